What follows belongs to an exercise in optimizing a design on an open flow for a short achievable clock period and few clock cycles; a production flow would make more cautious choices. RTL that was checked went through simulation tests only; none was proved equivalent to the original. The runs stand in the order in which they began. Some may have run side by side, so a run need not build on the results above it, and the first need not be the original design. The series may have gaps, and a smaller design here may also do less where the tests do not look. Function not checked in runs 4, 7, 9 to 12, 14, 15, 17, 18, 20 and 21: the RTL went through the layout flow alone. In runs 12, 15 to 17 and 22 the design's own scripts or RTL, not TritonCTS, make the clock network. No driver is modelled on the clock port, so clock power and skew are understated where the tree is cut down; a real chip needs a root buffer or a tree. No activity file was given, so power comes from the tool's default toggle rates.

--- design/flow/design.v ---
`timescale 1ns / 1ps
module ALU(function_select,shift,A,B,F,zero,neg,carry,overflow,X);
    input [3:0] function_select;
    input [2:0] shift;
    input [7:0] A,B;
    output reg [7:0] X;
    output wire [7:0] F;
    output zero,neg,carry,overflow;
     reg zero,neg,carry,overflow;
    reg [8:0] regcarry;  
    always@(*)begin
        regcarry = 9'b0;
        X = ~B+1;
        case(function_select)
            4'b0000: regcarry = A+B;
            4'b0001: regcarry = A&B;
            4'b0010: regcarry[7:0] = A+ (~B +1);
            4'b0011: regcarry = A<B;
            4'b0100: regcarry = ~A;
            4'b0101: regcarry = A|B;
            4'b0110: regcarry = A^B;
            4'b0111: regcarry = A<< shift;
            4'b1000: regcarry = A>> shift; 
            4'b1001: regcarry = A;
            default: regcarry = 9'b0;
        endcase
        if(regcarry == 0)
        begin
           zero = 1; 
        end
        else 
        begin 
            zero = 0;
         end
        if( regcarry[7]== 1 )
            begin 
            neg = 1;
            end
        else
            begin
            neg = 0;
            end
        if(regcarry[8]== 1'b1)
        begin
            carry = 1;
        end
        else
        begin
            carry = 0;
        end 
        if(function_select == 4'b0010)
        begin
            if(A[7]== X[7] && regcarry[7]!=A[7])
                begin
                overflow = 1;
                end
           else
                begin
                overflow = 0;
                end
        end
        else
        if(A[7]== B[7]&& regcarry[7]!=A[7])
        begin
            overflow = 1;
        end
        else
        begin
            overflow = 0;
        end
     end
    assign F = regcarry[7:0];
endmodule
`timescale 1ns / 1ps
module BranchDetection(BS_In,RW_In,MW_In,PS_In,Inst_In,BranchD_O,BS_N);
input wire [1:0] BS_In;
input wire  RW_In,MW_In,PS_In;
input wire [16:0] Inst_In;
output wire BS_N;
output wire [16:0] BranchD_O;
wire  BSTemp;
assign BSTemp = BS_In[0] || BS_In[1];
assign BS_N = ~ BSTemp;
assign RW_O = RW_In && BS_N;
assign MW_O = MW_In && BS_N;
assign PS_O = PS_In && BS_N;
assign BranchD_O = Inst_In & BS_N;
endmodule
`timescale 1ns / 1ps
module Branch_select(pc,bus_B,BrA);
input [7:0] pc,bus_B;
output reg [7:0]BrA;
always @(pc,bus_B)
begin
    BrA = pc + bus_B;
end
endmodule
`timescale 1ns / 1ps
module Constant_unit(IM,CS,cu_out);
input [5:0] IM;
input CS;
output reg [7:0] cu_out;
    always @(CS or IM)
begin
if(CS==0)
     cu_out[7:0] = {2'b00,IM[5:0]};
else if(CS==1 && IM[5]==1'b1)
     cu_out[7:0] = {{2{IM[5]}},IM[5:0]};
else
     cu_out[7:0] = {{2{IM[5]}},IM[5:0]};
end
endmodule
`timescale 1ns / 1ps
module DHS(MA,MB,RW,AA,BA,DA,DHS_O,DHS_I);
input wire MA,MB,RW;
input wire [2:0] AA,BA,DA;
output wire DHS_O,DHS_I;
wire HA,HB,CmpAOut,CmpBOut,NMA,NMB,DAOr;
assign CmpAOut = (AA == DA) ? 1:0;
assign CmpBOut = (BA == DA) ? 1:0;
assign DAOr = (DA[2] || DA[1] || DA[0]);
assign NMA = ~MA;
assign NMB = ~MB;
assign HA = RW && NMA && DAOr && CmpAOut;
assign HB = RW && NMB && DAOr && CmpBOut;
assign DHS_O = HA || HB;
assign DHS_I = ~DHS_O;
endmodule
`timescale 1ns / 1ps
module Reg_f(clk,A_add,B_add,D_add,Data_in,write_enable,A_data,B_data);
input clk;
input write_enable;
input [2:0] A_add,B_add,D_add;
input [7:0] Data_in;
output reg [7:0] A_data, B_data;
reg [7:0] Rf [1:7];  
always @(*) begin
    case(A_add)
    0 : A_data = 8'b0;
    1 : A_data = Rf[1];
    2 : A_data = Rf[2];
    3 : A_data = Rf[3];
    4 : A_data = Rf[4];
    5 : A_data = Rf[5];
    6 : A_data = Rf[6];
    default : A_data = Rf[7];
    endcase
    case(B_add)
    0 : B_data = 8'b0;
    1 : B_data = Rf[1];
    2 : B_data = Rf[2];
    3 : B_data = Rf[3];
    4 : B_data = Rf[4];
    5 : B_data = Rf[5];
    6 : B_data = Rf[6];
    default : B_data = Rf[7];
    endcase
end
always @(negedge clk)begin
    if(write_enable) begin
    case(D_add)
    0 : ;
    1 : Rf[1] <= Data_in;
    2 : Rf[2] <= Data_in;
    3 : Rf[3] <= Data_in;
    4 : Rf[4] <= Data_in;
    5 : Rf[5] <= Data_in;
    6 : Rf[6] <= Data_in;
    7 : Rf[7] <= Data_in;
endcase
    end
    end
endmodule
`timescale 1ns / 1ps
module MUX_A(registerA,pc_1,bus_A,MA);
    input [7:0] registerA;
    input [7:0] pc_1;
    input MA;
    output reg [7:0] bus_A;
    always@(MA or pc_1 or registerA)
    begin
        if(MA == 0)
        begin
            bus_A = registerA;
        end
       else 
        begin
            bus_A = pc_1;
        end
        end
endmodule
`timescale 1ns / 1ps
module MUX_B(registerB,CS,MB,bus_B);
input [7 :0] registerB;
    input [7:0] CS;
    input MB;
    output reg [7:0]bus_B;
    always@(MB or registerB or CS)
    begin
        if(MB == 0)
        begin
            bus_B = registerB;
        end
       else
        begin
            bus_B = CS;
        end
        end
endmodule
`timescale 1ns / 1ps
module MUX_C(BS,PCIn,PCout,BrA,RAA,PS,Z);
input PS,Z;
input [1:0] BS;
input [7:0] BrA,RAA,PCIn;
output [7:0] PCout;
wire [1:0] Select;
assign Select = {BS[1] & ~BS[0], BS[0] & (BS [1] | (PS^Z))};
assign PCout = (Select == 2'b00) ? PCIn:
               (Select == 2'b01) ? BrA:
               (Select == 2'b10) ? RAA:
               (Select == 2'b11) ? BrA:
               8'b0;
endmodule
`timescale 1ns / 1ps
module MUX_D(alu_fs,datamem_out,MD,bus_D,Fpga_imp);
input [7:0] alu_fs,datamem_out,Fpga_imp;
input [1:0] MD;
output reg [7:0] bus_D;
always@(*)
    begin
        if(MD == 0)
        begin
            bus_D = alu_fs;
        end
       else if (MD == 1)
        begin
            bus_D = datamem_out;
        end
        else if(MD == 2)
        begin 
            bus_D = Fpga_imp;
        end
        else
        begin
            bus_D = alu_fs;
        end
        end
endmodule
`timescale 1ns / 1ps
module Instruction_Decoder(instruct,RW,DA,MD,BS,PS,MW,FS,MA,MB,AA,BA,CS,fpga_wrt);
    input [16:0] instruct;
    output reg [1:0] MD,BS;
    output reg [3:0] FS;
    output reg RW,PS,MW,MA,MB,CS;
    output reg [2:0] DA,AA,BA;
    output reg fpga_wrt;  
    reg [4:0] OPCODE;
    always@(*)
    begin
    AA = instruct[8:6];
    BA = instruct[5:3];
    DA = instruct[11:9];
    OPCODE=instruct[16:12];
    FS = 4'b1001; MD = 2'b00; BS = 2'b00; RW = 1'b0; PS = 1'b0; MW = 1'b0;
    MA = 1'b0; MB = 1'b0; CS = 1'b0; fpga_wrt = 1'b0;
    case(OPCODE)
    5'b00000: begin
     FS = 4'b1001; 
     MD = 2'b00;
     BS = 2'b00; 
     RW = 1'b0;
     PS = 1'b0; 
     MW = 1'b0;
     MA = 1'b0; 
     MB = 1'b0; 
     CS = 1'b0;
     AA = 3'b000;
     BA = 3'b000;
     DA = 3'b000;
     end
    5'b00001: begin 
    FS = 4'b0000; 
    MD = 2'b00 ; 
    BS = 2'b00;
    RW = 1'b1;
    PS = 1'b0; 
    MW = 1'b0;
    MA = 1'b0; 
    MB = 1'b0; 
    CS = 1'b0; 
    AA = instruct[8:6];
    BA = instruct[5:3];
    DA = instruct[11:9];
    end
    5'b00010: begin 
    FS = 4'b0001; 
    MD = 2'b00 ; 
    BS = 2'b00;
    RW = 1'b1;
    PS = 1'b0; 
    MW = 1'b0;
    MA = 1'b0; 
    MB = 1'b1; 
    CS = 1'b0;
    BA = 3'b000; 
    AA = instruct[8:6];
    DA = instruct[11:9];
    end
    5'b00011: begin 
    FS = 4'b0000; 
    MD = 2'b00; 
    BS = 2'b00; 
    RW = 1'b1;
    PS = 1'b0; 
    MW = 1'b0;
    MA = 1'b0; 
    MB = 1'b1; 
    CS = 1'b1;
    BA = 3'b000;
    AA = instruct[8:6];
    DA = instruct[11:9];
    end
    5'b00100: begin 
    FS = 4'b0010; 
    MD = 2'b00 ; 
    BS = 2'b00;
    RW = 1'b1;
    PS = 1'b0; 
    MW = 1'b0;
    MA = 1'b0; 
    MB = 1'b0; 
    CS = 1'b0; 
    AA = instruct[8:6];
    BA = instruct[5:3];
    DA = instruct[11:9];
    end
    5'b00101: begin 
    FS = 4'b0011; 
    MD = 2'b00; 
    BS = 2'b00; 
    RW = 1'b1;
    PS = 1'b0; 
    MW = 1'b0;
    MA = 1'b0; 
    MB = 1'b0; 
    CS = 1'b0; 
    AA = instruct[8:6];
    BA = instruct[5:3];
    DA = instruct[11:9];
    end
    5'b00110: begin 
    FS = 4'b0100;
    MD = 2'b00; 
    BS = 2'b00; 
    RW = 1'b1;
    PS = 1'b0; 
    MW = 1'b0;
    MA = 1'b0; 
    MB = 1'b0; 
    CS = 1'b0;
    BA = 3'b000; 
    AA = instruct[8:6];
    DA = instruct[11:9];
    end
    5'b00111: begin 
    FS = 4'b1001; 
    MD = 2'b01; 
    BS = 2'b00;
    RW = 1'b1;
    PS = 1'b0; 
    MW = 1'b0;
    MA = 1'b0; 
    MB = 1'b0; 
    CS = 1'b0;
    BA = 3'b000;
    AA = instruct[8:6];
    DA = instruct[11:9];
    end
    5'b01000: begin 
    FS = 4'b1001; 
    MD = 2'b00; 
    BS = 2'b00; 
    RW = 1'b0;
    PS = 1'b0; 
    MW = 1'b1;
    MA = 1'b0; 
    MB = 1'b0; 
    CS = 1'b0;
    DA = 3'b000;
    AA = instruct[8:6]; 
    BA = instruct[5:3];
    end
    5'b01001: begin 
    FS = 4'b1001; 
    MD = 2'b00; 
    BS = 2'b00; 
    RW = 1'b1;
    PS = 1'b0; 
    MW = 1'b0;
    MA = 1'b0; 
    MB = 1'b0; 
    CS = 1'b0;
    BA = 3'b000; 
    AA = instruct[8:6];
    DA = instruct[11:9];
    end
    5'b01010: begin 
    FS = 4'b1001; 
    MD = 2'b00; 
    BS = 2'b11; 
    RW = 1'b0;
    PS = 1'b0; 
    MW = 1'b0;
    MA = 1'b1; 
    MB = 1'b1; 
    CS = 1'b1;
    DA = 3'b000;
    AA = 3'b000;
    BA = 3'b000; 
    end
    5'b01011:begin 
    FS = 4'b1001; 
    MD = 2'b00; 
    BS = 2'b10; 
    RW = 1'b0;
    PS = 1'b0; 
    MW = 1'b0;
    MA = 1'b0; 
    MB = 1'b0; 
    CS = 1'b1;
    DA = 3'b000;
    BA = instruct[5:3];
    AA = instruct[8:6]; 
    end
    5'b01100: begin 
    FS = 4'b1001; 
    MD = 2'b00; 
    BS = 2'b11; 
    RW = 1'b1;
    PS = 1'b0; 
    MW = 1'b0;
    MA = 1'b1; 
    MB = 1'b1; 
    CS = 1'b1;
    DA = instruct[11:9]; 
    AA = 3'b000;
    BA = 3'b000;
    end
    5'b01101: begin 
    FS = 4'b0101; 
    MD = 2'b00; 
    BS = 2'b00;
    RW = 1'b1;
    PS = 1'b0; 
    MW = 1'b0;
    MA = 1'b0; 
    MB = 1'b1; 
    CS = 1'b0;
    BA = 3'b000; 
    AA = instruct[8:6];
    DA = instruct[11:9];
    end 
    5'b01110: begin 
    FS = 4'b0110; 
    MD = 2'b00; 
    BS = 2'b00; 
    RW = 1'b1;
    PS = 1'b0; 
    MW = 1'b0;
    MA = 1'b0; 
    MB = 1'b0; 
    CS = 1'b0; 
    AA = instruct[8:6];
    BA = instruct[5:3];
    end
    5'b01111: begin 
    FS = 4'b0111; 
    MD = 2'b00; 
    BS = 2'b00; 
    RW = 1'b1;
    PS = 1'b0; 
    MW = 1'b0;
    MA = 1'b0; 
    MB = 1'b0; 
    CS = 1'b0;
    BA = 3'b000;  
    AA = instruct[8:6];
    DA = instruct[11:9];
    end
    5'b10001: begin 
    FS = 4'b1000; 
    MD = 2'b00; 
    BS = 2'b00;
    RW = 1'b1;
    PS = 1'b0; 
    MW = 1'b0;
    MA = 1'b0; 
    MB = 1'b0; 
    CS = 1'b0;
    BA = 3'b000;
    AA = instruct[8:6];
    DA = instruct[11:9]; 
    end
    5'b10010: begin 
    FS = 4'b1001; 
    MD = 2'b00; 
    BS = 2'b01; 
    RW = 1'b0;
    PS = 1'b0; 
    MW = 1'b0;
    MA = 1'b0; 
    MB = 1'b1; 
    CS = 1'b1;
    DA = 3'b000;
    AA = instruct[8:6];
    BA = 3'b000; 
    end
    5'b10011: begin 
    FS = 4'b1001; 
    MD = 2'b00; 
    BS = 2'b01;
    RW = 1'b0;
    PS = 1'b1; 
    MW = 1'b0;
    MA = 1'b0; 
    MB = 1'b1; 
    CS = 1'b1;
    DA = 3'b000;
    AA = instruct[8:6];
    BA = 3'b000; 
    end
    5'b10100: begin
    FS = 4'b0000; MD = 2'b10 ; BS = 2'b00; DA = instruct[11:9]; AA = instruct[8:6]; BA = instruct[5:3]; 
    RW = 1'b1;PS = 1'b0; MW = 1'b0;MA = 1'b0; MB = 1'b0; CS = 1'b0; fpga_wrt = 1'b0;
    end
    5'b10101: begin
     FS = 4'b0000; MD = 2'b00 ; BS = 2'b00; DA = 3'b000; AA = instruct[8:6]; BA = instruct[5:3]; 
    RW = 1'b1;PS = 1'b0; MW = 1'b0;MA = 1'b0; MB = 1'b0; CS = 1'b0; fpga_wrt = 1'b1;
    end
    default : begin
    AA = 3'b000; BA = 3'b000; DA = 3'b000;
    end
    endcase
    end
endmodule
`timescale 1ns / 1ps
module MCU(clk,reset,imem_addr,imem_data,dmem_addr,dmem_we,dmem_wdata,dmem_rdata,
           in_data,out_we,out_addr,out_data);
input clk,reset;
output [7:0] imem_addr;    
input [16:0] imem_data;    
output [7:0] dmem_addr;    
output dmem_we;            
output [7:0] dmem_wdata;   
input [7:0] dmem_rdata;    
input [7:0] in_data;       
output out_we;             
output [7:0] out_addr, out_data;
reg [7:0] PC_R;
wire [7:0] MuxC_Out;
wire [7:0] Pc_Fetch, Pc_pc1_Fetch;
wire [16:0] Inst_Fetch;
wire [16:0] Branch_Fetch;
reg [7:0] Pc1_IF_R;
reg [16:0] IR_IF_R;
assign Pc_Fetch = PC_R;
assign Pc_pc1_Fetch = PC_R + 8'h1;  
assign imem_addr = Pc_Fetch;
assign Inst_Fetch = imem_data;
wire [2:0] AA_Decoder,BA_Decoder, DA_Dec, SH_Dec;
wire [7:0] A_Data_Decoder,B_Data_Decoder,PC1_Dec;
wire RW_Dec,PS_Dec,MW_Dec, MA_Dec, MB_Dec,CS_Dec,BS_Invert_wire;
wire [1:0] MD_Dec, BS_Dec;
wire [3:0] FS_Dec;
wire [7:0] busA_Dec, busB_Dec, constant_output_Dec;
wire [5:0] IM_Dec;
wire [16:0] IR_Dec;
wire FPGA_Dec;  
reg [7:0] PC2_Dec_R, busA_Dec_R,busB_Dec_R;
reg RW_Dec_R,PS_Dec_R,MW_Dec_R;
reg [2:0] DA_Dec_R,SH_Dec_R;
reg [1:0] MD_Dec_R, BS_Dec_R;
reg [3 :0] FS_Dec_R;
assign PC1_Dec = Pc1_IF_R;
assign IR_Dec = IR_IF_R;
assign IM_Dec = IR_IF_R[5:0];
assign SH_Dec = IR_IF_R[2:0];
MUX_A MuxACall(.registerA(A_Data_Decoder),.pc_1(PC1_Dec),.bus_A(busA_Dec),.MA(MA_Dec));
MUX_B MuxBCall(.registerB(B_Data_Decoder),.CS(constant_output_Dec),.MB(MB_Dec),.bus_B(busB_Dec));
Instruction_Decoder InstructionDecoderCall(.instruct(IR_Dec),.RW(RW_Dec),.DA(DA_Dec),.MD(MD_Dec),.BS(BS_Dec),
           .PS(PS_Dec),.MW(MW_Dec),.FS(FS_Dec),.MA(MA_Dec),.MB(MB_Dec),.AA(AA_Decoder),.BA(BA_Decoder),.CS(CS_Dec),.fpga_wrt(FPGA_Dec));
   Constant_unit ConstantunitCall(.IM(IM_Dec),.CS(CS_Dec),.cu_out(constant_output_Dec));
BranchDetection BranchdetectCall(.BS_In(BS_Dec),.RW_In(RW_Dec),.MW_In(MW_Dec),.PS_In(PS_Dec),.Inst_In(Inst_Fetch),.BranchD_O(Branch_Fetch),.BS_N(BS_Invert_wire));   
wire RW_EX,PS_EX, MW_EX;
wire [2:0] DA_EX,SH_EX; 
wire [1:0] MD_EX,BS_EX;
wire [3:0] FS_EX; 
wire [7:0] PC2_EX;
wire [7:0] BrA_EX; 
wire [7:0] BusB_EX,RAA_EX;
wire [7:0] ALU_FS_EX,Datamem_EX;
wire Zero_EX,Carry_EX,Neg_EX,Overflow_EX;
wire DHS_Out, DHS_Not_W;
wire [7:0] Fpga_DataIO_Ex;  
reg RW_EX_R;
reg [2:0] DA_EX_R;
reg [1:0] MD_EX_R;
reg [7:0] ALU_EX_R, Datamem_EX_R;
reg [7:0] FPGA_DataIO_R;
reg FPGA_Dec_R;  
assign RW_EX = RW_Dec_R; 
assign PS_EX = PS_Dec_R;
assign MW_EX = MW_Dec_R;
assign DA_EX = DA_Dec_R; 
assign SH_EX = SH_Dec_R;
assign MD_EX = MD_Dec_R;
assign BS_EX = BS_Dec_R;
assign FS_EX = FS_Dec_R;
assign PC2_EX = PC2_Dec_R; 
assign BusB_EX = busB_Dec_R;
assign RAA_EX = busA_Dec_R;
Branch_select AdderCall(.pc(PC2_EX),.bus_B(BusB_EX),.BrA(BrA_EX));
ALU ALUCall(.function_select(FS_EX),.shift(SH_EX),.A(RAA_EX),.B(BusB_EX),.F(ALU_FS_EX),.zero(Zero_EX),.neg(Neg_EX),.carry(Carry_EX),.overflow(Overflow_EX));
assign dmem_addr = RAA_EX;
assign dmem_we = MW_EX;
assign dmem_wdata = BusB_EX;
assign Datamem_EX = dmem_rdata;
MUX_C PC_Fetch(.BS(BS_EX),.PCIn(Pc_pc1_Fetch),.PCout(MuxC_Out),.BrA(BrA_EX),.RAA(RAA_EX),.PS(PS_EX),.Z(Zero_EX));
DHS DHSCall(.MA(MA_Dec),.MB(MB_Dec),.RW(RW_EX),.AA(AA_Decoder),.BA(BA_Decoder),.DA(DA_EX),.DHS_O(DHS_Out),.DHS_I(DHS_Not_W));
assign out_we = FPGA_Dec_R;
assign out_addr = RAA_EX;
assign out_data = BusB_EX;
assign Fpga_DataIO_Ex = in_data;
wire [7:0] alu_wb,busD_wb;
wire [2:0] da_wb;
wire rw_wb;
wire [7:0] datamem_wb;
wire [1:0] md_wb;
wire [7:0] FPGA_wb;
assign alu_wb = ALU_EX_R;
assign da_wb = DA_EX_R;
assign rw_wb = RW_EX_R;
assign datamem_wb = Datamem_EX_R;
assign md_wb = MD_EX_R;
assign FPGA_wb = FPGA_DataIO_R;
Reg_f Regfile_Fetch(.clk(clk),.A_add(AA_Decoder),.B_add(BA_Decoder),.D_add(da_wb),.Data_in(busD_wb),.write_enable(rw_wb),.A_data(A_Data_Decoder),.B_data(B_Data_Decoder));
MUX_D MUX_D_Call(.alu_fs(alu_wb),.datamem_out(datamem_wb),.MD(md_wb),.bus_D(busD_wb),.Fpga_imp(FPGA_wb));
always @(posedge clk or negedge reset)
begin
if(!reset)
begin
PC_R <= 0;
Pc1_IF_R <= 0;
IR_IF_R <= 0;
PC2_Dec_R <= 0;
busA_Dec_R <= 0;
busB_Dec_R <= 0;
RW_Dec_R <= 0;
PS_Dec_R <= 0;
MW_Dec_R <= 0;
DA_Dec_R <= 0;
SH_Dec_R <= 0;
MD_Dec_R <= 0;
BS_Dec_R <= 0;
FS_Dec_R <= 0;
FPGA_Dec_R <= 0;
 RW_EX_R <= 0;
 DA_EX_R <= 0;
 MD_EX_R <= 0;
 ALU_EX_R <= 0;
 Datamem_EX_R <= 0;
 FPGA_DataIO_R <= 0;
end
else
begin
if(DHS_Out == 0)  
begin
PC_R <= MuxC_Out;
Pc1_IF_R <= Pc_pc1_Fetch;
IR_IF_R <= (BS_Dec[0] || BS_Dec[1]) ? Branch_Fetch : Inst_Fetch;
PC2_Dec_R <= PC1_Dec;
busA_Dec_R <= busA_Dec;
busB_Dec_R <= busB_Dec;
RW_Dec_R <= RW_Dec;
PS_Dec_R <= PS_Dec;
MW_Dec_R <= MW_Dec;
DA_Dec_R <= DA_Dec;
SH_Dec_R <= SH_Dec;
MD_Dec_R <= MD_Dec;
BS_Dec_R <= BS_Dec;
FS_Dec_R <= FS_Dec;
FPGA_Dec_R <= FPGA_Dec;
end
else  
begin
 PC_R   <= PC_R;
 Pc1_IF_R <= Pc1_IF_R;
 IR_IF_R <= IR_IF_R;
 PC2_Dec_R <= PC2_Dec_R;
 busA_Dec_R <= busA_Dec;
 busB_Dec_R <= busB_Dec;
 RW_Dec_R <= RW_Dec && DHS_Not_W;
 DA_Dec_R <= DA_Dec & {3{DHS_Not_W}};
 MD_Dec_R <= MD_Dec;
 BS_Dec_R <= BS_Dec & {2{DHS_Not_W}};
 PS_Dec_R <= PS_Dec;
 MW_Dec_R <= MW_Dec && DHS_Not_W;
 FS_Dec_R <= FS_Dec;
 SH_Dec_R <= SH_Dec;
 FPGA_Dec_R <= FPGA_Dec && DHS_Not_W;
  end 
 RW_EX_R <= RW_EX;
 DA_EX_R <= DA_EX;
 MD_EX_R <= MD_EX;
 ALU_EX_R <= ALU_FS_EX;
 Datamem_EX_R <= Datamem_EX;
 FPGA_DataIO_R <= Fpga_DataIO_Ex;
end
end
endmodule
--- design/flow/run.sh ---
#!/bin/bash
# synth_recipe.tcl (not shown) runs the flow's synth.tcl, then flattens the netlist and writes it again
# the make line also repeats each setting of config.mk as NAME=value (left out here)
make -C /OpenROAD-flow-scripts/flow DESIGN_CONFIG=/design/flow/config.mk WORK_HOME=/design/flow/orfs CLKGATE_MAP_FILE= SYNTH_SCRIPT=/design/flow/synth_recipe.tcl finish
--- design/flow/config.mk ---
export PLATFORM = sky130hd
export DESIGN_NAME = MCU
export DESIGN_NICKNAME = MCU
export VERILOG_FILES = /design/flow/design.v
export SDC_FILE = /design/flow/constraint.sdc
export NUM_CORES = 4
export LEC_CHECK = 0
export CAP_MARGIN = 20
export CORE_MARGIN = 2
export CORE_UTILIZATION = 40
export SLEW_MARGIN = 20
--- design/flow/constraint.sdc ---
create_clock -name core_clock -period 8.0 [get_ports {clk}]
set_input_delay 1.6000 -clock core_clock [delete_from_list [all_inputs] [get_ports {clk}]]
set_output_delay 1.6000 -clock core_clock [all_outputs]
set_load 0.01 [all_outputs]
==> results by group, run 1 <==
Routing
  – Vias: 7,634
  – Antenna-violating nets left: 0
  – DRC viols: 0
  – Vias per cell: ~5.8
  – WL final: ~27,000 microns
  – DR WL/cell: 20.5 microns
  – Iteration count of the initial detailed-routing pass: 6
  – First DRT Iteration DRCs: just over 700

Hold path
  – Worst Min Path Start: MD_Dec_R[0]$_DFF_PN0_
  – Worst Hold Class: reg -> reg
  – Hold endpoint: MD_EX_R[0]$_DFF_PN0_
  – Worst Hold Path Cells: 0

Synth
  – Synth Flop Type: dfrtp_1
  – Synth warn: 13
  – Fraction of registers with async set/reset: 0.652
  – Post-synth EDFFs: 56
  – Synth Instances: around 930
  – Synth unique cells: 71
  – Cell area after synthesis: 0.00921 sq mm
  – Post-synthesis sequential area ratio: 0.468
  – Mean post-synth cell area: between 9 and 10 sq um
  – Yosys reg bits: 161

Clock network
  – Number of gates resized after cts: 0
  – Reg clk slew, reported paths: about 0.070 ns
  – Htree depth: 4
  – # hold bufs at CTS: 0
  – CTS tree: done
  – Post-CTS setup buffers: 0
  – Clock Path Buffers: 2
  – Num CTS Buffers: 17
  – Root buf cell: clkbuf_16
  – TritonCTS Sinks: 161
  – Clock latency on the worst-skew pair: about 0.47 ns

Layout
  – NumNets Final: 1,094
  – Area growth, synth to finish: 18.5%
  – Final core utilization: 0.482
  – Ant. Diodes: 0
  – Multi-input gate area in the final layout: 0.00440 sq mm
  – Fillers: 2,113
  – Layout cells sized above 1: 0.0714
  – Post-route cell area: ~0.011 sq mm
  – Sequential cell area: 0.00431 sq mm
  – Most common cell after layout, fill and taps aside: nand2_1
  – Commonest cells after routing, fill and taps aside: 110 x nand2_1, 105 x dfrtp_1, 101 x inv_1

Worst setup path
  – Slowest-stage cell, CP: dfrtp_1
  – Crit start category: flop
  – Critical-path cell list: nand2b_1 > nand2_1 > nor2_1 > nor2_1
  – Most Frequent Cell on Critical Path: nor2_1
  – CP max stage delay: 0.63 ns
  – Crit Path Max Fanout: 14
  – Largest delay share family, worst path: simple AND/OR/NAND/NOR gates
  – Reg2reg end: Regfile_Fetch.Rf[7][2]$_DFFE_NP_
  – Reg-to-reg critical path startpoint: MD_EX_R[0]$_DFF_PN0_
  – WP buf/inv: 0
  – FF-to-FF path depth: 4
  – Required @ worst endpoint: about 4.2 ns
  – WP data arrival: 1.90 ns
  – WS Path Type: reg -> reg
  – FF-to-FF setup slack: 2.28 ns
  – Crit path capture type: flop

Global routing
  – Grt ovf: 0
  – Largest net degree at the start of global routing: 55
  – Vias in the first global route: 7,268
  – Initial antenna violation count: 0
  – GR Util All Layers: 0.228
  – Global-route wire length before repair: 42,000 microns

Placement
  – Hpwl dp: roughly 19,000 microns
  – PortBufs: 76
  – GPL Wtd Cong: 0.929
  – Placed cell areas: about 0.010 sq mm

Status
  – Status: finished clean

Timing
  – Least-Margin Pin Slew: around 1.1 ns
  – Slew Limit Fails: 0
  – Final Setup Violations: 0
  – Fin Setup TNS: 0 ns
  – Clock skew: 0.0440 ns
  – Max transition margin: 0.234
  – Hold Fails Final Rpt: 0
  – RSZ-0062 raised after global routing: no
  – Worst Hold Margin: between 0.3 and 0.4 ns

Pwr
  – Leakage: about 4.5 nW
  – IR drop worst, VDD: 210 uV
  – Cell Pwr Density: approximately 440 mW/mm^2

Floorplanning
  – Starting density of the core: 0.407
  – Num rows: 55
  – Number of placed I/O pins: 77
  – Die Span X: around 160 microns
  – Die Y: around 160 microns
  – Core area: 0.0226 sq mm
  – Die ar.: 0.0243 sq mm

Job
  – MaxCap Viol Count: 0
Yosys cell counts (18+ instances only):
cell type	n	area [sq um]
dfrtp_1	105	2630
mux2i_1	27	270
edfxtp_1	56	1680
a22oi_1	26	195
nand2_1	110	413
nor2b_1	19	119
inv_1	46	173
nor2_1	69	259
o21ai_0	66	330
a21oi_1	45	225
ha_1	33	413
clkbuf_1	37	139
nor3_1	18	90.1
worst max path at each step:
stage,from,to,slack [ns],cells past startpoint
after floorplan,DA_EX_R[2]$_DFF_PN0_,Regfile_Fetch.Rf[2][0]$_DFFE_NP_,2.58,1
after global placement,DA_EX_R[0]$_DFF_PN0_,Regfile_Fetch.Rf[6][1]$_DFFE_NP_,2.40,2
after detailed placement,MD_EX_R[0]$_DFF_PN0_,Regfile_Fetch.Rf[3][2]$_DFFE_NP_,2.31,4
after CTS,MD_EX_R[0]$_DFF_PN0_,Regfile_Fetch.Rf[6][0]$_DFFE_NP_,2.29,4
after global routing,MD_EX_R[0]$_DFF_PN0_,Regfile_Fetch.Rf[1][2]$_DFFE_NP_,2.12,4
final,MD_EX_R[0]$_DFF_PN0_,Regfile_Fetch.Rf[7][2]$_DFFE_NP_,2.28,4
where the power goes:
| group | switching (mW) | total (mW) | leakage (nW) | internal, mW |
|---|---|---|---|---|
| combinational | 1.22 | 2.15 | 2.06 | 0.925 |
| sequential | 0.476 | 1.61 | 1.82 | 1.14 |
| clock | 0.441 | 1.01 | 0.619 | 0.573 |
metrics by stage:
step	cells	worst slack [ns]	total power, mW
2_1_floorplan	933	2.58	3.04
4_1_cts	1321	2.29	4.76
3_5_place_dp	1234	2.31	3.78
5_1_grt	1321	2.12	5.10
3_3_place_gp	1234	2.40	3.76
6_report	1321	2.28	4.77
routing by layer:
metal / GRT usage / routed length, microns / share of wire / up-vias
li1: - / - / - / 3571
met1: 0.304 / 11800 / 0.44 / 3684
met2: 0.366 / 12700 / 0.47 / 309
met3: 0.0369 / 1520 / 0.056 / 70
met4: 0.105 / 1110 / 0.041 / 0
met5: 0 / 0 / 0 / -
flip-flops by register name, summed over array words and instances (netlist names), 2 cells and up:
name,cells
IR_IF_R,17
Datamem_EX_R,8
SH_Dec_R,3
ALU_EX_R,8
Pc1_IF_R,8
MD_EX_R,2
DA_Dec_R,3
FS_Dec_R,4
busB_Dec_R,8
busA_Dec_R,8
DA_EX_R,3
PC_R,8
BS_Dec_R,2
FPGA_DataIO_R,8
Regfile_Fetch.Rf,56
PC2_Dec_R,8
MD_Dec_R,2
cell families after synthesis:
family / Yosys count / share of synthesized area
AO/OA/AOI/OAI: 250 / 0.179
XOR/XNOR: 20 / 0.0198
adder cells (fa/ha/maj): 36 / 0.0513
buffers and inverters: 114 / 0.0561
flip-flops: 161 / 0.468
multiplexers: 48 / 0.0664
AND/OR/NAND/NOR: 304 / 0.159
cell type report:
class                   instances  share of cell area
clock inverters                71              0.0400
clock buffers                  17              0.0390
well taps                     285              0.0327
inverters                      45              0.0155
repair buffers                 84              0.0750
multi-input cells             658               0.403
flip-flops and latches        161               0.395
Testbench counts, summed over its fixed seeds: cycles 180,928.
==> inputs of run 2 (changes only) <==
==> design/flow/design.v (replaced) <==
`timescale 1ns / 1ps
module MCU(clk,reset,imem_addr,imem_data,dmem_addr,dmem_we,dmem_wdata,dmem_rdata,
           in_data,out_we,out_addr,out_data);
input clk,reset;
output [7:0] imem_addr;
input [16:0] imem_data;
output [7:0] dmem_addr;
output dmem_we;
output [7:0] dmem_wdata;
input [7:0] dmem_rdata;
input [7:0] in_data;
output out_we;
output [7:0] out_addr, out_data;
localparam [4:0] OP_ADD = 5'b00001, OP_ANI = 5'b00010, OP_ADI = 5'b00011,
                 OP_SUB = 5'b00100, OP_SLT = 5'b00101, OP_NOT = 5'b00110,
                 OP_LD  = 5'b00111, OP_ST  = 5'b01000, OP_MOV = 5'b01001,
                 OP_JMP = 5'b01010, OP_JMR = 5'b01011, OP_JML = 5'b01100,
                 OP_ORI = 5'b01101, OP_XOR = 5'b01110, OP_SHL = 5'b01111,
                 OP_SHR = 5'b10001, OP_BZ  = 5'b10010, OP_BNZ = 5'b10011,
                 OP_IN  = 5'b10100, OP_OUT = 5'b10101;
reg [7:0]  pc_f;         
reg        kill_f;       
reg [16:0] ir_d;         
reg [7:0]  pc1_d;        
reg        kill_d;       
reg [7:0]  a_ex, b_ex;   
reg [2:0]  sh_ex;
reg [2:0]  da_ex;
reg        rw_ex, mw_ex, out_ex;
reg        add_ex, sub_ex, slt_ex, and_ex, or_ex, xor_ex, not_ex, mov_ex,
           shl_ex, shr_ex, ld_ex, in_ex;
reg        bz_ex, bnz_ex, jr_ex, jpc_ex;
reg [7:0]  t_ex;         
reg [7:0]  rf [1:7];
wire [7:0] sum  = a_ex + b_ex;
wire [7:0] diff = a_ex - b_ex;
wire [7:0] shl  = a_ex << sh_ex;
wire [7:0] shr  = a_ex >> sh_ex;
wire       lt   = a_ex < b_ex;
wire [7:0] res_ex = ({8{add_ex}} & sum)
                  | ({8{sub_ex}} & diff)
                  | ({8{slt_ex}} & {7'b0, lt})
                  | ({8{and_ex}} & (a_ex & b_ex))
                  | ({8{or_ex}}  & (a_ex | b_ex))
                  | ({8{xor_ex}} & (a_ex ^ b_ex))
                  | ({8{not_ex}} & ~a_ex)
                  | ({8{mov_ex}} & a_ex)
                  | ({8{shl_ex}} & shl)
                  | ({8{shr_ex}} & shr)
                  | ({8{ld_ex}}  & dmem_rdata)
                  | ({8{in_ex}}  & in_data);
assign dmem_addr  = a_ex;
assign dmem_wdata = b_ex;
assign dmem_we    = mw_ex;
assign out_addr   = a_ex;
assign out_data   = b_ex;
assign out_we     = out_ex;
always @(posedge clk)
  if (rw_ex && da_ex != 3'd0) rf[da_ex] <= res_ex;
wire [4:0] op  = ir_d[16:12];
wire [2:0] da  = ir_d[11:9];
wire [2:0] aa  = ir_d[8:6];
wire [2:0] ba  = ir_d[5:3];
wire [5:0] im  = ir_d[5:0];
wire d_add = (op == OP_ADD) | (op == OP_ADI);
wire d_sub = (op == OP_SUB);
wire d_slt = (op == OP_SLT);
wire d_and = (op == OP_ANI);
wire d_or  = (op == OP_ORI);
wire d_xor = (op == OP_XOR);
wire d_not = (op == OP_NOT);
wire d_mov = (op == OP_MOV) | (op == OP_JML);
wire d_shl = (op == OP_SHL);
wire d_shr = (op == OP_SHR);
wire d_ld  = (op == OP_LD);
wire d_in  = (op == OP_IN);
wire d_st  = (op == OP_ST);
wire d_out = (op == OP_OUT);
wire d_jmp = (op == OP_JMP);
wire d_jml = (op == OP_JML);
wire d_jmr = (op == OP_JMR);
wire d_bz  = (op == OP_BZ);
wire d_bnz = (op == OP_BNZ);
wire d_rw  = d_add | d_sub | d_slt | d_and | d_or | d_xor | d_not | d_mov |
             d_shl | d_shr | d_ld | d_in;
wire d_imm  = (op == OP_ANI) | (op == OP_ORI) | (op == OP_ADI);
wire d_sext = (op == OP_ADI);
wire d_link = d_jmp | d_jml;        
wire [7:0] imm = {{2{d_sext & im[5]}}, im};
wire [7:0] rf_a = (aa == 3'd0) ? 8'd0 : rf[aa];
wire [7:0] rf_b = (ba == 3'd0) ? 8'd0 : rf[ba];
wire fwd_a = rw_ex && (da_ex != 3'd0) && (da_ex == aa) && !d_link;
wire fwd_b = rw_ex && (da_ex != 3'd0) && (da_ex == ba) && !d_imm;
wire [7:0] a_oth = d_link ? pc1_d : rf_a;
wire [7:0] b_oth = d_imm ? imm : rf_b;
wire [7:0] a_val = fwd_a ? res_ex : a_oth;
wire [7:0] b_val = fwd_b ? res_ex : b_oth;
wire [7:0] t_rel = pc1_d + {{2{im[5]}}, im};
wire       a_zero = (a_val == 8'd0);
wire       d_taken = d_jmp | d_jml | d_jmr | (d_bz & a_zero) | (d_bnz & ~a_zero);
wire [7:0] t_d = d_jmr ? a_val : t_rel;
wire [4:0] fop = imem_data[16:12];
wire f_isbr = ~kill_f & ((fop == OP_JMP) | (fop == OP_JMR) | (fop == OP_JML) |
                         (fop == OP_BZ) | (fop == OP_BNZ));
wire ex_taken = jpc_ex | jr_ex | (bz_ex & (a_ex == 8'd0)) | (bnz_ex & (a_ex != 8'd0));
wire take_d  = ~kill_f & ~kill_d & d_taken;
wire take_ex = kill_d & ex_taken;
wire [7:0] t_ex_full = jr_ex ? a_ex : t_ex;
wire [7:0] pc_seq = f_isbr ? pc_f + 8'd2 : pc_f + 8'd1;
wire [7:0] pc_nxt = take_d ? t_d : take_ex ? t_ex_full : pc_seq;
assign imem_addr = pc_f;
always @(posedge clk or negedge reset)
begin
  if (!reset) begin
    pc_f   <= 8'd0;
    kill_f <= 1'b0;
    ir_d   <= 17'd0;
    pc1_d  <= 8'd0;
    kill_d <= 1'b0;
    rw_ex  <= 1'b0;
    mw_ex  <= 1'b0;
    out_ex <= 1'b0;
    da_ex  <= 3'd0;
    add_ex <= 1'b0; sub_ex <= 1'b0; slt_ex <= 1'b0; and_ex <= 1'b0;
    or_ex  <= 1'b0; xor_ex <= 1'b0; not_ex <= 1'b0; mov_ex <= 1'b0;
    shl_ex <= 1'b0; shr_ex <= 1'b0; ld_ex  <= 1'b0; in_ex  <= 1'b0;
    bz_ex  <= 1'b0; bnz_ex <= 1'b0; jr_ex  <= 1'b0; jpc_ex <= 1'b0;
    a_ex   <= 8'd0;
    b_ex   <= 8'd0;
    sh_ex  <= 3'd0;
    t_ex   <= 8'd0;
  end else begin
    pc_f   <= pc_nxt;
    kill_f <= (take_d | take_ex) & f_isbr;
    ir_d   <= kill_f ? 17'd0 : imem_data;
    pc1_d  <= pc_f + 8'd1;
    kill_d <= kill_f;
    rw_ex  <= d_rw;
    mw_ex  <= d_st;
    out_ex <= d_out;
    da_ex  <= da;
    add_ex <= d_add; sub_ex <= d_sub; slt_ex <= d_slt; and_ex <= d_and;
    or_ex  <= d_or;  xor_ex <= d_xor; not_ex <= d_not; mov_ex <= d_mov;
    shl_ex <= d_shl; shr_ex <= d_shr; ld_ex  <= d_ld;  in_ex  <= d_in;
    bz_ex  <= d_bz;  bnz_ex <= d_bnz; jr_ex  <= d_jmr; jpc_ex <= d_jmp | d_jml;
    a_ex   <= a_val;
    b_ex   <= b_val;
    sh_ex  <= ir_d[2:0];
    t_ex   <= t_rel;
  end
end
endmodule
==> results by group, run 2 <==
Synth
  – Synth warn: 1 (-12)
  – Post-synth EDFFs: 56 (unchanged)
  – Fraction of registers with async set/reset: 0.600 (-0.0522)
  – Cell area after synthesis: 0.00872 sq mm (-5.4%)
  – Synth Flop Type: dfrtp_1
  – Synth unique cells: 83 (+17%)
  – Largest cells by area after synthesis: dfrtp_1 24%, edfxtp_1 19%, mux2i_1 6.5%, ha_1 4.9%, mux4_2 4.4%
  – Mean post-synth cell area: 10.9 sq um (+11%)
  – Synth top area share: 0.241 (-0.0440)
  – Synth Instances: 798 (-14%)
  – Most common cell in the synthesized netlist: dfrtp_1
  – Yosys reg bits: 140 (-13%)
  – Post-synthesis sequential area ratio: 0.434 (-0.0336)
  – Area leader, netlist: dfrtp_1
  – Commonest cells in the netlist: 84 x dfrtp_1, 57 x mux2i_1, 56 x edfxtp_1, 52 x nor2_1, 40 x inv_1

Placement
  – Placed cell areas: 0.00945 sq mm (-6.0%)
  – Placed Cells: 1,086 (-12%)
  – GPL Wtd Cong: 0.872 (-6.1%)
  – PortBufs: 76 (unchanged)
  – Hpwl dp: 16,400 microns (-14%)

Worst setup path
  – Slowest-stage cell, CP: or4b_1
  – Reg2reg end: pc_f[7]$_DFF_PN0_
  – Reg-to-reg critical path startpoint: a_ex[0]$_DFF_PN0_
  – Crit Path Max Fanout: 9 (-5)
  – Required @ worst endpoint: 8.31 ns (+4.13 ns)
  – Critical-path cell list: clkdlybuf4s50_1 > a22oi_1 > o21ai_0 > a2111oi_0 > nand4_1 > nand2_1 > o21ai_0 > or4b_1 > o211a_1 > mux2_4
  – WS Path Type: in -> reg
  – Crit path capture type: flop
  – Most Frequent Cell on Critical Path: o21ai_0
  – CP max stage delay: 0.57 ns (-0.06 ns)
  – WP data arrival: 4.88 ns (+2.98 ns)
  – FF-to-FF path depth: 12 (+8)
  – Crit start category: input pin
  – FF-to-FF setup slack: 3.49 ns (+1.21 ns)

Timing
  – Slew Limit Fails: 0 (unchanged)
  – Tmin final: approximately 4.6 ns
  – FMAX: about 220 MHz
  – RSZ-0062 raised after global routing: no
  – Tcrit/Tclk final: 0.570
  – Clock skew: 0.0105 ns (-0.0334 ns)
  – Final Setup Violations: 0 (unchanged)
  – Least-Margin Pin Slew: 1.07 ns (-0.0778 ns)
  – Max transition margin: 0.289 (+0.0547)
  – Fin Setup TNS: 0 ns (unchanged)
  – Hold Fails Final Rpt: 0 (unchanged)

Global routing
  – Largest net degree at the start of global routing: 85 (+55%)
  – GR Util All Layers: 0.207 (-0.0211)
  – Global-route wire length before repair: 35,300 microns (-16%)
  – Vias in the first global route: 6,056 (-17%)
  – Initial antenna violation count: 0 (unchanged)
  – Grt ovf: 0 (unchanged)

Layout
  – Layout cells sized above 1: 0.103 (+0.0312)
  – Commonest cells after routing, fill and taps aside: 84 x dfrtp_1, 75 x clkdlybuf4s50_1, 57 x mux2i_1
  – Ant. Diodes: 0 (unchanged)
  – Regs by FF count: rf (56), ir_d (17)
  – Reg with most FFs: rf
  – NumNets Final: 897 (-18%)
  – Most common cell after layout, fill and taps aside: dfrtp_1
  – Final core utilization: 0.466 (-0.0164)
  – Max FFs per register: 56 (unchanged)
  – Area growth, synth to finish: 15.5%
  – Non-Filler Instances: 1,118 (-15%)
  – Post-route cell area: 0.0101 sq mm (-7.7%)

Job
  – MaxCap Viol Count: 0 (unchanged)

Floorplanning
  – Num rows: 54 (-1.8%)
  – Die ar.: 0.0230 sq mm (-5.3%)
  – Die Y: 152 microns (-2.7%)
  – Core area: 0.0216 sq mm (-4.5%)
  – Die Span X: 152 microns (-2.7%)
  – Number of placed I/O pins: 77 (unchanged)
  – Starting density of the core: 0.403 (-0.00378)

Clock network
  – # hold bufs at CTS: 0 (unchanged)
  – Htree depth: 4 (unchanged)
  – Reg clk slew, reported paths: 0.06 ns (about the same)
  – CTS tree: done
  – Post-CTS setup buffers: 0 (unchanged)
  – Clock Path Buffers: 2 (unchanged)
  – TritonCTS Sinks: 140 (-13%)
  – Number of gates resized after cts: 0 (unchanged)
  – Num CTS Buffers: 17 (unchanged)
  – Root buf cell: clkbuf_16
  – Clock latency on the worst-skew pair: 0.43 ns (-0.04 ns)

Pwr
  – IR drop worst, VDD: 197 uV (-6.3%)
  – Leakage: 3.93 nW (-12%)
  – Final Power: 2.58 mW (-46%)
  – Cell Pwr Density: 256 mW/mm^2 (-41%)

Routing
  – DR WL/cell: 20.4 microns (-0.32%)
  – WL final: 22,900 microns (-16%)
  – Antenna-violating nets left: 0 (unchanged)
  – DRC viols: 0 (unchanged)
  – Iteration count of the initial detailed-routing pass: 5 (-1)
  – First DRT Iteration DRCs: 616 (-13%)
  – Vias per cell: 5.66 (-2.0%)
  – Vias: 6,330 (-17%)

Hold path
  – Worst Hold Path Cells: 0 (unchanged)
  – Hold endpoint: da_ex[1]$_DFF_PN0_
  – Worst Min Path Start: ir_d[10]$_DFF_PN0_
  – Worst Hold Class: reg -> reg

Status
  – Status: finished clean
==> run 2: report_power, final <==
group          internal [mW]  switching [mW]
Clock                  0.508           0.298
Sequential             0.860           0.146
Combinational          0.370           0.398
Total                   1.74           0.842
==> run 2: worst max-delay path, delay by kind of cell <==
family	cells	cell delay (ns)
muxes	1	0.36
and+or+nand+nor	3	1.23
AOI/OAI and AO/OA	5	1.30
buffers and inverters	1	0.40
==> run 2: worst max path at each step <==
stage                            from           endpoint  cells past startpoint
floorplan                  in_data[7]  pc_f[7]$_DFF_PN0_                      9
global placement           in_data[5]  pc_f[7]$_DFF_PN0_                     10
detailed placement         in_data[5]  pc_f[7]$_DFF_PN0_                     10
CTS                        in_data[5]  pc_f[7]$_DFF_PN0_                     10
global route        a_ex[0]$_DFF_PN0_  pc_f[7]$_DFF_PN0_                     12
finish                     in_data[5]  pc_f[7]$_DFF_PN0_                     10
==> run 2: layout make-up <==
class                           instances  area, sq um
Inverter                               41          154
Sequential cell                       140         3780
Timing Repair Buffer                   78          777
Tap cell                              280          350
Clock inverter                          9          108
Multi-Input combinational cell        547         4390
Clock buffer                           23          508
Fill cell                            2019        11600
==> run 2: cell families (layout without fill, tap and decap cells) <==
group / Yosys count / after routing / share of synthesized area
AOI/OAI and AO/OA: 167 / 167 / 0.142
xor gates and xnor gates: 28 / 28 / 0.0281
adders and majority gates: 37 / 37 / 0.0557
buffers and inverters: 111 / 151 / 0.0629
DFF: 140 / 140 / 0.434
muxes: 92 / 92 / 0.134
and+or+nand+nor: 223 / 223 / 0.143
==> run 2: stage by stage <==
step	setup slack, ns	hold slack, ns
3_3_place_gp	2.99	0.333
4_1_cts	3.43	0.348
5_1_grt	3.23	0.355
2_1_floorplan	4.10	0.331
3_5_place_dp	2.97	0.335
6_report	3.44	0.346
==> run 2: layer usage <==
metal  track usage  part of all wire
met1         0.300              0.47
met5             0                 0
met2         0.318              0.46
met3        0.0305             0.054
met4        0.0708             0.019
Testbench counts for the RTL of run 2, summed over its fixed seeds: cycles 140,939.
==> inputs of run 3 (changes only) <==
--- a/design/flow/config.mk
+++ b/design/flow/config.mk
@@ -5,7 +5,10 @@
 export SDC_FILE = /design/flow/constraint.sdc
 export NUM_CORES = 4
 export LEC_CHECK = 0
+export ABC_CLOCK_PERIOD_IN_PS = 2500
 export CAP_MARGIN = 20
 export CORE_MARGIN = 2
 export CORE_UTILIZATION = 40
+export SETUP_SLACK_MARGIN = 5
 export SLEW_MARGIN = 20
+export TNS_END_PERCENT = 100
==> results by group, run 3 <==
Global routing
  – Vias in the first global route: 6,532 (+7.9%)
  – GR Util All Layers: 0.225 (+0.0181)
  – Global-route wire length before repair: 38,300 microns (+8.6%)
  – Grt ovf: 0 (unchanged)
  – Largest net degree at the start of global routing: 85 (unchanged)
  – Initial antenna violation count: 1 (+1)

Synth
  – Simple-Gate Fraction of Synth Area: 0.143 (unchanged)
  – Cell area after synthesis: 0.00872 sq mm (unchanged)
  – Mean post-synth cell area: 10.9 sq um (unchanged)
  – Synth Instances: 798 (unchanged)
  – Synth warn: 1 (unchanged)
  – Synth top area share: 0.241 (unchanged)
  – Mux cell area share after synthesis: 0.134 (unchanged)
  – Adder-Cell Fraction of Synth Area: 0.0557 (unchanged)
  – Commonest cells in the netlist: 84 x dfrtp_1, 57 x mux2i_1, 56 x edfxtp_1, 52 x nor2_1, 40 x inv_1
  – Post-synth EDFFs: 56 (unchanged)
  – Fraction of registers with async set/reset: 0.600 (unchanged)
  – Synth unique cells: 83 (unchanged)
  – Xor-xnor portion of the synthesized cell area: 0.0281 (unchanged)
  – Post-synthesis sequential area ratio: 0.434 (unchanged)
  – Largest cells by area after synthesis: dfrtp_1 24%, edfxtp_1 19%, mux2i_1 6.5%, ha_1 4.9%, mux4_2 4.4%
  – Largest family of logic cells by synthesized area: simple AND/OR/NAND/NOR gates
  – Area leader, netlist: dfrtp_1
  – Most common cell in the synthesized netlist: dfrtp_1
  – Compound-Gate Fraction of Synth Area: 0.142 (unchanged)
  – Yosys reg bits: 140 (unchanged)
  – Synth Flop Type: dfrtp_1

Layout
  – Post-route cell area: 0.0108 sq mm (+7.1%)
  – NumNets Final: 962 (+7.2%)
  – Max FFs per register: 56 (unchanged)
  – Final core utilization: 0.499 (+0.0333)
  – Reg with most FFs: rf
  – Regs by FF count: rf (56), ir_d (17)
  – Fillers: 1,994 (-1.2%)
  – Area growth, synth to finish: 23.8%
  – Most common cell after layout, fill and taps aside: dfrtp_1
  – Commonest cells after routing, fill and taps aside: 65 x dfrtp_1, 56 x edfxtp_1, 55 x mux2i_1
  – Multi-input gate area in the final layout: 0.00460 sq mm (+4.8%)
  – Ant. Diodes: 0 (unchanged)
  – Sequential cell area: 0.00381 sq mm (+0.63%)
  – Layout cells sized above 1: 0.236 (+0.133)

Timing
  – Max transition margin: 0.258 (-0.0308)
  – Slew Limit Fails: 0 (unchanged)
  – Hold Fails Final Rpt: 0 (unchanged)
  – Worst Hold Margin: 0.345 ns (-0.00111 ns)
  – FMAX: 263 MHz (+20%)
  – RSZ-0062 raised after global routing: yes
  – Final Setup Violations: 0 (unchanged)
  – Tcrit/Tclk final: 0.476 (-0.0942)
  – Fin Setup TNS: 0 ns (unchanged)
  – Tmin final: 3.81 ns (-0.754 ns)
  – Clock skew: 0.0114 ns (+0.000843 ns)
  – Least-Margin Pin Slew: 1.10 ns (+0.0322 ns)

Routing
  – Vias: 6,705 (+5.9%)
  – DRC viols: 0 (unchanged)
  – Met2 wire length: 11,200 microns (+6.1%)
  – DR WL/cell: 21.4 microns (+4.4%)
  – Vias per cell: 5.67 (+0.10%)
  – First DRT Iteration DRCs: 554 (-10%)
  – Top sig layer: met4
  – Antenna-violating nets left: 0 (unchanged)
  – Met1 WL: 11,800 microns (+11%)
  – Iteration count of the initial detailed-routing pass: 5 (unchanged)
  – WL met3: 1370 microns (+10%)
  – WL final: 25,300 microns (+11%)

Worst setup path
  – Crit start category: input pin
  – Crit path capture type: flop
  – Required @ worst endpoint: 8.30 ns (about the same)
  – Crit Path Max Fanout: 7 (-2)
  – WP data arrival: 4.11 ns (-0.77 ns)
  – WS Path Type: in -> reg
  – FF-to-FF path depth: 13 (+1)

Floorplanning
  – Starting density of the core: 0.403 (unchanged)
  – Die Span X: 152 microns (unchanged)
  – Die ar.: 0.0230 sq mm (unchanged)
  – Number of placed I/O pins: 77 (unchanged)
  – Core area: 0.0216 sq mm (unchanged)
  – Die Y: 152 microns (unchanged)
  – Num rows: 54 (unchanged)

Clock network
  – Root buf cell: clkbuf_16
  – Clock Path Buffers: 2 (unchanged)
  – Clock latency on the worst-skew pair: 0.42 ns (about the same)
  – Htree depth: 4 (unchanged)
  – Reg clk slew, reported paths: 0.05 ns (about the same)
  – TritonCTS Sinks: 140 (unchanged)
  – CTS tree: done
  – # hold bufs at CTS: 0 (unchanged)
  – Num CTS Buffers: 17 (unchanged)

Pwr
  – P_int: 1.80 mW (+3.8%)
  – IR drop worst, VDD: 161 uV (-18%)
  – Leakage: 4.38 nW (+11%)
  – Sw frac: 0.332 (+0.00576)
  – Comb power frac: 0.349 (+0.051)
  – Final Power: 2.70 mW (+4.7%)
  – Cell Pwr Density: 250 mW/mm^2 (-2.2%)
  – Clock power frac: 0.292 (-0.020)
  – Seq pwr share: 0.359 (-0.031)
  – Switch Pwr: 0.897 mW (+6.6%)

Placement
  – Hpwl dp: 16,500 microns (+0.81%)
  – Placed cell areas: 0.00947 sq mm (+0.25%)
  – GPL Wtd Cong: 0.901 (+3.3%)
  – PortBufs: 76 (unchanged)

Hold path
  – Worst Hold Class: reg -> reg
  – Worst Hold Path Cells: 0 (unchanged)

Status
  – Status: finished clean

Job
  – MaxCap Viol Count: 0 (unchanged)
run 3: cell types whose count changed in the layout (fill, tap and decap cells not counted), moves of 5 or more:
cell,previous run,this run
clkdlybuf4s50_1,75,26
buf_4,2,46
dlygate4sd2_1,0,28
buf_6,1,21
dfrtp_1,84,65
dfrtp_2,0,19
clkbuf_2,0,11
clkbuf_1,0,6
a21oi_1,25,20
run 3: stage by stage:
stage / cells / setup slack, ns
after detailed placement: 1088 / 3.19
after floorplan: 798 / 4.17
after global routing: 1183 / 4.10
after CTS: 1174 / 4.21
after global placement: 1088 / 3.08
final: 1183 / 4.19
run 3: timing repair:
| action | CTS | global route |
|---|---|---|
| gates resized for setup | 127 | 52 |
| cloned | 0 | 0 |
| pin swaps | 39 | 28 |
| endpoints found under the setup margin | 103 | 40 |
| setup buffers | 54 | 9 |
run 3: cell families after synthesis:
| group | Yosys count |
|---|---|
| flops | 140 |
| mux | 92 |
| xor+xnor | 28 |
| fa+ha+maj | 37 |
| buf+inv | 111 |
| simple gates | 223 |
| compound gates | 167 |
run 3: path summary, 6_finish.rpt:
check                                   startpoint                 end  slack, ns
min in group asynchronous                    reset     rw_ex$_DFF_PN0_       1.23
worst max-delay path                    in_data[6]   pc_f[7]$_DFF_PN0_       4.19
worst min register to register  ir_d[11]$_DFF_PN0_  da_ex[2]$_DFF_PN0_       0.34
worst min-delay path            ir_d[11]$_DFF_PN0_  da_ex[2]$_DFF_PN0_       0.34
max in group asynchronous                    reset  sh_ex[0]$_DFF_PN0_       6.20
worst max register to register   a_ex[0]$_DFF_PN0_   pc_f[7]$_DFF_PN0_       4.22
run 3: critical path, stage by stage:
cell and delay (ns):
clkbuf_2 0.09, a22oi_1 0.14, and4_1 0.24, nand4b_1 0.17, nor4_4 0.43, a21oi_2 0.13, nor4_2 0.31, or4b_4 0.50
o211a_4 0.19, mux2_4 0.30
run 3: metal layers:
metal  GRT usage  up-vias
met4      0.0912        0
met3      0.0371       53
li1            -     3106
met5           0        -
met1       0.326     3326
met2       0.336      220
run 3: final cells by class:
| class | instances | area share |
|---|---|---|
| inverter | 41 | 0.0150 |
| multi-input combinational | 547 | 0.427 |
| clock inverter | 5 | 0.00754 |
| sequential | 140 | 0.353 |
| timing repair buffer | 143 | 0.118 |
| clock buffer | 27 | 0.0477 |
| tap | 280 | 0.0325 |
run 3: power groups by stage:
stage	Clock, mW	Sequential [mW]	Combinational, mW
2_1_floorplan	0	0.952	0.560
3_3_place_gp	0	1.02	0.773
3_5_place_dp	0	1.01	0.772
4_1_cts	0.797	0.967	0.902
5_1_grt	0.826	0.980	1.03
6_report	0.788	0.971	0.943
==> inputs of run 4 (changes only) <==
--- a/design/flow/design.v
+++ b/design/flow/design.v
@@ -1,4 +1,43 @@
 `timescale 1ns / 1ps
+module MCU_add8(a, b, cin, s, cout);
+input  [7:0] a, b;
+input        cin;
+output [7:0] s;
+output       cout;
+wire [7:0] p0 = a ^ b;
+wire [7:0] g0 = (a & b) | {7'b0, p0[0] & cin};
+wire [7:0] g1, p1, g2, p2, g3;
+genvar i;
+generate
+  for (i = 0; i < 8; i = i + 1) begin : l1
+    if (i >= 1) begin : x
+      assign g1[i] = g0[i] | (p0[i] & g0[i-1]);
+      assign p1[i] = p0[i] & p0[i-1];
+    end else begin : y
+      assign g1[i] = g0[i];
+      assign p1[i] = p0[i];
+    end
+  end
+  for (i = 0; i < 8; i = i + 1) begin : l2
+    if (i >= 2) begin : x
+      assign g2[i] = g1[i] | (p1[i] & g1[i-2]);
+      assign p2[i] = p1[i] & p1[i-2];
+    end else begin : y
+      assign g2[i] = g1[i];
+      assign p2[i] = p1[i];
+    end
+  end
+  for (i = 0; i < 8; i = i + 1) begin : l3
+    if (i >= 4) begin : x
+      assign g3[i] = g2[i] | (p2[i] & g2[i-4]);
+    end else begin : y
+      assign g3[i] = g2[i];
+    end
+  end
+endgenerate
+assign s    = p0 ^ {g3[6:0], cin};
+assign cout = g3[7];
+endmodule
 module MCU(clk,reset,imem_addr,imem_data,dmem_addr,dmem_we,dmem_wdata,dmem_rdata,
            in_data,out_we,out_addr,out_data);
 input clk,reset;
@@ -25,6 +64,7 @@
 reg        kill_d;       
 reg [7:0]  a_ex, b_ex;   
 reg [2:0]  sh_ex;
+reg [7:0]  mskl_ex, mskr_ex;   
 reg [2:0]  da_ex;
 reg        rw_ex, mw_ex, out_ex;
 reg        add_ex, sub_ex, slt_ex, and_ex, or_ex, xor_ex, not_ex, mov_ex,
@@ -32,11 +72,13 @@
 reg        bz_ex, bnz_ex, jr_ex, jpc_ex;
 reg [7:0]  t_ex;         
 reg [7:0]  rf [1:7];
-wire [7:0] sum  = a_ex + b_ex;
-wire [7:0] diff = a_ex - b_ex;
+wire [7:0] sum, diff;
+wire       c_add, c_sub;
+MCU_add8 u_add (.a(a_ex), .b(b_ex),  .cin(1'b0), .s(sum),  .cout(c_add));
+MCU_add8 u_sub (.a(a_ex), .b(~b_ex), .cin(1'b1), .s(diff), .cout(c_sub));
+wire       lt   = ~c_sub;
 wire [7:0] shl  = a_ex << sh_ex;
 wire [7:0] shr  = a_ex >> sh_ex;
-wire       lt   = a_ex < b_ex;
 wire [7:0] res_ex = ({8{add_ex}} & sum)
                   | ({8{sub_ex}} & diff)
                   | ({8{slt_ex}} & {7'b0, lt})
@@ -49,6 +91,20 @@
                   | ({8{shr_ex}} & shr)
                   | ({8{ld_ex}}  & dmem_rdata)
                   | ({8{in_ex}}  & in_data);
+wire z_add = ~|((a_ex ^ b_ex) ^ {a_ex[6:0] | b_ex[6:0], 1'b0});
+wire z_sub = ~|(a_ex ^ b_ex);
+wire z_res = (add_ex & z_add)
+           | (sub_ex & z_sub)
+           | (slt_ex & c_sub)
+           | (and_ex & ~|(a_ex & b_ex))
+           | (or_ex  & ~|(a_ex | b_ex))
+           | (xor_ex & z_sub)
+           | (not_ex & (&a_ex))
+           | (mov_ex & ~|a_ex)
+           | (shl_ex & ~|(a_ex & mskl_ex))
+           | (shr_ex & ~|(a_ex & mskr_ex))
+           | (ld_ex  & ~|dmem_rdata)
+           | (in_ex  & ~|in_data);
 assign dmem_addr  = a_ex;
 assign dmem_wdata = b_ex;
 assign dmem_we    = mw_ex;
@@ -62,6 +118,7 @@
 wire [2:0] aa  = ir_d[8:6];
 wire [2:0] ba  = ir_d[5:3];
 wire [5:0] im  = ir_d[5:0];
+wire [2:0] sh  = ir_d[2:0];
 wire d_add = (op == OP_ADD) | (op == OP_ADI);
 wire d_sub = (op == OP_SUB);
 wire d_slt = (op == OP_SLT);
@@ -89,25 +146,30 @@
 wire [7:0] imm = {{2{d_sext & im[5]}}, im};
 wire [7:0] rf_a = (aa == 3'd0) ? 8'd0 : rf[aa];
 wire [7:0] rf_b = (ba == 3'd0) ? 8'd0 : rf[ba];
-wire fwd_a = rw_ex && (da_ex != 3'd0) && (da_ex == aa) && !d_link;
-wire fwd_b = rw_ex && (da_ex != 3'd0) && (da_ex == ba) && !d_imm;
+wire ex_wr = rw_ex && (da_ex != 3'd0);
+wire fwd_a = ex_wr && (da_ex == aa) && !d_link;
+wire fwd_b = ex_wr && (da_ex == ba) && !d_imm;
 wire [7:0] a_oth = d_link ? pc1_d : rf_a;
 wire [7:0] b_oth = d_imm ? imm : rf_b;
 wire [7:0] a_val = fwd_a ? res_ex : a_oth;
 wire [7:0] b_val = fwd_b ? res_ex : b_oth;
 wire [7:0] t_rel = pc1_d + {{2{im[5]}}, im};
-wire       a_zero = (a_val == 8'd0);
-wire       d_taken = d_jmp | d_jml | d_jmr | (d_bz & a_zero) | (d_bnz & ~a_zero);
-wire [7:0] t_d = d_jmr ? a_val : t_rel;
+wire       a_zero = fwd_a ? z_res : (rf_a == 8'd0);
 wire [4:0] fop = imem_data[16:12];
-wire f_isbr = ~kill_f & ((fop == OP_JMP) | (fop == OP_JMR) | (fop == OP_JML) |
-                         (fop == OP_BZ) | (fop == OP_BNZ));
+wire f_isbr = ~kill_f & ((fop[4:1] == 4'b0101) | (fop == OP_JML) | (fop[4:1] == 4'b1001));
 wire ex_taken = jpc_ex | jr_ex | (bz_ex & (a_ex == 8'd0)) | (bnz_ex & (a_ex != 8'd0));
-wire take_d  = ~kill_f & ~kill_d & d_taken;
-wire take_ex = kill_d & ex_taken;
+wire take_ex  = kill_d & ex_taken;
 wire [7:0] t_ex_full = jr_ex ? a_ex : t_ex;
-wire [7:0] pc_seq = f_isbr ? pc_f + 8'd2 : pc_f + 8'd1;
-wire [7:0] pc_nxt = take_d ? t_d : take_ex ? t_ex_full : pc_seq;
+wire dv = ~kill_f;
+wire take_jr_fwd = dv & d_jmr & fwd_a;                  
+wire take_jr_rf  = dv & d_jmr & ~fwd_a;                 
+wire take_rel    = dv & (d_jmp | d_jml | (d_bz & a_zero) | (d_bnz & ~a_zero));
+wire take_d      = take_jr_fwd | take_jr_rf | take_rel;
+wire [7:0] pc_p1 = pc_f + 8'd1;
+wire [7:0] pc_p2 = pc_f + 8'd2;
+wire [7:0] pc_seq = take_ex ? t_ex_full : (f_isbr ? pc_p2 : pc_p1);
+wire [7:0] pc_b   = take_rel ? t_rel : take_jr_rf ? rf_a : pc_seq;
+wire [7:0] pc_nxt = take_jr_fwd ? res_ex : pc_b;
 assign imem_addr = pc_f;
 always @(posedge clk or negedge reset)
 begin
@@ -115,38 +177,37 @@
     pc_f   <= 8'd0;
     kill_f <= 1'b0;
     ir_d   <= 17'd0;
-    pc1_d  <= 8'd0;
     kill_d <= 1'b0;
     rw_ex  <= 1'b0;
     mw_ex  <= 1'b0;
     out_ex <= 1'b0;
-    da_ex  <= 3'd0;
     add_ex <= 1'b0; sub_ex <= 1'b0; slt_ex <= 1'b0; and_ex <= 1'b0;
     or_ex  <= 1'b0; xor_ex <= 1'b0; not_ex <= 1'b0; mov_ex <= 1'b0;
     shl_ex <= 1'b0; shr_ex <= 1'b0; ld_ex  <= 1'b0; in_ex  <= 1'b0;
     bz_ex  <= 1'b0; bnz_ex <= 1'b0; jr_ex  <= 1'b0; jpc_ex <= 1'b0;
-    a_ex   <= 8'd0;
-    b_ex   <= 8'd0;
-    sh_ex  <= 3'd0;
-    t_ex   <= 8'd0;
   end else begin
     pc_f   <= pc_nxt;
     kill_f <= (take_d | take_ex) & f_isbr;
     ir_d   <= kill_f ? 17'd0 : imem_data;
-    pc1_d  <= pc_f + 8'd1;
     kill_d <= kill_f;
     rw_ex  <= d_rw;
     mw_ex  <= d_st;
     out_ex <= d_out;
-    da_ex  <= da;
     add_ex <= d_add; sub_ex <= d_sub; slt_ex <= d_slt; and_ex <= d_and;
     or_ex  <= d_or;  xor_ex <= d_xor; not_ex <= d_not; mov_ex <= d_mov;
     shl_ex <= d_shl; shr_ex <= d_shr; ld_ex  <= d_ld;  in_ex  <= d_in;
     bz_ex  <= d_bz;  bnz_ex <= d_bnz; jr_ex  <= d_jmr; jpc_ex <= d_jmp | d_jml;
-    a_ex   <= a_val;
-    b_ex   <= b_val;
-    sh_ex  <= ir_d[2:0];
-    t_ex   <= t_rel;
-  end
+  end
+end
+always @(posedge clk)
+begin
+  pc1_d   <= pc_p1;
+  da_ex   <= da;
+  a_ex    <= a_val;
+  b_ex    <= b_val;
+  sh_ex   <= sh;
+  mskl_ex <= 8'hFF >> sh;
+  mskr_ex <= 8'hFF << sh;
+  t_ex    <= t_rel;
 end
 endmodule
==> results by group, run 4 <==
Clock network
  – Htree depth: 4 (unchanged)
  – TritonCTS Sinks: 147 (+5.0%)
  – # hold bufs at CTS: 0 (unchanged)
  – Clock latency on the worst-skew pair: 0.43 ns (about the same)
  – Num CTS Buffers: 17 (unchanged)
  – CTS tree: done
  – Root buf cell: clkbuf_16
  – Clock Path Buffers: 2 (unchanged)
  – Reg clk slew, reported paths: 0.07 ns (+0.02 ns)

Synth
  – Synth top area share: 0.190 (-0.0508)
  – Largest family of logic cells by synthesized area: compound AO/OA/AOI/OAI gates
  – Fraction of registers with async set/reset: 0.313 (-0.287)
  – Most common cell in the synthesized netlist: nor2_1
  – Mux cell area share after synthesis: 0.114 (-0.0194)
  – Simple-Gate Fraction of Synth Area: 0.126 (-0.0168)
  – Synth unique cells: 76 (-8.4%)
  – Mean post-synth cell area: 10.2 sq um (-6.4%)
  – Synth warn: 1 (unchanged)
  – Cell area after synthesis: 0.00883 sq mm (+1.4%)
  – Area leader, netlist: edfxtp_1
  – Synth Instances: 864 (+8.3%)
  – Commonest cells in the netlist: 71 x nor2_1, 58 x nand2_1, 56 x edfxtp_1, 52 x inv_1, 46 x dfrtp_1
  – Synth Flop Type: edfxtp_1
  – Yosys reg bits: 147 (+5.0%)
  – Post-synthesis sequential area ratio: 0.423 (-0.0115)
  – Adder-Cell Fraction of Synth Area: 0.0535 (-0.00217)
  – Xor-xnor portion of the synthesized cell area: 0.0406 (+0.0125)
  – Post-synth EDFFs: 56 (unchanged)
  – Largest cells by area after synthesis: edfxtp_1 19%, dfrtp_1 13%, dfxtp_1 10%, ha_1 4.7%, mux2i_1 4.5%
  – Compound-Gate Fraction of Synth Area: 0.171 (+0.0284)

Worst setup path
  – Slowest-stage cell, CP: o41a_4
  – WP buf/inv: 1 (unchanged)
  – Critical-path cell list: buf_6 > nor4_4 > nand4_1 > o21ai_1 > or4_4 > a211oi_4 > o41a_4 > a21oi_4 > mux2_4 > mux2_4
  – FF-to-FF setup slack: 4.65 ns (+0.43 ns)
  – WP data arrival: 3.80 ns (-0.31 ns)
  – Most Frequent Cell on Critical Path: mux2_4
  – CP max stage delay: 0.47 ns (-0.03 ns)
  – Crit start category: input pin
  – WS Path Type: in -> reg
  – Crit Path Max Fanout: 5 (-2)
  – Crit path capture type: flop
  – Required @ worst endpoint: 8.32 ns (+0.02 ns)
  – Largest delay share family, worst path: compound AO/OA/AOI/OAI gates

Timing
  – FMAX: 287 MHz (+9.5%)
  – Fin Setup TNS: 0 ns (unchanged)
  – Tmin final: 3.48 ns (-0.330 ns)
  – Max transition margin: 0.307 (+0.0491)
  – Clock skew: 0.00948 ns (-0.00189 ns)
  – RSZ-0062 raised after global routing: yes
  – Slew Limit Fails: 0 (unchanged)
  – Hold Fails Final Rpt: 0 (unchanged)
  – Least-Margin Pin Slew: 1.04 ns (-0.0597 ns)
  – Final Setup Violations: 0 (unchanged)
  – Tcrit/Tclk final: 0.435 (-0.0413)

Pwr
  – P_int: 1.82 mW (+1.0%)
  – Seq pwr share: 0.363 (+0.004)
  – Clock power frac: 0.287 (-0.005)
  – Switch Pwr: 0.979 mW (+9.1%)
  – Leakage: 4.40 nW (+0.41%)
  – Cell Pwr Density: 259 mW/mm^2 (+3.4%)
  – IR drop worst, VDD: 204 uV (+27%)
  – Comb power frac: 0.350 (about the same)
  – Sw frac: 0.349 (+0.0173)

Floorplanning
  – Starting density of the core: 0.406 (+0.00296)
  – Number of placed I/O pins: 77 (unchanged)
  – Die Y: 153 microns (+0.66%)
  – Core area: 0.0218 sq mm (+0.63%)
  – Die ar.: 0.0233 sq mm (+1.3%)
  – Num rows: 54 (unchanged)
  – Die Span X: 153 microns (+0.66%)

Global routing
  – GR Util All Layers: 0.228 (+0.00280)
  – Vias in the first global route: 6,894 (+5.5%)
  – Global-route wire length before repair: 41,200 microns (+7.4%)
  – Largest net degree at the start of global routing: 47 (-45%)
  – Grt ovf: 0 (unchanged)
  – Initial antenna violation count: 0 (-1)

Routing
  – Iteration count of the initial detailed-routing pass: 5 (unchanged)
  – DR WL/cell: 22.1 microns (+3.3%)
  – DRC viols: 0 (unchanged)
  – Vias per cell: 5.84 (+3.1%)
  – First DRT Iteration DRCs: 832 (+50%)
  – Vias: 7,160 (+6.8%)
  – Antenna-violating nets left: 0 (unchanged)
  – WL final: 27,000 microns (+7.0%)

Hold path
  – Worst Hold Class: reg -> reg

Job
  – MaxCap Viol Count: 0 (unchanged)

Status
  – Status: finished clean

Layout
  – Regs by FF count: rf (56), ir_d (17)
  – Reg with most FFs: rf
  – Max FFs per register: 56 (unchanged)
  – Commonest cells after routing, fill and taps aside: 65 x nor2_1, 57 x nand2_1, 56 x edfxtp_1
  – Layout cells sized above 1: 0.224 (-0.0115)
  – Most common cell after layout, fill and taps aside: nor2_1
  – Area growth, synth to finish: 22.5%
  – NumNets Final: 1,003 (+4.3%)
  – Post-route cell area: 0.0108 sq mm (+0.30%)
  – Ant. Diodes: 0 (unchanged)

Placement
  – Placed cell areas: 0.00962 sq mm (+1.5%)
  – Hpwl dp: 18,300 microns (+10%)
  – GPL Wtd Cong: 0.953 (+5.8%)
  – PortBufs: 76 (unchanged)
run 4: cell types whose count changed after synthesis, moves of 7 or more:
cell,previous run,this run
a21oi_1,25,41
a221oi_1,8,21
a22oi_1,19,12
dfrtp_1,84,46
dfxtp_1,0,45
inv_1,40,52
mux2i_1,57,40
nand2_1,38,58
nand3b_1,12,0
nor2_1,52,71
nor2b_1,35,25
xnor2_1,18,27
run 4: cell families (layout without fill, tap and decap cells):
logic type,Yosys count,in the layout
muxes,77,77
adders and majority gates,36,36
AOI/OAI and AO/OA,202,203
xor gates and xnor gates,41,41
and+or+nand+nor,232,232
DFF,147,147
buffers and inverters,129,209
run 4: layout make-up:
cell class | instances | area, sq um
fill | 2000 | 10900
clock buffer | 20 | 479
clock inverter | 12 | 118
tap | 280 | 350
inverter | 55 | 210
multi-input combinational | 589 | 4790
sequential | 147 | 3780
timing repair buffer | 122 | 1100
run 4: timing repair:
item | CTS | global route
setup endpoints to repair | 120 | 43
setup buffers | 27 | 9
resized for setup | 154 | 52
pin swaps | 16 | 20
gates cloned | 0 | 1
run 4: worst paths after layout:
| path | start | endpoint | depth (start not counted) |
|---|---|---|---|
| max | dmem_rdata[3] | pc_f[3]$_DFF_PN0_ | 10 |
| min | ir_d[11]$_DFF_PN0_ | da_ex[2]$_DFF_P_ | 0 |
| max reg2reg | a_ex[5]$_DFF_P_ | pc_f[3]$_DFF_PN0_ | 12 |
| min reg2reg | ir_d[11]$_DFF_PN0_ | da_ex[2]$_DFF_P_ | 0 |
| max in group asynchronous | reset | pc_f[6]$_DFF_PN0_ | 1 |
| min in group asynchronous | reset | in_ex$_DFF_PN0_ | 1 |
run 4: routing by layer:
metal	vias to the layer above	routed length, microns	global-route usage	share of wire
li1	3279	-	-	-
met1	3515	12000	0.327	0.44
met2	327	12400	0.350	0.46
met3	39	1930	0.0356	0.071
met4	0	655	0.0794	0.024
met5	-	0	0	0
run 4: power by group through the flow:
stage          Sequential (mW)  Clock (mW)  Combinational, mW
6_report                  1.02       0.804              0.982
3_3_place_gp              1.05           0              0.821
2_1_floorplan            0.989           0              0.583
3_5_place_dp              1.05           0              0.826
5_1_grt                   1.03       0.851               1.05
4_1_cts                   1.01       0.810              0.928
run 4: metrics by stage:
stage | instances | hold slack (ns) | setup slack [ns] | utilization | total power, mW
finish | 1225 | 0.341 | 4.52 | 0.497 | 2.80
global placement | 1156 | 0.327 | 3.53 | 0.442 | 1.87
detailed placement | 1156 | 0.327 | 3.46 | 0.442 | 1.88
global route | 1225 | 0.348 | 4.50 | 0.497 | 2.93
CTS | 1215 | 0.342 | 4.55 | 0.486 | 2.75
floorplan | 864 | 0.324 | 4.39 | - | 1.57
==> inputs of run 5 (changes only) <==
==> design/flow/design.v (replaced) <==
`timescale 1ns / 1ps
module MCU_add8(a, b, s, cout);
parameter CIN = 1'b0;
input  [7:0] a, b;
output [7:0] s;
output       cout;
wire [7:0] p0 = a ^ b;
wire       cin = CIN;
wire [7:0] g0 = (a & b) | {7'b0, p0[0] & cin};
wire [7:0] g1, p1, g2, p2, g3;
genvar i;
generate
  for (i = 0; i < 8; i = i + 1) begin : l1
    if (i >= 1) begin : x
      assign g1[i] = g0[i] | (p0[i] & g0[i-1]);
      assign p1[i] = p0[i] & p0[i-1];
    end else begin : y
      assign g1[i] = g0[i];
      assign p1[i] = p0[i];
    end
  end
  for (i = 0; i < 8; i = i + 1) begin : l2
    if (i >= 2) begin : x
      assign g2[i] = g1[i] | (p1[i] & g1[i-2]);
      assign p2[i] = p1[i] & p1[i-2];
    end else begin : y
      assign g2[i] = g1[i];
      assign p2[i] = p1[i];
    end
  end
  for (i = 0; i < 8; i = i + 1) begin : l3
    if (i >= 4) begin : x
      assign g3[i] = g2[i] | (p2[i] & g2[i-4]);
    end else begin : y
      assign g3[i] = g2[i];
    end
  end
endgenerate
assign s    = p0 ^ {g3[6:0], cin};
assign cout = g3[7];
endmodule
module MCU_alu(a, b, sh, mskl, mskr, op_add, op_sub, op_slt, op_and, op_or,
               op_xor, op_not, op_mov, op_shl, op_shr, op_ld, op_in,
               rdata, indata, res, zr);
input  [7:0] a, b;
input  [2:0] sh;
input  [7:0] mskl, mskr;
input        op_add, op_sub, op_slt, op_and, op_or, op_xor, op_not, op_mov,
             op_shl, op_shr, op_ld, op_in;
input  [7:0] rdata, indata;
output [7:0] res;
output       zr;
wire [7:0] sum, diff;
wire       c_add, c_sub;
MCU_add8 #(.CIN(1'b0)) u_add (.a(a), .b(b),  .s(sum),  .cout(c_add));
MCU_add8 #(.CIN(1'b1)) u_sub (.a(a), .b(~b), .s(diff), .cout(c_sub));
wire       lt  = ~c_sub;
wire [7:0] shl = a << sh;
wire [7:0] shr = a >> sh;
assign res = ({8{op_add}} & sum)
           | ({8{op_sub}} & diff)
           | ({8{op_slt}} & {7'b0, lt})
           | ({8{op_and}} & (a & b))
           | ({8{op_or}}  & (a | b))
           | ({8{op_xor}} & (a ^ b))
           | ({8{op_not}} & ~a)
           | ({8{op_mov}} & a)
           | ({8{op_shl}} & shl)
           | ({8{op_shr}} & shr)
           | ({8{op_ld}}  & rdata)
           | ({8{op_in}}  & indata);
wire z_add = ~|((a ^ b) ^ {a[6:0] | b[6:0], 1'b0});
wire z_eq  = ~|(a ^ b);
assign zr = (op_add & z_add)
          | (op_sub & z_eq)
          | (op_slt & c_sub)
          | (op_and & ~|(a & b))
          | (op_or  & ~|(a | b))
          | (op_xor & z_eq)
          | (op_not & (&a))
          | (op_mov & ~|a)
          | (op_shl & ~|(a & mskl))
          | (op_shr & ~|(a & mskr));
endmodule
`timescale 1ns / 1ps
module MCU_pcsel(r, t, p1, p2, jr, e1, e2, e3, z, b, pc, kill);
input  [7:0] r, t, p1, p2;
input        jr, e1, e2, e3, z, b;
output [7:0] pc;
output       kill;
wire taken = e1 | (e2 & z) | (e3 & ~z);
assign pc   = jr ? r : taken ? t : b ? p2 : p1;
assign kill = (jr | taken) & b;
endmodule
`timescale 1ns / 1ps
module MCU(clk,reset,imem_addr,imem_data,dmem_addr,dmem_we,dmem_wdata,dmem_rdata,
           in_data,out_we,out_addr,out_data);
input clk,reset;
output [7:0] imem_addr;
input [16:0] imem_data;
output [7:0] dmem_addr;
output dmem_we;
output [7:0] dmem_wdata;
input [7:0] dmem_rdata;
input [7:0] in_data;
output out_we;
output [7:0] out_addr, out_data;
localparam [4:0] OP_ADD = 5'b00001, OP_ANI = 5'b00010, OP_ADI = 5'b00011,
                 OP_SUB = 5'b00100, OP_SLT = 5'b00101, OP_NOT = 5'b00110,
                 OP_LD  = 5'b00111, OP_ST  = 5'b01000, OP_MOV = 5'b01001,
                 OP_JMP = 5'b01010, OP_JMR = 5'b01011, OP_JML = 5'b01100,
                 OP_ORI = 5'b01101, OP_XOR = 5'b01110, OP_SHL = 5'b01111,
                 OP_SHR = 5'b10001, OP_BZ  = 5'b10010, OP_BNZ = 5'b10011,
                 OP_IN  = 5'b10100, OP_OUT = 5'b10101;
reg [7:0]  pc_f;         
reg        kill_f;       
reg [16:0] ir_d;         
reg [7:0]  pc1_d;        
reg        kill_d;       
reg [7:0]  a_ex, b_ex;   
reg [7:0]  q_addr;       
reg [7:0]  q_wdata;      
reg [2:0]  sh_ex;
reg [7:0]  mskl_ex, mskr_ex;   
reg [2:0]  da_ex;
reg        rw_ex, mw_ex, out_ex;
reg        add_ex, sub_ex, slt_ex, and_ex, or_ex, xor_ex, not_ex, mov_ex,
           shl_ex, shr_ex, ld_ex, in_ex;
reg        bz_ex, bnz_ex, jr_ex, jpc_ex;
reg        pend_ex;      
reg [7:0]  t_ex;         
reg [7:0]  t1_ex;        
reg [7:0]  rf [1:7];
wire [7:0] res_ex;
wire       zr_ex;
MCU_alu u_alu (.a(a_ex), .b(b_ex), .sh(sh_ex), .mskl(mskl_ex), .mskr(mskr_ex),
               .op_add(add_ex), .op_sub(sub_ex), .op_slt(slt_ex), .op_and(and_ex),
               .op_or(or_ex), .op_xor(xor_ex), .op_not(not_ex), .op_mov(mov_ex),
               .op_shl(shl_ex), .op_shr(shr_ex), .op_ld(ld_ex), .op_in(in_ex),
               .rdata(dmem_rdata), .indata(in_data), .res(res_ex), .zr(zr_ex));
assign dmem_addr  = q_addr;
assign dmem_wdata = q_wdata;
assign dmem_we    = mw_ex;
assign out_addr   = q_addr;
assign out_data   = q_wdata;
assign out_we     = out_ex;
always @(posedge clk)
  if (rw_ex && da_ex != 3'd0) rf[da_ex] <= res_ex;
wire a_ex_zero = (a_ex == 8'd0);
wire ex_cond   = (bz_ex & a_ex_zero) | (bnz_ex & ~a_ex_zero);
wire ex_taken  = jpc_ex | jr_ex | ex_cond;
wire take_ex   = kill_d & ex_taken;         
wire recover   = pend_ex & ex_cond;         
wire [4:0] op  = ir_d[16:12];
wire [2:0] da  = ir_d[11:9];
wire [2:0] aa  = ir_d[8:6];
wire [2:0] ba  = ir_d[5:3];
wire [5:0] im  = ir_d[5:0];
wire [2:0] sh  = ir_d[2:0];
wire d_add = (op == OP_ADD) | (op == OP_ADI);
wire d_sub = (op == OP_SUB);
wire d_slt = (op == OP_SLT);
wire d_and = (op == OP_ANI);
wire d_or  = (op == OP_ORI);
wire d_xor = (op == OP_XOR);
wire d_not = (op == OP_NOT);
wire d_mov = (op == OP_MOV) | (op == OP_JML);
wire d_shl = (op == OP_SHL);
wire d_shr = (op == OP_SHR);
wire d_ld  = (op == OP_LD);
wire d_in  = (op == OP_IN);
wire d_st  = (op == OP_ST);
wire d_out = (op == OP_OUT);
wire d_jmp = (op == OP_JMP);
wire d_jml = (op == OP_JML);
wire d_jmr = (op == OP_JMR);
wire d_bz  = (op == OP_BZ);
wire d_bnz = (op == OP_BNZ);
wire d_isbr = d_jmp | d_jml | d_jmr | d_bz | d_bnz;
wire d_rw  = d_add | d_sub | d_slt | d_and | d_or | d_xor | d_not | d_mov |
             d_shl | d_shr | d_ld | d_in;
wire d_imm  = (op == OP_ANI) | (op == OP_ORI) | (op == OP_ADI);
wire d_sext = (op == OP_ADI);
wire d_link = d_jmp | d_jml;        
wire [7:0] imm = {{2{d_sext & im[5]}}, im};
wire [7:0] rf_a = (aa == 3'd0) ? 8'd0 : rf[aa];
wire [7:0] rf_b = (ba == 3'd0) ? 8'd0 : rf[ba];
wire ex_wr = rw_ex && (da_ex != 3'd0);
wire fwd_a = ex_wr && (da_ex == aa) && !d_link;
wire fwd_b = ex_wr && (da_ex == ba) && !d_imm;
wire [7:0] a_oth = d_link ? pc1_d : rf_a;
wire [7:0] b_oth = d_imm ? imm : rf_b;
wire [7:0] a_val = fwd_a ? res_ex : a_oth;
wire [7:0] b_val = fwd_b ? res_ex : b_oth;
wire [7:0] t_rel = pc1_d + {{2{im[5]}}, im};
wire       rf_a_zero = (rf_a == 8'd0);
wire dv    = ~kill_f & ~recover;            
wire defer = fwd_a & (ld_ex | in_ex);       
wire d_pend = dv & (d_bz | d_bnz) & defer;
wire jr = dv & d_jmr & fwd_a;
wire e1 = take_ex | recover
        | (dv & (d_jmp | d_jml | (d_jmr & ~fwd_a)))
        | (dv & ~fwd_a & ((d_bz & rf_a_zero) | (d_bnz & ~rf_a_zero)));
wire e2 = dv & fwd_a & ~defer & d_bz;
wire e3 = dv & fwd_a & ~defer & d_bnz;
wire [7:0] t = recover ? (d_isbr ? t1_ex : t_ex)
             : take_ex ? (jr_ex ? a_ex : t_ex)
             : (dv & d_jmr) ? rf_a
             : t_rel;
wire [4:0] fop = imem_data[16:12];
wire f_isbr = ~kill_f & ~recover &
              ((fop[4:1] == 4'b0101) | (fop == OP_JML) | (fop[4:1] == 4'b1001));
wire [7:0] pc_p1 = pc_f + 8'd1;
wire [7:0] pc_p2 = pc_f + 8'd2;
wire [7:0] pc_nxt;
wire       kill_nxt;
MCU_pcsel u_pcsel (.r(res_ex), .t(t), .p1(pc_p1), .p2(pc_p2), .jr(jr),
                   .e1(e1), .e2(e2), .e3(e3), .z(zr_ex), .b(f_isbr),
                   .pc(pc_nxt), .kill(kill_nxt));
assign imem_addr = pc_f;
always @(posedge clk or negedge reset)
begin
  if (!reset) begin
    pc_f    <= 8'd0;
    kill_f  <= 1'b0;
    ir_d    <= 17'd0;
    kill_d  <= 1'b0;
    rw_ex   <= 1'b0;
    mw_ex   <= 1'b0;
    out_ex  <= 1'b0;
    add_ex  <= 1'b0; sub_ex <= 1'b0; slt_ex <= 1'b0; and_ex <= 1'b0;
    or_ex   <= 1'b0; xor_ex <= 1'b0; not_ex <= 1'b0; mov_ex <= 1'b0;
    shl_ex  <= 1'b0; shr_ex <= 1'b0; ld_ex  <= 1'b0; in_ex  <= 1'b0;
    bz_ex   <= 1'b0; bnz_ex <= 1'b0; jr_ex  <= 1'b0; jpc_ex <= 1'b0;
    pend_ex <= 1'b0;
  end else begin
    pc_f    <= pc_nxt;
    kill_f  <= kill_nxt;
    ir_d    <= (kill_f | recover) ? 17'd0 : imem_data;
    kill_d  <= kill_f | recover;
    rw_ex   <= d_rw;
    mw_ex   <= d_st;
    out_ex  <= d_out;
    add_ex  <= d_add; sub_ex <= d_sub; slt_ex <= d_slt; and_ex <= d_and;
    or_ex   <= d_or;  xor_ex <= d_xor; not_ex <= d_not; mov_ex <= d_mov;
    shl_ex  <= d_shl; shr_ex <= d_shr; ld_ex  <= d_ld;  in_ex  <= d_in;
    bz_ex   <= d_bz;  bnz_ex <= d_bnz; jr_ex  <= d_jmr; jpc_ex <= d_jmp | d_jml;
    pend_ex <= d_pend;
  end
end
always @(posedge clk)
begin
  pc1_d   <= pc_p1;
  da_ex   <= da;
  a_ex    <= a_val;
  b_ex    <= b_val;
  if (d_ld | d_st | d_out) q_addr <= a_val;
  if (d_st | d_out) q_wdata <= b_val;
  sh_ex   <= sh;
  mskl_ex <= 8'hFF >> sh;
  mskr_ex <= 8'hFF << sh;
  t_ex    <= t_rel;
  t1_ex   <= t_rel + 8'd1;
end
endmodule
--- a/design/flow/config.mk
+++ b/design/flow/config.mk
@@ -5,10 +5,11 @@
 export SDC_FILE = /design/flow/constraint.sdc
 export NUM_CORES = 4
 export LEC_CHECK = 0
-export ABC_CLOCK_PERIOD_IN_PS = 2500
+export ABC_CLOCK_PERIOD_IN_PS = 2000
 export CAP_MARGIN = 20
 export CORE_MARGIN = 2
 export CORE_UTILIZATION = 40
 export SETUP_SLACK_MARGIN = 5
 export SLEW_MARGIN = 20
+export SYNTH_HIERARCHICAL = 1
 export TNS_END_PERCENT = 100
==> results by group, run 5 <==
Clock network
  – # hold bufs at CTS: 0 (unchanged)
  – Clock Path Buffers: 2 (unchanged)
  – Root buf cell: clkbuf_16
  – Num CTS Buffers: 17 (unchanged)
  – TritonCTS Sinks: 172 (+17%)
  – Htree depth: 4 (unchanged)
  – Reg clk slew, reported paths: 0.07 ns (about the same)
  – Clock latency on the worst-skew pair: 0.44 ns (about the same)
  – CTS tree: done

Timing
  – Slew Limit Fails: 0 (unchanged)
  – FMAX: 325 MHz (+13%)
  – Max transition margin: 0.427 (+0.120)
  – Hold Fails Final Rpt: 0 (unchanged)
  – Least-Margin Pin Slew: 0.857 ns (-0.183 ns)
  – Fin Setup TNS: 0 ns (unchanged)
  – Tcrit/Tclk final: 0.384 (-0.0504)
  – Clock skew: 0.00829 ns (-0.00119 ns)
  – Worst Hold Margin: 0.346 ns (+0.00490 ns)
  – Final Setup Violations: 0 (unchanged)
  – RSZ-0062 raised after global routing: yes
  – Tmin final: 3.08 ns (-0.403 ns)

Status
  – Status: finished clean

Global routing
  – Largest net degree at the start of global routing: 48 (+2.1%)
  – Initial antenna violation count: 0 (unchanged)
  – GR Util All Layers: 0.219 (-0.00850)
  – Grt ovf: 0 (unchanged)
  – Global-route wire length before repair: 44,100 microns (+7.1%)
  – Vias in the first global route: 7,726 (+12%)

Layout
  – Layout cells sized above 1: 0.219 (-0.00532)
  – Ant. Diodes: 0 (unchanged)
  – NumNets Final: 1,108 (+10%)
  – Reg with most FFs: rf
  – Commonest cells after routing, fill and taps aside: 72 x edfxtp_1, 65 x nand2_1, 62 x clkdlybuf4s50_1
  – Non-Filler Instances: 1,371 (+12%)
  – Fillers: 2,315 (+16%)
  – Max FFs per register: 56 (unchanged)
  – Regs by FF count: rf (56), ir_d (17)
  – Most common cell after layout, fill and taps aside: edfxtp_1
  – Area growth, synth to finish: 22.6% (about the same)

Placement
  – Placed Cells: 1,293 (+12%)
  – GPL Wtd Cong: 0.878 (-7.8%)
  – Hpwl dp: 20,200 microns (+10%)
  – PortBufs: 76 (unchanged)

Floorplanning
  – Num rows: 58 (+7.4%)
  – Die Y: 164 microns (+7.4%)
  – Die ar.: 0.0269 sq mm (+15%)
  – Starting density of the core: 0.407 (+0.00108)
  – Number of placed I/O pins: 77 (unchanged)
  – Die Span X: 164 microns (+7.4%)
  – Core area: 0.0251 sq mm (+15%)

Hold path
  – Hold endpoint: da_ex[2]$_DFF_P_
  – Worst Min Path Start: ir_d[11]$_DFF_PN0_
  – Worst Hold Class: reg -> reg
  – Worst Hold Path Cells: 0 (unchanged)

Synth
  – Synth warn: 7 (+6)
  – Mean post-synth cell area: 10.8 sq um (+5.4%)
  – Synth Instances: 949 (+9.8%)
  – Cell area after synthesis: 0.0102 sq mm (+16%)

Job
  – MaxCap Viol Count: 0 (unchanged)

Worst setup path
  – Reg-to-reg critical path startpoint: b_ex[2]$_DFF_P_
  – WP buf/inv: 4 (+3)
  – FF-to-FF setup slack: 4.92 ns (+0.27 ns)
  – Reg2reg end: pc_f[6]$_DFF_PN0_
  – FF-to-FF path depth: 15 (+3)
  – CP max stage delay: 0.38 ns (-0.09 ns)
  – WS Path Type: reg -> reg
  – Critical-path cell list: inv_1 > ha_4 > nor2b_4 > o21ai_2 > a21oi_2 > a211oi_2 > a21oi_2 > a2111oi_4 > nand4_1 > buf_6 > buf_6 > mux2i_4 > buf_6 > a21oi_2 > o31ai_1
  – Largest delay share family, worst path: compound AO/OA/AOI/OAI gates
  – Required @ worst endpoint: 8.33 ns (about the same)
  – Crit start category: flop
  – Crit Path Max Fanout: 5 (unchanged)
  – WP data arrival: 3.41 ns (-0.39 ns)
  – Slowest-stage cell, CP: dfxtp_1
  – Crit path capture type: flop

Pwr
  – Leakage: 4.92 nW (+12%)
  – Cell Pwr Density: 259 mW/mm^2 (about the same)
  – IR drop worst, VDD: 211 uV (+3.3%)
  – Final Power: 3.25 mW (+16%)

Routing
  – First DRT Iteration DRCs: 641 (-23%)
  – DRC viols: 0 (unchanged)
  – WL final: 28,900 microns (+7.0%)
  – DR WL/cell: 21.1 microns (-4.4%)
  – Antenna-violating nets left: 0 (unchanged)
  – Iteration count of the initial detailed-routing pass: 5 (unchanged)
  – Vias: 7,815 (+9.1%)
  – Vias per cell: 5.70 (-2.5%)
## run 5: metal layers
metal	wire length [microns]	global-route usage
met4	976	0.0877
met2	13600	0.348
met3	1580	0.0407
met1	12800	0.297
met5	0	0
## run 5: cell type report
| cell class | count | area (sq um) | area share |
|---|---|---|---|
| clock buffers | 17 | 425 | 0.0340 |
| repair buffers | 138 | 1390 | 0.111 |
| inverters | 49 | 188 | 0.0150 |
| flip-flops and latches | 172 | 4430 | 0.354 |
| clock inverters | 15 | 158 | 0.0126 |
| well taps | 330 | 413 | 0.0330 |
| multi-input cells | 650 | 5530 | 0.441 |
## run 5: worst max path at each step
stage	startpoint	end	slack [ns]	cells past startpoint
after floorplan	b_ex[0]$_DFF_P_	pc_f[5]$_DFF_PN0_	5.00	14
after detailed placement	imem_data[13]	pc_f[0]$_DFF_PN0_	3.82	9
after global placement	imem_data[13]	pc_f[1]$_DFF_PN0_	3.83	9
final	b_ex[2]$_DFF_P_	pc_f[6]$_DFF_PN0_	4.92	15
after CTS	b_ex[0]$_DFF_P_	pc_f[7]$_DFF_PN0_	4.99	15
after global routing	b_ex[0]$_DFF_P_	pc_f[6]$_DFF_PN0_	4.82	17
## run 5: power breakdown
group / internal (mW) / switching (mW) / leakage, nW
clock: 0.441 / 0.371 / 0.293
sequential: 1.07 / 0.123 / 1.70
combinational: 0.580 / 0.661 / 2.93
## run 5: worst register-to-register path, cell delays in order, from the launching register on
cell       delay [ns]
dfxtp_1          0.38
inv_1            0.13
ha_4             0.26
nor2b_4          0.12
o21ai_2          0.15
a21oi_2          0.10
a211oi_2         0.25
a21oi_2          0.09
a2111oi_4        0.37
nand4_1          0.15
buf_6            0.16
buf_6            0.12
mux2i_4          0.22
buf_6            0.16
a21oi_2          0.05
o31ai_1          0.26
## run 5: what timing repair did
item | 4_1_cts | 5_1_grt
pin swaps | 19 | 42
setup endpoints to repair | 61 | 30
gates cloned | 3 | 0
gates resized for setup | 72 | 50
setup buffers | 29 | 14
## run 5: stage by stage
stage | instance area [sq um] | utilization | setup slack (ns)
2_1_floorplan | 10200 | - | 5.00
3_3_place_gp | 11100 | 0.442 | 3.83
3_5_place_dp | 11100 | 0.442 | 3.82
4_1_cts | 12200 | 0.487 | 4.99
5_1_grt | 12500 | 0.499 | 4.82
6_report | 12500 | 0.499 | 4.92
Testbench counts for the RTL of run 5, summed over its fixed seeds: cycles 140,963.
==> inputs of run 6 (changes only) <==
==> design/flow/flow/run.sh (new file) <==
#!/bin/bash
set -euo pipefail
bash standard.sh SETUP_SLACK_MARGIN=5.8 finish > standard_flow.log 2>&1
==> design/flow/standard.sh (new file) <==
#!/bin/bash
# synth_recipe.tcl (not shown) runs the flow's synth.tcl, then flattens the netlist and writes it again
# the make line also repeats each setting of config.mk as NAME=value (left out here)
make -C /OpenROAD-flow-scripts/flow DESIGN_CONFIG=/design/flow/config.mk WORK_HOME=/design/flow/orfs CLKGATE_MAP_FILE= SYNTH_SCRIPT=/design/flow/synth_recipe.tcl "${@:-finish}"
--- a/design/flow/config.mk
+++ b/design/flow/config.mk
@@ -9,7 +9,6 @@
 export CAP_MARGIN = 20
 export CORE_MARGIN = 2
 export CORE_UTILIZATION = 40
-export SETUP_SLACK_MARGIN = 5
 export SLEW_MARGIN = 20
 export SYNTH_HIERARCHICAL = 1
 export TNS_END_PERCENT = 100
removed: design/flow/run.sh
==> results by group, run 6 <==
Routing
  – WL final: 30,800 microns (+6.6%)
  – Iteration count of the initial detailed-routing pass: 7 (+2)
  – DRC viols: 0 (unchanged)
  – DR WL/cell: 22.0 microns (+4.2%)
  – Vias: 8,101 (+3.7%)
  – Vias per cell: 5.78 (+1.4%)
  – First DRT Iteration DRCs: 695 (+8.4%)
  – Antenna-violating nets left: 0 (unchanged)

Clock network
  – Htree depth: 4 (unchanged)
  – Root buf cell: clkbuf_16
  – # hold bufs at CTS: 0 (unchanged)
  – Num CTS Buffers: 17 (unchanged)
  – CTS tree: done
  – Clock Path Buffers: 2 (unchanged)
  – TritonCTS Sinks: 172 (unchanged)
  – Clock latency on the worst-skew pair: 0.44 ns (about the same)
  – Reg clk slew, reported paths: 0.07 ns (about the same)

Layout
  – Regs by FF count: rf (56), ir_d (17)
  – Most common cell after layout, fill and taps aside: edfxtp_1
  – Final core utilization: 0.518 (+0.0193)
  – Commonest cells after routing, fill and taps aside: 72 x edfxtp_1, 64 x nand2_1, 63 x buf_4
  – Fillers: 2,243 (-3.1%)
  – Layout cells sized above 1: 0.339 (+0.120)
  – NumNets Final: 1,139 (+2.8%)
  – Max FFs per register: 56 (unchanged)
  – Reg with most FFs: rf
  – Ant. Diodes: 0 (unchanged)
  – Area growth, synth to finish: 27.3%

Timing
  – RSZ-0062 raised after global routing: yes
  – Max transition margin: 0.283 (-0.143)
  – Clock skew: 0.0100 ns (+0.00172 ns)
  – Final Setup Violations: 0 (unchanged)
  – Least-Margin Pin Slew: 1.07 ns (+0.210 ns)
  – Tmin final: 2.99 ns (-0.0838 ns)
  – Slew Limit Fails: 0 (unchanged)
  – FMAX: 334 MHz (+2.8%)
  – Fin Setup TNS: 0 ns (unchanged)
  – Hold Fails Final Rpt: 0 (unchanged)
  – Tcrit/Tclk final: 0.374 (-0.0105)

Worst setup path
  – Crit path capture type: flop
  – Slowest-stage cell, CP: fa_2
  – CP max stage delay: 0.42 ns (+0.04 ns)
  – WP data arrival: 3.30 ns (-0.11 ns)
  – Required @ worst endpoint: 8.31 ns (-0.02 ns)
  – Crit start category: flop
  – WS Path Type: reg -> reg
  – Crit Path Max Fanout: 4 (-1)
  – Critical-path cell list: inv_4 > inv_2 > ha_4 > fa_2 > nor2b_4 > o21ai_2 > a21oi_2 > a211oi_2 > a21oi_2 > a2111oi_4 > nand4_1 > buf_6 > mux2_4 > buf_12 > a2111oi_4 > o31ai_1
  – WP buf/inv: 4 (unchanged)
  – Largest delay share family, worst path: compound AO/OA/AOI/OAI gates

Floorplanning
  – Die Span X: 164 microns (unchanged)
  – Number of placed I/O pins: 77 (unchanged)
  – Core area: 0.0251 sq mm (unchanged)
  – Num rows: 58 (unchanged)
  – Starting density of the core: 0.407 (unchanged)
  – Die ar.: 0.0269 sq mm (unchanged)
  – Die Y: 164 microns (unchanged)

Placement
  – PortBufs: 76 (unchanged)
  – Hpwl dp: 20,200 microns (about the same)
  – GPL Wtd Cong: 0.902 (+2.7%)

Synth
  – Cell area after synthesis: 0.0102 sq mm (unchanged)
  – Synth Instances: 949 (unchanged)
  – Mean post-synth cell area: 10.8 sq um (unchanged)
  – Synth warn: 7 (unchanged)

Pwr
  – Cell Pwr Density: 267 mW/mm^2 (+3.0%)
  – Leakage: 5.11 nW (+3.8%)
  – P_int: 2.24 mW (+7.3%)
  – Seq pwr share: 0.344 (-0.023)
  – Clock power frac: 0.249 (about the same)
  – Sw frac: 0.354 (-0.00165)
  – Switch Pwr: 1.23 mW (+6.5%)
  – IR drop worst, VDD: 195 uV (-7.5%)
  – Comb power frac: 0.407 (+0.025)

Global routing
  – Vias in the first global route: 7,828 (+1.3%)
  – Global-route wire length before repair: 46,300 microns (+5.0%)
  – Grt ovf: 0 (unchanged)
  – Initial antenna violation count: 0 (unchanged)
  – Largest net degree at the start of global routing: 48 (unchanged)
  – GR Util All Layers: 0.230 (+0.0104)

Job
  – MaxCap Viol Count: 0 (unchanged)

Hold path
  – Worst Hold Class: reg -> reg

Status
  – Status: finished clean
[run 6: cell count changes in the layout (fill, tap and decap cells not counted), sizes merged]
cell	before	now
bufinv	1	2
clkdlybuf4s15	0	4
dlygate4sd2	10	7
clkdlybuf4s50	62	18
buf	61	137
clkinv	7	4
inv	55	53
clkinvlp	1	2
bufbuf	2	0
dlymetal6s2s	3	1
clkbuf	17	22
[run 6: final cells by class]
class	instances	area (sq um)	share of cell area
Clock inverter	12	148	0.0113
Multi-Input combinational cell	650	5890	0.453
Timing Repair Buffer	169	1450	0.111
Tap cell	330	413	0.0317
Sequential cell	172	4460	0.342
Clock buffer	20	468	0.0360
Inverter	49	190	0.0146
[run 6: power groups by stage]
stage | Sequential [mW] | Combinational, mW | Clock, mW
floorplan | 1.17 | 0.839 | 0
global placement | 1.23 | 1.09 | 0
detailed placement | 1.23 | 1.10 | 0
CTS | 1.19 | 1.27 | 0.870
global route | 1.21 | 1.52 | 0.908
finish | 1.20 | 1.41 | 0.864
[run 6: metrics by stage]
step / cell area, sq um / power (mW) / cells / setup slack, ns / hold WS, ns
floorplan: 10400 / 2.01 / 950 / 5.10 / 0.324
global placement: 11200 / 2.32 / 1284 / 4.06 / 0.324
detailed placement: 11200 / 2.33 / 1284 / 4.03 / 0.328
CTS: 12400 / 3.33 / 1370 / 5.01 / 0.345
global route: 13000 / 3.64 / 1402 / 4.93 / 0.348
finish: 13000 / 3.47 / 1402 / 5.01 / 0.344
[run 6: worst paths after layout]
kind                                         start                end  slack [ns]  cells past startpoint
worst max-delay path               b_ex[0]$_DFF_P_  pc_f[2]$_DFF_PN0_        5.01                     16
worst min-delay path            ir_d[11]$_DFF_PN0_   da_ex[2]$_DFF_P_        0.34                      0
worst max register to register     b_ex[0]$_DFF_P_  pc_f[2]$_DFF_PN0_        5.01                     16
worst min register to register  ir_d[11]$_DFF_PN0_   da_ex[2]$_DFF_P_        0.34                      0
max in group asynchronous                    reset  ir_d[8]$_DFF_PN0_        6.35                      1
min in group asynchronous                    reset  pc_f[6]$_DFF_PN0_        1.17                      1
[run 6: metal layers]
layer  share of wire  global-route usage
met1            0.44               0.323
met2            0.47               0.354
met3           0.057              0.0369
met4           0.033              0.0921
met5               0                   0
[run 6: repair_timing]
action                                  CTS  global route
pin swaps                                42            49
endpoints found under the setup margin  151           150
setup buffers                            52            32
gates cloned                              2             0
resized for setup                       289            86
==> inputs of run 7 (changes only) <==
--- a/design/flow/design.v
+++ b/design/flow/design.v
@@ -73,7 +73,6 @@
 wire z_eq  = ~|(a ^ b);
 assign zr = (op_add & z_add)
           | (op_sub & z_eq)
-          | (op_slt & c_sub)
           | (op_and & ~|(a & b))
           | (op_or  & ~|(a | b))
           | (op_xor & z_eq)
@@ -91,6 +90,11 @@
 wire taken = e1 | (e2 & z) | (e3 & ~z);
 assign pc   = jr ? r : taken ? t : b ? p2 : p1;
 assign kill = (jr | taken) & b;
+endmodule
+module MCU_isbr(op, y);
+input  [4:0] op;
+output       y;
+assign y = (op[4:1] == 4'b0101) | (op == 5'b01100) | (op[4:1] == 4'b1001);
 endmodule
 `timescale 1ns / 1ps
 module MCU(clk,reset,imem_addr,imem_data,dmem_addr,dmem_we,dmem_wdata,dmem_rdata,
@@ -131,6 +135,7 @@
 reg [7:0]  t_ex;         
 reg [7:0]  t1_ex;        
 reg [7:0]  rf [1:7];
+reg        rfz [1:7];    
 wire [7:0] res_ex;
 wire       zr_ex;
 MCU_alu u_alu (.a(a_ex), .b(b_ex), .sh(sh_ex), .mskl(mskl_ex), .mskr(mskr_ex),
@@ -145,7 +150,10 @@
 assign out_data   = q_wdata;
 assign out_we     = out_ex;
 always @(posedge clk)
-  if (rw_ex && da_ex != 3'd0) rf[da_ex] <= res_ex;
+  if (rw_ex && da_ex != 3'd0) begin
+    rf[da_ex]  <= res_ex;
+    rfz[da_ex] <= (res_ex == 8'd0);
+  end
 wire a_ex_zero = (a_ex == 8'd0);
 wire ex_cond   = (bz_ex & a_ex_zero) | (bnz_ex & ~a_ex_zero);
 wire ex_taken  = jpc_ex | jr_ex | ex_cond;
@@ -193,9 +201,9 @@
 wire [7:0] a_val = fwd_a ? res_ex : a_oth;
 wire [7:0] b_val = fwd_b ? res_ex : b_oth;
 wire [7:0] t_rel = pc1_d + {{2{im[5]}}, im};
-wire       rf_a_zero = (rf_a == 8'd0);
+wire       rf_a_zero = (aa == 3'd0) ? 1'b1 : rfz[aa];
 wire dv    = ~kill_f & ~recover;            
-wire defer = fwd_a & (ld_ex | in_ex);       
+wire defer = fwd_a & (ld_ex | in_ex | slt_ex);   
 wire d_pend = dv & (d_bz | d_bnz) & defer;
 wire jr = dv & d_jmr & fwd_a;
 wire e1 = take_ex | recover
@@ -208,8 +216,9 @@
              : (dv & d_jmr) ? rf_a
              : t_rel;
 wire [4:0] fop = imem_data[16:12];
-wire f_isbr = ~kill_f & ~recover &
-              ((fop[4:1] == 4'b0101) | (fop == OP_JML) | (fop[4:1] == 4'b1001));
+wire f_br;
+MCU_isbr u_isbr (.op(fop), .y(f_br));
+wire f_isbr = ~kill_f & ~recover & f_br;
 wire [7:0] pc_p1 = pc_f + 8'd1;
 wire [7:0] pc_p2 = pc_f + 8'd2;
 wire [7:0] pc_nxt;
==> design/flow/flow/run.sh (replaced) <==
#!/bin/bash
set -euo pipefail
bash standard.sh SETUP_SLACK_MARGIN=5.5 MATCH_CELL_FOOTPRINT=0 \
  "BUFFER_PORTS_ARGS=-buffer_cell sky130_fd_sc_hd__buf_4" finish > standard_flow.log 2>&1
==> results by group, run 7 <==
Status
  – Status: finished clean

Routing
  – Vias: 7,999 (-1.3%)
  – DR WL/cell: 22.2 microns (+0.90%)
  – Iteration count of the initial detailed-routing pass: 7 (unchanged)
  – WL final: 31,100 microns (+0.98%)
  – Antenna-violating nets left: 0 (unchanged)
  – DRC viols: 0 (unchanged)
  – First DRT Iteration DRCs: 900 (+29%)
  – Vias per cell: 5.70 (-1.3%)

Floorplanning
  – Core area: 0.0253 sq mm (+0.87%)
  – Die ar.: 0.0272 sq mm (+1.2%)
  – Num rows: 58 (unchanged)
  – Die Y: 165 microns (+0.61%)
  – Die Span X: 165 microns (+0.61%)
  – Number of placed I/O pins: 77 (unchanged)
  – Starting density of the core: 0.409 (+0.00154)

Global routing
  – Initial antenna violation count: 5 (+5)
  – Vias in the first global route: 7,827 (-0.013%)
  – Grt ovf: 0 (unchanged)
  – Largest net degree at the start of global routing: 48 (unchanged)
  – GR Util All Layers: 0.233 (+0.00316)
  – Global-route wire length before repair: 46,800 microns (+1.1%)

Clock network
  – Clock Path Buffers: 2 (unchanged)
  – CTS tree: done
  – Num CTS Buffers: 17 (unchanged)
  – Clock latency on the worst-skew pair: 0.44 ns (about the same)
  – TritonCTS Sinks: 179 (+4.1%)
  – Reg clk slew, reported paths: 0.07 ns (about the same)
  – Htree depth: 4 (unchanged)
  – Root buf cell: clkbuf_16

Layout
  – Layout cells sized above 1: 0.360 (+0.0218)
  – Max FFs per register: 56 (unchanged)
  – NumNets Final: 1,138 (-0.088%)
  – Area growth, synth to finish: 27.8%
  – Regs by FF count: rf (56), ir_d (17)
  – Commonest cells after routing, fill and taps aside: 94 x buf_4, 79 x edfxtp_1, 64 x buf_6
  – Most common cell after layout, fill and taps aside: buf_4
  – Reg with most FFs: rf
  – Fillers: 2,209 (-1.5%)

Placement
  – Pre-CTS setup slack: 3.62 ns (-0.409 ns)
  – PortBufs: 76 (unchanged)
  – GPL Wtd Cong: 0.911 (+1.0%)
  – Hpwl dp: 20,700 microns (+2.6%)

Pwr
  – Switch Pwr: 1.24 mW (+0.98%)
  – Sw frac: 0.354 (about the same)
  – P_int: 2.27 mW (+1.0%)
  – Comb power frac: 0.406 (about the same)
  – Seq pwr share: 0.355 (+0.011)
  – Leakage: 5.12 nW (+0.19%)
  – Final Power: 3.51 mW (+1.0%)
  – IR drop worst, VDD: 185 uV (-5.0%)
  – Cell Pwr Density: 265 mW/mm^2 (-0.64%)
  – Clock power frac: 0.238 (-0.011)

Timing
  – Fin Setup TNS: 0 ns (unchanged)
  – Tmin final: 3.33 ns (+0.342 ns)
  – FMAX: 300 MHz (-10%)
  – Final Setup Violations: 0 (unchanged)
  – Worst Hold Margin: 0.352 ns (+0.00827 ns)
  – Max transition margin: 0.274 (-0.00971)
  – Hold Fails Final Rpt: 0 (unchanged)
  – Tcrit/Tclk final: 0.417 (+0.0428)
  – Clock skew: 0.0110 ns (+0.00104 ns)
  – RSZ-0062 raised after global routing: yes
  – Slew Limit Fails: 0 (unchanged)
  – Least-Margin Pin Slew: 1.08 ns (+0.0155 ns)
  – Final worst slack: 4.67 ns (-0.342 ns)

Worst setup path
  – Crit path capture type: flop
  – WS Path Type: reg -> reg
  – WP data arrival: 3.61 ns (+0.31 ns)
  – Crit start category: flop
  – Crit Path Max Fanout: 7 (+3)
  – Required @ worst endpoint: 8.27 ns (-0.04 ns)
  – FF-to-FF path depth: 16 (unchanged)

Synth
  – Synth warn: 7 (unchanged)
  – Cell area after synthesis: 0.0104 sq mm (+1.2%)
  – Synth Instances: 947 (-0.21%)
  – Mean post-synth cell area: 10.9 sq um (+1.5%)

Hold path
  – Worst Hold Class: reg -> reg
  – Worst Hold Path Cells: 0 (unchanged)

Job
  – MaxCap Viol Count: 0 (unchanged)
run 7: final cells by class:
type                    instances  area, sq um  area share
multi-input cells             643         5740       0.434
flip-flops and latches        179         4670       0.353
repair buffers                169         1620       0.122
clock buffers                  20          458      0.0346
well taps                     330          413      0.0312
inverters                      48          193      0.0146
clock inverters                12          136      0.0103
diodes                          2         5.00    0.000378
run 7: routing by layer:
metal  track usage  wire [microns]  share of wire
met5             0              17        0.00055
met4        0.0889             996          0.032
met3        0.0445            2190          0.070
met2         0.361           14500           0.47
met1         0.323           13400           0.43
run 7: worst max-delay path, stage by stage (launching register included):
cell	delay, ns
dfxtp_4	0.36
buf_12	0.11
inv_4	0.03
ha_4	0.16
fa_2	0.39
nor2b_4	0.14
o21ai_4	0.08
buf_4	0.14
nand2_4	0.05
xor2_2	0.06
a22oi_2	0.19
nand2_1	0.09
a221oi_2	0.27
o2111ai_2	0.19
buf_6	0.18
or4_4	0.53
nor2_4	0.19
run 7: stage by stage:
step	instances	util	cell area [sq um]
2_1_floorplan	948	-	10500
3_3_place_gp	1287	0.441	11200
3_5_place_dp	1287	0.441	11200
4_1_cts	1365	0.499	12600
5_1_grt	1401	0.522	13200
6_report	1403	0.522	13200
run 7: path summary, 6_finish.rpt:
path,from,to,slack [ns]
worst max-delay path,a_ex[0]$_DFF_P_,rfz[5]$_DFFE_PP_,4.67
worst min-delay path,ir_d[11]$_DFF_PN0_,da_ex[2]$_DFF_P_,0.35
worst max register to register,a_ex[0]$_DFF_P_,rfz[5]$_DFFE_PP_,4.67
worst min register to register,ir_d[11]$_DFF_PN0_,da_ex[2]$_DFF_P_,0.35
max in group asynchronous,reset,ir_d[8]$_DFF_PN0_,6.39
min in group asynchronous,reset,pc_f[1]$_DFF_PN0_,1.17
run 7: timing repair:
item | in CTS | in global routing
resized for setup | 143 | 71
setup buffers | 45 | 36
pin swaps | 36 | 26
endpoints found under the setup margin | 148 | 148
cloned | 1 | 0
hold buffers | 0 | 0
run 7: power groups by stage:
| stage | Sequential, mW | Clock, mW | Combinational [mW] |
|---|---|---|---|
| after global routing | 1.26 | 0.886 | 1.54 |
| after floorplan | 1.21 | 0 | 0.829 |
| after global placement | 1.29 | 0 | 1.09 |
| after detailed placement | 1.29 | 0 | 1.09 |
| final | 1.25 | 0.836 | 1.43 |
| after CTS | 1.25 | 0.848 | 1.28 |
==> inputs of run 8 (changes only) <==
--- a/design/flow/design.v
+++ b/design/flow/design.v
@@ -73,6 +73,7 @@
 wire z_eq  = ~|(a ^ b);
 assign zr = (op_add & z_add)
           | (op_sub & z_eq)
+          | (op_slt & c_sub)
           | (op_and & ~|(a & b))
           | (op_or  & ~|(a | b))
           | (op_xor & z_eq)
@@ -90,11 +91,6 @@
 wire taken = e1 | (e2 & z) | (e3 & ~z);
 assign pc   = jr ? r : taken ? t : b ? p2 : p1;
 assign kill = (jr | taken) & b;
-endmodule
-module MCU_isbr(op, y);
-input  [4:0] op;
-output       y;
-assign y = (op[4:1] == 4'b0101) | (op == 5'b01100) | (op[4:1] == 4'b1001);
 endmodule
 `timescale 1ns / 1ps
 module MCU(clk,reset,imem_addr,imem_data,dmem_addr,dmem_we,dmem_wdata,dmem_rdata,
@@ -135,7 +131,6 @@
 reg [7:0]  t_ex;         
 reg [7:0]  t1_ex;        
 reg [7:0]  rf [1:7];
-reg        rfz [1:7];    
 wire [7:0] res_ex;
 wire       zr_ex;
 MCU_alu u_alu (.a(a_ex), .b(b_ex), .sh(sh_ex), .mskl(mskl_ex), .mskr(mskr_ex),
@@ -150,10 +145,7 @@
 assign out_data   = q_wdata;
 assign out_we     = out_ex;
 always @(posedge clk)
-  if (rw_ex && da_ex != 3'd0) begin
-    rf[da_ex]  <= res_ex;
-    rfz[da_ex] <= (res_ex == 8'd0);
-  end
+  if (rw_ex && da_ex != 3'd0) rf[da_ex] <= res_ex;
 wire a_ex_zero = (a_ex == 8'd0);
 wire ex_cond   = (bz_ex & a_ex_zero) | (bnz_ex & ~a_ex_zero);
 wire ex_taken  = jpc_ex | jr_ex | ex_cond;
@@ -201,9 +193,9 @@
 wire [7:0] a_val = fwd_a ? res_ex : a_oth;
 wire [7:0] b_val = fwd_b ? res_ex : b_oth;
 wire [7:0] t_rel = pc1_d + {{2{im[5]}}, im};
-wire       rf_a_zero = (aa == 3'd0) ? 1'b1 : rfz[aa];
+wire       rf_a_zero = (rf_a == 8'd0);
 wire dv    = ~kill_f & ~recover;            
-wire defer = fwd_a & (ld_ex | in_ex | slt_ex);   
+wire defer = fwd_a & (ld_ex | in_ex);       
 wire d_pend = dv & (d_bz | d_bnz) & defer;
 wire jr = dv & d_jmr & fwd_a;
 wire e1 = take_ex | recover
@@ -216,9 +208,8 @@
              : (dv & d_jmr) ? rf_a
              : t_rel;
 wire [4:0] fop = imem_data[16:12];
-wire f_br;
-MCU_isbr u_isbr (.op(fop), .y(f_br));
-wire f_isbr = ~kill_f & ~recover & f_br;
+wire f_isbr = ~kill_f & ~recover &
+              ((fop[4:1] == 4'b0101) | (fop == OP_JML) | (fop[4:1] == 4'b1001));
 wire [7:0] pc_p1 = pc_f + 8'd1;
 wire [7:0] pc_p2 = pc_f + 8'd2;
 wire [7:0] pc_nxt;
==> design/flow/flow/run.sh (replaced) <==
#!/bin/bash
set -euo pipefail
bash standard.sh SETUP_SLACK_MARGIN=5.5 finish > standard_flow.log 2>&1
==> results by group, run 8 <==
Floorplanning
  – Num rows: 58 (unchanged)
  – Die ar.: 0.0269 sq mm (-1.2%)
  – Number of placed I/O pins: 77 (unchanged)
  – Die Y: 164 microns (-0.60%)
  – Die Span X: 164 microns (-0.60%)
  – Starting density of the core: 0.407 (-0.00154)
  – Core area: 0.0251 sq mm (-0.86%)

Layout
  – Layout cells sized above 1: 0.327 (-0.0336)
  – Most common cell after layout, fill and taps aside: edfxtp_1
  – Max FFs per register: 56 (unchanged)
  – Commonest cells after routing, fill and taps aside: 72 x edfxtp_1, 65 x nand2_1, 61 x buf_4
  – Final core utilization: 0.511 (-0.0115)
  – Regs by FF count: rf (56), ir_d (17)
  – Ant. Diodes: 0 (-2)
  – NumNets Final: 1,135 (-0.26%)
  – Area growth, synth to finish: 25.5%
  – Reg with most FFs: rf

Pwr
  – Final Power: 3.35 mW (-4.4%)
  – Sw frac: 0.357 (+0.00326)
  – Switch Pwr: 1.20 mW (-3.5%)
  – Comb power frac: 0.408 (+0.002)
  – Seq pwr share: 0.355 (about the same)
  – P_int: 2.16 mW (-4.9%)
  – Leakage: 5.06 nW (-1.2%)
  – IR drop worst, VDD: 169 uV (-9.1%)
  – Cell Pwr Density: 261 mW/mm^2 (-1.4%)
  – Clock power frac: 0.237 (about the same)

Routing
  – WL final: 30,900 microns (-0.87%)
  – Iteration count of the initial detailed-routing pass: 7 (unchanged)
  – DR WL/cell: 22.1 microns (-0.51%)
  – Antenna-violating nets left: 0 (unchanged)
  – First DRT Iteration DRCs: 713 (-21%)
  – Vias: 8,070 (+0.89%)
  – DRC viols: 0 (unchanged)
  – Vias per cell: 5.77 (+1.2%)

Placement
  – PortBufs: 76 (unchanged)
  – Pre-CTS setup slack: 3.75 ns (+0.130 ns)
  – GPL Wtd Cong: 0.912 (about the same)
  – Hpwl dp: 20,400 microns (-1.2%)

Hold path
  – Worst Hold Class: reg -> reg

Worst setup path
  – Crit Path Max Fanout: 8 (+1)
  – Crit path capture type: flop
  – WS Path Type: in -> reg
  – Crit start category: input pin
  – Critical-path cell list: dlygate4sd2_1 > mux2i_1 > nor3b_1 > a31oi_1 > nor2_4 > buf_12 > buf_4 > a2111oi_4 > o31ai_1
  – Slowest-stage cell, CP: a2111oi_4
  – CP max stage delay: 0.32 ns (-0.21 ns)
  – WP data arrival: 3.24 ns (-0.37 ns)
  – Required @ worst endpoint: 8.31 ns (+0.04 ns)

Clock network
  – Clock Path Buffers: 2 (unchanged)
  – # hold bufs at CTS: 0 (unchanged)
  – Htree depth: 4 (unchanged)
  – Root buf cell: clkbuf_16
  – CTS tree: done
  – Clock latency on the worst-skew pair: 0.43 ns (about the same)
  – TritonCTS Sinks: 172 (-3.9%)
  – Reg clk slew, reported paths: 0.07 ns (about the same)
  – Num CTS Buffers: 17 (unchanged)

Timing
  – Least-Margin Pin Slew: 1.02 ns (-0.0645 ns)
  – Clock skew: 0.00794 ns (-0.00311 ns)
  – FMAX: 341 MHz (+14%)
  – Slew Limit Fails: 0 (unchanged)
  – Final worst slack: 5.07 ns (+0.405 ns)
  – RSZ-0062 raised after global routing: yes
  – Final Setup Violations: 0 (unchanged)
  – Max transition margin: 0.319 (+0.0453)
  – Tmin final: 2.93 ns (-0.405 ns)
  – Fin Setup TNS: 0 ns (unchanged)
  – Tcrit/Tclk final: 0.366 (-0.0506)
  – Hold Fails Final Rpt: 0 (unchanged)

Status
  – Status: finished clean

Global routing
  – Global-route wire length before repair: 47,800 microns (+2.1%)
  – Initial antenna violation count: 0 (-5)
  – Vias in the first global route: 8,006 (+2.3%)
  – Largest net degree at the start of global routing: 48 (unchanged)
  – Grt ovf: 0 (unchanged)
  – GR Util All Layers: 0.237 (+0.00430)

Job
  – MaxCap Viol Count: 0 (unchanged)

Synth
  – Mean post-synth cell area: 10.8 sq um (-1.4%)
  – Synth Instances: 949 (+0.21%)
  – Cell area after synthesis: 0.0102 sq mm (-1.2%)
  – Synth warn: 7 (unchanged)
run 8: worst paths after layout:
check,depth (start not counted),slack (ns),start,endpoint
worst max-delay path,9,5.07,imem_data[14],pc_f[6]$_DFF_PN0_
worst min-delay path,0,0.34,ir_d[9]$_DFF_PN0_,da_ex[0]$_DFF_P_
worst max register to register,15,5.07,b_ex[0]$_DFF_P_,pc_f[4]$_DFF_PN0_
worst min register to register,0,0.34,ir_d[9]$_DFF_PN0_,da_ex[0]$_DFF_P_
max in group asynchronous,2,6.25,reset,ir_d[6]$_DFF_PN0_
min in group asynchronous,2,1.27,reset,pc_f[4]$_DFF_PN0_
run 8: metal layers:
metal  vias to the layer above  share of wire  GRT usage
met5                         -              0          0
met4                         0          0.033     0.0937
met3                        58          0.064     0.0359
met2                       309           0.48      0.381
met1                      3983           0.43      0.322
li1                       3720              -          -
run 8: through the flow:
| stage | hold WS (ns) | instance area, sq um | std cells |
|---|---|---|---|
| 4_1_cts | 0.346 | 12500 | 1386 |
| 6_report | 0.340 | 12800 | 1398 |
| 3_5_place_dp | 0.331 | 11200 | 1286 |
| 5_1_grt | 0.365 | 12800 | 1398 |
| 2_1_floorplan | 0.324 | 10400 | 950 |
| 3_3_place_gp | 0.326 | 11200 | 1286 |
run 8: repair_timing:
item / 4_1_cts / 5_1_grt
setup endpoints to repair: 144 / 140
cloned: 1 / 0
hold endpoints to repair: 0 / 0
pin swaps: 60 / 42
setup buffers: 67 / 12
gates resized for setup: 325 / 43
run 8: area by class of cell:
cell class,instances,area [sq um]
Inverter,49,190
Sequential cell,172,4450
Timing Repair Buffer,165,1390
Tap cell,330,413
Clock inverter,10,76.3
Fill cell,2274,12300
Clock buffer,22,487
Multi-Input combinational cell,650,5820
run 8: power groups by stage:
stage / clock [mW] / sequential (mW) / combinational, mW
after floorplan: 0 / 1.17 / 0.829
after global placement: 0 / 1.22 / 1.09
after detailed placement: 0 / 1.22 / 1.09
after CTS: 0.801 / 1.19 / 1.29
after global routing: 0.841 / 1.20 / 1.48
final: 0.793 / 1.19 / 1.37
run 8: critical path: cells and delay by family:
kind | cells | cell delay [ns]
multiplexers | 1 | 0.20
AO/OA/AOI/OAI | 3 | 0.70
buffers and inverters | 3 | 0.54
AND/OR/NAND/NOR | 2 | 0.18
Testbench counts for the RTL of run 8, summed over its fixed seeds: cycles 140,963.
==> inputs of run 9 (changes only) <==
--- a/design/flow/design.v
+++ b/design/flow/design.v
@@ -41,7 +41,7 @@
 endmodule
 module MCU_alu(a, b, sh, mskl, mskr, op_add, op_sub, op_slt, op_and, op_or,
                op_xor, op_not, op_mov, op_shl, op_shr, op_ld, op_in,
-               rdata, indata, res, zr);
+               rdata, indata, res, zr, zall);
 input  [7:0] a, b;
 input  [2:0] sh;
 input  [7:0] mskl, mskr;
@@ -50,6 +50,7 @@
 input  [7:0] rdata, indata;
 output [7:0] res;
 output       zr;
+output       zall;    
 wire [7:0] sum, diff;
 wire       c_add, c_sub;
 MCU_add8 #(.CIN(1'b0)) u_add (.a(a), .b(b),  .s(sum),  .cout(c_add));
@@ -73,7 +74,6 @@
 wire z_eq  = ~|(a ^ b);
 assign zr = (op_add & z_add)
           | (op_sub & z_eq)
-          | (op_slt & c_sub)
           | (op_and & ~|(a & b))
           | (op_or  & ~|(a | b))
           | (op_xor & z_eq)
@@ -81,6 +81,10 @@
           | (op_mov & ~|a)
           | (op_shl & ~|(a & mskl))
           | (op_shr & ~|(a & mskr));
+assign zall = zr
+            | (op_slt & c_sub)
+            | (op_ld  & ~|rdata)
+            | (op_in  & ~|indata);
 endmodule
 `timescale 1ns / 1ps
 module MCU_pcsel(r, t, p1, p2, jr, e1, e2, e3, z, b, pc, kill);
@@ -91,6 +95,11 @@
 wire taken = e1 | (e2 & z) | (e3 & ~z);
 assign pc   = jr ? r : taken ? t : b ? p2 : p1;
 assign kill = (jr | taken) & b;
+endmodule
+module MCU_isbr(op, y);
+input  [4:0] op;
+output       y;
+assign y = (op[4:1] == 4'b0101) | (op == 5'b01100) | (op[4:1] == 4'b1001);
 endmodule
 `timescale 1ns / 1ps
 module MCU(clk,reset,imem_addr,imem_data,dmem_addr,dmem_we,dmem_wdata,dmem_rdata,
@@ -131,13 +140,14 @@
 reg [7:0]  t_ex;         
 reg [7:0]  t1_ex;        
 reg [7:0]  rf [1:7];
+reg        rfz [1:7];    
 wire [7:0] res_ex;
-wire       zr_ex;
+wire       zr_ex, zall_ex;
 MCU_alu u_alu (.a(a_ex), .b(b_ex), .sh(sh_ex), .mskl(mskl_ex), .mskr(mskr_ex),
                .op_add(add_ex), .op_sub(sub_ex), .op_slt(slt_ex), .op_and(and_ex),
                .op_or(or_ex), .op_xor(xor_ex), .op_not(not_ex), .op_mov(mov_ex),
                .op_shl(shl_ex), .op_shr(shr_ex), .op_ld(ld_ex), .op_in(in_ex),
-               .rdata(dmem_rdata), .indata(in_data), .res(res_ex), .zr(zr_ex));
+               .rdata(dmem_rdata), .indata(in_data), .res(res_ex), .zr(zr_ex), .zall(zall_ex));
 assign dmem_addr  = q_addr;
 assign dmem_wdata = q_wdata;
 assign dmem_we    = mw_ex;
@@ -145,7 +155,10 @@
 assign out_data   = q_wdata;
 assign out_we     = out_ex;
 always @(posedge clk)
-  if (rw_ex && da_ex != 3'd0) rf[da_ex] <= res_ex;
+  if (rw_ex && da_ex != 3'd0) begin
+    rf[da_ex]  <= res_ex;
+    rfz[da_ex] <= zall_ex;
+  end
 wire a_ex_zero = (a_ex == 8'd0);
 wire ex_cond   = (bz_ex & a_ex_zero) | (bnz_ex & ~a_ex_zero);
 wire ex_taken  = jpc_ex | jr_ex | ex_cond;
@@ -193,9 +206,9 @@
 wire [7:0] a_val = fwd_a ? res_ex : a_oth;
 wire [7:0] b_val = fwd_b ? res_ex : b_oth;
 wire [7:0] t_rel = pc1_d + {{2{im[5]}}, im};
-wire       rf_a_zero = (rf_a == 8'd0);
+wire       rf_a_zero = (aa == 3'd0) ? 1'b1 : rfz[aa];
 wire dv    = ~kill_f & ~recover;            
-wire defer = fwd_a & (ld_ex | in_ex);       
+wire defer = fwd_a & (ld_ex | in_ex | slt_ex);   
 wire d_pend = dv & (d_bz | d_bnz) & defer;
 wire jr = dv & d_jmr & fwd_a;
 wire e1 = take_ex | recover
@@ -208,8 +221,9 @@
              : (dv & d_jmr) ? rf_a
              : t_rel;
 wire [4:0] fop = imem_data[16:12];
-wire f_isbr = ~kill_f & ~recover &
-              ((fop[4:1] == 4'b0101) | (fop == OP_JML) | (fop[4:1] == 4'b1001));
+wire f_br;
+MCU_isbr u_isbr (.op(fop), .y(f_br));
+wire f_isbr = ~kill_f & ~recover & f_br;
 wire [7:0] pc_p1 = pc_f + 8'd1;
 wire [7:0] pc_p2 = pc_f + 8'd2;
 wire [7:0] pc_nxt;
==> design/flow/flow/run.sh (replaced) <==
#!/bin/bash
set -euo pipefail
bash standard.sh SETUP_SLACK_MARGIN=5.5 MATCH_CELL_FOOTPRINT=0 \
  "BUFFER_PORTS_ARGS=-buffer_cell sky130_fd_sc_hd__buf_4" finish > standard_flow.log 2>&1
==> results by group, run 9 <==
Status
  – Status: finished clean

Worst setup path
  – Crit path capture type: flop
  – Required @ worst endpoint: 8.18 ns (-0.13 ns)
  – WS Path Type: reg -> reg
  – Crit Path Max Fanout: 4 (-4)
  – WP data arrival: 3.23 ns (about the same)
  – Reg-to-reg critical path startpoint: a_ex[0]$_DFF_P_
  – Crit start category: flop
  – Crit path launch: a_ex[0]$_DFF_P_

Global routing
  – Grt ovf: 0 (unchanged)
  – Global-route wire length before repair: 50,800 microns (+6.4%)
  – GR Util All Layers: 0.239 (+0.00218)
  – Initial antenna violation count: 0 (unchanged)
  – Largest net degree at the start of global routing: 48 (unchanged)
  – Vias in the first global route: 8,470 (+5.8%)

Floorplanning
  – Die ar.: 0.0279 sq mm (+3.9%)
  – Core area: 0.0261 sq mm (+3.8%)
  – Number of placed I/O pins: 77 (unchanged)
  – Starting density of the core: 0.408 (+0.000958)
  – Die Span X: 167 microns (+1.9%)
  – Num rows: 59 (+1.7%)
  – Die Y: 167 microns (+1.9%)

Pwr
  – Seq pwr share: 0.350 (-0.005)
  – Clock power frac: 0.231 (-0.006)
  – IR drop worst, VDD: 165 uV (-2.4%)
  – Switch Pwr: 1.28 mW (+6.8%)
  – Final Power: 3.55 mW (+5.7%)
  – Sw frac: 0.361 (+0.00354)
  – Comb power frac: 0.420 (+0.012)
  – Cell Pwr Density: 255 mW/mm^2 (-2.5%)
  – P_int: 2.27 mW (+5.1%)
  – Leakage: 5.48 nW (+8.3%)

Synth
  – Cell area after synthesis: 0.0106 sq mm (+4.0%)
  – Synth Instances: 966 (+1.8%)
  – Mean post-synth cell area: 11.0 sq um (+2.2%)
  – Synth warn: 7 (unchanged)

Placement
  – GPL Wtd Cong: 0.895 (-1.9%)
  – Hpwl dp: 22,200 microns (+8.5%)
  – PortBufs: 76 (unchanged)
  – Placed cell areas: 0.0114 sq mm (+1.9%)

Routing
  – First DRT Iteration DRCs: 983 (+38%)
  – DR WL/cell: 23.3 microns (+5.7%)
  – Vias per cell: 5.96 (+3.2%)
  – WL final: 33,900 microns (+9.9%)
  – DRC viols: 0 (unchanged)
  – Vias: 8,659 (+7.3%)
  – Antenna-violating nets left: 0 (unchanged)
  – Iteration count of the initial detailed-routing pass: 6 (-1)

Layout
  – Ant. Diodes: 0 (unchanged)
  – Most common cell after layout, fill and taps aside: buf_4
  – Final core utilization: 0.533 (+0.0226)
  – Post-route cell area: 0.0139 sq mm (+8.4%)
  – Max FFs per register: 56 (unchanged)
  – Commonest cells after routing, fill and taps aside: 116 x buf_4, 79 x edfxtp_1, 75 x buf_6
  – Area growth, synth to finish: 30.7%
  – NumNets Final: 1,186 (+4.5%)
  – Layout cells sized above 1: 0.402 (+0.0754)
  – Reg with most FFs: rf
  – Regs by FF count: rf (56), ir_d (17)

Timing
  – Max transition margin: 0.271 (-0.0480)
  – Tmin final: 3.04 ns (+0.115 ns)
  – Tcrit/Tclk final: 0.381 (+0.0144)
  – Slew Limit Fails: 0 (unchanged)
  – Final Setup Violations: 0 (unchanged)
  – Least-Margin Pin Slew: 1.09 ns (+0.0717 ns)
  – RSZ-0062 raised after global routing: yes
  – FMAX: 328 MHz (-3.8%)
  – Clock skew: 0.0105 ns (+0.00258 ns)
  – Fin Setup TNS: 0 ns (unchanged)
  – Hold Fails Final Rpt: 0 (unchanged)
  – Worst Hold Margin: 0.351 ns (+0.0113 ns)

Clock network
  – Htree depth: 4 (unchanged)
  – Root buf cell: clkbuf_16
  – CTS tree: done
  – Clock Path Buffers: 2 (unchanged)
  – TritonCTS Sinks: 179 (+4.1%)
  – Reg clk slew, reported paths: 0.07 ns (about the same)
  – Clock latency on the worst-skew pair: 0.44 ns (about the same)
  – Num CTS Buffers: 17 (unchanged)

Hold path
  – Worst Hold Class: reg -> reg
  – Worst Min Path Start: ir_d[10]$_DFF_PN0_

Job
  – MaxCap Viol Count: 0 (unchanged)
==> run 9: what timing repair did <==
action,CTS,global route
endpoints found under the setup margin,149,146
gates resized for setup,183,70
gates cloned,3,0
setup buffers,89,21
hold buffers,0,0
pin swaps,47,31
==> run 9: layout make-up <==
class / count / area, sq um
Fill cell: 2254 / 12200
Multi-Input combinational cell: 658 / 6220
Sequential cell: 179 / 4670
Timing Repair Buffer: 195 / 1800
Clock buffer: 21 / 472
Tap cell: 335 / 419
Inverter: 55 / 221
Clock inverter: 11 / 104
==> run 9: power by group through the flow <==
stage	logic, mW	clock network, mW	registers (mW)
floorplan	0.839	0	1.20
global placement	1.09	0	1.29
detailed placement	1.09	0	1.28
CTS	1.37	0.824	1.23
global route	1.59	0.864	1.25
finish	1.49	0.818	1.24
==> run 9: worst max-delay path: stages (launching register included) <==
cell,delay [ns]
dfxtp_4,0.39
inv_1,0.08
ha_4,0.17
fa_2,0.39
nor2b_4,0.12
o21ai_2,0.07
a21oi_2,0.17
a211oi_2,0.06
a21oi_2,0.21
inv_2,0.07
a221oi_4,0.33
o2111ai_4,0.18
mux2_4,0.29
mux2_4,0.27
==> run 9: through the flow <==
step	std cells	setup WS (ns)
CTS	1433	5.00
floorplan	967	4.89
global placement	1308	4.24
detailed placement	1309	4.16
global route	1454	4.88
finish	1454	4.96
==> run 9: path summary, 6_finish.rpt <==
check	to	slack, ns	depth (start not counted)
worst min-delay path	da_ex[1]$_DFF_P_	0.35	0
worst max register to register	q_wdata[0]$_DFFE_PP_	4.96	13
worst min register to register	da_ex[1]$_DFF_P_	0.35	0
worst max-delay path	q_wdata[0]$_DFFE_PP_	4.96	13
min in group asynchronous	bnz_ex$_DFF_PN0_	1.19	1
max in group asynchronous	ir_d[15]$_DFF_PN0_	6.32	1
==> run 9: layer usage <==
layer | GRT usage | share of wire | vias up
li1 | - | - | 3883
met1 | 0.326 | 0.42 | 4297
met2 | 0.386 | 0.48 | 393
met3 | 0.0337 | 0.063 | 86
met4 | 0.0948 | 0.037 | 0
met5 | 0 | 0 | -
==> inputs of run 10 (changes only) <==
--- a/design/flow/config.mk
+++ b/design/flow/config.mk
@@ -9,6 +9,8 @@
 export CAP_MARGIN = 20
 export CORE_MARGIN = 2
 export CORE_UTILIZATION = 40
+export CTS_CLUSTER_DIAMETER = 150
+export CTS_CLUSTER_SIZE = 50
 export SLEW_MARGIN = 20
 export SYNTH_HIERARCHICAL = 1
 export TNS_END_PERCENT = 100
==> results by group, run 10 <==
Timing
  – Max transition margin: 0.271 (unchanged)
  – Tcrit/Tclk final: 0.381 (unchanged)
  – Tmin final: 3.04 ns (unchanged)
  – Fin Setup TNS: 0 ns (unchanged)
  – RSZ-0062 raised after global routing: yes
  – Hold Fails Final Rpt: 0 (unchanged)
  – Clock skew: 0.0105 ns (unchanged)
  – Least-Margin Pin Slew: 1.09 ns (unchanged)
  – Slew Limit Fails: 0 (unchanged)
  – Final Setup Violations: 0 (unchanged)
  – FMAX: 328 MHz (unchanged)

Placement
  – GPL Wtd Cong: 0.895 (unchanged)
  – PortBufs: 76 (unchanged)
  – Hpwl dp: 22,200 microns (unchanged)
  – Placed cell areas: 0.0114 sq mm (unchanged)

Floorplanning
  – Die Y: 167 microns (unchanged)
  – Core area: 0.0261 sq mm (unchanged)
  – Starting density of the core: 0.408 (unchanged)
  – Number of placed I/O pins: 77 (unchanged)
  – Die ar.: 0.0279 sq mm (unchanged)
  – Num rows: 59 (unchanged)
  – Die Span X: 167 microns (unchanged)

Layout
  – Commonest cells after routing, fill and taps aside: 116 x buf_4, 79 x edfxtp_1, 75 x buf_6
  – Max FFs per register: 56 (unchanged)
  – Reg with most FFs: rf
  – Ant. Diodes: 0 (unchanged)
  – Post-route cell area: 0.0139 sq mm (unchanged)
  – Fillers: 2,254 (unchanged)
  – Regs by FF count: rf (56), ir_d (17)
  – Most common cell after layout, fill and taps aside: buf_4
  – Area growth, synth to finish: 30.7% (unchanged)
  – Layout cells sized above 1: 0.402 (unchanged)
  – NumNets Final: 1,186 (unchanged)

Synth
  – Synth Instances: 966 (unchanged)
  – Synth warn: 7 (unchanged)
  – Mean post-synth cell area: 11.0 sq um (unchanged)
  – Cell area after synthesis: 0.0106 sq mm (unchanged)

Worst setup path
  – Crit start category: flop
  – Required @ worst endpoint: 8.18 ns (about the same)
  – WP data arrival: 3.23 ns (about the same)
  – Reg-to-reg critical path startpoint: a_ex[0]$_DFF_P_
  – Crit path capture type: flop
  – Crit path launch: a_ex[0]$_DFF_P_
  – Slowest-stage cell, CP: dfxtp_4
  – FF-to-FF setup slack: 4.96 ns (about the same)
  – Critical-path cell list: inv_1 > ha_4 > fa_2 > nor2b_4 > o21ai_2 > a21oi_2 > a211oi_2 > a21oi_2 > inv_2 > a221oi_4 > o2111ai_4 > mux2_4 > mux2_4
  – WS Path Type: reg -> reg
  – FF-to-FF path depth: 13 (unchanged)
  – Crit Path Max Fanout: 4 (unchanged)
  – Reg2reg end: q_wdata[0]$_DFFE_PP_
  – CP max stage delay: 0.39 ns (about the same)

Global routing
  – Initial antenna violation count: 0 (unchanged)
  – Largest net degree at the start of global routing: 48 (unchanged)
  – Grt ovf: 0 (unchanged)
  – Vias in the first global route: 8,470 (unchanged)
  – Global-route wire length before repair: 50,800 microns (unchanged)
  – GR Util All Layers: 0.239 (unchanged)

Pwr
  – IR drop worst, VDD: 165 uV (unchanged)
  – Leakage: 5.48 nW (unchanged)
  – Cell Pwr Density: 255 mW/mm^2 (unchanged)
  – Final Power: 3.55 mW (unchanged)

Routing
  – DRC viols: 0 (unchanged)
  – Vias: 8,659 (unchanged)
  – WL final: 33,900 microns (unchanged)
  – Antenna-violating nets left: 0 (unchanged)
  – Vias per cell: 5.96 (unchanged)
  – First DRT Iteration DRCs: 983 (unchanged)
  – DR WL/cell: 23.3 microns (unchanged)
  – Iteration count of the initial detailed-routing pass: 6 (unchanged)

Clock network
  – TritonCTS Sinks: 179 (unchanged)
  – Clock Path Buffers: 2 (unchanged)
  – Clock latency on the worst-skew pair: 0.44 ns (about the same)
  – Htree depth: 4 (unchanged)
  – Num CTS Buffers: 17 (unchanged)
  – Root buf cell: clkbuf_16
  – Reg clk slew, reported paths: 0.07 ns (about the same)
  – CTS tree: done

Job
  – MaxCap Viol Count: 0 (unchanged)

Hold path
  – Worst Min Path Start: ir_d[10]$_DFF_PN0_
  – Worst Hold Path Cells: 0 (unchanged)
  – Hold endpoint: da_ex[1]$_DFF_P_
  – Worst Hold Class: reg -> reg

Status
  – Status: finished clean
-- run 10: timing repair --
| item | in CTS | in global routing |
|---|---|---|
| endpoints found under the hold margin | 0 | 0 |
| endpoints found under the setup margin | 149 | 146 |
| hold buffers | 0 | 0 |
| resized for setup | 183 | 70 |
| pin swaps | 47 | 31 |
| cloned | 3 | 0 |
| buffers inserted | 89 | 21 |
-- run 10: layer usage --
metal | wire length, microns | GRT usage | part of all wire | vias up
li1 | - | - | - | 3883
met1 | 14200 | 0.326 | 0.42 | 4297
met2 | 16300 | 0.386 | 0.48 | 393
met3 | 2150 | 0.0337 | 0.063 | 86
met4 | 1270 | 0.0948 | 0.037 | 0
met5 | 0 | 0 | 0 | -
-- run 10: metrics by stage --
stage          hold slack (ns)  std cells  utilization  worst slack [ns]
2_1_floorplan            0.324        967            -              4.89
3_3_place_gp             0.329       1308        0.436              4.24
3_5_place_dp             0.327       1309        0.437              4.16
4_1_cts                  0.344       1433        0.515              5.00
5_1_grt                  0.358       1454        0.533              4.88
6_report                 0.351       1454        0.533              4.96
-- run 10: worst max-delay path by stage --
stage | to | slack [ns] | cells after the start
after floorplan | q_wdata[1]$_DFFE_PP_ | 4.89 | 5
after global placement | pc_f[2]$_DFF_PN0_ | 4.24 | 8
after detailed placement | pc_f[6]$_DFF_PN0_ | 4.16 | 8
after CTS | q_wdata[0]$_DFFE_PP_ | 5.00 | 14
after global routing | q_wdata[0]$_DFFE_PP_ | 4.88 | 13
final | q_wdata[0]$_DFFE_PP_ | 4.96 | 13
-- run 10: final cells by class --
cell class | count | area (sq um) | area share
clock buffers | 21 | 472 | 0.0339
clock inverters | 11 | 104 | 0.00747
inverters | 55 | 221 | 0.0159
multi-input cells | 658 | 6220 | 0.447
flip-flops and latches | 179 | 4670 | 0.336
well taps | 335 | 419 | 0.0302
repair buffers | 195 | 1800 | 0.129
-- run 10: critical path, delay by kind of cell, from the launching register on --
kind            cells  cell delay, ns
simple gates        1            0.12
mux                 2            0.56
buf+inv             2            0.15
flops               1            0.39
compound gates      6            1.02
fa+ha+maj           2            0.56
-- run 10: power breakdown --
group          switching [mW]  total (mW)  internal, mW
Sequential              0.129        1.24          1.11
Combinational           0.770        1.49         0.719
Clock                   0.380       0.818         0.438
==> inputs of run 11 (changes only) <==
--- a/design/flow/design.v
+++ b/design/flow/design.v
@@ -39,10 +39,10 @@
 assign s    = p0 ^ {g3[6:0], cin};
 assign cout = g3[7];
 endmodule
-module MCU_alu(a, b, sh, mskl, mskr, op_add, op_sub, op_slt, op_and, op_or,
+module MCU_alu(a, b, a2, b2, sh, mskl, mskr, op_add, op_sub, op_slt, op_and, op_or,
                op_xor, op_not, op_mov, op_shl, op_shr, op_ld, op_in,
                rdata, indata, res, zr, zall);
-input  [7:0] a, b;
+input  [7:0] a, b, a2, b2;
 input  [2:0] sh;
 input  [7:0] mskl, mskr;
 input        op_add, op_sub, op_slt, op_and, op_or, op_xor, op_not, op_mov,
@@ -50,26 +50,60 @@
 input  [7:0] rdata, indata;
 output [7:0] res;
 output       zr;
-output       zall;    
-wire [7:0] sum, diff;
+output       zall;
+wire [7:0] sum, diff, fast;
 wire       c_add, c_sub;
 MCU_add8 #(.CIN(1'b0)) u_add (.a(a), .b(b),  .s(sum),  .cout(c_add));
 MCU_add8 #(.CIN(1'b1)) u_sub (.a(a), .b(~b), .s(diff), .cout(c_sub));
-wire       lt  = ~c_sub;
+MCU_alufast u_fast (.a(a2), .b(b2), .sh(sh), .op_and(op_and), .op_or(op_or),
+                    .op_xor(op_xor), .op_not(op_not), .op_mov(op_mov),
+                    .op_shl(op_shl), .op_shr(op_shr), .op_ld(op_ld), .op_in(op_in),
+                    .rdata(rdata), .indata(indata), .y(fast));
+MCU_resmix u_mix (.fast(fast), .sum(sum), .diff(diff), .c_sub(c_sub),
+                  .op_add(op_add), .op_sub(op_sub), .op_slt(op_slt), .res(res));
+MCU_aluzero u_zero (.a(a2), .b(b2), .mskl(mskl), .mskr(mskr), .c_sub(c_sub),
+                    .op_add(op_add), .op_sub(op_sub), .op_slt(op_slt),
+                    .op_and(op_and), .op_or(op_or), .op_xor(op_xor),
+                    .op_not(op_not), .op_mov(op_mov), .op_shl(op_shl),
+                    .op_shr(op_shr), .op_ld(op_ld), .op_in(op_in),
+                    .rdata(rdata), .indata(indata), .zr(zr), .zall(zall));
+endmodule
+module MCU_alufast(a, b, sh, op_and, op_or, op_xor, op_not, op_mov, op_shl,
+                   op_shr, op_ld, op_in, rdata, indata, y);
+input  [7:0] a, b;
+input  [2:0] sh;
+input        op_and, op_or, op_xor, op_not, op_mov, op_shl, op_shr, op_ld, op_in;
+input  [7:0] rdata, indata;
+output [7:0] y;
 wire [7:0] shl = a << sh;
 wire [7:0] shr = a >> sh;
-assign res = ({8{op_add}} & sum)
+assign y = ({8{op_and}} & (a & b))
+         | ({8{op_or}}  & (a | b))
+         | ({8{op_xor}} & (a ^ b))
+         | ({8{op_not}} & ~a)
+         | ({8{op_mov}} & a)
+         | ({8{op_shl}} & shl)
+         | ({8{op_shr}} & shr)
+         | ({8{op_ld}}  & rdata)
+         | ({8{op_in}}  & indata);
+endmodule
+module MCU_resmix(fast, sum, diff, c_sub, op_add, op_sub, op_slt, res);
+input  [7:0] fast, sum, diff;
+input        c_sub, op_add, op_sub, op_slt;
+output [7:0] res;
+assign res = fast
+           | ({8{op_add}} & sum)
            | ({8{op_sub}} & diff)
-           | ({8{op_slt}} & {7'b0, lt})
-           | ({8{op_and}} & (a & b))
-           | ({8{op_or}}  & (a | b))
-           | ({8{op_xor}} & (a ^ b))
-           | ({8{op_not}} & ~a)
-           | ({8{op_mov}} & a)
-           | ({8{op_shl}} & shl)
-           | ({8{op_shr}} & shr)
-           | ({8{op_ld}}  & rdata)
-           | ({8{op_in}}  & indata);
+           | {7'b0, op_slt & ~c_sub};
+endmodule
+module MCU_aluzero(a, b, mskl, mskr, c_sub, op_add, op_sub, op_slt, op_and,
+                   op_or, op_xor, op_not, op_mov, op_shl, op_shr, op_ld, op_in,
+                   rdata, indata, zr, zall);
+input  [7:0] a, b, mskl, mskr;
+input        c_sub, op_add, op_sub, op_slt, op_and, op_or, op_xor, op_not,
+             op_mov, op_shl, op_shr, op_ld, op_in;
+input  [7:0] rdata, indata;
+output       zr, zall;
 wire z_add = ~|((a ^ b) ^ {a[6:0] | b[6:0], 1'b0});
 wire z_eq  = ~|(a ^ b);
 assign zr = (op_add & z_add)
@@ -86,6 +120,12 @@
             | (op_ld  & ~|rdata)
             | (op_in  & ~|indata);
 endmodule
+module MCU_opsel(res, oth, fwd, y);
+input  [7:0] res, oth;
+input        fwd;
+output [7:0] y;
+assign y = fwd ? res : oth;
+endmodule
 `timescale 1ns / 1ps
 module MCU_pcsel(r, t, p1, p2, jr, e1, e2, e3, z, b, pc, kill);
 input  [7:0] r, t, p1, p2;
@@ -127,6 +167,7 @@
 reg [7:0]  pc1_d;        
 reg        kill_d;       
 reg [7:0]  a_ex, b_ex;   
+reg [7:0]  a2_ex, b2_ex;   
 reg [7:0]  q_addr;       
 reg [7:0]  q_wdata;      
 reg [2:0]  sh_ex;
@@ -143,7 +184,7 @@
 reg        rfz [1:7];    
 wire [7:0] res_ex;
 wire       zr_ex, zall_ex;
-MCU_alu u_alu (.a(a_ex), .b(b_ex), .sh(sh_ex), .mskl(mskl_ex), .mskr(mskr_ex),
+MCU_alu u_alu (.a(a_ex), .b(b_ex), .a2(a2_ex), .b2(b2_ex), .sh(sh_ex), .mskl(mskl_ex), .mskr(mskr_ex),
                .op_add(add_ex), .op_sub(sub_ex), .op_slt(slt_ex), .op_and(and_ex),
                .op_or(or_ex), .op_xor(xor_ex), .op_not(not_ex), .op_mov(mov_ex),
                .op_shl(shl_ex), .op_shr(shr_ex), .op_ld(ld_ex), .op_in(in_ex),
@@ -159,7 +200,7 @@
     rf[da_ex]  <= res_ex;
     rfz[da_ex] <= zall_ex;
   end
-wire a_ex_zero = (a_ex == 8'd0);
+wire a_ex_zero = (a2_ex == 8'd0);
 wire ex_cond   = (bz_ex & a_ex_zero) | (bnz_ex & ~a_ex_zero);
 wire ex_taken  = jpc_ex | jr_ex | ex_cond;
 wire take_ex   = kill_d & ex_taken;         
@@ -203,8 +244,13 @@
 wire fwd_b = ex_wr && (da_ex == ba) && !d_imm;
 wire [7:0] a_oth = d_link ? pc1_d : rf_a;
 wire [7:0] b_oth = d_imm ? imm : rf_b;
-wire [7:0] a_val = fwd_a ? res_ex : a_oth;
-wire [7:0] b_val = fwd_b ? res_ex : b_oth;
+wire [7:0] a_val, a2_val, qa_val, b_val, b2_val, qd_val;
+MCU_opsel u_sa  (.res(res_ex), .oth(a_oth), .fwd(fwd_a), .y(a_val));
+MCU_opsel u_sa2 (.res(res_ex), .oth(a_oth), .fwd(fwd_a), .y(a2_val));
+MCU_opsel u_sqa (.res(res_ex), .oth(a_oth), .fwd(fwd_a), .y(qa_val));
+MCU_opsel u_sb  (.res(res_ex), .oth(b_oth), .fwd(fwd_b), .y(b_val));
+MCU_opsel u_sb2 (.res(res_ex), .oth(b_oth), .fwd(fwd_b), .y(b2_val));
+MCU_opsel u_sqd (.res(res_ex), .oth(b_oth), .fwd(fwd_b), .y(qd_val));
 wire [7:0] t_rel = pc1_d + {{2{im[5]}}, im};
 wire       rf_a_zero = (aa == 3'd0) ? 1'b1 : rfz[aa];
 wire dv    = ~kill_f & ~recover;            
@@ -217,7 +263,7 @@
 wire e2 = dv & fwd_a & ~defer & d_bz;
 wire e3 = dv & fwd_a & ~defer & d_bnz;
 wire [7:0] t = recover ? (d_isbr ? t1_ex : t_ex)
-             : take_ex ? (jr_ex ? a_ex : t_ex)
+             : take_ex ? (jr_ex ? a2_ex : t_ex)
              : (dv & d_jmr) ? rf_a
              : t_rel;
 wire [4:0] fop = imem_data[16:12];
@@ -268,8 +314,10 @@
   da_ex   <= da;
   a_ex    <= a_val;
   b_ex    <= b_val;
-  if (d_ld | d_st | d_out) q_addr <= a_val;
-  if (d_st | d_out) q_wdata <= b_val;
+  a2_ex   <= a2_val;
+  b2_ex   <= b2_val;
+  q_addr  <= qa_val;
+  q_wdata <= qd_val;
   sh_ex   <= sh;
   mskl_ex <= 8'hFF >> sh;
   mskr_ex <= 8'hFF << sh;
--- a/design/flow/config.mk
+++ b/design/flow/config.mk
@@ -9,8 +9,6 @@
 export CAP_MARGIN = 20
 export CORE_MARGIN = 2
 export CORE_UTILIZATION = 40
-export CTS_CLUSTER_DIAMETER = 150
-export CTS_CLUSTER_SIZE = 50
 export SLEW_MARGIN = 20
 export SYNTH_HIERARCHICAL = 1
 export TNS_END_PERCENT = 100
==> results by group, run 11 <==
Status
  – Status: finished clean

Worst setup path
  – Stages on the worst setup path: 6 (-7)
  – Required @ worst endpoint: 8.33 ns (+0.15 ns)
  – WP buf/inv: 1 (-1)
  – FF-to-FF setup slack: 5.13 ns (+0.17 ns)
  – Crit path launch: dmem_rdata[7]
  – Crit path capture type: flop
  – Largest delay share family, worst path: compound AO/OA/AOI/OAI gates
  – WP data arrival: 3.26 ns (+0.03 ns)
  – Critical-path cell list: buf_6 > a222oi_1 > o2111ai_1 > a21o_1 > a221o_2 > mux2_4
  – Crit Path Max Fanout: 7 (+3)
  – Crit path capture: a2_ex[7]$_DFF_P_
  – CP max stage delay: 0.42 ns (+0.03 ns)
  – FF-to-FF path depth: 10 (-3)
  – Crit start category: input pin
  – WS Path Type: in -> reg
  – Reg2reg end: pc_f[5]$_DFF_PN0_
  – Reg-to-reg critical path startpoint: ir_d[3]$_DFF_PN0_
  – Slowest-stage cell, CP: a221o_2

Floorplanning
  – Number of placed I/O pins: 77 (unchanged)
  – Die ar.: 0.0302 sq mm (+8.4%)
  – Die Span X: 174 microns (+4.1%)
  – Core area: 0.0285 sq mm (+9.6%)
  – Starting density of the core: 0.404 (-0.00363)
  – Num rows: 62 (+5.1%)
  – Die Y: 174 microns (+4.1%)

Clock network
  – Root buf cell: clkbuf_16
  – Num CTS Buffers: 17 (unchanged)
  – # hold bufs at CTS: 0 (unchanged)
  – Reg clk slew, reported paths: 0.09 ns (+0.02 ns)
  – Clock Path Buffers: 2 (unchanged)
  – TritonCTS Sinks: 195 (+8.9%)
  – CTS tree: done
  – Clock latency on the worst-skew pair: 0.46 ns (+0.02 ns)
  – Htree depth: 4 (unchanged)

Synth
  – Cell area after synthesis: 0.0115 sq mm (+8.6%)
  – Synth warn: 7 (unchanged)
  – Mean post-synth cell area: 11.3 sq um (+3.0%)
  – Synth Instances: 1,018 (+5.4%)

Timing
  – Tcrit/Tclk final: 0.365 (-0.0154)
  – Slew Limit Fails: 0 (unchanged)
  – Clock skew: 0.0249 ns (+0.0144 ns)
  – Max transition margin: 0.242 (-0.0287)
  – Fin Setup TNS: 0 ns (unchanged)
  – Final worst slack: 5.08 ns (+0.123 ns)
  – RSZ-0062 raised after global routing: yes
  – Hold Fails Final Rpt: 0 (unchanged)
  – Least-Margin Pin Slew: 1.13 ns (+0.0429 ns)
  – FMAX: 342 MHz (+4.2%)
  – Tmin final: 2.92 ns (-0.123 ns)
  – Final Setup Violations: 0 (unchanged)

Routing
  – Iteration count of the initial detailed-routing pass: 5 (-1)
  – First DRT Iteration DRCs: 735 (-25%)
  – Vias per cell: 5.65 (-5.1%)
  – WL final: 34,400 microns (+1.5%)
  – DRC viols: 0 (unchanged)
  – Antenna-violating nets left: 0 (unchanged)
  – Vias: 8,757 (+1.1%)
  – DR WL/cell: 22.2 microns (-4.8%)

Global routing
  – Grt ovf: 0 (unchanged)
  – Global-route wire length before repair: 52,200 microns (+2.8%)
  – Largest net degree at the start of global routing: 48 (unchanged)
  – Initial antenna violation count: 0 (unchanged)
  – Vias in the first global route: 8,530 (+0.71%)
  – GR Util All Layers: 0.227 (-0.0123)

Layout
  – Reg with most FFs: rf
  – Commonest cells after routing, fill and taps aside: 111 x buf_4, 70 x inv_1, 63 x edfxtp_1
  – Layout cells sized above 1: 0.394 (-0.00815)
  – Post-route cell area: 0.0145 sq mm (+4.6%)
  – Max FFs per register: 56 (unchanged)
  – Fillers: 2,581 (+15%)
  – Ant. Diodes: 0 (unchanged)
  – Area growth, synth to finish: 25.9%
  – Sequential cell area: 0.00485 sq mm (+3.9%)
  – NumNets Final: 1,248 (+5.2%)
  – Most common cell after layout, fill and taps aside: buf_4
  – Multi-input gate area in the final layout: 0.00660 sq mm (+6.0%)
  – Regs by FF count: rf (56), ir_d (17)

Placement
  – GPL Wtd Cong: 0.866 (-3.1%)
  – Placed cell areas: 0.0123 sq mm (+8.1%)
  – PortBufs: 76 (unchanged)
  – Hpwl dp: 22,100 microns (-0.50%)
  – Pre-CTS setup slack: 4.22 ns (+0.0670 ns)

Pwr
  – Leakage: 5.90 nW (+7.7%)
  – Cell Pwr Density: 260 mW/mm^2 (+2.0%)
  – IR drop worst, VDD: 218 uV (+32%)

Job
  – MaxCap Viol Count: 0 (unchanged)

Hold path
  – Worst Hold Path Cells: 0 (unchanged)
  – Worst Hold Class: reg -> reg
## run 11: per-stage QoR
step	hold WS (ns)	power [mW]	util	std cells
2_1_floorplan	0.324	2.19	-	1019
3_3_place_gp	0.329	2.51	0.431	1422
3_5_place_dp	0.329	2.53	0.431	1422
4_1_cts	0.349	3.69	0.493	1520
5_1_grt	0.356	3.95	0.509	1549
6_report	0.348	3.78	0.509	1549
## run 11: worst min path at each step
stage                             startpoint                to  slack (ns)
after floorplan            ir_d[9]$_DFF_PN0_  da_ex[0]$_DFF_P_        0.32
after global placement    ir_d[10]$_DFF_PN0_  da_ex[1]$_DFF_P_        0.33
after detailed placement  ir_d[10]$_DFF_PN0_  da_ex[1]$_DFF_P_        0.33
after CTS                 ir_d[11]$_DFF_PN0_  da_ex[2]$_DFF_P_        0.35
after global routing       ir_d[9]$_DFF_PN0_  da_ex[0]$_DFF_P_        0.36
final                     ir_d[10]$_DFF_PN0_  da_ex[1]$_DFF_P_        0.35
## run 11: final cells by class
class                      instances  share of cell area
clock inverter                    15              0.0160
timing repair buffer             177               0.116
tap                              384              0.0330
multi-input combinational        690               0.454
inverter                          71              0.0183
clock buffer                      17              0.0293
sequential                       195               0.334
## run 11: report_power, final
part	internal [mW]	switching, mW	leakage, nW
sequential	1.20	0.137	1.88
clock	0.469	0.465	0.315
combinational	0.737	0.772	3.70
total	2.41	1.37	5.90
## run 11: routing by layer
layer / GRT usage / wire (microns) / up-vias
met5: 0 / 0 / -
met1: 0.317 / 15200 / 4347
met2: 0.363 / 16300 / 340
met3: 0.0315 / 2040 / 52
met4: 0.0767 / 836 / 0
li1: - / - / 4018
## run 11: timing repair
| action | 4_1_cts | 5_1_grt |
|---|---|---|
| endpoints found under the setup margin | 161 | 161 |
| setup buffers | 59 | 28 |
| gates resized for setup | 152 | 42 |
| gates cloned | 7 | 0 |
| pin swaps | 22 | 29 |
==> inputs of run 12 (changes only) <==
--- a/design/flow/design.v
+++ b/design/flow/design.v
@@ -57,8 +57,7 @@
 MCU_add8 #(.CIN(1'b1)) u_sub (.a(a), .b(~b), .s(diff), .cout(c_sub));
 MCU_alufast u_fast (.a(a2), .b(b2), .sh(sh), .op_and(op_and), .op_or(op_or),
                     .op_xor(op_xor), .op_not(op_not), .op_mov(op_mov),
-                    .op_shl(op_shl), .op_shr(op_shr), .op_ld(op_ld), .op_in(op_in),
-                    .rdata(rdata), .indata(indata), .y(fast));
+                    .op_shl(op_shl), .op_shr(op_shr), .y(fast));
 MCU_resmix u_mix (.fast(fast), .sum(sum), .diff(diff), .c_sub(c_sub),
                   .op_add(op_add), .op_sub(op_sub), .op_slt(op_slt), .res(res));
 MCU_aluzero u_zero (.a(a2), .b(b2), .mskl(mskl), .mskr(mskr), .c_sub(c_sub),
@@ -69,11 +68,10 @@
                     .rdata(rdata), .indata(indata), .zr(zr), .zall(zall));
 endmodule
 module MCU_alufast(a, b, sh, op_and, op_or, op_xor, op_not, op_mov, op_shl,
-                   op_shr, op_ld, op_in, rdata, indata, y);
+                   op_shr, y);
 input  [7:0] a, b;
 input  [2:0] sh;
-input        op_and, op_or, op_xor, op_not, op_mov, op_shl, op_shr, op_ld, op_in;
-input  [7:0] rdata, indata;
+input        op_and, op_or, op_xor, op_not, op_mov, op_shl, op_shr;
 output [7:0] y;
 wire [7:0] shl = a << sh;
 wire [7:0] shr = a >> sh;
@@ -83,9 +81,7 @@
          | ({8{op_not}} & ~a)
          | ({8{op_mov}} & a)
          | ({8{op_shl}} & shl)
-         | ({8{op_shr}} & shr)
-         | ({8{op_ld}}  & rdata)
-         | ({8{op_in}}  & indata);
+         | ({8{op_shr}} & shr);
 endmodule
 module MCU_resmix(fast, sum, diff, c_sub, op_add, op_sub, op_slt, res);
 input  [7:0] fast, sum, diff;
@@ -120,21 +116,31 @@
             | (op_ld  & ~|rdata)
             | (op_in  & ~|indata);
 endmodule
-module MCU_opsel(res, oth, fwd, y);
-input  [7:0] res, oth;
-input        fwd;
+module MCU_opsel(res, rdata, indata, oth, s_res, s_ld, s_in, s_oth, y);
+input  [7:0] res, rdata, indata, oth;
+input        s_res, s_ld, s_in, s_oth;
 output [7:0] y;
-assign y = fwd ? res : oth;
+assign y = ({8{s_res}} & res) | ({8{s_ld}} & rdata) | ({8{s_in}} & indata)
+         | ({8{s_oth}} & oth);
 endmodule
 `timescale 1ns / 1ps
-module MCU_pcsel(r, t, p1, p2, jr, e1, e2, e3, z, b, pc, kill);
+module MCU_pcsel(r, t, p1, p2, jr, e1, e2, e3, z, bok, c0, c1, k1);
 input  [7:0] r, t, p1, p2;
-input        jr, e1, e2, e3, z, b;
+input        jr, e1, e2, e3, z, bok;
+output [7:0] c0, c1;
+output       k1;
+wire taken = e1 | (e2 & z) | (e3 & ~z);
+assign c0 = jr ? r : taken ? t : p1;
+assign c1 = ~bok ? c0 : jr ? r : taken ? t : p2;
+assign k1 = bok & (jr | taken);
+endmodule
+module MCU_bsel(b, c0, c1, k1, pc, kill);
+input  [7:0] c0, c1;
+input        b, k1;
 output [7:0] pc;
 output       kill;
-wire taken = e1 | (e2 & z) | (e3 & ~z);
-assign pc   = jr ? r : taken ? t : b ? p2 : p1;
-assign kill = (jr | taken) & b;
+assign pc   = b ? c1 : c0;
+assign kill = b & k1;
 endmodule
 module MCU_isbr(op, y);
 input  [4:0] op;
@@ -182,13 +188,17 @@
 reg [7:0]  t1_ex;        
 reg [7:0]  rf [1:7];
 reg        rfz [1:7];    
-wire [7:0] res_ex;
+wire [7:0] alu_ex;       
+wire [7:0] res_ex;       
 wire       zr_ex, zall_ex;
 MCU_alu u_alu (.a(a_ex), .b(b_ex), .a2(a2_ex), .b2(b2_ex), .sh(sh_ex), .mskl(mskl_ex), .mskr(mskr_ex),
                .op_add(add_ex), .op_sub(sub_ex), .op_slt(slt_ex), .op_and(and_ex),
                .op_or(or_ex), .op_xor(xor_ex), .op_not(not_ex), .op_mov(mov_ex),
                .op_shl(shl_ex), .op_shr(shr_ex), .op_ld(ld_ex), .op_in(in_ex),
-               .rdata(dmem_rdata), .indata(in_data), .res(res_ex), .zr(zr_ex), .zall(zall_ex));
+               .rdata(dmem_rdata), .indata(in_data), .res(alu_ex), .zr(zr_ex), .zall(zall_ex));
+MCU_opsel u_wb (.res(alu_ex), .rdata(dmem_rdata), .indata(in_data), .oth(8'd0),
+                .s_res(~ld_ex & ~in_ex), .s_ld(ld_ex), .s_in(in_ex), .s_oth(1'b0),
+                .y(res_ex));
 assign dmem_addr  = q_addr;
 assign dmem_wdata = q_wdata;
 assign dmem_we    = mw_ex;
@@ -244,13 +254,21 @@
 wire fwd_b = ex_wr && (da_ex == ba) && !d_imm;
 wire [7:0] a_oth = d_link ? pc1_d : rf_a;
 wire [7:0] b_oth = d_imm ? imm : rf_b;
+wire fa_res = fwd_a & ~ld_ex & ~in_ex, fa_ld = fwd_a & ld_ex, fa_in = fwd_a & in_ex;
+wire fb_res = fwd_b & ~ld_ex & ~in_ex, fb_ld = fwd_b & ld_ex, fb_in = fwd_b & in_ex;
 wire [7:0] a_val, a2_val, qa_val, b_val, b2_val, qd_val;
-MCU_opsel u_sa  (.res(res_ex), .oth(a_oth), .fwd(fwd_a), .y(a_val));
-MCU_opsel u_sa2 (.res(res_ex), .oth(a_oth), .fwd(fwd_a), .y(a2_val));
-MCU_opsel u_sqa (.res(res_ex), .oth(a_oth), .fwd(fwd_a), .y(qa_val));
-MCU_opsel u_sb  (.res(res_ex), .oth(b_oth), .fwd(fwd_b), .y(b_val));
-MCU_opsel u_sb2 (.res(res_ex), .oth(b_oth), .fwd(fwd_b), .y(b2_val));
-MCU_opsel u_sqd (.res(res_ex), .oth(b_oth), .fwd(fwd_b), .y(qd_val));
+MCU_opsel u_sa  (.res(alu_ex), .rdata(dmem_rdata), .indata(in_data), .oth(a_oth),
+                 .s_res(fa_res), .s_ld(fa_ld), .s_in(fa_in), .s_oth(~fwd_a), .y(a_val));
+MCU_opsel u_sa2 (.res(alu_ex), .rdata(dmem_rdata), .indata(in_data), .oth(a_oth),
+                 .s_res(fa_res), .s_ld(fa_ld), .s_in(fa_in), .s_oth(~fwd_a), .y(a2_val));
+MCU_opsel u_sqa (.res(alu_ex), .rdata(dmem_rdata), .indata(in_data), .oth(a_oth),
+                 .s_res(fa_res), .s_ld(fa_ld), .s_in(fa_in), .s_oth(~fwd_a), .y(qa_val));
+MCU_opsel u_sb  (.res(alu_ex), .rdata(dmem_rdata), .indata(in_data), .oth(b_oth),
+                 .s_res(fb_res), .s_ld(fb_ld), .s_in(fb_in), .s_oth(~fwd_b), .y(b_val));
+MCU_opsel u_sb2 (.res(alu_ex), .rdata(dmem_rdata), .indata(in_data), .oth(b_oth),
+                 .s_res(fb_res), .s_ld(fb_ld), .s_in(fb_in), .s_oth(~fwd_b), .y(b2_val));
+MCU_opsel u_sqd (.res(alu_ex), .rdata(dmem_rdata), .indata(in_data), .oth(b_oth),
+                 .s_res(fb_res), .s_ld(fb_ld), .s_in(fb_in), .s_oth(~fwd_b), .y(qd_val));
 wire [7:0] t_rel = pc1_d + {{2{im[5]}}, im};
 wire       rf_a_zero = (aa == 3'd0) ? 1'b1 : rfz[aa];
 wire dv    = ~kill_f & ~recover;            
@@ -269,14 +287,17 @@
 wire [4:0] fop = imem_data[16:12];
 wire f_br;
 MCU_isbr u_isbr (.op(fop), .y(f_br));
-wire f_isbr = ~kill_f & ~recover & f_br;
 wire [7:0] pc_p1 = pc_f + 8'd1;
 wire [7:0] pc_p2 = pc_f + 8'd2;
 wire [7:0] pc_nxt;
 wire       kill_nxt;
+wire [7:0] pc_c0, pc_c1;
+wire       pc_k1;
 MCU_pcsel u_pcsel (.r(res_ex), .t(t), .p1(pc_p1), .p2(pc_p2), .jr(jr),
-                   .e1(e1), .e2(e2), .e3(e3), .z(zr_ex), .b(f_isbr),
-                   .pc(pc_nxt), .kill(kill_nxt));
+                   .e1(e1), .e2(e2), .e3(e3), .z(zr_ex), .bok(~kill_f & ~recover),
+                   .c0(pc_c0), .c1(pc_c1), .k1(pc_k1));
+MCU_bsel u_bsel (.b(f_br), .c0(pc_c0), .c1(pc_c1), .k1(pc_k1), .pc(pc_nxt),
+                 .kill(kill_nxt));
 assign imem_addr = pc_f;
 always @(posedge clk or negedge reset)
 begin
==> design/flow/flow/run.sh (replaced) <==
#!/bin/bash
# The standard layout (standard.sh: the standard synthesis, floorplan,
# placement, CTS and routing) with these changes:
#  - ports are buffered with buf_4 (later resized) instead of delay cells;
#  - the clock tree is two levels of clkbuf_16 (four, then twelve) (flow/manual_cts.tcl,
#    sourced by ORFS's cts.tcl in place of TritonCTS).
# The SDC and the clock period are unchanged.
set -euo pipefail
bash standard.sh SETUP_SLACK_MARGIN=5.5 MATCH_CELL_FOOTPRINT=0 \
  "BUFFER_PORTS_ARGS=-buffer_cell sky130_fd_sc_hd__buf_4" \
  "PRE_CTS_TCL=$PWD/flow/manual_cts.tcl" finish > standard_flow.log 2>&1
==> design/flow/flow/manual_cts.tcl (new file) <==
# Sourced by ORFS's cts.tcl before it builds the clock tree (PRE_CTS_TCL).
# Replaces TritonCTS with a two-level tree of clkbuf_16: the clock port
# drives four buffers, one at the centre of each quarter of the flip-flops;
# each drives three leaf buffers, one at the centre of each third of its
# quarter, which drive the flip-flops.  Everything else in cts.tcl (timing
# repair, detailed placement) runs as usual.
proc mcts_centre { g } {
  set sx 0; set sy 0
  foreach s $g { incr sx [lindex $s 1]; incr sy [lindex $s 2] }
  return [list [expr { $sx / [llength $g] }] [expr { $sy / [llength $g] }]]
}

proc mcts_split { g k idx } {
  set srt [lsort -integer -index $idx $g]
  set n [llength $srt]
  set out {}
  for { set i 0 } { $i < $k } { incr i } {
    set a [expr { ($n * $i) / $k }]
    set b [expr { ($n * ($i + 1)) / $k - 1 }]
    lappend out [lrange $srt $a $b]
  }
  return $out
}

proc mcts_buffer { block master name in_net xy } {
  set inst [odb::dbInst_create $block $master $name]
  set net [odb::dbNet_create $block "net_$name"]
  $net setSigType CLOCK
  [$inst findITerm A] connect $in_net
  [$inst findITerm X] connect $net
  $inst setLocation [lindex $xy 0] [lindex $xy 1]
  $inst setPlacementStatus PLACED
  return $net
}

proc clock_tree_synthesis { args } {
  set block [ord::get_db_block]
  set master [[ord::get_db] findMaster sky130_fd_sc_hd__clkbuf_16]
  set clk [$block findNet clk]
  $clk setSigType CLOCK
  set sinks {}
  foreach it [$clk getITerms] {
    if { [$it isInputSignal] } {
      set bb [[$it getInst] getBBox]
      lappend sinks [list $it [expr { ([$bb xMin] + [$bb xMax]) / 2 }] \
        [expr { ([$bb yMin] + [$bb yMax]) / 2 }]]
    }
  }
  puts "manual_cts: [llength $sinks] clock sinks"
  set quarters {}
  foreach half [mcts_split $sinks 2 1] {
    foreach q [mcts_split $half 2 2] { lappend quarters $q }
  }
  set i 0
  foreach q $quarters {
    set c [mcts_centre $q]
    set n1 [mcts_buffer $block $master "clkbuf_m_$i" $clk $c]
    puts "manual_cts: clkbuf_m_$i at $c"
    set j 0
    foreach leaf [mcts_split $q 3 [expr { 1 + $i % 2 }]] {
      set lc [mcts_centre $leaf]
      set n2 [mcts_buffer $block $master "clkbuf_m_${i}_$j" $n1 $lc]
      foreach s $leaf {
        set it [lindex $s 0]
        $it disconnect
        $it connect $n2
      }
      puts "manual_cts: clkbuf_m_${i}_$j at $lc drives [llength $leaf] sinks"
      incr j
    }
    incr i
  }
  set_propagated_clock [all_clocks]
}
==> results by group, run 12 <==
Status
  – Status: finished clean

Hold path
  – Worst Min Path Start: ir_d[10]$_DFF_PN0_
  – Worst Hold Path Cells: 0 (unchanged)
  – Hold endpoint: da_ex[1]$_DFF_P_
  – Worst Hold Class: reg -> reg

Worst setup path
  – FF-to-FF setup slack: 4.88 ns (-0.25 ns)
  – FF-to-FF path depth: 14 (+4)
  – WP data arrival: 3.30 ns (+0.04 ns)
  – Slowest-stage cell, CP: a221o_2
  – Critical-path cell list: ha_2 > inv_1 > fa_2 > nor2b_4 > o21ai_2 > a21oi_2 > a211oi_2 > xnor2_1 > a221o_2 > a22oi_2 > nand2_4 > a221oi_2 > o21ba_1 > mux2_4
  – Crit start category: flop
  – CP max stage delay: 0.41 ns (about the same)
  – WS Path Type: reg -> reg
  – Largest delay share family, worst path: compound AO/OA/AOI/OAI gates
  – Reg-to-reg critical path startpoint: a_ex[0]$_DFF_P_
  – Crit path capture type: flop
  – Reg2reg end: pc_f[6]$_DFF_PN0_
  – Crit Path Max Fanout: 2 (-5)
  – WP buf/inv: 1 (unchanged)
  – Required @ worst endpoint: 8.18 ns (-0.15 ns)

Layout
  – Max FFs per register: 56 (unchanged)
  – Post-route cell area: 0.0152 sq mm (+4.4%)
  – Regs by FF count: rf (56), ir_d (17)
  – Sequential cell area: 0.00486 sq mm (about the same)
  – Area growth, synth to finish: 22.8%
  – Layout cells sized above 1: 0.369 (-0.0246)
  – Fillers: 2,732 (+5.9%)
  – Ant. Diodes: 0 (unchanged)
  – Commonest cells after routing, fill and taps aside: 160 x buf_4, 94 x nand2_1, 69 x inv_1
  – Most common cell after layout, fill and taps aside: buf_4
  – Multi-input gate area in the final layout: 0.00736 sq mm (+12%)
  – Reg with most FFs: rf
  – Final core utilization: 0.498 (-0.0118)
  – NumNets Final: 1,411 (+13%)

Placement
  – Hpwl dp: 25,500 microns (+16%)
  – GPL Wtd Cong: 0.889 (+2.6%)
  – Placed cell areas: 0.0131 sq mm (+6.6%)
  – PortBufs: 76 (unchanged)

Pwr
  – Seq pwr share: 0.371 (+0.017)
  – Clock power frac: 0.189 (-0.058)
  – Leakage: 6.12 nW (+3.7%)
  – IR drop worst, VDD: 139 uV (-36%)
  – Cell Pwr Density: 238 mW/mm^2 (-8.7%)
  – Switch Pwr: 1.30 mW (-5.7%)
  – P_int: 2.31 mW (-4.1%)
  – Final Power: 3.61 mW (-4.6%)
  – Comb power frac: 0.440 (+0.041)
  – Sw frac: 0.360 (-0.00391)

Job
  – MaxCap Viol Count: 0 (unchanged)

Global routing
  – Grt ovf: 0 (unchanged)
  – Initial antenna violation count: 0 (unchanged)
  – GR Util All Layers: 0.224 (-0.00309)
  – Global-route wire length before repair: 57,600 microns (+10%)
  – Largest net degree at the start of global routing: 48 (unchanged)
  – Vias in the first global route: 9,730 (+14%)

Timing
  – Clock skew: 0.0238 ns (-0.00108 ns)
  – Max transition margin: 0.337 (+0.0944)
  – RSZ-0062 raised after global routing: yes
  – Tcrit/Tclk final: 0.390 (+0.0246)
  – Fin Setup TNS: 0 ns (unchanged)
  – Tmin final: 3.12 ns (+0.197 ns)
  – Final Setup Violations: 0 (unchanged)
  – Slew Limit Fails: 0 (unchanged)
  – Hold Fails Final Rpt: 0 (unchanged)
  – FMAX: 321 MHz (-6.3%)
  – Least-Margin Pin Slew: 0.991 ns (-0.141 ns)

Routing
  – WL final: 37,900 microns (+10%)
  – DR WL/cell: 22.2 microns (-0.26%)
  – Antenna-violating nets left: 0 (unchanged)
  – DRC viols: 0 (unchanged)
  – Iteration count of the initial detailed-routing pass: 5 (unchanged)
  – Vias: 9,929 (+13%)
  – Vias per cell: 5.81 (+2.8%)
  – First DRT Iteration DRCs: 974 (+33%)

Synth
  – Mean post-synth cell area: 10.5 sq um (-7.4%)
  – Synth warn: 7 (unchanged)
  – Cell area after synthesis: 0.0124 sq mm (+7.0%)
  – Synth Instances: 1,177 (+16%)

Floorplanning
  – Num rows: 64 (+3.2%)
  – Starting density of the core: 0.405 (+0.000605)
  – Die Y: 180 microns (+3.4%)
  – Die Span X: 180 microns (+3.4%)
  – Core area: 0.0305 sq mm (+6.9%)
  – Number of placed I/O pins: 77 (unchanged)
  – Die ar.: 0.0323 sq mm (+6.9%)

Clock network
  – Clock latency on the worst-skew pair: 0.30 ns (-0.16 ns)
  – Reg clk slew, reported paths: 0.09 ns (about the same)
==> run 12: worst max path at each step <==
stage                     startpoint           endpoint  slack, ns  depth (start not counted)
finish               a_ex[0]$_DFF_P_  pc_f[6]$_DFF_PN0_       4.88                         14
CTS                  a_ex[0]$_DFF_P_  pc_f[6]$_DFF_PN0_       4.92                         14
detailed placement  sh_ex[1]$_DFF_P_  pc_f[5]$_DFF_PN0_       4.37                         10
floorplan            b_ex[0]$_DFF_P_  pc_f[6]$_DFF_PN0_       5.03                         15
global placement    a2_ex[5]$_DFF_P_  pc_f[5]$_DFF_PN0_       4.19                         10
global route        a2_ex[5]$_DFF_P_  pc_f[7]$_DFF_PN0_       4.79                         12
==> run 12: timing repair <==
item,4_1_cts,5_1_grt
setup buffers,91,22
pin swaps,40,48
gates resized for setup,114,61
setup endpoints to repair,129,108
cloned,4,0
hold buffers,0,0
hold endpoints to repair,0,0
==> run 12: layout make-up <==
type	count	share of cell area
tap	396	0.0326
buffer	16	0.0264
timing repair inverter	1	0.000495
multi-input combinational	824	0.485
inverter	78	0.0195
timing repair buffer	199	0.116
sequential	195	0.320
==> run 12: worst reg2reg max path, stage by stage (launching register included) <==
cell	delay [ns]
dfxtp_2	0.35
ha_2	0.19
inv_1	0.06
fa_2	0.39
nor2b_4	0.12
o21ai_2	0.07
a21oi_2	0.16
a211oi_2	0.05
xnor2_1	0.14
a221o_2	0.41
a22oi_2	0.21
nand2_4	0.11
a221oi_2	0.31
o21ba_1	0.18
mux2_4	0.26
==> run 12: power groups by stage <==
stage | combinational [mW] | sequential, mW | clock (mW)
finish | 1.59 | 1.34 | 0.681
global route | 1.71 | 1.35 | 0.724
CTS | 1.48 | 1.33 | 0.686
detailed placement | 1.26 | 1.39 | 0
global placement | 1.25 | 1.39 | 0
floorplan | 0.946 | 1.32 | 0
==> run 12: layer usage <==
metal | vias to the layer above | track usage | wire, microns
met5 | - | 0 | 0
met4 | 0 | 0.0683 | 1540
met3 | 78 | 0.0150 | 1820
met2 | 353 | 0.379 | 17900
met1 | 4892 | 0.308 | 16600
li1 | 4606 | - | -
==> run 12: stage by stage <==
stage / hold WS [ns] / cells / setup slack (ns)
2_1_floorplan: 0.324 / 1186 / 5.03
3_3_place_gp: 0.326 / 1575 / 4.19
3_5_place_dp: 0.327 / 1576 / 4.37
4_1_cts: 0.347 / 1687 / 4.92
5_1_grt: 0.360 / 1709 / 4.79
6_report: 0.340 / 1709 / 4.88
==> inputs of run 13 (changes only) <==
--- a/design/flow/design.v
+++ b/design/flow/design.v
@@ -124,23 +124,14 @@
          | ({8{s_oth}} & oth);
 endmodule
 `timescale 1ns / 1ps
-module MCU_pcsel(r, t, p1, p2, jr, e1, e2, e3, z, bok, c0, c1, k1);
+module MCU_pcsel(r, t, p1, p2, jr, e1, e2, e3, z, b, pc, kill);
 input  [7:0] r, t, p1, p2;
-input        jr, e1, e2, e3, z, bok;
-output [7:0] c0, c1;
-output       k1;
-wire taken = e1 | (e2 & z) | (e3 & ~z);
-assign c0 = jr ? r : taken ? t : p1;
-assign c1 = ~bok ? c0 : jr ? r : taken ? t : p2;
-assign k1 = bok & (jr | taken);
-endmodule
-module MCU_bsel(b, c0, c1, k1, pc, kill);
-input  [7:0] c0, c1;
-input        b, k1;
+input        jr, e1, e2, e3, z, b;
 output [7:0] pc;
 output       kill;
-assign pc   = b ? c1 : c0;
-assign kill = b & k1;
+wire taken = e1 | (e2 & z) | (e3 & ~z);
+assign pc   = jr ? r : taken ? t : b ? p2 : p1;
+assign kill = (jr | taken) & b;
 endmodule
 module MCU_isbr(op, y);
 input  [4:0] op;
@@ -287,17 +278,14 @@
 wire [4:0] fop = imem_data[16:12];
 wire f_br;
 MCU_isbr u_isbr (.op(fop), .y(f_br));
+wire f_isbr = ~kill_f & ~recover & f_br;
 wire [7:0] pc_p1 = pc_f + 8'd1;
 wire [7:0] pc_p2 = pc_f + 8'd2;
 wire [7:0] pc_nxt;
 wire       kill_nxt;
-wire [7:0] pc_c0, pc_c1;
-wire       pc_k1;
 MCU_pcsel u_pcsel (.r(res_ex), .t(t), .p1(pc_p1), .p2(pc_p2), .jr(jr),
-                   .e1(e1), .e2(e2), .e3(e3), .z(zr_ex), .bok(~kill_f & ~recover),
-                   .c0(pc_c0), .c1(pc_c1), .k1(pc_k1));
-MCU_bsel u_bsel (.b(f_br), .c0(pc_c0), .c1(pc_c1), .k1(pc_k1), .pc(pc_nxt),
-                 .kill(kill_nxt));
+                   .e1(e1), .e2(e2), .e3(e3), .z(zr_ex), .b(f_isbr),
+                   .pc(pc_nxt), .kill(kill_nxt));
 assign imem_addr = pc_f;
 always @(posedge clk or negedge reset)
 begin
==> design/flow/flow/run.sh (replaced) <==
#!/bin/bash
set -euo pipefail
bash standard.sh SETUP_SLACK_MARGIN=5.5 MATCH_CELL_FOOTPRINT=0 \
  "BUFFER_PORTS_ARGS=-buffer_cell sky130_fd_sc_hd__buf_4" finish > standard_flow.log 2>&1
removed: design/flow/flow/manual_cts.tcl
==> results by group, run 13 <==
Routing
  – WL final: 38,000 microns (+0.31%)
  – Iteration count of the initial detailed-routing pass: 6 (+1)
  – First DRT Iteration DRCs: 1,023 (+5.0%)
  – Antenna-violating nets left: 0 (unchanged)
  – DRC viols: 0 (unchanged)
  – Vias per cell: 5.81 (about the same)
  – Vias: 10,100 (+1.8%)
  – DR WL/cell: 21.9 microns (-1.4%)

Global routing
  – Grt ovf: 0 (unchanged)
  – M3 GR Usage: 0.0307 (+0.0158)
  – GR Util All Layers: 0.236 (+0.0125)
  – Largest net degree at the start of global routing: 48 (unchanged)
  – Most Crowded Layer GR: met2
  – Vias in the first global route: 9,554 (-1.8%)
  – Met1 usage: 0.308 (+0.000382)
  – Initial antenna violation count: 1 (+1)
  – GRT met2 Usage: 0.395 (+0.0163)
  – Global-route wire length before repair: 57,000 microns (-1.0%)

Placement
  – PortBufs: 76 (unchanged)
  – Pre-CTS setup slack: 4.18 ns (-0.191 ns)
  – Hpwl dp: 24,600 microns (-3.5%)
  – GPL Wtd Cong: 0.871 (-2.1%)

Timing
  – Final worst slack: 5.21 ns (+0.333 ns)
  – Tmin final: 2.79 ns (-0.333 ns)
  – Max transition margin: 0.320 (-0.0166)
  – FMAX: 359 MHz (+12%)
  – Slew Limit Fails: 0 (unchanged)
  – Least-Margin Pin Slew: 1.01 ns (+0.0200 ns)
  – Tcrit/Tclk final: 0.348 (-0.0416)
  – RSZ-0062 raised after global routing: yes
  – Hold Fails Final Rpt: 0 (unchanged)
  – Clock skew: 0.0205 ns (-0.00336 ns)
  – Fin Setup TNS: 0 ns (unchanged)
  – Final Setup Violations: 0 (unchanged)

Layout
  – NumNets Final: 1,423 (+0.85%)
  – Reg with most FFs: rf
  – Commonest cells after routing, fill and taps aside: 136 x buf_4, 104 x nand2_1, 69 x inv_1, 69 x buf_6
  – Layout cells sized above 1: 0.404 (+0.0351)
  – Max FFs per register: 56 (unchanged)
  – Area growth, synth to finish: 27.7%
  – Regs by FF count: rf (56), ir_d (17)
  – Most common cell after layout, fill and taps aside: buf_4

Floorplanning
  – Num rows: 64 (unchanged)
  – Number of placed I/O pins: 77 (unchanged)
  – Die ar.: 0.0320 sq mm (-0.94%)
  – Core area: 0.0303 sq mm (-0.53%)
  – Starting density of the core: 0.403 (-0.00178)
  – Die Y: 179 microns (-0.47%)
  – Die Span X: 179 microns (-0.47%)

Worst setup path
  – Required @ worst endpoint: 8.33 ns (+0.15 ns)
  – Crit path capture type: flop
  – CP max stage delay: 0.42 ns (about the same)
  – Crit start category: flop
  – WP data arrival: 3.11 ns (-0.19 ns)
  – Slowest-stage cell, CP: dfxtp_4
  – WS Path Type: reg -> reg
  – Most Frequent Cell on Critical Path: buf_6
  – Crit Path Max Fanout: 8 (+6)
  – Critical-path cell list: buf_4 > buf_6 > inv_4 > ha_4 > nor4_1 > o211ai_1 > and3_1 > nand4_1 > buf_6 > mux2i_4 > a21oi_1 > o31ai_1
  – FF-to-FF path depth: 12 (-2)

Synth
  – Synth warn: 7 (unchanged)
  – Mean post-synth cell area: 10.5 sq um (-0.11%)
  – Cell area after synthesis: 0.0122 sq mm (-0.96%)
  – Synth Instances: 1,167 (-0.85%)

Clock network
  – Num CTS Buffers: 17
  – Htree depth: 4
  – CTS tree: done
  – TritonCTS Sinks: just under 200
  – Clock latency on the worst-skew pair: 0.45 ns (+0.15 ns)
  – Reg clk slew, reported paths: 0.08 ns (about the same)
  – Root buf cell: clkbuf_16
  – Clock Path Buffers: 2

Job
  – MaxCap Viol Count: 0 (unchanged)

Hold path
  – Worst Hold Path Cells: 0 (unchanged)
  – Worst Hold Class: reg -> reg

Status
  – Status: finished clean

Pwr
  – Leakage: 6.21 nW (+1.5%)
  – IR drop worst, VDD: 239 uV (+71%)
  – Cell Pwr Density: 243 mW/mm^2 (+2.4%)
[run 13: report_power, final]
| group | switching [mW] | internal, mW | leakage (nW) |
|---|---|---|---|
| logic | 0.827 | 0.788 | 4.03 |
| registers | 0.145 | 1.20 | 1.89 |
| clock network | 0.417 | 0.425 | 0.283 |
[run 13: metrics by stage]
step | utilization | instance area (sq um) | total power [mW] | std cells | hold slack [ns]
CTS | 0.484 | 14700 | 3.58 | 1694 | 0.343
global placement | 0.420 | 12800 | 2.53 | 1567 | 0.328
floorplan | - | 12300 | 2.18 | 1176 | 0.324
detailed placement | 0.420 | 12800 | 2.54 | 1567 | 0.328
finish | 0.515 | 15600 | 3.80 | 1738 | 0.344
global route | 0.515 | 15600 | 3.98 | 1736 | 0.356
[run 13: path summary, 6_finish.rpt]
check	startpoint	slack [ns]	end
worst max-delay path	a2_ex[5]$_DFF_P_	5.21	pc_f[3]$_DFF_PN0_
worst min-delay path	ir_d[10]$_DFF_PN0_	0.34	da_ex[1]$_DFF_P_
worst max register to register	a2_ex[5]$_DFF_P_	5.21	pc_f[3]$_DFF_PN0_
worst min register to register	ir_d[10]$_DFF_PN0_	0.34	da_ex[1]$_DFF_P_
max in group asynchronous	reset	6.38	ir_d[13]$_DFF_PN0_
min in group asynchronous	reset	1.16	ir_d[6]$_DFF_PN0_
[run 13: worst max-delay path: cells and delay by family, from the launching register on]
kind	cells	cell delay, ns
AO/OA/AOI/OAI	3	0.62
adder cells (fa/ha/maj)	1	0.22
buffers and inverters	4	0.41
flip-flops	1	0.42
multiplexers	1	0.38
AND/OR/NAND/NOR	3	0.60
[run 13: repair_timing]
action,in CTS,in global routing
hold endpoints to repair,0,0
endpoints found under the setup margin,163,160
buffers inserted,90,42
gates cloned,5,0
hold buffers,0,0
pin swaps,52,104
gates resized for setup,184,119
[run 13: per-layer routing]
layer | vias to the layer above | share of wire
met3 | 74 | 0.046
met1 | 5048 | 0.42
met2 | 368 | 0.49
met5 | - | 0
met4 | 0 | 0.040
li1 | 4615 | -
[run 13: area by class of cell]
cell class                      count  area [sq um]
Antenna cell                        2          5.00
Clock buffer                       19           443
Clock inverter                     13           140
Fill cell                        2630         14700
Inverter                           79           309
Multi-Input combinational cell    815          7330
Sequential cell                   195          4880
Tap cell                          396           495
Timing Repair Buffer              217          2020
Timing Repair inverter              2          15.0
Testbench counts for the RTL of run 13, summed over its fixed seeds: cycles 140,966.
==> inputs of run 14 (changes only) <==
--- a/design/flow/design.v
+++ b/design/flow/design.v
@@ -124,14 +124,25 @@
          | ({8{s_oth}} & oth);
 endmodule
 `timescale 1ns / 1ps
-module MCU_pcsel(r, t, p1, p2, jr, e1, e2, e3, z, b, pc, kill);
-input  [7:0] r, t, p1, p2;
-input        jr, e1, e2, e3, z, b;
+module MCU_pcsel(ra, rd, ri, t, p1, p2, jra, jrd, jri, e1, e2, e3, z, bok, c0, c1, k1);
+input  [7:0] ra, rd, ri, t, p1, p2;
+input        jra, jrd, jri, e1, e2, e3, z, bok;
+output [7:0] c0, c1;
+output       k1;
+wire jr = jra | jrd | jri;
+wire taken = e1 | (e2 & z) | (e3 & ~z);
+wire [7:0] r = ({8{jra}} & ra) | ({8{jrd}} & rd) | ({8{jri}} & ri);
+assign c0 = r | ({8{~jr}} & (taken ? t : p1));
+assign c1 = ~bok ? c0 : (r | ({8{~jr}} & (taken ? t : p2)));
+assign k1 = bok & (jr | taken);
+endmodule
+module MCU_bsel(b, c0, c1, k1, pc, kill);
+input  [7:0] c0, c1;
+input        b, k1;
 output [7:0] pc;
 output       kill;
-wire taken = e1 | (e2 & z) | (e3 & ~z);
-assign pc   = jr ? r : taken ? t : b ? p2 : p1;
-assign kill = (jr | taken) & b;
+assign pc   = b ? c1 : c0;
+assign kill = b & k1;
 endmodule
 module MCU_isbr(op, y);
 input  [4:0] op;
@@ -177,6 +188,17 @@
 reg        pend_ex;      
 reg [7:0]  t_ex;         
 reg [7:0]  t1_ex;        
+reg        az_ex;        
+reg        fc_v;         
+reg [7:0]  fc_key;       
+reg [7:0]  fc_s;         
+reg [7:0]  fc_t;         
+reg [7:0]  fc_x3;        
+reg [2:0]  fc_r;         
+reg        fc_pol;       
+reg        fold_f;       
+reg        fold_v;       
+reg        fv_pred;      
 reg [7:0]  rf [1:7];
 reg        rfz [1:7];    
 wire [7:0] alu_ex;       
@@ -201,7 +223,7 @@
     rf[da_ex]  <= res_ex;
     rfz[da_ex] <= zall_ex;
   end
-wire a_ex_zero = (a2_ex == 8'd0);
+wire a_ex_zero = az_ex;
 wire ex_cond   = (bz_ex & a_ex_zero) | (bnz_ex & ~a_ex_zero);
 wire ex_taken  = jpc_ex | jr_ex | ex_cond;
 wire take_ex   = kill_d & ex_taken;         
@@ -262,30 +284,55 @@
                  .s_res(fb_res), .s_ld(fb_ld), .s_in(fb_in), .s_oth(~fwd_b), .y(qd_val));
 wire [7:0] t_rel = pc1_d + {{2{im[5]}}, im};
 wire       rf_a_zero = (aa == 3'd0) ? 1'b1 : rfz[aa];
-wire dv    = ~kill_f & ~recover;            
+wire [2:0] fr   = fc_r;
+wire fw_a   = d_rw & (da == fr) & (fr != 3'd0);     
+wire fw_e   = ex_wr & (da_ex == fr);                
+wire fslowa = fw_a & (d_ld | d_in | d_slt);
+wire fslowe = ~fw_a & fw_e & (ld_ex | in_ex | slt_ex);
+wire unfold = fold_f & (fslowa | fslowe);
+wire fpred  = fold_f & fw_a & ~fslowa;              
+wire fexe   = fold_f & ~fw_a & fw_e & ~fslowe;      
+wire frfz   = (fr == 3'd0) ? 1'b1 : rfz[fr];
+wire fexr   = fold_f & ~fw_a & ~fw_e;               
+wire frecover = fold_v & ((fc_pol ? ~zr_ex : zr_ex) != fv_pred);
+wire kill_cur = recover | unfold | frecover;        
+wire dv    = ~kill_f & ~kill_cur;           
 wire defer = fwd_a & (ld_ex | in_ex | slt_ex);   
 wire d_pend = dv & (d_bz | d_bnz) & defer;
 wire jr = dv & d_jmr & fwd_a;
-wire e1 = take_ex | recover
+wire e1 = take_ex | recover | unfold | frecover
+        | (fpred & fc_pol)
+        | (fexr & (fc_pol ? ~frfz : frfz))
         | (dv & (d_jmp | d_jml | (d_jmr & ~fwd_a)))
         | (dv & ~fwd_a & ((d_bz & rf_a_zero) | (d_bnz & ~rf_a_zero)));
-wire e2 = dv & fwd_a & ~defer & d_bz;
-wire e3 = dv & fwd_a & ~defer & d_bnz;
-wire [7:0] t = recover ? (d_isbr ? t1_ex : t_ex)
+wire e2 = (dv & fwd_a & ~defer & d_bz) | (fexe & ~fc_pol);
+wire e3 = (dv & fwd_a & ~defer & d_bnz) | (fexe & fc_pol);
+wire [7:0] t = unfold ? fc_s - 8'd2
+             : frecover ? (fv_pred ? fc_x3 : fc_t)
+             : fold_f ? fc_t
+             : recover ? (d_isbr ? t1_ex : t_ex)
              : take_ex ? (jr_ex ? a2_ex : t_ex)
              : (dv & d_jmr) ? rf_a
              : t_rel;
 wire [4:0] fop = imem_data[16:12];
 wire f_br;
 MCU_isbr u_isbr (.op(fop), .y(f_br));
-wire f_isbr = ~kill_f & ~recover & f_br;
 wire [7:0] pc_p1 = pc_f + 8'd1;
 wire [7:0] pc_p2 = pc_f + 8'd2;
+wire fhit = fc_v & (pc_f == fc_key) & ~kill_f & ~kill_d & ~fold_f & ~fold_v &
+            ~take_ex & ~recover & ~d_isbr;
+wire [7:0] p1 = fhit ? fc_s : fold_f ? fc_x3 : pc_p1;
+wire ffill = dv & (d_bz | d_bnz) & ~defer & im[5] & ~f_br;
 wire [7:0] pc_nxt;
 wire       kill_nxt;
-MCU_pcsel u_pcsel (.r(res_ex), .t(t), .p1(pc_p1), .p2(pc_p2), .jr(jr),
-                   .e1(e1), .e2(e2), .e3(e3), .z(zr_ex), .b(f_isbr),
-                   .pc(pc_nxt), .kill(kill_nxt));
+wire [7:0] pc_c0, pc_c1;
+wire       pc_k1;
+MCU_pcsel u_pcsel (.ra(alu_ex), .rd(dmem_rdata), .ri(in_data), .t(t), .p1(p1), .p2(pc_p2),
+                   .jra(jr & ~ld_ex & ~in_ex), .jrd(jr & ld_ex), .jri(jr & in_ex),
+                   .e1(e1), .e2(e2), .e3(e3), .z(zr_ex), .bok(~kill_f & ~kill_cur),
+                   .c0(pc_c0), .c1(pc_c1), .k1(pc_k1));
+MCU_bsel u_bsel (.b(f_br), .c0(pc_c0), .c1(pc_c1), .k1(pc_k1), .pc(pc_nxt),
+                 .kill(kill_nxt));
 assign imem_addr = pc_f;
 always @(posedge clk or negedge reset)
 begin
@@ -302,11 +349,17 @@
     shl_ex  <= 1'b0; shr_ex <= 1'b0; ld_ex  <= 1'b0; in_ex  <= 1'b0;
     bz_ex   <= 1'b0; bnz_ex <= 1'b0; jr_ex  <= 1'b0; jpc_ex <= 1'b0;
     pend_ex <= 1'b0;
+    fc_v    <= 1'b0;
+    fold_f  <= 1'b0;
+    fold_v  <= 1'b0;
   end else begin
     pc_f    <= pc_nxt;
     kill_f  <= kill_nxt;
-    ir_d    <= (kill_f | recover) ? 17'd0 : imem_data;
-    kill_d  <= kill_f | recover;
+    ir_d    <= (kill_f | kill_cur) ? 17'd0 : imem_data;
+    kill_d  <= kill_f | kill_cur;
+    fold_f  <= fhit & ~f_br;
+    fold_v  <= fpred;
+    if (ffill) fc_v <= 1'b1;
     rw_ex   <= d_rw;
     mw_ex   <= d_st;
     out_ex  <= d_out;
@@ -320,6 +373,15 @@
 always @(posedge clk)
 begin
   pc1_d   <= pc_p1;
+  fv_pred <= fc_pol;
+  if (ffill) begin
+    fc_key <= pc1_d - 8'd2;
+    fc_s   <= pc_f;
+    fc_t   <= t_rel;
+    fc_x3  <= pc_p1;
+    fc_r   <= aa;
+    fc_pol <= d_bnz;
+  end
   da_ex   <= da;
   a_ex    <= a_val;
   b_ex    <= b_val;
@@ -331,6 +393,7 @@
   mskl_ex <= 8'hFF >> sh;
   mskr_ex <= 8'hFF << sh;
   t_ex    <= t_rel;
+  az_ex   <= d_link ? (pc1_d == 8'd0) : fwd_a ? zall_ex : rf_a_zero;
   t1_ex   <= t_rel + 8'd1;
 end
 endmodule
==> results by group, run 14 <==
Routing
  – First DRT Iteration DRCs: 1,414 (+38%)
  – DR WL/cell: 24.2 microns (+11%)
  – Antenna-violating nets left: 0 (unchanged)
  – WL final: 50,400 microns (+33%)
  – Iteration count of the initial detailed-routing pass: 8 (+2)
  – Vias: 12,600 (+25%)
  – Vias per cell: 6.04 (+3.9%)
  – DRC viols: 0 (unchanged)

Timing
  – Least-Margin Pin Slew: 1.08 ns (+0.0684 ns)
  – Slew Limit Fails: 0 (unchanged)
  – Max transition margin: 0.278 (-0.0425)
  – Final Setup Violations: 0 (unchanged)
  – Clock skew: 0.0311 ns (+0.0106 ns)
  – RSZ-0062 raised after global routing: yes
  – Tcrit/Tclk final: 0.457 (+0.108)
  – Tmin final: 3.65 ns (+0.867 ns)
  – FMAX: 274 MHz (-24%)
  – Fin Setup TNS: 0 ns (unchanged)
  – Hold Fails Final Rpt: 0 (unchanged)

Global routing
  – Grt ovf: 0 (unchanged)
  – Initial antenna violation count: 0 (-1)
  – Vias in the first global route: 12,300 (+28%)
  – GR Util All Layers: 0.251 (+0.0150)
  – Global-route wire length before repair: 74,900 microns (+31%)
  – Largest net degree at the start of global routing: 51 (+6.3%)

Worst setup path
  – WP data arrival: 4.13 ns (+1.02 ns)
  – WS Path Type: reg -> reg
  – Crit start category: flop
  – Required @ worst endpoint: 8.48 ns (+0.15 ns)
  – Crit path capture type: flop
  – Crit Path Max Fanout: 8 (unchanged)

Floorplanning
  – Core area: 0.0368 sq mm (+21%)
  – Number of placed I/O pins: 77 (unchanged)
  – Die Span X: 198 microns (+11%)
  – Die Y: 198 microns (+11%)
  – Die ar.: 0.0391 sq mm (+22%)
  – Num rows: 70 (+9.4%)
  – Starting density of the core: 0.408 (+0.00511)

Clock network
  – Num CTS Buffers: 27 (+10)
  – Clock latency on the worst-skew pair: 0.56 ns (+0.11 ns)
  – Clock Path Buffers: 3 (+1)
  – # hold bufs at CTS: 0 (unchanged)
  – Root buf cell: clkbuf_16
  – Reg clk slew, reported paths: 0.07 ns (about the same)
  – Htree depth: 1 (-3)
  – TritonCTS Sinks: 239 (+23%)
  – CTS tree: done

Layout
  – NumNets Final: 1,691 (+19%)
  – Final core utilization: 0.507 (-0.00810)
  – Reg with most FFs: rf
  – Ant. Diodes: 0 (-2)
  – Most common cell after layout, fill and taps aside: buf_4
  – Layout cells sized above 1: 0.354 (-0.0501)
  – Commonest cells after routing, fill and taps aside: 127 x buf_4, 118 x nand2_1, 99 x edfxtp_1
  – Area growth, synth to finish: 24.2%
  – Fillers: 3,223 (+23%)
  – Max FFs per register: 56 (unchanged)
  – Regs by FF count: rf (56), ir_d (17)

Synth
  – Cell area after synthesis: 0.0150 sq mm (+23%)
  – Synth Instances: 1,450 (+24%)
  – Mean post-synth cell area: 10.4 sq um (-1.2%)
  – Synth warn: 7 (unchanged)

Pwr
  – Leakage: 7.46 nW (+20%)
  – Cell Pwr Density: 259 mW/mm^2 (+6.6%)
  – IR drop worst, VDD: 173 uV (-27%)

Job
  – MaxCap Viol Count: 0 (unchanged)

Hold path
  – Worst Hold Class: reg -> reg

Placement
  – Hpwl dp: 33,200 microns (+35%)
  – PortBufs: 76 (unchanged)
  – GPL Wtd Cong: 0.940 (+8.0%)

Status
  – Status: finished clean
## run 14: changes by cell type in the layout (fill, tap and decap cells not counted), moves of 10 or more
cell       delta
a21oi_1      +16
clkbuf_16    +12
edfxtp_1     +36
mux2_4       +11
mux2i_1      +18
nand2_1      +14
nand2_2      +11
nand3_1      +12
nor2_1       +22
o211ai_1     +19
o21ai_0      +10
xnor2_1      +14
xor2_1       +12
## run 14: final timing paths
check / slack [ns] / end / startpoint / depth (start not counted)
worst max-delay path: 4.35 / pc_f[0]$_DFF_PN0_ / a2_ex[2]$_DFF_P_ / 18
worst min-delay path: 0.42 / da_ex[0]$_DFF_P_ / ir_d[9]$_DFF_PN0_ / 0
worst max register to register: 4.35 / pc_f[0]$_DFF_PN0_ / a2_ex[2]$_DFF_P_ / 18
worst min register to register: 0.42 / da_ex[0]$_DFF_P_ / ir_d[9]$_DFF_PN0_ / 0
max in group asynchronous: 6.35 / ir_d[14]$_DFF_PN0_ / reset / 1
min in group asynchronous: 1.10 / rw_ex$_DFF_PN0_ / reset / 1
## run 14: per-stage QoR
| stage | worst slack [ns] | instance area (sq um) | total power [mW] | std cells | hold slack, ns |
|---|---|---|---|---|---|
| finish | 4.35 | 18700 | 4.84 | 2082 | 0.425 |
| global route | 4.23 | 18700 | 5.02 | 2082 | 0.446 |
| CTS | 4.43 | 18200 | 4.70 | 2055 | 0.424 |
| detailed placement | 2.91 | 15700 | 3.18 | 1908 | 0.410 |
| global placement | 3.10 | 15700 | 3.18 | 1908 | 0.406 |
| floorplan | 4.52 | 15200 | 2.68 | 1459 | 0.386 |
## run 14: where the power goes
group	total [mW]	internal, mW	switching, mW
logic	1.89	0.878	1.02
clock network	1.23	0.709	0.519
registers	1.71	1.50	0.211
total	4.84	3.09	1.75
## run 14: worst max-delay path, stage by stage (launching register included)
cell and delay, ns:
dfxtp_4 0.39, inv_2 0.05, ha_4 0.28, xnor2_1 0.13, nor4_2 0.09, a211oi_2 0.23
nand4_1 0.12, buf_6 0.17, xor2_4 0.16, nor2_4 0.16, nor2_4 0.08, o2111a_2 0.21
buf_6 0.14, nand3_2 0.05, o21ai_2 0.07, mux2_4 0.31, or2_4 0.29, o311ai_1 0.40
mux2_4 0.23
## run 14: area by class of cell
cell class | count | area (sq um) | area share
clock inverters | 12 | 71.3 | 0.00382
multi-input cells | 1026 | 8770 | 0.470
repair inverters | 2 | 23.8 | 0.00127
inverters | 92 | 377 | 0.0202
clock buffers | 38 | 811 | 0.0435
repair buffers | 205 | 1890 | 0.101
well taps | 468 | 586 | 0.0314
flip-flops and latches | 239 | 6130 | 0.328
## run 14: per-layer routing
| layer | track usage | part of all wire | routed length (microns) |
|---|---|---|---|
| met5 | 0 | 0 | 0 |
| met2 | 0.410 | 0.47 | 23500 |
| met1 | 0.334 | 0.41 | 20600 |
| met4 | 0.112 | 0.046 | 2300 |
| met3 | 0.0336 | 0.080 | 4010 |
## run 14: timing repair
| item | 4_1_cts | 5_1_grt |
|---|---|---|
| pin swaps | 68 | 57 |
| endpoints found under the setup margin | 226 | 225 |
| gates cloned | 5 | 0 |
| buffers inserted | 92 | 27 |
| resized for setup | 229 | 59 |
==> inputs of run 15 (changes only) <==
==> design/flow/flow/run.sh (replaced) <==
#!/bin/bash
# The standard layout (standard.sh: the standard synthesis, floorplan,
# placement, CTS and routing) with these changes:
#  - ports are buffered with buf_4 (later resized) instead of delay cells;
#  - the clock tree is two levels of clkbuf_16 (four, then twelve) (flow/manual_cts.tcl,
#    sourced by ORFS's cts.tcl in place of TritonCTS).
# The SDC and the clock period are unchanged.
set -euo pipefail
bash standard.sh SETUP_SLACK_MARGIN=5.5 MATCH_CELL_FOOTPRINT=0 \
  "BUFFER_PORTS_ARGS=-buffer_cell sky130_fd_sc_hd__buf_4" \
  "PRE_CTS_TCL=$PWD/flow/manual_cts.tcl" finish > standard_flow.log 2>&1
==> design/flow/flow/manual_cts.tcl: back to that of run 12 <==
==> results by group, run 15 <==
Status
  – Status: finished clean

Layout
  – Reg with most FFs: rf
  – Commonest cells after routing, fill and taps aside: 168 x buf_4, 116 x nand2_1, 99 x edfxtp_1
  – Multi-input gate area in the final layout: 0.00887 sq mm (+1.1%)
  – Fillers: 3,287 (+2.0%)
  – Sequential cell area: 0.00611 sq mm (-0.25%)
  – Max FFs per register: 56 (unchanged)
  – NumNets Final: 1,689 (-0.12%)
  – Post-route cell area: 0.0182 sq mm (-2.2%)
  – Final core utilization: 0.496 (-0.0112)
  – Most common cell after layout, fill and taps aside: buf_4
  – Regs by FF count: rf (56), ir_d (17)
  – Layout cells sized above 1: 0.349 (-0.00575)
  – Area growth, synth to finish: 21.4%
  – Ant. Diodes: 0 (unchanged)

Floorplanning
  – Number of placed I/O pins: 77 (unchanged)
  – Starting density of the core: 0.408 (unchanged)
  – Die Y: 198 microns (unchanged)
  – Num rows: 70 (unchanged)
  – Die Span X: 198 microns (unchanged)
  – Die ar.: 0.0391 sq mm (unchanged)
  – Core area: 0.0368 sq mm (unchanged)

Pwr
  – IR drop worst, VDD: 159 uV (-8.2%)
  – Leakage: 7.24 nW (-3.0%)
  – Cell Pwr Density: 237 mW/mm^2 (-8.7%)

Global routing
  – Grt ovf: 0 (unchanged)
  – Global-route wire length before repair: 73,600 microns (-1.8%)
  – Initial antenna violation count: 3 (+3)
  – Vias in the first global route: 11,900 (-2.9%)
  – GR Util All Layers: 0.245 (-0.00608)
  – Largest net degree at the start of global routing: 51 (unchanged)

Clock network
  – Reg clk slew, reported paths: 0.09 ns (+0.02 ns)
  – Clock latency on the worst-skew pair: 0.31 ns (-0.25 ns)
  – # hold bufs at CTS: 0 (unchanged)

Timing
  – Slew Limit Fails: 0 (unchanged)
  – Fin Setup TNS: 0 ns (unchanged)
  – Final worst slack: 4.40 ns (+0.0525 ns)
  – Hold Fails Final Rpt: 0 (unchanged)
  – Clock skew: 0.0202 ns (-0.0109 ns)
  – Max transition margin: 0.295 (+0.0177)
  – FMAX: 278 MHz (+1.5%)
  – Tcrit/Tclk final: 0.450 (-0.00657)
  – RSZ-0062 raised after global routing: yes
  – Final Setup Violations: 0 (unchanged)
  – Tmin final: 3.60 ns (-0.0525 ns)
  – Least-Margin Pin Slew: 1.05 ns (-0.0265 ns)

Worst setup path
  – Crit start category: flop
  – WS Path Type: reg -> reg
  – Largest delay share family, worst path: simple AND/OR/NAND/NOR gates
  – Reg-to-reg critical path startpoint: a2_ex[1]$_DFF_P_
  – Slowest-stage cell, CP: dfxtp_4
  – Crit Path Max Fanout: 7 (-1)
  – Reg2reg end: pc_f[4]$_DFF_PN0_
  – CP max stage delay: 0.37 ns (-0.03 ns)
  – WP buf/inv: 3 (unchanged)
  – FF-to-FF path depth: 18 (unchanged)
  – WP data arrival: 3.79 ns (-0.34 ns)
  – Required @ worst endpoint: 8.19 ns (-0.29 ns)
  – Critical-path cell list: buf_4 > ha_1 > nor3_2 > nand4b_1 > and3_1 > nand4_1 > buf_6 > xor2_4 > nor2_4 > nor2_4 > o2111a_2 > buf_6 > and2_4 > a21oi_2 > o221a_1 > o211ai_1 > o311ai_1 > mux2_4
  – Crit path capture type: flop
  – FF-to-FF setup slack: 4.40 ns (+0.05 ns)

Placement
  – Placed cell areas: 0.0157 sq mm (unchanged)
  – Pre-CTS setup slack: 2.91 ns (unchanged)
  – Hpwl dp: 33,200 microns (unchanged)
  – PortBufs: 76 (unchanged)
  – GPL Wtd Cong: 0.940 (unchanged)

Synth
  – Cell area after synthesis: 0.0150 sq mm (unchanged)
  – Synth warn: 7 (unchanged)
  – Synth Instances: 1,450 (unchanged)
  – Mean post-synth cell area: 10.4 sq um (unchanged)

Routing
  – Iteration count of the initial detailed-routing pass: 10 (+2)
  – Antenna-violating nets left: 0 (unchanged)
  – Vias: 12,500 (-0.52%)
  – Vias per cell: 6.08 (+0.69%)
  – DR WL/cell: 24.3 microns (+0.22%)
  – WL final: 49,900 microns (-0.98%)
  – DRC viols: 0 (unchanged)
  – First DRT Iteration DRCs: 1,582 (+12%)

Hold path
  – Worst Min Path Start: ir_d[10]$_DFF_PN0_
  – Hold endpoint: da_ex[1]$_DFF_P_
  – Worst Hold Path Cells: 0 (unchanged)
  – Worst Hold Class: reg -> reg

Job
  – MaxCap Viol Count: 0 (unchanged)
==> run 15: worst max-delay path by stage <==
stage | from | to | depth (start not counted)
2_1_floorplan | a2_ex[1]$_DFF_P_ | pc_f[6]$_DFF_PN0_ | 19
3_3_place_gp | a2_ex[6]$_DFF_P_ | pc_f[2]$_DFF_PN0_ | 15
3_5_place_dp | a2_ex[6]$_DFF_P_ | pc_f[4]$_DFF_PN0_ | 15
4_1_cts | a2_ex[4]$_DFF_P_ | pc_f[4]$_DFF_PN0_ | 17
5_1_grt | a2_ex[1]$_DFF_P_ | pc_f[2]$_DFF_PN0_ | 19
6_report | a2_ex[1]$_DFF_P_ | pc_f[4]$_DFF_PN0_ | 18
==> run 15: timing repair <==
item | 4_1_cts | 5_1_grt
pin swaps | 49 | 63
buffers inserted | 83 | 45
endpoints found under the setup margin | 194 | 189
resized for setup | 152 | 124
hold endpoints to repair | 0 | 0
gates cloned | 4 | 1
==> run 15: metrics by stage <==
| step | power, mW | instances | hold slack (ns) |
|---|---|---|---|
| after global routing | 4.50 | 2057 | 0.446 |
| after detailed placement | 3.18 | 1908 | 0.410 |
| after floorplan | 2.68 | 1459 | 0.386 |
| final | 4.32 | 2057 | 0.413 |
| after global placement | 3.18 | 1908 | 0.406 |
| after CTS | 4.13 | 2011 | 0.421 |
==> run 15: final cells by class <==
type	count	area share
repair inverters	3	0.00247
well taps	468	0.0321
inverters	92	0.0213
repair buffers	214	0.101
multi-input cells	1025	0.486
plain buffers	16	0.0219
flip-flops and latches	239	0.335
==> run 15: per-layer routing <==
layer  up-vias  track usage  wire (microns)
li1       5613            -               -
met1      6093        0.336           20300
met2       654        0.401           23100
met3       150       0.0332            4250
met4         6       0.0805            2210
met5         -            0              35
==> run 15: power by group <==
group,switching [mW],internal (mW),total [mW]
combinational,1.02,0.860,1.88
clock,0.380,0.359,0.739
sequential,0.203,1.50,1.70
total,1.60,2.71,4.32
==> inputs of run 16 (changes only) <==
--- a/design/flow/design.v
+++ b/design/flow/design.v
@@ -124,17 +124,18 @@
          | ({8{s_oth}} & oth);
 endmodule
 `timescale 1ns / 1ps
-module MCU_pcsel(ra, rd, ri, t, p1, p2, jra, jrd, jri, e1, e2, e3, z, bok, c0, c1, k1);
+module MCU_pcsel(ra, rd, ri, t, p1, p2, jra, jrd, jri, e1, e2, e3, e4, z, bok, c0, c1, k1);
 input  [7:0] ra, rd, ri, t, p1, p2;
-input        jra, jrd, jri, e1, e2, e3, z, bok;
+input        jra, jrd, jri, e1, e2, e3, e4, z, bok;
 output [7:0] c0, c1;
 output       k1;
 wire jr = jra | jrd | jri;
 wire taken = e1 | (e2 & z) | (e3 & ~z);
+wire fix   = e4 & z;              
 wire [7:0] r = ({8{jra}} & ra) | ({8{jrd}} & rd) | ({8{jri}} & ri);
-assign c0 = r | ({8{~jr}} & (taken ? t : p1));
-assign c1 = ~bok ? c0 : (r | ({8{~jr}} & (taken ? t : p2)));
-assign k1 = bok & (jr | taken);
+assign c0 = r | ({8{~jr}} & ((taken | fix) ? t : p1));
+assign c1 = ~bok ? c0 : (r | ({8{~jr}} & ((taken | fix) ? t : p2)));
+assign k1 = bok & (jr | taken) & ~fix;
 endmodule
 module MCU_bsel(b, c0, c1, k1, pc, kill);
 input  [7:0] c0, c1;
@@ -199,6 +200,13 @@
 reg        fold_f;       
 reg        fold_v;       
 reg        fv_pred;      
+reg        pf_en;        
+reg [7:0]  pf_key, pf_s, pf_t, pf_x3;
+reg [2:0]  pf_r;
+reg        pf_pol;
+reg        fw_a_r, fw_e_r, fslowa_r, fslowe_r, frfz_r;
+reg        pz_a;         
+reg        pone_a;       
 reg [7:0]  rf [1:7];
 reg        rfz [1:7];    
 wire [7:0] alu_ex;       
@@ -234,31 +242,7 @@
 wire [2:0] ba  = ir_d[5:3];
 wire [5:0] im  = ir_d[5:0];
 wire [2:0] sh  = ir_d[2:0];
-wire d_add = (op == OP_ADD) | (op == OP_ADI);
-wire d_sub = (op == OP_SUB);
-wire d_slt = (op == OP_SLT);
-wire d_and = (op == OP_ANI);
-wire d_or  = (op == OP_ORI);
-wire d_xor = (op == OP_XOR);
-wire d_not = (op == OP_NOT);
-wire d_mov = (op == OP_MOV) | (op == OP_JML);
-wire d_shl = (op == OP_SHL);
-wire d_shr = (op == OP_SHR);
-wire d_ld  = (op == OP_LD);
-wire d_in  = (op == OP_IN);
-wire d_st  = (op == OP_ST);
-wire d_out = (op == OP_OUT);
-wire d_jmp = (op == OP_JMP);
-wire d_jml = (op == OP_JML);
-wire d_jmr = (op == OP_JMR);
-wire d_bz  = (op == OP_BZ);
-wire d_bnz = (op == OP_BNZ);
-wire d_isbr = d_jmp | d_jml | d_jmr | d_bz | d_bnz;
-wire d_rw  = d_add | d_sub | d_slt | d_and | d_or | d_xor | d_not | d_mov |
-             d_shl | d_shr | d_ld | d_in;
-wire d_imm  = (op == OP_ANI) | (op == OP_ORI) | (op == OP_ADI);
-wire d_sext = (op == OP_ADI);
-wire d_link = d_jmp | d_jml;        
+reg d_add, d_sub, d_slt, d_and, d_or, d_xor, d_not, d_mov, d_shl, d_shr, d_ld, d_in, d_st, d_out, d_jmp, d_jml, d_jmr, d_bz, d_bnz, d_isbr, d_rw, d_imm, d_sext, d_link, d_dec;
 wire [7:0] imm = {{2{d_sext & im[5]}}, im};
 wire [7:0] rf_a = (aa == 3'd0) ? 8'd0 : rf[aa];
 wire [7:0] rf_b = (ba == 3'd0) ? 8'd0 : rf[ba];
@@ -283,44 +267,85 @@
 MCU_opsel u_sqd (.res(alu_ex), .rdata(dmem_rdata), .indata(in_data), .oth(b_oth),
                  .s_res(fb_res), .s_ld(fb_ld), .s_in(fb_in), .s_oth(~fwd_b), .y(qd_val));
 wire [7:0] t_rel = pc1_d + {{2{im[5]}}, im};
-wire       rf_a_zero = (aa == 3'd0) ? 1'b1 : rfz[aa];
+wire       rf_a_zero = pz_a;
 wire [2:0] fr   = fc_r;
-wire fw_a   = d_rw & (da == fr) & (fr != 3'd0);     
-wire fw_e   = ex_wr & (da_ex == fr);                
-wire fslowa = fw_a & (d_ld | d_in | d_slt);
-wire fslowe = ~fw_a & fw_e & (ld_ex | in_ex | slt_ex);
+wire fw_a   = fw_a_r;
+wire fw_e   = fw_e_r;
+wire fslowa = fslowa_r;
+wire fslowe = fslowe_r;
 wire unfold = fold_f & (fslowa | fslowe);
-wire fpred  = fold_f & fw_a & ~fslowa;              
+wire [7:0] rf_one;
+assign rf_one[0] = 1'b0;
+genvar gi;
+generate
+  for (gi = 1; gi < 8; gi = gi + 1) begin : one
+    assign rf_one[gi] = (rf[gi] == 8'd1);
+  end
+endgenerate
+wire fdec   = fold_f & fw_a & d_dec & ~fwd_a;
+wire fdecz  = pone_a;
+wire fpred  = fold_f & fw_a & ~fslowa & ~fdec;      
 wire fexe   = fold_f & ~fw_a & fw_e & ~fslowe;      
-wire frfz   = (fr == 3'd0) ? 1'b1 : rfz[fr];
+wire frfz   = frfz_r;
 wire fexr   = fold_f & ~fw_a & ~fw_e;               
-wire frecover = fold_v & ((fc_pol ? ~zr_ex : zr_ex) != fv_pred);
-wire kill_cur = recover | unfold | frecover;        
+wire frecover = fold_v & zr_ex;
+wire kill_cur = recover | unfold;                   
 wire dv    = ~kill_f & ~kill_cur;           
 wire defer = fwd_a & (ld_ex | in_ex | slt_ex);   
 wire d_pend = dv & (d_bz | d_bnz) & defer;
 wire jr = dv & d_jmr & fwd_a;
-wire e1 = take_ex | recover | unfold | frecover
+wire e1 = take_ex | recover | unfold
         | (fpred & fc_pol)
         | (fexr & (fc_pol ? ~frfz : frfz))
+        | (fdec & (fc_pol ? ~fdecz : fdecz))
         | (dv & (d_jmp | d_jml | (d_jmr & ~fwd_a)))
         | (dv & ~fwd_a & ((d_bz & rf_a_zero) | (d_bnz & ~rf_a_zero)));
 wire e2 = (dv & fwd_a & ~defer & d_bz) | (fexe & ~fc_pol);
 wire e3 = (dv & fwd_a & ~defer & d_bnz) | (fexe & fc_pol);
 wire [7:0] t = unfold ? fc_s - 8'd2
-             : frecover ? (fv_pred ? fc_x3 : fc_t)
+             : fold_v ? (fv_pred ? fc_x3 : fc_t)
              : fold_f ? fc_t
              : recover ? (d_isbr ? t1_ex : t_ex)
              : take_ex ? (jr_ex ? a2_ex : t_ex)
              : (dv & d_jmr) ? rf_a
              : t_rel;
 wire [4:0] fop = imem_data[16:12];
+wire n_add = (fop == OP_ADD) | (fop == OP_ADI);
+wire n_sub = (fop == OP_SUB);
+wire n_slt = (fop == OP_SLT);
+wire n_and = (fop == OP_ANI);
+wire n_or  = (fop == OP_ORI);
+wire n_xor = (fop == OP_XOR);
+wire n_not = (fop == OP_NOT);
+wire n_mov = (fop == OP_MOV) | (fop == OP_JML);
+wire n_shl = (fop == OP_SHL);
+wire n_shr = (fop == OP_SHR);
+wire n_ld  = (fop == OP_LD);
+wire n_in  = (fop == OP_IN);
+wire n_st  = (fop == OP_ST);
+wire n_out = (fop == OP_OUT);
+wire n_jmp = (fop == OP_JMP);
+wire n_jml = (fop == OP_JML);
+wire n_jmr = (fop == OP_JMR);
+wire n_bz  = (fop == OP_BZ);
+wire n_bnz = (fop == OP_BNZ);
+wire n_isbr = n_jmp | n_jml | n_jmr | n_bz | n_bnz;
+wire n_rw  = n_add | n_sub | n_slt | n_and | n_or | n_xor | n_not | n_mov |
+             n_shl | n_shr | n_ld | n_in;
+wire n_imm  = (fop == OP_ANI) | (fop == OP_ORI) | (fop == OP_ADI);
+wire n_sext = (fop == OP_ADI);
+wire n_link = n_jmp | n_jml;        
+wire [2:0] faa = imem_data[8:6];
+wire fw_a_n = n_rw & (imem_data[11:9] == fc_r) & (fc_r != 3'd0);
+wire fw_e_n = d_rw & (da == fc_r) & (fc_r != 3'd0);
+wire f_exw = ex_wr & (da_ex == faa);      
+wire n_dec  = (fop == OP_ADI) & (imem_data[5:0] == 6'h3F) & ~f_exw;
 wire f_br;
 MCU_isbr u_isbr (.op(fop), .y(f_br));
 wire [7:0] pc_p1 = pc_f + 8'd1;
 wire [7:0] pc_p2 = pc_f + 8'd2;
 wire fhit = fc_v & (pc_f == fc_key) & ~kill_f & ~kill_d & ~fold_f & ~fold_v &
-            ~take_ex & ~recover & ~d_isbr;
+            ~take_ex & ~recover & ~d_isbr & ~pf_en;
 wire [7:0] p1 = fhit ? fc_s : fold_f ? fc_x3 : pc_p1;
 wire ffill = dv & (d_bz | d_bnz) & ~defer & im[5] & ~f_br;
 wire [7:0] pc_nxt;
@@ -329,17 +354,43 @@
 wire       pc_k1;
 MCU_pcsel u_pcsel (.ra(alu_ex), .rd(dmem_rdata), .ri(in_data), .t(t), .p1(p1), .p2(pc_p2),
                    .jra(jr & ~ld_ex & ~in_ex), .jrd(jr & ld_ex), .jri(jr & in_ex),
-                   .e1(e1), .e2(e2), .e3(e3), .z(zr_ex), .bok(~kill_f & ~kill_cur),
+                   .e1(e1), .e2(e2), .e3(e3), .e4(fold_v), .z(zr_ex), .bok(~kill_f & ~kill_cur),
                    .c0(pc_c0), .c1(pc_c1), .k1(pc_k1));
 MCU_bsel u_bsel (.b(f_br), .c0(pc_c0), .c1(pc_c1), .k1(pc_k1), .pc(pc_nxt),
                  .kill(kill_nxt));
 assign imem_addr = pc_f;
+wire kd = kill_f | kill_cur | frecover;    
 always @(posedge clk or negedge reset)
 begin
   if (!reset) begin
     pc_f    <= 8'd0;
     kill_f  <= 1'b0;
     ir_d    <= 17'd0;
+    d_add <= 1'b0;
+    d_sub <= 1'b0;
+    d_slt <= 1'b0;
+    d_and <= 1'b0;
+    d_or <= 1'b0;
+    d_xor <= 1'b0;
+    d_not <= 1'b0;
+    d_mov <= 1'b0;
+    d_shl <= 1'b0;
+    d_shr <= 1'b0;
+    d_ld <= 1'b0;
+    d_in <= 1'b0;
+    d_st <= 1'b0;
+    d_out <= 1'b0;
+    d_jmp <= 1'b0;
+    d_jml <= 1'b0;
+    d_jmr <= 1'b0;
+    d_bz <= 1'b0;
+    d_bnz <= 1'b0;
+    d_isbr <= 1'b0;
+    d_rw <= 1'b0;
+    d_imm <= 1'b0;
+    d_sext <= 1'b0;
+    d_link <= 1'b0;
+    d_dec <= 1'b0;
     kill_d  <= 1'b0;
     rw_ex   <= 1'b0;
     mw_ex   <= 1'b0;
@@ -352,14 +403,41 @@
     fc_v    <= 1'b0;
     fold_f  <= 1'b0;
     fold_v  <= 1'b0;
+    pf_en   <= 1'b0;
   end else begin
     pc_f    <= pc_nxt;
     kill_f  <= kill_nxt;
-    ir_d    <= (kill_f | kill_cur) ? 17'd0 : imem_data;
-    kill_d  <= kill_f | kill_cur;
+    ir_d    <= (kill_f | kill_cur | frecover) ? 17'd0 : imem_data;
+    d_add <= kd ? 1'b0 : n_add;
+    d_sub <= kd ? 1'b0 : n_sub;
+    d_slt <= kd ? 1'b0 : n_slt;
+    d_and <= kd ? 1'b0 : n_and;
+    d_or <= kd ? 1'b0 : n_or;
+    d_xor <= kd ? 1'b0 : n_xor;
+    d_not <= kd ? 1'b0 : n_not;
+    d_mov <= kd ? 1'b0 : n_mov;
+    d_shl <= kd ? 1'b0 : n_shl;
+    d_shr <= kd ? 1'b0 : n_shr;
+    d_ld <= kd ? 1'b0 : n_ld;
+    d_in <= kd ? 1'b0 : n_in;
+    d_st <= kd ? 1'b0 : n_st;
+    d_out <= kd ? 1'b0 : n_out;
+    d_jmp <= kd ? 1'b0 : n_jmp;
+    d_jml <= kd ? 1'b0 : n_jml;
+    d_jmr <= kd ? 1'b0 : n_jmr;
+    d_bz <= kd ? 1'b0 : n_bz;
+    d_bnz <= kd ? 1'b0 : n_bnz;
+    d_isbr <= kd ? 1'b0 : n_isbr;
+    d_rw <= kd ? 1'b0 : n_rw;
+    d_imm <= kd ? 1'b0 : n_imm;
+    d_sext <= kd ? 1'b0 : n_sext;
+    d_link <= kd ? 1'b0 : n_link;
+    d_dec <= kd ? 1'b0 : n_dec;
+    kill_d  <= kill_f | kill_cur | frecover;
     fold_f  <= fhit & ~f_br;
     fold_v  <= fpred;
-    if (ffill) fc_v <= 1'b1;
+    pf_en   <= ffill;
+    if (pf_en) fc_v <= 1'b1;
     rw_ex   <= d_rw;
     mw_ex   <= d_st;
     out_ex  <= d_out;
@@ -373,14 +451,27 @@
 always @(posedge clk)
 begin
   pc1_d   <= pc_p1;
+  fw_a_r   <= fw_a_n;
+  fw_e_r   <= fw_e_n;
+  fslowa_r <= fw_a_n & (n_ld | n_in | n_slt);
+  fslowe_r <= ~fw_a_n & fw_e_n & (d_ld | d_in | d_slt);
+  frfz_r   <= (fc_r == 3'd0) ? 1'b1 : (ex_wr & (da_ex == fc_r)) ? zall_ex : rfz[fc_r];
+  pz_a    <= (faa == 3'd0) ? 1'b1 : f_exw ? zall_ex : rfz[faa];
+  pone_a  <= (faa != 3'd0) & rf_one[faa];
   fv_pred <= fc_pol;
-  if (ffill) begin
-    fc_key <= pc1_d - 8'd2;
-    fc_s   <= pc_f;
-    fc_t   <= t_rel;
-    fc_x3  <= pc_p1;
-    fc_r   <= aa;
-    fc_pol <= d_bnz;
+  pf_key  <= pc1_d - 8'd2;
+  pf_s    <= pc_f;
+  pf_t    <= t_rel;
+  pf_x3   <= pc_p1;
+  pf_r    <= aa;
+  pf_pol  <= d_bnz;
+  if (pf_en) begin
+    fc_key <= pf_key;
+    fc_s   <= pf_s;
+    fc_t   <= pf_t;
+    fc_x3  <= pf_x3;
+    fc_r   <= pf_r;
+    fc_pol <= pf_pol;
   end
   da_ex   <= da;
   a_ex    <= a_val;
==> results by group, run 16 <==
Status
  – Status: finished clean

Layout
  – Ant. Diodes: 0 (unchanged)
  – Commonest cells after routing, fill and taps aside: 168 x buf_4, 114 x nand2_1, 99 x edfxtp_1
  – Regs by FF count: rf (56), ir_d (12)
  – Post-route cell area: 0.0200 sq mm (+9.4%)
  – Most common cell after layout, fill and taps aside: buf_4
  – Fillers: 3,474 (+5.7%)
  – Area growth, synth to finish: 23.1%
  – Final core utilization: 0.500 (+0.00422)
  – NumNets Final: 1,770 (+4.8%)
  – Sequential cell area: 0.00716 sq mm (+17%)
  – Reg with most FFs: rf
  – Max FFs per register: 56 (unchanged)
  – Multi-input gate area in the final layout: 0.00930 sq mm (+4.9%)
  – Layout cells sized above 1: 0.367 (+0.0184)
  – Non-Filler Instances: 2,195 (+6.7%)

Floorplanning
  – Die Span X: 205 microns (+3.8%)
  – Starting density of the core: 0.406 (-0.00205)
  – Number of placed I/O pins: 77 (unchanged)
  – Core area: 0.0399 sq mm (+8.5%)
  – Num rows: 73 (+4.3%)
  – Die ar.: 0.0422 sq mm (+7.8%)
  – Die Y: 205 microns (+3.8%)

Timing
  – Least-Margin Pin Slew: 1.09 ns (+0.0320 ns)
  – Tmin final: 2.97 ns (-0.634 ns)
  – Final worst slack: 5.03 ns (+0.634 ns)
  – Slew Limit Fails: 0 (unchanged)
  – Max transition margin: 0.274 (-0.0214)
  – Final Setup Violations: 0 (unchanged)
  – Tcrit/Tclk final: 0.371 (-0.0793)
  – Hold Fails Final Rpt: 0 (unchanged)
  – FMAX: 337 MHz (+21%)
  – Fin Setup TNS: 0 ns (unchanged)
  – RSZ-0062 raised after global routing: yes
  – Clock skew: 0.0290 ns (+0.00875 ns)

Routing
  – WL final: 54,700 microns (+9.6%)
  – Antenna-violating nets left: 0 (unchanged)
  – Vias: 13,400 (+6.8%)
  – First DRT Iteration DRCs: 1,420 (-10%)
  – Vias per cell: 6.09 (+0.11%)
  – DR WL/cell: 24.9 microns (+2.7%)
  – Iteration count of the initial detailed-routing pass: 7 (-3)
  – DRC viols: 0 (unchanged)

Placement
  – GPL Wtd Cong: 0.960 (+2.0%)
  – Pre-CTS setup slack: 4.23 ns (+1.32 ns)
  – Hpwl dp: 36,100 microns (+8.5%)
  – PortBufs: 76 (unchanged)
  – Placed cell areas: 0.0168 sq mm (+7.3%)
  – Placed Cells: 2,038 (+6.8%)

Global routing
  – Grt ovf: 0 (unchanged)
  – Initial antenna violation count: 2 (-1)
  – GR Util All Layers: 0.250 (+0.00431)
  – Global-route wire length before repair: 80,900 microns (+9.9%)
  – Vias in the first global route: 13,100 (+10%)
  – Largest net degree at the start of global routing: 72 (+41%)

Clock network
  – # hold bufs at CTS: 0 (unchanged)
  – Reg clk slew, reported paths: 0.11 ns (+0.02 ns)
  – Clock latency on the worst-skew pair: 0.32 ns (about the same)

Pwr
  – Cell Pwr Density: 235 mW/mm^2 (-0.59%)
  – Leakage: 7.85 nW (+8.5%)
  – IR drop worst, VDD: 131 uV (-18%)

Worst setup path
  – Required @ worst endpoint: 8.26 ns (+0.07 ns)
  – Crit path capture type: flop
  – WP data arrival: 3.23 ns (-0.56 ns)
  – Crit Path Max Fanout: 8 (+1)
  – WS Path Type: reg -> reg
  – Crit start category: flop

Synth
  – Mean post-synth cell area: 10.6 sq um (+2.3%)
  – Synth Instances: 1,530 (+5.5%)
  – Synth warn: 7 (unchanged)
  – Cell area after synthesis: 0.0162 sq mm (+8.0%)

Job
  – MaxCap Viol Count: 0 (unchanged)

Hold path
  – Worst Hold Class: reg -> reg
## run 16: final timing paths
| kind | cells after the start | slack, ns | startpoint | to |
|---|---|---|---|---|
| worst min-delay path | 0 | 0.35 | d_out$_DFF_PN0_ | out_ex$_DFF_PN0_ |
| worst min register to register | 0 | 0.35 | d_out$_DFF_PN0_ | out_ex$_DFF_PN0_ |
| worst max-delay path | 10 | 5.03 | a2_ex[1]$_DFF_P_ | pc_f[0]$_DFF_PN0_ |
| min in group asynchronous | 1 | 1.42 | reset | ir_d[8]$_DFF_PN0_ |
| worst max register to register | 10 | 5.03 | a2_ex[1]$_DFF_P_ | pc_f[0]$_DFF_PN0_ |
| max in group asynchronous | 1 | 5.87 | reset | ir_d[1]$_DFF_PN0_ |
## run 16: final cells by class
type | count | share of cell area
flip-flops and latches | 284 | 0.358
repair buffers | 230 | 0.105
well taps | 525 | 0.0329
multi-input cells | 1052 | 0.466
plain buffers | 16 | 0.0201
inverters | 88 | 0.0173
## run 16: per-stage QoR
step                hold WS [ns]  power, mW
global placement           0.338       3.36
CTS                        0.355       4.54
finish                     0.355       4.70
floorplan                  0.331       2.89
detailed placement         0.338       3.39
global route               0.387       4.90
## run 16: critical path, cell delays in order (launching register included)
cell      delay (ns)
dfxtp_4         0.42
inv_4           0.05
ha_4            0.24
xnor2_2         0.15
nor4_4          0.34
a211oi_2        0.13
nand4_1         0.27
or4b_4          0.56
and2_4          0.23
o311ai_1        0.31
mux2_4          0.20
## run 16: power breakdown
| part | internal (mW) | switching (mW) | leakage (nW) |
|---|---|---|---|
| Clock | 0.362 | 0.437 | 0.197 |
| Combinational | 0.916 | 0.976 | 4.88 |
| Sequential | 1.75 | 0.256 | 2.78 |
## run 16: routing by layer
metal / global-route usage / wire [microns] / part of all wire
met4: 0.0892 / 2270 / 0.041
met2: 0.408 / 25800 / 0.47
met1: 0.339 / 22600 / 0.41
met3: 0.0345 / 4070 / 0.074
met5: 0 / 0 / 0
## run 16: repair_timing
action                                  4_1_cts  5_1_grt
hold endpoints to repair                      0        0
buffers inserted                            113       25
endpoints found under the setup margin      176      164
pin swaps                                   100       63
resized for setup                           282      127
cloned                                        2        1
Testbench counts for the RTL of run 16, summed over its fixed seeds: cycles 134,013.
==> inputs of run 17 (changes only) <==
--- a/design/flow/design.v
+++ b/design/flow/design.v
@@ -124,18 +124,40 @@
          | ({8{s_oth}} & oth);
 endmodule
 `timescale 1ns / 1ps
-module MCU_pcsel(ra, rd, ri, t, p1, p2, jra, jrd, jri, e1, e2, e3, e4, z, bok, c0, c1, k1);
+module MCU_pcsel(ra, rd, ri, t, p1, p2, jra, jrd, jri, e1, e2, e3, e4, bok,
+                 c00, c01, c10, c11, k0, k1);
 input  [7:0] ra, rd, ri, t, p1, p2;
-input        jra, jrd, jri, e1, e2, e3, e4, z, bok;
-output [7:0] c0, c1;
-output       k1;
+input        jra, jrd, jri, e1, e2, e3, e4, bok;
+output [7:0] c00, c01, c10, c11;    
+output       k0, k1;                
 wire jr = jra | jrd | jri;
-wire taken = e1 | (e2 & z) | (e3 & ~z);
-wire fix   = e4 & z;              
+wire tk0 = e1 | e3;                 
+wire tk1 = e1 | e2;                 
+wire fx1 = e4;                      
+assign c00 = tk0 ? t : p1;
+assign c10 = (tk1 | fx1) ? t : p1;
+assign c01 = ~bok ? c00 : (tk0 ? t : p2);
+assign c11 = ~bok ? c10 : ((tk1 | fx1) ? t : p2);
+assign k0 = bok & (jr | tk0);
+assign k1 = bok & (jr | tk1) & ~fx1;
+endmodule
+module MCU_jsel(ra, rd, ri, jra, jrd, jri, c0, c1, j0, j1);
+input  [7:0] ra, rd, ri, c0, c1;
+input        jra, jrd, jri;
+output [7:0] j0, j1;
+wire       jr = jra | jrd | jri;
 wire [7:0] r = ({8{jra}} & ra) | ({8{jrd}} & rd) | ({8{jri}} & ri);
-assign c0 = r | ({8{~jr}} & ((taken | fix) ? t : p1));
-assign c1 = ~bok ? c0 : (r | ({8{~jr}} & ((taken | fix) ? t : p2)));
-assign k1 = bok & (jr | taken) & ~fix;
+assign j0 = r | ({8{~jr}} & c0);
+assign j1 = r | ({8{~jr}} & c1);
+endmodule
+module MCU_zsel(z, c00, c01, c10, c11, k0, k1, c0, c1, k);
+input        z, k0, k1;
+input  [7:0] c00, c01, c10, c11;
+output [7:0] c0, c1;
+output       k;
+assign c0 = z ? c10 : c00;
+assign c1 = z ? c11 : c01;
+assign k  = z ? k1 : k0;
 endmodule
 module MCU_bsel(b, c0, c1, k1, pc, kill);
 input  [7:0] c0, c1;
@@ -205,6 +227,8 @@
 reg [2:0]  pf_r;
 reg        pf_pol;
 reg        fw_a_r, fw_e_r, fslowa_r, fslowe_r, frfz_r;
+reg        fwd_a_r, fwd_b_r;
+reg [7:0]  pa, pb, pt;
 reg        pz_a;         
 reg        pone_a;       
 reg [7:0]  rf [1:7];
@@ -244,11 +268,11 @@
 wire [2:0] sh  = ir_d[2:0];
 reg d_add, d_sub, d_slt, d_and, d_or, d_xor, d_not, d_mov, d_shl, d_shr, d_ld, d_in, d_st, d_out, d_jmp, d_jml, d_jmr, d_bz, d_bnz, d_isbr, d_rw, d_imm, d_sext, d_link, d_dec;
 wire [7:0] imm = {{2{d_sext & im[5]}}, im};
-wire [7:0] rf_a = (aa == 3'd0) ? 8'd0 : rf[aa];
-wire [7:0] rf_b = (ba == 3'd0) ? 8'd0 : rf[ba];
+wire [7:0] rf_a = pa;     
+wire [7:0] rf_b = pb;     
 wire ex_wr = rw_ex && (da_ex != 3'd0);
-wire fwd_a = ex_wr && (da_ex == aa) && !d_link;
-wire fwd_b = ex_wr && (da_ex == ba) && !d_imm;
+wire fwd_a = fwd_a_r;    
+wire fwd_b = fwd_b_r;    
 wire [7:0] a_oth = d_link ? pc1_d : rf_a;
 wire [7:0] b_oth = d_imm ? imm : rf_b;
 wire fa_res = fwd_a & ~ld_ex & ~in_ex, fa_ld = fwd_a & ld_ex, fa_in = fwd_a & in_ex;
@@ -266,7 +290,7 @@
                  .s_res(fb_res), .s_ld(fb_ld), .s_in(fb_in), .s_oth(~fwd_b), .y(b2_val));
 MCU_opsel u_sqd (.res(alu_ex), .rdata(dmem_rdata), .indata(in_data), .oth(b_oth),
                  .s_res(fb_res), .s_ld(fb_ld), .s_in(fb_in), .s_oth(~fwd_b), .y(qd_val));
-wire [7:0] t_rel = pc1_d + {{2{im[5]}}, im};
+wire [7:0] t_rel = pt;     
 wire       rf_a_zero = pz_a;
 wire [2:0] fr   = fc_r;
 wire fw_a   = fw_a_r;
@@ -336,9 +360,13 @@
 wire n_sext = (fop == OP_ADI);
 wire n_link = n_jmp | n_jml;        
 wire [2:0] faa = imem_data[8:6];
+wire fwd_a_n = d_rw & (da != 3'd0) & (da == imem_data[8:6]) & ~n_link;
+wire fwd_b_n = d_rw & (da != 3'd0) & (da == imem_data[5:3]) & ~n_imm;
 wire fw_a_n = n_rw & (imem_data[11:9] == fc_r) & (fc_r != 3'd0);
 wire fw_e_n = d_rw & (da == fc_r) & (fc_r != 3'd0);
 wire f_exw = ex_wr & (da_ex == faa);      
+wire [2:0] fba = imem_data[5:3];
+wire f_exwb = ex_wr & (da_ex == fba);
 wire n_dec  = (fop == OP_ADI) & (imem_data[5:0] == 6'h3F) & ~f_exw;
 wire f_br;
 MCU_isbr u_isbr (.op(fop), .y(f_br));
@@ -350,13 +378,21 @@
 wire ffill = dv & (d_bz | d_bnz) & ~defer & im[5] & ~f_br;
 wire [7:0] pc_nxt;
 wire       kill_nxt;
-wire [7:0] pc_c0, pc_c1;
+wire [7:0] pc_c0, pc_c1, pc_c00, pc_c01, pc_c10, pc_c11;
+wire       pc_k0, pc_k1z;
 wire       pc_k1;
 MCU_pcsel u_pcsel (.ra(alu_ex), .rd(dmem_rdata), .ri(in_data), .t(t), .p1(p1), .p2(pc_p2),
                    .jra(jr & ~ld_ex & ~in_ex), .jrd(jr & ld_ex), .jri(jr & in_ex),
-                   .e1(e1), .e2(e2), .e3(e3), .e4(fold_v), .z(zr_ex), .bok(~kill_f & ~kill_cur),
-                   .c0(pc_c0), .c1(pc_c1), .k1(pc_k1));
-MCU_bsel u_bsel (.b(f_br), .c0(pc_c0), .c1(pc_c1), .k1(pc_k1), .pc(pc_nxt),
+                   .e1(e1), .e2(e2), .e3(e3), .e4(fold_v), .bok(~kill_f & ~kill_cur),
+                   .c00(pc_c00), .c01(pc_c01), .c10(pc_c10), .c11(pc_c11),
+                   .k0(pc_k0), .k1(pc_k1z));
+MCU_zsel u_zsel (.z(zr_ex), .c00(pc_c00), .c01(pc_c01), .c10(pc_c10), .c11(pc_c11),
+                 .k0(pc_k0), .k1(pc_k1z), .c0(pc_c0), .c1(pc_c1), .k(pc_k1));
+wire [7:0] pc_j0, pc_j1;
+MCU_jsel u_jsel (.ra(alu_ex), .rd(dmem_rdata), .ri(in_data),
+                 .jra(jr & ~ld_ex & ~in_ex), .jrd(jr & ld_ex), .jri(jr & in_ex),
+                 .c0(pc_c0), .c1(pc_c1), .j0(pc_j0), .j1(pc_j1));
+MCU_bsel u_bsel (.b(f_br), .c0(pc_j0), .c1(pc_j1), .k1(pc_k1), .pc(pc_nxt),
                  .kill(kill_nxt));
 assign imem_addr = pc_f;
 wire kd = kill_f | kill_cur | frecover;    
@@ -367,6 +403,8 @@
     kill_f  <= 1'b0;
     ir_d    <= 17'd0;
     d_add <= 1'b0;
+    fwd_a_r <= 1'b0;
+    fwd_b_r <= 1'b0;
     d_sub <= 1'b0;
     d_slt <= 1'b0;
     d_and <= 1'b0;
@@ -409,6 +447,8 @@
     kill_f  <= kill_nxt;
     ir_d    <= (kill_f | kill_cur | frecover) ? 17'd0 : imem_data;
     d_add <= kd ? 1'b0 : n_add;
+    fwd_a_r <= kd ? 1'b0 : fwd_a_n;
+    fwd_b_r <= kd ? 1'b0 : fwd_b_n;
     d_sub <= kd ? 1'b0 : n_sub;
     d_slt <= kd ? 1'b0 : n_slt;
     d_and <= kd ? 1'b0 : n_and;
@@ -456,6 +496,9 @@
   fslowa_r <= fw_a_n & (n_ld | n_in | n_slt);
   fslowe_r <= ~fw_a_n & fw_e_n & (d_ld | d_in | d_slt);
   frfz_r   <= (fc_r == 3'd0) ? 1'b1 : (ex_wr & (da_ex == fc_r)) ? zall_ex : rfz[fc_r];
+  pa      <= (faa == 3'd0) ? 8'd0 : f_exw ? res_ex : rf[faa];
+  pb      <= (fba == 3'd0) ? 8'd0 : f_exwb ? res_ex : rf[fba];
+  pt      <= pc_p1 + {{2{imem_data[5]}}, imem_data[5:0]};
   pz_a    <= (faa == 3'd0) ? 1'b1 : f_exw ? zall_ex : rfz[faa];
   pone_a  <= (faa != 3'd0) & rf_one[faa];
   fv_pred <= fc_pol;
==> results by group, run 17 <==
Worst setup path
  – Crit start category: flop
  – WP buf/inv: 2 (+1)
  – WP data arrival: 3.25 ns (+0.02 ns)
  – WS Path Type: reg -> reg
  – Largest delay share family, worst path: compound AO/OA/AOI/OAI gates
  – Crit path capture type: flop
  – Required @ worst endpoint: 8.22 ns (-0.04 ns)
  – Slowest-stage cell, CP: a2111o_2
  – Crit Path Max Fanout: 8 (unchanged)
  – CP max stage delay: 0.58 ns (+0.02 ns)
  – Critical-path cell list: buf_12 > o21a_4 > a2111o_2 > mux2_2 > o2111ai_2 > a31oi_1 > o31ai_1 > o21ai_1 > mux2_4 > inv_1 > o21ai_1 > mux2_4

Pwr
  – Leakage: 8.65 nW (+10%)
  – Cell Pwr Density: 243 mW/mm^2 (+3.4%)
  – IR drop worst, VDD: 121 uV (-7.6%)
  – Final Power: 5.34 mW (+14%)

Floorplanning
  – Core area: 0.0441 sq mm (+11%)
  – Die Span X: 215 microns (+4.7%)
  – Die ar.: 0.0463 sq mm (+9.7%)
  – Num rows: 77 (+5.5%)
  – Die Y: 215 microns (+4.7%)
  – Number of placed I/O pins: 77 (unchanged)
  – Starting density of the core: 0.404 (-0.00254)

Layout
  – Regs by FF count: rf (64), ir_d (12)
  – Post-route cell area: 0.0220 sq mm (+10%)
  – Max FFs per register: 64 (+14%)
  – Layout cells sized above 1: 0.373 (+0.00583)
  – NumNets Final: 1,886 (+6.6%)
  – Area growth, synth to finish: 23.3%
  – Most common cell after layout, fill and taps aside: buf_4
  – Commonest cells after routing, fill and taps aside: 138 x buf_4, 113 x dfxtp_1, 107 x edfxtp_1
  – Reg with most FFs: rf
  – Final core utilization: 0.498 (-0.00235)

Job
  – MaxCap Viol Count: 0 (unchanged)

Routing
  – Antenna-violating nets left: 0 (unchanged)
  – Vias: 14,000 (+4.7%)
  – Iteration count of the initial detailed-routing pass: 6 (-1)
  – WL final: 57,900 microns (+5.9%)
  – DRC viols: 0 (unchanged)
  – DR WL/cell: 24.3 microns (-2.4%)
  – First DRT Iteration DRCs: 1,330 (-6.3%)
  – Vias per cell: 5.88 (-3.4%)

Timing
  – FMAX: 331 MHz (-1.9%)
  – Final Setup Violations: 0 (unchanged)
  – Max transition margin: 0.272 (-0.00232)
  – Least-Margin Pin Slew: 1.09 ns (+0.00749 ns)
  – Final worst slack: 4.98 ns (-0.0575 ns)
  – Tmin final: 3.02 ns (+0.0575 ns)
  – Tcrit/Tclk final: 0.378 (+0.00719)
  – Slew Limit Fails: 0 (unchanged)
  – Fin Setup TNS: 0 ns (unchanged)
  – Clock skew: 0.0336 ns (+0.00460 ns)
  – Hold Fails Final Rpt: 0 (unchanged)
  – RSZ-0062 raised after global routing: yes

Status
  – Status: finished clean

Clock network
  – Reg clk slew, reported paths: 0.11 ns (about the same)
  – Clock latency on the worst-skew pair: 0.33 ns (about the same)
  – # hold bufs at CTS: 0 (unchanged)

Global routing
  – Largest net degree at the start of global routing: 61 (-15%)
  – Global-route wire length before repair: 86,800 microns (+7.4%)
  – Initial antenna violation count: 2 (unchanged)
  – GR Util All Layers: 0.241 (-0.00829)
  – Grt ovf: 0 (unchanged)
  – Vias in the first global route: 13,700 (+4.5%)

Hold path
  – Worst Hold Class: reg -> reg

Placement
  – Hpwl dp: 38,700 microns (+7.3%)
  – GPL Wtd Cong: 0.890 (-7.3%)
  – Pre-CTS setup slack: 4.19 ns (-0.0360 ns)
  – Placed cell areas: 0.0186 sq mm (+10%)
  – PortBufs: 76 (unchanged)

Synth
  – Cell area after synthesis: 0.0178 sq mm (+9.9%)
  – Synth warn: 7 (unchanged)
  – Synth Instances: 1,638 (+7.1%)
  – Mean post-synth cell area: 10.9 sq um (+2.6%)
## run 17: power breakdown
part,internal [mW],leakage (nW),total [mW],switching (mW)
Sequential,1.97,3.10,2.27,0.299
Combinational,1.12,5.35,2.22,1.11
Clock,0.364,0.197,0.848,0.484
Total,3.45,8.65,5.34,1.89
## run 17: through the flow
step	hold WS [ns]	std cells
after floorplan	0.324	1655
after global placement	0.327	2214
after detailed placement	0.329	2214
after CTS	0.353	2351
after global routing	0.361	2378
final	0.352	2380
## run 17: worst paths after layout
kind | cells after the start | end | from | slack (ns)
hold reg to reg | 0 | pf_r[1]$_DFF_P_ | ir_d[7]$_DFF_PN0_ | 0.35
min in group asynchronous | 1 | pc_f[5]$_DFF_PN0_ | reset | 1.14
setup reg to reg | 12 | pc_f[6]$_DFF_PN0_ | fold_f$_DFF_PN0_ | 4.98
max in group asynchronous | 2 | pf_en$_DFF_PN0_ | reset | 5.95
hold / removal | 0 | pf_r[1]$_DFF_P_ | ir_d[7]$_DFF_PN0_ | 0.35
setup / recovery | 12 | pc_f[6]$_DFF_PN0_ | fold_f$_DFF_PN0_ | 4.98
## run 17: layer usage
| metal | vias to the layer above | part of all wire | global-route usage |
|---|---|---|---|
| met5 | - | 0 | 0 |
| li1 | 6291 | - | - |
| met3 | 115 | 0.054 | 0.0161 |
| met4 | 0 | 0.032 | 0.0637 |
| met1 | 7000 | 0.42 | 0.326 |
| met2 | 598 | 0.49 | 0.420 |
## run 17: final cells by class
cell class                      instances  area (sq um)
Multi-Input combinational cell       1107         10100
Sequential cell                       318          7900
Buffer                                 16           400
Inverter                              119           463
Tap cell                              592           741
Timing Repair inverter                  1          5.00
Antenna cell                            2          5.00
Fill cell                            3933         22200
Timing Repair Buffer                  225          2360
## run 17: what timing repair did
action,CTS,global route
pin swaps,96,68
endpoints found under the setup margin,202,174
gates resized for setup,263,132
gates cloned,12,1
buffers inserted,109,26
==> inputs of run 18 (changes only) <==
==> design/flow/flow/run.sh (replaced) <==
#!/bin/bash
set -euo pipefail
bash standard.sh SETUP_SLACK_MARGIN=5.5 MATCH_CELL_FOOTPRINT=0 \
  "BUFFER_PORTS_ARGS=-buffer_cell sky130_fd_sc_hd__buf_4" finish > standard_flow.log 2>&1
removed: design/flow/flow/manual_cts.tcl
==> results by group, run 18 <==
Status
  – Status: finished clean

Timing
  – Tmin final: 3.02 ns (-0.00799 ns)
  – Clock skew: 0.0161 ns (-0.0175 ns)
  – Fin Setup TNS: 0 ns (unchanged)
  – Least-Margin Pin Slew: 1.15 ns (+0.0624 ns)
  – Final Setup Violations: 0 (unchanged)
  – FMAX: 332 MHz (+0.26%)
  – RSZ-0062 raised after global routing: yes
  – Slew Limit Fails: 0 (unchanged)
  – Hold Fails Final Rpt: 0 (unchanged)
  – Tcrit/Tclk final: 0.377 (-0.000999)
  – Worst Hold Margin: 0.341 ns (-0.0109 ns)
  – Max transition margin: 0.230 (-0.0416)

Placement
  – Hpwl dp: 38,700 microns (unchanged)
  – PortBufs: 76 (unchanged)
  – GPL Wtd Cong: 0.890 (unchanged)
  – Placed Cells: 2,214 (unchanged)

Floorplanning
  – Die Y: 215 microns (unchanged)
  – Die ar.: 0.0463 sq mm (unchanged)
  – Core area: 0.0441 sq mm (unchanged)
  – Die Span X: 215 microns (unchanged)
  – Starting density of the core: 0.404 (unchanged)
  – Number of placed I/O pins: 77 (unchanged)
  – Num rows: 77 (unchanged)

Layout
  – Most common cell after layout, fill and taps aside: buf_4
  – Fillers: 3,866 (-1.7%)
  – Reg with most FFs: rf
  – Final core utilization: 0.517 (+0.0187)
  – Sequential cell area: 0.00792 sq mm (+0.21%)
  – Layout cells sized above 1: 0.393 (+0.0202)
  – NumNets Final: 1,898 (+0.64%)
  – Max FFs per register: 64 (unchanged)
  – Regs by FF count: rf (64), ir_d (12)
  – Commonest cells after routing, fill and taps aside: 113 x buf_4, 107 x edfxtp_1, 101 x inv_1
  – Non-Filler Instances: 2,422 (+1.8%)
  – Area growth, synth to finish: 27.9%
  – Multi-input gate area in the final layout: 0.0101 sq mm (+0.27%)

Routing
  – Antenna-violating nets left: 0 (unchanged)
  – Iteration count of the initial detailed-routing pass: 5 (-1)
  – WL final: 59,100 microns (+2.1%)
  – Vias: 14,100 (+0.66%)
  – Vias per cell: 5.82 (-1.1%)
  – DRC viols: 0 (unchanged)
  – First DRT Iteration DRCs: 1,370 (+3.0%)
  – DR WL/cell: 24.4 microns (+0.36%)

Clock network
  – Reg clk slew, reported paths: 0.06 ns (-0.05 ns)
  – Num CTS Buffers: 37
  – CTS tree: done
  – Clock Path Buffers: 3
  – Root buf cell: clkbuf_16
  – Htree depth: 2
  – Clock latency on the worst-skew pair: 0.56 ns (+0.23 ns)
  – TritonCTS Sinks: between 300 and 400
  – # hold bufs at CTS: 0 (unchanged)

Job
  – MaxCap Viol Count: 0 (unchanged)

Pwr
  – Cell Pwr Density: 275 mW/mm^2 (+13%)
  – IR drop worst, VDD: 283 uV (+130%)
  – Comb power frac: 0.354 (-0.062)
  – Seq pwr share: 0.366 (-0.059)
  – Leakage: 9.01 nW (+4.1%)
  – Switch Pwr: 2.11 mW (+11%)
  – Sw frac: 0.336 (-0.0176)
  – P_int: 4.16 mW (+21%)
  – Clock power frac: 0.280 (+0.121)

Synth
  – Synth Instances: 1,638 (unchanged)
  – Synth warn: 7 (unchanged)
  – Mean post-synth cell area: 10.9 sq um (unchanged)
  – Cell area after synthesis: 0.0178 sq mm (unchanged)

Worst setup path
  – Crit start category: flop
  – Most Frequent Cell on Critical Path: mux2_4
  – Required @ worst endpoint: 8.44 ns (+0.22 ns)
  – Crit path capture type: flop
  – Crit Path Max Fanout: 7 (-1)
  – CP max stage delay: 0.49 ns (-0.09 ns)
  – Critical-path cell list: xor2_2 > nor4_4 > nand3_2 > nor4_4 > buf_12 > mux2_4 > mux2i_4 > o21ai_2 > mux2_4 > inv_2 > o21ai_1 > mux2_4
  – Slowest-stage cell, CP: dfrtp_2
  – WS Path Type: reg -> reg
  – WP data arrival: 3.45 ns (+0.20 ns)

Global routing
  – Initial antenna violation count: 1 (-1)
  – Largest net degree at the start of global routing: 61 (unchanged)
  – GR Util All Layers: 0.248 (+0.00698)
  – Vias in the first global route: 13,800 (+0.78%)
  – Global-route wire length before repair: 87,700 microns (+0.99%)
  – Grt ovf: 0 (unchanged)

Hold path
  – Worst Hold Class: reg -> reg
==> run 18: path summary, 6_finish.rpt <==
check	from	end	slack, ns	cells past startpoint
setup reg to reg	pc_f[6]$_DFF_PN0_	pc_f[4]$_DFF_PN0_	4.98	12
max in group asynchronous	reset	pf_en$_DFF_PN0_	5.93	2
hold / removal	ir_d[8]$_DFF_PN0_	pf_r[2]$_DFF_P_	0.34	0
min in group asynchronous	reset	fold_f$_DFF_PN0_	0.92	1
setup / recovery	pc_f[6]$_DFF_PN0_	pc_f[4]$_DFF_PN0_	4.98	12
hold reg to reg	ir_d[8]$_DFF_PN0_	pf_r[2]$_DFF_P_	0.34	0
==> run 18: worst max-delay path, delay by kind of cell (launching register included) <==
family | cells | cell delay (ns)
and+or+nand+nor | 3 | 0.78
xor gates and xnor gates | 1 | 0.18
DFF | 1 | 0.49
AOI/OAI and AO/OA | 2 | 0.14
muxes | 4 | 1.06
buffers and inverters | 2 | 0.24
==> run 18: per-stage QoR <==
stage	setup WS (ns)	instance area, sq um	power [mW]
final	4.98	22800	6.27
after CTS	4.95	21800	6.06
after global routing	4.90	22800	6.55
after detailed placement	4.19	18600	3.95
after floorplan	5.05	18200	3.38
after global placement	4.18	18600	3.92
==> run 18: final cells by class <==
| class | instances | share of cell area |
|---|---|---|
| inverter | 119 | 0.0200 |
| timing repair inverter | 1 | 0.000220 |
| tap | 592 | 0.0325 |
| multi-input combinational | 1105 | 0.444 |
| timing repair buffer | 218 | 0.100 |
| clock buffer | 55 | 0.0498 |
| clock inverter | 13 | 0.00582 |
| antenna | 1 | 0.000110 |
| sequential | 318 | 0.347 |
==> run 18: timing repair <==
action	4_1_cts	5_1_grt
buffers inserted	91	37
gates resized for setup	264	145
cloned	8	3
pin swaps	83	78
endpoints found under the setup margin	233	201
==> run 18: per-layer routing <==
metal  vias to the layer above  GRT usage  part of all wire
li1                       6365          -                 -
met1                      7011      0.327              0.42
met2                       573      0.412              0.48
met3                       147     0.0413             0.062
met4                         0     0.0917             0.041
met5                         -          0                 0
==> run 18: power by group through the flow <==
stage,Sequential [mW],Combinational [mW],Clock (mW)
floorplan,2.16,1.23,0
global placement,2.34,1.58,0
detailed placement,2.34,1.60,0
CTS,2.29,1.99,1.78
global route,2.31,2.39,1.84
finish,2.30,2.22,1.75
==> inputs of run 19 (changes only) <==
==> design/flow/design.v: back to that of run 16 <==
==> results by group, run 19 <==
Status
  – Status: finished clean

Clock network
  – Num CTS Buffers: 31 (-16%)
  – Root buf cell: clkbuf_16
  – Reg clk slew, reported paths: 0.07 ns (about the same)
  – Clock latency on the worst-skew pair: 0.58 ns (+0.02 ns)
  – TritonCTS Sinks: 284 (-11%)
  – # hold bufs at CTS: 0 (unchanged)
  – Htree depth: 1 (-1)
  – CTS tree: done
  – Clock Path Buffers: 3 (unchanged)

Routing
  – Iteration count of the initial detailed-routing pass: 14 (+9)
  – Vias per cell: 6.04 (+3.8%)
  – Vias: 13,400 (-4.7%)
  – WL final: 55,200 microns (-6.7%)
  – Antenna-violating nets left: 0 (unchanged)
  – First DRT Iteration DRCs: 1,404 (+2.5%)
  – DRC viols: 0 (unchanged)
  – DR WL/cell: 24.8 microns (+1.6%)

Global routing
  – Initial antenna violation count: 1 (unchanged)
  – Largest net degree at the start of global routing: 72 (+18%)
  – Vias in the first global route: 13,400 (-3.5%)
  – Grt ovf: 0 (unchanged)
  – GR Util All Layers: 0.257 (+0.00871)
  – Global-route wire length before repair: 82,100 microns (-6.3%)

Worst setup path
  – FF-to-FF setup slack: 5.08 ns (+0.09 ns)
  – CP max stage delay: 0.67 ns (+0.18 ns)
  – FF-to-FF path depth: 9 (-3)
  – WP data arrival: 3.38 ns (-0.07 ns)
  – WS Path Type: reg -> reg
  – Required @ worst endpoint: 8.46 ns (+0.02 ns)
  – WP buf/inv: 1 (-1)
  – Reg-to-reg critical path startpoint: ir_d[7]$_DFF_PN0_
  – Slowest-stage cell, CP: a221oi_1
  – Crit start category: flop
  – Reg2reg end: pc_f[5]$_DFF_PN0_
  – Crit path capture type: flop
  – Stages on the worst setup path: 9 (-3)
  – Largest delay share family, worst path: compound AO/OA/AOI/OAI gates
  – Crit path launch: ir_d[7]$_DFF_PN0_
  – Crit Path Max Fanout: 5 (-2)
  – Critical-path cell list: buf_4 > nor2b_1 > a221oi_1 > nor4_4 > a2111oi_4 > o41ai_2 > nand4_1 > o311ai_2 > mux2_4
  – Crit path capture: pc_f[5]$_DFF_PN0_

Pwr
  – Final Power: 5.44 mW (-13%)
  – Leakage: 8.13 nW (-9.7%)
  – Cell Pwr Density: 264 mW/mm^2 (-3.8%)
  – IR drop worst, VDD: 176 uV (-38%)

Job
  – MaxCap Viol Count: 0 (unchanged)

Layout
  – Max FFs per register: 56 (-13%)
  – Regs by FF count: rf (56), ir_d (12)
  – Most common cell after layout, fill and taps aside: buf_4
  – Ant. Diodes: 0 (-1)
  – Fillers: 3,386 (-12%)
  – Reg with most FFs: rf
  – Area growth, synth to finish: 26.7%
  – Non-Filler Instances: 2,224 (-8.2%)
  – NumNets Final: 1,772 (-6.6%)
  – Layout cells sized above 1: 0.374 (-0.0194)
  – Commonest cells after routing, fill and taps aside: 132 x buf_4, 114 x nand2_1, 99 x edfxtp_1

Timing
  – FMAX: 342 MHz (+3.2%)
  – RSZ-0062 raised after global routing: yes
  – Tmin final: 2.92 ns (-0.0944 ns)
  – Hold Fails Final Rpt: 0 (unchanged)
  – Final Setup Violations: 0 (unchanged)
  – Clock skew: 0.0104 ns (-0.00571 ns)
  – Fin Setup TNS: 0 ns (unchanged)
  – Least-Margin Pin Slew: 1.05 ns (-0.100 ns)
  – Max transition margin: 0.291 (+0.0608)
  – Tcrit/Tclk final: 0.365 (-0.0118)
  – Slew Limit Fails: 0 (unchanged)

Placement
  – GPL Wtd Cong: 0.960 (+7.9%)
  – Placed Cells: 2,038 (-7.9%)
  – PortBufs: 76 (unchanged)
  – Hpwl dp: 36,100 microns (-6.8%)

Floorplanning
  – Num rows: 73 (-5.2%)
  – Die Y: 205 microns (-4.5%)
  – Number of placed I/O pins: 77 (unchanged)
  – Starting density of the core: 0.406 (+0.00254)
  – Core area: 0.0399 sq mm (-9.5%)
  – Die Span X: 205 microns (-4.5%)
  – Die ar.: 0.0422 sq mm (-8.8%)

Hold path
  – Worst Hold Path Cells: 0 (unchanged)
  – Worst Hold Class: reg -> reg

Synth
  – Mean post-synth cell area: 10.6 sq um (-2.5%)
  – Synth warn: 7 (unchanged)
  – Synth Instances: 1,530 (-6.6%)
  – Cell area after synthesis: 0.0162 sq mm (-9.0%)
==> run 19: area by class of cell <==
type                            instances  area (sq um)  area share
Inverter                               88           343      0.0167
Sequential cell                       284          7170       0.349
Tap cell                              525           657      0.0320
Clock inverter                         17           228      0.0111
Clock buffer                           41           863      0.0420
Multi-Input combinational cell       1052          9260       0.450
Timing Repair Buffer                  217          2040      0.0991
==> run 19: report_power, final <==
group | switching [mW] | internal, mW | total (mW)
logic | 0.985 | 0.908 | 1.89
clock network | 0.617 | 0.921 | 1.54
registers | 0.253 | 1.75 | 2.01
total | 1.86 | 3.58 | 5.44
==> run 19: how the worst min path moves through the flow <==
stage	startpoint	to	slack [ns]
6_report	d_out$_DFF_PN0_	out_ex$_DFF_PN0_	0.35
3_5_place_dp	d_out$_DFF_PN0_	out_ex$_DFF_PN0_	0.34
2_1_floorplan	d_add$_DFF_PN0_	add_ex$_DFF_PN0_	0.33
4_1_cts	d_out$_DFF_PN0_	out_ex$_DFF_PN0_	0.35
5_1_grt	d_out$_DFF_PN0_	out_ex$_DFF_PN0_	0.38
3_3_place_gp	d_out$_DFF_PN0_	out_ex$_DFF_PN0_	0.34
==> run 19: worst reg2reg max path, stage by stage, from the launching register on <==
cell and delay [ns]:
dfrtp_4 0.53, buf_4 0.18, nor2b_1 0.20, a221oi_1 0.67, nor4_4 0.12, a2111oi_4 0.42
o41ai_2 0.15, nand4_1 0.16, o311ai_2 0.12, mux2_4 0.27
==> run 19: metal layers <==
layer	track usage	up-vias	part of all wire
met3	0.0475	149	0.081
met5	0	-	0
li1	-	5970	-
met1	0.340	6647	0.41
met4	0.113	0	0.044
met2	0.412	672	0.47
==> run 19: timing repair <==
item                                    CTS  global route
endpoints found under the setup margin  210           200
gates resized for setup                 289           125
gates cloned                              2             1
setup buffers                            96            29
pin swaps                                84            72
==> run 19: per-stage QoR <==
stage                util  hold slack, ns  cell area [sq um]  worst slack (ns)
floorplan               -           0.331              16300              4.84
global placement    0.422           0.338              16800              4.20
detailed placement  0.422           0.338              16800              4.23
CTS                 0.496           0.353              19800              5.09
global route        0.515           0.379              20600              4.98
finish              0.515           0.351              20600              5.08
Testbench counts for the RTL of run 19, summed over its fixed seeds: cycles 134,013.
==> inputs of run 20 (changes only) <==
--- a/design/flow/design.v
+++ b/design/flow/design.v
@@ -124,18 +124,40 @@
          | ({8{s_oth}} & oth);
 endmodule
 `timescale 1ns / 1ps
-module MCU_pcsel(ra, rd, ri, t, p1, p2, jra, jrd, jri, e1, e2, e3, e4, z, bok, c0, c1, k1);
+module MCU_pcsel(ra, rd, ri, t, p1, p2, jra, jrd, jri, e1, e2, e3, e4, bok,
+                 c00, c01, c10, c11, k0, k1);
 input  [7:0] ra, rd, ri, t, p1, p2;
-input        jra, jrd, jri, e1, e2, e3, e4, z, bok;
-output [7:0] c0, c1;
-output       k1;
+input        jra, jrd, jri, e1, e2, e3, e4, bok;
+output [7:0] c00, c01, c10, c11;    
+output       k0, k1;                
 wire jr = jra | jrd | jri;
-wire taken = e1 | (e2 & z) | (e3 & ~z);
-wire fix   = e4 & z;              
+wire tk0 = e1 | e3;                 
+wire tk1 = e1 | e2;                 
+wire fx1 = e4;                      
+assign c00 = tk0 ? t : p1;
+assign c10 = (tk1 | fx1) ? t : p1;
+assign c01 = ~bok ? c00 : (tk0 ? t : p2);
+assign c11 = ~bok ? c10 : ((tk1 | fx1) ? t : p2);
+assign k0 = bok & (jr | tk0);
+assign k1 = bok & (jr | tk1) & ~fx1;
+endmodule
+module MCU_jsel(ra, rd, ri, jra, jrd, jri, c0, c1, j0, j1);
+input  [7:0] ra, rd, ri, c0, c1;
+input        jra, jrd, jri;
+output [7:0] j0, j1;
+wire       jr = jra | jrd | jri;
 wire [7:0] r = ({8{jra}} & ra) | ({8{jrd}} & rd) | ({8{jri}} & ri);
-assign c0 = r | ({8{~jr}} & ((taken | fix) ? t : p1));
-assign c1 = ~bok ? c0 : (r | ({8{~jr}} & ((taken | fix) ? t : p2)));
-assign k1 = bok & (jr | taken) & ~fix;
+assign j0 = r | ({8{~jr}} & c0);
+assign j1 = r | ({8{~jr}} & c1);
+endmodule
+module MCU_zsel(z, c00, c01, c10, c11, k0, k1, c0, c1, k);
+input        z, k0, k1;
+input  [7:0] c00, c01, c10, c11;
+output [7:0] c0, c1;
+output       k;
+assign c0 = z ? c10 : c00;
+assign c1 = z ? c11 : c01;
+assign k  = z ? k1 : k0;
 endmodule
 module MCU_bsel(b, c0, c1, k1, pc, kill);
 input  [7:0] c0, c1;
@@ -171,6 +193,7 @@
                  OP_SHR = 5'b10001, OP_BZ  = 5'b10010, OP_BNZ = 5'b10011,
                  OP_IN  = 5'b10100, OP_OUT = 5'b10101;
 reg [7:0]  pc_f;         
+reg [7:0]  pc_o;         
 reg        kill_f;       
 reg [16:0] ir_d;         
 reg [7:0]  pc1_d;        
@@ -205,6 +228,8 @@
 reg [2:0]  pf_r;
 reg        pf_pol;
 reg        fw_a_r, fw_e_r, fslowa_r, fslowe_r, frfz_r;
+reg        fwd_a_r, fwd_b_r;
+reg [7:0]  pa, pb, pt;
 reg        pz_a;         
 reg        pone_a;       
 reg [7:0]  rf [1:7];
@@ -244,11 +269,11 @@
 wire [2:0] sh  = ir_d[2:0];
 reg d_add, d_sub, d_slt, d_and, d_or, d_xor, d_not, d_mov, d_shl, d_shr, d_ld, d_in, d_st, d_out, d_jmp, d_jml, d_jmr, d_bz, d_bnz, d_isbr, d_rw, d_imm, d_sext, d_link, d_dec;
 wire [7:0] imm = {{2{d_sext & im[5]}}, im};
-wire [7:0] rf_a = (aa == 3'd0) ? 8'd0 : rf[aa];
-wire [7:0] rf_b = (ba == 3'd0) ? 8'd0 : rf[ba];
+wire [7:0] rf_a = pa;     
+wire [7:0] rf_b = pb;     
 wire ex_wr = rw_ex && (da_ex != 3'd0);
-wire fwd_a = ex_wr && (da_ex == aa) && !d_link;
-wire fwd_b = ex_wr && (da_ex == ba) && !d_imm;
+wire fwd_a = fwd_a_r;    
+wire fwd_b = fwd_b_r;    
 wire [7:0] a_oth = d_link ? pc1_d : rf_a;
 wire [7:0] b_oth = d_imm ? imm : rf_b;
 wire fa_res = fwd_a & ~ld_ex & ~in_ex, fa_ld = fwd_a & ld_ex, fa_in = fwd_a & in_ex;
@@ -266,7 +291,7 @@
                  .s_res(fb_res), .s_ld(fb_ld), .s_in(fb_in), .s_oth(~fwd_b), .y(b2_val));
 MCU_opsel u_sqd (.res(alu_ex), .rdata(dmem_rdata), .indata(in_data), .oth(b_oth),
                  .s_res(fb_res), .s_ld(fb_ld), .s_in(fb_in), .s_oth(~fwd_b), .y(qd_val));
-wire [7:0] t_rel = pc1_d + {{2{im[5]}}, im};
+wire [7:0] t_rel = pt;     
 wire       rf_a_zero = pz_a;
 wire [2:0] fr   = fc_r;
 wire fw_a   = fw_a_r;
@@ -336,9 +361,13 @@
 wire n_sext = (fop == OP_ADI);
 wire n_link = n_jmp | n_jml;        
 wire [2:0] faa = imem_data[8:6];
+wire fwd_a_n = d_rw & (da != 3'd0) & (da == imem_data[8:6]) & ~n_link;
+wire fwd_b_n = d_rw & (da != 3'd0) & (da == imem_data[5:3]) & ~n_imm;
 wire fw_a_n = n_rw & (imem_data[11:9] == fc_r) & (fc_r != 3'd0);
 wire fw_e_n = d_rw & (da == fc_r) & (fc_r != 3'd0);
 wire f_exw = ex_wr & (da_ex == faa);      
+wire [2:0] fba = imem_data[5:3];
+wire f_exwb = ex_wr & (da_ex == fba);
 wire n_dec  = (fop == OP_ADI) & (imem_data[5:0] == 6'h3F) & ~f_exw;
 wire f_br;
 MCU_isbr u_isbr (.op(fop), .y(f_br));
@@ -350,23 +379,38 @@
 wire ffill = dv & (d_bz | d_bnz) & ~defer & im[5] & ~f_br;
 wire [7:0] pc_nxt;
 wire       kill_nxt;
-wire [7:0] pc_c0, pc_c1;
+wire [7:0] pc_c0, pc_c1, pc_c00, pc_c01, pc_c10, pc_c11;
+wire       pc_k0, pc_k1z;
 wire       pc_k1;
 MCU_pcsel u_pcsel (.ra(alu_ex), .rd(dmem_rdata), .ri(in_data), .t(t), .p1(p1), .p2(pc_p2),
                    .jra(jr & ~ld_ex & ~in_ex), .jrd(jr & ld_ex), .jri(jr & in_ex),
-                   .e1(e1), .e2(e2), .e3(e3), .e4(fold_v), .z(zr_ex), .bok(~kill_f & ~kill_cur),
-                   .c0(pc_c0), .c1(pc_c1), .k1(pc_k1));
-MCU_bsel u_bsel (.b(f_br), .c0(pc_c0), .c1(pc_c1), .k1(pc_k1), .pc(pc_nxt),
+                   .e1(e1), .e2(e2), .e3(e3), .e4(fold_v), .bok(~kill_f & ~kill_cur),
+                   .c00(pc_c00), .c01(pc_c01), .c10(pc_c10), .c11(pc_c11),
+                   .k0(pc_k0), .k1(pc_k1z));
+MCU_zsel u_zsel (.z(zr_ex), .c00(pc_c00), .c01(pc_c01), .c10(pc_c10), .c11(pc_c11),
+                 .k0(pc_k0), .k1(pc_k1z), .c0(pc_c0), .c1(pc_c1), .k(pc_k1));
+wire [7:0] pc_j0, pc_j1;
+MCU_jsel u_jsel (.ra(alu_ex), .rd(dmem_rdata), .ri(in_data),
+                 .jra(jr & ~ld_ex & ~in_ex), .jrd(jr & ld_ex), .jri(jr & in_ex),
+                 .c0(pc_c0), .c1(pc_c1), .j0(pc_j0), .j1(pc_j1));
+MCU_bsel u_bsel (.b(f_br), .c0(pc_j0), .c1(pc_j1), .k1(pc_k1), .pc(pc_nxt),
                  .kill(kill_nxt));
-assign imem_addr = pc_f;
+wire [7:0] pc_nxt_o;
+wire       kill_nxt_o;
+MCU_bsel u_bsel_o (.b(f_br), .c0(pc_j0), .c1(pc_j1), .k1(pc_k1), .pc(pc_nxt_o),
+                   .kill(kill_nxt_o));
+assign imem_addr = pc_o;
 wire kd = kill_f | kill_cur | frecover;    
 always @(posedge clk or negedge reset)
 begin
   if (!reset) begin
     pc_f    <= 8'd0;
+    pc_o    <= 8'd0;
     kill_f  <= 1'b0;
     ir_d    <= 17'd0;
     d_add <= 1'b0;
+    fwd_a_r <= 1'b0;
+    fwd_b_r <= 1'b0;
     d_sub <= 1'b0;
     d_slt <= 1'b0;
     d_and <= 1'b0;
@@ -406,9 +450,12 @@
     pf_en   <= 1'b0;
   end else begin
     pc_f    <= pc_nxt;
+    pc_o    <= pc_nxt_o;
     kill_f  <= kill_nxt;
     ir_d    <= (kill_f | kill_cur | frecover) ? 17'd0 : imem_data;
     d_add <= kd ? 1'b0 : n_add;
+    fwd_a_r <= kd ? 1'b0 : fwd_a_n;
+    fwd_b_r <= kd ? 1'b0 : fwd_b_n;
     d_sub <= kd ? 1'b0 : n_sub;
     d_slt <= kd ? 1'b0 : n_slt;
     d_and <= kd ? 1'b0 : n_and;
@@ -456,6 +503,9 @@
   fslowa_r <= fw_a_n & (n_ld | n_in | n_slt);
   fslowe_r <= ~fw_a_n & fw_e_n & (d_ld | d_in | d_slt);
   frfz_r   <= (fc_r == 3'd0) ? 1'b1 : (ex_wr & (da_ex == fc_r)) ? zall_ex : rfz[fc_r];
+  pa      <= (faa == 3'd0) ? 8'd0 : f_exw ? res_ex : rf[faa];
+  pb      <= (fba == 3'd0) ? 8'd0 : f_exwb ? res_ex : rf[fba];
+  pt      <= pc_p1 + {{2{imem_data[5]}}, imem_data[5:0]};
   pz_a    <= (faa == 3'd0) ? 1'b1 : f_exw ? zall_ex : rfz[faa];
   pone_a  <= (faa != 3'd0) & rf_one[faa];
   fv_pred <= fc_pol;
==> results by group, run 20 <==
Clock network
  – Root buf cell: clkbuf_16
  – Num CTS Buffers: 37 (+19%)
  – Clock latency on the worst-skew pair: 0.57 ns (about the same)
  – CTS tree: done
  – # hold bufs at CTS: 0 (unchanged)
  – Htree depth: 2 (+1)
  – TritonCTS Sinks: 326 (+15%)
  – Clock Path Buffers: 3 (unchanged)
  – Reg clk slew, reported paths: 0.06 ns (about the same)

Worst setup path
  – Largest delay share family, worst path: compound AO/OA/AOI/OAI gates
  – Crit start category: flop
  – CP max stage delay: 0.39 ns (-0.28 ns)
  – Critical-path cell list: inv_2 > inv_2 > ha_4 > fa_2 > nor2b_4 > o21ai_2 > a21oi_2 > a211oi_2 > xnor2_1 > a221o_2 > a222oi_1 > buf_4 > o21ai_2 > mux2_4
  – WP data arrival: 3.46 ns (+0.08 ns)
  – Required @ worst endpoint: 8.42 ns (-0.04 ns)
  – Reg-to-reg critical path startpoint: b_ex[0]$_DFF_P_
  – Crit Path Max Fanout: 3 (-2)
  – WS Path Type: reg -> reg
  – WP buf/inv: 3 (+2)
  – Crit path capture type: flop
  – Crit path launch: b_ex[0]$_DFF_P_
  – Slowest-stage cell, CP: a221o_2

Global routing
  – Initial antenna violation count: 0 (-1)
  – Global-route wire length before repair: 86,900 microns (+5.8%)
  – Largest net degree at the start of global routing: 65 (-9.7%)
  – GR Util All Layers: 0.242 (-0.0152)
  – Vias in the first global route: 14,200 (+6.3%)
  – Grt ovf: 0 (unchanged)

Routing
  – Antenna-violating nets left: 0 (unchanged)
  – Vias per cell: 5.80 (-4.0%)
  – DR WL/cell: 23.6 microns (-5.0%)
  – DRC viols: 0 (unchanged)
  – First DRT Iteration DRCs: 1,625 (+16%)
  – Vias: 14,200 (+5.7%)
  – WL final: 57,700 microns (+4.7%)
  – Iteration count of the initial detailed-routing pass: 6 (-8)

Layout
  – Regs by FF count: rf (64), ir_d (12)
  – NumNets Final: 1,918 (+8.2%)
  – Post-route cell area: 0.0231 sq mm (+12%)
  – Layout cells sized above 1: 0.403 (+0.0292)
  – Fillers: 3,964 (+17%)
  – Ant. Diodes: 0 (unchanged)
  – Reg with most FFs: rf
  – Max FFs per register: 64 (+14%)
  – Area growth, synth to finish: 27.0%
  – Non-Filler Instances: 2,449 (+10%)
  – Most common cell after layout, fill and taps aside: buf_4
  – Commonest cells after routing, fill and taps aside: 114 x buf_4, 107 x edfxtp_1, 99 x inv_1, 99 x dfxtp_1, 88 x nand2_1

Placement
  – Placed Cells: 2,239 (+9.9%)
  – PortBufs: 76 (unchanged)
  – Hpwl dp: 38,000 microns (+5.4%)
  – GPL Wtd Cong: 0.915 (-4.7%)
  – Placed cell areas: 0.0189 sq mm (+12%)

Floorplanning
  – Core area: 0.0451 sq mm (+13%)
  – Number of placed I/O pins: 77 (unchanged)
  – Die ar.: 0.0471 sq mm (+12%)
  – Die Span X: 217 microns (+5.7%)
  – Num rows: 78 (+6.8%)
  – Die Y: 217 microns (+5.7%)
  – Starting density of the core: 0.403 (-0.00378)

Timing
  – Final Setup Violations: 0 (unchanged)
  – RSZ-0062 raised after global routing: yes
  – FMAX: 329 MHz (-4.0%)
  – Slew Limit Fails: 0 (unchanged)
  – Fin Setup TNS: 0 ns (unchanged)
  – Tcrit/Tclk final: 0.380 (+0.0151)
  – Least-Margin Pin Slew: 1.37 ns (+0.319 ns)
  – Tmin final: 3.04 ns (+0.121 ns)
  – Hold Fails Final Rpt: 0 (unchanged)
  – Max transition margin: 0.0841 (-0.207)
  – Clock skew: 0.0375 ns (+0.0270 ns)

Synth
  – Mean post-synth cell area: 11.0 sq um (+3.5%)
  – Synth Instances: 1,655 (+8.2%)
  – Cell area after synthesis: 0.0182 sq mm (+12%)
  – Synth warn: 7 (unchanged)

Pwr
  – Leakage: 9.08 nW (+12%)
  – Cell Pwr Density: 272 mW/mm^2 (+2.7%)
  – IR drop worst, VDD: 161 uV (-8.5%)

Status
  – Status: finished clean

Hold path
  – Worst Hold Class: reg -> reg
  – Worst Min Path Start: ir_d[8]$_DFF_PN0_

Job
  – MaxCap Viol Count: 0 (unchanged)
run 20: changes by cell type in the layout (fill, tap and decap cells not counted), sizes merged, moves of 14 or more:
| cell | previous run | this run |
|---|---|---|
| mux4 | 16 | 34 |
| mux2 | 40 | 81 |
| and3 | 11 | 25 |
| dfxtp | 114 | 138 |
| inv | 91 | 119 |
| o21ai | 41 | 95 |
| nand2 | 130 | 106 |
run 20: through the flow:
stage / setup WS [ns] / hold slack, ns / power, mW / util
2_1_floorplan: 5.05 / 0.324 / 3.48 / -
3_3_place_gp: 4.10 / 0.326 / 3.99 / 0.420
3_5_place_dp: 4.06 / 0.329 / 4.03 / 0.420
4_1_cts: 4.98 / 0.343 / 6.13 / 0.492
5_1_grt: 4.82 / 0.349 / 6.55 / 0.511
6_report: 4.96 / 0.340 / 6.26 / 0.511
run 20: per-layer routing:
metal,wire (microns),part of all wire,vias up,global-route usage
li1,-,-,6413,-
met1,24300,0.42,7007,0.321
met2,26700,0.46,626,0.388
met3,3920,0.068,160,0.0414
met4,2730,0.047,2,0.108
met5,85,0.0015,-,0
run 20: what timing repair did:
action	in CTS	in global routing
setup buffers	106	29
endpoints found under the setup margin	238	222
cloned	6	1
resized for setup	289	135
pin swaps	91	108
run 20: report_power, final:
part / switching, mW / internal, mW / total, mW
Sequential: 0.303 / 2.04 / 2.34
Clock: 0.706 / 1.00 / 1.71
Combinational: 1.09 / 1.12 / 2.21
Total: 2.10 / 4.17 / 6.26
run 20: path summary, 6_finish.rpt:
path                                endpoint  slack, ns  depth (start not counted)
max in group asynchronous    pf_en$_DFF_PN0_       5.85                          2
max reg2reg                pc_f[6]$_DFF_PN0_       4.96                         14
min                          pf_r[2]$_DFF_P_       0.34                          0
min reg2reg                  pf_r[2]$_DFF_P_       0.34                          0
min in group asynchronous  ir_d[7]$_DFF_PN0_       0.93                          1
max                        pc_f[6]$_DFF_PN0_       4.96                         14
run 20: final cells by class:
| cell class | count | area [sq um] | area share |
|---|---|---|---|
| inverter | 119 | 464 | 0.0201 |
| timing repair buffer | 221 | 2230 | 0.0967 |
| timing repair inverter | 1 | 5.00 | 0.000217 |
| clock buffer | 50 | 1020 | 0.0441 |
| sequential | 326 | 8110 | 0.352 |
| multi-input combinational | 1114 | 10300 | 0.445 |
| tap | 600 | 751 | 0.0326 |
| clock inverter | 18 | 225 | 0.00977 |
==> inputs of run 21 (changes only) <==
--- a/design/flow/design.v
+++ b/design/flow/design.v
@@ -327,13 +327,17 @@
         | (dv & ~fwd_a & ((d_bz & rf_a_zero) | (d_bnz & ~rf_a_zero)));
 wire e2 = (dv & fwd_a & ~defer & d_bz) | (fexe & ~fc_pol);
 wire e3 = (dv & fwd_a & ~defer & d_bnz) | (fexe & fc_pol);
-wire [7:0] t = unfold ? fc_s - 8'd2
-             : fold_v ? (fv_pred ? fc_x3 : fc_t)
-             : fold_f ? fc_t
-             : recover ? (d_isbr ? t1_ex : t_ex)
-             : take_ex ? (jr_ex ? a2_ex : t_ex)
-             : (dv & d_jmr) ? rf_a
-             : t_rel;
+wire ts1 = unfold;                                    
+wire ts2 = fold_v & fv_pred;                          
+wire ts3 = (fold_v & ~fv_pred) | (fold_f & ~unfold);  
+wire ts4 = recover & d_isbr;
+wire ts5 = (recover & ~d_isbr) | (take_ex & ~jr_ex);
+wire ts6 = take_ex & jr_ex;
+wire ts7 = dv & d_jmr;
+wire ts8 = ~(ts1 | ts2 | ts3 | ts4 | ts5 | ts6 | ts7);
+wire [7:0] t = ({8{ts1}} & (fc_s - 8'd2)) | ({8{ts2}} & fc_x3) | ({8{ts3}} & fc_t)
+             | ({8{ts4}} & t1_ex) | ({8{ts5}} & t_ex) | ({8{ts6}} & a2_ex)
+             | ({8{ts7}} & rf_a) | ({8{ts8}} & t_rel);
 wire [4:0] fop = imem_data[16:12];
 wire n_add = (fop == OP_ADD) | (fop == OP_ADI);
 wire n_sub = (fop == OP_SUB);
==> results by group, run 21 <==
Status
  – Status: finished clean

Floorplanning
  – Num rows: 77 (-1.3%)
  – Die Y: 215 microns (-0.91%)
  – Die ar.: 0.0462 sq mm (-1.8%)
  – Die Span X: 215 microns (-0.91%)
  – Number of placed I/O pins: 77 (unchanged)
  – Starting density of the core: 0.404 (+0.00119)
  – Core area: 0.0441 sq mm (-2.1%)

Pwr
  – Cell Pwr Density: 272 mW/mm^2 (about the same)
  – Clock power frac: 0.282 (+0.009)
  – Leakage: 9.09 nW (+0.14%)
  – Switch Pwr: 2.07 mW (-1.1%)
  – P_int: 4.14 mW (-0.57%)
  – Comb power frac: 0.343 (-0.010)
  – IR drop worst, VDD: 154 uV (-4.0%)
  – Seq pwr share: 0.375 (about the same)
  – Sw frac: 0.334 (-0.00127)

Timing
  – Clock skew: 0.0291 ns (-0.00838 ns)
  – Tcrit/Tclk final: 0.377 (-0.00310)
  – RSZ-0062 raised after global routing: yes
  – Slew Limit Fails: 0 (unchanged)
  – Least-Margin Pin Slew: 1.12 ns (-0.250 ns)
  – Hold Fails Final Rpt: 0 (unchanged)
  – Final Setup Violations: 0 (unchanged)
  – Tmin final: 3.02 ns (-0.0248 ns)
  – Fin Setup TNS: 0 ns (unchanged)
  – FMAX: 332 MHz (+0.82%)
  – Max transition margin: 0.251 (+0.167)

Synth
  – Cell area after synthesis: 0.0178 sq mm (-1.8%)
  – Mean post-synth cell area: 11.1 sq um (+1.3%)
  – Synth warn: 7 (unchanged)
  – Synth Instances: 1,604 (-3.1%)

Routing
  – DRC viols: 0 (unchanged)
  – DR WL/cell: 24.1 microns (+2.4%)
  – Vias: 14,200 (-0.31%)
  – Antenna-violating nets left: 0 (unchanged)
  – Vias per cell: 5.90 (+1.7%)
  – Iteration count of the initial detailed-routing pass: 8 (+2)
  – First DRT Iteration DRCs: 1,774 (+9.2%)
  – WL final: 58,000 microns (+0.41%)

Clock network
  – Root buf cell: clkbuf_16
  – Clock latency on the worst-skew pair: 0.57 ns (about the same)
  – Reg clk slew, reported paths: 0.07 ns (about the same)
  – TritonCTS Sinks: 326 (unchanged)
  – CTS tree: done
  – # hold bufs at CTS: 0 (unchanged)
  – Clock Path Buffers: 3 (unchanged)
  – Htree depth: 2 (unchanged)
  – Num CTS Buffers: 37 (unchanged)

Worst setup path
  – CP max stage delay: 0.39 ns (about the same)
  – WP data arrival: 3.45 ns (about the same)
  – Required @ worst endpoint: 8.44 ns (+0.02 ns)
  – FF-to-FF path depth: 14 (unchanged)
  – Reg2reg end: pc_f[6]$_DFF_PN0_
  – Crit path capture type: flop
  – Crit Path Max Fanout: 2 (-1)
  – Reg-to-reg critical path startpoint: b_ex[0]$_DFF_P_
  – WS Path Type: reg -> reg
  – Crit start category: flop
  – FF-to-FF setup slack: 4.98 ns (+0.02 ns)
  – Slowest-stage cell, CP: a221o_2
  – Critical-path cell list: inv_2 > inv_2 > ha_4 > fa_2 > nor2b_4 > o21ai_2 > a21oi_2 > a211oi_2 > xnor2_1 > a221o_2 > a222oi_1 > buf_4 > o21ai_2 > mux2_4

Layout
  – Area growth, synth to finish: 28.3%
  – Max FFs per register: 64 (unchanged)
  – Commonest cells after routing, fill and taps aside: 120 x buf_4, 107 x edfxtp_1, 99 x nand2_1
  – Most common cell after layout, fill and taps aside: buf_4
  – Final core utilization: 0.518 (+0.00674)
  – Ant. Diodes: 0 (unchanged)
  – NumNets Final: 1,879 (-2.0%)
  – Regs by FF count: rf (64), ir_d (12)
  – Layout cells sized above 1: 0.410 (+0.00725)
  – Reg with most FFs: rf

Global routing
  – Initial antenna violation count: 1 (+1)
  – Grt ovf: 0 (unchanged)
  – Global-route wire length before repair: 85,600 microns (-1.5%)
  – GR Util All Layers: 0.241 (-0.000811)
  – Vias in the first global route: 13,800 (-2.7%)
  – Largest net degree at the start of global routing: 71 (+9.2%)

Placement
  – PortBufs: 76 (unchanged)
  – GPL Wtd Cong: 0.900 (-1.6%)
  – Hpwl dp: 37,200 microns (-2.0%)

Hold path
  – Hold endpoint: not_ex$_DFF_PN0_
  – Worst Min Path Start: d_not$_DFF_PN0_
  – Worst Hold Path Cells: 0 (unchanged)
  – Worst Hold Class: reg -> reg

Job
  – MaxCap Viol Count: 0 (unchanged)
==> run 21: power groups by stage <==
stage                     clock network (mW)  logic [mW]  registers, mW
after floorplan                            0        1.21           2.22
after global placement                     0        1.56           2.35
after detailed placement                   0        1.60           2.35
after CTS                               1.79        1.90           2.32
after global routing                    1.86        2.29           2.36
final                                   1.75        2.13           2.33
==> run 21: cell type report <==
cell class                 count  area [sq um]
clock buffer                  48          1090
clock inverter                19           169
fill                        3827         21300
inverter                     116           463
multi-input combinational   1075         10000
sequential                   326          8130
tap                          592           741
timing repair buffer         225          2260
==> run 21: what timing repair did <==
action                                  CTS  global route
endpoints found under the hold margin     0             0
endpoints found under the setup margin  239           224
resized for setup                       261           193
buffers inserted                         95            39
pin swaps                                71           112
gates cloned                              7             4
==> run 21: metrics by stage <==
step / hold slack (ns) / setup slack, ns / power (mW) / instances / cell area, sq um
3_5_place_dp: 0.327 / 4.15 / 3.95 / 2189 / 18600
4_1_cts: 0.337 / 5.05 / 6.01 / 2358 / 21700
5_1_grt: 0.350 / 4.93 / 6.50 / 2401 / 22900
3_3_place_gp: 0.325 / 4.26 / 3.91 / 2189 / 18600
6_report: 0.336 / 4.98 / 6.22 / 2401 / 22900
2_1_floorplan: 0.324 / 5.07 / 3.43 / 1621 / 18100
==> run 21: worst max-delay path by stage <==
stage | to | cells past startpoint | slack, ns | from
6_report | pc_f[6]$_DFF_PN0_ | 14 | 4.98 | b_ex[0]$_DFF_P_
5_1_grt | pc_o[0]$_DFF_PN0_ | 16 | 4.93 | b_ex[0]$_DFF_P_
4_1_cts | pc_f[6]$_DFF_PN0_ | 13 | 5.05 | a_ex[0]$_DFF_P_
3_5_place_dp | pc_f[5]$_DFF_PN0_ | 8 | 4.15 | sh_ex[1]$_DFF_P_
3_3_place_gp | pc_o[0]$_DFF_PN0_ | 13 | 4.26 | a_ex[0]$_DFF_P_
2_1_floorplan | pa[6]$_SDFF_PN0_ | 7 | 5.07 | imem_data[7]
==> run 21: metal layers <==
| metal | track usage | up-vias | part of all wire | routed length, microns |
|---|---|---|---|---|
| li1 | - | 6277 | - | - |
| met1 | 0.316 | 7002 | 0.40 | 23000 |
| met2 | 0.389 | 721 | 0.47 | 27500 |
| met3 | 0.0498 | 162 | 0.085 | 4940 |
| met4 | 0.100 | 2 | 0.044 | 2520 |
| met5 | 0 | - | 0.00021 | 12 |
==> run 21: critical path: cells and delay by family (launching register included) <==
kind	cells	cell delay, ns
AO/OA/AOI/OAI	6	1.16
XOR/XNOR	1	0.15
adder cells (fa/ha/maj)	2	0.52
buffers and inverters	3	0.31
flip-flops	1	0.35
multiplexers	1	0.27
AND/OR/NAND/NOR	1	0.12
==> inputs of run 22 (changes only) <==
--- a/design/flow/design.v
+++ b/design/flow/design.v
@@ -124,13 +124,11 @@
          | ({8{s_oth}} & oth);
 endmodule
 `timescale 1ns / 1ps
-module MCU_pcsel(ra, rd, ri, t, p1, p2, jra, jrd, jri, e1, e2, e3, e4, bok,
-                 c00, c01, c10, c11, k0, k1);
-input  [7:0] ra, rd, ri, t, p1, p2;
-input        jra, jrd, jri, e1, e2, e3, e4, bok;
+module MCU_pcsel(t, p1, p2, e1, e2, e3, e4, bok, c00, c01, c10, c11, k0, k1);
+input  [7:0] t, p1, p2;
+input        e1, e2, e3, e4, bok;
 output [7:0] c00, c01, c10, c11;    
 output       k0, k1;                
-wire jr = jra | jrd | jri;
 wire tk0 = e1 | e3;                 
 wire tk1 = e1 | e2;                 
 wire fx1 = e4;                      
@@ -138,17 +136,8 @@
 assign c10 = (tk1 | fx1) ? t : p1;
 assign c01 = ~bok ? c00 : (tk0 ? t : p2);
 assign c11 = ~bok ? c10 : ((tk1 | fx1) ? t : p2);
-assign k0 = bok & (jr | tk0);
-assign k1 = bok & (jr | tk1) & ~fx1;
-endmodule
-module MCU_jsel(ra, rd, ri, jra, jrd, jri, c0, c1, j0, j1);
-input  [7:0] ra, rd, ri, c0, c1;
-input        jra, jrd, jri;
-output [7:0] j0, j1;
-wire       jr = jra | jrd | jri;
-wire [7:0] r = ({8{jra}} & ra) | ({8{jrd}} & rd) | ({8{jri}} & ri);
-assign j0 = r | ({8{~jr}} & c0);
-assign j1 = r | ({8{~jr}} & c1);
+assign k0 = bok & tk0;
+assign k1 = bok & tk1 & ~fx1;
 endmodule
 module MCU_zsel(z, c00, c01, c10, c11, k0, k1, c0, c1, k);
 input        z, k0, k1;
@@ -260,7 +249,7 @@
 wire ex_cond   = (bz_ex & a_ex_zero) | (bnz_ex & ~a_ex_zero);
 wire ex_taken  = jpc_ex | jr_ex | ex_cond;
 wire take_ex   = kill_d & ex_taken;         
-wire recover   = pend_ex & ex_cond;         
+wire recover   = pend_ex & (ex_cond | jr_ex);   
 wire [4:0] op  = ir_d[16:12];
 wire [2:0] da  = ir_d[11:9];
 wire [2:0] aa  = ir_d[8:6];
@@ -317,8 +306,7 @@
 wire kill_cur = recover | unfold;                   
 wire dv    = ~kill_f & ~kill_cur;           
 wire defer = fwd_a & (ld_ex | in_ex | slt_ex);   
-wire d_pend = dv & (d_bz | d_bnz) & defer;
-wire jr = dv & d_jmr & fwd_a;
+wire d_pend = dv & (((d_bz | d_bnz) & defer) | (d_jmr & fwd_a));
 wire e1 = take_ex | recover | unfold
         | (fpred & fc_pol)
         | (fexr & (fc_pol ? ~frfz : frfz))
@@ -330,14 +318,15 @@
 wire ts1 = unfold;                                    
 wire ts2 = fold_v & fv_pred;                          
 wire ts3 = (fold_v & ~fv_pred) | (fold_f & ~unfold);  
-wire ts4 = recover & d_isbr;
-wire ts5 = (recover & ~d_isbr) | (take_ex & ~jr_ex);
-wire ts6 = take_ex & jr_ex;
+wire ts4 = recover & ~jr_ex & d_isbr;
+wire ts5 = (recover & ~jr_ex & ~d_isbr) | (take_ex & ~jr_ex);
+wire ts6 = (take_ex & jr_ex) | (recover & jr_ex & ~d_isbr);
+wire ts9 = recover & jr_ex & d_isbr;
 wire ts7 = dv & d_jmr;
-wire ts8 = ~(ts1 | ts2 | ts3 | ts4 | ts5 | ts6 | ts7);
+wire ts8 = ~(ts1 | ts2 | ts3 | ts4 | ts5 | ts6 | ts7 | ts9);
 wire [7:0] t = ({8{ts1}} & (fc_s - 8'd2)) | ({8{ts2}} & fc_x3) | ({8{ts3}} & fc_t)
              | ({8{ts4}} & t1_ex) | ({8{ts5}} & t_ex) | ({8{ts6}} & a2_ex)
-             | ({8{ts7}} & rf_a) | ({8{ts8}} & t_rel);
+             | ({8{ts7}} & rf_a) | ({8{ts8}} & t_rel) | ({8{ts9}} & (a2_ex + 8'd1));
 wire [4:0] fop = imem_data[16:12];
 wire n_add = (fop == OP_ADD) | (fop == OP_ADI);
 wire n_sub = (fop == OP_SUB);
@@ -386,22 +375,17 @@
 wire [7:0] pc_c0, pc_c1, pc_c00, pc_c01, pc_c10, pc_c11;
 wire       pc_k0, pc_k1z;
 wire       pc_k1;
-MCU_pcsel u_pcsel (.ra(alu_ex), .rd(dmem_rdata), .ri(in_data), .t(t), .p1(p1), .p2(pc_p2),
-                   .jra(jr & ~ld_ex & ~in_ex), .jrd(jr & ld_ex), .jri(jr & in_ex),
+MCU_pcsel u_pcsel (.t(t), .p1(p1), .p2(pc_p2),
                    .e1(e1), .e2(e2), .e3(e3), .e4(fold_v), .bok(~kill_f & ~kill_cur),
                    .c00(pc_c00), .c01(pc_c01), .c10(pc_c10), .c11(pc_c11),
                    .k0(pc_k0), .k1(pc_k1z));
 MCU_zsel u_zsel (.z(zr_ex), .c00(pc_c00), .c01(pc_c01), .c10(pc_c10), .c11(pc_c11),
                  .k0(pc_k0), .k1(pc_k1z), .c0(pc_c0), .c1(pc_c1), .k(pc_k1));
-wire [7:0] pc_j0, pc_j1;
-MCU_jsel u_jsel (.ra(alu_ex), .rd(dmem_rdata), .ri(in_data),
-                 .jra(jr & ~ld_ex & ~in_ex), .jrd(jr & ld_ex), .jri(jr & in_ex),
-                 .c0(pc_c0), .c1(pc_c1), .j0(pc_j0), .j1(pc_j1));
-MCU_bsel u_bsel (.b(f_br), .c0(pc_j0), .c1(pc_j1), .k1(pc_k1), .pc(pc_nxt),
+MCU_bsel u_bsel (.b(f_br), .c0(pc_c0), .c1(pc_c1), .k1(pc_k1), .pc(pc_nxt),
                  .kill(kill_nxt));
 wire [7:0] pc_nxt_o;
 wire       kill_nxt_o;
-MCU_bsel u_bsel_o (.b(f_br), .c0(pc_j0), .c1(pc_j1), .k1(pc_k1), .pc(pc_nxt_o),
+MCU_bsel u_bsel_o (.b(f_br), .c0(pc_c0), .c1(pc_c1), .k1(pc_k1), .pc(pc_nxt_o),
                    .kill(kill_nxt_o));
 assign imem_addr = pc_o;
 wire kd = kill_f | kill_cur | frecover;    
==> design/flow/flow/run.sh (replaced) <==
#!/bin/bash
# The standard layout (standard.sh: the standard synthesis, floorplan,
# placement, CTS and routing) with these changes:
#  - ports are buffered with buf_4 (later resized) instead of delay cells;
#  - the clock tree is two levels of clkbuf_16 (four, then twelve) (flow/manual_cts.tcl,
#    sourced by ORFS's cts.tcl in place of TritonCTS).
# The SDC and the clock period are unchanged.
set -euo pipefail
bash standard.sh SETUP_SLACK_MARGIN=5.5 MATCH_CELL_FOOTPRINT=0 \
  "BUFFER_PORTS_ARGS=-buffer_cell sky130_fd_sc_hd__buf_4" \
  "PRE_CTS_TCL=$PWD/flow/manual_cts.tcl" finish > standard_flow.log 2>&1
==> design/flow/flow/manual_cts.tcl: back to that of run 12 <==
==> results by group, run 22 <==
Pwr
  – Switch Pwr: 1.77 mW (-15%)
  – Seq pwr share: 0.442 (+0.067)
  – Comb power frac: 0.395 (+0.052)
  – P_int: 3.44 mW (-17%)
  – Clock power frac: 0.163 (-0.119)
  – Cell Pwr Density: 243 mW/mm^2 (-11%)
  – IR drop worst, VDD: 174 uV (+13%)
  – Sw frac: 0.340 (+0.00648)
  – Leakage: 8.41 nW (-7.5%)

Global routing
  – Global-route wire length before repair: 81,400 microns (-4.9%)
  – GR Util All Layers: 0.225 (-0.0156)
  – Initial antenna violation count: 3 (+2)
  – Largest net degree at the start of global routing: 64 (-9.9%)
  – Grt ovf: 0 (unchanged)
  – Vias in the first global route: 13,200 (-4.6%)

Worst setup path
  – WP buf/inv: 4 (+1)
  – Crit Path Max Fanout: 5 (+3)
  – Crit path capture type: flop
  – Crit start category: flop
  – Slowest-stage cell, CP: fa_2
  – Reg-to-reg critical path startpoint: b_ex[0]$_DFF_P_
  – Critical-path cell list: inv_2 > inv_2 > ha_4 > fa_2 > nor2b_4 > o21ai_2 > a21oi_2 > buf_4 > a211oi_2 > a21oi_2 > nand2b_4 > nand3_4 > a22oi_2 > nand2_2 > buf_4
  – WS Path Type: reg -> reg
  – WP data arrival: 2.90 ns (-0.55 ns)
  – CP max stage delay: 0.37 ns (-0.02 ns)
  – FF-to-FF setup slack: 5.19 ns (+0.20 ns)
  – Largest delay share family, worst path: compound AO/OA/AOI/OAI gates
  – Required @ worst endpoint: 8.09 ns (-0.35 ns)
  – Crit path launch: b_ex[0]$_DFF_P_

Placement
  – GPL Wtd Cong: 0.911 (+1.2%)
  – PortBufs: 76 (unchanged)
  – Placed Cells: 2,164 (-1.1%)
  – Hpwl dp: 36,300 microns (-2.3%)
  – Placed cell areas: 0.0186 sq mm (about the same)

Timing
  – Hold Fails Final Rpt: 0 (unchanged)
  – Worst Hold Margin: 0.358 ns (+0.0215 ns)
  – Slew Limit Fails: 0 (unchanged)
  – Final Setup Violations: 0 (unchanged)
  – Tmin final: 2.81 ns (-0.204 ns)
  – FMAX: 356 MHz (+7.3%)
  – Max transition margin: 0.286 (+0.0351)
  – Fin Setup TNS: 0 ns (unchanged)
  – Least-Margin Pin Slew: 1.07 ns (-0.0526 ns)
  – RSZ-0062 raised after global routing: yes
  – Clock skew: 0.0134 ns (-0.0157 ns)
  – Tcrit/Tclk final: 0.352 (-0.0255)

Routing
  – First DRT Iteration DRCs: 1,642 (-7.4%)
  – DR WL/cell: 23.5 microns (-2.6%)
  – Iteration count of the initial detailed-routing pass: 7 (-1)
  – DRC viols: 0 (unchanged)
  – Antenna-violating nets left: 0 (unchanged)
  – WL final: 54,300 microns (-6.2%)
  – Vias per cell: 5.85 (-0.84%)
  – Vias: 13,500 (-4.6%)

Hold path
  – Worst Min Path Start: ir_d[6]$_DFF_PN0_
  – Worst Hold Class: reg -> reg

Floorplanning
  – Core area: 0.0441 sq mm (unchanged)
  – Num rows: 77 (unchanged)
  – Number of placed I/O pins: 77 (unchanged)
  – Die Y: 215 microns (about the same)
  – Die ar.: 0.0463 sq mm (about the same)
  – Die Span X: 215 microns (about the same)
  – Starting density of the core: 0.404 (about the same)

Layout
  – Area growth, synth to finish: 20.2%
  – NumNets Final: 1,817 (-3.3%)
  – Final core utilization: 0.486 (-0.0325)
  – Non-Filler Instances: 2,310 (-3.8%)
  – Commonest cells after routing, fill and taps aside: 148 x buf_4, 114 x dfxtp_1, 107 x edfxtp_1
  – Regs by FF count: rf (64), ir_d (12)
  – Layout cells sized above 1: 0.359 (-0.0512)
  – Max FFs per register: 64 (unchanged)
  – Most common cell after layout, fill and taps aside: buf_4
  – Post-route cell area: 0.0214 sq mm (-6.3%)
  – Reg with most FFs: rf

Clock network
  – Clock latency on the worst-skew pair: 0.32 ns (-0.25 ns)
  – Reg clk slew, reported paths: 0.10 ns (+0.03 ns)

Job
  – MaxCap Viol Count: 0 (unchanged)

Synth
  – Mean post-synth cell area: 11.3 sq um (+1.7%)
  – Synth Instances: 1,579 (-1.6%)
  – Cell area after synthesis: 0.0178 sq mm (about the same)
  – Synth warn: 7 (unchanged)

Status
  – Status: finished clean
[run 22: worst paths after layout]
check | to | cells past startpoint
worst min register to register | pf_r[0]$_DFF_P_ | 0
worst max-delay path | rf[6][0]$_DFFE_PP_ | 15
worst max register to register | rf[6][0]$_DFFE_PP_ | 15
max in group asynchronous | ld_ex$_DFF_PN0_ | 2
worst min-delay path | pf_r[0]$_DFF_P_ | 0
min in group asynchronous | pc_f[7]$_DFF_PN0_ | 1
[run 22: what timing repair did]
action / CTS / global route
buffers inserted: 90 / 26
pin swaps: 77 / 55
hold buffers: 0 / 0
setup endpoints to repair: 201 / 159
cloned: 11 / 0
resized for setup: 241 / 86
[run 22: power groups by stage]
stage / Combinational, mW / Clock, mW / Sequential [mW]
final: 2.06 / 0.848 / 2.30
after global routing: 2.22 / 0.918 / 2.33
after CTS: 1.87 / 0.860 / 2.29
after detailed placement: 1.55 / 0 / 2.36
after global placement: 1.52 / 0 / 2.36
after floorplan: 1.19 / 0 / 2.22
[run 22: through the flow]
step / setup slack (ns) / power (mW)
4_1_cts: 5.16 / 5.02
3_5_place_dp: 4.31 / 3.92
3_3_place_gp: 4.44 / 3.89
2_1_floorplan: 4.99 / 3.41
6_report: 5.19 / 5.21
5_1_grt: 5.03 / 5.46
[run 22: final cells by class]
type                       count  area [sq um]
buffer                        16           400
fill                        3947         22700
inverter                     101           393
tap                          592           741
timing repair buffer         205          2030
multi-input combinational   1067          9760
timing repair inverter         1          5.00
sequential                   326          8100
antenna                        2          5.00
[run 22: metal layers]
metal	global-route usage	vias to the layer above	routed length, microns
met3	0.0350	141	4050
li1	-	6069	-
met4	0.0821	2	2360
met1	0.301	6661	22600
met2	0.371	640	25300
met5	0	-	13
Testbench counts for the RTL of run 22, summed over its fixed seeds: cycles 136,101.
==> inputs of run 23 (changes only) <==
==> design/flow/flow/run.sh (replaced) <==
#!/bin/bash
set -euo pipefail
bash standard.sh SETUP_SLACK_MARGIN=5.5 MATCH_CELL_FOOTPRINT=0 \
  "BUFFER_PORTS_ARGS=-buffer_cell sky130_fd_sc_hd__buf_4" finish > standard_flow.log 2>&1
removed: design/flow/flow/manual_cts.tcl
==> results by group, run 23 <==
Worst setup path
  – Largest delay share family, worst path: compound AO/OA/AOI/OAI gates
  – Crit start category: flop
  – Reg-to-reg critical path startpoint: a_ex[0]$_DFF_P_
  – WP data arrival: 3.07 ns (+0.17 ns)
  – Crit path launch: a_ex[0]$_DFF_P_
  – CP max stage delay: 0.45 ns (+0.08 ns)
  – WS Path Type: reg -> reg
  – Crit path capture type: flop
  – Critical-path cell list: inv_2 > ha_4 > fa_2 > nor2b_4 > o21ai_2 > a21oi_2 > a211oi_2 > xnor2_1 > a221o_2 > a22oi_2 > nand2_4 > buf_12
  – Slowest-stage cell, CP: a221o_2
  – Required @ worst endpoint: 8.30 ns (+0.21 ns)
  – Crit Path Max Fanout: 3 (-2)
  – WP buf/inv: 2 (-2)

Clock network
  – Root buf cell: clkbuf_16
  – Clock Path Buffers: 3
  – Num CTS Buffers: 35
  – Htree depth: 2
  – Clock latency on the worst-skew pair: 0.55 ns (+0.23 ns)
  – CTS tree: done
  – TritonCTS Sinks: roughly 330
  – # hold bufs at CTS: 0 (unchanged)
  – Reg clk slew, reported paths: 0.06 ns (-0.04 ns)

Layout
  – Most common cell after layout, fill and taps aside: buf_4
  – Max FFs per register: 64 (unchanged)
  – Layout cells sized above 1: 0.375 (+0.0160)
  – Reg with most FFs: rf
  – Area growth, synth to finish: 23.9%
  – NumNets Final: 1,827 (+0.55%)
  – Final core utilization: 0.501 (+0.0150)
  – Non-Filler Instances: 2,350 (+1.7%)
  – Regs by FF count: rf (64), ir_d (12)
  – Commonest cells after routing, fill and taps aside: 112 x buf_4, 107 x edfxtp_1, 98 x dfxtp_1

Synth
  – Cell area after synthesis: 0.0178 sq mm (unchanged)
  – Synth warn: 7 (unchanged)
  – Mean post-synth cell area: 11.3 sq um (unchanged)
  – Synth Instances: 1,579 (unchanged)

Pwr
  – IR drop worst, VDD: 169 uV (-2.8%)
  – Cell Pwr Density: 271 mW/mm^2 (+12%)
  – P_int: 4.04 mW (+18%)
  – Clock power frac: 0.273 (+0.110)
  – Seq pwr share: 0.390 (-0.052)
  – Switch Pwr: 1.95 mW (+10%)
  – Sw frac: 0.326 (-0.0143)
  – Leakage: 8.76 nW (+4.1%)
  – Comb power frac: 0.337 (-0.058)
  – Final Power: 5.99 mW (+15%)

Timing
  – Clock skew: 0.0215 ns (+0.00811 ns)
  – Hold Fails Final Rpt: 0 (unchanged)
  – Least-Margin Pin Slew: 1.19 ns (+0.119 ns)
  – Max transition margin: 0.207 (-0.0791)
  – Fin Setup TNS: 0 ns (unchanged)
  – Slew Limit Fails: 0 (unchanged)
  – RSZ-0062 raised after global routing: yes
  – Final Setup Violations: 0 (unchanged)
  – Tmin final: 2.77 ns (-0.0430 ns)
  – Tcrit/Tclk final: 0.346 (-0.00538)
  – FMAX: 361 MHz (+1.6%)

Routing
  – Iteration count of the initial detailed-routing pass: 6 (-1)
  – WL final: 54,600 microns (+0.56%)
  – Vias per cell: 5.75 (-1.7%)
  – DRC viols: 0 (unchanged)
  – Vias: 13,500 (+0.052%)
  – First DRT Iteration DRCs: 1,434 (-13%)
  – DR WL/cell: 23.3 microns (-1.1%)
  – Antenna-violating nets left: 0 (unchanged)

Floorplanning
  – Core area: 0.0441 sq mm (unchanged)
  – Die Y: 215 microns (unchanged)
  – Num rows: 77 (unchanged)
  – Die ar.: 0.0463 sq mm (unchanged)
  – Starting density of the core: 0.404 (unchanged)
  – Number of placed I/O pins: 77 (unchanged)
  – Die Span X: 215 microns (unchanged)

Global routing
  – Vias in the first global route: 13,400 (+1.4%)
  – GR Util All Layers: 0.231 (+0.00522)
  – Largest net degree at the start of global routing: 64 (unchanged)
  – Initial antenna violation count: 4 (+1)
  – Grt ovf: 0 (unchanged)
  – Global-route wire length before repair: 81,900 microns (+0.64%)

Status
  – Status: finished clean

Placement
  – GPL Wtd Cong: 0.911 (unchanged)
  – Hpwl dp: 36,300 microns (unchanged)
  – Placed Cells: 2,164 (unchanged)
  – PortBufs: 76 (unchanged)

Hold path
  – Worst Min Path Start: d_not$_DFF_PN0_
  – Worst Hold Class: reg -> reg

Job
  – MaxCap Viol Count: 0 (unchanged)
[run 23: worst register-to-register path, delay by kind of cell, from the launching register on]
family	cells	cell delay, ns
flops	1	0.37
buf+inv	2	0.22
simple gates	2	0.25
compound gates	5	1.03
xor+xnor	1	0.14
fa+ha+maj	2	0.53
[run 23: path summary, 6_finish.rpt]
check                           slack [ns]  cells past startpoint                 end
worst min-delay path                  0.35                      0    not_ex$_DFF_PN0_
min in group asynchronous             0.93                      1    kill_f$_DFF_PN0_
max in group asynchronous             5.88                      2     ld_ex$_DFF_PN0_
worst max-delay path                  5.23                     12  rf[7][6]$_DFFE_PP_
worst max register to register        5.23                     12  rf[7][6]$_DFFE_PP_
worst min register to register        0.35                      0    not_ex$_DFF_PN0_
[run 23: final cells by class]
type                    instances  area [sq um]
clock inverters                13           141
fillers                      3888         22000
inverters                     101           388
clock buffers                  51          1030
repair inverters                1          5.00
repair buffers                198          1980
diodes                          3          7.51
multi-input cells            1065          9690
well taps                     592           741
flip-flops and latches        326          8120
[run 23: power by group through the flow]
stage | combinational, mW | sequential (mW) | clock (mW)
global placement | 1.52 | 2.36 | 0
floorplan | 1.19 | 2.22 | 0
CTS | 1.82 | 2.32 | 1.67
detailed placement | 1.55 | 2.36 | 0
finish | 2.02 | 2.34 | 1.64
global route | 2.18 | 2.36 | 1.73
[run 23: metrics by stage]
step	instance area, sq um	setup WS, ns	hold slack [ns]
after floorplan	18100	4.99	0.324
after global placement	18600	4.44	0.326
after detailed placement	18600	4.31	0.330
after CTS	21300	5.25	0.341
after global routing	22100	5.12	0.348
final	22100	5.23	0.346
[run 23: what timing repair did]
action,in CTS,in global routing
buffers inserted,70,40
gates cloned,9,0
endpoints found under the setup margin,239,185
resized for setup,227,115
pin swaps,74,81
[run 23: per-layer routing]
layer,vias to the layer above,part of all wire,GRT usage
met1,6650,0.41,0.300
met3,143,0.076,0.0473
met2,596,0.46,0.368
li1,6129,-,-
met4,2,0.048,0.111
met5,-,0.00024,0
==> inputs of run 24 (changes only) <==
--- a/design/flow/design.v
+++ b/design/flow/design.v
@@ -4,7 +4,22 @@
 input  [7:0] a, b;
 output [7:0] s;
 output       cout;
+wire [7:0] p, c;
+MCU_pfx8 #(.CIN(CIN)) u_pfx (.a(a), .b(b), .p(p), .c(c), .cout(cout));
+MCU_xor8 u_xor (.p(p), .c(c), .s(s));
+endmodule
+module MCU_xor8(p, c, s);
+input  [7:0] p, c;
+output [7:0] s;
+assign s = p ^ c;
+endmodule
+module MCU_pfx8(a, b, p, c, cout);
+parameter CIN = 1'b0;
+input  [7:0] a, b;
+output [7:0] p, c;
+output       cout;
 wire [7:0] p0 = a ^ b;
+assign p = p0;
 wire       cin = CIN;
 wire [7:0] g0 = (a & b) | {7'b0, p0[0] & cin};
 wire [7:0] g1, p1, g2, p2, g3;
@@ -36,7 +51,7 @@
     end
   end
 endgenerate
-assign s    = p0 ^ {g3[6:0], cin};
+assign c    = {g3[6:0], cin};
 assign cout = g3[7];
 endmodule
 module MCU_alu(a, b, a2, b2, sh, mskl, mskr, op_add, op_sub, op_slt, op_and, op_or,
==> results by group, run 24 <==
Worst setup path
  – Most Frequent Cell on Critical Path: mux2_4
  – WP buf/inv: 0 (-2)
  – CP max stage delay: 0.47 ns (+0.02 ns)
  – Required @ worst endpoint: 8.43 ns (+0.13 ns)
  – Crit start category: flop
  – Crit path capture type: flop
  – Critical-path cell list: mux2_4 > a22o_1 > a221o_1 > a211o_1 > a211o_1 > o31ai_4 > o21ai_1 > mux2_4 > mux2_4
  – Slowest-stage cell, CP: edfxtp_1
  – WS Path Type: reg -> reg
  – Crit Path Max Fanout: 2 (-1)
  – WP data arrival: 3.13 ns (+0.06 ns)
  – Largest delay share family, worst path: compound AO/OA/AOI/OAI gates

Layout
  – NumNets Final: 1,809 (-0.99%)
  – Max FFs per register: 64 (unchanged)
  – Sequential cell area: 0.00812 sq mm (about the same)
  – Fillers: 3,839 (-1.3%)
  – Layout cells sized above 1: 0.378 (+0.00309)
  – Multi-input gate area in the final layout: 0.00973 sq mm (+0.37%)
  – Area growth, synth to finish: 25.2%
  – Regs by FF count: rf (64), ir_d (12)
  – Most common cell after layout, fill and taps aside: buf_4
  – Commonest cells after routing, fill and taps aside: 113 x buf_4, 107 x edfxtp_1, 97 x dfxtp_1
  – Reg with most FFs: rf

Routing
  – First DRT Iteration DRCs: 1,427 (-0.49%)
  – Vias per cell: 5.78 (+0.39%)
  – Antenna-violating nets left: 0 (unchanged)
  – Iteration count of the initial detailed-routing pass: 8 (+2)
  – WL final: 53,800 microns (-1.6%)
  – DRC viols: 0 (unchanged)
  – Vias: 13,500 (-0.30%)
  – DR WL/cell: 23.0 microns (-0.90%)

Pwr
  – Cell Pwr Density: 269 mW/mm^2 (-0.74%)
  – Final Power: 5.97 mW (-0.48%)
  – Leakage: 8.87 nW (+1.2%)
  – Sw frac: 0.323 (-0.00325)
  – Clock power frac: 0.279 (+0.006)
  – IR drop worst, VDD: 208 uV (+23%)
  – Seq pwr share: 0.392 (+0.002)
  – Switch Pwr: 1.92 mW (-1.5%)
  – Comb power frac: 0.329 (-0.008)
  – P_int: 4.04 mW (about the same)

Synth
  – Synth Instances: 1,570 (-0.57%)
  – Cell area after synthesis: 0.0177 sq mm (-0.83%)
  – Mean post-synth cell area: 11.3 sq um (-0.26%)
  – Synth warn: 7 (unchanged)

Placement
  – Hpwl dp: 35,600 microns (-2.0%)
  – PortBufs: 76 (unchanged)
  – GPL Wtd Cong: 0.908 (-0.38%)

Floorplanning
  – Die ar.: 0.0459 sq mm (-0.81%)
  – Starting density of the core: 0.403 (-0.00159)
  – Number of placed I/O pins: 77 (unchanged)
  – Core area: 0.0439 sq mm (-0.44%)
  – Die Y: 214 microns (-0.41%)
  – Num rows: 77 (unchanged)
  – Die Span X: 214 microns (-0.41%)

Job
  – MaxCap Viol Count: 0 (unchanged)

Timing
  – Tmin final: 2.69 ns (-0.0754 ns)
  – Fin Setup TNS: 0 ns (unchanged)
  – Max transition margin: 0.263 (+0.0564)
  – Clock skew: 0.0326 ns (+0.0111 ns)
  – Least-Margin Pin Slew: 1.11 ns (-0.0846 ns)
  – RSZ-0062 raised after global routing: yes
  – Slew Limit Fails: 0 (unchanged)
  – Final Setup Violations: 0 (unchanged)
  – Tcrit/Tclk final: 0.337 (-0.00943)
  – FMAX: 371 MHz (+2.8%)
  – Hold Fails Final Rpt: 0 (unchanged)

Clock network
  – CTS tree: done
  – Root buf cell: clkbuf_16
  – TritonCTS Sinks: 326 (unchanged)
  – Clock latency on the worst-skew pair: 0.56 ns (about the same)
  – Num CTS Buffers: 35 (unchanged)
  – # hold bufs at CTS: 0 (unchanged)
  – Clock Path Buffers: 3 (unchanged)
  – Htree depth: 2 (unchanged)
  – Reg clk slew, reported paths: 0.06 ns (about the same)

Global routing
  – Vias in the first global route: 13,300 (-0.85%)
  – Initial antenna violation count: 4 (unchanged)
  – GR Util All Layers: 0.229 (-0.00184)
  – Global-route wire length before repair: 81,200 microns (-0.86%)
  – Largest net degree at the start of global routing: 65 (+1.6%)
  – Grt ovf: 0 (unchanged)

Status
  – Status: finished clean

Hold path
  – Worst Hold Class: reg -> reg
[run 24: layer usage]
| layer | share of wire | global-route usage | vias up |
|---|---|---|---|
| li1 | - | - | 6081 |
| met4 | 0.030 | 0.0785 | 0 |
| met1 | 0.41 | 0.303 | 6708 |
| met2 | 0.48 | 0.379 | 597 |
| met5 | 0 | 0 | - |
| met3 | 0.074 | 0.0401 | 94 |
[run 24: cell type report]
| cell class | instances | area share |
|---|---|---|
| multi-input combinational | 1062 | 0.439 |
| sequential | 326 | 0.366 |
| timing repair buffer | 194 | 0.0899 |
| clock buffer | 55 | 0.0518 |
| tap | 592 | 0.0334 |
| inverter | 92 | 0.0160 |
| clock inverter | 8 | 0.00265 |
| antenna | 4 | 0.000452 |
| timing repair inverter | 1 | 0.000226 |
[run 24: final timing paths]
| path | start | endpoint | slack, ns | cells past startpoint |
|---|---|---|---|---|
| setup / recovery | fc_x3[6]$_DFFE_PP_ | pc_o[6]$_DFF_PN0_ | 5.31 | 9 |
| hold / removal | d_sub$_DFF_PN0_ | sub_ex$_DFF_PN0_ | 0.34 | 0 |
| setup reg to reg | fc_x3[6]$_DFFE_PP_ | pc_o[6]$_DFF_PN0_ | 5.31 | 9 |
| hold reg to reg | d_sub$_DFF_PN0_ | sub_ex$_DFF_PN0_ | 0.34 | 0 |
| max in group asynchronous | reset | pf_en$_DFF_PN0_ | 5.83 | 2 |
| min in group asynchronous | reset | pc_o[3]$_DFF_PN0_ | 0.94 | 1 |
[run 24: what timing repair did]
item	4_1_cts	5_1_grt
pin swaps	82	74
cloned	12	0
endpoints found under the setup margin	240	194
buffers inserted	77	28
hold endpoints to repair	0	0
gates resized for setup	246	111
[run 24: metrics by stage]
| step | instance area (sq um) | cells | utilization | hold WS [ns] | setup WS (ns) |
|---|---|---|---|---|---|
| finish | 22200 | 2334 | 0.504 | 0.336 | 5.31 |
| global route | 22200 | 2334 | 0.504 | 0.343 | 5.25 |
| CTS | 21400 | 2302 | 0.487 | 0.337 | 5.28 |
| detailed placement | 18400 | 2150 | 0.420 | 0.335 | 4.16 |
| global placement | 18400 | 2150 | 0.420 | 0.329 | 4.23 |
| floorplan | 18000 | 1587 | - | 0.324 | 4.99 |
[run 24: power groups by stage]
| stage | registers [mW] | clock network, mW | logic, mW |
|---|---|---|---|
| after floorplan | 2.22 | 0 | 1.15 |
| after global placement | 2.35 | 0 | 1.47 |
| after detailed placement | 2.36 | 0 | 1.51 |
| after CTS | 2.32 | 1.69 | 1.78 |
| after global routing | 2.36 | 1.76 | 2.11 |
| final | 2.34 | 1.67 | 1.96 |
Testbench counts for the RTL of run 24, summed over its fixed seeds: cycles 136,101.
==> inputs of run 25 (changes only) <==
==> design/flow/flow/run.sh (replaced) <==
#!/bin/bash
set -euo pipefail
bash standard.sh SETUP_SLACK_MARGIN=5.8 MATCH_CELL_FOOTPRINT=0 \
  "BUFFER_PORTS_ARGS=-buffer_cell sky130_fd_sc_hd__buf_4" finish > standard_flow.log 2>&1
==> results by group, run 25 <==
Worst setup path
  – Crit path capture type: flop
  – Reg2reg end: pc_f[4]$_DFF_PN0_
  – Slowest-stage cell, CP: dfrtp_2
  – CP max stage delay: 0.37 ns (-0.10 ns)
  – WP data arrival: 3.26 ns (+0.13 ns)
  – WS Path Type: reg -> reg
  – Critical-path cell list: buf_4 > a21o_1 > a211oi_4 > buf_6 > buf_4 > and2_2 > a22o_1 > a211o_1 > o31ai_1 > o21ai_1 > mux2_4 > mux2_4
  – Largest delay share family, worst path: compound AO/OA/AOI/OAI gates
  – Crit start category: flop
  – Reg-to-reg critical path startpoint: pend_ex$_DFF_PN0_
  – Crit path launch: pend_ex$_DFF_PN0_
  – Crit path capture: pc_f[4]$_DFF_PN0_
  – Stages on the worst setup path: 12 (+3)
  – FF-to-FF setup slack: 5.17 ns (-0.14 ns)
  – FF-to-FF path depth: 12 (+3)
  – Crit Path Max Fanout: 11 (+9)
  – WP buf/inv: 3 (+3)
  – Required @ worst endpoint: 8.43 ns (about the same)

Timing
  – Tcrit/Tclk final: 0.354 (+0.0174)
  – Clock skew: 0.0291 ns (-0.00347 ns)
  – Least-Margin Pin Slew: 1.10 ns (-0.00212 ns)
  – FMAX: 353 MHz (-4.9%)
  – Tmin final: 2.83 ns (+0.139 ns)
  – Max transition margin: 0.264 (+0.00141)
  – Final Setup Violations: 0 (unchanged)
  – Final worst slack: 5.17 ns (-0.139 ns)
  – Slew Limit Fails: 0 (unchanged)
  – Hold Fails Final Rpt: 0 (unchanged)
  – RSZ-0062 raised after global routing: yes
  – Fin Setup TNS: 0 ns (unchanged)

Layout
  – Most common cell after layout, fill and taps aside: buf_4
  – Reg with most FFs: rf
  – Commonest cells after routing, fill and taps aside: 131 x buf_4, 107 x edfxtp_1, 94 x dfxtp_1, 94 x buf_6, 82 x nand2_1
  – Non-Filler Instances: 2,406 (+3.1%)
  – Max FFs per register: 64 (unchanged)
  – Area growth, synth to finish: 34.2%
  – Fillers: 3,674 (-4.3%)
  – Sequential cell area: 0.00812 sq mm (about the same)
  – Multi-input gate area in the final layout: 0.0103 sq mm (+6.2%)
  – Layout cells sized above 1: 0.450 (+0.0721)
  – NumNets Final: 1,882 (+4.0%)
  – Regs by FF count: rf (64), ir_d (12)

Floorplanning
  – Num rows: 77 (unchanged)
  – Number of placed I/O pins: 77 (unchanged)
  – Die ar.: 0.0459 sq mm (unchanged)
  – Starting density of the core: 0.403 (unchanged)
  – Die Span X: 214 microns (unchanged)
  – Die Y: 214 microns (unchanged)
  – Core area: 0.0439 sq mm (unchanged)

Clock network
  – Clock Path Buffers: 3 (unchanged)
  – Root buf cell: clkbuf_16
  – CTS tree: done
  – Num CTS Buffers: 36 (+2.9%)
  – Reg clk slew, reported paths: 0.06 ns (about the same)
  – Htree depth: 2 (unchanged)
  – TritonCTS Sinks: 326 (unchanged)
  – # hold bufs at CTS: 0 (unchanged)
  – Clock latency on the worst-skew pair: 0.55 ns (about the same)

Routing
  – DR WL/cell: 23.6 microns (+2.6%)
  – Antenna-violating nets left: 0 (unchanged)
  – First DRT Iteration DRCs: 1,357 (-4.9%)
  – DRC viols: 0 (unchanged)
  – Iteration count of the initial detailed-routing pass: 8 (unchanged)
  – WL final: 56,900 microns (+5.7%)
  – Vias: 14,100 (+5.0%)
  – Vias per cell: 5.88 (+1.8%)

Placement
  – Hpwl dp: 35,500 microns (-0.18%)
  – Placed Cells: 2,151 (+0.047%)
  – Pre-CTS setup slack: 4.34 ns (+0.182 ns)
  – GPL Wtd Cong: 0.921 (+1.5%)
  – PortBufs: 76 (unchanged)

Global routing
  – Largest net degree at the start of global routing: 55 (-15%)
  – GR Util All Layers: 0.239 (+0.0104)
  – Most Crowded Layer GR: met2
  – Initial antenna violation count: 1 (-3)
  – Grt ovf: 0 (unchanged)
  – Global-route wire length before repair: 85,300 microns (+5.1%)
  – M3 GR Usage: 0.0294 (-0.0108)
  – Vias in the first global route: 13,800 (+4.1%)
  – Met1 usage: 0.320 (+0.0171)
  – GRT met2 Usage: 0.396 (+0.0169)

Pwr
  – Cell Pwr Density: 264 mW/mm^2 (-2.0%)
  – IR drop worst, VDD: 197 uV (-5.6%)
  – Leakage: 9.45 nW (+6.6%)

Synth
  – Synth warn: 7 (unchanged)
  – Mean post-synth cell area: 11.3 sq um (unchanged)
  – Cell area after synthesis: 0.0177 sq mm (unchanged)
  – Synth Instances: 1,570 (unchanged)

Hold path
  – Worst Hold Class: reg -> reg

Status
  – Status: finished clean

Job
  – MaxCap Viol Count: 0 (unchanged)
## run 25: routing by layer
metal,vias up,part of all wire
li1,6241,-
met1,7070,0.41
met2,694,0.48
met3,144,0.068
met4,0,0.042
met5,-,0
## run 25: worst min path at each step
stage	from	to	slack [ns]	cells after the start
floorplan	ir_d[6]$_DFF_PN0_	pf_r[0]$_DFF_P_	0.32	0
global placement	ir_d[6]$_DFF_PN0_	pf_r[0]$_DFF_P_	0.33	0
detailed placement	ir_d[6]$_DFF_PN0_	pf_r[0]$_DFF_P_	0.33	0
CTS	ir_d[7]$_DFF_PN0_	pf_r[1]$_DFF_P_	0.34	0
global route	ir_d[6]$_DFF_PN0_	pf_r[0]$_DFF_P_	0.35	0
finish	ir_d[7]$_DFF_PN0_	pf_r[1]$_DFF_P_	0.33	0
## run 25: stage by stage
stage / util / area (sq um) / hold slack (ns) / total power [mW]
2_1_floorplan: - / 18300 / 0.324 / 3.42
3_3_place_gp: 0.426 / 18700 / 0.332 / 3.89
3_5_place_dp: 0.426 / 18700 / 0.329 / 3.92
4_1_cts: 0.520 / 22900 / 0.338 / 6.10
5_1_grt: 0.540 / 23700 / 0.350 / 6.54
6_report: 0.540 / 23700 / 0.333 / 6.26
## run 25: area by class of cell
cell class / instances / area share
multi-input combinational: 1063 / 0.435
tap: 592 / 0.0312
sequential: 326 / 0.342
antenna: 1 / 0.000105
clock buffer: 48 / 0.0434
timing repair inverter: 1 / 0.000211
clock inverter: 18 / 0.0111
inverter: 92 / 0.0158
timing repair buffer: 265 / 0.121
## run 25: worst reg2reg max path, stage by stage, from the launching register on
cell,delay [ns]
dfrtp_2,0.37
buf_4,0.13
a21o_1,0.16
a211oi_4,0.06
buf_6,0.13
buf_4,0.20
and2_2,0.26
a22o_1,0.24
a211o_1,0.28
o31ai_1,0.13
o21ai_1,0.18
mux2_4,0.31
mux2_4,0.28
## run 25: what timing repair did
action	in CTS	in global routing
resized for setup	392	101
setup endpoints to repair	245	245
pin swaps	164	95
cloned	14	2
buffers inserted	126	46
## run 25: where the power goes
| part | leakage (nW) | switching [mW] | total [mW] | internal (mW) |
|---|---|---|---|---|
| combinational | 5.65 | 1.02 | 2.13 | 1.11 |
| clock | 0.621 | 0.686 | 1.79 | 1.11 |
| sequential | 3.18 | 0.309 | 2.34 | 2.04 |
==> inputs of run 26 (changes only) <==
==> design/flow/flow/run.sh (replaced) <==
#!/bin/bash
set -euo pipefail
bash standard.sh SETUP_SLACK_MARGIN=5.5 MATCH_CELL_FOOTPRINT=0 \
  "BUFFER_PORTS_ARGS=-buffer_cell sky130_fd_sc_hd__buf_4" finish > standard_flow.log 2>&1
--- a/design/flow/config.mk
+++ b/design/flow/config.mk
@@ -8,7 +8,7 @@
 export ABC_CLOCK_PERIOD_IN_PS = 2000
 export CAP_MARGIN = 20
 export CORE_MARGIN = 2
-export CORE_UTILIZATION = 40
+export CORE_UTILIZATION = 55
 export SLEW_MARGIN = 20
 export SYNTH_HIERARCHICAL = 1
 export TNS_END_PERCENT = 100
==> results by group, run 26 <==
Status
  – Status: finished clean

Timing
  – Hold Fails Final Rpt: 0 (unchanged)
  – Tmin final: 2.76 ns (-0.0696 ns)
  – Slew Limit Fails: 0 (unchanged)
  – FMAX: 362 MHz (+2.5%)
  – Clock skew: 0.0184 ns (-0.0107 ns)
  – Tcrit/Tclk final: 0.345 (-0.00870)
  – Max transition margin: 0.271 (+0.00691)
  – Final Setup Violations: 0 (unchanged)
  – RSZ-0062 raised after global routing: yes
  – Fin Setup TNS: 0 ns (unchanged)
  – Least-Margin Pin Slew: 1.09 ns (-0.0104 ns)

Layout
  – Layout cells sized above 1: 0.393 (-0.0570)
  – Commonest cells after routing, fill and taps aside: 114 x buf_4, 107 x edfxtp_1, 93 x nand2_1, 93 x dfxtp_1, 78 x inv_1
  – NumNets Final: 1,826 (-3.0%)
  – Most common cell after layout, fill and taps aside: buf_4
  – Multi-input gate area in the final layout: 0.00985 sq mm (-4.7%)
  – Sequential cell area: 0.00812 sq mm (about the same)
  – Fillers: 2,263 (-38%)
  – Area growth, synth to finish: 25.9%
  – Reg with most FFs: rf
  – Regs by FF count: rf (64), ir_d (12)
  – Max FFs per register: 64 (unchanged)
  – Ant. Diodes: 0 (-1)
  – Non-Filler Instances: 2,160 (-10%)

Floorplanning
  – Num rows: 65 (-16%)
  – Die Y: 183 microns (-14%)
  – Core area: 0.0316 sq mm (-28%)
  – Number of placed I/O pins: 77 (unchanged)
  – Die ar.: 0.0336 sq mm (-27%)
  – Die Span X: 183 microns (-14%)
  – Starting density of the core: 0.559 (+0.156)

Global routing
  – GR Util All Layers: 0.322 (+0.0829)
  – Initial antenna violation count: 0 (-1)
  – Vias in the first global route: 13,400 (-2.8%)
  – Global-route wire length before repair: 82,400 microns (-3.4%)
  – Largest net degree at the start of global routing: 46 (-16%)
  – Grt ovf: 0 (unchanged)

Job
  – MaxCap Viol Count: 0 (unchanged)

Routing
  – Iteration count of the initial detailed-routing pass: 8 (unchanged)
  – Antenna-violating nets left: 0 (unchanged)
  – DR WL/cell: 25.2 microns (+6.7%)
  – Vias: 13,600 (-3.6%)
  – DRC viols: 0 (unchanged)
  – First DRT Iteration DRCs: 1,523 (+12%)
  – WL final: 54,500 microns (-4.2%)
  – Vias per cell: 6.32 (+7.4%)

Synth
  – Synth Instances: 1,570 (unchanged)
  – Mean post-synth cell area: 11.3 sq um (unchanged)
  – Synth warn: 7 (unchanged)
  – Cell area after synthesis: 0.0177 sq mm (unchanged)

Clock network
  – Num CTS Buffers: 37 (+2.8%)
  – CTS tree: done
  – Reg clk slew, reported paths: 0.06 ns (about the same)
  – TritonCTS Sinks: 326 (unchanged)
  – Clock Path Buffers: 3 (unchanged)
  – Root buf cell: clkbuf_16
  – Clock latency on the worst-skew pair: 0.53 ns (-0.02 ns)
  – # hold bufs at CTS: 0 (unchanged)
  – Htree depth: 2 (unchanged)

Worst setup path
  – Required @ worst endpoint: 8.37 ns (-0.06 ns)
  – Crit path capture type: flop
  – WS Path Type: reg -> reg
  – Crit start category: flop
  – Crit Path Max Fanout: 3 (-8)
  – WP data arrival: 3.14 ns (-0.12 ns)

Placement
  – GPL Wtd Cong: 0.918 (-0.40%)
  – Hpwl dp: 35,200 microns (-1.0%)
  – Placed Cells: 1,961 (-8.8%)
  – PortBufs: 76 (unchanged)

Pwr
  – Leakage: 9.01 nW (-4.7%)
  – Cell Pwr Density: 270 mW/mm^2 (+2.3%)
  – IR drop worst, VDD: 186 uV (-5.3%)
  – Final Power: 6.01 mW (-4.0%)

Hold path
  – Worst Hold Class: reg -> reg
run 26: metrics by stage:
step                      cell area (sq um)  hold WS, ns  setup WS, ns  utilization
after floorplan                       18000        0.324          4.99            -
after global placement                18200        0.326          4.17        0.576
after detailed placement              18200        0.330          4.15        0.576
after CTS                             21400        0.343          5.23        0.678
after global routing                  22300        0.349          5.18        0.704
final                                 22300        0.341          5.24        0.704
run 26: what timing repair did:
item / 4_1_cts / 5_1_grt
resized for setup: 266 / 131
endpoints found under the hold margin: 0 / 0
buffers inserted: 90 / 24
pin swaps: 83 / 79
endpoints found under the setup margin: 240 / 193
cloned: 13 / 3
run 26: layout make-up:
type	instances	area share
Clock buffer	50	0.0501
Clock inverter	18	0.00528
Inverter	92	0.0161
Multi-Input combinational cell	1061	0.442
Sequential cell	326	0.365
Tap cell	402	0.0226
Timing Repair Buffer	210	0.0989
Timing Repair inverter	1	0.000225
run 26: power by group:
group / internal [mW] / total (mW) / leakage (nW) / switching [mW]
Combinational: 1.02 / 1.99 / 5.20 / 0.969
Clock: 0.989 / 1.70 / 0.626 / 0.708
Sequential: 2.04 / 2.33 / 3.18 / 0.293
run 26: layer usage:
| metal | vias to the layer above | part of all wire | track usage | routed length, microns |
|---|---|---|---|---|
| met2 | 591 | 0.48 | 0.537 | 26400 |
| met3 | 136 | 0.064 | 0.0498 | 3510 |
| met4 | 0 | 0.032 | 0.102 | 1730 |
| met5 | - | 0 | 0 | 0 |
| li1 | 6114 | - | - | - |
| met1 | 6800 | 0.42 | 0.434 | 22800 |
run 26: worst paths after layout:
| path | from | to | slack, ns | depth (start not counted) |
|---|---|---|---|---|
| max | a_ex[1]$_DFF_P_ | pa[7]$_SDFF_PN0_ | 5.24 | 11 |
| min reg2reg | ir_d[7]$_DFF_PN0_ | pf_r[1]$_DFF_P_ | 0.34 | 0 |
| max in group asynchronous | reset | fold_v$_DFF_PN0_ | 5.87 | 2 |
| min | ir_d[7]$_DFF_PN0_ | pf_r[1]$_DFF_P_ | 0.34 | 0 |
| max reg2reg | a_ex[1]$_DFF_P_ | pa[7]$_SDFF_PN0_ | 5.24 | 11 |
| min in group asynchronous | reset | kill_f$_DFF_PN0_ | 1.04 | 1 |
run 26: critical path, stage by stage (launching register included):
cell and delay, ns:
dfxtp_4 0.36, ha_4 0.25, a211oi_4 0.27, o31ai_4 0.10
a21o_1 0.27, a21o_2 0.23, xor2_1 0.14, a221o_2 0.40
a22oi_2 0.18, nand2_2 0.12, mux2i_2 0.20, nor2_1 0.09
==> inputs of run 27 (changes only) <==
--- a/design/flow/config.mk
+++ b/design/flow/config.mk
@@ -8,7 +8,7 @@
 export ABC_CLOCK_PERIOD_IN_PS = 2000
 export CAP_MARGIN = 20
 export CORE_MARGIN = 2
-export CORE_UTILIZATION = 55
+export CORE_UTILIZATION = 30
 export SLEW_MARGIN = 20
 export SYNTH_HIERARCHICAL = 1
 export TNS_END_PERCENT = 100
==> results by group, run 27 <==
Worst setup path
  – WP data arrival: 3.17 ns (+0.03 ns)
  – Reg-to-reg critical path startpoint: az_ex$_DFF_P_
  – WS Path Type: reg -> reg
  – Crit path capture type: flop
  – Crit path launch: az_ex$_DFF_P_
  – Crit start category: flop
  – Required @ worst endpoint: 8.40 ns (+0.03 ns)
  – Crit Path Max Fanout: 6 (+3)

Floorplanning
  – Num rows: 89 (+37%)
  – Die Y: 247 microns (+35%)
  – Core area: 0.0587 sq mm (+85%)
  – Starting density of the core: 0.301 (-0.258)
  – Die Span X: 247 microns (+35%)
  – Number of placed I/O pins: 77 (unchanged)
  – Die ar.: 0.0609 sq mm (+81%)

Routing
  – Vias per cell: 5.42 (-14%)
  – First DRT Iteration DRCs: 1,572 (+3.2%)
  – DRC viols: 0 (unchanged)
  – Vias: 13,700 (+0.088%)
  – WL final: 54,300 microns (-0.25%)
  – Iteration count of the initial detailed-routing pass: 6 (-2)
  – DR WL/cell: 21.6 microns (-15%)
  – Antenna-violating nets left: 0 (unchanged)

Layout
  – Regs by FF count: rf (64), ir_d (12)
  – Reg with most FFs: rf
  – Most common cell after layout, fill and taps aside: buf_4
  – Max FFs per register: 64 (unchanged)
  – Non-Filler Instances: 2,520 (+17%)
  – Area growth, synth to finish: 26.4%
  – NumNets Final: 1,817 (-0.49%)
  – Fillers: 5,475 (+140%)
  – Layout cells sized above 1: 0.370 (-0.0231)
  – Commonest cells after routing, fill and taps aside: 109 x buf_4, 107 x edfxtp_1, 95 x dfxtp_1

Synth
  – Synth Instances: 1,570 (unchanged)
  – Cell area after synthesis: 0.0177 sq mm (unchanged)
  – Synth warn: 7 (unchanged)
  – Mean post-synth cell area: 11.3 sq um (unchanged)

Timing
  – Fin Setup TNS: 0 ns (unchanged)
  – Tcrit/Tclk final: 0.346 (+0.000576)
  – RSZ-0062 raised after global routing: yes
  – Slew Limit Fails: 0 (unchanged)
  – Least-Margin Pin Slew: 1.20 ns (+0.109 ns)
  – Clock skew: 0.0150 ns (-0.00346 ns)
  – Final Setup Violations: 0 (unchanged)
  – Hold Fails Final Rpt: 0 (unchanged)
  – Tmin final: 2.77 ns (+0.00461 ns)
  – FMAX: 361 MHz (-0.17%)
  – Max transition margin: 0.198 (-0.0729)

Global routing
  – Vias in the first global route: 13,500 (+0.61%)
  – Global-route wire length before repair: 80,600 microns (-2.2%)
  – Initial antenna violation count: 3 (+3)
  – Largest net degree at the start of global routing: 66 (+43%)
  – Grt ovf: 0 (unchanged)
  – GR Util All Layers: 0.172 (-0.150)

Clock network
  – Reg clk slew, reported paths: 0.06 ns (about the same)
  – # hold bufs at CTS: 0 (unchanged)
  – Root buf cell: clkbuf_16
  – Clock Path Buffers: 3 (unchanged)
  – Clock latency on the worst-skew pair: 0.53 ns (about the same)
  – TritonCTS Sinks: 326 (unchanged)
  – Num CTS Buffers: 35 (-5.4%)
  – CTS tree: done
  – Htree depth: 2 (unchanged)

Pwr
  – IR drop worst, VDD: 200 uV (+7.6%)
  – Cell Pwr Density: 267 mW/mm^2 (-1.1%)
  – Leakage: 8.87 nW (-1.5%)

Status
  – Status: finished clean

Placement
  – GPL Wtd Cong: 0.925 (+0.76%)
  – PortBufs: 76 (unchanged)
  – Placed Cells: 2,333 (+19%)
  – Hpwl dp: 35,900 microns (+2.0%)

Job
  – MaxCap Viol Count: 0 (unchanged)

Hold path
  – Worst Min Path Start: ir_d[8]$_DFF_PN0_
  – Worst Hold Class: reg -> reg
run 27: repair_timing:
| item | 4_1_cts | 5_1_grt |
|---|---|---|
| endpoints found under the hold margin | 0 | 0 |
| setup buffers | 78 | 33 |
| gates cloned | 7 | 4 |
| endpoints found under the setup margin | 240 | 202 |
| pin swaps | 57 | 76 |
| resized for setup | 208 | 138 |
run 27: worst max-delay path, cell delays in order (launching register included):
cell and delay (ns):
dfxtp_2 0.34, mux2_4 0.35, and4b_4 0.24, buf_4 0.14, a222oi_1 0.43, nand4_1 0.32
o21ai_2 0.17, o21ai_0 0.11, mux2_4 0.28, mux2_4 0.27
run 27: cell type report:
class                      count  area, sq um  area share
antenna                        1         2.50    0.000112
multi-input combinational   1060         9600       0.429
timing repair buffer         205         2130      0.0955
inverter                      92          348      0.0156
tap                          773          967      0.0433
sequential                   326         8120       0.363
clock inverter                 9          128     0.00571
clock buffer                  54         1060      0.0474
run 27: where the power goes:
part	switching, mW	total (mW)	internal [mW]
Combinational	0.960	1.98	1.02
Clock	0.652	1.66	1.01
Sequential	0.294	2.33	2.04
run 27: path summary, 6_finish.rpt:
path	end	slack [ns]	depth (start not counted)
setup / recovery	pc_o[0]$_DFF_PN0_	5.23	9
setup reg to reg	pc_o[0]$_DFF_PN0_	5.23	9
hold reg to reg	pf_r[2]$_DFF_P_	0.34	0
max in group asynchronous	pf_en$_DFF_PN0_	5.85	2
hold / removal	pf_r[2]$_DFF_P_	0.34	0
min in group asynchronous	pc_f[7]$_DFF_PN0_	0.94	1
run 27: stage by stage:
stage | util | hold slack, ns | worst slack, ns | total power [mW] | instance area [sq um]
2_1_floorplan | - | 0.324 | 4.99 | 3.37 | 18000
3_3_place_gp | 0.318 | 0.330 | 4.43 | 3.83 | 18700
3_5_place_dp | 0.318 | 0.330 | 4.35 | 3.87 | 18700
4_1_cts | 0.365 | 0.344 | 5.30 | 5.78 | 21400
5_1_grt | 0.381 | 0.350 | 5.22 | 6.23 | 22400
6_report | 0.381 | 0.343 | 5.23 | 5.97 | 22400
run 27: layer usage:
metal  GRT usage  part of all wire  vias to the layer above
li1            -                 -                     6092
met1       0.216              0.41                     6743
met2       0.293              0.48                      642
met3      0.0282             0.065                      174
met4      0.0746             0.046                        2
met5           0           0.00029                        -

## port drivers added, routing unchanged
No port has a modelled driver above. Below, the same layouts with a new extraction and two added sets of constraints.
Step 1, drivers: a clkbuf_16 drives clk and a buf_2 each remaining input, both assumed.
Step 2 also shifts input and output timing later by t, the mid clock arrival at the registers, as if the neighbouring blocks saw the same clock.
Three values: ideal, step 1, step 2; two values: the first two.
| run | t (ns) | slack for setup (ns) | hold WS [ns] | worst setup path at the end | worst slew at a driven data input, ns |
|---|---|---|---|---|---|
| run 2 | 0.468 | 3.437 / 3.455 / 2.988 | 0.346 / 0.346 / 0.346 | input to register | 0.04 |
| run 3 | 0.463 | 4.191 / 4.204 / 3.741 | 0.345 / 0.345 / 0.345 | input to register | 0.05 |
| run 4 | 0.464 | 4.521 / 4.523 / 4.059 | 0.341 / 0.341 / 0.341 | input to register | 0.05 |
| run 5 | 0.478 | 4.924 / 4.924 / 4.557 | 0.346 / 0.346 / 0.346 | input to register | 0.04 |
| run 6 | 0.478 | 5.008 / 5.008 / 4.617 | 0.344 / 0.344 / 0.344 | input to register | 0.04 |
| run 7 | 0.477 | 4.666 / 4.666 / 4.448 | 0.352 / 0.352 / 0.352 | input to register | 0.04 |
| run 8 | 0.467 | 5.070 / 5.073 / 4.626 | 0.340 / 0.340 / 0.340 | input to register | 0.04 |
| run 9 | 0.478 | 4.955 / 4.955 / 4.530 | 0.351 / 0.351 / 0.351 | input to register | 0.06 |
| run 10 | 0.478 | 4.955 / 4.955 / 4.530 | 0.351 / 0.351 / 0.351 | input to register | 0.06 |
| run 11 | 0.491 | 5.078 / 5.091 / 4.599 | 0.348 / 0.348 / 0.348 | input to register | 0.05 |
| run 12 | 0.386 | 4.881 / 4.881 / 4.881 | 0.340 / 0.340 / 0.340 | register to register | 0.07 |
| run 13 | 0.488 | 5.214 / 5.214 / 4.836 | 0.344 / 0.344 / 0.344 | input to register | 0.08 |
| run 14 | 0.601 | 4.347 / 4.347 / 4.347 | 0.425 / 0.425 / 0.425 | register to register | 0.07 |
| run 15 | 0.406 | 4.400 / 4.400 / 4.400 | 0.413 / 0.413 / 0.413 | register to register | 0.06 |
| run 16 | 0.417 | 5.034 / 5.034 / 5.021 | 0.355 / 0.355 / 0.355 | input to register | 0.07 |
| run 17 | 0.431 | 4.977 / 4.977 / 4.808 | 0.352 / 0.352 / 0.352 | input to register | 0.23 |
| run 18 | 0.603 | 4.985 / 4.948 / 4.792 | 0.341 / 0.341 / 0.341 | input to register | 0.20 |
| run 19 | 0.630 | 5.079 / 5.079 / 4.825 | 0.351 / 0.351 / 0.351 | input to register | 0.04 |
| run 20 | 0.607 | 4.959 / 4.959 / 4.882 | 0.340 / 0.340 / 0.340 | input to register | 0.06 |
| run 21 | 0.611 | 4.983 / 4.983 / 4.755 | 0.336 / 0.336 / 0.336 | input to register | 0.20 |
| run 22 | 0.427 | 5.187 / 5.188 / 4.795 | 0.358 / 0.358 / 0.358 | input to register | 0.15 |
| run 23 | 0.593 | 5.230 / 5.230 / 4.680 | 0.346 / 0.346 / 0.346 | input to register | 0.15 |
| run 24 | 0.597 | 5.306 / 5.256 / 4.725 | 0.336 / 0.336 / 0.336 | input to register | 0.22 |
| run 25 | 0.586 | 5.167 / 5.167 / 4.759 | 0.333 / 0.333 / 0.333 | input to register | 0.20 |
| run 26 | 0.577 | 5.236 / 5.231 / 4.653 | 0.341 / 0.341 / 0.341 | input to register | 0.18 |
| run 27 | 0.579 | 5.232 / 5.232 / 4.741 | 0.343 / 0.343 / 0.343 | input to register | 0.21 |
After both steps setup and hold are still met in every run listed. For run 26, which loses most, drivers alone change the setup slack by -0.005 ns; drivers and shift together by -0.583 ns.
